This is an optimization exercise on Yosys and OpenROAD, whose aim is small area and a short achievable clock period, not a production implementation. RTL that was checked went through simulation tests only; none was proved equivalent to the original. Runs are listed by start time; runs that overlapped did not see each other's results, and the first one shown may already differ from the original design. Some runs may be left out. An edit can pass the tests and still lose a function that they never use. For runs 11, 17 to 20, 23, 25, 31 and 32, only the layout was checked, not whether the RTL still works.

==> flow/design.v <==
module unsigned_wallace_tree_multiplier #(
    parameter in1_width = 8,
    parameter in2_width = 8
)(
    input  logic [in1_width - 1 : 0]             in1,
    input  logic [in2_width - 1 : 0]             in2,
    output logic [in1_width + in2_width - 1 : 0] out
);
    assign out = in1 * in2;
endmodule
module cla #(
    parameter width = 8
)(
    input  logic [width - 1 : 0] x,
    input  logic [width - 1 : 0] y,
    output logic [width - 1 : 0] sum
);
    assign sum = x + y;
endmodule
module mapper_lrn #(
    parameter N_WIDTH = 2,     
    parameter M_WIDTH = 10,     
    parameter E_WIDTH = 6,     
    parameter F_WIDTH = 6,     
    parameter V_WIDTH = 2,     
    parameter ADDR_BUS_WIDTH = 20,     
    parameter DATA_WIDTH     = 16,     
    parameter ROW_MAJOR      = 1      
)(
    input  logic                             core_clk,                
    input  logic                             reset,                   
    input  logic                             start_normalization,     
    input  logic [N_WIDTH- 1 : 0]            dim4,                    
    input  logic [M_WIDTH- 1 : 0]            dim3,                    
    input  logic [E_WIDTH- 1 : 0]            dim2,                    
    input  logic [F_WIDTH- 1 : 0]            dim1,                    
    input  logic [V_WIDTH- 1 : 0]            padding_num,             
    input  logic                             normalized_window,    
    input  logic                             full_flag,               
    input  logic                             div_out_valid,           
    output logic [ADDR_BUS_WIDTH - 1 : 0]    r_addr,                  
    output logic                             r_enable,                
    output logic [ADDR_BUS_WIDTH - 1 : 0]    w_addr,                  
    output logic                             w_enable,                
    output logic                             normalized_layer         
);  
    logic [(F_WIDTH + E_WIDTH + M_WIDTH) - 1 : 0]  normalized_pixels_count;
    logic [E_WIDTH- 1 : 0] padded_dim2;
    logic [F_WIDTH- 1 : 0] padded_dim1;
    logic [N_WIDTH- 1 : 0]  idx4_w;
    logic [M_WIDTH- 1 : 0]  idx3_w;
    logic [E_WIDTH- 1 : 0]  idx2_w;
    logic [F_WIDTH- 1 : 0]  idx1_w;
    logic [N_WIDTH- 1 : 0]  idx4_r;
    logic [M_WIDTH- 1 : 0]  idx3_r;
    logic [E_WIDTH- 1 : 0]  idx2_r;
    logic [F_WIDTH- 1 : 0]  idx1_r;
    always_comb begin
        padded_dim2 = dim2 + (padding_num << 1);
        padded_dim1 = dim1 + (padding_num << 1);
    end
    logic [F_WIDTH + E_WIDTH - 1 : 0] r_temp_1, r_temp_2; 
    logic [F_WIDTH + E_WIDTH + M_WIDTH - 1 : 0] r_temp_3,r_temp_4; 
    logic [F_WIDTH + E_WIDTH + M_WIDTH + N_WIDTH - 1 : 0] r_temp_5;
    logic [V_WIDTH + E_WIDTH - 1 : 0] w_temp_1; 
    logic [V_WIDTH + F_WIDTH - 1 : 0] w_temp_2; 
    logic [E_WIDTH + V_WIDTH + F_WIDTH - 1 : 0] w_temp_3; 
    logic [F_WIDTH + E_WIDTH - 1 : 0] w_temp_4; 
    logic [F_WIDTH + E_WIDTH + M_WIDTH - 1 : 0] w_temp_5,w_temp_6; 
    logic [F_WIDTH + E_WIDTH + M_WIDTH + N_WIDTH- 1 : 0] w_temp_7;
    unsigned_wallace_tree_multiplier #(.in1_width(F_WIDTH), .in2_width(E_WIDTH)) R_1(
        .in1(idx1_r),
        .in2(dim2),
        .out(r_temp_1)
    );
    unsigned_wallace_tree_multiplier #(.in1_width(F_WIDTH), .in2_width(E_WIDTH)) R_2(
        .in1(dim1),
        .in2(dim2),
        .out(r_temp_2)
    );
    unsigned_wallace_tree_multiplier #(.in1_width(F_WIDTH + E_WIDTH), .in2_width(M_WIDTH)) R_3(
        .in1(r_temp_2),
        .in2(idx3_r),
        .out(r_temp_3)
    );
    unsigned_wallace_tree_multiplier #(.in1_width(F_WIDTH + E_WIDTH), .in2_width(M_WIDTH)) R_4(
        .in1(r_temp_2),
        .in2(dim3),
        .out(r_temp_4)
    );
    unsigned_wallace_tree_multiplier #(.in1_width(F_WIDTH + E_WIDTH + M_WIDTH), .in2_width(N_WIDTH)) R_5(
        .in1(r_temp_4),
        .in2(idx4_r),
        .out(r_temp_5)
    );
    cla #(.width(V_WIDTH + E_WIDTH)) W_1(
        .x({{E_WIDTH{1'b0}}, padding_num}),
        .y({{V_WIDTH{1'b0}}, idx2_w}),
        .sum(w_temp_1)
    );
    cla #(.width(V_WIDTH + F_WIDTH)) W_2(
        .x({{F_WIDTH{1'b0}}, padding_num}),
        .y({{V_WIDTH{1'b0}}, idx1_w}),
        .sum(w_temp_2)
    );
    unsigned_wallace_tree_multiplier #(.in1_width(E_WIDTH), .in2_width(V_WIDTH + F_WIDTH)) W_3(
        .in1(padded_dim2),
        .in2(w_temp_2),
        .out(w_temp_3)
    );
    unsigned_wallace_tree_multiplier #(.in1_width(F_WIDTH), .in2_width(E_WIDTH)) W_4(
        .in1(padded_dim1),
        .in2(padded_dim2),
        .out(w_temp_4)
    );
    unsigned_wallace_tree_multiplier #(.in1_width(F_WIDTH + E_WIDTH), .in2_width(M_WIDTH)) W_5(
        .in1(w_temp_4),
        .in2(idx3_w),
        .out(w_temp_5)
    );
    unsigned_wallace_tree_multiplier #(.in1_width(F_WIDTH + E_WIDTH), .in2_width(M_WIDTH)) W_6(
        .in1(w_temp_4),
        .in2(dim3),
        .out(w_temp_6)
    );
    unsigned_wallace_tree_multiplier #(.in1_width(F_WIDTH + E_WIDTH + M_WIDTH), .in2_width(N_WIDTH)) W_7(
        .in1(w_temp_6),
        .in2(idx4_w),
        .out(w_temp_7)
    );
    assign r_addr = r_temp_5 + r_temp_3 + r_temp_1 + idx2_r;
    assign w_addr = w_temp_7 + w_temp_5 + w_temp_3 + w_temp_1;
    typedef enum logic [2:0] {IDLE, WAIT, READ, PROCESS, WRITE} state_t;
    (* fsm_encoding = "gray" *)
    state_t current_state, next_state;
    always_ff @ (posedge core_clk or posedge reset)
    begin
        if (reset)
            current_state <= IDLE;
        else 
            current_state <= next_state;
    end  
    always @(*) begin
        case(current_state) 
            IDLE  : next_state = (start_normalization) ? READ : IDLE;
            READ  : begin 
                if(full_flag) begin
                    next_state = PROCESS; 
                end else begin
                    next_state = READ; 
                end
            end 
            PROCESS: begin
                if(normalized_layer) begin
                    next_state = IDLE; 
                end
                else if(div_out_valid) begin
                    next_state = WRITE;         
                end else if (normalized_window) begin
                    next_state = WAIT;
                end else begin
                    next_state = PROCESS;       
                end
            end
            WRITE  : begin
                 if(!normalized_window) begin
                    next_state = PROCESS;           
                end
                else begin
                    next_state = WRITE;             
                end
            end 
            WAIT   : begin
                next_state = READ; 
            end
            default: next_state = IDLE;
        endcase 
    end
    always_ff @ (posedge core_clk or posedge reset) begin
        if (reset) begin
            idx4_r <= 0;
            idx3_r <= 0;
            idx2_r <= 0;
            idx1_r <= 0;
            idx4_w <= 0;
            idx3_w <= 0;
            idx2_w <= 0;
            idx1_w <= 0;
            w_enable <= 0;
            r_enable <= 0;
            normalized_pixels_count <= 0;
            normalized_layer <= 0;
        end
        else begin
            case (current_state)
                IDLE: begin
                    idx4_r <= 0;
                    idx3_r <= 0;
                    idx2_r <= 0;
                    idx1_r <= 0;
                    idx4_w <= 0;
                    idx3_w <= 0;
                    idx2_w <= 0;
                    idx1_w <= 0;
                    w_enable <= 0;
                    r_enable <= 0;
                    normalized_pixels_count <= 0;
                    normalized_layer <= 0;
                    if(next_state == READ) r_enable <= 1;
                end
                READ: begin
                        w_enable <= 0;
                        if (idx3_r == dim3-1) r_enable <= 0;
                        if(r_enable) begin
                            if (idx4_r == dim4-1) begin
                                idx4_r <= 0;
                                if (idx3_r == dim3-1) begin
                                    idx3_r <= 0;
                                    if (idx2_r == dim2-1) begin
                                        idx2_r <= 0;
                                        if (idx1_r == dim1-1) begin
                                            idx1_r <= 0;
                                        end
                                        else begin
                                            idx1_r <= idx1_r + 1;
                                        end
                                    end
                                    else idx2_r <= idx2_r + 1;
                                end
                                else idx3_r <= idx3_r + 1;
                            end
                            else idx4_r <= idx4_r + 1;
                        end
                end
                PROCESS: begin
                    r_enable <= 0;
                    normalized_layer <= 0; 
                    if(div_out_valid) begin
                        w_enable <= 1;
                        normalized_pixels_count <= normalized_pixels_count + 1;
                    end
                end
                WRITE: begin
                        r_enable <= 0;
                        w_enable <= 0;
                        if (normalized_pixels_count == dim1 * dim2 * dim3 * dim4) begin
                                normalized_pixels_count <= 0;
                                normalized_layer        <= 1;        
                        end
                        if (w_enable) begin
                        if (idx4_w == dim4-1) begin
                                idx4_w <= 0;
                                if (idx3_w == dim3-1) begin
                                    idx3_w <= 0;
                                    if (idx2_w == dim2-1) begin
                                        idx2_w <= 0;
                                        if (idx1_w == dim1-1) begin
                                            idx1_w <= 0;
                                        end
                                        else begin
                                            idx1_w <= idx1_w + 1;
                                        end
                                    end
                                    else idx2_w <= idx2_w + 1;
                                end
                                else idx3_w <= idx3_w + 1;
                            end
                            else idx4_w <= idx4_w + 1;
                        end              
                end
                WAIT: begin
                    if(next_state == IDLE) r_enable <= 0;
                    else                   r_enable <= 1;
                    normalized_layer <= 0;
                end
            endcase 
        end
    end
endmodule
==> flow/run.sh <==
#!/bin/bash
# synth_recipe.tcl (not shown) runs the flow's synth.tcl, then flattens the netlist and writes it again
# the make line also repeats each setting of config.mk as NAME=value (left out here)
make -C /OpenROAD-flow-scripts/flow DESIGN_CONFIG=/design/flow/config.mk WORK_HOME=/design/flow/orfs CLKGATE_MAP_FILE= SYNTH_SCRIPT=/design/flow/synth_recipe.tcl finish
==> flow/config.mk <==
export PLATFORM = sky130hd
export DESIGN_NAME = mapper_lrn
export DESIGN_NICKNAME = mapper_lrn
export VERILOG_FILES = /design/flow/design.v
export SDC_FILE = /design/flow/constraint.sdc
export NUM_CORES = 4
export LEC_CHECK = 0
export CAP_MARGIN = 20
export CORE_MARGIN = 2
export CORE_UTILIZATION = 40
export SLEW_MARGIN = 20
==> flow/constraint.sdc <==
create_clock -name core_clock -period 20.0 [get_ports {core_clk}]
set_input_delay 4.0000 -clock core_clock [delete_from_list [all_inputs] [get_ports {core_clk}]]
set_output_delay 4.0000 -clock core_clock [all_outputs]
set_load 0.01 [all_outputs]
==> reports/summary.txt, run 1 <==
CTS buffer count - 9
H-tree levels - 3
DR vias/cell - 5.09
Commonest non-fill, non-tap cell in the layout - inv_1
CP endpoint kind - output port
Global placer's final weighted congestion - 0.906
RSZ-0062 raised after global routing - true
Max Slew Vio Count - 0
FF-to-FF path depth - 8
Num ports - 75
Largest net degree at the start of global routing - 49
Hold-fix buffers at CTS - 0
Skew-Pair Late Insertion Delay - 0.37 ns
Die Y - 280 um
Post-synth top area cell - fa_1
Fin Clk Skew - 0.0130 ns
Routed vias - 24,100
Avg Inst Size Synth - 8.64 um2
Critical Path Sink - w_addr[19]
Required @ worst endpoint - 16.00 ns
Final ANT Viol Nets - 0
Root Driver - clkbuf_16
DRT iter0 DRCs - 1,209
IO buf count - 74
Die footprint - 0.0786 mm2
Register Area - 0.00190 mm2
Multi-input gate area - 0.0265 mm2
Syn. warnings - 1
Reg2reg start - idx3_w[8]
Commonest cells after routing, fill and taps aside - inv_1 (635), fa_1 (497), nand2_1 (398)
Fin. Hold Viols - 0
Initial core utilization - 40.3%
Worst slew pin tran - 1.04 ns
Layout cells sized above 1 - 13.3%
Mapped Area - 0.0306 mm2
Max-cap violations - 0
CP max stage delay - 0.53 ns
Worst path slowest cell - fa_1
Dpl hpwl - 65,000 um
Grt total ovfl - 0
Ys flop type - dfrtp_1
Crit path DAT - 15.76 ns
Antenna violations before repair - 5
# nets final - 4,671
Seq cells post-synth - 76
Core area - 0.0758 mm2
CP dominant cell by count - fa_1
Wirelength per Cell - 16.7 um
Tightest Hold Check Type - flop to flop
DIE WIDTH - 280 um
Vias in the first global route - 25,200
Synth unique cells - 88
Global Route Usage Sum - 20.7%
Reg2Reg Setup Slack - 16.48 ns
Share of the synthesized area in the top cell type - 33.0%
FMAX - 50.6 MHz
Drt drc - 0
Slew margin rel. - 30.7%
Clk slew on worst S/H paths - 0.07 ns
Asr flop ratio synth - 100%
Sequential area share after synthesis - 6.22%
Cell row count - 101
# fillers - 7,350
Number of enable flip-flop cells after synthesis - 0
Final period util - 98.8%
Worst Setup Path Type - primary input to output port
Drt pass-1 iters - 5
Clock Sinks - 76
Net count after synthesis - 4,459
CTS tree - done
PnR worst setup slack - 0.242 ns
Cells after Synth - 3,535
Status - complete, no violations
Area contributors post-synth - fa_1 (33%), ha_1 (16%), inv_1 (7.9%)
Max Root-Sink Buffers - 2
Place WS - -1.29 ns
Critical Path Start Type - primary input
First-pass GRT wire length - 130,000 um
Synth-to-Final Area Change - 15.5%
Final setup violation count - 0
CP max FO - 6
FF-to-FF End - idx1_w[3]
Critical Path Source - dim1[1]
Routed wire length - 79,100 um
Post-layout minimum cycle time - 19.76 ns
==> final cells by class <==
type	instances	share of cell area, %
clock buffers	9	0.638
diodes	1	0.00709
inverters	643	6.84
flip-flops and latches	76	5.39
multi-input cells	2644	75.0
well taps	978	3.47
repair buffers	373	8.40
clock inverters	7	0.284
==> metal layers <==
layer | vias to the layer above | track usage [%] | share of wire [%]
li1 | 11500 | - | -
met1 | 12000 | 27.1 | 44
met2 | 467 | 36.1 | 48
met3 | 102 | 3.52 | 5.4
met4 | 6 | 3.80 | 1.8
met5 | - | 0 | 0.037
==> cell families after synthesis <==
family | after synthesis | synth area share [%]
mux | 10 | 0.352
compound gates | 362 | 8.10
simple gates | 1158 | 19.5
xor+xnor | 222 | 6.84
buf+inv | 815 | 10.1
flops | 76 | 6.22
fa+ha+maj | 892 | 48.9
==> cells in the mapped netlist, types with 36 or more instances <==
cell	count
o21ai_0	80
a21o_1	36
nor2_1	109
nand2b_1	38
ha_1	389
nand2_1	399
clkbuf_1	160
and2_1	346
inv_1	640
a21oi_1	67
fa_1	503
nor2b_1	42
and3_1	50
dfrtp_1	76
xnor2_1	134
nand3_1	49
xor2_1	77
==> worst max-delay path: cells and delay by family <==
family	cells	cell delay, ns
and+or+nand+nor	7	1.06
AOI/OAI and AO/OA	8	1.34
xor gates and xnor gates	5	0.78
buffers and inverters	13	1.28
adders and majority gates	19	7.32
==> per-stage QoR <==
step / instances / util (%) / area, um2 / hold WS (ns) / TNS (ns)
after floorplan: 3535 / - / 30600 / 0.470 / 0
after global placement: 4700 / 44.9 / 34000 / 0.503 / -9.86
after detailed placement: 4700 / 44.9 / 34000 / 0.521 / -11.26
after CTS: 4720 / 45.7 / 34600 / 0.535 / -0.255
after global routing: 4731 / 46.6 / 35300 / 0.567 / -0.373
final: 4731 / 46.6 / 35300 / 0.536 / 0
==> flip-flops by register name, indices dropped and copies added (netlist names) <==
| signal | count |
|---|---|
| idx3_r | 10 |
| normalized_pixels_count | 22 |
| normalized_layer | 1 |
| r_enable | 1 |
| idx2_w | 6 |
| w_enable | 1 |
| current_state | 3 |
| idx1_r | 6 |
| idx2_r | 6 |
| idx4_w | 2 |
| idx1_w | 6 |
| idx3_w | 10 |
| idx4_r | 2 |
==> worst min-delay path by stage <==
stage	from	end	slack, ns	depth (start not counted)
2_1_floorplan	normalized_pixels_count[21]	normalized_pixels_count[21]	0.47	1
3_3_place_gp	normalized_pixels_count[21]	normalized_pixels_count[21]	0.50	1
3_5_place_dp	normalized_layer	current_state[2]	0.52	1
4_1_cts	normalized_layer	current_state[2]	0.53	1
5_1_grt	normalized_pixels_count[21]	normalized_pixels_count[21]	0.57	1
6_report	normalized_layer	current_state[2]	0.54	1
==> timing repair <==
action,4_1_cts,5_1_grt
pin swaps,14,98
gates cloned,0,0
endpoints found under the hold margin,0,0
gates resized for setup,87,142
buffers inserted,4,10
endpoints found under the setup margin,17,18
Power of run 1 is not shown: default switching activity piles up to over one toggle a cycle in this logic, so the estimate is an artifact.
==> inputs of run 2 (changes only) <==
--- a/flow/design.v
+++ b/flow/design.v
@@ -1,22 +1,3 @@
-module unsigned_wallace_tree_multiplier #(
-    parameter in1_width = 8,
-    parameter in2_width = 8
-)(
-    input  logic [in1_width - 1 : 0]             in1,
-    input  logic [in2_width - 1 : 0]             in2,
-    output logic [in1_width + in2_width - 1 : 0] out
-);
-    assign out = in1 * in2;
-endmodule
-module cla #(
-    parameter width = 8
-)(
-    input  logic [width - 1 : 0] x,
-    input  logic [width - 1 : 0] y,
-    output logic [width - 1 : 0] sum
-);
-    assign sum = x + y;
-endmodule
 module mapper_lrn #(
     parameter N_WIDTH = 2,     
     parameter M_WIDTH = 10,     
@@ -59,77 +40,20 @@
         padded_dim2 = dim2 + (padding_num << 1);
         padded_dim1 = dim1 + (padding_num << 1);
     end
-    logic [F_WIDTH + E_WIDTH - 1 : 0] r_temp_1, r_temp_2; 
-    logic [F_WIDTH + E_WIDTH + M_WIDTH - 1 : 0] r_temp_3,r_temp_4; 
-    logic [F_WIDTH + E_WIDTH + M_WIDTH + N_WIDTH - 1 : 0] r_temp_5;
-    logic [V_WIDTH + E_WIDTH - 1 : 0] w_temp_1; 
-    logic [V_WIDTH + F_WIDTH - 1 : 0] w_temp_2; 
-    logic [E_WIDTH + V_WIDTH + F_WIDTH - 1 : 0] w_temp_3; 
-    logic [F_WIDTH + E_WIDTH - 1 : 0] w_temp_4; 
-    logic [F_WIDTH + E_WIDTH + M_WIDTH - 1 : 0] w_temp_5,w_temp_6; 
-    logic [F_WIDTH + E_WIDTH + M_WIDTH + N_WIDTH- 1 : 0] w_temp_7;
-    unsigned_wallace_tree_multiplier #(.in1_width(F_WIDTH), .in2_width(E_WIDTH)) R_1(
-        .in1(idx1_r),
-        .in2(dim2),
-        .out(r_temp_1)
-    );
-    unsigned_wallace_tree_multiplier #(.in1_width(F_WIDTH), .in2_width(E_WIDTH)) R_2(
-        .in1(dim1),
-        .in2(dim2),
-        .out(r_temp_2)
-    );
-    unsigned_wallace_tree_multiplier #(.in1_width(F_WIDTH + E_WIDTH), .in2_width(M_WIDTH)) R_3(
-        .in1(r_temp_2),
-        .in2(idx3_r),
-        .out(r_temp_3)
-    );
-    unsigned_wallace_tree_multiplier #(.in1_width(F_WIDTH + E_WIDTH), .in2_width(M_WIDTH)) R_4(
-        .in1(r_temp_2),
-        .in2(dim3),
-        .out(r_temp_4)
-    );
-    unsigned_wallace_tree_multiplier #(.in1_width(F_WIDTH + E_WIDTH + M_WIDTH), .in2_width(N_WIDTH)) R_5(
-        .in1(r_temp_4),
-        .in2(idx4_r),
-        .out(r_temp_5)
-    );
-    cla #(.width(V_WIDTH + E_WIDTH)) W_1(
-        .x({{E_WIDTH{1'b0}}, padding_num}),
-        .y({{V_WIDTH{1'b0}}, idx2_w}),
-        .sum(w_temp_1)
-    );
-    cla #(.width(V_WIDTH + F_WIDTH)) W_2(
-        .x({{F_WIDTH{1'b0}}, padding_num}),
-        .y({{V_WIDTH{1'b0}}, idx1_w}),
-        .sum(w_temp_2)
-    );
-    unsigned_wallace_tree_multiplier #(.in1_width(E_WIDTH), .in2_width(V_WIDTH + F_WIDTH)) W_3(
-        .in1(padded_dim2),
-        .in2(w_temp_2),
-        .out(w_temp_3)
-    );
-    unsigned_wallace_tree_multiplier #(.in1_width(F_WIDTH), .in2_width(E_WIDTH)) W_4(
-        .in1(padded_dim1),
-        .in2(padded_dim2),
-        .out(w_temp_4)
-    );
-    unsigned_wallace_tree_multiplier #(.in1_width(F_WIDTH + E_WIDTH), .in2_width(M_WIDTH)) W_5(
-        .in1(w_temp_4),
-        .in2(idx3_w),
-        .out(w_temp_5)
-    );
-    unsigned_wallace_tree_multiplier #(.in1_width(F_WIDTH + E_WIDTH), .in2_width(M_WIDTH)) W_6(
-        .in1(w_temp_4),
-        .in2(dim3),
-        .out(w_temp_6)
-    );
-    unsigned_wallace_tree_multiplier #(.in1_width(F_WIDTH + E_WIDTH + M_WIDTH), .in2_width(N_WIDTH)) W_7(
-        .in1(w_temp_6),
-        .in2(idx4_w),
-        .out(w_temp_7)
-    );
-    assign r_addr = r_temp_5 + r_temp_3 + r_temp_1 + idx2_r;
-    assign w_addr = w_temp_7 + w_temp_5 + w_temp_3 + w_temp_1;
+    logic [M_WIDTH + N_WIDTH - 1 : 0]                     r_h1, w_h1;
+    logic [M_WIDTH + N_WIDTH + F_WIDTH - 1 : 0]           r_h2, w_h2;
+    assign r_h1   = idx4_r * dim3 + idx3_r;
+    assign r_h2   = r_h1 * dim1 + idx1_r;
+    assign r_addr = r_h2 * dim2 + idx2_r;
+    assign w_h1   = idx4_w * dim3 + idx3_w;
+    assign w_h2   = w_h1 * padded_dim1 + idx1_w + padding_num;
+    assign w_addr = w_h2 * padded_dim2 + idx2_w + padding_num;
+    logic [M_WIDTH + N_WIDTH - 1 : 0]                     n_h1;
+    logic [M_WIDTH + N_WIDTH + F_WIDTH - 1 : 0]           n_h2;
+    logic [F_WIDTH + E_WIDTH + M_WIDTH - 1 : 0]           layer_size;
+    assign n_h1       = dim4 * dim3;
+    assign n_h2       = n_h1 * dim1;
+    assign layer_size = n_h2 * dim2;
     typedef enum logic [2:0] {IDLE, WAIT, READ, PROCESS, WRITE} state_t;
     (* fsm_encoding = "gray" *)
     state_t current_state, next_state;
@@ -243,7 +167,7 @@
                 WRITE: begin
                         r_enable <= 0;
                         w_enable <= 0;
-                        if (normalized_pixels_count == dim1 * dim2 * dim3 * dim4) begin
+                        if (normalized_pixels_count == layer_size) begin
                                 normalized_pixels_count <= 0;
                                 normalized_layer        <= 1;        
                         end
==> reports/summary.txt, run 2 <==
Status - complete, no violations
Net count after synthesis - 3,562 (-20%)
Die Y - 250 um (-11%)
Fin Clk Skew - 0.0217 ns (+0.00869 ns)
Final ANT Viol Nets - 0 (unchanged)
Critical Path Start Type - primary input
Post-CTS sizing - 0 (-100%)
Vias in the first global route - 21,000 (-17%)
Skew-Pair Late Insertion Delay - 0.38 ns (about the same)
Routed vias - 19,700 (-18%)
DRT iter0 DRCs - 1,019 (-16%)
Num ports - 75 (unchanged)
Cells after Synth - 2,919 (-17%)
WP buf/inv - 3 (-10)
Most common cell in the netlist - inv_1
Crit path DAT - 15.40 ns (-0.36 ns)
Root Driver - clkbuf_16
Largest net degree at the start of global routing - 50 (+2.0%)
Commonest cells after routing, fill and taps aside - inv_1 (460), fa_1 (348), nand2_1 (311)
Cell row count - 90 (-11%)
DR vias/cell - 5.28 (+3.8%)
Place WS - 0.354 ns (+1.64 ns)
Number of enable flip-flop cells after synthesis - 0 (unchanged)
Share of the synthesized area in the top cell type - 28.7% (-4.2 points)
Max-cap violations - 0 (unchanged)
Multi-input gate area - 0.0203 mm2 (-23%)
Post-layout minimum cycle time - 19.40 ns (-0.361 ns)
CP max FO - 10 (+4)
Max Slew Vio Count - 0 (unchanged)
# nets final - 3,578 (-23%)
Syn. warnings - 1 (unchanged)
Slew margin rel. - 37.1% (+6.3 points)
Family with the most delay on the worst path - adder cells
H-tree levels - 3 (unchanged)
Ys flop type - dfrtp_1
Synth-to-Final Area Change - 7.76%
Die footprint - 0.0626 mm2 (-20%)
Synth unique cells - 74 (-16%)
Tightest Hold Check Type - flop to flop
Avg Inst Size Synth - 8.31 um2 (-3.9%)
Drt drc - 0 (unchanged)
Clk slew on worst S/H paths - 0.09 ns (+0.02 ns)
PnR worst setup slack - 0.603 ns (+0.361 ns)
Routed wire length - 61,700 um (-22%)
IO buf count - 74 (unchanged)
Initial core utilization - 40.3% (about the same)
Dpl hpwl - 50,800 um (-22%)
CTS tree - done
Sequential area share after synthesis - 7.84% (+1.6 points)
Required @ worst endpoint - 16.00 ns (about the same)
Final period util - 97.0% (-1.8 points)
Commonest non-fill, non-tap cell in the layout - inv_1
Register Area - 0.00190 mm2 (unchanged)
FMAX - 51.6 MHz (+1.9%)
Drt pass-1 iters - 5 (unchanged)
Setup TNS - 0 ns (unchanged)
Top reg by flops - normalized_pixels_count
CP max stage delay - 0.63 ns (+0.10 ns)
Hold-fix buffers at CTS - 0 (unchanged)
CP dominant cell by count - fa_1
Core area - 0.0601 mm2 (-21%)
Grt total ovfl - 0 (unchanged)
Biggest regs - normalized_pixels_count (22), idx3_r (10), idx3_w (10)
First-pass GRT wire length - 105,000 um (-19%)
Area contributors post-synth - fa_1 (29%), ha_1 (14%), dfrtp_1 (7.8%)
Wirelength per Cell - 16.6 um (-0.75%)
Worst path slowest cell - clkdlybuf4s50_1
# fillers - 6,028 (-18%)
Asr flop ratio synth - 100% (unchanged)
RSZ-0062 raised after global routing - true
Worst Setup Path Type - primary input to output port
Final setup violation count - 0 (unchanged)
Clock Sinks - 76 (unchanged)
Most instantiated cells after synthesis - inv_1 (461), fa_1 (348), nand2_1 (311)
DIE WIDTH - 250 um (-11%)
Mapped Area - 0.0243 mm2 (-21%)
CP endpoint kind - output port
Post-synth top area cell - fa_1
Layout cells sized above 1 - 2.82% (-10 points)
Seq cells post-synth - 76 (unchanged)
Global Route Usage Sum - 20.4% (-0.28 points)
Post-CTS Setup Bufs - 0 (-4)
CTS buffer count - 9 (unchanged)
Global placer's final weighted congestion - 0.893 (-1.4%)
Fin. Hold Viols - 0 (unchanged)
Antenna violations before repair - 2 (-3)
Final core occ - 43.5% (-3.1 points)
Max reg flops - 22 (unchanged)
Max Root-Sink Buffers - 2 (unchanged)
Worst slew pin tran - 0.937 ns (-0.0985 ns)
run 2: changes by cell type in the layout (fill, tap and decap cells not counted), sizes merged, moves of 24 or more:
cell,change
a21oi,+24
nand2,-88
ha,-126
buf,-276
fa,-155
and2,-77
inv,-175
nor2,+58
run 2: routing by layer:
layer	GRT usage [%]	routed length [um]	up-vias
met4	5.77	1550	0
met2	36.7	30700	367
li1	-	-	9391
met1	26.0	27400	9825
met3	1.95	1990	81
met5	0	0	-
run 2: path summary, 6_finish.rpt:
path,from,end,slack [ns],cells past startpoint
worst max-delay path,dim3[3],r_addr[19],0.60,40
worst min register to register,idx1_r[5],idx1_r[5],0.48,1
worst max register to register,current_state[0],normalized_pixels_count[19],16.22,11
min in group asynchronous,reset,idx3_w[4],4.02,2
max in group asynchronous,reset,idx2_r[4],14.88,3
worst min-delay path,idx1_r[5],idx1_r[5],0.48,1
run 2: kinds of logic after synthesis:
logic type | Yosys count | share of synthesized area (%)
and+or+nand+nor | 1067 | 22.3
adders and majority gates | 611 | 42.3
buffers and inverters | 558 | 8.68
AOI/OAI and AO/OA | 383 | 10.1
xor gates and xnor gates | 216 | 8.32
DFF | 76 | 7.84
muxes | 8 | 0.402
run 2: stage by stage:
step                hold slack, ns  instance area, um2  cells
floorplan                    0.445               24300   2919
CTS                          0.484               26100   3722
finish                       0.483               26100   3723
global route                 0.530               26100   3722
detailed placement           0.472               25800   3706
global placement             0.472               25800   3706
run 2: final cells by class:
type                            instances  area share (%)
Clock buffer                            9           0.862
Inverter                              461            6.63
Tap cell                              782            3.74
Antenna cell                            1         0.00958
Clock inverter                          7           0.249
Timing Repair Buffer                  102            3.60
Multi-Input combinational cell       2285            77.6
Sequential cell                        76            7.28
Power of run 2 is left out for the same reason.
--- run 3: outline of the changes from run 2 ---
flow/design.v: 203 -> 2011 lines; modules unchanged: 0
  lrn_fa: new, 4 lines
  lrn_ha: new, 4 lines
  mapper_lrn: edited, 203 -> 2003 lines, shown in part
==> module lrn_fa as of run 3 <==
module lrn_fa (input logic a, input logic b, input logic c, output logic s, output logic co);
    assign s  = a ^ b ^ c;
    assign co = (a & b) | (a & c) | (b & c);
endmodule
==> module lrn_ha as of run 3 <==
module lrn_ha (input logic a, input logic b, output logic s, output logic co);
    assign s  = a ^ b;
    assign co = a & b;
endmodule
==> module mapper_lrn as of run 3, first 35 of 2003 lines <==
module mapper_lrn #(
    parameter N_WIDTH = 2,     
    parameter M_WIDTH = 10,     
    parameter E_WIDTH = 6,     
    parameter F_WIDTH = 6,     
    parameter V_WIDTH = 2,     
    parameter ADDR_BUS_WIDTH = 20,     
    parameter DATA_WIDTH     = 16,     
    parameter ROW_MAJOR      = 1      
)(
    input  logic                             core_clk,                
    input  logic                             reset,                   
    input  logic                             start_normalization,     
    input  logic [N_WIDTH- 1 : 0]            dim4,                    
    input  logic [M_WIDTH- 1 : 0]            dim3,                    
    input  logic [E_WIDTH- 1 : 0]            dim2,                    
    input  logic [F_WIDTH- 1 : 0]            dim1,                    
    input  logic [V_WIDTH- 1 : 0]            padding_num,             
    input  logic                             normalized_window,    
    input  logic                             full_flag,               
    input  logic                             div_out_valid,           
    output logic [ADDR_BUS_WIDTH - 1 : 0]    r_addr,                  
    output logic                             r_enable,                
    output logic [ADDR_BUS_WIDTH - 1 : 0]    w_addr,                  
    output logic                             w_enable,                
    output logic                             normalized_layer         
);  
    logic [(F_WIDTH + E_WIDTH + M_WIDTH) - 1 : 0]  normalized_pixels_count;
    logic [N_WIDTH- 1 : 0]  idx4_w;
    logic [M_WIDTH- 1 : 0]  idx3_w;
    logic [E_WIDTH- 1 : 0]  idx2_w;
    logic [F_WIDTH- 1 : 0]  idx1_w;
    logic [N_WIDTH- 1 : 0]  idx4_r;
    logic [M_WIDTH- 1 : 0]  idx3_r;
    logic [E_WIDTH- 1 : 0]  idx2_r;
--- a/flow/config.mk
+++ b/flow/config.mk
@@ -9,3 +9,5 @@
 export CORE_MARGIN = 2
 export CORE_UTILIZATION = 40
 export SLEW_MARGIN = 20
+export SYNTH_HIERARCHICAL = 1
+export SYNTH_MINIMUM_KEEP_SIZE = 0
==> reports/summary.txt, run 3 <==
Net count after synthesis - 2,864 (-20%)
Core area - 0.0536 mm2 (-11%)
Family with the most delay on the worst path - adder cells
Ys flop type - dfrtp_1
Seq cells post-synth - 76 (unchanged)
Post-layout minimum cycle time - 18.38 ns (-1.01 ns)
Fin Clk Skew - 0.00756 ns (-0.0142 ns)
CP dominant cell by count - fa_1
Clock Sinks - 76 (unchanged)
Routed vias - 15,600 (-21%)
Most common cell in the netlist - nor2_1
Top reg by flops - normalized_pixels_count
Fin. Hold Viols - 0 (unchanged)
Slew margin rel. - 25.3% (-12 points)
Worst slew pin tran - 1.12 ns (+0.180 ns)
Hold_sp - normalized_pixels_count[4]
Required @ worst endpoint - 16.00 ns (about the same)
Drt drc - 0 (unchanged)
Largest net degree at the start of global routing - 77 (+54%)
Worst Setup Path Type - primary input to output port
Most instantiated cells after synthesis - nor2_1 (526), fa_1 (509), and2_1 (145)
Post-CTS Setup Bufs - 0 (unchanged)
Final setup violation count - 0 (unchanged)
Tightest Hold Check Type - flop to flop
Num ports - 75 (unchanged)
Cell row count - 85 (-5.6%)
Reg2reg start - normalized_pixels_count[2]
Met3 Use GR - 2.17% (+0.21 points)
DR vias/cell - 5.41 (+2.5%)
Die Y - 236 um (-5.5%)
Cells after Synth - 2,233 (-24%)
CP max stage delay - 0.98 ns (+0.35 ns)
Die footprint - 0.0559 mm2 (-11%)
Hold endpoint - normalized_pixels_count[4]
First-pass GRT wire length - 89,900 um (-14%)
Wirelength per Cell - 18.3 um (+10%)
H-tree levels - 3 (unchanged)
Routed wire length - 52,900 um (-14%)
CTS buffer count - 9 (unchanged)
Global Route Usage Sum - 19.8% (-0.57 points)
FMAX - 54.4 MHz (+5.5%)
Global placer's final weighted congestion - 0.848 (-5.1%)
CP max FO - 14 (+4)
Skew-Pair Late Insertion Delay - 0.36 ns (-0.02 ns)
Crit path DAT - 14.38 ns (-1.02 ns)
Synth unique cells - 77 (+4.1%)
Post-synth top area cell - fa_1
Hold path cells - 1 (unchanged)
Dpl hpwl - 42,400 um (-17%)
Avg Inst Size Synth - 9.68 um2 (+17%)
Share of the synthesized area in the top cell type - 47.1% (+18 points)
DRT iter0 DRCs - 1,032 (+1.3%)
Sequential area share after synthesis - 8.80% (+0.96 points)
# fillers - 5,272 (-13%)
Antenna diodes - 0 (-1)
Area contributors post-synth - fa_1 (47%), nor2_1 (9.1%), dfrtp_1 (8.8%)
Initial core utilization - 40.3% (about the same)
Mapped Area - 0.0216 mm2 (-11%)
GRT met1 Usage - 27.1% (+1.1 points)
Status - complete, no violations
RSZ-0062 raised after global routing - false
Clk slew on worst S/H paths - 0.06 ns (-0.03 ns)
FF-to-FF path depth - 21 (+10)
Syn. warnings - 7 (+6)
# nets final - 2,815 (-21%)
Commonest cells after routing, fill and taps aside - nor2_1 (526), fa_1 (509), and2_1 (145)
Critical Path Start Type - primary input
Layout cells sized above 1 - 3.47% (+0.65 points)
Biggest regs - normalized_pixels_count (22), idx3_r (10), idx3_w (10)
Grt total ovfl - 0 (unchanged)
FF-to-FF End - normalized_pixels_count[19]
Reg2Reg Setup Slack - 12.13 ns (-4.09 ns)
Number of enable flip-flop cells after synthesis - 0 (unchanged)
Commonest non-fill, non-tap cell in the layout - nor2_1
Placed Cells - 2,869 (-23%)
Max Slew Vio Count - 0 (unchanged)
IO buf count - 74 (unchanged)
Synth-to-Final Area Change - 6.56%
Worst path slowest cell - fa_1
WP buf/inv - 4 (+1)
Root Driver - clkbuf_16
Hold-fix buffers at CTS - 0 (unchanged)
Max reg flops - 22 (unchanged)
Non-Filler Instances - 2,885 (-23%)
CTS tree - done
Register Area - 0.00190 mm2 (unchanged)
CP endpoint kind - output port
Max-cap violations - 0 (unchanged)
DIE WIDTH - 236 um (-5.5%)
Final period util - 91.9% (-5.1 points)
Max Root-Sink Buffers - 2 (unchanged)
Final ANT Viol Nets - 0 (unchanged)
Setup TNS - 0 ns (unchanged)
GRT Max-Usage Layer - met2
Vias in the first global route - 17,200 (-18%)
Met2 Use GR - 34.4% (-2.2 points)
Drt pass-1 iters - 5 (unchanged)
Multi-input gate area - 0.0186 mm2 (-8.2%)
Antenna violations before repair - 1 (-1)
Asr flop ratio synth - 100% (unchanged)
Post-CTS sizing - 0 (unchanged)
run 3: Yosys stat by module (local to each module, per instance):
module	cells inside	copies in the design	flip-flops and latches	area (um2)
mapper_lrn	1740	1	76	11700
lrn_fa	1	493	0	20.0
run 3: routing by layer:
| layer | routed length (um) | up-vias | part of all wire (%) |
|---|---|---|---|
| met5 | 12 | - | 0.023 |
| met3 | 2380 | 62 | 4.5 |
| li1 | - | 6988 | - |
| met2 | 26900 | 359 | 51 |
| met4 | 842 | 2 | 1.6 |
| met1 | 22700 | 8202 | 43 |
run 3: metrics by stage:
stage	instance area, um2	util [%]	hold WS, ns	setup WS (ns)
after global placement	22700	42.3	0.471	1.74
final	23000	43.0	0.507	1.62
after global routing	23000	43.0	0.531	1.18
after CTS	23000	42.9	0.494	1.49
after floorplan	21600	-	0.453	3.37
after detailed placement	22700	42.4	0.490	1.54
run 3: logic make-up (layout without fill, tap and decap cells):
| family | after synthesis | count (layout) | synth area share, % |
|---|---|---|---|
| AO/OA/AOI/OAI | 199 | 199 | 6.12 |
| flip-flops | 76 | 76 | 8.80 |
| multiplexers | 11 | 11 | 0.527 |
| adder cells (fa/ha/maj) | 599 | 599 | 52.4 |
| AND/OR/NAND/NOR | 949 | 949 | 20.5 |
| XOR/XNOR | 138 | 138 | 6.27 |
| buffers and inverters | 261 | 217 | 5.38 |
run 3: cell type report:
type / count / share of cell area, %
sequential: 76 / 8.26
multi-input combinational: 1896 / 80.8
timing repair buffer: 106 / 4.28
clock buffer: 10 / 1.04
inverter: 95 / 1.55
clock inverter: 6 / 0.277
tap: 696 / 3.78
run 3: how the worst max path moves through the flow:
stage          cells after the start    start  slack, ns    endpoint
6_report                          27  dim2[2]       1.62  w_addr[19]
5_1_grt                           26  dim2[2]       1.18  w_addr[19]
4_1_cts                           25  dim2[2]       1.49  w_addr[19]
3_5_place_dp                      25  dim2[2]       1.54  w_addr[19]
3_3_place_gp                      25  dim2[2]       1.74  w_addr[19]
2_1_floorplan                     28  dim2[2]       3.37  w_addr[17]
Power of run 3 is not shown: the default activity estimate is doubtful for this run.
==> inputs of run 4 (changes only) <==
--- a/flow/config.mk
+++ b/flow/config.mk
@@ -8,6 +8,7 @@
 export CAP_MARGIN = 20
 export CORE_MARGIN = 2
 export CORE_UTILIZATION = 40
+export SETUP_SLACK_MARGIN = 2.5
 export SLEW_MARGIN = 20
 export SYNTH_HIERARCHICAL = 1
 export SYNTH_MINIMUM_KEEP_SIZE = 0
==> reports/summary.txt, run 4 <==
Critical Path Source - dim2[1]
Wirelength per Cell - 18.4 um (+0.17%)
Fin Clk Skew - 0.00665 ns (-0.000913 ns)
Net count after synthesis - 2,864 (unchanged)
Number of enable flip-flop cells after synthesis - 0 (unchanged)
Final setup violation count - 0 (unchanged)
Crit path DAT - 13.18 ns (-1.20 ns)
Routed wire length - 53,100 um (+0.52%)
Synth unique cells - 77 (unchanged)
Sequential area share after synthesis - 8.80% (unchanged)
CP endpoint kind - output port
Reg2reg start - normalized_pixels_count[2]
Post-synth top area cell - fa_1
Die footprint - 0.0559 mm2 (unchanged)
DRT iter0 DRCs - 1,027 (-0.48%)
Final period util - 85.9% (-6.0 points)
Largest net degree at the start of global routing - 77 (unchanged)
Vias in the first global route - 17,200 (+0.13%)
First-pass GRT wire length - 89,900 um (about the same)
Max-cap violations - 0 (unchanged)
DR vias/cell - 5.44 (+0.46%)
Antenna violations before repair - 1 (unchanged)
H-tree levels - 3 (unchanged)
Biggest regs - normalized_pixels_count (22), idx3_r (10), idx3_w (10)
Status - complete, no violations
Worst slew pin tran - 1.04 ns (-0.0808 ns)
Global placer's final weighted congestion - 0.848 (unchanged)
Most instantiated cells after synthesis - nor2_1 (526), fa_1 (509), and2_1 (145)
Max Root-Sink Buffers - 2 (unchanged)
Cell row count - 85 (unchanged)
DIE WIDTH - 236 um (unchanged)
# nets final - 2,825 (+0.36%)
Drt drc - 0 (unchanged)
Commonest non-fill, non-tap cell in the layout - nor2_1
FF-to-FF path depth - 21 (unchanged)
FMAX - 58.2 MHz (+7.0%)
Tightest Hold Check Type - flop to flop
Num ports - 75 (unchanged)
Slew margin rel. - 30.7% (+5.4 points)
Avg Inst Size Synth - 9.68 um2 (unchanged)
Synth-to-Final Area Change - 7.80%
Ys flop type - dfrtp_1
Grt total ovfl - 0 (unchanged)
Required @ worst endpoint - 16.00 ns (about the same)
Syn. warnings - 7 (unchanged)
Antenna diodes - 0 (unchanged)
Die Y - 236 um (unchanged)
Mapped Area - 0.0216 mm2 (unchanged)
Clk slew on worst S/H paths - 0.06 ns (about the same)
Register Area - 0.00190 mm2 (unchanged)
# fillers - 5,257 (-0.28%)
CTS buffer count - 9 (unchanged)
Commonest cells after routing, fill and taps aside - nor2_1 (526), fa_1 (504), and2_1 (145)
Worst Setup Path Type - primary input to output port
Cells after Synth - 2,233 (unchanged)
Share of the synthesized area in the top cell type - 47.1% (unchanged)
RSZ-0062 raised after global routing - true
Most common cell in the netlist - nor2_1
CTS tree - done
CP max FO - 9 (-5)
Routed vias - 15,700 (+0.81%)
Layout cells sized above 1 - 5.05% (+1.6 points)
Seq cells post-synth - 76 (unchanged)
Skew-Pair Late Insertion Delay - 0.36 ns (about the same)
Post-layout minimum cycle time - 17.18 ns (-1.20 ns)
IO buf count - 74 (unchanged)
Setup TNS - 0 ns (unchanged)
Asr flop ratio synth - 100% (unchanged)
Fin. Hold Viols - 0 (unchanged)
Initial core utilization - 40.3% (unchanged)
Final ANT Viol Nets - 0 (unchanged)
Global Route Usage Sum - 19.9% (+0.022 points)
Top reg by flops - normalized_pixels_count
Hold_sp - normalized_pixels_count[4]
Max Slew Vio Count - 0 (unchanged)
Root Driver - clkbuf_16
Hold path cells - 1 (unchanged)
Dpl hpwl - 42,400 um (unchanged)
Max reg flops - 22 (unchanged)
Area contributors post-synth - fa_1 (47%), nor2_1 (9.1%), dfrtp_1 (8.8%)
Clock Sinks - 76 (unchanged)
Multi-input gate area - 0.0188 mm2 (+0.85%)
Critical Path Start Type - primary input
Core area - 0.0536 mm2 (unchanged)
Drt pass-1 iters - 6 (+1)
-- run 4: changes by cell type in the layout (fill, tap and decap cells not counted), sizes merged --
cell,change
dlymetal6s2s,+5
buf,+10
inv,-6
clkdlybuf4s50,-11
clkdlybuf4s15,+3
clkinvlp,+6
dlygate4sd2,+3
-- run 4: critical path, stage by stage --
cell and delay [ns]:
clkdlybuf4s15_1 0.39, ha_1 0.35, inv_1 0.08, fa_2 0.48
nor2_1 0.18, fa_1 0.47, ha_1 0.34, clkinvlp_4 0.13
nor2_1 0.15, fa_1 0.44, fa_1 0.39, fa_1 0.40
fa_1 0.42, fa_1 0.39, fa_1 0.39, fa_1 0.47
fa_1 0.57, fa_1 0.44, fa_1 0.41, fa_1 0.54
and4_1 0.22, nand2_1 0.09, o21ai_2 0.18, nand2_1 0.12
o2111ai_2 0.27, a21oi_1 0.12, xnor2_1 0.16, clkdlybuf4s50_1 0.56
-- run 4: logic make-up (layout without fill, tap and decap cells) --
logic type	after synthesis	after routing	synth area share, %
muxes	11	11	0.527
xor gates and xnor gates	138	138	6.27
buffers and inverters	261	227	5.38
DFF	76	76	8.80
AOI/OAI and AO/OA	199	199	6.12
adders and majority gates	599	599	52.4
and+or+nand+nor	949	949	20.5
-- run 4: metal layers --
layer  wire [um]  vias up  track usage, %
li1            -     7001               -
met1       22800     8297            27.1
met2       27200      378            34.5
met3        2260       61            2.17
met4         866        2            3.61
met5          12        -               0
-- run 4: worst paths after layout --
kind / endpoint / slack [ns]
worst max-delay path: w_addr[19] / 2.82
worst min-delay path: normalized_pixels_count[4] / 0.50
worst max register to register: normalized_pixels_count[19] / 12.11
worst min register to register: normalized_pixels_count[4] / 0.50
max in group asynchronous: idx1_r[0] / 15.32
min in group asynchronous: normalized_layer / 4.14
-- run 4: stage by stage --
stage	cell area, um2	hold slack (ns)	instances	utilization [%]	setup WS, ns
floorplan	21600	0.453	2233	-	3.37
global placement	22700	0.471	2869	42.3	1.74
detailed placement	22700	0.490	2869	42.4	1.54
CTS	23100	0.494	2886	43.0	2.51
global route	23300	0.531	2895	43.5	2.46
finish	23300	0.503	2895	43.5	2.82
-- run 4: Yosys stat by module, one instance, submodules excluded --
module,copies in the design,flops+latches
lrn_fa,493,0
mapper_lrn,1,76
-- run 4: cell type report --
cell class / instances / area share (%)
Sequential cell: 76 / 8.16
Tap cell: 696 / 3.74
Timing Repair Buffer: 116 / 4.59
Clock buffer: 10 / 1.03
Multi-Input combinational cell: 1896 / 80.6
Inverter: 95 / 1.63
Clock inverter: 6 / 0.274
-- run 4: what timing repair did --
item | 4_1_cts | 5_1_grt
endpoints found under the setup margin | 7 | 9
pin swaps | 1 | 1
setup buffers | 1 | 9
gates resized for setup | 21 | 29
hold buffers | 0 | 0
hold endpoints to repair | 0 | 0
Power of run 4 is not shown: the default activity estimate is doubtful for this run.
==> inputs of run 5 (changes only) <==
--- a/flow/config.mk
+++ b/flow/config.mk
@@ -8,7 +8,7 @@
 export CAP_MARGIN = 20
 export CORE_MARGIN = 2
 export CORE_UTILIZATION = 40
-export SETUP_SLACK_MARGIN = 2.5
+export SETUP_SLACK_MARGIN = 5
 export SLEW_MARGIN = 20
 export SYNTH_HIERARCHICAL = 1
 export SYNTH_MINIMUM_KEEP_SIZE = 0
==> reports/summary.txt, run 5 <==
Clk slew on worst S/H paths - 0.06 ns (about the same)
Required @ worst endpoint - 16.00 ns (about the same)
Syn. warnings - 7 (unchanged)
Tightest Hold Check Type - flop to flop
Top reg by flops - normalized_pixels_count
Synth unique cells - 77 (unchanged)
Seq cells post-synth - 76 (unchanged)
CTS tree - done
Share of the synthesized area in the top cell type - 47.1% (unchanged)
Global Route Usage Sum - 20.7% (+0.81 points)
Placed inst area - 0.0229 mm2 (+0.66%)
Avg Inst Size Synth - 9.68 um2 (unchanged)
Worst Setup Path Type - primary input to output port
Final instance area - 0.0251 mm2 (+7.7%)
Sequential area share after synthesis - 8.80% (unchanged)
Slew margin rel. - 31.4% (+0.72 points)
Cells after Synth - 2,233 (unchanged)
Fin. Hold Viols - 0 (unchanged)
Num ports - 75 (unchanged)
Antenna diodes - 0 (unchanged)
Place WS - 2.18 ns (+0.643 ns)
Skew-Pair Late Insertion Delay - 0.36 ns (about the same)
Clock Sinks - 76 (unchanged)
Final setup violation count - 0 (unchanged)
CP endpoint kind - output port
Max Root-Sink Buffers - 2 (unchanged)
Commonest cells after routing, fill and taps aside - nor2_1 (502), fa_1 (438), and2_1 (133)
Most instantiated cells after synthesis - nor2_1 (526), fa_1 (509), and2_1 (145)
Final ANT Viol Nets - 0 (unchanged)
DIE WIDTH - 236 um (unchanged)
Grt total ovfl - 0 (unchanged)
FMAX - 63.6 MHz (+9.4%)
Synth-to-Final Area Change - 16.1%
CTS buffer count - 9 (unchanged)
Hold_sp - normalized_pixels_count[4]
Hold Slack - 0.489 ns (-0.0134 ns)
Ys flop type - dfrtp_1
Routed wire length - 55,800 um (+5.1%)
Dpl hpwl - 42,300 um (-0.17%)
Biggest regs - normalized_pixels_count (22), idx3_r (10), idx3_w (10)
Critical Path Source - dim3[8]
Final period util - 78.6% (-7.3 points)
Most common cell in the netlist - nor2_1
Die footprint - 0.0559 mm2 (unchanged)
Fin Clk Skew - 0.00893 ns (+0.00228 ns)
RSZ-0062 raised after global routing - true
Core area - 0.0536 mm2 (unchanged)
IO buf count - 74 (unchanged)
Reg2reg start - normalized_pixels_count[1]
Routed vias - 16,300 (+3.3%)
Cell row count - 85 (unchanged)
Initial core utilization - 40.3% (unchanged)
Layout cells sized above 1 - 17.9% (+13 points)
Setup TNS - 0 ns (unchanged)
Critical Path Start Type - primary input
Register Area - 0.00190 mm2 (unchanged)
DRT iter0 DRCs - 1,108 (+7.9%)
Area contributors post-synth - fa_1 (47%), nor2_1 (9.1%), dfrtp_1 (8.8%)
Global placer's final weighted congestion - 0.871 (+2.8%)
Net count after synthesis - 2,864 (unchanged)
Crit path DAT - 11.71 ns (-1.47 ns)
Die Y - 236 um (unchanged)
# fillers - 5,038 (-4.2%)
Antenna violations before repair - 1 (unchanged)
Multi-input gate area - 0.0197 mm2 (+4.9%)
Worst slew pin tran - 1.02 ns (-0.0146 ns)
PnR worst setup slack - 4.29 ns (+1.47 ns)
CP max FO - 3 (-6)
Status - complete, no violations
First-pass GRT wire length - 93,500 um (+3.9%)
H-tree levels - 3 (unchanged)
Max reg flops - 22 (unchanged)
Mapped Area - 0.0216 mm2 (unchanged)
# nets final - 2,919 (+3.3%)
Post-layout minimum cycle time - 15.71 ns (-1.47 ns)
Root Driver - clkbuf_16
Max Slew Vio Count - 0 (unchanged)
Vias in the first global route - 17,700 (+2.9%)
Post-synth top area cell - fa_1
Largest net degree at the start of global routing - 77 (unchanged)
DR vias/cell - 5.44 (about the same)
Asr flop ratio synth - 100% (unchanged)
Commonest non-fill, non-tap cell in the layout - nor2_1
Drt pass-1 iters - 5 (-1)
Number of enable flip-flop cells after synthesis - 0 (unchanged)
Max-cap violations - 0 (unchanged)
Wirelength per Cell - 18.7 um (+1.8%)
Drt drc - 0 (unchanged)
-- run 5: cell families after synthesis --
logic type      share of synthesized area, %
compound gates                          6.12
xor+xnor                                6.27
fa+ha+maj                               52.4
buf+inv                                 5.38
flops                                   8.80
mux                                    0.527
simple gates                            20.5
-- run 5: layout make-up --
| cell class | count | share of cell area (%) |
|---|---|---|
| multi-input cells | 1896 | 78.5 |
| inverters | 95 | 1.59 |
| flip-flops and latches | 76 | 7.58 |
| repair inverters | 1 | 0.0199 |
| repair buffers | 209 | 7.57 |
| well taps | 696 | 3.47 |
| clock inverters | 7 | 0.419 |
| clock buffers | 9 | 0.897 |
-- run 5: modules after synthesis (local to each module, per instance) --
module      cell area (um2)  cells inside
mapper_lrn            11700          1740
lrn_fa                 20.0             1
-- run 5: what timing repair did --
action                                  in CTS  in global routing
buffers inserted                            93                 10
hold buffers                                 0                  0
gates resized for setup                    347                 61
pin swaps                                  115                 55
cloned                                       2                  1
endpoints found under the setup margin      27                 22
-- run 5: worst max-delay path: stages --
cell and delay (ns):
clkdlybuf4s50_1 0.42, buf_6 0.14, and2_1 0.17, fa_1 0.55, ha_1 0.23, and2_1 0.21, a22o_1 0.27, a311oi_4 0.31
o21ba_4 0.24, nor2_1 0.06, fa_1 0.48, fa_1 0.54, fa_1 0.43, fa_1 0.51, fa_1 0.44, fa_2 0.36
fa_1 0.52, fa_1 0.42, ha_2 0.23, nor3_4 0.20, o21ai_4 0.09, a31o_2 0.25, fa_2 0.54, buf_6 0.11
-- run 5: through the flow --
step / std cells / utilization, %
global placement: 2867 / 42.6
global route: 2989 / 46.8
floorplan: 2233 / -
finish: 2989 / 46.8
CTS: 2978 / 46.2
detailed placement: 2867 / 42.6
-- run 5: path summary, 6_finish.rpt --
| path | to | slack (ns) | cells past startpoint |
|---|---|---|---|
| setup / recovery | w_addr[16] | 4.29 | 24 |
| hold reg to reg | normalized_pixels_count[4] | 0.49 | 1 |
| hold / removal | normalized_pixels_count[4] | 0.49 | 1 |
| max in group asynchronous | idx3_r[4] | 15.33 | 3 |
| min in group asynchronous | idx3_r[9] | 4.18 | 3 |
| setup reg to reg | normalized_pixels_count[8] | 12.26 | 21 |
-- run 5: per-layer routing --
layer	share of wire (%)	routed length (um)	GRT usage [%]	vias to the layer above
met5	0.020	11	0	-
met1	45	25200	29.4	8584
li1	-	-	-	7190
met3	4.2	2330	2.37	61
met2	50	27700	34.9	426
met4	1.1	588	3.13	2
Power of run 5 is not shown: the default activity estimate is doubtful for this run.
==> inputs of run 6 (changes only) <==
==> flow/flow/run.sh (new file) <==
#!/bin/bash
set -euo pipefail
bash standard.sh BUFFER_PORTS_ARGS="-buffer_cell sky130_fd_sc_hd__buf_4" finish > standard.log 2>&1
==> flow/standard.sh (new file) <==
#!/bin/bash
# synth_recipe.tcl (not shown) runs the flow's synth.tcl, then flattens the netlist and writes it again
# the make line also repeats each setting of config.mk as NAME=value (left out here)
make -C /OpenROAD-flow-scripts/flow DESIGN_CONFIG=/design/flow/config.mk WORK_HOME=/design/flow/orfs CLKGATE_MAP_FILE= SYNTH_SCRIPT=/design/flow/synth_recipe.tcl "${@:-finish}"
--- a/flow/config.mk
+++ b/flow/config.mk
@@ -8,7 +8,7 @@
 export CAP_MARGIN = 20
 export CORE_MARGIN = 2
 export CORE_UTILIZATION = 40
-export SETUP_SLACK_MARGIN = 5
+export SETUP_SLACK_MARGIN = 4
 export SLEW_MARGIN = 20
 export SYNTH_HIERARCHICAL = 1
 export SYNTH_MINIMUM_KEEP_SIZE = 0
removed: flow/run.sh
==> reports/summary.txt, run 6 <==
Biggest regs - normalized_pixels_count (22), idx3_r (10), idx3_w (10)
Dpl hpwl - 42,700 um (+0.77%)
Synth unique cells - 77 (unchanged)
Fin Clk Skew - 0.00584 ns (-0.00309 ns)
Placed inst area - 0.0225 mm2 (-1.6%)
Num ports - 75 (unchanged)
Final ANT Viol Nets - 0 (unchanged)
Die footprint - 0.0559 mm2 (unchanged)
Grt total ovfl - 0 (unchanged)
Max Root-Sink Buffers - 2 (unchanged)
Fin. Hold Viols - 0 (unchanged)
Worst path slowest cell - fa_2
Non-Filler Instances - 2,923 (-2.2%)
Reg2Reg Setup Slack - 12.17 ns (-0.09 ns)
Share of the synthesized area in the top cell type - 47.1% (unchanged)
CP max FO - 5 (+2)
Antenna violations before repair - 1 (unchanged)
Drt drc - 0 (unchanged)
DIE WIDTH - 236 um (unchanged)
CTS tree - done
Placed Cells - 2,864 (-0.10%)
Crit path DAT - 11.97 ns (+0.26 ns)
Cell row count - 85 (unchanged)
Syn. warnings - 7 (unchanged)
Final setup violation count - 0 (unchanged)
Antenna diodes - 0 (unchanged)
Final period util - 79.9% (+1.3 points)
Sequential area share after synthesis - 8.80% (unchanged)
WP buf/inv - 5 (+2)
Routed vias - 16,000 (-1.9%)
Avg Inst Size Synth - 9.68 um2 (unchanged)
RSZ-0062 raised after global routing - true
Root Driver - clkbuf_16
FMAX - 62.6 MHz (-1.6%)
H-tree levels - 3 (unchanged)
Top reg by flops - normalized_pixels_count
Required @ worst endpoint - 16.00 ns (about the same)
Max Slew Vio Count - 0 (unchanged)
CTS buffer count - 9 (unchanged)
Skew-Pair Late Insertion Delay - 0.36 ns (about the same)
Mapped Area - 0.0216 mm2 (unchanged)
Seq cells post-synth - 76 (unchanged)
Net count after synthesis - 2,864 (unchanged)
Wirelength per Cell - 18.5 um (-1.1%)
Commonest cells after routing, fill and taps aside - nor2_1 (511), fa_1 (483), and2_1 (145)
Cells after Synth - 2,233 (unchanged)
CP endpoint kind - output port
Area contributors post-synth - fa_1 (47%), nor2_1 (9.1%), dfrtp_1 (8.8%)
Slew margin rel. - 26.2% (-5.2 points)
Clk slew on worst S/H paths - 0.06 ns (about the same)
DRT iter0 DRCs - 1,138 (+2.7%)
Core area - 0.0536 mm2 (unchanged)
Most common cell in the netlist - nor2_1
Clock Sinks - 76 (unchanged)
Asr flop ratio synth - 100% (unchanged)
Worst slew pin tran - 1.10 ns (+0.0780 ns)
Family with the most delay on the worst path - adder cells
Post-layout minimum cycle time - 15.97 ns (+0.261 ns)
Largest net degree at the start of global routing - 77 (unchanged)
Hold-fix buffers at CTS - 0 (unchanged)
Layout cells sized above 1 - 12.6% (-5.3 points)
Ys flop type - dfrtp_1
Most instantiated cells after synthesis - nor2_1 (526), fa_1 (509), and2_1 (145)
# fillers - 5,165 (+2.5%)
First-pass GRT wire length - 90,000 um (-3.7%)
Global Route Usage Sum - 20.0% (-0.68 points)
Vias in the first global route - 17,300 (-2.3%)
Initial core utilization - 40.3% (unchanged)
Max-cap violations - 0 (unchanged)
Final core occ - 44.4% (-2.4 points)
Number of enable flip-flop cells after synthesis - 0 (unchanged)
Commonest non-fill, non-tap cell in the layout - nor2_1
Final instance area - 0.0238 mm2 (-5.2%)
# nets final - 2,854 (-2.2%)
Worst Setup Path Type - primary input to output port
Tightest Hold Check Type - flop to flop
Die Y - 236 um (unchanged)
Routed wire length - 54,000 um (-3.3%)
IO buf count - 74 (unchanged)
Drt pass-1 iters - 7 (+2)
DR vias/cell - 5.46 (+0.32%)
Synth-to-Final Area Change - 10.1%
CP dominant cell by count - fa_2
Max reg flops - 22 (unchanged)
CP max stage delay - 0.61 ns (+0.06 ns)
Post-synth top area cell - fa_1
Setup TNS - 0 ns (unchanged)
Status - complete, no violations
Critical Path Start Type - primary input
Global placer's final weighted congestion - 0.876 (+0.50%)
-- run 6: cell count changes in the layout (fill, tap and decap cells not counted), sizes merged --
cell           previous run  this run
clkdlybuf4s50            34         0
buf                     164       145
clkdlybuf4s15             5         0
inv                      90        86
dlygate4sd2               3         0
bufbuf                    1         0
clkbuf                   10        11
dlymetal6s2s              1         0
-- run 6: kinds of logic (layout without fill, tap and decap cells) --
group	count (synthesis)	count (layout)	synth area share, %
mux	11	11	0.527
flops	76	76	8.80
xor+xnor	138	138	6.27
buf+inv	261	255	5.38
compound gates	199	199	6.12
simple gates	949	949	20.5
fa+ha+maj	599	599	52.4
-- run 6: path summary, 6_finish.rpt --
check / startpoint / endpoint / cells after the start
min reg2reg: normalized_pixels_count[4] / normalized_pixels_count[4] / 1
max: padding_num[1] / w_addr[17] / 27
min: normalized_pixels_count[4] / normalized_pixels_count[4] / 1
max reg2reg: normalized_pixels_count[2] / normalized_pixels_count[12] / 21
max in group asynchronous: reset / idx1_w[0] / 3
min in group asynchronous: reset / normalized_layer / 3
-- run 6: worst reg2reg max path: stages (launching register included) --
cell and delay [ns]:
dfrtp_1 0.41, inv_1 0.09, fa_1 0.45, fa_1 0.50, fa_1 0.41, fa_1 0.45, fa_1 0.43, fa_1 0.44
fa_1 0.45, fa_1 0.43, fa_1 0.42, fa_1 0.39, fa_1 0.39, fa_1 0.39, xnor2_1 0.17, nor4_1 0.38
nand2_1 0.19, o22ai_1 0.16, buf_4 0.24, nand3_1 0.34, or3_1 0.46, a21oi_1 0.15
-- run 6: area by class of cell --
cell class | instances | area [um2] | share of cell area, %
Timing Repair Buffer | 145 | 1160 | 4.89
Tap cell | 696 | 871 | 3.66
Multi-Input combinational cell | 1896 | 19200 | 80.5
Clock inverter | 4 | 72.6 | 0.305
Inverter | 95 | 387 | 1.62
Clock buffer | 11 | 253 | 1.06
Sequential cell | 76 | 1900 | 7.99
-- run 6: through the flow --
step,hold WS (ns),setup slack [ns]
after floorplan,0.453,4.02
after global placement,0.478,3.03
after detailed placement,0.480,2.92
after CTS,0.490,4.00
after global routing,0.540,3.75
final,0.488,4.03
-- run 6: timing repair --
action / in CTS / in global routing
resized for setup: 61 / 70
hold endpoints to repair: 0 / 0
endpoints found under the setup margin: 12 / 9
pin swaps: 18 / 40
buffers inserted: 20 / 24
-- run 6: Yosys stat by module, one instance, submodules excluded --
module | copies in the design | flops+latches | cell area [um2] | cells
lrn_fa | 493 | 0 | 20.0 | 1
mapper_lrn | 1 | 76 | 11700 | 1740
-- run 6: routing by layer --
metal / global-route usage [%] / share of wire [%]
met1: 27.4 / 44
met2: 33.9 / 50
met3: 2.82 / 4.7
met4: 4.16 / 1.7
met5: 0 / 0.015
Power of run 6 is not shown: the default activity estimate is doubtful for this run.
==> inputs of run 7 (changes only) <==
==> flow/flow/run.sh (replaced) <==
#!/bin/bash
set -euo pipefail
bash standard.sh BUFFER_PORTS_ARGS="-buffer_cell sky130_fd_sc_hd__buf_2" SETUP_SLACK_MARGIN=5.5 finish > standard.log 2>&1
--- a/flow/config.mk
+++ b/flow/config.mk
@@ -8,7 +8,6 @@
 export CAP_MARGIN = 20
 export CORE_MARGIN = 2
 export CORE_UTILIZATION = 40
-export SETUP_SLACK_MARGIN = 4
 export SLEW_MARGIN = 20
 export SYNTH_HIERARCHICAL = 1
 export SYNTH_MINIMUM_KEEP_SIZE = 0
==> reports/summary.txt, run 7 <==
Reg2Reg Setup Slack - 12.10 ns (-0.07 ns)
Status - complete, no violations
Final ANT Viol Nets - 0 (unchanged)
First-pass GRT wire length - 91,500 um (+1.7%)
Place WS - 3.21 ns (+0.289 ns)
Hold-fix buffers at CTS - 0 (unchanged)
CP max FO - 4 (-1)
Fin Clk Skew - 0.00882 ns (+0.00298 ns)
Top reg by flops - normalized_pixels_count
Worst slew pin tran - 1.04 ns (-0.0610 ns)
Hold_sp - normalized_pixels_count[4]
Synth unique cells - 77 (unchanged)
Antenna violations before repair - 2 (+1)
Post-synth top area cell - fa_1
RSZ-0062 raised after global routing - true
Clk slew on worst S/H paths - 0.06 ns (about the same)
Root Driver - clkbuf_16
Avg Inst Size Synth - 9.68 um2 (unchanged)
Hold endpoint - normalized_pixels_count[4]
H-tree levels - 3 (unchanged)
Mapped Area - 0.0216 mm2 (unchanged)
Skew-Pair Late Insertion Delay - 0.35 ns (about the same)
Area contributors post-synth - fa_1 (47%), nor2_1 (9.1%), dfrtp_1 (8.8%)
Tightest Hold Check Type - flop to flop
Post-layout minimum cycle time - 15.77 ns (-0.202 ns)
Crit path DAT - 11.77 ns (-0.20 ns)
CTS buffer count - 9 (unchanged)
PnR worst setup slack - 4.23 ns (+0.202 ns)
Routed vias - 16,300 (+2.3%)
Required @ worst endpoint - 16.00 ns (about the same)
Fin. Hold Viols - 0 (unchanged)
Most instantiated cells after synthesis - nor2_1 (526), fa_1 (509), and2_1 (145)
Antenna diodes - 0 (unchanged)
Largest net degree at the start of global routing - 77 (unchanged)
DR vias/cell - 5.47 (+0.15%)
Max-cap violations - 0 (unchanged)
Cell row count - 85 (unchanged)
CP dominant cell by count - fa_2
Grt total ovfl - 0 (unchanged)
Reg2reg start - normalized_pixels_count[2]
Commonest non-fill, non-tap cell in the layout - nor2_1
Final period util - 78.9% (-1.0 points)
Asr flop ratio synth - 100% (unchanged)
Die Y - 236 um (unchanged)
Synth-to-Final Area Change - 14.7%
CP max stage delay - 0.54 ns (-0.07 ns)
Dpl hpwl - 42,800 um (+0.30%)
# nets final - 2,916 (+2.2%)
Initial core utilization - 40.3% (unchanged)
Drt drc - 0 (unchanged)
Max Root-Sink Buffers - 2 (unchanged)
Max Slew Vio Count - 0 (unchanged)
FF-to-FF path depth - 21 (unchanged)
CTS tree - done
Critical Path Start Type - primary input
FF-to-FF End - normalized_pixels_count[14]
Core area - 0.0536 mm2 (unchanged)
Number of enable flip-flop cells after synthesis - 0 (unchanged)
Global placer's final weighted congestion - 0.879 (+0.31%)
Most common cell in the netlist - nor2_1
Biggest regs - normalized_pixels_count (22), idx3_r (10), idx3_w (10)
Wirelength per Cell - 18.7 um (+1.1%)
Drt pass-1 iters - 5 (-2)
Cells after Synth - 2,233 (unchanged)
Slew margin rel. - 30.3% (+4.1 points)
Commonest cells after routing, fill and taps aside - nor2_1 (506), fa_1 (448), and2_1 (139)
Routed wire length - 55,800 um (+3.3%)
Net count after synthesis - 2,864 (unchanged)
Vias in the first global route - 17,500 (+1.2%)
Die footprint - 0.0559 mm2 (unchanged)
DIE WIDTH - 236 um (unchanged)
Sequential area share after synthesis - 8.80% (unchanged)
CP endpoint kind - output port
Global Route Usage Sum - 20.3% (+0.29 points)
Clock Sinks - 76 (unchanged)
Num ports - 75 (unchanged)
Worst path slowest cell - fa_1
Ys flop type - dfrtp_1
Final setup violation count - 0 (unchanged)
IO buf count - 74 (unchanged)
Share of the synthesized area in the top cell type - 47.1% (unchanged)
FMAX - 63.4 MHz (+1.3%)
Worst Setup Path Type - primary input to output port
DRT iter0 DRCs - 981 (-14%)
Hold path cells - 1 (unchanged)
Syn. warnings - 7 (unchanged)
Layout cells sized above 1 - 18.3% (+5.7 points)
Setup TNS - 0 ns (unchanged)
Seq cells post-synth - 76 (unchanged)
Max reg flops - 22 (unchanged)
## run 7: cell counts after synthesis
No cell type changed its count.
## run 7: cells by family after synthesis
| logic type | Yosys count | share of synthesized area, % |
|---|---|---|
| and+or+nand+nor | 949 | 20.5 |
| adders and majority gates | 599 | 52.4 |
| buffers and inverters | 261 | 5.38 |
| AOI/OAI and AO/OA | 199 | 6.12 |
| xor gates and xnor gates | 138 | 6.27 |
| DFF | 76 | 8.80 |
| muxes | 11 | 0.527 |
## run 7: worst max-delay path by stage
| stage | slack, ns | depth (start not counted) | start | to |
|---|---|---|---|---|
| after floorplan | 4.30 | 27 | dim2[1] | w_addr[16] |
| after global placement | 3.25 | 26 | padding_num[0] | w_addr[19] |
| after detailed placement | 3.21 | 26 | dim2[1] | w_addr[19] |
| after CTS | 4.23 | 24 | padding_num[1] | w_addr[16] |
| after global routing | 3.94 | 29 | dim2[2] | w_addr[19] |
| final | 4.23 | 27 | padding_num[0] | w_addr[16] |
## run 7: routing by layer
layer,vias up,GRT usage (%),wire length (um)
li1,7191,-,-
met1,8613,28.0,24200
met2,444,34.3,27600
met3,72,3.19,3140
met4,2,3.51,824
met5,-,0,13
## run 7: worst max-delay path, delay by kind of cell
family          cells  cell delay, ns
fa+ha+maj          15            6.18
buf+inv             5            0.58
xor+xnor            1            0.20
compound gates      2            0.36
simple gates        4            0.44
## run 7: timing repair
item	4_1_cts	5_1_grt
pin swaps	77	75
endpoints found under the setup margin	24	24
resized for setup	150	72
gates cloned	2	3
setup buffers	57	46
## run 7: modules after synthesis (local to each module, per instance)
| module | flip-flops and latches | cell area (um2) |
|---|---|---|
| lrn_fa | 0 | 20.0 |
| mapper_lrn | 76 | 11700 |
## run 7: final cells by class
cell class | instances | area (um2)
well taps | 696 | 871
clock buffers | 9 | 225
inverters | 95 | 397
clock inverters | 7 | 82.6
flip-flops and latches | 76 | 1900
fillers | 5051 | 28800
multi-input cells | 1896 | 19600
repair inverters | 1 | 5.00
repair buffers | 206 | 1700
## run 7: through the flow
stage	util, %	std cells	hold WS [ns]	area [um2]
floorplan	-	2233	0.453	21900
global placement	41.9	2862	0.471	22500
detailed placement	42.0	2862	0.484	22500
CTS	44.8	2937	0.495	24000
global route	46.3	2986	0.516	24800
finish	46.3	2986	0.497	24800
Power of run 7 is left out: the tool's default activity adds up to more than one toggle a clock period on the data nets, which glitch-free logic cannot reach.
==> inputs of run 8 (changes only) <==
==> flow/flow/run.sh (replaced) <==
#!/bin/bash
set -euo pipefail
bash standard.sh BUFFER_PORTS_ARGS="-buffer_cell sky130_fd_sc_hd__buf_2" SETUP_SLACK_MARGIN=7 finish > standard.log 2>&1
==> reports/summary.txt, run 8 <==
Worst slew pin tran - 1.04 ns (+0.00224 ns)
Fin Clk Skew - 0.00774 ns (-0.00107 ns)
Final instance area - 0.0251 mm2 (+1.1%)
FMAX - 63.2 MHz (-0.40%)
Routed wire length - 56,200 um (+0.79%)
Sequential area share after synthesis - 8.80% (unchanged)
Antenna violations before repair - 3 (+1)
Asr flop ratio synth - 100% (unchanged)
IO buf count - 74 (unchanged)
Setup TNS - 0 ns (unchanged)
Worst Setup Path Type - primary input to output port
DRT iter0 DRCs - 947 (-3.5%)
Register Area - 0.00190 mm2 (unchanged)
Die footprint - 0.0559 mm2 (unchanged)
Required @ worst endpoint - 16.00 ns (about the same)
Antenna diodes - 0 (unchanged)
Max reg flops - 22 (unchanged)
Clk slew on worst S/H paths - 0.06 ns (about the same)
Tightest Hold Check Type - flop to flop
Hold path cells - 1 (unchanged)
Share of the synthesized area in the top cell type - 47.1% (unchanged)
Number of enable flip-flop cells after synthesis - 0 (unchanged)
CP max stage delay - 0.61 ns (+0.07 ns)
Multi-input gate area - 0.0198 mm2 (+1.1%)
Final core occ - 46.7% (+0.49 points)
Reg2Reg Setup Slack - 12.29 ns (+0.19 ns)
# nets final - 2,919 (+0.10%)
Cell row count - 85 (unchanged)
Placed inst area - 0.0227 mm2 (+0.97%)
RSZ-0062 raised after global routing - true
Fin. Hold Viols - 0 (unchanged)
Area contributors post-synth - fa_1 (47%), nor2_1 (9.1%), dfrtp_1 (8.8%)
Largest net degree at the start of global routing - 77 (unchanged)
Initial core utilization - 40.3% (unchanged)
Critical Path Start Type - primary input
# fillers - 5,037 (-0.28%)
Most instantiated cells after synthesis - nor2_1 (526), fa_1 (509), and2_1 (145)
Commonest non-fill, non-tap cell in the layout - nor2_1
FF-to-FF End - normalized_pixels_count[14]
Hold_sp - normalized_pixels_count[4]
Skew-Pair Late Insertion Delay - 0.36 ns (about the same)
CP endpoint kind - output port
Max Root-Sink Buffers - 2 (unchanged)
First-pass GRT wire length - 93,900 um (+2.5%)
Status - complete, no violations
Dpl hpwl - 42,800 um (+0.12%)
CP Depth - 26 (-3.7%)
Post-synth top area cell - fa_1
Worst path slowest cell - fa_2
Commonest cells after routing, fill and taps aside - nor2_1 (499), fa_1 (419), and2_1 (139)
Wirelength per Cell - 18.8 um (+0.69%)
Drt pass-1 iters - 5 (unchanged)
Final period util - 79.2% (+0.31 points)
FF-to-FF path depth - 21 (unchanged)
Layout cells sized above 1 - 20.6% (+2.3 points)
Hold-fix buffers at CTS - 0 (unchanged)
Num ports - 75 (unchanged)
CTS tree - done
Crit path DAT - 11.83 ns (+0.06 ns)
Final ANT Viol Nets - 0 (unchanged)
Mapped Area - 0.0216 mm2 (unchanged)
DIE WIDTH - 236 um (unchanged)
CTS buffer count - 9 (unchanged)
Avg Inst Size Synth - 9.68 um2 (unchanged)
Seq cells post-synth - 76 (unchanged)
Max-cap violations - 0 (unchanged)
Global Route Usage Sum - 20.9% (+0.62 points)
Die Y - 236 um (unchanged)
Biggest regs - normalized_pixels_count (22), idx3_r (10), idx3_w (10)
H-tree levels - 3 (unchanged)
Ys flop type - dfrtp_1
Clock Sinks - 76 (unchanged)
Drt drc - 0 (unchanged)
Root Driver - clkbuf_16
Cells after Synth - 2,233 (unchanged)
Routed vias - 16,200 (-0.93%)
Reg2reg start - normalized_pixels_count[1]
Most common cell in the netlist - nor2_1
Net count after synthesis - 2,864 (unchanged)
Synth-to-Final Area Change - 15.9%
Family with the most delay on the worst path - adder cells
Grt total ovfl - 0 (unchanged)
Hold endpoint - normalized_pixels_count[4]
Post-layout minimum cycle time - 15.83 ns (+0.0628 ns)
Synth unique cells - 77 (unchanged)
Final setup violation count - 0 (unchanged)
CP max FO - 5 (+1)
WP buf/inv - 6 (+1)
Slew margin rel. - 30.1% (-0.15 points)
Core area - 0.0536 mm2 (unchanged)
Syn. warnings - 7 (unchanged)
Max Slew Vio Count - 0 (unchanged)
Vias in the first global route - 17,800 (+1.5%)
Top reg by flops - normalized_pixels_count
DR vias/cell - 5.41 (-1.0%)
Global placer's final weighted congestion - 0.875 (-0.40%)
## run 8: final cells by class
type                    instances  area share (%)
multi-input cells            1897            79.1
flip-flops and latches         76            7.59
repair buffers                208            6.80
well taps                     696            3.48
inverters                      95            1.65
clock buffers                  10           0.954
clock inverters                 6           0.374
repair inverters                1          0.0150
## run 8: metrics by stage
| step | std cells | setup WS (ns) | hold slack [ns] |
|---|---|---|---|
| floorplan | 2233 | 4.33 | 0.453 |
| global placement | 2859 | 3.24 | 0.474 |
| detailed placement | 2859 | 3.21 | 0.484 |
| CTS | 2949 | 4.21 | 0.493 |
| global route | 2989 | 3.96 | 0.507 |
| finish | 2989 | 4.17 | 0.489 |
## run 8: timing repair
item / 4_1_cts / 5_1_grt
resized for setup: 149 / 90
endpoints found under the hold margin: 0 / 0
setup endpoints to repair: 46 / 45
cloned: 3 / 0
buffers inserted: 71 / 40
pin swaps: 84 / 72
## run 8: cell families after synthesis
kind of cell / Yosys count / synth area share, %
fa+ha+maj: 599 / 52.4
simple gates: 949 / 20.5
xor+xnor: 138 / 6.27
flops: 76 / 8.80
compound gates: 199 / 6.12
mux: 11 / 0.527
buf+inv: 261 / 5.38
## run 8: worst max path at each step
stage,start,endpoint,slack (ns)
after detailed placement,dim2[1],w_addr[19],3.21
after global placement,dim2[1],w_addr[16],3.24
after CTS,padding_num[0],w_addr[16],4.21
after floorplan,dim2[1],w_addr[16],4.33
after global routing,dim3[1],w_addr[16],3.96
final,padding_num[0],w_addr[16],4.17
## run 8: worst register-to-register path: cells and delay by family, from the launching register on
kind | cells | cell delay [ns]
AO/OA/AOI/OAI | 3 | 0.71
flip-flops | 1 | 0.38
AND/OR/NAND/NOR | 3 | 0.76
adder cells (fa/ha/maj) | 12 | 5.20
buffers and inverters | 2 | 0.36
XOR/XNOR | 1 | 0.18
## run 8: layer usage
metal / wire length, um / global-route usage, % / part of all wire [%]
met1: 24300 / 28.8 / 43
met2: 27900 / 34.9 / 50
met3: 3200 / 3.61 / 5.7
met4: 729 / 4.18 / 1.3
met5: 18 / 0 / 0.032
## run 8: per-module statistics from Yosys (local to each module, per instance)
module	flops+latches	copies in the design	cells	area, um2
lrn_fa	0	493	1	20.0
mapper_lrn	76	1	1740	11700
Power of run 8 is not shown: the default activity estimate is doubtful for this run.
==> inputs of run 9 (changes only) <==
==> flow/flow/run.sh (replaced) <==
#!/bin/bash
set -euo pipefail
bash standard.sh BUFFER_PORTS_ARGS="-buffer_cell sky130_fd_sc_hd__buf_2" finish > standard.log 2>&1
--- a/flow/config.mk
+++ b/flow/config.mk
@@ -8,6 +8,7 @@
 export CAP_MARGIN = 20
 export CORE_MARGIN = 2
 export CORE_UTILIZATION = 40
+export SETUP_SLACK_MARGIN = 4
 export SLEW_MARGIN = 20
 export SYNTH_HIERARCHICAL = 1
 export SYNTH_MINIMUM_KEEP_SIZE = 0
==> reports/summary.txt, run 9 <==
Top reg by flops - normalized_pixels_count
Number of enable flip-flop cells after synthesis - 0 (unchanged)
Fin Clk Skew - 0.00678 ns (-0.000959 ns)
Clock Sinks - 76 (unchanged)
Cells after Synth - 2,233 (unchanged)
CP max stage delay - 0.58 ns (-0.03 ns)
Max Root-Sink Buffers - 2 (unchanged)
Antenna violations before repair - 0 (-3)
H-tree levels - 3 (unchanged)
Sequential area share after synthesis - 8.80% (unchanged)
Seq cells post-synth - 76 (unchanged)
CP max FO - 4 (-1)
Ys flop type - dfrtp_1
# fillers - 5,123 (+1.7%)
CTS tree - done
Largest family of logic cells by synthesized area - adder cells
Critical Path Source - padding_num[0]
Root Driver - clkbuf_16
CTS buffer count - 9 (unchanged)
Share of the synthesized area in the top cell type - 47.1% (unchanged)
Routed wire length - 54,400 um (-3.2%)
Initial core utilization - 40.3% (unchanged)
CP endpoint kind - output port
Xor/xnor share of the synthesized area - 6.27% (unchanged)
Adder-Cell Fraction of Synth Area - 52.4% (unchanged)
Global Route Usage Sum - 20.1% (-0.82 points)
Commonest non-fill, non-tap cell in the layout - nor2_1
Die Y - 236 um (unchanged)
Family with the most delay on the worst path - adder cells
IO buf count - 74 (unchanged)
Syn. warnings - 7 (unchanged)
Num ports - 75 (unchanged)
Synth-to-Final Area Change - 10.6%
Share of synthesized cell area in and, or, nand and nor gates - 20.5% (unchanged)
Post-synth top area cell - fa_1
Core area - 0.0536 mm2 (unchanged)
Final period util - 79.3% (+0.13 points)
Post-layout minimum cycle time - 15.86 ns (+0.0253 ns)
Global placer's final weighted congestion - 0.894 (+2.2%)
Worst Setup Path Type - primary input to output port
Hold_sp - normalized_pixels_count[4]
Fin. Hold Viols - 0 (unchanged)
Skew-Pair Late Insertion Delay - 0.34 ns (-0.02 ns)
First-pass GRT wire length - 91,300 um (-2.8%)
Most instantiated cells after synthesis - nor2_1 (526), fa_1 (509), and2_1 (145)
Hold-fix buffers at CTS - 0 (unchanged)
Mapped Area - 0.0216 mm2 (unchanged)
Worst slew pin tran - 1.05 ns (+0.0124 ns)
Max-cap violations - 0 (unchanged)
# nets final - 2,863 (-1.9%)
Largest net degree at the start of global routing - 77 (unchanged)
Synth unique cells - 77 (unchanged)
WP buf/inv - 5 (-1)
Tightest Hold Check Type - flop to flop
Worst path slowest cell - fa_2
Crit path DAT - 11.86 ns (+0.03 ns)
Layout cells sized above 1 - 14.8% (-5.9 points)
RSZ-0062 raised after global routing - true
DRT iter0 DRCs - 989 (+4.4%)
Vias in the first global route - 17,500 (-1.6%)
Biggest regs - normalized_pixels_count (22), idx3_r (10), idx3_w (10)
DIE WIDTH - 236 um (unchanged)
Net count after synthesis - 2,864 (unchanged)
Commonest cells after routing, fill and taps aside - nor2_1 (503), fa_1 (465), and2_1 (141)
Die footprint - 0.0559 mm2 (unchanged)
Fraction of synthesized area in multiplexers - 0.527% (unchanged)
Avg Inst Size Synth - 9.68 um2 (unchanged)
Drt pass-1 iters - 5 (unchanged)
Routed vias - 16,000 (-1.1%)
Area contributors post-synth - fa_1 (47%), nor2_1 (9.1%), dfrtp_1 (8.8%)
Required @ worst endpoint - 16.00 ns (about the same)
Slew margin rel. - 29.6% (-0.56 points)
Most common cell in the netlist - nor2_1
Dpl hpwl - 42,800 um (about the same)
Cell row count - 85 (unchanged)
Final setup violation count - 0 (unchanged)
Reg2reg start - normalized_pixels_count[2]
Wirelength per Cell - 18.5 um (-1.3%)
Status - complete, no violations
Final ANT Viol Nets - 0 (unchanged)
Asr flop ratio synth - 100% (unchanged)
Max Slew Vio Count - 0 (unchanged)
Synth Area in Compound Gates - 6.12% (unchanged)
Antenna diodes - 0 (unchanged)
Max reg flops - 22 (unchanged)
Setup TNS - 0 ns (unchanged)
Grt total ovfl - 0 (unchanged)
Clk slew on worst S/H paths - 0.06 ns (about the same)
Critical Path Start Type - primary input
FMAX - 63.1 MHz (-0.16%)
DR vias/cell - 5.45 (+0.74%)
Drt drc - 0 (unchanged)
==> run 9: cell count changes in the layout (fill, tap and decap cells not counted), sizes merged <==
cell	delta
clkinv	+3
xnor2	-1
buf	-55
bufbuf	-1
inv	-6
clkbuf	+1
clkinvlp	+3
==> run 9: kinds of logic (layout without fill, tap and decap cells) <==
| kind of cell | after synthesis | after routing |
|---|---|---|
| AND/OR/NAND/NOR | 949 | 949 |
| adder cells (fa/ha/maj) | 599 | 599 |
| buffers and inverters | 261 | 265 |
| AO/OA/AOI/OAI | 199 | 199 |
| XOR/XNOR | 138 | 138 |
| flip-flops | 76 | 76 |
| multiplexers | 11 | 11 |
==> run 9: Yosys stat by module, one instance, submodules excluded <==
module / cell area, um2 / copies in the design
mapper_lrn: 11700 / 1
lrn_fa: 20.0 / 493
==> run 9: worst paths after layout <==
path	to	slack [ns]	depth (start not counted)
max	w_addr[16]	4.14	26
min	normalized_pixels_count[4]	0.49	1
max reg2reg	normalized_pixels_count[16]	12.17	21
min reg2reg	normalized_pixels_count[4]	0.49	1
max in group asynchronous	idx2_w[5]	15.66	3
min in group asynchronous	normalized_layer	3.84	3
==> run 9: layout make-up <==
cell class	instances	area [um2]	area share (%)
Clock inverter	7	91.3	0.382
Multi-Input combinational cell	1896	19300	80.8
Timing Repair Buffer	154	1090	4.58
Inverter	95	394	1.65
Sequential cell	76	1900	7.96
Tap cell	696	871	3.64
Clock buffer	9	225	0.942
==> run 9: repair_timing <==
action                                  in CTS  in global routing
setup buffers                               27                 27
endpoints found under the setup margin      12                 10
gates resized for setup                     70                127
pin swaps                                   26                 88
==> run 9: metrics by stage <==
| stage | setup WS (ns) | instance area, um2 | hold WS [ns] | std cells | utilization [%] |
|---|---|---|---|---|---|
| floorplan | 4.02 | 21600 | 0.453 | 2233 | - |
| global placement | 2.95 | 22300 | 0.480 | 2863 | 41.6 |
| detailed placement | 2.87 | 22300 | 0.478 | 2863 | 41.6 |
| CTS | 4.01 | 23200 | 0.491 | 2906 | 43.3 |
| global route | 3.96 | 23900 | 0.545 | 2933 | 44.6 |
| finish | 4.14 | 23900 | 0.488 | 2933 | 44.6 |
==> run 9: routing by layer <==
layer	vias to the layer above	part of all wire, %	global-route usage [%]
li1	7083	-	-
met1	8460	44	28.2
met2	405	51	34.8
met3	37	4.4	2.04
met4	0	0.87	2.34
met5	-	0	0
Power of run 9 is not shown: the default activity estimate is doubtful for this run.
==> inputs of run 10 (changes only) <==
--- a/flow/config.mk
+++ b/flow/config.mk
@@ -7,7 +7,8 @@
 export LEC_CHECK = 0
 export CAP_MARGIN = 20
 export CORE_MARGIN = 2
-export CORE_UTILIZATION = 40
+export CORE_UTILIZATION = 60
+export CTS_BUF_LIST = sky130_fd_sc_hd__clkbuf_8
 export SETUP_SLACK_MARGIN = 4
 export SLEW_MARGIN = 20
 export SYNTH_HIERARCHICAL = 1
==> reports/summary.txt, run 10 <==
Status - complete, no violations
Top reg by flops - normalized_pixels_count
CP dominant cell by count - fa_2
Sequential area share after synthesis - 8.80% (unchanged)
H-tree levels - 3 (unchanged)
Die Y - 194 um (-18%)
Clock Sinks - 76 (unchanged)
Worst Setup Path Type - primary input to output port
Setup TNS - 0 ns (unchanged)
Critical Path Start Type - primary input
Worst slew pin tran - 1.00 ns (-0.0485 ns)
Layout cells sized above 1 - 14.3% (-0.49 points)
Family with the most delay on the worst path - adder cells
Routed wire length - 54,900 um (+0.97%)
Hold_sp - normalized_pixels_count[4]
Ys flop type - dfrtp_1
Num ports - 75 (unchanged)
Biggest regs - normalized_pixels_count (22), idx3_r (10), idx3_w (10)
Avg Inst Size Synth - 9.68 um2 (unchanged)
WP buf/inv - 4 (-1)
IO buf count - 74 (unchanged)
Most common cell in the netlist - nor2_1
CP max stage delay - 0.64 ns (+0.06 ns)
Dpl hpwl - 42,300 um (-1.3%)
Global placer's final weighted congestion - 0.901 (+0.74%)
Seq cells post-synth - 76 (unchanged)
Cells after Synth - 2,233 (unchanged)
Drt pass-1 iters - 6 (+1)
Required @ worst endpoint - 16.00 ns (about the same)
GRT met1 Usage - 44.5% (+16 points)
Core area - 0.0355 mm2 (-34%)
Max Slew Vio Count - 0 (unchanged)
Met3 Use GR - 3.90% (+1.9 points)
Asr flop ratio synth - 100% (unchanged)
Synth unique cells - 77 (unchanged)
CTS tree - done
Commonest cells after routing, fill and taps aside - nor2_1 (509), fa_1 (472), and2_1 (145)
Area contributors post-synth - fa_1 (47%), nor2_1 (9.1%), dfrtp_1 (8.8%)
Wirelength per Cell - 20.3 um (+9.2%)
Reg2reg start - normalized_pixels_count[2]
Drt drc - 0 (unchanged)
Fin Clk Skew - 0.0157 ns (+0.00894 ns)
Max-cap violations - 0 (unchanged)
Most instantiated cells after synthesis - nor2_1 (526), fa_1 (509), and2_1 (145)
Antenna violations before repair - 2 (+2)
GRT Max-Usage Layer - met2
Post-synth top area cell - fa_1
Max Root-Sink Buffers - 2 (unchanged)
Clk slew on worst S/H paths - 0.09 ns (+0.03 ns)
Number of enable flip-flop cells after synthesis - 0 (unchanged)
Final period util - 79.6% (+0.26 points)
Largest net degree at the start of global routing - 77 (unchanged)
Net count after synthesis - 2,864 (unchanged)
Root Driver - clkbuf_8
Critical Path Source - dim2[1]
Routed vias - 16,200 (+1.3%)
CP endpoint kind - output port
Skew-Pair Late Insertion Delay - 0.37 ns (+0.03 ns)
Met2 Use GR - 50.3% (+15 points)
DR vias/cell - 5.97 (+9.5%)
Mapped Area - 0.0216 mm2 (unchanged)
CTS buffer count - 9 (unchanged)
Fin. Hold Viols - 0 (unchanged)
Synth-to-Final Area Change - 9.00%
FMAX - 62.8 MHz (-0.33%)
RSZ-0062 raised after global routing - true
Worst path slowest cell - fa_2
DIE WIDTH - 194 um (-18%)
Slew margin rel. - 33.0% (+3.4 points)
Initial core utilization - 60.9% (+21 points)
Final ANT Viol Nets - 0 (unchanged)
Crit path DAT - 11.91 ns (+0.05 ns)
Commonest non-fill, non-tap cell in the layout - nor2_1
Tightest Hold Check Type - flop to flop
Global Route Usage Sum - 30.6% (+11 points)
Share of the synthesized area in the top cell type - 47.1% (unchanged)
Die footprint - 0.0376 mm2 (-33%)
Post-layout minimum cycle time - 15.91 ns (+0.0530 ns)
First-pass GRT wire length - 91,700 um (+0.53%)
Cell row count - 69 (-19%)
Grt total ovfl - 0 (unchanged)
Max reg flops - 22 (unchanged)
DRT iter0 DRCs - 1,043 (+5.5%)
# nets final - 2,876 (+0.45%)
Syn. warnings - 7 (unchanged)
Final setup violation count - 0 (unchanged)
Vias in the first global route - 17,500 (-0.21%)
CP max FO - 7 (+3)
## run 10: final cells by class
| type | instances | area, um2 |
|---|---|---|
| Clock inverter | 6 | 93.8 |
| Fill cell | 2945 | 11900 |
| Inverter | 95 | 390 |
| Antenna cell | 1 | 2.50 |
| Timing Repair Buffer | 167 | 1160 |
| Sequential cell | 76 | 1900 |
| Clock buffer | 10 | 138 |
| Multi-Input combinational cell | 1896 | 19300 |
| Tap cell | 461 | 577 |
## run 10: final timing paths
| kind | end | slack [ns] | cells after the start |
|---|---|---|---|
| worst max-delay path | w_addr[16] | 4.09 | 26 |
| worst min-delay path | normalized_pixels_count[4] | 0.49 | 1 |
| worst max register to register | normalized_pixels_count[14] | 11.94 | 21 |
| worst min register to register | normalized_pixels_count[4] | 0.49 | 1 |
| max in group asynchronous | idx3_r[7] | 15.67 | 3 |
| min in group asynchronous | idx3_r[4] | 3.83 | 3 |
## run 10: modules after synthesis (local to each module, per instance)
module / cell area [um2] / flip-flops and latches / times used
mapper_lrn: 11700 / 76 / 1
lrn_fa: 20.0 / 0 / 493
## run 10: logic make-up (layout without fill, tap and decap cells)
group	Yosys count	in the layout	share of synthesized area, %
compound gates	199	199	6.12
mux	11	11	0.527
simple gates	949	949	20.5
other cells	0	1	0
fa+ha+maj	599	599	52.4
buf+inv	261	278	5.38
xor+xnor	138	138	6.27
flops	76	76	8.80
## run 10: layer usage
| layer | routed length [um] | up-vias |
|---|---|---|
| met5 | 7 | - |
| met4 | 862 | 2 |
| met3 | 3070 | 59 |
| met2 | 26900 | 505 |
| met1 | 24100 | 8510 |
| li1 | - | 7112 |
## run 10: timing repair
item                       CTS  global route
setup buffers               28            33
hold buffers                 0             0
pin swaps                   32            46
gates cloned                 0             1
setup endpoints to repair   12            10
resized for setup           86            84
## run 10: through the flow
step	instance area, um2	setup WS (ns)	hold slack, ns	std cells	util (%)
2_1_floorplan	21600	4.02	0.453	2233	-
3_3_place_gp	22000	2.99	0.471	2633	62.1
3_5_place_dp	22100	2.76	0.481	2633	62.1
4_1_cts	22900	4.01	0.494	2677	64.7
5_1_grt	23600	3.83	0.509	2712	66.4
6_report	23600	4.09	0.495	2712	66.4
Power of run 10 is not shown: the default activity estimate is doubtful for this run.
--- run 11: outline of the changes from run 10 ---
flow/design.v: 2011 -> 2145 lines; modules unchanged: 2
  mapper_lrn: edited, 2003 -> 2137 lines, shown in part
==> module mapper_lrn as of run 11, first 35 of 2137 lines <==
module mapper_lrn #(
    parameter N_WIDTH = 2,     
    parameter M_WIDTH = 10,     
    parameter E_WIDTH = 6,     
    parameter F_WIDTH = 6,     
    parameter V_WIDTH = 2,     
    parameter ADDR_BUS_WIDTH = 20,     
    parameter DATA_WIDTH     = 16,     
    parameter ROW_MAJOR      = 1      
)(
    input  logic                             core_clk,                
    input  logic                             reset,                   
    input  logic                             start_normalization,     
    input  logic [N_WIDTH- 1 : 0]            dim4,                    
    input  logic [M_WIDTH- 1 : 0]            dim3,                    
    input  logic [E_WIDTH- 1 : 0]            dim2,                    
    input  logic [F_WIDTH- 1 : 0]            dim1,                    
    input  logic [V_WIDTH- 1 : 0]            padding_num,             
    input  logic                             normalized_window,    
    input  logic                             full_flag,               
    input  logic                             div_out_valid,           
    output logic [ADDR_BUS_WIDTH - 1 : 0]    r_addr,                  
    output logic                             r_enable,                
    output logic [ADDR_BUS_WIDTH - 1 : 0]    w_addr,                  
    output logic                             w_enable,                
    output logic                             normalized_layer         
);  
    logic [(F_WIDTH + E_WIDTH + M_WIDTH) - 1 : 0]  normalized_pixels_count;
    logic [N_WIDTH- 1 : 0]  idx4_w;
    logic [M_WIDTH- 1 : 0]  idx3_w;
    logic [E_WIDTH- 1 : 0]  idx2_w;
    logic [F_WIDTH- 1 : 0]  idx1_w;
    logic [N_WIDTH- 1 : 0]  idx4_r;
    logic [M_WIDTH- 1 : 0]  idx3_r;
    logic [E_WIDTH- 1 : 0]  idx2_r;
--- a/flow/config.mk
+++ b/flow/config.mk
@@ -7,8 +7,7 @@
 export LEC_CHECK = 0
 export CAP_MARGIN = 20
 export CORE_MARGIN = 2
-export CORE_UTILIZATION = 60
-export CTS_BUF_LIST = sky130_fd_sc_hd__clkbuf_8
+export CORE_UTILIZATION = 40
 export SETUP_SLACK_MARGIN = 4
 export SLEW_MARGIN = 20
 export SYNTH_HIERARCHICAL = 1
==> reports/summary.txt, run 11 <==
Biggest regs - normalized_pixels_count (22), idx3_r (10), idx3_w (10)
Hold_sp - normalized_layer
Mapped Area - 0.0216 mm2 (about the same)
Root Driver - clkbuf_16
CP endpoint kind - output port
FF-to-FF End - normalized_pixels_count[2]
Final instance area - 0.0241 mm2 (+2.2%)
Initial core utilization - 40.3% (-21 points)
Largest family of logic cells by synthesized area - adder cells
Number of enable flip-flop cells after synthesis - 0 (unchanged)
Max Root-Sink Buffers - 2 (unchanged)
Hold path cells - 1 (unchanged)
DR vias/cell - 5.46 (-8.6%)
FF-to-FF path depth - 20 (-4.8%)
Fin Clk Skew - 0.00951 ns (-0.00622 ns)
Grt total ovfl - 0 (unchanged)
Asr flop ratio synth - 100% (unchanged)
Reg2Reg Setup Slack - 11.35 ns (-0.59 ns)
Routed wire length - 55,300 um (+0.67%)
PnR worst setup slack - 4.18 ns (+0.0917 ns)
Sequential area share after synthesis - 8.80% (about the same)
Wirelength per Cell - 18.8 um (-7.4%)
Max layer used - met5
DIE WIDTH - 236 um (+22%)
Seq cells post-synth - 76 (unchanged)
First-pass GRT wire length - 92,800 um (+1.2%)
# nets final - 2,865 (-0.38%)
Critical Path Start Type - primary input
Most common cell in the netlist - nor2_1
Crit path DAT - 11.82 ns (-0.09 ns)
Cells after Synth - 2,224 (-0.40%)
Global Route Usage Sum - 20.5% (-10 points)
Commonest non-fill, non-tap cell in the layout - nor2_1
Slew margin rel. - 28.1% (-4.9 points)
CP max FO - 11 (+4)
Met2 WL - 28,300 um (+5.0%)
Max reg flops - 22 (unchanged)
Layout cells sized above 1 - 15.6% (+1.3 points)
Core area - 0.0536 mm2 (+51%)
Hold endpoint - current_state[2]
Clock Sinks - 76 (unchanged)
Register Area - 0.00190 mm2 (unchanged)
Worst Setup Path Type - primary input to output port
Synth Area in Compound Gates - 7.31% (+1.2 points)
# fillers - 5,092 (+73%)
Status - complete, no violations
Area contributors post-synth - fa_1 (46%), nor2_1 (9.3%), dfrtp_1 (8.8%)
Vias in the first global route - 17,800 (+2.0%)
Dpl hpwl - 43,000 um (+1.7%)
Share of synthesized cell area in and, or, nand and nor gates - 20.2% (-0.31 points)
Synth-to-Final Area Change - 11.4%
Top reg by flops - normalized_pixels_count
Required @ worst endpoint - 16.00 ns (about the same)
Tightest Hold Check Type - flop to flop
Drt pass-1 iters - 5 (-1)
DRT met1 WL - 24,300 um (+1.0%)
Net count after synthesis - 2,843 (-0.73%)
Adder-Cell Fraction of Synth Area - 51.3% (-1.1 points)
Cell row count - 85 (+23%)
Final period util - 79.1% (-0.46 points)
Syn. warnings - 7 (unchanged)
Setup TNS - 0 ns (unchanged)
Ys flop type - dfrtp_1
Largest net degree at the start of global routing - 67 (-13%)
CTS buffer count - 9 (unchanged)
Final core occ - 44.9% (-21 points)
Fin. Hold Viols - 0 (unchanged)
WL met3 - 2370 um (-23%)
Multi-input gate area - 0.0194 mm2 (+0.68%)
Final setup violation count - 0 (unchanged)
Share of the synthesized area in the top cell type - 46.2% (-0.94 points)
Max Slew Vio Count - 0 (unchanged)
Fraction of synthesized area in multiplexers - 0.359% (-0.17 points)
Final ANT Viol Nets - 0 (unchanged)
Post-layout minimum cycle time - 15.82 ns (-0.0917 ns)
Commonest cells after routing, fill and taps aside - nor2_1 (523), fa_1 (456), and2_1 (146)
Place WS - 2.81 ns (+0.0479 ns)
Hold-fix buffers at CTS - 0 (unchanged)
Global placer's final weighted congestion - 0.876 (-2.7%)
Worst slew pin tran - 1.08 ns (+0.0740 ns)
Most instantiated cells after synthesis - nor2_1 (537), fa_1 (499), and2_1 (148)
Num ports - 75 (unchanged)
CTS tree - done
Post-synth top area cell - fa_1
Xor/xnor share of the synthesized area - 7.00% (+0.73 points)
Placed inst area - 0.0224 mm2 (+1.6%)
Die Y - 236 um (+22%)
Routed vias - 16,100 (-0.64%)
IO buf count - 74 (unchanged)
Avg Inst Size Synth - 9.72 um2 (+0.43%)
Reg2reg start - normalized_pixels_count[3]
Drt drc - 0 (unchanged)
FMAX - 63.2 MHz (+0.58%)
H-tree levels - 3 (unchanged)
Antenna violations before repair - 3 (+1)
Synth unique cells - 82 (+6.5%)
Clk slew on worst S/H paths - 0.06 ns (-0.03 ns)
Die footprint - 0.0559 mm2 (+49%)
RSZ-0062 raised after global routing - true
DRT iter0 DRCs - 1,093 (+4.8%)
Skew-Pair Late Insertion Delay - 0.35 ns (-0.02 ns)
Max-cap violations - 0 (unchanged)
==> run 11: final cells by class <==
| class | instances | area share (%) |
|---|---|---|
| flip-flops and latches | 76 | 7.90 |
| repair buffers | 169 | 5.31 |
| clock inverters | 7 | 0.239 |
| inverters | 81 | 1.34 |
| multi-input cells | 1909 | 80.7 |
| well taps | 696 | 3.62 |
| diodes | 1 | 0.0104 |
| clock buffers | 9 | 0.935 |
==> run 11: Yosys stat by module (local to each module, per instance) <==
module	copies in the design	flops+latches
lrn_fa	493	0
mapper_lrn	1	76
==> run 11: stage by stage <==
step / cells / hold slack [ns]
final: 2948 / 0.517
after global routing: 2947 / 0.549
after floorplan: 2224 / 0.505
after global placement: 2867 / 0.495
after detailed placement: 2867 / 0.513
after CTS: 2916 / 0.511
==> run 11: critical path, stage by stage <==
cell	delay (ns)
buf_4	0.17
and2_1	0.18
fa_1	0.50
ha_1	0.26
a21o_1	0.18
a21oi_2	0.18
nor2b_1	0.07
o21a_1	0.22
o2111a_1	0.30
a311oi_4	0.32
nor2_1	0.11
fa_1	0.57
fa_1	0.43
fa_1	0.52
fa_1	0.43
fa_1	0.48
fa_2	0.38
fa_1	0.56
fa_1	0.45
ha_4	0.24
or2_4	0.25
a21oi_4	0.14
a21oi_4	0.06
a21o_1	0.19
fa_2	0.33
xor2_1	0.14
buf_2	0.15
==> run 11: cell families (layout without fill, tap and decap cells) <==
group	count (synthesis)	after routing
buf+inv	239	266
other cells	0	1
xor+xnor	165	165
simple gates	928	928
mux	7	7
fa+ha+maj	587	587
compound gates	222	222
flops	76	76
==> run 11: how the worst max path moves through the flow <==
stage	start	end	slack [ns]	depth (start not counted)
final	dim3[0]	w_addr[17]	4.18	27
after global routing	dim3[0]	w_addr[17]	3.96	27
after CTS	dim2[1]	w_addr[16]	4.03	26
after detailed placement	dim2[1]	w_addr[16]	2.81	25
after global placement	dim2[1]	w_addr[17]	2.97	25
after floorplan	dim3[2]	w_addr[17]	4.01	28
==> run 11: layer usage <==
metal / GRT usage (%) / up-vias
met4: 2.44 / 4
met5: 0 / -
met1: 28.5 / 8571
met2: 35.9 / 342
met3: 1.89 / 33
li1: - / 7134
==> run 11: timing repair <==
item / CTS / global route
setup endpoints to repair: 16 / 9
buffers inserted: 33 / 29
resized for setup: 98 / 82
pin swaps: 46 / 58
cloned: 0 / 2
Power of run 11 is not shown: the default activity estimate is doubtful for this run.
## Run 12: large edit since run 11, in outline
flow/design.v: 2145 -> 1996 lines; modules unchanged: 2
  lrn_inc: new, 8 lines
  lrn_step: new, 15 lines
  mapper_lrn: edited, 2137 -> 1965 lines, shown in part
==> module lrn_inc as of run 12 <==
module lrn_inc #(parameter W = 4) (input logic [W-1:0] a, output logic [W:0] y);
    logic [W:0] c;
    assign c[0] = 1'b1;
    for (genvar i = 0; i < W; i++) begin : g_bit
        lrn_ha u_ha (.a(a[i]), .b(c[i]), .s(y[i]), .co(c[i+1]));
    end
    assign y[W] = c[W];
endmodule
==> module lrn_step as of run 12 <==
module lrn_step #(parameter W = 4) (
    input  logic [W-1:0] a_r,
    input  logic [W-1:0] a_w,
    input  logic         sel_w,
    input  logic [W-1:0] dim,
    output logic [W-1:0] nx,
    output logic         wrap
);
    logic [W-1:0] a;
    logic [W:0]   inc;
    assign a = sel_w ? a_w : a_r;
    lrn_inc #(.W(W)) u_inc (.a(a), .y(inc));
    assign wrap = (inc == {1'b0, dim});
    assign nx = wrap ? '0 : inc[W-1:0];
endmodule
==> module mapper_lrn as of run 12, first 35 of 1965 lines <==
module mapper_lrn #(
    parameter N_WIDTH = 2,     
    parameter M_WIDTH = 10,     
    parameter E_WIDTH = 6,     
    parameter F_WIDTH = 6,     
    parameter V_WIDTH = 2,     
    parameter ADDR_BUS_WIDTH = 20,     
    parameter DATA_WIDTH     = 16,     
    parameter ROW_MAJOR      = 1      
)(
    input  logic                             core_clk,                
    input  logic                             reset,                   
    input  logic                             start_normalization,     
    input  logic [N_WIDTH- 1 : 0]            dim4,                    
    input  logic [M_WIDTH- 1 : 0]            dim3,                    
    input  logic [E_WIDTH- 1 : 0]            dim2,                    
    input  logic [F_WIDTH- 1 : 0]            dim1,                    
    input  logic [V_WIDTH- 1 : 0]            padding_num,             
    input  logic                             normalized_window,    
    input  logic                             full_flag,               
    input  logic                             div_out_valid,           
    output logic [ADDR_BUS_WIDTH - 1 : 0]    r_addr,                  
    output logic                             r_enable,                
    output logic [ADDR_BUS_WIDTH - 1 : 0]    w_addr,                  
    output logic                             w_enable,                
    output logic                             normalized_layer         
);  
    logic [(F_WIDTH + E_WIDTH + M_WIDTH) - 1 : 0]  normalized_pixels_count;
    logic [N_WIDTH- 1 : 0]  idx4_w;
    logic [M_WIDTH- 1 : 0]  idx3_w;
    logic [E_WIDTH- 1 : 0]  idx2_w;
    logic [F_WIDTH- 1 : 0]  idx1_w;
    logic [N_WIDTH- 1 : 0]  idx4_r;
    logic [M_WIDTH- 1 : 0]  idx3_r;
    logic [E_WIDTH- 1 : 0]  idx2_r;
==> flow/flow/run.sh (replaced) <==
#!/bin/bash
set -euo pipefail
bash standard.sh BUFFER_PORTS_ARGS="-buffer_cell sky130_fd_sc_hd__buf_1" finish > standard.log 2>&1
--- a/flow/config.mk
+++ b/flow/config.mk
@@ -8,6 +8,7 @@
 export CAP_MARGIN = 20
 export CORE_MARGIN = 2
 export CORE_UTILIZATION = 40
+export CTS_BUF_LIST = sky130_fd_sc_hd__clkbuf_8
 export SETUP_SLACK_MARGIN = 4
 export SLEW_MARGIN = 20
 export SYNTH_HIERARCHICAL = 1
==> reports/summary.txt, run 12 <==
Cells after Synth - 2,118 (-4.8%)
FF-to-FF End - normalized_pixels_count[11]
H-tree levels - 3 (unchanged)
Worst Setup Path Type - primary input to output port
Routed vias - 14,700 (-8.8%)
Final setup violation count - 0 (unchanged)
Antenna violations before repair - 1 (-2)
Required @ worst endpoint - 16.00 ns (about the same)
DIE WIDTH - 231 um (-2.5%)
Routed wire length - 48,600 um (-12%)
Num ports - 75 (unchanged)
Mapped Area - 0.0205 mm2 (-5.0%)
Drt pass-1 iters - 5 (unchanged)
Global Route Usage Sum - 19.2% (-1.2 points)
Max-cap violations - 0 (unchanged)
Cell row count - 83 (-2.4%)
Root Driver - clkbuf_8
DR vias/cell - 5.18 (-5.0%)
Commonest cells after routing, fill and taps aside - nor2_1 (511), fa_1 (477), nand2_1 (152)
RSZ-0062 raised after global routing - true
Fin Clk Skew - 0.00735 ns (-0.00215 ns)
Reg2Reg Setup Slack - 12.50 ns (+1.15 ns)
Commonest non-fill, non-tap cell in the layout - nor2_1
# nets final - 2,792 (-2.5%)
Skew-Pair Late Insertion Delay - 0.37 ns (+0.02 ns)
Layout cells sized above 1 - 12.9% (-2.7 points)
Largest net degree at the start of global routing - 77 (+15%)
DRT iter0 DRCs - 730 (-33%)
IO buf count - 74 (unchanged)
CP endpoint kind - output port
Share of the synthesized area in the top cell type - 49.6% (+3.4 points)
Vias in the first global route - 16,300 (-8.7%)
Clock Sinks - 76 (unchanged)
Post-synth top area cell - fa_1
Hold endpoint - idx3_r[0]
Crit path DAT - 11.99 ns (+0.17 ns)
Asr flop ratio synth - 100% (unchanged)
Global placer's final weighted congestion - 0.843 (-3.8%)
Net count after synthesis - 2,763 (-2.8%)
Hold_sp - idx3_r[0]
Number of enable flip-flop cells after synthesis - 0 (unchanged)
CP max FO - 8 (-3)
Critical Path Start Type - primary input
Final core occ - 44.7% (-0.23 points)
Status - complete, no violations
CTS tree - done
Final ANT Viol Nets - 0 (unchanged)
Wirelength per Cell - 17.2 um (-8.5%)
Worst slew pin tran - 1.07 ns (-0.00926 ns)
FF-to-FF path depth - 18 (-10%)
Max Slew Vio Count - 0 (unchanged)
Hold path cells - 2 (+1)
Fin. Hold Viols - 0 (unchanged)
Most instantiated cells after synthesis - nor2_1 (533), fa_1 (509), nand2_1 (152)
Dpl hpwl - 38,700 um (-10%)
Most common cell in the netlist - nor2_1
Area contributors post-synth - fa_1 (50%), nor2_1 (9.7%), dfrtp_1 (9.3%)
Reg2reg start - normalized_pixels_count[1]
PnR worst setup slack - 4.01 ns (-0.172 ns)
Die Y - 231 um (-2.5%)
Max reg flops - 22 (unchanged)
Place WS - 2.38 ns (-0.426 ns)
Max Root-Sink Buffers - 2 (unchanged)
Seq cells post-synth - 76 (unchanged)
Sequential area share after synthesis - 9.26% (+0.46 points)
Avg Inst Size Synth - 9.70 um2 (-0.24%)
Initial core utilization - 40.3% (-0.052 points)
Ys flop type - dfrtp_1
Setup TNS - 0 ns (unchanged)
First-pass GRT wire length - 82,300 um (-11%)
Post-layout minimum cycle time - 15.99 ns (+0.172 ns)
Drt drc - 0 (unchanged)
Grt total ovfl - 0 (unchanged)
Top reg by flops - normalized_pixels_count
Die footprint - 0.0532 mm2 (-4.9%)
FMAX - 62.5 MHz (-1.1%)
Final period util - 80.0% (+0.86 points)
Syn. warnings - 7 (unchanged)
Antenna diodes - 0 (-1)
Hold Slack - 0.529 ns (+0.0114 ns)
CTS buffer count - 9 (unchanged)
Slew margin rel. - 28.6% (+0.54 points)
Synth unique cells - 66 (-20%)
Core area - 0.0510 mm2 (-4.9%)
Tightest Hold Check Type - flop to flop
Clk slew on worst S/H paths - 0.07 ns (about the same)
Biggest regs - normalized_pixels_count (22), idx3_r (10), idx3_w (10)
Synth-to-Final Area Change - 11.0%
[run 12: changes by cell type after synthesis, sizes merged, moves of 10 or more]
| cell | before | now |
|---|---|---|
| nand2 | 50 | 153 |
| xnor2 | 102 | 60 |
| nand3 | 39 | 12 |
| nor2b | 37 | 10 |
| a21oi | 43 | 24 |
| o21ai | 53 | 71 |
| ha | 88 | 104 |
| o31ai | 18 | 3 |
| clkbuf | 108 | 94 |
| nand4 | 20 | 9 |
| fa | 499 | 509 |
[run 12: worst max-delay path by stage]
stage,from,end,slack [ns],depth (start not counted)
6_report,dim1[1],w_addr[17],4.01,28
5_1_grt,dim3[1],w_addr[17],3.82,28
4_1_cts,dim3[2],w_addr[17],4.00,28
3_5_place_dp,dim2[1],w_addr[17],2.38,25
3_3_place_gp,dim2[1],w_addr[17],2.41,25
2_1_floorplan,dim2[1],w_addr[17],4.01,27
[run 12: routing by layer]
layer	wire (um)	global-route usage, %	share of wire, %	up-vias
met1	21200	26.4	44	7765
met2	24600	33.2	51	270
li1	-	-	-	6586
met5	0	0	0	-
met4	885	3.95	1.8	0
met3	1890	2.16	3.9	53
[run 12: modules after synthesis, one instance, submodules excluded, a selection]
module | flops+latches | copies in the design
mapper_lrn | 76 | 1
lrn_fa | 0 | 493
lrn_ha | 0 | 24
[run 12: layout make-up]
cell class / count / area, um2
clock buffer: 11 / 151
multi-input combinational: 1805 / 18300
timing repair buffer: 170 / 1170
fill: 4825 / 28200
sequential: 76 / 1900
clock inverter: 4 / 120
inverter: 85 / 345
tap: 680 / 851
[run 12: through the flow]
stage,cells,instance area [um2]
floorplan,2118,20600
global placement,2749,21200
detailed placement,2749,21200
CTS,2813,22400
global route,2831,22800
finish,2831,22800
[run 12: repair_timing]
action	in CTS	in global routing
hold buffers	0	0
gates cloned	1	0
hold endpoints to repair	0	0
setup endpoints to repair	16	9
resized for setup	136	53
buffers inserted	48	18
pin swaps	62	28
[run 12: worst max-delay path, stage by stage]
cell and delay, ns:
buf_8 0.11, ha_4 0.14, inv_1 0.05, fa_2 0.57, buf_6 0.11, nor2_2 0.04, fa_2 0.38, fa_1 0.53
fa_2 0.48, ha_4 0.29, clkinvlp_4 0.17, buf_6 0.16, buf_4 0.15, nor2_4 0.10, fa_1 0.45, fa_1 0.59
fa_1 0.45, fa_1 0.54, fa_1 0.43, fa_2 0.36, fa_2 0.38, ha_4 0.22, and3_4 0.18, and3_4 0.17
a31o_4 0.26, fa_2 0.35, xor2_1 0.14, buf_2 0.16
[run 12: logic make-up after synthesis]
group           share of synthesized area (%)
compound gates                           4.54
other cells                            0.0731
simple gates                             19.9
fa+ha+maj                                55.9
mux                                    0.0487
xor+xnor                                 4.99
flops                                    9.26
buf+inv                                  5.29
Power of run 12 is not shown: default switching activity piles up to over one toggle a cycle in this logic, so the estimate is an artifact.
==> inputs of run 13 (changes only) <==
==> flow/flow/run.sh (replaced) <==
#!/bin/bash
set -euo pipefail
bash standard.sh BUFFER_PORTS_ARGS="-buffer_cell sky130_fd_sc_hd__buf_2" finish > standard.log 2>&1
--- a/flow/config.mk
+++ b/flow/config.mk
@@ -8,7 +8,6 @@
 export CAP_MARGIN = 20
 export CORE_MARGIN = 2
 export CORE_UTILIZATION = 40
-export CTS_BUF_LIST = sky130_fd_sc_hd__clkbuf_8
 export SETUP_SLACK_MARGIN = 4
 export SLEW_MARGIN = 20
 export SYNTH_HIERARCHICAL = 1
==> reports/summary.txt, run 13 <==
Tightest Hold Check Type - flop to flop
Synth unique cells - 66 (unchanged)
H-tree levels - 3 (unchanged)
Most instantiated cells after synthesis - nor2_1 (533), fa_1 (509), nand2_1 (152)
Commonest non-fill, non-tap cell in the layout - nor2_1
Antenna diodes - 0 (unchanged)
Ys flop type - dfrtp_1
Biggest regs - normalized_pixels_count (22), idx3_r (10), idx3_w (10)
Routed wire length - 49,200 um (+1.3%)
Max-cap violations - 0 (unchanged)
Share of the synthesized area in the top cell type - 49.6% (unchanged)
CP dominant cell by count - fa_1
Max Root-Sink Buffers - 2 (unchanged)
Fin. Hold Viols - 0 (unchanged)
Global Route Usage Sum - 19.7% (+0.49 points)
Asr flop ratio synth - 100% (unchanged)
Root Driver - clkbuf_16
Largest family of logic cells by synthesized area - adder cells
RSZ-0062 raised after global routing - true
Vias in the first global route - 16,500 (+1.6%)
# fillers - 4,811 (-0.29%)
Area contributors post-synth - fa_1 (50%), nor2_1 (9.7%), dfrtp_1 (9.3%)
Cell row count - 83 (unchanged)
DR vias/cell - 5.20 (+0.33%)
Mapped Area - 0.0205 mm2 (unchanged)
Largest net degree at the start of global routing - 77 (unchanged)
Grt total ovfl - 0 (unchanged)
Clock Sinks - 76 (unchanged)
Max Slew Vio Count - 0 (unchanged)
Top reg by flops - normalized_pixels_count
Cells along the critical path - buf_2 -> clkinvlp_4 -> buf_4 -> nor2_1 -> fa_1 -> fa_1 -> fa_1 -> fa_1 -> fa_1 -> fa_2 -> fa_2 -> fa_2 -> fa_1 -> fa_1 -> fa_1 -> fa_2 -> fa_2 -> ha_4 -> and3_4 -> and3_4 -> a31o_4 -> fa_2 -> xor2_1 -> buf_2
IO buf count - 74 (unchanged)
Final core occ - 44.8% (+0.086 points)
CP endpoint kind - output port
Slew margin rel. - 31.1% (+2.4 points)
Die footprint - 0.0532 mm2 (unchanged)
Drt pass-1 iters - 5 (unchanged)
Global placer's final weighted congestion - 0.850 (+0.89%)
Cells after Synth - 2,118 (unchanged)
Max reg flops - 22 (unchanged)
Reg2reg start - normalized_pixels_count[2]
Synth Area in Compound Gates - 4.54% (unchanged)
Share of synthesized cell area in and, or, nand and nor gates - 19.9% (unchanged)
Worst Setup Path Type - primary input to output port
Setup TNS - 0 ns (unchanged)
Routed vias - 14,700 (+0.19%)
Final ANT Viol Nets - 0 (unchanged)
Required @ worst endpoint - 16.00 ns (about the same)
Multi-input gate area - 0.0182 mm2 (-0.37%)
Hold_sp - idx3_r[0]
Avg Inst Size Synth - 9.70 um2 (unchanged)
Hold-fix buffers at CTS - 0 (unchanged)
Antenna violations before repair - 1 (unchanged)
Die Y - 231 um (unchanged)
Layout cells sized above 1 - 14.4% (+1.5 points)
CP max FO - 16 (+8)
Post-synth top area cell - fa_1
First-pass GRT wire length - 84,300 um (+2.5%)
Drt drc - 0 (unchanged)
# nets final - 2,787 (-0.18%)
Number of enable flip-flop cells after synthesis - 0 (unchanged)
Fin Clk Skew - 0.00443 ns (-0.00292 ns)
Worst path slowest cell - fa_1
DRT iter0 DRCs - 764 (+4.7%)
Most common cell in the netlist - nor2_1
Adder-Cell Fraction of Synth Area - 55.9% (unchanged)
DIE WIDTH - 231 um (unchanged)
Status - complete, no violations
Clk slew on worst S/H paths - 0.06 ns (about the same)
Initial core utilization - 40.3% (unchanged)
Syn. warnings - 7 (unchanged)
Skew-Pair Late Insertion Delay - 0.35 ns (-0.02 ns)
Dpl hpwl - 39,000 um (+0.80%)
Final setup violation count - 0 (unchanged)
Final period util - 79.6% (-0.38 points)
Worst slew pin tran - 1.03 ns (-0.0365 ns)
Critical Path Start Type - primary input
CTS buffer count - 9 (unchanged)
Non-Filler Instances - 2,827 (-0.14%)
Sequential area share after synthesis - 9.26% (unchanged)
Xor/xnor share of the synthesized area - 4.99% (unchanged)
Register Area - 0.00190 mm2 (unchanged)
FMAX - 62.8 MHz (+0.48%)
CTS tree - done
Net count after synthesis - 2,763 (unchanged)
Wirelength per Cell - 17.4 um (+1.4%)
Commonest cells after routing, fill and taps aside - nor2_1 (520), fa_1 (479), nand2_1 (151)
Seq cells post-synth - 76 (unchanged)
Placed Cells - 2,746 (-0.11%)
Crit path DAT - 11.92 ns (-0.07 ns)
Synth-to-Final Area Change - 11.2%
Fraction of synthesized area in multiplexers - 0.0487% (unchanged)
Core area - 0.0510 mm2 (unchanged)
CP max stage delay - 0.53 ns (-0.06 ns)
Post-layout minimum cycle time - 15.92 ns (-0.0767 ns)
Num ports - 75 (unchanged)
Critical Path Source - dim2[0]
## run 13: cell counts after synthesis
Identical to the previous run, type by type.
## run 13: metrics by stage
step | instance area, um2 | hold WS (ns) | setup slack, ns
floorplan | 20600 | 0.478 | 4.01
global placement | 21300 | 0.525 | 2.75
detailed placement | 21300 | 0.533 | 2.75
CTS | 22600 | 0.543 | 3.94
global route | 22800 | 0.561 | 3.81
finish | 22800 | 0.532 | 4.08
## run 13: per-layer routing
metal | routed length, um | GRT usage (%) | up-vias | part of all wire, %
met4 | 600 | 2.94 | 0 | 1.2
li1 | - | - | 6584 | -
met3 | 1960 | 2.24 | 43 | 4.0
met2 | 25300 | 34.9 | 280 | 51
met1 | 21300 | 26.7 | 7795 | 43
met5 | 0 | 0 | - | 0
## run 13: critical path, delay by kind of cell
| family | cells | cell delay (ns) |
|---|---|---|
| compound gates | 1 | 0.24 |
| fa+ha+maj | 15 | 6.04 |
| simple gates | 3 | 0.49 |
| xor+xnor | 1 | 0.15 |
| buf+inv | 4 | 0.97 |
## run 13: cell families (layout without fill, tap and decap cells)
group                      count (synthesis)  after routing
and+or+nand+nor                          919            919
adders and majority gates                613            613
buffers and inverters                    238            266
AOI/OAI and AO/OA                        150            150
xor gates and xnor gates                 117            118
DFF                                       76             76
other                                      4              4
muxes                                      1              1
## run 13: worst paths after layout
kind,slack [ns],endpoint,cells after the start
max in group asynchronous,15.64,idx2_r[2],3
worst max register to register,12.54,normalized_pixels_count[19],18
worst max-delay path,4.08,w_addr[17],24
worst min-delay path,0.53,idx3_r[0],2
worst min register to register,0.53,idx3_r[0],2
min in group asynchronous,3.81,normalized_pixels_count[17],3
## run 13: area by class of cell
class                           instances  share of cell area, %
Timing Repair Buffer                  165                   5.26
Inverter                               85                   1.52
Sequential cell                        76                   8.33
Clock buffer                           12                   1.12
Clock inverter                          4                  0.416
Multi-Input combinational cell       1805                   79.6
Tap cell                              680                   3.73
## run 13: modules after synthesis (local to each module, per instance), excerpt
module | cells inside | times used | flops+latches
mapper_lrn | 1593 | 1 | 76
lrn_fa | 1 | 493 | 0
lrn_ha | 1 | 24 | 0
## run 13: repair_timing
item / 4_1_cts / 5_1_grt
gates cloned: 1 / 0
resized for setup: 109 / 26
setup buffers: 51 / 13
setup endpoints to repair: 13 / 10
pin swaps: 57 / 39
Power of run 13 is left out for the same reason.
==> inputs of run 14 (changes only) <==
--- a/flow/config.mk
+++ b/flow/config.mk
@@ -8,7 +8,7 @@
 export CAP_MARGIN = 20
 export CORE_MARGIN = 2
 export CORE_UTILIZATION = 40
-export SETUP_SLACK_MARGIN = 4
+export SETUP_SLACK_MARGIN = 3
 export SLEW_MARGIN = 20
 export SYNTH_HIERARCHICAL = 1
 export SYNTH_MINIMUM_KEEP_SIZE = 0
==> reports/summary.txt, run 14 <==
Final setup violation count - 0 (unchanged)
Most instantiated cells after synthesis - nor2_1 (533), fa_1 (509), nand2_1 (152)
Clk slew on worst S/H paths - 0.05 ns (about the same)
Largest net degree at the start of global routing - 77 (unchanged)
Drt drc - 0 (unchanged)
Ys flop type - dfrtp_1
Crit path DAT - 12.62 ns (+0.70 ns)
Commonest cells after routing, fill and taps aside - nor2_1 (531), fa_1 (505), nand2_1 (152)
Global placer's final weighted congestion - 0.859 (+1.0%)
RSZ-0062 raised after global routing - false
Cell row count - 83 (unchanged)
Vias in the first global route - 16,000 (-3.2%)
# fillers - 4,989 (+3.7%)
Cells after Synth - 2,118 (unchanged)
First-pass GRT wire length - 81,800 um (-2.9%)
Final core occ - 42.9% (-1.9 points)
Max reg flops - 22 (unchanged)
Post-synth top area cell - fa_1
Antenna violations before repair - 0 (-1)
Post-layout minimum cycle time - 16.62 ns (+0.703 ns)
DIE WIDTH - 231 um (unchanged)
Share of the synthesized area in the top cell type - 49.6% (unchanged)
Global Route Usage Sum - 19.1% (-0.67 points)
Most common cell in the netlist - nor2_1
Final period util - 83.1% (+3.5 points)
Initial core utilization - 40.3% (unchanged)
Root Driver - clkbuf_16
Critical Path Start Type - primary input
Tightest Hold Check Type - flop to flop
Worst slew pin tran - 0.992 ns (-0.0413 ns)
Asr flop ratio synth - 100% (unchanged)
Routed wire length - 47,900 um (-2.5%)
Multi-input gate area - 0.0178 mm2 (-2.3%)
DRT iter0 DRCs - 639 (-16%)
Worst Setup Path Type - primary input to output port
Syn. warnings - 7 (unchanged)
Max Slew Vio Count - 0 (unchanged)
CTS buffer count - 9 (unchanged)
Core area - 0.0510 mm2 (unchanged)
IO buf count - 74 (unchanged)
Slew margin rel. - 33.0% (+2.0 points)
# nets final - 2,733 (-1.9%)
Fin. Hold Viols - 0 (unchanged)
Status - complete, no violations
FMAX - 60.2 MHz (-4.2%)
Top reg by flops - normalized_pixels_count
Commonest non-fill, non-tap cell in the layout - nor2_1
Layout cells sized above 1 - 8.84% (-5.6 points)
Seq cells post-synth - 76 (unchanged)
Register Area - 0.00190 mm2 (unchanged)
Synth unique cells - 66 (unchanged)
Net count after synthesis - 2,763 (unchanged)
CP max FO - 12 (-4)
Max Root-Sink Buffers - 2 (unchanged)
CP endpoint kind - output port
Wirelength per Cell - 17.3 um (-0.68%)
Routed vias - 14,500 (-1.1%)
Num ports - 75 (unchanged)
Clock Sinks - 76 (unchanged)
Sequential area share after synthesis - 9.26% (unchanged)
CTS tree - done
Required @ worst endpoint - 16.00 ns (about the same)
Synth-to-Final Area Change - 6.42%
Number of enable flip-flop cells after synthesis - 0 (unchanged)
Drt pass-1 iters - 6 (+1)
Skew-Pair Late Insertion Delay - 0.34 ns (about the same)
Dpl hpwl - 39,000 um (about the same)
Biggest regs - normalized_pixels_count (22), idx3_r (10), idx3_w (10)
DR vias/cell - 5.24 (+0.75%)
H-tree levels - 3 (unchanged)
Max-cap violations - 0 (unchanged)
Avg Inst Size Synth - 9.70 um2 (unchanged)
Grt total ovfl - 0 (unchanged)
Setup TNS - 0 ns (unchanged)
Mapped Area - 0.0205 mm2 (unchanged)
Die footprint - 0.0532 mm2 (unchanged)
Area contributors post-synth - fa_1 (50%), nor2_1 (9.7%), dfrtp_1 (9.3%)
Die Y - 231 um (unchanged)
Fin Clk Skew - 0.00831 ns (+0.00388 ns)
Final ANT Viol Nets - 0 (unchanged)
==> run 14: cell types whose count changed in the layout (fill, tap and decap cells not counted), sizes merged <==
cell	delta
clkinv	-1
buf	-55
diode	+1
clkbuf	+3
inv	+4
clkinvlp	-3
xnor2	-1
bufinv	-1
==> run 14: cell type report <==
type	instances	share of cell area, %
clock inverter	3	0.309
tap	680	3.89
antenna	1	0.0114
inverter	85	1.51
sequential	76	8.70
clock buffer	13	1.24
multi-input combinational	1804	81.3
timing repair buffer	112	3.07
==> run 14: path summary, 6_finish.rpt <==
check | from | end | slack (ns) | cells past startpoint
max | dim1[2] | w_addr[19] | 3.38 | 27
min | idx3_r[0] | idx3_r[0] | 0.53 | 2
max reg2reg | normalized_pixels_count[1] | normalized_pixels_count[9] | 12.49 | 18
min reg2reg | idx3_r[0] | idx3_r[0] | 0.53 | 2
max in group asynchronous | reset | idx2_r[5] | 15.62 | 3
min in group asynchronous | reset | normalized_pixels_count[17] | 3.82 | 3
==> run 14: cell families after synthesis <==
group	count (synthesis)	share of synthesized area, %
compound gates	150	4.54
xor+xnor	117	4.99
fa+ha+maj	613	55.9
buf+inv	238	5.29
flops	76	9.26
mux	1	0.0487
other cells	4	0.0731
simple gates	919	19.9
==> run 14: what timing repair did <==
action	CTS	global route
setup buffers	2	7
gates resized for setup	6	24
gates cloned	0	0
hold buffers	0	0
hold endpoints to repair	0	0
endpoints found under the setup margin	4	5
pin swaps	1	5
==> run 14: per-module statistics from Yosys, one instance, submodules excluded, a selection <==
module | copies in the design | flip-flops and latches | cells
lrn_fa | 493 | 0 | 1
mapper_lrn | 1 | 76 | 1593
lrn_ha | 24 | 0 | 1
==> run 14: routing by layer <==
layer	GRT usage, %	wire length [um]
met3	2.22	1670
met1	25.7	20800
met4	3.51	844
met5	0	0
met2	33.4	24600
==> run 14: worst max-delay path, cell delays in order <==
cell and delay (ns):
buf_2 0.16, ha_1 0.31, a21oi_1 0.18, nor2b_1 0.08
ha_1 0.19, xnor2_1 0.53, nor2_1 0.11, fa_1 0.56
fa_1 0.45, fa_1 0.41, fa_1 0.57, xnor2_4 0.47
nor2_1 0.10, fa_1 0.53, fa_1 0.45, fa_1 0.56
fa_1 0.44, fa_1 0.41, fa_1 0.37, ha_1 0.32
and3_1 0.22, and3_1 0.20, a31o_2 0.27, a31o_2 0.28
a21oi_2 0.16, xnor2_1 0.14, buf_2 0.15
==> run 14: stage by stage <==
stage	instances	area [um2]	hold WS (ns)	worst slack (ns)
2_1_floorplan	2118	20500	0.478	3.62
4_1_cts	2766	21700	0.544	3.04
6_report	2774	21900	0.530	3.38
3_3_place_gp	2748	21300	0.521	2.65
3_5_place_dp	2748	21300	0.531	2.72
5_1_grt	2773	21900	0.557	2.97
Power of run 14 is left out for the same reason.
==> inputs of run 15 (changes only) <==
--- a/flow/config.mk
+++ b/flow/config.mk
@@ -8,7 +8,7 @@
 export CAP_MARGIN = 20
 export CORE_MARGIN = 2
 export CORE_UTILIZATION = 40
-export SETUP_SLACK_MARGIN = 3
+export SETUP_SLACK_MARGIN = 5
 export SLEW_MARGIN = 20
 export SYNTH_HIERARCHICAL = 1
 export SYNTH_MINIMUM_KEEP_SIZE = 0
==> reports/summary.txt, run 15 <==
Setup TNS - 0 ns (unchanged)
Core area - 0.0510 mm2 (unchanged)
First-pass GRT wire length - 84,900 um (+3.7%)
Vias in the first global route - 16,700 (+4.2%)
Mapped Area - 0.0205 mm2 (unchanged)
Global placer's final weighted congestion - 0.848 (-1.3%)
Root Driver - clkbuf_16
RSZ-0062 raised after global routing - true
DRT iter0 DRCs - 656 (+2.7%)
Crit path DAT - 11.90 ns (-0.72 ns)
Net count after synthesis - 2,763 (unchanged)
Tightest Hold Check Type - flop to flop
Top reg by flops - normalized_pixels_count
Hold-fix buffers at CTS - 0 (unchanged)
Met3 Use GR - 2.27% (+0.049 points)
Family with the most delay on the worst path - adder cells
Slew margin rel. - 31.7% (-1.3 points)
WP buf/inv - 2 (unchanged)
Wirelength per Cell - 17.6 um (+1.9%)
Avg Inst Size Synth - 9.70 um2 (unchanged)
Clock Sinks - 76 (unchanged)
Most instantiated cells after synthesis - nor2_1 (533), fa_1 (509), nand2_1 (152)
Skew-Pair Late Insertion Delay - 0.35 ns (about the same)
Worst slew pin tran - 1.01 ns (+0.0191 ns)
FMAX - 62.9 MHz (+4.5%)
Final period util - 79.5% (-3.6 points)
Dpl hpwl - 39,100 um (+0.35%)
Final core occ - 45.5% (+2.7 points)
Worst path slowest cell - fa_1
IO buf count - 74 (unchanged)
Final setup violation count - 0 (unchanged)
Critical Path Start Type - primary input
Initial core utilization - 40.3% (unchanged)
Met2 Use GR - 35.0% (+1.6 points)
Register Area - 0.00190 mm2 (unchanged)
Largest net degree at the start of global routing - 77 (unchanged)
Clk slew on worst S/H paths - 0.06 ns (about the same)
Synth unique cells - 66 (unchanged)
Max Root-Sink Buffers - 2 (unchanged)
Ys flop type - dfrtp_1
Antenna violations before repair - 2 (+2)
Layout cells sized above 1 - 17.3% (+8.5 points)
Commonest non-fill, non-tap cell in the layout - nor2_1
CP max stage delay - 0.52 ns (-0.05 ns)
Commonest cells after routing, fill and taps aside - nor2_1 (520), fa_1 (450), nand2_1 (152)
Multi-input gate area - 0.0184 mm2 (+3.5%)
Drt pass-1 iters - 4 (-2)
Required @ worst endpoint - 16.00 ns (about the same)
Max reg flops - 22 (unchanged)
Area contributors post-synth - fa_1 (50%), nor2_1 (9.7%), dfrtp_1 (9.3%)
Fin Clk Skew - 0.00999 ns (+0.00167 ns)
CP max FO - 3 (-9)
Number of enable flip-flop cells after synthesis - 0 (unchanged)
Synth-to-Final Area Change - 13.0%
CP endpoint kind - output port
CP dominant cell by count - fa_1
Share of the synthesized area in the top cell type - 49.6% (unchanged)
Seq cells post-synth - 76 (unchanged)
Most common cell in the netlist - nor2_1
Routed vias - 14,900 (+2.6%)
Status - complete, no violations
H-tree levels - 3 (unchanged)
Post-synth top area cell - fa_1
Cell row count - 83 (unchanged)
DR vias/cell - 5.24 (about the same)
Die footprint - 0.0532 mm2 (unchanged)
Max Slew Vio Count - 0 (unchanged)
Drt drc - 0 (unchanged)
CTS tree - done
Num ports - 75 (unchanged)
DIE WIDTH - 231 um (unchanged)
Grt total ovfl - 0 (unchanged)
Post-layout minimum cycle time - 15.90 ns (-0.721 ns)
Cells after Synth - 2,118 (unchanged)
Syn. warnings - 7 (unchanged)
Asr flop ratio synth - 100% (unchanged)
CTS buffer count - 9 (unchanged)
# fillers - 4,844 (-2.9%)
Global Route Usage Sum - 19.8% (+0.76 points)
Worst Setup Path Type - primary input to output port
Max-cap violations - 0 (unchanged)
Routed wire length - 50,200 um (+4.6%)
Fin. Hold Viols - 0 (unchanged)
Biggest regs - normalized_pixels_count (22), idx3_r (10), idx3_w (10)
Die Y - 231 um (unchanged)
Final ANT Viol Nets - 0 (unchanged)
Sequential area share after synthesis - 9.26% (unchanged)
GRT Max-Usage Layer - met2
GRT met1 Usage - 26.9% (+1.2 points)
# nets final - 2,806 (+2.7%)
## run 15: cell counts after synthesis
Identical to the previous run, type by type.
## run 15: timing repair
| item | 4_1_cts | 5_1_grt |
|---|---|---|
| buffers inserted | 65 | 13 |
| gates cloned | 2 | 0 |
| endpoints found under the setup margin | 20 | 18 |
| resized for setup | 131 | 32 |
| pin swaps | 57 | 34 |
## run 15: path summary, 6_finish.rpt
| check | from | end | slack, ns | depth (start not counted) |
|---|---|---|---|---|
| hold reg to reg | idx3_w[0] | idx3_w[0] | 0.53 | 2 |
| setup reg to reg | normalized_pixels_count[2] | normalized_pixels_count[12] | 12.37 | 18 |
| hold / removal | idx3_w[0] | idx3_w[0] | 0.53 | 2 |
| min in group asynchronous | reset | current_state[0] | 3.84 | 3 |
| setup / recovery | dim3[2] | w_addr[19] | 4.10 | 29 |
| max in group asynchronous | reset | idx1_r[0] | 15.67 | 3 |
## run 15: kinds of logic after synthesis
group / synth area share, %
multiplexers: 0.0487
XOR/XNOR: 4.99
flip-flops: 9.26
buffers and inverters: 5.29
AO/OA/AOI/OAI: 4.54
AND/OR/NAND/NOR: 19.9
other: 0.0731
adder cells (fa/ha/maj): 55.9
## run 15: metrics by stage
stage | std cells | instance area, um2 | hold slack (ns) | setup slack, ns
5_1_grt | 2847 | 23200 | 0.577 | 3.79
3_3_place_gp | 2750 | 21500 | 0.524 | 3.24
2_1_floorplan | 2118 | 20900 | 0.478 | 4.28
3_5_place_dp | 2750 | 21500 | 0.527 | 3.17
6_report | 2848 | 23200 | 0.529 | 4.10
4_1_cts | 2833 | 23000 | 0.541 | 4.09
## run 15: Yosys stat by module (local to each module, per instance), a selection
module | copies in the design | cell area (um2) | flops+latches
mapper_lrn | 1 | 10300 | 76
lrn_ha | 24 | 12.5 | 0
lrn_fa | 493 | 20.0 | 0
## run 15: per-layer routing
metal / vias up / part of all wire [%]
met5: - / 0
li1: 6620 / -
met2: 333 / 52
met3: 41 / 4.3
met4: 0 / 1.1
met1: 7924 / 43
## run 15: worst register-to-register path: cells and delay by family, from the launching register on
family / cells / cell delay [ns]
fa+ha+maj: 12 / 5.40
buf+inv: 1 / 0.10
flops: 1 / 0.36
simple gates: 5 / 1.64
## run 15: area by class of cell
class | count | share of cell area [%]
well taps | 680 | 3.66
clock inverters | 5 | 0.259
clock buffers | 11 | 1.09
diodes | 2 | 0.0216
inverters | 85 | 1.49
flip-flops and latches | 76 | 8.19
multi-input cells | 1805 | 79.2
repair buffers | 184 | 6.09
Power of run 15 is left out for the same reason.
==> inputs of run 16 (changes only) <==
==> flow/flow/run.sh (replaced) <==
#!/bin/bash
set -euo pipefail
bash standard.sh BUFFER_PORTS_ARGS="-buffer_cell sky130_fd_sc_hd__buf_2" RECOVER_POWER=100 finish > standard.log 2>&1
--- a/flow/config.mk
+++ b/flow/config.mk
@@ -8,7 +8,7 @@
 export CAP_MARGIN = 20
 export CORE_MARGIN = 2
 export CORE_UTILIZATION = 40
-export SETUP_SLACK_MARGIN = 5
+export SETUP_SLACK_MARGIN = 4
 export SLEW_MARGIN = 20
 export SYNTH_HIERARCHICAL = 1
 export SYNTH_MINIMUM_KEEP_SIZE = 0
==> reports/summary.txt, run 16 <==
Status - finished with violations
Blocking Checks - capacitance limit, slew limit
CP endpoint kind - output port
Number of enable flip-flop cells after synthesis - 0 (unchanged)
Most instantiated cells after synthesis - nor2_1 (533), fa_1 (509), nand2_1 (152)
Hold_sp - idx3_r[0]
Placed inst area - 0.0213 mm2 (-0.99%)
Max Root-Sink Buffers - 2 (unchanged)
Max layer used - met4
Mapped Area - 0.0205 mm2 (unchanged)
CTS tree - done
Grt total ovfl - 0 (unchanged)
Clock Sinks - 76 (unchanged)
Multi-input gate area - 0.0181 mm2 (-1.4%)
Top reg by flops - normalized_pixels_count
Drt drc - 0 (unchanged)
Area contributors post-synth - fa_1 (50%), nor2_1 (9.7%), dfrtp_1 (9.3%)
Initial core utilization - 40.3% (unchanged)
Drt pass-1 iters - 5 (+1)
Commonest cells after routing, fill and taps aside - nor2_1 (520), fa_1 (483), nand2_1 (151)
Met2 WL - 25,300 um (-2.0%)
DRT iter0 DRCs - 756 (+15%)
Critical Path Start Type - primary input
Synth unique cells - 66 (unchanged)
Cell row count - 83 (unchanged)
Avg Inst Size Synth - 9.70 um2 (unchanged)
Largest family of logic cells by synthesized area - adder cells
Final setup violation count - 0 (unchanged)
Reg2reg start - normalized_pixels_count[2]
Net count after synthesis - 2,763 (unchanged)
Ys flop type - dfrtp_1
Fin. Hold Viols - 0 (unchanged)
Syn. warnings - 7 (unchanged)
Layout cells sized above 1 - 12.0% (-5.3 points)
Global Route Usage Sum - 19.7% (-0.095 points)
Final period util - 85.3% (+5.8 points)
Num ports - 75 (unchanged)
Max reg flops - 22 (unchanged)
Synth-to-Final Area Change - 10.6%
Setup TNS - 0 ns (unchanged)
Core area - 0.0510 mm2 (unchanged)
Xor/xnor share of the synthesized area - 4.99% (unchanged)
DIE WIDTH - 231 um (unchanged)
Register Area - 0.00190 mm2 (unchanged)
Root Driver - clkbuf_16
Largest net degree at the start of global routing - 77 (unchanged)
Share of synthesized cell area in and, or, nand and nor gates - 19.9% (unchanged)
Max Slew Vio Count - 77 (+77)
CTS buffer count - 9 (unchanged)
Antenna violations before repair - 1 (-1)
DRT met1 WL - 21,200 um (-2.0%)
Adder-Cell Fraction of Synth Area - 55.9% (unchanged)
Wirelength per Cell - 17.4 um (-1.0%)
Biggest regs - normalized_pixels_count (22), idx3_r (10), idx3_w (10)
Worst Setup Path Type - primary input to output port
Required @ worst endpoint - 16.00 ns (about the same)
Synth Area in Compound Gates - 4.54% (unchanged)
Share of the synthesized area in the top cell type - 49.6% (unchanged)
Routed vias - 14,700 (-1.2%)
Tightest Hold Check Type - flop to flop
Dpl hpwl - 39,000 um (-0.35%)
CP max FO - 24 (+21)
Die footprint - 0.0532 mm2 (unchanged)
Slew margin rel. - -176% (-210 points)
Hold Slack - 0.534 ns (+0.00495 ns)
Fin Clk Skew - 0.00510 ns (-0.00488 ns)
Seq cells post-synth - 76 (unchanged)
Global placer's final weighted congestion - 0.850 (+0.27%)
Worst slew pin tran - 4.14 ns (+3.13 ns)
Post-synth top area cell - fa_1
IO buf count - 74 (unchanged)
DR vias/cell - 5.21 (-0.49%)
Skew-Pair Late Insertion Delay - 0.35 ns (about the same)
RSZ-0062 raised after global routing - true
Cells after Synth - 2,118 (unchanged)
First-pass GRT wire length - 84,300 um (-0.74%)
Antenna diodes - 0 (-2)
Post-layout minimum cycle time - 17.06 ns (+1.16 ns)
WL met3 - 2190 um (+0.64%)
FMAX - 58.6 MHz (-6.8%)
# fillers - 4,840 (-0.083%)
H-tree levels - 3 (unchanged)
Fraction of synthesized area in multiplexers - 0.0487% (unchanged)
Most common cell in the netlist - nor2_1
Final ANT Viol Nets - 0 (unchanged)
Hold-fix buffers at CTS - 0 (unchanged)
Die Y - 231 um (unchanged)
Max-cap violations - 1 (+1)
# nets final - 2,787 (-0.68%)
Crit path DAT - 13.06 ns (+1.16 ns)
Sequential area share after synthesis - 9.26% (unchanged)
Routed wire length - 49,300 um (-1.8%)
Final core occ - 44.6% (-0.98 points)
Final instance area - 0.0227 mm2 (-2.1%)
Clk slew on worst S/H paths - 0.06 ns (about the same)
Asr flop ratio synth - 100% (unchanged)
Commonest non-fill, non-tap cell in the layout - nor2_1
Vias in the first global route - 16,500 (-0.83%)
Critical Path Source - dim2[0]
-- run 16: path summary, 6_finish.rpt --
path	to	slack [ns]	cells past startpoint
worst max-delay path	r_addr[16]	2.94	24
worst min-delay path	idx3_r[0]	0.53	2
worst max register to register	normalized_pixels_count[17]	11.94	18
worst min register to register	idx3_r[0]	0.53	2
max in group asynchronous	idx2_r[1]	12.38	3
min in group asynchronous	normalized_pixels_count[17]	5.26	3
-- run 16: Yosys stat by module (local to each module, per instance), excerpt --
module | area (um2) | flops+latches | cells inside | times used
lrn_fa | 20.0 | 0 | 1 | 493
mapper_lrn | 10300 | 76 | 1593 | 1
lrn_ha | 12.5 | 0 | 1 | 24
-- run 16: per-layer routing --
layer  GRT usage [%]  vias up
li1                -     6579
met1            26.7     7796
met2            34.9      318
met3            2.24       43
met4            2.94        0
met5               0        -
-- run 16: timing repair --
action	CTS	global route
resized for setup	109	26
cloned	1	0
pin swaps	57	39
setup buffers	51	13
endpoints found under the setup margin	13	10
endpoints found under the hold margin	0	0
-- run 16: final cells by class --
cell class / count / area share (%)
sequential: 76 / 8.37
inverter: 85 / 1.51
tap: 680 / 3.74
clock inverter: 4 / 0.419
timing repair buffer: 165 / 5.00
multi-input combinational: 1805 / 79.8
clock buffer: 12 / 1.13
-- run 16: stage by stage --
step / setup WS [ns] / std cells
2_1_floorplan: 4.01 / 2118
3_3_place_gp: 2.75 / 2746
3_5_place_dp: 2.75 / 2746
4_1_cts: 3.94 / 2814
5_1_grt: 2.51 / 2827
6_report: 2.94 / 2827
-- run 16: cell families (layout without fill, tap and decap cells) --
logic type	after synthesis	count (layout)
other	4	4
AO/OA/AOI/OAI	150	150
AND/OR/NAND/NOR	919	919
flip-flops	76	76
buffers and inverters	238	266
multiplexers	1	1
XOR/XNOR	117	118
adder cells (fa/ha/maj)	613	613
-- run 16: critical path: stages --
cell        delay [ns]
clkbuf_1          0.58
clkinvlp_2        0.61
nor2_1            0.26
fa_1              0.24
fa_1              0.23
fa_1              0.48
ha_1              0.31
inv_1             0.05
clkbuf_1          1.06
nor2_1            0.18
fa_1              0.59
fa_1              0.43
fa_1              0.42
fa_1              0.58
fa_1              0.44
fa_1              0.40
fa_1              0.42
ha_1              0.40
a21o_1            0.20
a221oi_1          0.31
o31a_1            0.24
fa_1              0.42
inv_1             0.06
buf_2             0.12
Power of run 16 is left out for the same reason.
## Run 17: large edit since run 16, in outline
flow/design.v: 1996 -> 2036 lines; modules unchanged: 4
  mapper_lrn: edited, 1965 -> 2005 lines, shown in part
==> module mapper_lrn as of run 17, first 35 of 2005 lines <==
module mapper_lrn #(
    parameter N_WIDTH = 2,     
    parameter M_WIDTH = 10,     
    parameter E_WIDTH = 6,     
    parameter F_WIDTH = 6,     
    parameter V_WIDTH = 2,     
    parameter ADDR_BUS_WIDTH = 20,     
    parameter DATA_WIDTH     = 16,     
    parameter ROW_MAJOR      = 1      
)(
    input  logic                             core_clk,                
    input  logic                             reset,                   
    input  logic                             start_normalization,     
    input  logic [N_WIDTH- 1 : 0]            dim4,                    
    input  logic [M_WIDTH- 1 : 0]            dim3,                    
    input  logic [E_WIDTH- 1 : 0]            dim2,                    
    input  logic [F_WIDTH- 1 : 0]            dim1,                    
    input  logic [V_WIDTH- 1 : 0]            padding_num,             
    input  logic                             normalized_window,    
    input  logic                             full_flag,               
    input  logic                             div_out_valid,           
    output logic [ADDR_BUS_WIDTH - 1 : 0]    r_addr,                  
    output logic                             r_enable,                
    output logic [ADDR_BUS_WIDTH - 1 : 0]    w_addr,                  
    output logic                             w_enable,                
    output logic                             normalized_layer         
);  
    logic [(F_WIDTH + E_WIDTH + M_WIDTH) - 1 : 0]  normalized_pixels_count;
    logic [N_WIDTH- 1 : 0]  idx4_w;
    logic [M_WIDTH- 1 : 0]  idx3_w;
    logic [E_WIDTH- 1 : 0]  idx2_w;
    logic [F_WIDTH- 1 : 0]  idx1_w;
    logic [N_WIDTH- 1 : 0]  idx4_r;
    logic [M_WIDTH- 1 : 0]  idx3_r;
    logic [E_WIDTH- 1 : 0]  idx2_r;
==> flow/flow/run.sh (replaced) <==
#!/bin/bash
set -euo pipefail
bash standard.sh BUFFER_PORTS_ARGS="-buffer_cell sky130_fd_sc_hd__buf_2" finish > standard.log 2>&1
==> reports/summary.txt, run 17 <==
Status - complete, no violations
FF-to-FF path depth - 18 (unchanged)
Max Root-Sink Buffers - 2 (unchanged)
CP endpoint kind - output port
Slew margin rel. - 33.1% (+210 points)
Final ANT Viol Nets - 0 (unchanged)
Drt drc - 0 (unchanged)
Synth-to-Final Area Change - 10.6% (about the same)
Max Slew Vio Count - 0 (-100%)
Tightest Hold Check Type - flop to flop
Post-synth top area cell - fa_1
Global placer's final weighted congestion - 0.840 (-1.2%)
Worst Setup Path Type - primary input to output port
Placed inst area - 0.0216 mm2 (+1.4%)
Share of the synthesized area in the top cell type - 48.0% (-1.6 points)
Asr flop ratio synth - 100% (unchanged)
FF-to-FF End - normalized_pixels_count[3]
Antenna violations before repair - 1 (unchanged)
Reg2Reg Setup Slack - 12.53 ns (+0.59 ns)
Required @ worst endpoint - 16.00 ns (about the same)
Dpl hpwl - 40,000 um (+2.6%)
Grt total ovfl - 0 (unchanged)
H-tree levels - 3 (unchanged)
Drt pass-1 iters - 5 (unchanged)
Routed wire length - 49,800 um (+0.95%)
RSZ-0062 raised after global routing - true
Critical Path Source - dim3[1]
Most common cell in the netlist - fa_1
CP Depth - 26 (+8.3%)
Vias in the first global route - 16,400 (-0.75%)
CTS tree - done
Number of enable flip-flop cells after synthesis - 0 (unchanged)
DR vias/cell - 5.25 (+0.64%)
Area contributors post-synth - fa_1 (48%), dfrtp_1 (9.1%), nor2_1 (6.9%)
Final core occ - 44.8% (+0.27 points)
Crit path DAT - 11.89 ns (-1.17 ns)
# nets final - 2,761 (-0.93%)
Critical Path Start Type - primary input
Initial core utilization - 40.6% (+0.27 points)
Final setup violation count - 0 (unchanged)
CP max FO - 6 (-75%)
Ys flop type - dfrtp_1
Cell row count - 83 (unchanged)
DRT iter0 DRCs - 693 (-8.3%)
IO buf count - 74 (unchanged)
Placed Cells - 2,738 (-0.29%)
Worst slew pin tran - 0.999 ns (-3.14 ns)
Die footprint - 0.0541 mm2 (+1.7%)
Post-layout minimum cycle time - 15.89 ns (-1.17 ns)
Mapped Area - 0.0209 mm2 (+1.7%)
FMAX - 62.9 MHz (+7.3%)
Largest net degree at the start of global routing - 77 (unchanged)
Sequential area share after synthesis - 9.11% (-0.15 points)
Synth unique cells - 62 (-6.1%)
Core area - 0.0515 mm2 (+1.0%)
Fin Clk Skew - 0.00663 ns (+0.00153 ns)
Max-cap violations - 0 (-1)
Root Driver - clkbuf_16
Setup TNS - 0 ns (unchanged)
Commonest non-fill, non-tap cell in the layout - fa_1
Worst path slowest cell - or4_4
Family with the most delay on the worst path - adder cells
CTS buffer count - 9 (unchanged)
Avg Inst Size Synth - 9.94 um2 (+2.5%)
Fin. Hold Viols - 0 (unchanged)
CP max stage delay - 0.57 ns (-0.49 ns)
CP dominant cell by count - fa_1
Net count after synthesis - 2,744 (-0.69%)
Most instantiated cells after synthesis - fa_1 (501), nor2_1 (384), and2_1 (216)
Hold-fix buffers at CTS - 0 (unchanged)
Cells after Synth - 2,101 (-0.80%)
Syn. warnings - 7 (unchanged)
Layout cells sized above 1 - 14.0% (+2.0 points)
Max reg flops - 22 (unchanged)
Final period util - 79.5% (-5.8 points)
Top reg by flops - normalized_pixels_count
Skew-Pair Late Insertion Delay - 0.35 ns (about the same)
Critical Path Sink - w_addr[16]
DIE WIDTH - 233 um (+0.83%)
Reg2reg start - normalized_pixels_count[1]
Clk slew on worst S/H paths - 0.06 ns (about the same)
Biggest regs - normalized_pixels_count (22), idx3_r (10), idx3_w (10)
Commonest cells after routing, fill and taps aside - fa_1 (466), nor2_1 (372), and2_1 (211)
WP buf/inv - 3 (-3)
Routed vias - 14,700 (-0.18%)
First-pass GRT wire length - 83,700 um (-0.74%)
Seq cells post-synth - 76 (unchanged)
Non-Filler Instances - 2,804 (-0.81%)
Final instance area - 0.0231 mm2 (+1.6%)
Global Route Usage Sum - 19.4% (-0.35 points)
Clock Sinks - 76 (unchanged)
Die Y - 233 um (+0.83%)
Wirelength per Cell - 17.7 um (+1.8%)
Num ports - 75 (unchanged)
run 17: cell count changes in the layout (fill, tap and decap cells not counted), sizes merged, moves of 8 or more:
cell    change
buf        +25
nor2      -150
a21o       +10
a21oi      +14
clkbuf     -37
and3        +8
and2       +72
fa          -8
a22o       +13
nor2b      +51
nand2      -14
o21ai      -25
run 17: how the worst min path moves through the flow:
stage	start	cells past startpoint	slack [ns]	end
after detailed placement	idx3_r[0]	2	0.51	idx3_r[0]
after floorplan	idx3_r[0]	2	0.48	idx3_r[0]
after global placement	idx3_r[0]	2	0.51	idx3_r[0]
after global routing	idx3_r[0]	2	0.57	idx3_r[0]
after CTS	idx3_r[0]	2	0.54	idx3_r[0]
final	idx3_r[0]	2	0.53	idx3_r[0]
run 17: what timing repair did:
action	4_1_cts	5_1_grt
buffers inserted	19	30
gates resized for setup	53	127
pin swaps	12	67
setup endpoints to repair	15	6
run 17: cells by family (layout without fill, tap and decap cells):
family | after synthesis | count (layout) | share of synthesized area, %
compound gates | 155 | 155 | 4.83
xor+xnor | 125 | 125 | 5.28
fa+ha+maj | 611 | 611 | 54.6
buf+inv | 226 | 248 | 5.03
flops | 76 | 76 | 9.11
mux | 7 | 7 | 0.335
other cells | 4 | 5 | 0.0719
simple gates | 897 | 897 | 20.7
run 17: worst register-to-register path: cells and delay by family, from the launching register on:
kind | cells | cell delay [ns]
adders and majority gates | 12 | 5.24
and+or+nand+nor | 5 | 1.57
DFF | 1 | 0.39
buffers and inverters | 1 | 0.12
run 17: area by class of cell:
| type | instances | area, um2 |
|---|---|---|
| antenna | 1 | 2.50 |
| clock buffer | 12 | 256 |
| clock inverter | 4 | 47.5 |
| fill | 4927 | 28400 |
| inverter | 79 | 312 |
| multi-input combinational | 1799 | 18600 |
| sequential | 76 | 1900 |
| tap | 680 | 851 |
| timing repair buffer | 153 | 1100 |
run 17: modules after synthesis, one instance, submodules excluded, excerpt:
module	times used	area [um2]	cells	flip-flops and latches
lrn_ha	24	12.5	1	0
lrn_fa	482	20.0	1	0
mapper_lrn	1	10900	1587	76
run 17: through the flow:
step	setup WS, ns	hold slack [ns]
after floorplan	4.14	0.478
after global placement	3.09	0.513
after detailed placement	2.94	0.509
after CTS	4.01	0.537
after global routing	3.89	0.569
final	4.11	0.529
run 17: metal layers:
metal | share of wire (%) | vias up | global-route usage (%)
met2 | 51 | 306 | 33.7
met1 | 43 | 7800 | 26.5
met5 | 0 | - | 0
met4 | 0.75 | 0 | 2.75
met3 | 4.5 | 29 | 2.61
li1 | - | 6574 | -
Power of run 17 is not shown: the default activity estimate is doubtful for this run.
==> inputs of run 18 (changes only) <==
--- a/flow/config.mk
+++ b/flow/config.mk
@@ -8,7 +8,7 @@
 export CAP_MARGIN = 20
 export CORE_MARGIN = 2
 export CORE_UTILIZATION = 40
-export SETUP_SLACK_MARGIN = 4
+export SETUP_SLACK_MARGIN = 3
 export SLEW_MARGIN = 20
 export SYNTH_HIERARCHICAL = 1
 export SYNTH_MINIMUM_KEEP_SIZE = 0
==> reports/summary.txt, run 18 <==
Die footprint - 0.0541 mm2 (unchanged)
Seq cells post-synth - 76 (unchanged)
Die Y - 233 um (unchanged)
Grt total ovfl - 0 (unchanged)
Mapped Area - 0.0209 mm2 (unchanged)
Drt drc - 0 (unchanged)
RSZ-0062 raised after global routing - true
# nets final - 2,717 (-1.6%)
Syn. warnings - 7 (unchanged)
Area contributors post-synth - fa_1 (48%), dfrtp_1 (9.1%), nor2_1 (6.9%)
Routed wire length - 48,600 um (-2.4%)
Cell row count - 83 (unchanged)
Vias in the first global route - 16,200 (-1.4%)
Core area - 0.0515 mm2 (unchanged)
Layout cells sized above 1 - 7.60% (-6.4 points)
WP buf/inv - 3 (unchanged)
CTS tree - done
Adder-Cell Fraction of Synth Area - 54.6% (unchanged)
Most common cell in the netlist - fa_1
Max Slew Vio Count - 0 (unchanged)
Placed Cells - 2,738 (unchanged)
Synth-to-Final Area Change - 5.66%
Net count after synthesis - 2,744 (unchanged)
Crit path DAT - 12.62 ns (+0.73 ns)
Sequential area share after synthesis - 9.11% (unchanged)
Share of the synthesized area in the top cell type - 48.0% (unchanged)
Root Driver - clkbuf_16
DRT iter0 DRCs - 694 (+0.14%)
Largest family of logic cells by synthesized area - adder cells
Dpl hpwl - 40,000 um (unchanged)
Asr flop ratio synth - 100% (unchanged)
CP dominant cell by count - fa_1
Cells after Synth - 2,101 (unchanged)
First-pass GRT wire length - 82,700 um (-1.1%)
Clock Sinks - 76 (unchanged)
Final setup violation count - 0 (unchanged)
Routed vias - 14,400 (-2.0%)
Fin Clk Skew - 0.00744 ns (+0.000809 ns)
Max-cap violations - 0 (unchanged)
FMAX - 60.2 MHz (-4.4%)
Slew margin rel. - 27.5% (-5.6 points)
Top reg by flops - normalized_pixels_count
DIE WIDTH - 233 um (unchanged)
Final core occ - 42.8% (-2.0 points)
Non-Filler Instances - 2,760 (-1.6%)
Skew-Pair Late Insertion Delay - 0.35 ns (about the same)
Worst slew pin tran - 1.08 ns (+0.0850 ns)
Global Route Usage Sum - 19.2% (-0.22 points)
CP max FO - 14 (+8)
Critical Path Start Type - primary input
Final period util - 83.1% (+3.6 points)
Num ports - 75 (unchanged)
Antenna violations before repair - 2 (+1)
CP max stage delay - 0.64 ns (+0.07 ns)
Tightest Hold Check Type - flop to flop
CP endpoint kind - output port
Post-layout minimum cycle time - 16.62 ns (+0.726 ns)
Number of enable flip-flop cells after synthesis - 0 (unchanged)
Max reg flops - 22 (unchanged)
DR vias/cell - 5.22 (-0.48%)
Xor/xnor share of the synthesized area - 5.28% (unchanged)
Commonest cells after routing, fill and taps aside - fa_1 (500), nor2_1 (384), and2_1 (216)
Setup TNS - 0 ns (unchanged)
Wirelength per Cell - 17.6 um (-0.85%)
Fin. Hold Viols - 0 (unchanged)
Biggest regs - normalized_pixels_count (22), idx3_r (10), idx3_w (10)
Worst path slowest cell - fa_1
Worst Setup Path Type - primary input to output port
Global placer's final weighted congestion - 0.840 (unchanged)
Max Root-Sink Buffers - 2 (unchanged)
Share of synthesized cell area in and, or, nand and nor gates - 20.7% (unchanged)
Avg Inst Size Synth - 9.94 um2 (unchanged)
Largest net degree at the start of global routing - 77 (unchanged)
Synth unique cells - 62 (unchanged)
IO buf count - 74 (unchanged)
Drt pass-1 iters - 5 (unchanged)
Required @ worst endpoint - 16.00 ns (about the same)
Most instantiated cells after synthesis - fa_1 (501), nor2_1 (384), and2_1 (216)
Initial core utilization - 40.6% (unchanged)
Family with the most delay on the worst path - adder cells
Final ANT Viol Nets - 0 (unchanged)
Ys flop type - dfrtp_1
CTS buffer count - 9 (unchanged)
H-tree levels - 3 (unchanged)
Clk slew on worst S/H paths - 0.06 ns (about the same)
Fraction of synthesized area in multiplexers - 0.335% (unchanged)
Synth Area in Compound Gates - 4.83% (unchanged)
Status - complete, no violations
Post-synth top area cell - fa_1
Commonest non-fill, non-tap cell in the layout - fa_1
## run 18: final cells by class
type / instances / area (um2)
fillers: 5037 / 29400
multi-input cells: 1799 / 18100
flip-flops and latches: 76 / 1900
well taps: 680 / 851
repair buffers: 109 / 637
inverters: 79 / 304
clock buffers: 12 / 256
clock inverters: 4 / 47.5
diodes: 1 / 2.50
## run 18: routing by layer
metal | global-route usage, % | vias up | part of all wire, %
li1 | - | 6491 | -
met1 | 26.3 | 7633 | 45
met2 | 33.3 | 251 | 51
met3 | 2.46 | 31 | 3.5
met4 | 2.61 | 2 | 0.94
met5 | 0 | - | 0.023
## run 18: stage by stage
stage          instance area [um2]  hold slack, ns  setup slack [ns]
2_1_floorplan                20900           0.478              4.14
3_3_place_gp                 21600           0.513              3.09
3_5_place_dp                 21600           0.509              2.94
4_1_cts                      21900           0.537              3.02
5_1_grt                      22100           0.569              2.93
6_report                     22100           0.530              3.38
## run 18: cell families after synthesis
logic type      after synthesis
simple gates                897
fa+ha+maj                   611
buf+inv                     226
compound gates              155
xor+xnor                    125
flops                        76
mux                           7
other cells                   4
## run 18: Yosys stat by module, one instance, submodules excluded, a selection
module	flops+latches	copies in the design	area (um2)	cells inside
lrn_fa	0	482	20.0	1
mapper_lrn	76	1	10900	1587
lrn_ha	0	24	12.5	1
## run 18: worst register-to-register path, cell delays in order, from the launching register on
cell and delay [ns]:
dfrtp_1 0.39, inv_1 0.12, fa_1 0.46, fa_1 0.48, fa_1 0.43, fa_1 0.43
fa_1 0.43, fa_1 0.43, fa_1 0.44, fa_1 0.43, fa_1 0.41, fa_1 0.40
fa_1 0.40, fa_1 0.50, nand4_1 0.14, or3_1 0.41, nor4_2 0.42, or2_2 0.49
nor2_1 0.11
## run 18: final timing paths
| path | startpoint | endpoint | slack (ns) | cells after the start |
|---|---|---|---|---|
| max | dim2[1] | w_addr[17] | 3.38 | 27 |
| min | idx3_r[0] | idx3_r[0] | 0.53 | 2 |
| max reg2reg | normalized_pixels_count[1] | normalized_pixels_count[3] | 12.54 | 18 |
| min reg2reg | idx3_r[0] | idx3_r[0] | 0.53 | 2 |
| max in group asynchronous | reset | idx2_w[1] | 15.64 | 3 |
| min in group asynchronous | reset | normalized_pixels_count[19] | 3.84 | 3 |
## run 18: repair_timing
action	4_1_cts	5_1_grt
buffers inserted	0	5
pin swaps	0	1
resized for setup	3	11
endpoints found under the hold margin	0	0
hold buffers	0	0
setup endpoints to repair	2	5
Power of run 18 is not shown: the default activity estimate is doubtful for this run.
==> run 19: too many edits to list; what changed since run 18 <==
flow/design.v: 2036 -> 1999 lines; modules unchanged: 4
  lrn_bsel: new, 3 lines
  mapper_lrn: edited, 2005 -> 1965 lines, shown in part
==> module lrn_bsel as of run 19 <==
module lrn_bsel (input logic one, input logic two, input logic a, input logic b, input logic neg, output logic y);
    assign y = ((one & a) | (two & b)) ^ neg;
endmodule
==> module mapper_lrn as of run 19, first 35 of 1965 lines <==
module mapper_lrn #(
    parameter N_WIDTH = 2,     
    parameter M_WIDTH = 10,     
    parameter E_WIDTH = 6,     
    parameter F_WIDTH = 6,     
    parameter V_WIDTH = 2,     
    parameter ADDR_BUS_WIDTH = 20,     
    parameter DATA_WIDTH     = 16,     
    parameter ROW_MAJOR      = 1      
)(
    input  logic                             core_clk,                
    input  logic                             reset,                   
    input  logic                             start_normalization,     
    input  logic [N_WIDTH- 1 : 0]            dim4,                    
    input  logic [M_WIDTH- 1 : 0]            dim3,                    
    input  logic [E_WIDTH- 1 : 0]            dim2,                    
    input  logic [F_WIDTH- 1 : 0]            dim1,                    
    input  logic [V_WIDTH- 1 : 0]            padding_num,             
    input  logic                             normalized_window,    
    input  logic                             full_flag,               
    input  logic                             div_out_valid,           
    output logic [ADDR_BUS_WIDTH - 1 : 0]    r_addr,                  
    output logic                             r_enable,                
    output logic [ADDR_BUS_WIDTH - 1 : 0]    w_addr,                  
    output logic                             w_enable,                
    output logic                             normalized_layer         
);  
    logic [(F_WIDTH + E_WIDTH + M_WIDTH) - 1 : 0]  normalized_pixels_count;
    logic [N_WIDTH- 1 : 0]  idx4_w;
    logic [M_WIDTH- 1 : 0]  idx3_w;
    logic [E_WIDTH- 1 : 0]  idx2_w;
    logic [F_WIDTH- 1 : 0]  idx1_w;
    logic [N_WIDTH- 1 : 0]  idx4_r;
    logic [M_WIDTH- 1 : 0]  idx3_r;
    logic [E_WIDTH- 1 : 0]  idx2_r;
--- a/flow/config.mk
+++ b/flow/config.mk
@@ -8,7 +8,7 @@
 export CAP_MARGIN = 20
 export CORE_MARGIN = 2
 export CORE_UTILIZATION = 40
-export SETUP_SLACK_MARGIN = 3
+export SETUP_SLACK_MARGIN = 4
 export SLEW_MARGIN = 20
 export SYNTH_HIERARCHICAL = 1
 export SYNTH_MINIMUM_KEEP_SIZE = 0
==> reports/summary.txt, run 19 <==
# fillers - 4,981 (-1.1%)
Core area - 0.0513 mm2 (-0.40%)
Multi-input gate area - 0.0184 mm2 (+1.6%)
FMAX - 61.3 MHz (+1.8%)
Reg2Reg Setup Slack - 12.48 ns (-0.06 ns)
Global Route Usage Sum - 20.3% (+1.2 points)
Layout cells sized above 1 - 13.0% (+5.4 points)
Vias in the first global route - 16,500 (+1.7%)
FF-to-FF End - normalized_pixels_count[8]
Hold path cells - 2 (unchanged)
Top reg by flops - normalized_pixels_count
Most common cell in the netlist - fa_1
Num ports - 75 (unchanged)
DIE WIDTH - 232 um (-0.30%)
Most instantiated cells after synthesis - fa_1 (509), nor2_1 (414), and2_1 (185)
Max-cap violations - 0 (unchanged)
H-tree levels - 3 (unchanged)
DR vias/cell - 5.28 (+1.1%)
Grt total ovfl - 0 (unchanged)
Avg Inst Size Synth - 9.90 um2 (-0.46%)
Worst slew pin tran - 0.989 ns (-0.0951 ns)
CP Depth - 27 (unchanged)
Seq cells post-synth - 76 (unchanged)
Critical Path Sink - w_addr[16]
Post-synth top area cell - fa_1
Hold-fix buffers at CTS - 0 (unchanged)
CP dominant cell by count - fa_2
Drt drc - 0 (unchanged)
Synth-to-Final Area Change - 10.2%
CP max stage delay - 0.63 ns (about the same)
Family with the most delay on the worst path - adder cells
Final period util - 81.6% (-1.5 points)
Cells after Synth - 2,098 (-0.14%)
Largest net degree at the start of global routing - 77 (unchanged)
CP endpoint kind - output port
Critical Path Source - dim2[1]
First-pass GRT wire length - 86,300 um (+4.3%)
CTS tree - done
Commonest cells after routing, fill and taps aside - fa_1 (488), nor2_1 (411), and2_1 (180)
Critical Path Start Type - primary input
Slew margin rel. - 34.0% (+6.6 points)
Crit path DAT - 12.32 ns (-0.30 ns)
Global placer's final weighted congestion - 0.863 (+2.8%)
Fin. Hold Viols - 0 (unchanged)
Initial core utilization - 40.5% (-0.082 points)
Cell row count - 83 (unchanged)
CTS buffer count - 9 (unchanged)
Fin Clk Skew - 0.0102 ns (+0.00277 ns)
Commonest non-fill, non-tap cell in the layout - fa_1
Setup TNS - 0 ns (unchanged)
Antenna violations before repair - 4 (+2)
WP buf/inv - 3 (unchanged)
Die footprint - 0.0537 mm2 (-0.60%)
Synth unique cells - 61 (-1.6%)
Biggest regs - normalized_pixels_count (22), idx3_r (10), idx3_w (10)
Final setup violation count - 0 (unchanged)
Post-layout minimum cycle time - 16.32 ns (-0.296 ns)
Share of the synthesized area in the top cell type - 49.1% (+1.1 points)
# nets final - 2,769 (+1.9%)
Routed wire length - 52,500 um (+8.2%)
Asr flop ratio synth - 100% (unchanged)
Worst Setup Path Type - primary input to output port
Mapped Area - 0.0208 mm2 (-0.61%)
CP max FO - 5 (-9)
Clock Sinks - 76 (unchanged)
Tightest Hold Check Type - flop to flop
Final ANT Viol Nets - 0 (unchanged)
Area contributors post-synth - fa_1 (49%), dfrtp_1 (9.2%), nor2_1 (7.5%)
Net count after synthesis - 2,743 (-0.036%)
Max reg flops - 22 (unchanged)
Drt pass-1 iters - 7 (+2)
IO buf count - 74 (unchanged)
Routed vias - 14,800 (+3.0%)
Worst path slowest cell - fa_2
Required @ worst endpoint - 16.00 ns (about the same)
Sequential area share after synthesis - 9.16% (+0.055 points)
Root Driver - clkbuf_16
Reg2reg start - normalized_pixels_count[3]
Wirelength per Cell - 18.7 um (+6.3%)
Dpl hpwl - 40,600 um (+1.5%)
FF-to-FF path depth - 18 (unchanged)
Register Area - 0.00190 mm2 (unchanged)
RSZ-0062 raised after global routing - true
DRT iter0 DRCs - 787 (+13%)
Clk slew on worst S/H paths - 0.06 ns (about the same)
Max Slew Vio Count - 0 (unchanged)
Final core occ - 44.6% (+1.8 points)
Number of enable flip-flop cells after synthesis - 0 (unchanged)
Skew-Pair Late Insertion Delay - 0.35 ns (about the same)
Die Y - 232 um (-0.30%)
Syn. warnings - 7 (unchanged)
Max Root-Sink Buffers - 2 (unchanged)
Ys flop type - dfrtp_1
Status - complete, no violations
run 19: cell count changes after synthesis, sizes merged, moves of 5 or more:
cell | before | now
o21ai | 46 | 67
fa | 501 | 509
a22o | 13 | 0
nor2b | 61 | 66
nand2 | 139 | 153
mux2i | 7 | 1
and2 | 216 | 185
ha | 110 | 104
nor2 | 385 | 416
a21oi | 38 | 32
clkinv | 0 | 8
a21o | 20 | 8
run 19: layout make-up:
type / instances / area share (%)
antenna: 2 / 0.0219
clock buffer: 11 / 1.02
clock inverter: 4 / 0.224
inverter: 83 / 1.45
multi-input combinational: 1797 / 80.2
sequential: 76 / 8.31
tap: 680 / 3.72
timing repair buffer: 157 / 5.03
run 19: kinds of logic (layout without fill, tap and decap cells):
logic type / count (synthesis) / in the layout / synth area share (%)
compound gates: 146 / 146 / 4.31
xor+xnor: 122 / 124 / 5.26
fa+ha+maj: 613 / 613 / 55.3
buf+inv: 227 / 255 / 5.04
flops: 76 / 76 / 9.16
mux: 1 / 1 / 0.0482
other cells: 4 / 6 / 0.0723
simple gates: 909 / 909 / 20.8
run 19: worst min path at each step:
stage                   start        end  slack [ns]
floorplan           idx3_r[0]  idx3_r[0]        0.48
global placement    idx3_w[0]  idx3_w[0]        0.51
detailed placement  idx3_w[0]  idx3_w[0]        0.51
CTS                 idx3_w[0]  idx3_w[0]        0.52
global route        idx3_w[0]  idx3_w[0]        0.56
finish              idx3_w[0]  idx3_w[0]        0.52
run 19: per-module statistics from Yosys, one instance, submodules excluded, a selection:
| module | flip-flops and latches | area, um2 |
|---|---|---|
| lrn_fa | 0 | 20.0 |
| lrn_ha | 0 | 12.5 |
| mapper_lrn | 76 | 10500 |
run 19: through the flow:
stage	hold slack (ns)	cell area (um2)	setup slack, ns	std cells
finish	0.520	22900	3.68	2810
global route	0.563	22900	3.47	2808
CTS	0.524	22500	3.66	2787
detailed placement	0.511	21700	2.67	2742
global placement	0.510	21700	2.86	2742
floorplan	0.478	20900	3.98	2098
run 19: metal layers:
metal  track usage (%)  up-vias  wire (um)  share of wire (%)
li1                  -     6560          -                  -
met4              3.67        2        679                1.3
met1              27.5     7841      22700                 43
met2              35.5      379      26500                 51
met5                 0        -         12              0.023
met3              2.41       53       2610                5.0
run 19: repair_timing:
item                                    4_1_cts  5_1_grt
resized for setup                            74       22
endpoints found under the setup margin       16       10
gates cloned                                  1        3
buffers inserted                             29       18
pin swaps                                    33       21
run 19: worst register-to-register path, cell delays in order (launching register included):
cell,delay [ns]
dfrtp_1,0.37
inv_1,0.10
fa_1,0.58
fa_1,0.44
fa_1,0.41
fa_1,0.47
fa_1,0.43
fa_1,0.42
fa_1,0.39
fa_1,0.40
fa_1,0.39
fa_1,0.41
fa_1,0.42
fa_1,0.54
nand4_1,0.15
or3_1,0.40
nor4_1,0.44
or2_2,0.52
nor2_1,0.11
Power of run 19 is left out: the tool's default activity adds up to more than one toggle a clock period on the data nets, which glitch-free logic cannot reach.
==> run 20: too many edits to list; what changed since run 19 <==
flow/design.v: 1999 -> 2159 lines; modules unchanged: 5
  mapper_lrn: edited, 1965 -> 2125 lines, shown in part
==> module mapper_lrn as of run 20, first 35 of 2125 lines <==
module mapper_lrn #(
    parameter N_WIDTH = 2,     
    parameter M_WIDTH = 10,     
    parameter E_WIDTH = 6,     
    parameter F_WIDTH = 6,     
    parameter V_WIDTH = 2,     
    parameter ADDR_BUS_WIDTH = 20,     
    parameter DATA_WIDTH     = 16,     
    parameter ROW_MAJOR      = 1      
)(
    input  logic                             core_clk,                
    input  logic                             reset,                   
    input  logic                             start_normalization,     
    input  logic [N_WIDTH- 1 : 0]            dim4,                    
    input  logic [M_WIDTH- 1 : 0]            dim3,                    
    input  logic [E_WIDTH- 1 : 0]            dim2,                    
    input  logic [F_WIDTH- 1 : 0]            dim1,                    
    input  logic [V_WIDTH- 1 : 0]            padding_num,             
    input  logic                             normalized_window,    
    input  logic                             full_flag,               
    input  logic                             div_out_valid,           
    output logic [ADDR_BUS_WIDTH - 1 : 0]    r_addr,                  
    output logic                             r_enable,                
    output logic [ADDR_BUS_WIDTH - 1 : 0]    w_addr,                  
    output logic                             w_enable,                
    output logic                             normalized_layer         
);  
    logic [(F_WIDTH + E_WIDTH + M_WIDTH) - 1 : 0]  normalized_pixels_count;
    logic [N_WIDTH- 1 : 0]  idx4_w;
    logic [M_WIDTH- 1 : 0]  idx3_w;
    logic [E_WIDTH- 1 : 0]  idx2_w;
    logic [F_WIDTH- 1 : 0]  idx1_w;
    logic [N_WIDTH- 1 : 0]  idx4_r;
    logic [M_WIDTH- 1 : 0]  idx3_r;
    logic [E_WIDTH- 1 : 0]  idx2_r;
==> reports/summary.txt, run 20 <==
Non-Filler Instances - 2,841 (+1.1%)
Commonest non-fill, non-tap cell in the layout - nor2_1
Avg Inst Size Synth - 9.87 um2 (-0.25%)
Routed wire length - 53,300 um (+1.5%)
Antenna violations before repair - 7 (+3)
Setup TNS - 0 ns (unchanged)
Fin. Hold Viols - 0 (unchanged)
Routed vias - 15,100 (+1.6%)
Slew margin rel. - 28.5% (-5.6 points)
Dpl hpwl - 41,100 um (+1.2%)
Final period util - 80.6% (-1.1 points)
Net count after synthesis - 2,821 (+2.8%)
# fillers - 4,962 (-0.38%)
Core area - 0.0524 mm2 (+2.2%)
CTS tree - done
Most instantiated cells after synthesis - nor2_1 (483), fa_1 (482), and2_1 (178)
Tightest Hold Check Type - flop to flop
Skew-Pair Late Insertion Delay - 0.36 ns (about the same)
Num ports - 75 (unchanged)
Asr flop ratio synth - 100% (unchanged)
Area contributors post-synth - fa_1 (46%), ha_1 (9.5%), dfrtp_1 (9.0%)
First-pass GRT wire length - 88,200 um (+2.2%)
Clk slew on worst S/H paths - 0.07 ns (about the same)
Initial core utilization - 40.4% (-0.078 points)
Die footprint - 0.0548 mm2 (+2.0%)
Crit path DAT - 12.11 ns (-0.21 ns)
Worst Setup Path Type - primary input to output port
Largest net degree at the start of global routing - 77 (unchanged)
CP max FO - 5 (unchanged)
Drt drc - 0 (unchanged)
Fin Clk Skew - 0.0106 ns (+0.000376 ns)
Post-synth top area cell - fa_1
CP endpoint kind - output port
Mapped Area - 0.0212 mm2 (+2.0%)
Global placer's final weighted congestion - 0.847 (-1.9%)
Status - complete, no violations
Wirelength per Cell - 18.8 um (+0.42%)
Vias in the first global route - 16,800 (+2.2%)
Share of the synthesized area in the top cell type - 45.6% (-3.5 points)
Sequential area share after synthesis - 8.98% (-0.18 points)
Global Route Usage Sum - 20.4% (+0.072 points)
DR vias/cell - 5.30 (+0.48%)
Xor/xnor share of the synthesized area - 5.13% (-0.13 points)
Max Slew Vio Count - 0 (unchanged)
Most common cell in the netlist - nor2_1
Largest family of logic cells by synthesized area - adder cells
Root Driver - clkbuf_16
DRT iter0 DRCs - 754 (-4.2%)
Max Root-Sink Buffers - 2 (unchanged)
H-tree levels - 3 (unchanged)
Max reg flops - 22 (unchanged)
Commonest cells after routing, fill and taps aside - nor2_1 (473), fa_1 (471), and2_1 (176)
WP buf/inv - 5 (+2)
Adder-Cell Fraction of Synth Area - 55.1% (-0.29 points)
Final setup violation count - 0 (unchanged)
IO buf count - 74 (unchanged)
Worst slew pin tran - 1.07 ns (+0.0834 ns)
FMAX - 62.1 MHz (+1.3%)
Placed Cells - 2,780 (+1.4%)
Seq cells post-synth - 76 (unchanged)
CP dominant cell by count - fa_1
Family with the most delay on the worst path - adder cells
# nets final - 2,818 (+1.8%)
Cells after Synth - 2,146 (+2.3%)
Die Y - 234 um (+0.99%)
Post-layout minimum cycle time - 16.11 ns (-0.211 ns)
Worst path slowest cell - fa_1
Layout cells sized above 1 - 12.8% (-0.21 points)
Clock Sinks - 76 (unchanged)
Synth unique cells - 63 (+3.3%)
Max-cap violations - 0 (unchanged)
Hold-fix buffers at CTS - 0 (unchanged)
Final ANT Viol Nets - 0 (unchanged)
Number of enable flip-flop cells after synthesis - 0 (unchanged)
Fraction of synthesized area in multiplexers - 1.85% (+1.8 points)
CTS buffer count - 9 (unchanged)
Share of synthesized cell area in and, or, nand and nor gates - 18.6% (-2.1 points)
Biggest regs - normalized_pixels_count (22), idx3_r (10), idx3_w (10)
Drt pass-1 iters - 5 (-2)
RSZ-0062 raised after global routing - true
Hold Slack - 0.533 ns (+0.0121 ns)
Required @ worst endpoint - 16.00 ns (about the same)
Grt total ovfl - 0 (unchanged)
Synth Area in Compound Gates - 4.95% (+0.64 points)
Synth-to-Final Area Change - 9.66%
DIE WIDTH - 234 um (+0.99%)
Cell row count - 84 (+1.2%)
Critical Path Start Type - primary input
Syn. warnings - 7 (unchanged)
Ys flop type - dfrtp_1
CP max stage delay - 0.57 ns (-0.06 ns)
Top reg by flops - normalized_pixels_count
## run 20: changes by cell type after synthesis, moves of 24 or more
cell | previous run | this run
nand2_1 | 153 | 74
nor2_1 | 414 | 483
ha_1 | 104 | 161
nor2b_1 | 66 | 33
mux2_2 | 0 | 30
fa_1 | 509 | 482
a21o_1 | 8 | 32
## run 20: timing repair
| item | 4_1_cts | 5_1_grt |
|---|---|---|
| cloned | 1 | 1 |
| setup endpoints to repair | 16 | 11 |
| pin swaps | 55 | 48 |
| setup buffers | 23 | 15 |
| gates resized for setup | 81 | 33 |
## run 20: stage by stage
step	setup slack, ns	util, %	instance area (um2)
2_1_floorplan	4.00	-	21200
4_1_cts	3.86	43.7	22900
3_5_place_dp	2.28	41.9	22000
3_3_place_gp	2.47	41.8	21900
5_1_grt	3.58	44.3	23200
6_report	3.89	44.3	23200
## run 20: per-module statistics from Yosys (local to each module, per instance), a selection
module / cells / flip-flops and latches / times used / cell area, um2
lrn_ha: 1 / 0 / 68 / 12.5
mapper_lrn: 1617 / 76 / 1 / 11200
lrn_fa: 1 / 0 / 453 / 20.0
## run 20: worst register-to-register path, cell delays in order (launching register included)
cell and delay, ns:
dfrtp_1 0.48, inv_1 0.15, nor3_2 0.40, buf_4 0.35
mux2_2 0.38, ha_1 0.20, ha_1 0.19, ha_1 0.19
ha_1 0.19, ha_1 0.18, ha_1 0.19, ha_1 0.19
ha_1 0.18, ha_1 0.19, ha_1 0.31, xor2_1 0.15
or4_1 0.50, nor3_1 0.61, nor2_1 0.37, or2_1 0.51
nor2_2 0.37, mux2_2 0.39
## run 20: layout make-up
class / instances / area [um2] / area share (%)
clock buffers: 9 / 225 / 0.970
clock inverters: 7 / 100 / 0.431
diodes: 5 / 12.5 / 0.0539
multi-input cells: 1824 / 18800 / 81.0
well taps: 688 / 861 / 3.71
repair buffers: 138 / 957 / 4.12
inverters: 94 / 362 / 1.56
flip-flops and latches: 76 / 1900 / 8.19
## run 20: worst paths after layout
| path | startpoint | to | slack, ns | depth (start not counted) |
|---|---|---|---|---|
| min in group asynchronous | reset | idx1_w[0] | 3.87 | 3 |
| max reg2reg | current_state[2] | idx1_w[1] | 13.24 | 21 |
| max in group asynchronous | reset | normalized_pixels_count[21] | 15.62 | 3 |
| min | idx2_r[2] | idx2_r[2] | 0.53 | 2 |
| min reg2reg | idx2_r[2] | idx2_r[2] | 0.53 | 2 |
| max | padding_num[0] | w_addr[16] | 3.89 | 31 |
## run 20: logic make-up after synthesis
family / after synthesis
simple gates: 854
fa+ha+maj: 643
buf+inv: 248
compound gates: 162
xor+xnor: 124
flops: 76
mux: 35
other cells: 4
## run 20: layer usage
| metal | share of wire, % | vias up | global-route usage [%] | wire length [um] |
|---|---|---|---|---|
| li1 | - | 6724 | - | - |
| met1 | 44 | 7922 | 27.4 | 23300 |
| met2 | 50 | 357 | 35.0 | 26500 |
| met3 | 4.6 | 64 | 2.43 | 2430 |
| met4 | 2.1 | 4 | 5.42 | 1130 |
| met5 | 0.036 | - | 0 | 19 |
Power of run 20 is not shown: the default activity estimate is doubtful for this run.
==> inputs of run 21 (changes only) <==
==> flow/design.v: back to that of run 12 <==
--- a/flow/config.mk
+++ b/flow/config.mk
@@ -7,7 +7,8 @@
 export LEC_CHECK = 0
 export CAP_MARGIN = 20
 export CORE_MARGIN = 2
-export CORE_UTILIZATION = 40
+export CORE_UTILIZATION = 55
+export PLACE_DENSITY = 0.8
 export SETUP_SLACK_MARGIN = 4
 export SLEW_MARGIN = 20
 export SYNTH_HIERARCHICAL = 1
==> reports/summary.txt, run 21 <==
Area contributors post-synth - fa_1 (50%), nor2_1 (9.7%), dfrtp_1 (9.3%)
Hold_sp - idx3_w[0]
Layout cells sized above 1 - 14.9% (+2.1 points)
Global Route Usage Sum - 26.9% (+6.5 points)
Routed vias - 15,300 (+1.2%)
CP max FO - 14 (+9)
Final period util - 80.1% (-0.51 points)
Die footprint - 0.0389 mm2 (-29%)
Core area - 0.0367 mm2 (-30%)
Synth-to-Final Area Change - 10.1%
Met2 WL - 25,200 um (-5.0%)
Drt pass-1 iters - 5 (unchanged)
Num ports - 75 (unchanged)
Share of the synthesized area in the top cell type - 49.6% (+4.1 points)
CP endpoint kind - output port
Crit path DAT - 12.01 ns (-0.10 ns)
Ys flop type - dfrtp_1
IO buf count - 74 (unchanged)
Status - complete, no violations
Placed inst area - 0.0210 mm2 (-4.5%)
Final ANT Viol Nets - 0 (unchanged)
WL met3 - 3010 um (+24%)
Commonest non-fill, non-tap cell in the layout - nor2_1
CTS tree - done
CTS buffer count - 9 (unchanged)
Family with the most delay on the worst path - adder cells
Worst slew pin tran - 1.08 ns (+0.00586 ns)
WP buf/inv - 4 (-1)
Critical Path Start Type - primary input
Drt drc - 0 (unchanged)
Hold path cells - 2 (unchanged)
CP max stage delay - 0.55 ns (-0.02 ns)
# nets final - 2,777 (-1.5%)
Largest net degree at the start of global routing - 77 (unchanged)
Placed Cells - 2,530 (-9.0%)
Fin. Hold Viols - 0 (unchanged)
Max-cap violations - 0 (unchanged)
Clock Sinks - 76 (unchanged)
CP dominant cell by count - fa_1
Root Driver - clkbuf_16
Fin Clk Skew - 0.0118 ns (+0.00123 ns)
Hold endpoint - idx3_w[0]
Wirelength per Cell - 18.9 um (+0.68%)
Required @ worst endpoint - 16.00 ns (about the same)
Dpl hpwl - 37,500 um (-8.6%)
DIE WIDTH - 197 um (-16%)
Max Root-Sink Buffers - 2 (unchanged)
Cell row count - 70 (-17%)
Final instance area - 0.0226 mm2 (-2.7%)
DR vias/cell - 5.86 (+10%)
Top reg by flops - normalized_pixels_count
Max reg flops - 22 (unchanged)
Tightest Hold Check Type - flop to flop
Die Y - 197 um (-16%)
Setup TNS - 0 ns (unchanged)
Final setup violation count - 0 (unchanged)
Reg2Reg Setup Slack - 12.46 ns (-0.78 ns)
First-pass GRT wire length - 84,000 um (-4.8%)
Seq cells post-synth - 76 (unchanged)
Max Slew Vio Count - 0 (unchanged)
# fillers - 2,827 (-43%)
Antenna diodes - 0 (-5)
Multi-input gate area - 0.0183 mm2 (-2.9%)
Vias in the first global route - 17,400 (+3.3%)
Worst path slowest cell - fa_1
Sequential area share after synthesis - 9.26% (+0.28 points)
Net count after synthesis - 2,763 (-2.1%)
Antenna violations before repair - 0 (-7)
Mapped Area - 0.0205 mm2 (-3.0%)
Post-layout minimum cycle time - 16.01 ns (-0.102 ns)
Skew-Pair Late Insertion Delay - 0.34 ns (-0.02 ns)
Most instantiated cells after synthesis - nor2_1 (533), fa_1 (509), nand2_1 (152)
Max layer used - met4
Synth unique cells - 66 (+4.8%)
Slew margin rel. - 28.1% (-0.39 points)
Grt total ovfl - 0 (unchanged)
Global placer's final weighted congestion - 0.902 (+6.5%)
Final core occ - 61.6% (+17 points)
DRT met1 WL - 19,500 um (-16%)
Register Area - 0.00190 mm2 (unchanged)
H-tree levels - 3 (unchanged)
Post-synth top area cell - fa_1
Cells after Synth - 2,118 (-1.3%)
Clk slew on worst S/H paths - 0.06 ns (about the same)
FF-to-FF End - normalized_pixels_count[2]
Initial core utilization - 56.0% (+16 points)
Non-Filler Instances - 2,605 (-8.3%)
Reg2reg start - normalized_pixels_count[1]
Commonest cells after routing, fill and taps aside - nor2_1 (519), fa_1 (467), nand2_1 (152)
FMAX - 62.5 MHz (+0.64%)
RSZ-0062 raised after global routing - true
DRT iter0 DRCs - 1,090 (+45%)
Number of enable flip-flop cells after synthesis - 0 (unchanged)
Most common cell in the netlist - nor2_1
Routed wire length - 49,200 um (-7.7%)
Syn. warnings - 7 (unchanged)
Biggest regs - normalized_pixels_count (22), idx3_r (10), idx3_w (10)
Worst Setup Path Type - primary input to output port
Avg Inst Size Synth - 9.70 um2 (-1.7%)
Asr flop ratio synth - 100% (unchanged)
FF-to-FF path depth - 18 (-14%)
==> run 21: cell types whose count changed after synthesis, sizes merged, moves of 10 or more <==
cell   previous run  this run
mux2             34         0
and3              2        13
ha              161       104
xnor2            83        60
xor2             41        57
nor2            487       535
fa              482       509
and2            178       144
a21o             32        10
nor2b            33        10
inv              94        84
o21ai            49        71
nand2            74       153
==> run 21: worst min-delay path, stage by stage (launching register included) <==
cell,delay [ns]
dfrtp_1,0.38
nand2_1,0.06
o21ai_0,0.07
==> run 21: cells by family after synthesis <==
family | count (synthesis) | share of synthesized area, %
xor gates and xnor gates | 117 | 4.99
muxes | 1 | 0.0487
buffers and inverters | 238 | 5.29
other | 4 | 0.0731
adders and majority gates | 613 | 55.9
AOI/OAI and AO/OA | 150 | 4.54
DFF | 76 | 9.26
and+or+nand+nor | 919 | 19.9
==> run 21: metrics by stage <==
| stage | hold slack [ns] | setup slack (ns) |
|---|---|---|
| 3_5_place_dp | 0.535 | 2.54 |
| 2_1_floorplan | 0.478 | 4.01 |
| 3_3_place_gp | 0.513 | 2.77 |
| 4_1_cts | 0.554 | 3.96 |
| 5_1_grt | 0.583 | 3.74 |
| 6_report | 0.542 | 3.99 |
==> run 21: layer usage <==
metal  global-route usage (%)  up-vias
li1                         -     6556
met1                     34.8     7986
met2                     46.9      580
met3                     4.32      134
met4                     8.27        0
met5                        0        -
==> run 21: worst max-delay path by stage <==
stage          slack, ns  cells past startpoint            from          to
2_1_floorplan       4.01                     27         dim2[1]  w_addr[17]
6_report            3.99                     29         dim2[2]  w_addr[19]
3_5_place_dp        2.54                     26         dim2[1]  w_addr[19]
4_1_cts             3.96                     29  padding_num[0]  w_addr[19]
3_3_place_gp        2.77                     26         dim2[1]  w_addr[19]
5_1_grt             3.74                     29         dim3[2]  w_addr[19]
==> run 21: cell type report <==
| type | instances | area share [%] |
|---|---|---|
| Clock buffer | 10 | 1.01 |
| Sequential cell | 76 | 8.41 |
| Inverter | 85 | 1.53 |
| Multi-Input combinational cell | 1804 | 80.8 |
| Timing Repair Buffer | 156 | 5.04 |
| Clock inverter | 6 | 0.603 |
| Tap cell | 468 | 2.59 |
==> run 21: repair_timing <==
action | CTS | global route
endpoints found under the setup margin | 13 | 11
hold buffers | 0 | 0
buffers inserted | 50 | 9
gates resized for setup | 119 | 52
pin swaps | 64 | 36
==> run 21: modules after synthesis (local to each module, per instance), a selection <==
module | cells inside | cell area [um2] | flops+latches | copies in the design
mapper_lrn | 1593 | 10300 | 76 | 1
lrn_ha | 1 | 12.5 | 0 | 24
lrn_fa | 1 | 20.0 | 0 | 493
Power of run 21 is not shown: default switching activity piles up to over one toggle a cycle in this logic, so the estimate is an artifact.
--- run 22: outline of the changes from run 21 ---
flow/design.v: 1996 -> 2016 lines; modules unchanged: 4
  lrn_pgi: new, 4 lines
  lrn_bsel: new, 3 lines
  mapper_lrn: edited, 1965 -> 1978 lines, shown in part
==> module lrn_pgi as of run 22 <==
module lrn_pgi (input logic a, input logic b, output logic p, output logic g);
    assign p = a ^ b;
    assign g = ~(a | b);
endmodule
==> module lrn_bsel as of run 22 <==
module lrn_bsel (input logic one, input logic two, input logic a, input logic b, input logic neg, output logic y);
    assign y = ((one & a) | (two & b)) ^ neg;
endmodule
==> module mapper_lrn as of run 22, first 35 of 1978 lines <==
module mapper_lrn #(
    parameter N_WIDTH = 2,     
    parameter M_WIDTH = 10,     
    parameter E_WIDTH = 6,     
    parameter F_WIDTH = 6,     
    parameter V_WIDTH = 2,     
    parameter ADDR_BUS_WIDTH = 20,     
    parameter DATA_WIDTH     = 16,     
    parameter ROW_MAJOR      = 1      
)(
    input  logic                             core_clk,                
    input  logic                             reset,                   
    input  logic                             start_normalization,     
    input  logic [N_WIDTH- 1 : 0]            dim4,                    
    input  logic [M_WIDTH- 1 : 0]            dim3,                    
    input  logic [E_WIDTH- 1 : 0]            dim2,                    
    input  logic [F_WIDTH- 1 : 0]            dim1,                    
    input  logic [V_WIDTH- 1 : 0]            padding_num,             
    input  logic                             normalized_window,    
    input  logic                             full_flag,               
    input  logic                             div_out_valid,           
    output logic [ADDR_BUS_WIDTH - 1 : 0]    r_addr,                  
    output logic                             r_enable,                
    output logic [ADDR_BUS_WIDTH - 1 : 0]    w_addr,                  
    output logic                             w_enable,                
    output logic                             normalized_layer         
);  
    logic [(F_WIDTH + E_WIDTH + M_WIDTH) - 1 : 0]  normalized_pixels_count;
    logic [N_WIDTH- 1 : 0]  idx4_w;
    logic [M_WIDTH- 1 : 0]  idx3_w;
    logic [E_WIDTH- 1 : 0]  idx2_w;
    logic [F_WIDTH- 1 : 0]  idx1_w;
    logic [N_WIDTH- 1 : 0]  idx4_r;
    logic [M_WIDTH- 1 : 0]  idx3_r;
    logic [E_WIDTH- 1 : 0]  idx2_r;
--- a/flow/config.mk
+++ b/flow/config.mk
@@ -7,8 +7,7 @@
 export LEC_CHECK = 0
 export CAP_MARGIN = 20
 export CORE_MARGIN = 2
-export CORE_UTILIZATION = 55
-export PLACE_DENSITY = 0.8
+export CORE_UTILIZATION = 40
 export SETUP_SLACK_MARGIN = 4
 export SLEW_MARGIN = 20
 export SYNTH_HIERARCHICAL = 1
==> reports/summary.txt, run 22 <==
Status - complete, no violations
# nets final - 2,897 (+4.3%)
Worst slew pin tran - 1.05 ns (-0.0252 ns)
Global placer's final weighted congestion - 0.854 (-5.3%)
Xor/xnor share of the synthesized area - 4.65% (-0.33 points)
CTS tree - done
Avg Inst Size Synth - 9.20 um2 (-5.2%)
Synth-to-Final Area Change - 9.97% (about the same)
Fin. Hold Viols - 0 (unchanged)
Final ANT Viol Nets - 0 (unchanged)
Max Slew Vio Count - 0 (unchanged)
Biggest regs - normalized_pixels_count (22), idx3_r (10), idx3_w (10)
Layout cells sized above 1 - 13.6% (-1.4 points)
Post-synth top area cell - fa_1
Net count after synthesis - 2,897 (+4.8%)
Final period util - 79.1% (-0.91 points)
Die footprint - 0.0536 mm2 (+38%)
Fin Clk Skew - 0.0144 ns (+0.00260 ns)
Mapped Area - 0.0207 mm2 (+0.77%)
Die Y - 231 um (+17%)
DR vias/cell - 5.18 (-12%)
DIE WIDTH - 231 um (+17%)
Num ports - 75 (unchanged)
Synth unique cells - 64 (-3.0%)
Largest net degree at the start of global routing - 77 (unchanged)
Initial core utilization - 40.4% (-16 points)
Largest family of logic cells by synthesized area - adder cells
CP endpoint kind - output port
Most instantiated cells after synthesis - nand2_1 (741), fa_1 (493), inv_1 (199)
Reg2Reg Setup Slack - 12.44 ns (-0.02 ns)
Setup TNS - 0 ns (unchanged)
Drt drc - 0 (unchanged)
First-pass GRT wire length - 83,700 um (-0.29%)
Root Driver - clkbuf_16
RSZ-0062 raised after global routing - true
Share of the synthesized area in the top cell type - 47.7% (-1.9 points)
Grt total ovfl - 0 (unchanged)
Sequential area share after synthesis - 9.19% (-0.071 points)
Core area - 0.0512 mm2 (+40%)
FF-to-FF path depth - 18 (unchanged)
Drt pass-1 iters - 5 (unchanged)
Worst Setup Path Type - primary input to output port
Asr flop ratio synth - 100% (unchanged)
Skew-Pair Late Insertion Delay - 0.36 ns (+0.02 ns)
Synth Area in Compound Gates - 4.53% (-0.011 points)
Critical Path Start Type - primary input
Commonest cells after routing, fill and taps aside - nand2_1 (736), fa_1 (469), inv_1 (188)
FMAX - 63.2 MHz (+1.1%)
PnR worst setup slack - 4.17 ns (+0.182 ns)
Max Root-Sink Buffers - 2 (unchanged)
Commonest non-fill, non-tap cell in the layout - nand2_1
Final core occ - 44.5% (-17 points)
Clock Sinks - 76 (unchanged)
Hold-fix buffers at CTS - 0 (unchanged)
Post-layout minimum cycle time - 15.83 ns (-0.182 ns)
Cells after Synth - 2,251 (+6.3%)
Crit path DAT - 11.83 ns (-0.18 ns)
Required @ worst endpoint - 16.00 ns (about the same)
DRT iter0 DRCs - 973 (-11%)
Share of synthesized cell area in and, or, nand and nor gates - 17.7% (-2.2 points)
Max reg flops - 22 (unchanged)
Worst path slowest cell - fa_1
# fillers - 4,837 (+71%)
Fraction of synthesized area in multiplexers - 0.967% (+0.92 points)
Hold path cells - 2 (unchanged)
Vias in the first global route - 16,400 (-5.8%)
Antenna diodes - 0 (unchanged)
Cell row count - 83 (+19%)
Max-cap violations - 0 (unchanged)
Seq cells post-synth - 76 (unchanged)
IO buf count - 74 (unchanged)
Routed wire length - 49,600 um (+0.81%)
Number of enable flip-flop cells after synthesis - 0 (unchanged)
H-tree levels - 3 (unchanged)
Global Route Usage Sum - 19.5% (-7.4 points)
CP max FO - 8 (-6)
Slew margin rel. - 29.5% (+1.4 points)
Routed vias - 15,200 (-0.31%)
Tightest Hold Check Type - flop to flop
CP max stage delay - 0.58 ns (+0.03 ns)
Wirelength per Cell - 16.9 um (-11%)
Ys flop type - dfrtp_1
Adder-Cell Fraction of Synth Area - 55.0% (-0.95 points)
Top reg by flops - normalized_pixels_count
Most common cell in the netlist - nand2_1
Dpl hpwl - 39,300 um (+4.8%)
CTS buffer count - 9 (unchanged)
Clk slew on worst S/H paths - 0.06 ns (about the same)
Antenna violations before repair - 0 (unchanged)
Area contributors post-synth - fa_1 (48%), nand2_1 (13%), dfrtp_1 (9.2%)
Syn. warnings - 7 (unchanged)
Place WS - 2.90 ns (+0.361 ns)
Final setup violation count - 0 (unchanged)
[run 22: cell count changes after synthesis, sizes merged, moves of 6 or more]
cell	before	now
nand2	153	741
and3	13	7
a22o	0	12
fa	509	493
a21o	10	19
mux2	0	12
inv	84	199
nor2	535	74
ha	104	121
clkbuf	94	123
o21ai	71	53
and2	144	4
a31oi	8	2
[run 22: layer usage]
| layer | wire, um | global-route usage (%) | vias to the layer above |
|---|---|---|---|
| met5 | 0 | 0 | - |
| met4 | 636 | 3.06 | 0 |
| met3 | 2380 | 2.90 | 51 |
| met2 | 24900 | 33.2 | 335 |
| met1 | 21700 | 26.8 | 8011 |
| li1 | - | - | 6811 |
[run 22: worst paths after layout]
kind                                            startpoint                     endpoint
worst min-delay path                             idx3_r[7]                    idx3_r[7]
worst max register to register  normalized_pixels_count[1]  normalized_pixels_count[13]
min in group asynchronous                            reset  normalized_pixels_count[19]
worst max-delay path                               dim1[2]                   w_addr[17]
worst min register to register                   idx3_r[7]                    idx3_r[7]
max in group asynchronous                            reset                    idx2_r[0]
[run 22: cells by family (layout without fill, tap and decap cells)]
kind of cell    Yosys count  after routing
buf+inv                 382            386
compound gates          146            146
mux                      14             14
xor+xnor                110            110
simple gates            905            905
flops                    76             76
fa+ha+maj               614            614
other cells               4              4
[run 22: per-stage QoR]
stage          std cells  hold slack, ns  cell area [um2]
6_report            2935           0.482            22800
5_1_grt             2935           0.516            22800
4_1_cts             2887           0.486            22000
3_5_place_dp        2847           0.472            21300
3_3_place_gp        2847           0.464            21300
2_1_floorplan       2251           0.450            20700
[run 22: modules after synthesis (local to each module, per instance), excerpt]
module | copies in the design | flip-flops and latches | cells inside | area, um2
mapper_lrn | 1 | 76 | 1525 | 9140
lrn_fa | 493 | 0 | 1 | 20.0
lrn_pgi | 67 | 0 | 3 | 20.0
lrn_ha | 24 | 0 | 1 | 12.5
[run 22: timing repair]
item                                    in CTS  in global routing
endpoints found under the setup margin      14                  9
buffers inserted                            24                 48
gates resized for setup                     54                111
gates cloned                                 1                  0
pin swaps                                   10                 50
[run 22: cell type report]
class                      count  area, um2  area share, %
clock buffer                  10        239           1.05
clock inverter                 5       36.3          0.159
inverter                     199        769           3.38
multi-input combinational   1793      17700           77.8
sequential                    76       1900           8.35
tap                          680        851           3.74
timing repair buffer         172       1250           5.51
[run 22: worst max-delay path: cells and delay by family]
kind	cells	cell delay [ns]
compound gates	2	0.32
simple gates	7	0.76
fa+ha+maj	16	6.11
xor+xnor	1	0.14
buf+inv	5	0.49
Power of run 22 is not shown: the default activity estimate is doubtful for this run.
==> inputs of run 23 (changes only) <==
--- a/flow/design.v
+++ b/flow/design.v
@@ -476,110 +476,110 @@
     assign n400 = ~idx2_r[5];
     lrn_fa u401 (.a(n395), .b(n359), .c(n221), .s(s401), .co(c401));
     lrn_fa u402 (.a(n396), .b(n360), .c(n365), .s(s402), .co(c402));
-    lrn_fa u403 (.a(n233), .b(s402), .c(c401), .s(s403), .co(c403));
+    lrn_fa u403 (.a(s402), .b(n233), .c(c401), .s(s403), .co(c403));
     lrn_fa u404 (.a(n397), .b(n361), .c(n366), .s(s404), .co(c404));
     lrn_fa u405 (.a(n371), .b(c402), .c(s404), .s(s405), .co(c405));
-    lrn_fa u406 (.a(n234), .b(n245), .c(s405), .s(s406), .co(c406));
+    lrn_fa u406 (.a(s405), .b(n234), .c(n245), .s(s406), .co(c406));
     lrn_fa u407 (.a(n223), .b(c403), .c(s406), .s(s407), .co(c407));
     lrn_fa u408 (.a(n398), .b(n362), .c(n367), .s(s408), .co(c408));
     lrn_fa u409 (.a(n372), .b(n377), .c(c404), .s(s409), .co(c409));
-    lrn_fa u410 (.a(s408), .b(n246), .c(c405), .s(s410), .co(c410));
-    lrn_fa u411 (.a(s409), .b(n235), .c(n257), .s(s411), .co(c411));
-    lrn_fa u412 (.a(n224), .b(c406), .c(s410), .s(s412), .co(c412));
+    lrn_fa u410 (.a(s408), .b(c405), .c(s409), .s(s410), .co(c410));
+    lrn_fa u411 (.a(n246), .b(n235), .c(s410), .s(s411), .co(c411));
+    lrn_fa u412 (.a(n224), .b(c406), .c(n257), .s(s412), .co(c412));
     lrn_fa u413 (.a(s411), .b(c407), .c(s412), .s(s413), .co(c413));
     lrn_fa u414 (.a(n399), .b(n363), .c(n368), .s(s414), .co(c414));
     lrn_fa u415 (.a(n373), .b(n378), .c(n383), .s(s415), .co(c415));
     lrn_fa u416 (.a(c408), .b(s414), .c(s415), .s(s416), .co(c416));
     lrn_fa u417 (.a(c409), .b(s416), .c(n247), .s(s417), .co(c417));
-    lrn_fa u418 (.a(c410), .b(n258), .c(n236), .s(s418), .co(c418));
-    lrn_fa u419 (.a(s417), .b(n225), .c(n269), .s(s419), .co(c419));
-    lrn_fa u420 (.a(c411), .b(c412), .c(s418), .s(s420), .co(c420));
+    lrn_fa u418 (.a(c410), .b(n236), .c(n258), .s(s418), .co(c418));
+    lrn_fa u419 (.a(s417), .b(n225), .c(c411), .s(s419), .co(c419));
+    lrn_fa u420 (.a(n269), .b(c412), .c(s418), .s(s420), .co(c420));
     lrn_fa u421 (.a(s419), .b(c413), .c(s420), .s(s421), .co(c421));
     lrn_fa u422 (.a(n400), .b(n364), .c(n369), .s(s422), .co(c422));
     lrn_fa u423 (.a(n374), .b(n379), .c(n384), .s(s423), .co(c423));
     lrn_fa u424 (.a(n389), .b(c414), .c(c415), .s(s424), .co(c424));
     lrn_fa u425 (.a(s422), .b(s423), .c(c416), .s(s425), .co(c425));
-    lrn_fa u426 (.a(s424), .b(n259), .c(n248), .s(s426), .co(c426));
-    lrn_fa u427 (.a(s425), .b(c417), .c(n237), .s(s427), .co(c427));
-    lrn_fa u428 (.a(n270), .b(c418), .c(s426), .s(s428), .co(c428));
-    lrn_fa u429 (.a(n226), .b(s427), .c(n281), .s(s429), .co(c429));
-    lrn_fa u430 (.a(c419), .b(c420), .c(s428), .s(s430), .co(c430));
+    lrn_fa u426 (.a(s424), .b(s425), .c(n248), .s(s426), .co(c426));
+    lrn_fa u427 (.a(n259), .b(c417), .c(n237), .s(s427), .co(c427));
+    lrn_fa u428 (.a(s426), .b(n226), .c(n270), .s(s428), .co(c428));
+    lrn_fa u429 (.a(c418), .b(c419), .c(s427), .s(s429), .co(c429));
+    lrn_fa u430 (.a(n281), .b(c420), .c(s428), .s(s430), .co(c430));
     lrn_fa u431 (.a(s429), .b(c421), .c(s430), .s(s431), .co(c431));
     lrn_fa u432 (.a(n370), .b(n375), .c(n380), .s(s432), .co(c432));
     lrn_fa u433 (.a(n385), .b(n390), .c(c422), .s(s433), .co(c433));
     lrn_fa u434 (.a(c423), .b(s432), .c(c424), .s(s434), .co(c434));
     lrn_fa u435 (.a(s433), .b(c425), .c(s434), .s(s435), .co(c435));
-    lrn_fa u436 (.a(n260), .b(n249), .c(n271), .s(s436), .co(c436));
-    lrn_fa u437 (.a(c426), .b(s435), .c(n227), .s(s437), .co(c437));
-    lrn_fa u438 (.a(n238), .b(c427), .c(n282), .s(s438), .co(c438));
-    lrn_fa u439 (.a(s436), .b(c428), .c(s437), .s(s439), .co(c439));
-    lrn_fa u440 (.a(n293), .b(c429), .c(s438), .s(s440), .co(c440));
+    lrn_fa u436 (.a(n260), .b(n249), .c(s435), .s(s436), .co(c436));
+    lrn_fa u437 (.a(c426), .b(n227), .c(n238), .s(s437), .co(c437));
+    lrn_fa u438 (.a(n271), .b(c427), .c(s436), .s(s438), .co(c438));
+    lrn_fa u439 (.a(n282), .b(c428), .c(s437), .s(s439), .co(c439));
+    lrn_fa u440 (.a(c429), .b(s438), .c(n293), .s(s440), .co(c440));
     lrn_fa u441 (.a(c430), .b(s439), .c(s440), .s(s441), .co(c441));
     lrn_fa u442 (.a(n376), .b(n381), .c(n386), .s(s442), .co(c442));
     lrn_fa u443 (.a(n391), .b(c432), .c(s442), .s(s443), .co(c443));
     lrn_fa u444 (.a(c433), .b(s443), .c(c434), .s(s444), .co(c444));
-    lrn_fa u445 (.a(n261), .b(c435), .c(s444), .s(s445), .co(c445));
-    lrn_fa u446 (.a(n272), .b(n228), .c(n239), .s(s446), .co(c446));
-    lrn_fa u447 (.a(n250), .b(n283), .c(c436), .s(s447), .co(c447));
-    lrn_fa u448 (.a(s445), .b(c437), .c(s446), .s(s448), .co(c448));
-    lrn_fa u449 (.a(n294), .b(c438), .c(s447), .s(s449), .co(c449));
+    lrn_fa u445 (.a(c435), .b(s444), .c(n261), .s(s445), .co(c445));
+    lrn_fa u446 (.a(n228), .b(n239), .c(n250), .s(s446), .co(c446));
+    lrn_fa u447 (.a(n272), .b(c436), .c(s445), .s(s447), .co(c447));
+    lrn_fa u448 (.a(c437), .b(n283), .c(s446), .s(s448), .co(c448));
+    lrn_fa u449 (.a(c438), .b(s447), .c(n294), .s(s449), .co(c449));
     lrn_fa u450 (.a(c439), .b(s448), .c(n305), .s(s450), .co(c450));
     lrn_fa u451 (.a(c440), .b(s449), .c(s450), .s(s451), .co(c451));
     lrn_fa u452 (.a(n382), .b(n387), .c(n392), .s(s452), .co(c452));
     lrn_fa u453 (.a(c442), .b(s452), .c(c443), .s(s453), .co(c453));
-    lrn_fa u454 (.a(s453), .b(c444), .c(n273), .s(s454), .co(c454));
-    lrn_fa u455 (.a(n229), .b(n240), .c(n251), .s(s455), .co(c455));
-    lrn_fa u456 (.a(n262), .b(c445), .c(n284), .s(s456), .co(c456));
-    lrn_fa u457 (.a(s454), .b(c446), .c(s455), .s(s457), .co(c457));
-    lrn_fa u458 (.a(n295), .b(c447), .c(s456), .s(s458), .co(c458));
-    lrn_fa u459 (.a(c448), .b(s457), .c(n306), .s(s459), .co(c459));
+    lrn_fa u454 (.a(s453), .b(c444), .c(n229), .s(s454), .co(c454));
+    lrn_fa u455 (.a(n240), .b(n251), .c(n262), .s(s455), .co(c455));
+    lrn_fa u456 (.a(n273), .b(c445), .c(c446), .s(s456), .co(c456));
+    lrn_fa u457 (.a(n284), .b(s454), .c(s455), .s(s457), .co(c457));
+    lrn_fa u458 (.a(c447), .b(n295), .c(c448), .s(s458), .co(c458));
+    lrn_fa u459 (.a(s456), .b(s457), .c(n306), .s(s459), .co(c459));
     lrn_fa u460 (.a(c449), .b(s458), .c(c450), .s(s460), .co(c460));
     lrn_fa u461 (.a(n317), .b(s459), .c(c451), .s(s461), .co(c461));
     lrn_fa u462 (.a(n388), .b(n393), .c(c452), .s(s462), .co(c462));
     lrn_fa u463 (.a(s462), .b(c453), .c(n241), .s(s463), .co(c463));
     lrn_fa u464 (.a(n252), .b(n263), .c(n274), .s(s464), .co(c464));
-    lrn_fa u465 (.a(n230), .b(n285), .c(c454), .s(s465), .co(c465));
-    lrn_fa u466 (.a(c455), .b(s463), .c(s464), .s(s466), .co(c466));
-    lrn_fa u467 (.a(n296), .b(c456), .c(s465), .s(s467), .co(c467));
-    lrn_fa u468 (.a(c457), .b(s466), .c(n307), .s(s468), .co(c468));
+    lrn_fa u465 (.a(n230), .b(c454), .c(c455), .s(s465), .co(c465));
+    lrn_fa u466 (.a(n285), .b(s463), .c(s464), .s(s466), .co(c466));
+    lrn_fa u467 (.a(c456), .b(n296), .c(c457), .s(s467), .co(c467));
+    lrn_fa u468 (.a(s465), .b(s466), .c(n307), .s(s468), .co(c468));
     lrn_fa u469 (.a(c458), .b(s467), .c(c459), .s(s469), .co(c469));
     lrn_fa u470 (.a(n318), .b(s468), .c(n329), .s(s470), .co(c470));
     lrn_fa u471 (.a(c460), .b(s469), .c(s470), .s(s471), .co(c471));
     lrn_fa u472 (.a(n394), .b(c462), .c(n253), .s(s472), .co(c472));
     lrn_fa u473 (.a(n264), .b(n275), .c(n231), .s(s473), .co(c473));
-    lrn_fa u474 (.a(n242), .b(n286), .c(c463), .s(s474), .co(c474));
-    lrn_fa u475 (.a(c464), .b(s472), .c(n297), .s(s475), .co(c475));
-    lrn_fa u476 (.a(c465), .b(s473), .c(c466), .s(s476), .co(c476));
-    lrn_fa u477 (.a(s474), .b(n308), .c(c467), .s(s477), .co(c477));
-    lrn_fa u478 (.a(s475), .b(s476), .c(c468), .s(s478), .co(c478));
+    lrn_fa u474 (.a(n242), .b(c463), .c(n286), .s(s474), .co(c474));
+    lrn_fa u475 (.a(c464), .b(s472), .c(s473), .s(s475), .co(c475));
+    lrn_fa u476 (.a(c465), .b(n297), .c(c466), .s(s476), .co(c476));
+    lrn_fa u477 (.a(s474), .b(n308), .c(s475), .s(s477), .co(c477));
+    lrn_fa u478 (.a(c467), .b(s476), .c(c468), .s(s478), .co(c478));
     lrn_fa u479 (.a(n319), .b(s477), .c(n330), .s(s479), .co(c479));
     lrn_fa u480 (.a(n340), .b(c469), .c(s478), .s(s480), .co(c480));
     lrn_fa u481 (.a(c470), .b(s479), .c(s480), .s(s481), .co(c481));
     lrn_fa u482 (.a(n265), .b(n276), .c(n232), .s(s482), .co(c482));
-    lrn_fa u483 (.a(n243), .b(n254), .c(n287), .s(s483), .co(c483));
-    lrn_fa u484 (.a(c472), .b(s482), .c(c473), .s(s484), .co(c484));
-    lrn_fa u485 (.a(n298), .b(s483), .c(c474), .s(s485), .co(c485));
+    lrn_fa u483 (.a(n243), .b(n254), .c(c472), .s(s483), .co(c483));
+    lrn_fa u484 (.a(n287), .b(s482), .c(c473), .s(s484), .co(c484));
+    lrn_fa u485 (.a(n298), .b(c474), .c(s483), .s(s485), .co(c485));
     lrn_fa u486 (.a(n309), .b(c475), .c(s484), .s(s486), .co(c486));
     lrn_fa u487 (.a(c476), .b(s485), .c(n320), .s(s487), .co(c487));
-    lrn_fa u488 (.a(n350), .b(c477), .c(s486), .s(s488), .co(c488));
+    lrn_fa u488 (.a(c477), .b(s486), .c(n350), .s(s488), .co(c488));
     lrn_fa u489 (.a(n331), .b(n341), .c(c478), .s(s489), .co(c489));
     lrn_fa u490 (.a(s487), .b(s488), .c(c479), .s(s490), .co(c490));
     lrn_fa u491 (.a(c480), .b(s489), .c(s490), .s(s491), .co(c491));
     lrn_fa u492 (.a(n277), .b(n244), .c(n255), .s(s492), .co(c492));
     lrn_fa u493 (.a(n266), .b(n288), .c(c482), .s(s493), .co(c493));
-    lrn_fa u494 (.a(n299), .b(c483), .c(s492), .s(s494), .co(c494));
-    lrn_fa u495 (.a(s493), .b(n310), .c(c484), .s(s495), .co(c495));
-    lrn_fa u496 (.a(c485), .b(s494), .c(n321), .s(s496), .co(c496));
-    lrn_fa u497 (.a(n351), .b(c486), .c(s495), .s(s497), .co(c497));
+    lrn_fa u494 (.a(s492), .b(c483), .c(n299), .s(s494), .co(c494));
+    lrn_fa u495 (.a(s493), .b(c484), .c(n310), .s(s495), .co(c495));
+    lrn_fa u496 (.a(c485), .b(s494), .c(c486), .s(s496), .co(c496));
+    lrn_fa u497 (.a(n321), .b(s495), .c(n351), .s(s497), .co(c497));
     lrn_fa u498 (.a(n332), .b(n342), .c(c487), .s(s498), .co(c498));
     lrn_fa u499 (.a(s496), .b(c488), .c(s497), .s(s499), .co(c499));
     lrn_fa u500 (.a(c489), .b(s498), .c(s499), .s(s500), .co(c500));
     lrn_fa u501 (.a(c490), .b(s500), .c(c491), .s(s501), .co(c501));
     lrn_fa u502 (.a(n256), .b(n267), .c(n278), .s(s502), .co(c502));
-    lrn_fa u503 (.a(n289), .b(c492), .c(n300), .s(s503), .co(c503));
-    lrn_fa u504 (.a(s502), .b(c493), .c(n311), .s(s504), .co(c504));
-    lrn_fa u505 (.a(c494), .b(s503), .c(n322), .s(s505), .co(c505));
-    lrn_fa u506 (.a(s504), .b(c495), .c(n352), .s(s506), .co(c506));
+    lrn_fa u503 (.a(n289), .b(c492), .c(s502), .s(s503), .co(c503));
+    lrn_fa u504 (.a(n300), .b(c493), .c(n311), .s(s504), .co(c504));
+    lrn_fa u505 (.a(s503), .b(c494), .c(c495), .s(s505), .co(c505));
+    lrn_fa u506 (.a(n322), .b(s504), .c(n352), .s(s506), .co(c506));
     lrn_fa u507 (.a(n333), .b(n343), .c(c496), .s(s507), .co(c507));
     lrn_fa u508 (.a(s505), .b(c497), .c(s506), .s(s508), .co(c508));
     lrn_fa u509 (.a(c498), .b(s507), .c(c499), .s(s509), .co(c509));
@@ -603,8 +603,8 @@
     lrn_fa u527 (.a(c519), .b(n325), .c(s526), .s(s527), .co(c527));
     lrn_fa u528 (.a(n355), .b(c520), .c(n336), .s(s528), .co(c528));
     lrn_fa u529 (.a(n346), .b(s527), .c(c521), .s(s529), .co(c529));
-    lrn_fa u530 (.a(c522), .b(s528), .c(s529), .s(s530), .co(c530));
-    lrn_fa u531 (.a(c523), .b(c524), .c(s530), .s(s531), .co(c531));
+    lrn_fa u530 (.a(c522), .b(s528), .c(c523), .s(s530), .co(c530));
+    lrn_fa u531 (.a(s529), .b(c524), .c(s530), .s(s531), .co(c531));
     lrn_fa u532 (.a(n304), .b(n315), .c(c526), .s(s532), .co(c532));
     lrn_fa u533 (.a(n326), .b(n356), .c(n337), .s(s533), .co(c533));
     lrn_fa u534 (.a(n347), .b(c527), .c(s532), .s(s534), .co(c534));
@@ -1236,130 +1236,130 @@
     assign n1160 = ~idx2_w[5];
     assign n1161 = ~padding_num[0];
     assign n1162 = ~padding_num[1];
-    lrn_fa u1163 (.a(n1155), .b(n1161), .c(n1107), .s(s1163), .co(c1163));
-    lrn_fa u1164 (.a(n1143), .b(n969), .c(s1163), .s(s1164), .co(c1164));
-    lrn_fa u1165 (.a(n1156), .b(n1162), .c(n1113), .s(s1165), .co(c1165));
-    lrn_fa u1166 (.a(n1149), .b(n1108), .c(n1144), .s(s1166), .co(c1166));
-    lrn_fa u1167 (.a(c1163), .b(s1165), .c(n981), .s(s1167), .co(c1167));
-    lrn_fa u1168 (.a(s1166), .b(n970), .c(c1164), .s(s1168), .co(c1168));
-    lrn_fa u1169 (.a(n1157), .b(n1119), .c(n1114), .s(s1169), .co(c1169));
-    lrn_fa u1170 (.a(n1150), .b(n1109), .c(n1145), .s(s1170), .co(c1170));
-    lrn_fa u1171 (.a(c1165), .b(c1166), .c(s1169), .s(s1171), .co(c1171));
-    lrn_fa u1172 (.a(n982), .b(s1170), .c(n971), .s(s1172), .co(c1172));
-    lrn_fa u1173 (.a(c1167), .b(s1171), .c(n993), .s(s1173), .co(c1173));
-    lrn_fa u1174 (.a(c1168), .b(s1172), .c(s1173), .s(s1174), .co(c1174));
+    lrn_fa u1163 (.a(n1155), .b(n1161), .c(n1143), .s(s1163), .co(c1163));
+    lrn_fa u1164 (.a(n1107), .b(s1163), .c(n969), .s(s1164), .co(c1164));
+    lrn_fa u1165 (.a(n1156), .b(n1162), .c(n1149), .s(s1165), .co(c1165));
+    lrn_fa u1166 (.a(n1113), .b(n1144), .c(n1108), .s(s1166), .co(c1166));
+    lrn_fa u1167 (.a(c1163), .b(s1165), .c(s1166), .s(s1167), .co(c1167));
+    lrn_fa u1168 (.a(n981), .b(c1164), .c(n970), .s(s1168), .co(c1168));
+    lrn_fa u1169 (.a(n1157), .b(n1119), .c(n1150), .s(s1169), .co(c1169));
+    lrn_fa u1170 (.a(n1114), .b(n1145), .c(c1165), .s(s1170), .co(c1170));
+    lrn_fa u1171 (.a(n1109), .b(s1169), .c(c1166), .s(s1171), .co(c1171));
+    lrn_fa u1172 (.a(s1170), .b(n982), .c(c1167), .s(s1172), .co(c1172));
+    lrn_fa u1173 (.a(s1171), .b(n971), .c(c1168), .s(s1173), .co(c1173));
+    lrn_fa u1174 (.a(s1172), .b(n993), .c(s1173), .s(s1174), .co(c1174));
     lrn_fa u1175 (.a(n1158), .b(n1125), .c(n1120), .s(s1175), .co(c1175));
-    lrn_fa u1176 (.a(n1115), .b(n1151), .c(c1169), .s(s1176), .co(c1176));
-    lrn_fa u1177 (.a(s1175), .b(n1110), .c(n1146), .s(s1177), .co(c1177));
-    lrn_fa u1178 (.a(c1170), .b(n983), .c(c1171), .s(s1178), .co(c1178));
-    lrn_fa u1179 (.a(s1176), .b(s1177), .c(n972), .s(s1179), .co(c1179));
-    lrn_fa u1180 (.a(n994), .b(c1172), .c(s1178), .s(s1180), .co(c1180));
+    lrn_fa u1176 (.a(n1151), .b(n1115), .c(c1169), .s(s1176), .co(c1176));
+    lrn_fa u1177 (.a(n1146), .b(s1175), .c(n1110), .s(s1177), .co(c1177));
+    lrn_fa u1178 (.a(c1170), .b(s1176), .c(c1171), .s(s1178), .co(c1178));
+    lrn_fa u1179 (.a(n983), .b(s1177), .c(c1172), .s(s1179), .co(c1179));
+    lrn_fa u1180 (.a(s1178), .b(n972), .c(n994), .s(s1180), .co(c1180));
     lrn_fa u1181 (.a(c1173), .b(s1179), .c(s1180), .s(s1181), .co(c1181));
-    lrn_fa u1182 (.a(n1005), .b(c1174), .c(s1181), .s(s1182), .co(c1182));
+    lrn_fa u1182 (.a(c1174), .b(n1005), .c(s1181), .s(s1182), .co(c1182));
     lrn_fa u1183 (.a(n1159), .b(n1131), .c(n1126), .s(s1183), .co(c1183));
-    lrn_fa u1184 (.a(n1121), .b(c1175), .c(s1183), .s(s1184), .co(c1184));
-    lrn_fa u1185 (.a(n1116), .b(n1152), .c(n1111), .s(s1185), .co(c1185));
-    lrn_fa u1186 (.a(n1147), .b(c1176), .c(s1184), .s(s1186), .co(c1186));
-    lrn_fa u1187 (.a(c1177), .b(n984), .c(n995), .s(s1187), .co(c1187));
-    lrn_fa u1188 (.a(s1185), .b(n973), .c(c1178), .s(s1188), .co(c1188));
-    lrn_fa u1189 (.a(s1186), .b(c1179), .c(s1187), .s(s1189), .co(c1189));
-    lrn_fa u1190 (.a(c1180), .b(s1188), .c(n1006), .s(s1190), .co(c1190));
-    lrn_fa u1191 (.a(s1189), .b(c1181), .c(n1017), .s(s1191), .co(c1191));
+    lrn_fa u1184 (.a(n1121), .b(n1152), .c(c1175), .s(s1184), .co(c1184));
+    lrn_fa u1185 (.a(s1183), .b(n1116), .c(n1147), .s(s1185), .co(c1185));
+    lrn_fa u1186 (.a(n1111), .b(c1176), .c(s1184), .s(s1186), .co(c1186));
+    lrn_fa u1187 (.a(c1177), .b(s1185), .c(c1178), .s(s1187), .co(c1187));
+    lrn_fa u1188 (.a(n984), .b(s1186), .c(n995), .s(s1188), .co(c1188));
+    lrn_fa u1189 (.a(n973), .b(c1179), .c(s1187), .s(s1189), .co(c1189));
+    lrn_fa u1190 (.a(c1180), .b(s1188), .c(s1189), .s(s1190), .co(c1190));
+    lrn_fa u1191 (.a(n1006), .b(c1181), .c(n1017), .s(s1191), .co(c1191));
     lrn_fa u1192 (.a(s1190), .b(c1182), .c(s1191), .s(s1192), .co(c1192));
     lrn_fa u1193 (.a(n1160), .b(n1137), .c(n1132), .s(s1193), .co(c1193));
     lrn_fa u1194 (.a(n1127), .b(c1183), .c(s1193), .s(s1194), .co(c1194));
-    lrn_fa u1195 (.a(n1122), .b(n1117), .c(n1153), .s(s1195), .co(c1195));
-    lrn_fa u1196 (.a(n1112), .b(n1148), .c(c1184), .s(s1196), .co(c1196));
-    lrn_fa u1197 (.a(s1194), .b(n996), .c(c1185), .s(s1197), .co(c1197));
-    lrn_fa u1198 (.a(s1195), .b(n985), .c(c1186), .s(s1198), .co(c1198));
-    lrn_fa u1199 (.a(s1196), .b(c1187), .c(n974), .s(s1199), .co(c1199));
-    lrn_fa u1200 (.a(s1197), .b(c1188), .c(s1198), .s(s1200), .co(c1200));
-    lrn_fa u1201 (.a(n1007), .b(c1189), .c(s1199), .s(s1201), .co(c1201));
-    lrn_fa u1202 (.a(n1018), .b(c1190), .c(s1200), .s(s1202), .co(c1202));
+    lrn_fa u1195 (.a(n1122), .b(n1153), .c(n1117), .s(s1195), .co(c1195));
+    lrn_fa u1196 (.a(n1148), .b(c1184), .c(n1112), .s(s1196), .co(c1196));
+    lrn_fa u1197 (.a(s1194), .b(c1185), .c(s1195), .s(s1197), .co(c1197));
+    lrn_fa u1198 (.a(c1186), .b(s1196), .c(n996), .s(s1198), .co(c1198));
+    lrn_fa u1199 (.a(n985), .b(s1197), .c(c1187), .s(s1199), .co(c1199));
+    lrn_fa u1200 (.a(n974), .b(c1188), .c(s1198), .s(s1200), .co(c1200));
+    lrn_fa u1201 (.a(c1189), .b(s1199), .c(n1007), .s(s1201), .co(c1201));
+    lrn_fa u1202 (.a(s1200), .b(c1190), .c(n1018), .s(s1202), .co(c1202));
     lrn_fa u1203 (.a(s1201), .b(n1029), .c(c1191), .s(s1203), .co(c1203));
     lrn_fa u1204 (.a(s1202), .b(c1192), .c(s1203), .s(s1204), .co(c1204));
     lrn_fa u1205 (.a(n1138), .b(n1133), .c(c1193), .s(s1205), .co(c1205));
-    lrn_fa u1206 (.a(n1128), .b(n1123), .c(n1118), .s(s1206), .co(c1206));
-    lrn_fa u1207 (.a(n1154), .b(c1194), .c(s1205), .s(s1207), .co(c1207));
-    lrn_fa u1208 (.a(c1195), .b(n997), .c(c1196), .s(s1208), .co(c1208));
-    lrn_fa u1209 (.a(s1206), .b(s1207), .c(c1197), .s(s1209), .co(c1209));
-    lrn_fa u1210 (.a(n975), .b(n986), .c(c1198), .s(s1210), .co(c1210));
-    lrn_fa u1211 (.a(s1208), .b(n1008), .c(c1199), .s(s1211), .co(c1211));
-    lrn_fa u1212 (.a(s1209), .b(c1200), .c(s1210), .s(s1212), .co(c1212));
-    lrn_fa u1213 (.a(n1019), .b(c1201), .c(s1211), .s(s1213), .co(c1213));
-    lrn_fa u1214 (.a(n1030), .b(c1202), .c(s1212), .s(s1214), .co(c1214));
+    lrn_fa u1206 (.a(n1128), .b(n1123), .c(n1154), .s(s1206), .co(c1206));
+    lrn_fa u1207 (.a(n1118), .b(c1194), .c(s1205), .s(s1207), .co(c1207));
+    lrn_fa u1208 (.a(c1195), .b(s1206), .c(c1196), .s(s1208), .co(c1208));
+    lrn_fa u1209 (.a(s1207), .b(n997), .c(c1197), .s(s1209), .co(c1209));
+    lrn_fa u1210 (.a(s1208), .b(n975), .c(n986), .s(s1210), .co(c1210));
+    lrn_fa u1211 (.a(c1198), .b(s1209), .c(c1199), .s(s1211), .co(c1211));
+    lrn_fa u1212 (.a(n1008), .b(s1210), .c(c1200), .s(s1212), .co(c1212));
+    lrn_fa u1213 (.a(s1211), .b(n1019), .c(c1201), .s(s1213), .co(c1213));
+    lrn_fa u1214 (.a(s1212), .b(n1030), .c(c1202), .s(s1214), .co(c1214));
     lrn_fa u1215 (.a(s1213), .b(n1041), .c(c1203), .s(s1215), .co(c1215));
-    lrn_fa u1216 (.a(s1214), .b(c1204), .c(s1215), .s(s1216), .co(c1216));
+    lrn_fa u1216 (.a(s1214), .b(s1215), .c(c1204), .s(s1216), .co(c1216));
     lrn_fa u1217 (.a(n1139), .b(n1134), .c(n1129), .s(s1217), .co(c1217));
-    lrn_fa u1218 (.a(c1205), .b(n1124), .c(s1217), .s(s1218), .co(c1218));
-    lrn_fa u1219 (.a(c1206), .b(c1207), .c(n976), .s(s1219), .co(c1219));
-    lrn_fa u1220 (.a(n987), .b(n998), .c(s1218), .s(s1220), .co(c1220));
-    lrn_fa u1221 (.a(c1208), .b(n1009), .c(c1209), .s(s1221), .co(c1221));
-    lrn_fa u1222 (.a(s1219), .b(s1220), .c(c1210), .s(s1222), .co(c1222));
-    lrn_fa u1223 (.a(n1020), .b(c1211), .c(s1221), .s(s1223), .co(c1223));
-    lrn_fa u1224 (.a(c1212), .b(s1222), .c(n1031), .s(s1224), .co(c1224));
+    lrn_fa u1218 (.a(c1205), .b(n1124), .c(c1206), .s(s1218), .co(c1218));
+    lrn_fa u1219 (.a(s1217), .b(c1207), .c(s1218), .s(s1219), .co(c1219));
+    lrn_fa u1220 (.a(c1208), .b(n976), .c(n987), .s(s1220), .co(c1220));
+    lrn_fa u1221 (.a(n998), .b(c1209), .c(s1219), .s(s1221), .co(c1221));
+    lrn_fa u1222 (.a(c1210), .b(n1009), .c(s1220), .s(s1222), .co(c1222));
+    lrn_fa u1223 (.a(c1211), .b(s1221), .c(n1020), .s(s1223), .co(c1223));
+    lrn_fa u1224 (.a(s1222), .b(c1212), .c(n1031), .s(s1224), .co(c1224));
     lrn_fa u1225 (.a(c1213), .b(s1223), .c(n1042), .s(s1225), .co(c1225));
     lrn_fa u1226 (.a(c1214), .b(s1224), .c(n1053), .s(s1226), .co(c1226));
     lrn_fa u1227 (.a(c1215), .b(s1225), .c(s1226), .s(s1227), .co(c1227));
     lrn_fa u1228 (.a(n1140), .b(n1135), .c(n1130), .s(s1228), .co(c1228));
-    lrn_fa u1229 (.a(c1217), .b(s1228), .c(n977), .s(s1229), .co(c1229));
-    lrn_fa u1230 (.a(n988), .b(n999), .c(c1218), .s(s1230), .co(c1230));
-    lrn_fa u1231 (.a(n1010), .b(c1219), .c(s1229), .s(s1231), .co(c1231));
-    lrn_fa u1232 (.a(c1220), .b(s1230), .c(n1021), .s(s1232), .co(c1232));
-    lrn_fa u1233 (.a(c1221), .b(s1231), .c(c1222), .s(s1233), .co(c1233));
-    lrn_fa u1234 (.a(n1032), .b(s1232), .c(c1223), .s(s1234), .co(c1234));
+    lrn_fa u1229 (.a(c1217), .b(s1228), .c(c1218), .s(s1229), .co(c1229));
+    lrn_fa u1230 (.a(n977), .b(n988), .c(n999), .s(s1230), .co(c1230));
+    lrn_fa u1231 (.a(c1219), .b(s1229), .c(c1220), .s(s1231), .co(c1231));
+    lrn_fa u1232 (.a(n1010), .b(s1230), .c(c1221), .s(s1232), .co(c1232));
+    lrn_fa u1233 (.a(n1021), .b(c1222), .c(s1231), .s(s1233), .co(c1233));
+    lrn_fa u1234 (.a(s1232), .b(n1032), .c(c1223), .s(s1234), .co(c1234));
     lrn_fa u1235 (.a(s1233), .b(n1043), .c(c1224), .s(s1235), .co(c1235));
     lrn_fa u1236 (.a(s1234), .b(n1054), .c(c1225), .s(s1236), .co(c1236));
     lrn_fa u1237 (.a(s1235), .b(c1226), .c(n1065), .s(s1237), .co(c1237));
     lrn_fa u1238 (.a(s1236), .b(c1227), .c(s1237), .s(s1238), .co(c1238));
     lrn_fa u1239 (.a(n1141), .b(n1136), .c(c1228), .s(s1239), .co(c1239));
-    lrn_fa u1240 (.a(n989), .b(n1000), .c(s1239), .s(s1240), .co(c1240));
-    lrn_fa u1241 (.a(n978), .b(n1011), .c(c1229), .s(s1241), .co(c1241));
-    lrn_fa u1242 (.a(c1230), .b(s1240), .c(n1022), .s(s1242), .co(c1242));
-    lrn_fa u1243 (.a(c1231), .b(s1241), .c(n1033), .s(s1243), .co(c1243));
-    lrn_fa u1244 (.a(c1232), .b(s1242), .c(c1233), .s(s1244), .co(c1244));
-    lrn_fa u1245 (.a(n1044), .b(s1243), .c(c1234), .s(s1245), .co(c1245));
-    lrn_fa u1246 (.a(n1055), .b(s1244), .c(c1235), .s(s1246), .co(c1246));
+    lrn_fa u1240 (.a(s1239), .b(n989), .c(n1000), .s(s1240), .co(c1240));
+    lrn_fa u1241 (.a(c1229), .b(n978), .c(c1230), .s(s1241), .co(c1241));
+    lrn_fa u1242 (.a(n1011), .b(s1240), .c(c1231), .s(s1242), .co(c1242));
+    lrn_fa u1243 (.a(n1022), .b(s1241), .c(c1232), .s(s1243), .co(c1243));
+    lrn_fa u1244 (.a(n1033), .b(c1233), .c(s1242), .s(s1244), .co(c1244));
+    lrn_fa u1245 (.a(s1243), .b(n1044), .c(c1234), .s(s1245), .co(c1245));
+    lrn_fa u1246 (.a(s1244), .b(n1055), .c(c1235), .s(s1246), .co(c1246));
     lrn_fa u1247 (.a(s1245), .b(n1066), .c(c1236), .s(s1247), .co(c1247));
     lrn_fa u1248 (.a(s1246), .b(n1077), .c(c1237), .s(s1248), .co(c1248));
     lrn_fa u1249 (.a(s1247), .b(c1238), .c(s1248), .s(s1249), .co(c1249));
-    lrn_fa u1250 (.a(n1142), .b(n1001), .c(c1239), .s(s1250), .co(c1250));
-    lrn_fa u1251 (.a(n979), .b(n990), .c(n1012), .s(s1251), .co(c1251));
-    lrn_fa u1252 (.a(c1240), .b(s1250), .c(n1023), .s(s1252), .co(c1252));
-    lrn_fa u1253 (.a(s1251), .b(c1241), .c(n1034), .s(s1253), .co(c1253));
-    lrn_fa u1254 (.a(c1242), .b(s1252), .c(n1045), .s(s1254), .co(c1254));
-    lrn_fa u1255 (.a(c1243), .b(s1253), .c(n1056), .s(s1255), .co(c1255));
-    lrn_fa u1256 (.a(c1244), .b(s1254), .c(c1245), .s(s1256), .co(c1256));
-    lrn_fa u1257 (.a(n1067), .b(s1255), .c(c1246), .s(s1257), .co(c1257));
+    lrn_fa u1250 (.a(n1142), .b(c1239), .c(n1001), .s(s1250), .co(c1250));
+    lrn_fa u1251 (.a(n979), .b(n990), .c(c1240), .s(s1251), .co(c1251));
+    lrn_fa u1252 (.a(n1012), .b(s1250), .c(c1241), .s(s1252), .co(c1252));
+    lrn_fa u1253 (.a(n1023), .b(s1251), .c(c1242), .s(s1253), .co(c1253));
+    lrn_fa u1254 (.a(n1034), .b(s1252), .c(c1243), .s(s1254), .co(c1254));
+    lrn_fa u1255 (.a(n1045), .b(c1244), .c(s1253), .s(s1255), .co(c1255));
+    lrn_fa u1256 (.a(n1056), .b(s1254), .c(c1245), .s(s1256), .co(c1256));
+    lrn_fa u1257 (.a(s1255), .b(n1067), .c(c1246), .s(s1257), .co(c1257));
     lrn_fa u1258 (.a(s1256), .b(n1078), .c(n1088), .s(s1258), .co(c1258));
     lrn_fa u1259 (.a(c1247), .b(s1257), .c(s1258), .s(s1259), .co(c1259));
     lrn_fa u1260 (.a(c1248), .b(s1259), .c(c1249), .s(s1260), .co(c1260));
     lrn_fa u1261 (.a(n980), .b(n991), .c(n1002), .s(s1261), .co(c1261));
-    lrn_fa u1262 (.a(n1013), .b(c1250), .c(n1024), .s(s1262), .co(c1262));
-    lrn_fa u1263 (.a(c1251), .b(s1261), .c(n1035), .s(s1263), .co(c1263));
-    lrn_fa u1264 (.a(c1252), .b(s1262), .c(n1046), .s(s1264), .co(c1264));
-    lrn_fa u1265 (.a(c1253), .b(s1263), .c(n1057), .s(s1265), .co(c1265));
-    lrn_fa u1266 (.a(c1254), .b(s1264), .c(c1255), .s(s1266), .co(c1266));
-    lrn_fa u1267 (.a(n1068), .b(s1265), .c(n1098), .s(s1267), .co(c1267));
-    lrn_fa u1268 (.a(c1256), .b(n1079), .c(n1089), .s(s1268), .co(c1268));
-    lrn_fa u1269 (.a(s1266), .b(c1257), .c(s1267), .s(s1269), .co(c1269));
+    lrn_fa u1262 (.a(c1250), .b(n1013), .c(s1261), .s(s1262), .co(c1262));
+    lrn_fa u1263 (.a(c1251), .b(n1024), .c(c1252), .s(s1263), .co(c1263));
+    lrn_fa u1264 (.a(s1262), .b(n1035), .c(c1253), .s(s1264), .co(c1264));
+    lrn_fa u1265 (.a(n1046), .b(s1263), .c(c1254), .s(s1265), .co(c1265));
+    lrn_fa u1266 (.a(n1057), .b(c1255), .c(s1264), .s(s1266), .co(c1266));
+    lrn_fa u1267 (.a(s1265), .b(n1068), .c(n1098), .s(s1267), .co(c1267));
+    lrn_fa u1268 (.a(c1256), .b(s1266), .c(n1079), .s(s1268), .co(c1268));
+    lrn_fa u1269 (.a(n1089), .b(c1257), .c(s1267), .s(s1269), .co(c1269));
     lrn_fa u1270 (.a(c1258), .b(s1268), .c(s1269), .s(s1270), .co(c1270));
     lrn_fa u1271 (.a(c1259), .b(s1270), .c(c1260), .s(s1271), .co(c1271));
     lrn_fa u1272 (.a(n992), .b(n1003), .c(n1014), .s(s1272), .co(c1272));
     lrn_fa u1273 (.a(c1261), .b(n1025), .c(s1272), .s(s1273), .co(c1273));
-    lrn_fa u1274 (.a(n1036), .b(c1262), .c(s1273), .s(s1274), .co(c1274));
-    lrn_fa u1275 (.a(n1047), .b(c1263), .c(s1274), .s(s1275), .co(c1275));
+    lrn_fa u1274 (.a(c1262), .b(n1036), .c(s1273), .s(s1274), .co(c1274));
+    lrn_fa u1275 (.a(c1263), .b(n1047), .c(s1274), .s(s1275), .co(c1275));
     lrn_fa u1276 (.a(n1058), .b(c1264), .c(s1275), .s(s1276), .co(c1276));
     lrn_fa u1277 (.a(c1265), .b(n1069), .c(n1099), .s(s1277), .co(c1277));
-    lrn_fa u1278 (.a(n1080), .b(n1090), .c(s1276), .s(s1278), .co(c1278));
-    lrn_fa u1279 (.a(c1266), .b(c1267), .c(s1277), .s(s1279), .co(c1279));
+    lrn_fa u1278 (.a(c1266), .b(n1080), .c(n1090), .s(s1278), .co(c1278));
+    lrn_fa u1279 (.a(s1276), .b(c1267), .c(s1277), .s(s1279), .co(c1279));
     lrn_fa u1280 (.a(c1268), .b(s1278), .c(c1269), .s(s1280), .co(c1280));
     lrn_fa u1281 (.a(s1279), .b(c1270), .c(s1280), .s(s1281), .co(c1281));
     lrn_fa u1282 (.a(n1004), .b(n1015), .c(n1026), .s(s1282), .co(c1282));
     lrn_fa u1283 (.a(c1272), .b(n1037), .c(c1273), .s(s1283), .co(c1283));
     lrn_fa u1284 (.a(s1282), .b(n1048), .c(c1274), .s(s1284), .co(c1284));
-    lrn_fa u1285 (.a(s1283), .b(n1059), .c(c1275), .s(s1285), .co(c1285));
-    lrn_fa u1286 (.a(s1284), .b(n1070), .c(n1100), .s(s1286), .co(c1286));
+    lrn_fa u1285 (.a(s1283), .b(n1059), .c(s1284), .s(s1285), .co(c1285));
+    lrn_fa u1286 (.a(c1275), .b(n1070), .c(n1100), .s(s1286), .co(c1286));
     lrn_fa u1287 (.a(s1285), .b(c1276), .c(n1081), .s(s1287), .co(c1287));
     lrn_fa u1288 (.a(n1091), .b(c1277), .c(s1286), .s(s1288), .co(c1288));
     lrn_fa u1289 (.a(c1278), .b(s1287), .c(c1279), .s(s1289), .co(c1289));
@@ -1373,8 +1373,8 @@
     lrn_fa u1297 (.a(c1287), .b(s1295), .c(c1288), .s(s1297), .co(c1297));
     lrn_fa u1298 (.a(s1296), .b(c1289), .c(s1297), .s(s1298), .co(c1298));
     lrn_fa u1299 (.a(n1028), .b(n1039), .c(n1050), .s(s1299), .co(c1299));
-    lrn_fa u1300 (.a(c1291), .b(n1061), .c(c1292), .s(s1300), .co(c1300));
-    lrn_fa u1301 (.a(s1299), .b(n1072), .c(n1102), .s(s1301), .co(c1301));
+    lrn_fa u1300 (.a(c1291), .b(n1061), .c(s1299), .s(s1300), .co(c1300));
+    lrn_fa u1301 (.a(c1292), .b(n1072), .c(n1102), .s(s1301), .co(c1301));
     lrn_fa u1302 (.a(s1300), .b(c1293), .c(n1083), .s(s1302), .co(c1302));
     lrn_fa u1303 (.a(n1093), .b(c1294), .c(s1301), .s(s1303), .co(c1303));
     lrn_fa u1304 (.a(c1295), .b(s1302), .c(c1296), .s(s1304), .co(c1304));
@@ -1387,13 +1387,13 @@
     lrn_fa u1311 (.a(s1309), .b(c1304), .c(s1310), .s(s1311), .co(c1311));
     lrn_fa u1312 (.a(n1052), .b(n1063), .c(c1306), .s(s1312), .co(c1312));
     lrn_fa u1313 (.a(n1074), .b(n1104), .c(n1085), .s(s1313), .co(c1313));
-    lrn_fa u1314 (.a(n1095), .b(s1312), .c(c1307), .s(s1314), .co(c1314));
+    lrn_fa u1314 (.a(n1095), .b(c1307), .c(s1312), .s(s1314), .co(c1314));
     lrn_fa u1315 (.a(c1308), .b(s1313), .c(s1314), .s(s1315), .co(c1315));
     lrn_fa u1316 (.a(c1309), .b(s1315), .c(c1310), .s(s1316), .co(c1316));
     lrn_fa u1317 (.a(n1064), .b(n1075), .c(n1105), .s(s1317), .co(c1317));
     lrn_fa u1318 (.a(n1086), .b(n1096), .c(c1312), .s(s1318), .co(c1318));
-    lrn_fa u1319 (.a(s1317), .b(c1313), .c(s1318), .s(s1319), .co(c1319));
-    lrn_fa u1320 (.a(c1314), .b(s1319), .c(c1315), .s(s1320), .co(c1320));
+    lrn_fa u1319 (.a(s1317), .b(c1313), .c(c1314), .s(s1319), .co(c1319));
+    lrn_fa u1320 (.a(s1318), .b(c1315), .c(s1319), .s(s1320), .co(c1320));
     lrn_fa u1321 (.a(n1076), .b(n1106), .c(n1087), .s(s1321), .co(c1321));
     lrn_fa u1322 (.a(n1097), .b(c1317), .c(s1321), .s(s1322), .co(c1322));
     lrn_fa u1323 (.a(c1318), .b(s1322), .c(c1319), .s(s1323), .co(c1323));
@@ -1749,9 +1749,9 @@
     assign n1673 = ~(n100 & n1530);
     assign n1674 = ~(n100 & n1531);
     assign n1675 = ~(n100 & n1532);
-    lrn_fa u1676 (.a(normalized_pixels_count[1]), .b(n1534), .c(n1545), .s(s1676), .co(c1676));
+    lrn_fa u1676 (.a(normalized_pixels_count[1]), .b(n1545), .c(n1534), .s(s1676), .co(c1676));
     lrn_fa u1677 (.a(normalized_pixels_count[2]), .b(n1546), .c(n1535), .s(s1677), .co(c1677));
-    lrn_fa u1678 (.a(c1676), .b(n1557), .c(s1677), .s(s1678), .co(c1678));
+    lrn_fa u1678 (.a(n1557), .b(c1676), .c(s1677), .s(s1678), .co(c1678));
     lrn_fa u1679 (.a(normalized_pixels_count[3]), .b(n1547), .c(n1558), .s(s1679), .co(c1679));
     lrn_fa u1680 (.a(n1536), .b(c1677), .c(n1569), .s(s1680), .co(c1680));
     lrn_fa u1681 (.a(s1679), .b(c1678), .c(s1680), .s(s1681), .co(c1681));
@@ -1760,20 +1760,20 @@
     lrn_fa u1684 (.a(s1682), .b(n1581), .c(c1680), .s(s1684), .co(c1684));
     lrn_fa u1685 (.a(s1683), .b(c1681), .c(s1684), .s(s1685), .co(c1685));
     lrn_fa u1686 (.a(normalized_pixels_count[5]), .b(n1560), .c(n1549), .s(s1686), .co(c1686));
-    lrn_fa u1687 (.a(c1682), .b(n1571), .c(n1538), .s(s1687), .co(c1687));
+    lrn_fa u1687 (.a(n1571), .b(c1682), .c(n1538), .s(s1687), .co(c1687));
     lrn_fa u1688 (.a(s1686), .b(n1582), .c(c1683), .s(s1688), .co(c1688));
     lrn_fa u1689 (.a(s1687), .b(n1593), .c(c1684), .s(s1689), .co(c1689));
     lrn_fa u1690 (.a(s1688), .b(c1685), .c(s1689), .s(s1690), .co(c1690));
     lrn_fa u1691 (.a(normalized_pixels_count[6]), .b(n1561), .c(n1572), .s(s1691), .co(c1691));
     lrn_fa u1692 (.a(n1539), .b(n1550), .c(c1686), .s(s1692), .co(c1692));
-    lrn_fa u1693 (.a(n1583), .b(c1687), .c(s1691), .s(s1693), .co(c1693));
+    lrn_fa u1693 (.a(n1583), .b(s1691), .c(c1687), .s(s1693), .co(c1693));
     lrn_fa u1694 (.a(s1692), .b(n1594), .c(c1688), .s(s1694), .co(c1694));
     lrn_fa u1695 (.a(s1693), .b(n1605), .c(c1689), .s(s1695), .co(c1695));
     lrn_fa u1696 (.a(s1694), .b(c1690), .c(s1695), .s(s1696), .co(c1696));
     lrn_fa u1697 (.a(normalized_pixels_count[7]), .b(n1573), .c(n1540), .s(s1697), .co(c1697));
     lrn_fa u1698 (.a(n1551), .b(n1562), .c(n1584), .s(s1698), .co(c1698));
     lrn_fa u1699 (.a(c1691), .b(s1697), .c(c1692), .s(s1699), .co(c1699));
-    lrn_fa u1700 (.a(n1595), .b(c1693), .c(s1698), .s(s1700), .co(c1700));
+    lrn_fa u1700 (.a(n1595), .b(s1698), .c(c1693), .s(s1700), .co(c1700));
     lrn_fa u1701 (.a(s1699), .b(n1606), .c(c1694), .s(s1701), .co(c1701));
     lrn_fa u1702 (.a(s1700), .b(n1617), .c(c1695), .s(s1702), .co(c1702));
     lrn_fa u1703 (.a(s1701), .b(c1696), .c(s1702), .s(s1703), .co(c1703));
@@ -1781,43 +1781,43 @@
     lrn_fa u1705 (.a(n1563), .b(n1574), .c(n1585), .s(s1705), .co(c1705));
     lrn_fa u1706 (.a(c1697), .b(s1704), .c(n1596), .s(s1706), .co(c1706));
     lrn_fa u1707 (.a(c1698), .b(s1705), .c(c1699), .s(s1707), .co(c1707));
-    lrn_fa u1708 (.a(n1607), .b(c1700), .c(s1706), .s(s1708), .co(c1708));
+    lrn_fa u1708 (.a(n1607), .b(s1706), .c(c1700), .s(s1708), .co(c1708));
     lrn_fa u1709 (.a(s1707), .b(n1618), .c(c1701), .s(s1709), .co(c1709));
     lrn_fa u1710 (.a(s1708), .b(n1629), .c(c1702), .s(s1710), .co(c1710));
     lrn_fa u1711 (.a(s1709), .b(c1703), .c(s1710), .s(s1711), .co(c1711));
     lrn_fa u1712 (.a(normalized_pixels_count[9]), .b(n1553), .c(n1564), .s(s1712), .co(c1712));
-    lrn_fa u1713 (.a(n1575), .b(n1542), .c(n1586), .s(s1713), .co(c1713));
+    lrn_fa u1713 (.a(n1575), .b(n1586), .c(n1542), .s(s1713), .co(c1713));
     lrn_fa u1714 (.a(c1704), .b(s1712), .c(n1597), .s(s1714), .co(c1714));
     lrn_fa u1715 (.a(c1705), .b(s1713), .c(n1608), .s(s1715), .co(c1715));
     lrn_fa u1716 (.a(c1706), .b(s1714), .c(c1707), .s(s1716), .co(c1716));
-    lrn_fa u1717 (.a(n1619), .b(c1708), .c(s1715), .s(s1717), .co(c1717));
+    lrn_fa u1717 (.a(n1619), .b(s1715), .c(c1708), .s(s1717), .co(c1717));
     lrn_fa u1718 (.a(s1716), .b(n1630), .c(c1709), .s(s1718), .co(c1718));
     lrn_fa u1719 (.a(s1717), .b(n1641), .c(c1710), .s(s1719), .co(c1719));
-    lrn_fa u1720 (.a(s1718), .b(s1719), .c(c1711), .s(s1720), .co(c1720));
+    lrn_fa u1720 (.a(s1718), .b(c1711), .c(s1719), .s(s1720), .co(c1720));
     lrn_fa u1721 (.a(normalized_pixels_count[10]), .b(n1565), .c(n1576), .s(s1721), .co(c1721));
-    lrn_fa u1722 (.a(n1543), .b(n1554), .c(n1587), .s(s1722), .co(c1722));
+    lrn_fa u1722 (.a(n1587), .b(n1543), .c(n1554), .s(s1722), .co(c1722));
     lrn_fa u1723 (.a(c1712), .b(s1721), .c(n1598), .s(s1723), .co(c1723));
     lrn_fa u1724 (.a(c1713), .b(s1722), .c(n1609), .s(s1724), .co(c1724));
     lrn_fa u1725 (.a(c1714), .b(s1723), .c(n1620), .s(s1725), .co(c1725));
     lrn_fa u1726 (.a(c1715), .b(s1724), .c(c1716), .s(s1726), .co(c1726));
     lrn_fa u1727 (.a(n1631), .b(s1725), .c(c1717), .s(s1727), .co(c1727));
-    lrn_fa u1728 (.a(s1726), .b(n1642), .c(n1653), .s(s1728), .co(c1728));
+    lrn_fa u1728 (.a(n1642), .b(n1653), .c(s1726), .s(s1728), .co(c1728));
     lrn_fa u1729 (.a(c1718), .b(s1727), .c(s1728), .s(s1729), .co(c1729));
     lrn_fa u1730 (.a(c1719), .b(s1729), .c(c1720), .s(s1730), .co(c1730));
     lrn_fa u1731 (.a(normalized_pixels_count[11]), .b(n1577), .c(n1544), .s(s1731), .co(c1731));
-    lrn_fa u1732 (.a(n1555), .b(n1566), .c(n1588), .s(s1732), .co(c1732));
+    lrn_fa u1732 (.a(n1588), .b(n1555), .c(n1566), .s(s1732), .co(c1732));
     lrn_fa u1733 (.a(c1721), .b(s1731), .c(n1599), .s(s1733), .co(c1733));
     lrn_fa u1734 (.a(c1722), .b(s1732), .c(n1610), .s(s1734), .co(c1734));
     lrn_fa u1735 (.a(c1723), .b(s1733), .c(n1621), .s(s1735), .co(c1735));
     lrn_fa u1736 (.a(c1724), .b(s1734), .c(c1725), .s(s1736), .co(c1736));
     lrn_fa u1737 (.a(n1632), .b(s1735), .c(n1665), .s(s1737), .co(c1737));
-    lrn_fa u1738 (.a(c1726), .b(n1643), .c(n1654), .s(s1738), .co(c1738));
-    lrn_fa u1739 (.a(s1736), .b(c1727), .c(s1737), .s(s1739), .co(c1739));
+    lrn_fa u1738 (.a(n1643), .b(n1654), .c(c1726), .s(s1738), .co(c1738));
+    lrn_fa u1739 (.a(s1736), .b(s1737), .c(c1727), .s(s1739), .co(c1739));
     lrn_fa u1740 (.a(c1728), .b(s1738), .c(s1739), .s(s1740), .co(c1740));
     lrn_fa u1741 (.a(c1729), .b(s1740), .c(c1730), .s(s1741), .co(c1741));
-    lrn_fa u1742 (.a(normalized_pixels_count[12]), .b(n1556), .c(n1567), .s(s1742), .co(c1742));
-    lrn_fa u1743 (.a(n1578), .b(n1589), .c(c1731), .s(s1743), .co(c1743));
-    lrn_fa u1744 (.a(s1742), .b(n1600), .c(c1732), .s(s1744), .co(c1744));
+    lrn_fa u1742 (.a(normalized_pixels_count[12]), .b(n1556), .c(n1589), .s(s1742), .co(c1742));
+    lrn_fa u1743 (.a(n1567), .b(n1578), .c(c1731), .s(s1743), .co(c1743));
+    lrn_fa u1744 (.a(n1600), .b(c1732), .c(s1742), .s(s1744), .co(c1744));
     lrn_fa u1745 (.a(s1743), .b(n1611), .c(c1733), .s(s1745), .co(c1745));
     lrn_fa u1746 (.a(s1744), .b(n1622), .c(c1734), .s(s1746), .co(c1746));
     lrn_fa u1747 (.a(s1745), .b(c1735), .c(n1633), .s(s1747), .co(c1747));
@@ -1827,29 +1827,29 @@
     lrn_fa u1751 (.a(s1749), .b(c1739), .c(s1750), .s(s1751), .co(c1751));
     lrn_fa u1752 (.a(c1740), .b(s1751), .c(c1741), .s(s1752), .co(c1752));
     lrn_fa u1753 (.a(normalized_pixels_count[13]), .b(n1568), .c(n1579), .s(s1753), .co(c1753));
-    lrn_fa u1754 (.a(n1590), .b(c1742), .c(s1753), .s(s1754), .co(c1754));
-    lrn_fa u1755 (.a(n1601), .b(c1743), .c(n1612), .s(s1755), .co(c1755));
+    lrn_fa u1754 (.a(n1590), .b(n1601), .c(c1742), .s(s1754), .co(c1754));
+    lrn_fa u1755 (.a(s1753), .b(c1743), .c(n1612), .s(s1755), .co(c1755));
     lrn_fa u1756 (.a(c1744), .b(s1754), .c(n1623), .s(s1756), .co(c1756));
     lrn_fa u1757 (.a(c1745), .b(s1755), .c(n1634), .s(s1757), .co(c1757));
-    lrn_fa u1758 (.a(s1756), .b(c1746), .c(n1667), .s(s1758), .co(c1758));
+    lrn_fa u1758 (.a(s1756), .b(n1667), .c(c1746), .s(s1758), .co(c1758));
     lrn_fa u1759 (.a(n1645), .b(n1656), .c(c1747), .s(s1759), .co(c1759));
     lrn_fa u1760 (.a(s1757), .b(s1758), .c(c1748), .s(s1760), .co(c1760));
     lrn_fa u1761 (.a(c1749), .b(s1759), .c(c1750), .s(s1761), .co(c1761));
     lrn_fa u1762 (.a(s1760), .b(c1751), .c(s1761), .s(s1762), .co(c1762));
     lrn_fa u1763 (.a(normalized_pixels_count[14]), .b(n1580), .c(n1591), .s(s1763), .co(c1763));
-    lrn_fa u1764 (.a(c1753), .b(n1602), .c(s1763), .s(s1764), .co(c1764));
-    lrn_fa u1765 (.a(c1754), .b(n1613), .c(s1764), .s(s1765), .co(c1765));
+    lrn_fa u1764 (.a(n1602), .b(c1753), .c(s1763), .s(s1764), .co(c1764));
+    lrn_fa u1765 (.a(n1613), .b(c1754), .c(s1764), .s(s1765), .co(c1765));
     lrn_fa u1766 (.a(n1624), .b(c1755), .c(s1765), .s(s1766), .co(c1766));
     lrn_fa u1767 (.a(c1756), .b(n1635), .c(n1668), .s(s1767), .co(c1767));
-    lrn_fa u1768 (.a(s1766), .b(n1646), .c(n1657), .s(s1768), .co(c1768));
+    lrn_fa u1768 (.a(n1646), .b(n1657), .c(s1766), .s(s1768), .co(c1768));
     lrn_fa u1769 (.a(c1757), .b(c1758), .c(s1767), .s(s1769), .co(c1769));
     lrn_fa u1770 (.a(s1768), .b(c1759), .c(s1769), .s(s1770), .co(c1770));
     lrn_fa u1771 (.a(c1760), .b(s1770), .c(c1761), .s(s1771), .co(c1771));
     lrn_fa u1772 (.a(normalized_pixels_count[15]), .b(n1592), .c(n1603), .s(s1772), .co(c1772));
-    lrn_fa u1773 (.a(c1763), .b(n1614), .c(c1764), .s(s1773), .co(c1773));
-    lrn_fa u1774 (.a(s1772), .b(n1625), .c(c1765), .s(s1774), .co(c1774));
-    lrn_fa u1775 (.a(s1773), .b(n1636), .c(n1669), .s(s1775), .co(c1775));
-    lrn_fa u1776 (.a(c1766), .b(s1774), .c(n1647), .s(s1776), .co(c1776));
+    lrn_fa u1773 (.a(c1763), .b(n1614), .c(s1772), .s(s1773), .co(c1773));
+    lrn_fa u1774 (.a(c1764), .b(n1625), .c(s1773), .s(s1774), .co(c1774));
+    lrn_fa u1775 (.a(c1765), .b(n1636), .c(n1669), .s(s1775), .co(c1775));
+    lrn_fa u1776 (.a(s1774), .b(c1766), .c(n1647), .s(s1776), .co(c1776));
     lrn_fa u1777 (.a(n1658), .b(c1767), .c(s1775), .s(s1777), .co(c1777));
     lrn_fa u1778 (.a(c1768), .b(s1776), .c(c1769), .s(s1778), .co(c1778));
     lrn_fa u1779 (.a(s1777), .b(c1770), .c(s1778), .s(s1779), .co(c1779));
@@ -1864,8 +1864,8 @@
     lrn_fa u1788 (.a(c1780), .b(n1638), .c(s1787), .s(s1788), .co(c1788));
     lrn_fa u1789 (.a(n1671), .b(c1781), .c(n1649), .s(s1789), .co(c1789));
     lrn_fa u1790 (.a(n1660), .b(s1788), .c(c1782), .s(s1790), .co(c1790));
-    lrn_fa u1791 (.a(c1783), .b(s1789), .c(s1790), .s(s1791), .co(c1791));
-    lrn_fa u1792 (.a(c1784), .b(c1785), .c(s1791), .s(s1792), .co(c1792));
+    lrn_fa u1791 (.a(c1783), .b(s1789), .c(c1784), .s(s1791), .co(c1791));
+    lrn_fa u1792 (.a(s1790), .b(c1785), .c(s1791), .s(s1792), .co(c1792));
     lrn_fa u1793 (.a(normalized_pixels_count[18]), .b(n1628), .c(c1787), .s(s1793), .co(c1793));
     lrn_fa u1794 (.a(n1639), .b(n1672), .c(n1650), .s(s1794), .co(c1794));
     lrn_fa u1795 (.a(n1661), .b(c1788), .c(s1793), .s(s1795), .co(c1795));
==> reports/summary.txt, run 23 <==
Status - complete, no violations
Top reg by flops - normalized_pixels_count
Slew margin rel. - 25.3% (-4.3 points)
Fin Clk Skew - 0.00881 ns (-0.00560 ns)
Fin. Hold Viols - 0 (unchanged)
Wirelength per Cell - 17.8 um (+5.2%)
CP dominant cell by count - fa_2
Share of the synthesized area in the top cell type - 47.7% (unchanged)
Clock Sinks - 76 (unchanged)
Largest net degree at the start of global routing - 77 (unchanged)
Most common cell in the netlist - nand2_1
Core area - 0.0512 mm2 (unchanged)
IO buf count - 74 (unchanged)
WP buf/inv - 5 (unchanged)
Vias in the first global route - 16,400 (+0.32%)
Crit path DAT - 11.84 ns (about the same)
CP max stage delay - 0.55 ns (-0.03 ns)
Most instantiated cells after synthesis - nand2_1 (741), fa_1 (493), inv_1 (199)
Mapped Area - 0.0207 mm2 (unchanged)
Avg Inst Size Synth - 9.20 um2 (unchanged)
Routed vias - 15,100 (-0.66%)
Max reg flops - 22 (unchanged)
H-tree levels - 3 (unchanged)
Ys flop type - dfrtp_1
Die footprint - 0.0536 mm2 (unchanged)
DIE WIDTH - 231 um (unchanged)
Final ANT Viol Nets - 0 (unchanged)
Worst slew pin tran - 1.12 ns (+0.0637 ns)
Die Y - 231 um (unchanged)
Grt total ovfl - 0 (unchanged)
Antenna violations before repair - 5 (+5)
Tightest Hold Check Type - flop to flop
Family with the most delay on the worst path - adder cells
Synth-to-Final Area Change - 9.03%
Xor/xnor share of the synthesized area - 4.65% (unchanged)
Sequential area share after synthesis - 9.19% (unchanged)
Num ports - 75 (unchanged)
FMAX - 63.1 MHz (about the same)
Max Root-Sink Buffers - 2 (unchanged)
Synth Area in Compound Gates - 4.53% (unchanged)
Reg2Reg Setup Slack - 12.59 ns (+0.15 ns)
Max-cap violations - 0 (unchanged)
Critical Path Start Type - primary input
Required @ worst endpoint - 16.00 ns (about the same)
Skew-Pair Late Insertion Delay - 0.37 ns (about the same)
CTS tree - done
Net count after synthesis - 2,897 (unchanged)
Syn. warnings - 7 (unchanged)
Reg2reg start - normalized_pixels_count[2]
Routed wire length - 51,500 um (+3.8%)
Adder-Cell Fraction of Synth Area - 55.0% (unchanged)
Number of enable flip-flop cells after synthesis - 0 (unchanged)
RSZ-0062 raised after global routing - true
Asr flop ratio synth - 100% (unchanged)
Setup TNS - 0 ns (unchanged)
# nets final - 2,858 (-1.3%)
Dpl hpwl - 41,200 um (+4.7%)
Critical Path Source - padding_num[1]
Worst path slowest cell - fa_1
Drt drc - 0 (unchanged)
Post-layout minimum cycle time - 15.84 ns (+0.0108 ns)
Global Route Usage Sum - 20.1% (+0.61 points)
Cell row count - 83 (unchanged)
Max Slew Vio Count - 0 (unchanged)
Hold_sp - idx3_r[6]
Hold-fix buffers at CTS - 0 (unchanged)
Worst Setup Path Type - primary input to output port
CP endpoint kind - output port
Seq cells post-synth - 76 (unchanged)
Largest family of logic cells by synthesized area - adder cells
CP max FO - 7 (-1)
Fraction of synthesized area in multiplexers - 0.967% (unchanged)
DRT iter0 DRCs - 852 (-12%)
Biggest regs - normalized_pixels_count (22), idx3_r (10), idx3_w (10)
Commonest non-fill, non-tap cell in the layout - nand2_1
CTS buffer count - 9 (unchanged)
DR vias/cell - 5.21 (+0.64%)
Drt pass-1 iters - 5 (unchanged)
Layout cells sized above 1 - 12.4% (-1.1 points)
Commonest cells after routing, fill and taps aside - nand2_1 (739), fa_1 (453), inv_1 (196)
Initial core utilization - 40.4% (unchanged)
Share of synthesized cell area in and, or, nand and nor gates - 17.7% (unchanged)
Synth unique cells - 64 (unchanged)
Post-synth top area cell - fa_1
Root Driver - clkbuf_16
Cells after Synth - 2,251 (unchanged)
Final setup violation count - 0 (unchanged)
Global placer's final weighted congestion - 0.848 (-0.67%)
Area contributors post-synth - fa_1 (48%), nand2_1 (13%), dfrtp_1 (9.2%)
Antenna diodes - 0 (unchanged)
First-pass GRT wire length - 85,300 um (+1.8%)
Clk slew on worst S/H paths - 0.06 ns (about the same)
Final period util - 79.2% (about the same)
## run 23: per-module statistics from Yosys, one instance, submodules excluded, excerpt
module / cells / flops+latches
lrn_fa: 1 / 0
mapper_lrn: 1525 / 76
lrn_pgi: 3 / 0
lrn_ha: 1 / 0
## run 23: layer usage
layer  routed length [um]  track usage, %  up-vias
li1                     -               -     6762
met3                 2510            3.09       83
met2                26300            35.1      361
met1                21300            25.7     7891
met5                   67               0        -
met4                 1330            6.11       10
## run 23: what timing repair did
action                                  CTS  global route
pin swaps                                12            27
buffers inserted                         17            13
gates cloned                              1             1
gates resized for setup                  80            73
endpoints found under the setup margin   12             7
## run 23: area by class of cell
class / count / area (um2)
Fill cell: 4906 / 28600
Tap cell: 680 / 851
Timing Repair Buffer: 133 / 952
Inverter: 199 / 752
Clock buffer: 12 / 256
Sequential cell: 76 / 1900
Multi-Input combinational cell: 1793 / 17800
Clock inverter: 4 / 55.1
## run 23: kinds of logic after synthesis
| family | Yosys count |
|---|---|
| and+or+nand+nor | 905 |
| AOI/OAI and AO/OA | 146 |
| other | 4 |
| adders and majority gates | 614 |
| DFF | 76 |
| buffers and inverters | 382 |
| muxes | 14 |
| xor gates and xnor gates | 110 |
## run 23: final timing paths
check / end / depth (start not counted)
min in group asynchronous: current_state[2] / 3
worst max-delay path: w_addr[17] / 31
worst max register to register: normalized_pixels_count[17] / 18
worst min register to register: idx3_r[6] / 2
max in group asynchronous: idx3_w[7] / 3
worst min-delay path: idx3_r[6] / 2
## run 23: worst min-delay path: stages (launching register included)
cell     delay, ns
dfrtp_1       0.34
nand2_1       0.04
o21ai_0       0.06
## run 23: stage by stage
| step | instance area (um2) | hold slack, ns | cells | util [%] | setup slack, ns |
|---|---|---|---|---|---|
| 2_1_floorplan | 20700 | 0.450 | 2251 | - | 4.01 |
| 3_3_place_gp | 21300 | 0.464 | 2848 | 41.5 | 2.95 |
| 3_5_place_dp | 21300 | 0.472 | 2849 | 41.6 | 2.61 |
| 4_1_cts | 22100 | 0.485 | 2883 | 43.2 | 3.99 |
| 5_1_grt | 22600 | 0.522 | 2897 | 44.1 | 3.86 |
| 6_report | 22600 | 0.479 | 2897 | 44.1 | 4.16 |
Power of run 23 is not shown: the default activity estimate is doubtful for this run.
==> inputs of run 24 (changes only) <==
--- a/flow/design.v
+++ b/flow/design.v
@@ -10,6 +10,12 @@
     assign p = a ^ b;
     assign g = ~(a | b);
 endmodule
+module lrn_xor2 (input logic a, input logic b, output logic y);
+    assign y = a ^ b;
+endmodule
+module lrn_nor2 (input logic a, input logic b, output logic y);
+    assign y = ~(a | b);
+endmodule
 module lrn_bsel (input logic one, input logic two, input logic a, input logic b, input logic neg, output logic y);
     assign y = ((one & a) | (two & b)) ^ neg;
 endmodule
@@ -131,16 +137,21 @@
     lrn_fa u55 (.a(c51), .b(s54), .c(c52), .s(s55), .co(c55));
     lrn_fa u56 (.a(n30), .b(n35), .c(c54), .s(s56), .co(c56));
     assign n57 = ~n1;
-    lrn_pgi u58 (.a(n2), .b(n7), .p(p58), .g(g58));
+    lrn_xor2 u58x (.a(n2), .b(n7), .y(p58));
+    lrn_nor2 u58n (.a(n2), .b(n7), .y(g58));
     assign n59 = ~s37;
     assign n60 = ~s39;
     assign n61 = ~s42;
     assign n62 = ~s46;
     assign n63 = ~s50;
-    lrn_pgi u64 (.a(c50), .b(s53), .p(p64), .g(g64));
-    lrn_pgi u65 (.a(c53), .b(s55), .p(p65), .g(g65));
-    lrn_pgi u66 (.a(c55), .b(s56), .p(p66), .g(g66));
-    lrn_pgi u67 (.a(n36), .b(c56), .p(p67), .g(g67));
+    lrn_xor2 u64x (.a(c50), .b(s53), .y(p64));
+    lrn_nor2 u64n (.a(c50), .b(s53), .y(g64));
+    lrn_xor2 u65x (.a(c53), .b(s55), .y(p65));
+    lrn_nor2 u65n (.a(c53), .b(s55), .y(g65));
+    lrn_xor2 u66x (.a(c55), .b(s56), .y(p66));
+    lrn_nor2 u66n (.a(c55), .b(s56), .y(g66));
+    lrn_xor2 u67x (.a(n36), .b(c56), .y(p67));
+    lrn_nor2 u67n (.a(n36), .b(c56), .y(g67));
     assign n68 = p58 & n57;
     assign n69 = n60 & n59;
     assign n70 = n62 & n61;
@@ -223,17 +234,27 @@
     lrn_fa u147 (.a(n138), .b(n118), .c(n127), .s(s147), .co(c147));
     lrn_fa u148 (.a(n139), .b(n119), .c(n128), .s(s148), .co(c148));
     lrn_fa u149 (.a(n140), .b(n120), .c(n129), .s(s149), .co(c149));
-    lrn_pgi u150 (.a(n111), .b(n131), .p(p150), .g(g150));
+    lrn_xor2 u150x (.a(n111), .b(n131), .y(p150));
+    lrn_nor2 u150n (.a(n111), .b(n131), .y(g150));
     assign n151 = ~s141;
-    lrn_pgi u152 (.a(c141), .b(s142), .p(p152), .g(g152));
-    lrn_pgi u153 (.a(c142), .b(s143), .p(p153), .g(g153));
-    lrn_pgi u154 (.a(c143), .b(s144), .p(p154), .g(g154));
-    lrn_pgi u155 (.a(c144), .b(s145), .p(p155), .g(g155));
-    lrn_pgi u156 (.a(c145), .b(s146), .p(p156), .g(g156));
-    lrn_pgi u157 (.a(c146), .b(s147), .p(p157), .g(g157));
-    lrn_pgi u158 (.a(c147), .b(s148), .p(p158), .g(g158));
-    lrn_pgi u159 (.a(c148), .b(s149), .p(p159), .g(g159));
-    lrn_pgi u160 (.a(n130), .b(c149), .p(p160), .g(g160));
+    lrn_xor2 u152x (.a(c141), .b(s142), .y(p152));
+    lrn_nor2 u152n (.a(c141), .b(s142), .y(g152));
+    lrn_xor2 u153x (.a(c142), .b(s143), .y(p153));
+    lrn_nor2 u153n (.a(c142), .b(s143), .y(g153));
+    lrn_xor2 u154x (.a(c143), .b(s144), .y(p154));
+    lrn_nor2 u154n (.a(c143), .b(s144), .y(g154));
+    lrn_xor2 u155x (.a(c144), .b(s145), .y(p155));
+    lrn_nor2 u155n (.a(c144), .b(s145), .y(g155));
+    lrn_xor2 u156x (.a(c145), .b(s146), .y(p156));
+    lrn_nor2 u156n (.a(c145), .b(s146), .y(g156));
+    lrn_xor2 u157x (.a(c146), .b(s147), .y(p157));
+    lrn_nor2 u157n (.a(c146), .b(s147), .y(g157));
+    lrn_xor2 u158x (.a(c147), .b(s148), .y(p158));
+    lrn_nor2 u158n (.a(c147), .b(s148), .y(g158));
+    lrn_xor2 u159x (.a(c148), .b(s149), .y(p159));
+    lrn_nor2 u159n (.a(c148), .b(s149), .y(g159));
+    lrn_xor2 u160x (.a(n130), .b(c149), .y(p160));
+    lrn_nor2 u160n (.a(n130), .b(c149), .y(g160));
     assign n161 = n151 & g150;
     assign n162 = n151 & p150;
     assign n163 = p153 & g152;
@@ -618,25 +639,39 @@
     lrn_fa u542 (.a(n349), .b(c537), .c(s541), .s(s542), .co(c542));
     lrn_fa u543 (.a(c538), .b(s542), .c(c539), .s(s543), .co(c543));
     assign n544 = ~s401;
-    lrn_pgi u545 (.a(n222), .b(s403), .p(p545), .g(g545));
+    lrn_xor2 u545x (.a(n222), .b(s403), .y(p545));
+    lrn_nor2 u545n (.a(n222), .b(s403), .y(g545));
     assign n546 = ~s407;
     assign n547 = ~s413;
     assign n548 = ~s421;
     assign n549 = ~s431;
-    lrn_pgi u550 (.a(c431), .b(s441), .p(p550), .g(g550));
-    lrn_pgi u551 (.a(c441), .b(s451), .p(p551), .g(g551));
-    lrn_pgi u552 (.a(s460), .b(s461), .p(p552), .g(g552));
-    lrn_pgi u553 (.a(c461), .b(s471), .p(p553), .g(g553));
-    lrn_pgi u554 (.a(c471), .b(s481), .p(p554), .g(g554));
-    lrn_pgi u555 (.a(c481), .b(s491), .p(p555), .g(g555));
+    lrn_xor2 u550x (.a(c431), .b(s441), .y(p550));
+    lrn_nor2 u550n (.a(c431), .b(s441), .y(g550));
+    lrn_xor2 u551x (.a(c441), .b(s451), .y(p551));
+    lrn_nor2 u551n (.a(c441), .b(s451), .y(g551));
+    lrn_xor2 u552x (.a(s460), .b(s461), .y(p552));
+    lrn_nor2 u552n (.a(s460), .b(s461), .y(g552));
+    lrn_xor2 u553x (.a(c461), .b(s471), .y(p553));
+    lrn_nor2 u553n (.a(c461), .b(s471), .y(g553));
+    lrn_xor2 u554x (.a(c471), .b(s481), .y(p554));
+    lrn_nor2 u554n (.a(c471), .b(s481), .y(g554));
+    lrn_xor2 u555x (.a(c481), .b(s491), .y(p555));
+    lrn_nor2 u555n (.a(c481), .b(s491), .y(g555));
     assign n556 = ~s501;
-    lrn_pgi u557 (.a(c501), .b(s510), .p(p557), .g(g557));
-    lrn_pgi u558 (.a(c510), .b(s518), .p(p558), .g(g558));
-    lrn_pgi u559 (.a(c518), .b(s525), .p(p559), .g(g559));
-    lrn_pgi u560 (.a(c525), .b(s531), .p(p560), .g(g560));
-    lrn_pgi u561 (.a(c531), .b(s536), .p(p561), .g(g561));
-    lrn_pgi u562 (.a(c536), .b(s540), .p(p562), .g(g562));
-    lrn_pgi u563 (.a(c540), .b(s543), .p(p563), .g(g563));
+    lrn_xor2 u557x (.a(c501), .b(s510), .y(p557));
+    lrn_nor2 u557n (.a(c501), .b(s510), .y(g557));
+    lrn_xor2 u558x (.a(c510), .b(s518), .y(p558));
+    lrn_nor2 u558n (.a(c510), .b(s518), .y(g558));
+    lrn_xor2 u559x (.a(c518), .b(s525), .y(p559));
+    lrn_nor2 u559n (.a(c518), .b(s525), .y(g559));
+    lrn_xor2 u560x (.a(c525), .b(s531), .y(p560));
+    lrn_nor2 u560n (.a(c525), .b(s531), .y(g560));
+    lrn_xor2 u561x (.a(c531), .b(s536), .y(p561));
+    lrn_nor2 u561n (.a(c531), .b(s536), .y(g561));
+    lrn_xor2 u562x (.a(c536), .b(s540), .y(p562));
+    lrn_nor2 u562n (.a(c536), .b(s540), .y(g562));
+    lrn_xor2 u563x (.a(c540), .b(s543), .y(p563));
+    lrn_nor2 u563n (.a(c540), .b(s543), .y(g563));
     assign n564 = p545 & n544;
     assign n565 = n547 & n546;
     assign n566 = n549 & n548;
@@ -767,8 +802,10 @@
     assign n691 = ~padding_num[0];
     assign n692 = ~padding_num[1];
     assign n693 = ~n685;
-    lrn_pgi u694 (.a(n686), .b(n691), .p(p694), .g(g694));
-    lrn_pgi u695 (.a(n687), .b(n692), .p(p695), .g(g695));
+    lrn_xor2 u694x (.a(n686), .b(n691), .y(p694));
+    lrn_nor2 u694n (.a(n686), .b(n691), .y(g694));
+    lrn_xor2 u695x (.a(n687), .b(n692), .y(p695));
+    lrn_nor2 u695n (.a(n687), .b(n692), .y(g695));
     assign n696 = ~n688;
     assign n697 = ~n689;
     assign n698 = ~n690;
@@ -799,8 +836,10 @@
     assign n723 = ~padding_num[0];
     assign n724 = ~padding_num[1];
     assign n725 = ~n717;
-    lrn_pgi u726 (.a(n718), .b(n723), .p(p726), .g(g726));
-    lrn_pgi u727 (.a(n719), .b(n724), .p(p727), .g(g727));
+    lrn_xor2 u726x (.a(n718), .b(n723), .y(p726));
+    lrn_nor2 u726n (.a(n718), .b(n723), .y(g726));
+    lrn_xor2 u727x (.a(n719), .b(n724), .y(p727));
+    lrn_nor2 u727n (.a(n719), .b(n724), .y(g727));
     assign n728 = ~n720;
     assign n729 = ~n721;
     assign n730 = ~n722;
@@ -861,17 +900,27 @@
     lrn_fa u785 (.a(n776), .b(n756), .c(n765), .s(s785), .co(c785));
     lrn_fa u786 (.a(n777), .b(n757), .c(n766), .s(s786), .co(c786));
     lrn_fa u787 (.a(n778), .b(n758), .c(n767), .s(s787), .co(c787));
-    lrn_pgi u788 (.a(n749), .b(n769), .p(p788), .g(g788));
+    lrn_xor2 u788x (.a(n749), .b(n769), .y(p788));
+    lrn_nor2 u788n (.a(n749), .b(n769), .y(g788));
     assign n789 = ~s779;
-    lrn_pgi u790 (.a(c779), .b(s780), .p(p790), .g(g790));
-    lrn_pgi u791 (.a(c780), .b(s781), .p(p791), .g(g791));
-    lrn_pgi u792 (.a(c781), .b(s782), .p(p792), .g(g792));
-    lrn_pgi u793 (.a(c782), .b(s783), .p(p793), .g(g793));
-    lrn_pgi u794 (.a(c783), .b(s784), .p(p794), .g(g794));
-    lrn_pgi u795 (.a(c784), .b(s785), .p(p795), .g(g795));
-    lrn_pgi u796 (.a(c785), .b(s786), .p(p796), .g(g796));
-    lrn_pgi u797 (.a(c786), .b(s787), .p(p797), .g(g797));
-    lrn_pgi u798 (.a(n768), .b(c787), .p(p798), .g(g798));
+    lrn_xor2 u790x (.a(c779), .b(s780), .y(p790));
+    lrn_nor2 u790n (.a(c779), .b(s780), .y(g790));
+    lrn_xor2 u791x (.a(c780), .b(s781), .y(p791));
+    lrn_nor2 u791n (.a(c780), .b(s781), .y(g791));
+    lrn_xor2 u792x (.a(c781), .b(s782), .y(p792));
+    lrn_nor2 u792n (.a(c781), .b(s782), .y(g792));
+    lrn_xor2 u793x (.a(c782), .b(s783), .y(p793));
+    lrn_nor2 u793n (.a(c782), .b(s783), .y(g793));
+    lrn_xor2 u794x (.a(c783), .b(s784), .y(p794));
+    lrn_nor2 u794n (.a(c783), .b(s784), .y(g794));
+    lrn_xor2 u795x (.a(c784), .b(s785), .y(p795));
+    lrn_nor2 u795n (.a(c784), .b(s785), .y(g795));
+    lrn_xor2 u796x (.a(c785), .b(s786), .y(p796));
+    lrn_nor2 u796n (.a(c785), .b(s786), .y(g796));
+    lrn_xor2 u797x (.a(c786), .b(s787), .y(p797));
+    lrn_nor2 u797n (.a(c786), .b(s787), .y(g797));
+    lrn_xor2 u798x (.a(n768), .b(c787), .y(p798));
+    lrn_nor2 u798n (.a(n768), .b(c787), .y(g798));
     assign n799 = n789 & g788;
     assign n800 = n789 & p788;
     assign n801 = p791 & g790;
@@ -989,16 +1038,21 @@
     lrn_fa u913 (.a(c909), .b(s912), .c(c910), .s(s913), .co(c913));
     lrn_fa u914 (.a(n888), .b(n893), .c(c912), .s(s914), .co(c914));
     assign n915 = ~n859;
-    lrn_pgi u916 (.a(n860), .b(n865), .p(p916), .g(g916));
+    lrn_xor2 u916x (.a(n860), .b(n865), .y(p916));
+    lrn_nor2 u916n (.a(n860), .b(n865), .y(g916));
     assign n917 = ~s895;
     assign n918 = ~s897;
     assign n919 = ~s900;
     assign n920 = ~s904;
     assign n921 = ~s908;
-    lrn_pgi u922 (.a(c908), .b(s911), .p(p922), .g(g922));
-    lrn_pgi u923 (.a(c911), .b(s913), .p(p923), .g(g923));
-    lrn_pgi u924 (.a(c913), .b(s914), .p(p924), .g(g924));
-    lrn_pgi u925 (.a(n894), .b(c914), .p(p925), .g(g925));
+    lrn_xor2 u922x (.a(c908), .b(s911), .y(p922));
+    lrn_nor2 u922n (.a(c908), .b(s911), .y(g922));
+    lrn_xor2 u923x (.a(c911), .b(s913), .y(p923));
+    lrn_nor2 u923n (.a(c911), .b(s913), .y(g923));
+    lrn_xor2 u924x (.a(c913), .b(s914), .y(p924));
+    lrn_nor2 u924n (.a(c913), .b(s914), .y(g924));
+    lrn_xor2 u925x (.a(n894), .b(c914), .y(p925));
+    lrn_nor2 u925n (.a(n894), .b(c914), .y(g925));
     assign n926 = p916 & n915;
     assign n927 = n918 & n917;
     assign n928 = n920 & n919;
@@ -1398,25 +1452,35 @@
     lrn_fa u1322 (.a(n1097), .b(c1317), .c(s1321), .s(s1322), .co(c1322));
     lrn_fa u1323 (.a(c1318), .b(s1322), .c(c1319), .s(s1323), .co(c1323));
     assign n1324 = ~s1164;
-    lrn_pgi u1325 (.a(s1167), .b(s1168), .p(p1325), .g(g1325));
+    lrn_xor2 u1325x (.a(s1167), .b(s1168), .y(p1325));
+    lrn_nor2 u1325n (.a(s1167), .b(s1168), .y(g1325));
     assign n1326 = ~s1174;
     assign n1327 = ~s1182;
     assign n1328 = ~s1192;
     assign n1329 = ~s1204;
     assign n1330 = ~s1216;
-    lrn_pgi u1331 (.a(c1216), .b(s1227), .p(p1331), .g(g1331));
+    lrn_xor2 u1331x (.a(c1216), .b(s1227), .y(p1331));
+    lrn_nor2 u1331n (.a(c1216), .b(s1227), .y(g1331));
     assign n1332 = ~s1238;
     assign n1333 = ~s1249;
     assign n1334 = ~s1260;
     assign n1335 = ~s1271;
-    lrn_pgi u1336 (.a(c1271), .b(s1281), .p(p1336), .g(g1336));
-    lrn_pgi u1337 (.a(c1281), .b(s1290), .p(p1337), .g(g1337));
-    lrn_pgi u1338 (.a(c1290), .b(s1298), .p(p1338), .g(g1338));
-    lrn_pgi u1339 (.a(c1298), .b(s1305), .p(p1339), .g(g1339));
-    lrn_pgi u1340 (.a(c1305), .b(s1311), .p(p1340), .g(g1340));
-    lrn_pgi u1341 (.a(c1311), .b(s1316), .p(p1341), .g(g1341));
-    lrn_pgi u1342 (.a(c1316), .b(s1320), .p(p1342), .g(g1342));
-    lrn_pgi u1343 (.a(c1320), .b(s1323), .p(p1343), .g(g1343));
+    lrn_xor2 u1336x (.a(c1271), .b(s1281), .y(p1336));
+    lrn_nor2 u1336n (.a(c1271), .b(s1281), .y(g1336));
+    lrn_xor2 u1337x (.a(c1281), .b(s1290), .y(p1337));
+    lrn_nor2 u1337n (.a(c1281), .b(s1290), .y(g1337));
+    lrn_xor2 u1338x (.a(c1290), .b(s1298), .y(p1338));
+    lrn_nor2 u1338n (.a(c1290), .b(s1298), .y(g1338));
+    lrn_xor2 u1339x (.a(c1298), .b(s1305), .y(p1339));
+    lrn_nor2 u1339n (.a(c1298), .b(s1305), .y(g1339));
+    lrn_xor2 u1340x (.a(c1305), .b(s1311), .y(p1340));
+    lrn_nor2 u1340n (.a(c1305), .b(s1311), .y(g1340));
+    lrn_xor2 u1341x (.a(c1311), .b(s1316), .y(p1341));
+    lrn_nor2 u1341n (.a(c1311), .b(s1316), .y(g1341));
+    lrn_xor2 u1342x (.a(c1316), .b(s1320), .y(p1342));
+    lrn_nor2 u1342n (.a(c1316), .b(s1320), .y(g1342));
+    lrn_xor2 u1343x (.a(c1320), .b(s1323), .y(p1343));
+    lrn_nor2 u1343n (.a(c1320), .b(s1323), .y(g1343));
     assign n1344 = p1325 & n1324;
     assign n1345 = n1327 & n1326;
     assign n1346 = n1329 & n1328;
@@ -1539,15 +1603,24 @@
     assign n1463 = ~(dim4[1] & dim3[8]);
     assign n1464 = ~(dim4[1] & dim3[9]);
     assign n1465 = ~n1445;
-    lrn_pgi u1466 (.a(n1446), .b(n1455), .p(p1466), .g(g1466));
-    lrn_pgi u1467 (.a(n1447), .b(n1456), .p(p1467), .g(g1467));
-    lrn_pgi u1468 (.a(n1448), .b(n1457), .p(p1468), .g(g1468));
-    lrn_pgi u1469 (.a(n1449), .b(n1458), .p(p1469), .g(g1469));
-    lrn_pgi u1470 (.a(n1450), .b(n1459), .p(p1470), .g(g1470));
-    lrn_pgi u1471 (.a(n1451), .b(n1460), .p(p1471), .g(g1471));
-    lrn_pgi u1472 (.a(n1452), .b(n1461), .p(p1472), .g(g1472));
-    lrn_pgi u1473 (.a(n1453), .b(n1462), .p(p1473), .g(g1473));
-    lrn_pgi u1474 (.a(n1454), .b(n1463), .p(p1474), .g(g1474));
+    lrn_xor2 u1466x (.a(n1446), .b(n1455), .y(p1466));
+    lrn_nor2 u1466n (.a(n1446), .b(n1455), .y(g1466));
+    lrn_xor2 u1467x (.a(n1447), .b(n1456), .y(p1467));
+    lrn_nor2 u1467n (.a(n1447), .b(n1456), .y(g1467));
+    lrn_xor2 u1468x (.a(n1448), .b(n1457), .y(p1468));
+    lrn_nor2 u1468n (.a(n1448), .b(n1457), .y(g1468));
+    lrn_xor2 u1469x (.a(n1449), .b(n1458), .y(p1469));
+    lrn_nor2 u1469n (.a(n1449), .b(n1458), .y(g1469));
+    lrn_xor2 u1470x (.a(n1450), .b(n1459), .y(p1470));
+    lrn_nor2 u1470n (.a(n1450), .b(n1459), .y(g1470));
+    lrn_xor2 u1471x (.a(n1451), .b(n1460), .y(p1471));
+    lrn_nor2 u1471n (.a(n1451), .b(n1460), .y(g1471));
+    lrn_xor2 u1472x (.a(n1452), .b(n1461), .y(p1472));
+    lrn_nor2 u1472n (.a(n1452), .b(n1461), .y(g1472));
+    lrn_xor2 u1473x (.a(n1453), .b(n1462), .y(p1473));
+    lrn_nor2 u1473n (.a(n1453), .b(n1462), .y(g1473));
+    lrn_xor2 u1474x (.a(n1454), .b(n1463), .y(p1474));
+    lrn_nor2 u1474n (.a(n1454), .b(n1463), .y(g1474));
     assign n1475 = ~n1464;
     assign n1476 = p1466 & n1465;
     assign n1477 = p1468 & g1467;
==> reports/summary.txt, run 24 <==
Status - complete, no violations
Crit path DAT - 11.96 ns (+0.12 ns)
DRT iter0 DRCs - 832 (-2.3%)
Seq cells post-synth - 76 (unchanged)
Cell row count - 82 (-1.2%)
Global placer's final weighted congestion - 0.847 (-0.13%)
# nets final - 2,746 (-3.9%)
First-pass GRT wire length - 83,500 um (-2.1%)
Final setup violation count - 0 (unchanged)
Worst path slowest cell - fa_2
Die footprint - 0.0523 mm2 (-2.4%)
# fillers - 4,837 (-1.4%)
Hold Slack - 0.480 ns (+0.00129 ns)
Root Driver - clkbuf_16
Placed Cells - 2,780 (-2.4%)
H-tree levels - 3 (unchanged)
Max reg flops - 22 (unchanged)
Top reg by flops - normalized_pixels_count
Family with the most delay on the worst path - adder cells
Max Root-Sink Buffers - 2 (unchanged)
Commonest cells after routing, fill and taps aside - nand2_1 (735), fa_1 (456), nor2_1 (130)
Num ports - 75 (unchanged)
Avg Inst Size Synth - 9.25 um2 (+0.62%)
Synth-to-Final Area Change - 9.85%
Most instantiated cells after synthesis - nand2_1 (741), fa_1 (493), nor2_1 (138)
Routed wire length - 50,300 um (-2.4%)
Synth unique cells - 64 (unchanged)
Vias in the first global route - 16,100 (-1.9%)
DIE WIDTH - 229 um (-1.2%)
Global Route Usage Sum - 19.9% (-0.18 points)
CP endpoint kind - output port
Worst Setup Path Type - primary input to output port
Drt drc - 0 (unchanged)
Asr flop ratio synth - 100% (unchanged)
Syn. warnings - 7 (unchanged)
Cells after Synth - 2,182 (-3.1%)
DR vias/cell - 5.22 (about the same)
IO buf count - 74 (unchanged)
Routed vias - 14,800 (-1.8%)
Final ANT Viol Nets - 0 (unchanged)
Share of the synthesized area in the top cell type - 48.9% (+1.2 points)
Non-Filler Instances - 2,845 (-1.8%)
Skew-Pair Late Insertion Delay - 0.36 ns (about the same)
Wirelength per Cell - 17.7 um (-0.59%)
WP buf/inv - 5 (unchanged)
Critical Path Start Type - primary input
Fin. Hold Viols - 0 (unchanged)
Die Y - 229 um (-1.2%)
Dpl hpwl - 40,100 um (-2.5%)
Layout cells sized above 1 - 13.7% (+1.2 points)
Biggest regs - normalized_pixels_count (22), idx3_r (10), idx3_w (10)
Clk slew on worst S/H paths - 0.05 ns (about the same)
CP max stage delay - 0.54 ns (about the same)
Largest net degree at the start of global routing - 77 (unchanged)
CTS buffer count - 9 (unchanged)
Most common cell in the netlist - nand2_1
RSZ-0062 raised after global routing - true
Initial core utilization - 40.4% (about the same)
Tightest Hold Check Type - flop to flop
Post-layout minimum cycle time - 15.96 ns (+0.118 ns)
Ys flop type - dfrtp_1
CTS tree - done
Net count after synthesis - 2,761 (-4.7%)
Worst slew pin tran - 1.05 ns (-0.0652 ns)
Post-synth top area cell - fa_1
CP max FO - 5 (-2)
Commonest non-fill, non-tap cell in the layout - nand2_1
Number of enable flip-flop cells after synthesis - 0 (unchanged)
Core area - 0.0500 mm2 (-2.4%)
Slew margin rel. - 29.9% (+4.6 points)
Grt total ovfl - 0 (unchanged)
Max-cap violations - 0 (unchanged)
Antenna violations before repair - 3 (-2)
Final period util - 79.8% (+0.59 points)
Area contributors post-synth - fa_1 (49%), nand2_1 (14%), dfrtp_1 (9.4%)
Max Slew Vio Count - 0 (unchanged)
CP dominant cell by count - fa_2
Sequential area share after synthesis - 9.42% (+0.23 points)
Clock Sinks - 76 (unchanged)
Mapped Area - 0.0202 mm2 (-2.5%)
Drt pass-1 iters - 5 (unchanged)
Required @ worst endpoint - 16.00 ns (about the same)
FMAX - 62.7 MHz (-0.74%)
Setup TNS - 0 ns (unchanged)
Fin Clk Skew - 0.00891 ns (+0.0000980 ns)
Hold-fix buffers at CTS - 0 (unchanged)
-- run 24: worst paths after layout --
| check | startpoint | endpoint | slack (ns) | depth (start not counted) |
|---|---|---|---|---|
| min | idx3_r[8] | idx3_r[8] | 0.48 | 2 |
| max | padding_num[0] | w_addr[17] | 4.04 | 30 |
| min reg2reg | idx3_r[8] | idx3_r[8] | 0.48 | 2 |
| max reg2reg | normalized_pixels_count[2] | normalized_pixels_count[11] | 12.63 | 18 |
| max in group asynchronous | reset | idx2_w[3] | 15.65 | 3 |
| min in group asynchronous | reset | idx3_w[5] | 3.84 | 3 |
-- run 24: modules after synthesis (local to each module, per instance), excerpt --
module / copies in the design / cells / flops+latches / area [um2]
mapper_lrn: 1 / 1525 / 76 / 9140
lrn_ha: 24 / 1 / 0 / 12.5
lrn_xor2: 67 / 1 / 0 / 8.76
lrn_nor2: 65 / 1 / 0 / 3.75
lrn_fa: 493 / 1 / 0 / 20.0
-- run 24: cells by family after synthesis --
group,synth area share (%)
multiplexers,0.992
adder cells (fa/ha/maj),52.2
AO/OA/AOI/OAI,4.64
AND/OR/NAND/NOR,19.3
XOR/XNOR,7.68
buffers and inverters,5.63
other,0.0743
flip-flops,9.42
-- run 24: repair_timing --
action	CTS	global route
pin swaps	4	55
cloned	0	2
endpoints found under the setup margin	10	9
hold endpoints to repair	0	0
buffers inserted	13	33
resized for setup	40	118
-- run 24: worst reg2reg max path, stage by stage (launching register included) --
cell and delay [ns]:
dfrtp_1 0.43, fa_1 0.46, fa_1 0.48, fa_1 0.41
fa_1 0.43, fa_1 0.43, fa_1 0.43, fa_1 0.43
fa_1 0.43, fa_1 0.42, fa_1 0.38, fa_1 0.38
fa_1 0.46, nor4_1 0.17, nand2_1 0.10, nor4_1 0.28
nand4_1 0.30, nand2_1 0.68, nor2_1 0.12
-- run 24: cell type report --
| cell class | instances | area (um2) | share of cell area [%] |
|---|---|---|---|
| Inverter | 65 | 268 | 1.21 |
| Timing Repair Buffer | 157 | 1180 | 5.32 |
| Multi-Input combinational cell | 1858 | 17700 | 79.7 |
| Sequential cell | 76 | 1900 | 8.58 |
| Antenna cell | 1 | 2.50 | 0.0113 |
| Clock buffer | 10 | 239 | 1.08 |
| Clock inverter | 6 | 62.6 | 0.282 |
| Tap cell | 672 | 841 | 3.79 |
-- run 24: routing by layer --
layer / vias to the layer above / share of wire, % / global-route usage [%]
li1: 6643 / - / -
met1: 7842 / 43 / 26.4
met2: 304 / 51 / 35.2
met3: 50 / 3.8 / 2.54
met4: 2 / 1.5 / 3.66
met5: - / 0.022 / 0
-- run 24: per-stage QoR --
stage	area (um2)	worst slack (ns)	util [%]
floorplan	20200	4.03	-
global placement	20800	3.19	41.7
detailed placement	20800	3.06	41.7
CTS	21400	3.94	42.8
global route	22200	3.71	44.4
finish	22200	4.04	44.4
Power of run 24 is not shown: the default activity estimate is doubtful for this run.
==> inputs of run 25 (changes only) <==
--- a/flow/design.v
+++ b/flow/design.v
@@ -118,40 +118,40 @@
     assign n36 = ~(dim1[5] & dim2[5]);
     lrn_fa u37 (.a(n3), .b(n8), .c(n13), .s(s37), .co(c37));
     lrn_fa u38 (.a(n4), .b(n9), .c(n14), .s(s38), .co(c38));
-    lrn_fa u39 (.a(n19), .b(c37), .c(s38), .s(s39), .co(c39));
-    lrn_fa u40 (.a(n5), .b(n10), .c(n15), .s(s40), .co(c40));
-    lrn_fa u41 (.a(n20), .b(n25), .c(c38), .s(s41), .co(c41));
-    lrn_fa u42 (.a(s40), .b(c39), .c(s41), .s(s42), .co(c42));
-    lrn_fa u43 (.a(n6), .b(n11), .c(n16), .s(s43), .co(c43));
-    lrn_fa u44 (.a(n21), .b(n26), .c(n31), .s(s44), .co(c44));
-    lrn_fa u45 (.a(c40), .b(s43), .c(s44), .s(s45), .co(c45));
-    lrn_fa u46 (.a(c41), .b(s45), .c(c42), .s(s46), .co(c46));
-    lrn_fa u47 (.a(n12), .b(n17), .c(n22), .s(s47), .co(c47));
-    lrn_fa u48 (.a(n27), .b(n32), .c(c43), .s(s48), .co(c48));
-    lrn_fa u49 (.a(c44), .b(s47), .c(c45), .s(s49), .co(c49));
-    lrn_fa u50 (.a(s48), .b(s49), .c(c46), .s(s50), .co(c50));
-    lrn_fa u51 (.a(n18), .b(n23), .c(n28), .s(s51), .co(c51));
-    lrn_fa u52 (.a(n33), .b(c47), .c(s51), .s(s52), .co(c52));
-    lrn_fa u53 (.a(c48), .b(s52), .c(c49), .s(s53), .co(c53));
-    lrn_fa u54 (.a(n24), .b(n29), .c(n34), .s(s54), .co(c54));
-    lrn_fa u55 (.a(c51), .b(s54), .c(c52), .s(s55), .co(c55));
-    lrn_fa u56 (.a(n30), .b(n35), .c(c54), .s(s56), .co(c56));
+    lrn_fa u39 (.a(n5), .b(n10), .c(n15), .s(s39), .co(c39));
+    lrn_fa u40 (.a(n6), .b(n11), .c(n16), .s(s40), .co(c40));
+    lrn_fa u41 (.a(n21), .b(n26), .c(n31), .s(s41), .co(c41));
+    lrn_fa u42 (.a(n12), .b(n17), .c(n22), .s(s42), .co(c42));
+    lrn_fa u43 (.a(n18), .b(n23), .c(n28), .s(s43), .co(c43));
+    lrn_fa u44 (.a(n24), .b(n29), .c(n34), .s(s44), .co(c44));
+    lrn_fa u45 (.a(n19), .b(c37), .c(s38), .s(s45), .co(c45));
+    lrn_fa u46 (.a(n20), .b(n25), .c(c38), .s(s46), .co(c46));
+    lrn_fa u47 (.a(c39), .b(s40), .c(s41), .s(s47), .co(c47));
+    lrn_fa u48 (.a(n27), .b(n32), .c(c40), .s(s48), .co(c48));
+    lrn_fa u49 (.a(n33), .b(c42), .c(s43), .s(s49), .co(c49));
+    lrn_fa u50 (.a(n30), .b(n35), .c(c44), .s(s50), .co(c50));
+    lrn_fa u51 (.a(s39), .b(c45), .c(s46), .s(s51), .co(c51));
+    lrn_fa u52 (.a(c41), .b(s42), .c(c47), .s(s52), .co(c52));
+    lrn_fa u53 (.a(c43), .b(s44), .c(c49), .s(s53), .co(c53));
+    lrn_fa u54 (.a(c46), .b(s47), .c(c51), .s(s54), .co(c54));
+    lrn_fa u55 (.a(c48), .b(s49), .c(c52), .s(s55), .co(c55));
+    lrn_fa u56 (.a(s48), .b(s52), .c(c54), .s(s56), .co(c56));
     assign n57 = ~n1;
     lrn_xor2 u58x (.a(n2), .b(n7), .y(p58));
     lrn_nor2 u58n (.a(n2), .b(n7), .y(g58));
     assign n59 = ~s37;
-    assign n60 = ~s39;
-    assign n61 = ~s42;
-    assign n62 = ~s46;
-    assign n63 = ~s50;
-    lrn_xor2 u64x (.a(c50), .b(s53), .y(p64));
-    lrn_nor2 u64n (.a(c50), .b(s53), .y(g64));
-    lrn_xor2 u65x (.a(c53), .b(s55), .y(p65));
-    lrn_nor2 u65n (.a(c53), .b(s55), .y(g65));
-    lrn_xor2 u66x (.a(c55), .b(s56), .y(p66));
-    lrn_nor2 u66n (.a(c55), .b(s56), .y(g66));
-    lrn_xor2 u67x (.a(n36), .b(c56), .y(p67));
-    lrn_nor2 u67n (.a(n36), .b(c56), .y(g67));
+    assign n60 = ~s45;
+    assign n61 = ~s51;
+    assign n62 = ~s54;
+    assign n63 = ~s56;
+    lrn_xor2 u64x (.a(c56), .b(s55), .y(p64));
+    lrn_nor2 u64n (.a(c56), .b(s55), .y(g64));
+    lrn_xor2 u65x (.a(s53), .b(c55), .y(p65));
+    lrn_nor2 u65n (.a(s53), .b(c55), .y(g65));
+    lrn_xor2 u66x (.a(s50), .b(c53), .y(p66));
+    lrn_nor2 u66n (.a(s50), .b(c53), .y(g66));
+    lrn_xor2 u67x (.a(n36), .b(c50), .y(p67));
+    lrn_nor2 u67n (.a(n36), .b(c50), .y(g67));
     assign n68 = p58 & n57;
     assign n69 = n60 & n59;
     assign n70 = n62 & n61;
@@ -234,8 +234,8 @@
     lrn_fa u147 (.a(n138), .b(n118), .c(n127), .s(s147), .co(c147));
     lrn_fa u148 (.a(n139), .b(n119), .c(n128), .s(s148), .co(c148));
     lrn_fa u149 (.a(n140), .b(n120), .c(n129), .s(s149), .co(c149));
-    lrn_xor2 u150x (.a(n111), .b(n131), .y(p150));
-    lrn_nor2 u150n (.a(n111), .b(n131), .y(g150));
+    lrn_xor2 u150x (.a(n131), .b(n111), .y(p150));
+    lrn_nor2 u150n (.a(n131), .b(n111), .y(g150));
     assign n151 = ~s141;
     lrn_xor2 u152x (.a(c141), .b(s142), .y(p152));
     lrn_nor2 u152n (.a(c141), .b(s142), .y(g152));
@@ -497,76 +497,76 @@
     assign n400 = ~idx2_r[5];
     lrn_fa u401 (.a(n395), .b(n359), .c(n221), .s(s401), .co(c401));
     lrn_fa u402 (.a(n396), .b(n360), .c(n365), .s(s402), .co(c402));
-    lrn_fa u403 (.a(s402), .b(n233), .c(c401), .s(s403), .co(c403));
-    lrn_fa u404 (.a(n397), .b(n361), .c(n366), .s(s404), .co(c404));
-    lrn_fa u405 (.a(n371), .b(c402), .c(s404), .s(s405), .co(c405));
-    lrn_fa u406 (.a(s405), .b(n234), .c(n245), .s(s406), .co(c406));
-    lrn_fa u407 (.a(n223), .b(c403), .c(s406), .s(s407), .co(c407));
-    lrn_fa u408 (.a(n398), .b(n362), .c(n367), .s(s408), .co(c408));
-    lrn_fa u409 (.a(n372), .b(n377), .c(c404), .s(s409), .co(c409));
-    lrn_fa u410 (.a(s408), .b(c405), .c(s409), .s(s410), .co(c410));
-    lrn_fa u411 (.a(n246), .b(n235), .c(s410), .s(s411), .co(c411));
-    lrn_fa u412 (.a(n224), .b(c406), .c(n257), .s(s412), .co(c412));
-    lrn_fa u413 (.a(s411), .b(c407), .c(s412), .s(s413), .co(c413));
-    lrn_fa u414 (.a(n399), .b(n363), .c(n368), .s(s414), .co(c414));
-    lrn_fa u415 (.a(n373), .b(n378), .c(n383), .s(s415), .co(c415));
-    lrn_fa u416 (.a(c408), .b(s414), .c(s415), .s(s416), .co(c416));
-    lrn_fa u417 (.a(c409), .b(s416), .c(n247), .s(s417), .co(c417));
-    lrn_fa u418 (.a(c410), .b(n236), .c(n258), .s(s418), .co(c418));
-    lrn_fa u419 (.a(s417), .b(n225), .c(c411), .s(s419), .co(c419));
-    lrn_fa u420 (.a(n269), .b(c412), .c(s418), .s(s420), .co(c420));
-    lrn_fa u421 (.a(s419), .b(c413), .c(s420), .s(s421), .co(c421));
-    lrn_fa u422 (.a(n400), .b(n364), .c(n369), .s(s422), .co(c422));
-    lrn_fa u423 (.a(n374), .b(n379), .c(n384), .s(s423), .co(c423));
-    lrn_fa u424 (.a(n389), .b(c414), .c(c415), .s(s424), .co(c424));
-    lrn_fa u425 (.a(s422), .b(s423), .c(c416), .s(s425), .co(c425));
-    lrn_fa u426 (.a(s424), .b(s425), .c(n248), .s(s426), .co(c426));
-    lrn_fa u427 (.a(n259), .b(c417), .c(n237), .s(s427), .co(c427));
-    lrn_fa u428 (.a(s426), .b(n226), .c(n270), .s(s428), .co(c428));
-    lrn_fa u429 (.a(c418), .b(c419), .c(s427), .s(s429), .co(c429));
-    lrn_fa u430 (.a(n281), .b(c420), .c(s428), .s(s430), .co(c430));
-    lrn_fa u431 (.a(s429), .b(c421), .c(s430), .s(s431), .co(c431));
-    lrn_fa u432 (.a(n370), .b(n375), .c(n380), .s(s432), .co(c432));
-    lrn_fa u433 (.a(n385), .b(n390), .c(c422), .s(s433), .co(c433));
-    lrn_fa u434 (.a(c423), .b(s432), .c(c424), .s(s434), .co(c434));
-    lrn_fa u435 (.a(s433), .b(c425), .c(s434), .s(s435), .co(c435));
-    lrn_fa u436 (.a(n260), .b(n249), .c(s435), .s(s436), .co(c436));
-    lrn_fa u437 (.a(c426), .b(n227), .c(n238), .s(s437), .co(c437));
-    lrn_fa u438 (.a(n271), .b(c427), .c(s436), .s(s438), .co(c438));
-    lrn_fa u439 (.a(n282), .b(c428), .c(s437), .s(s439), .co(c439));
-    lrn_fa u440 (.a(c429), .b(s438), .c(n293), .s(s440), .co(c440));
-    lrn_fa u441 (.a(c430), .b(s439), .c(s440), .s(s441), .co(c441));
-    lrn_fa u442 (.a(n376), .b(n381), .c(n386), .s(s442), .co(c442));
-    lrn_fa u443 (.a(n391), .b(c432), .c(s442), .s(s443), .co(c443));
-    lrn_fa u444 (.a(c433), .b(s443), .c(c434), .s(s444), .co(c444));
-    lrn_fa u445 (.a(c435), .b(s444), .c(n261), .s(s445), .co(c445));
-    lrn_fa u446 (.a(n228), .b(n239), .c(n250), .s(s446), .co(c446));
-    lrn_fa u447 (.a(n272), .b(c436), .c(s445), .s(s447), .co(c447));
-    lrn_fa u448 (.a(c437), .b(n283), .c(s446), .s(s448), .co(c448));
-    lrn_fa u449 (.a(c438), .b(s447), .c(n294), .s(s449), .co(c449));
-    lrn_fa u450 (.a(c439), .b(s448), .c(n305), .s(s450), .co(c450));
-    lrn_fa u451 (.a(c440), .b(s449), .c(s450), .s(s451), .co(c451));
-    lrn_fa u452 (.a(n382), .b(n387), .c(n392), .s(s452), .co(c452));
-    lrn_fa u453 (.a(c442), .b(s452), .c(c443), .s(s453), .co(c453));
-    lrn_fa u454 (.a(s453), .b(c444), .c(n229), .s(s454), .co(c454));
-    lrn_fa u455 (.a(n240), .b(n251), .c(n262), .s(s455), .co(c455));
-    lrn_fa u456 (.a(n273), .b(c445), .c(c446), .s(s456), .co(c456));
-    lrn_fa u457 (.a(n284), .b(s454), .c(s455), .s(s457), .co(c457));
-    lrn_fa u458 (.a(c447), .b(n295), .c(c448), .s(s458), .co(c458));
-    lrn_fa u459 (.a(s456), .b(s457), .c(n306), .s(s459), .co(c459));
-    lrn_fa u460 (.a(c449), .b(s458), .c(c450), .s(s460), .co(c460));
-    lrn_fa u461 (.a(n317), .b(s459), .c(c451), .s(s461), .co(c461));
-    lrn_fa u462 (.a(n388), .b(n393), .c(c452), .s(s462), .co(c462));
-    lrn_fa u463 (.a(s462), .b(c453), .c(n241), .s(s463), .co(c463));
+    lrn_fa u403 (.a(n397), .b(n361), .c(n366), .s(s403), .co(c403));
+    lrn_fa u404 (.a(n398), .b(n362), .c(n367), .s(s404), .co(c404));
+    lrn_fa u405 (.a(n399), .b(n363), .c(n368), .s(s405), .co(c405));
+    lrn_fa u406 (.a(n373), .b(n378), .c(n383), .s(s406), .co(c406));
+    lrn_fa u407 (.a(n400), .b(n364), .c(n369), .s(s407), .co(c407));
+    lrn_fa u408 (.a(n374), .b(n379), .c(n384), .s(s408), .co(c408));
+    lrn_fa u409 (.a(n370), .b(n375), .c(n380), .s(s409), .co(c409));
+    lrn_fa u410 (.a(n376), .b(n381), .c(n386), .s(s410), .co(c410));
+    lrn_fa u411 (.a(n382), .b(n387), .c(n392), .s(s411), .co(c411));
+    lrn_fa u412 (.a(s402), .b(n233), .c(c401), .s(s412), .co(c412));
+    lrn_fa u413 (.a(n371), .b(c402), .c(s403), .s(s413), .co(c413));
+    lrn_fa u414 (.a(n372), .b(n377), .c(c403), .s(s414), .co(c414));
+    lrn_fa u415 (.a(c404), .b(s405), .c(s406), .s(s415), .co(c415));
+    lrn_fa u416 (.a(n389), .b(c405), .c(c406), .s(s416), .co(c416));
+    lrn_fa u417 (.a(n385), .b(n390), .c(c407), .s(s417), .co(c417));
+    lrn_fa u418 (.a(n391), .b(c409), .c(s410), .s(s418), .co(c418));
+    lrn_fa u419 (.a(n388), .b(n393), .c(c411), .s(s419), .co(c419));
+    lrn_fa u420 (.a(s404), .b(c413), .c(s414), .s(s420), .co(c420));
+    lrn_fa u421 (.a(s407), .b(s408), .c(c415), .s(s421), .co(c421));
+    lrn_fa u422 (.a(c408), .b(s409), .c(c416), .s(s422), .co(c422));
+    lrn_fa u423 (.a(c410), .b(s411), .c(c418), .s(s423), .co(c423));
+    lrn_fa u424 (.a(c414), .b(s415), .c(c420), .s(s424), .co(c424));
+    lrn_fa u425 (.a(s417), .b(c421), .c(s422), .s(s425), .co(c425));
+    lrn_fa u426 (.a(c417), .b(s418), .c(c422), .s(s426), .co(c426));
+    lrn_fa u427 (.a(s416), .b(s421), .c(c424), .s(s427), .co(c427));
+    lrn_fa u428 (.a(s413), .b(n234), .c(n245), .s(s428), .co(c428));
+    lrn_fa u429 (.a(n223), .b(c412), .c(s428), .s(s429), .co(c429));
+    lrn_fa u430 (.a(n246), .b(n235), .c(s420), .s(s430), .co(c430));
+    lrn_fa u431 (.a(n224), .b(c428), .c(n257), .s(s431), .co(c431));
+    lrn_fa u432 (.a(s430), .b(c429), .c(s431), .s(s432), .co(c432));
+    lrn_fa u433 (.a(n247), .b(n236), .c(n258), .s(s433), .co(c433));
+    lrn_fa u434 (.a(n225), .b(s424), .c(c430), .s(s434), .co(c434));
+    lrn_fa u435 (.a(n269), .b(c431), .c(s433), .s(s435), .co(c435));
+    lrn_fa u436 (.a(s434), .b(c432), .c(s435), .s(s436), .co(c436));
+    lrn_fa u437 (.a(n248), .b(n259), .c(n237), .s(s437), .co(c437));
+    lrn_fa u438 (.a(n226), .b(n270), .c(c433), .s(s438), .co(c438));
+    lrn_fa u439 (.a(s427), .b(c434), .c(s437), .s(s439), .co(c439));
+    lrn_fa u440 (.a(n281), .b(c435), .c(s438), .s(s440), .co(c440));
+    lrn_fa u441 (.a(s439), .b(c436), .c(s440), .s(s441), .co(c441));
+    lrn_fa u442 (.a(n260), .b(n249), .c(s425), .s(s442), .co(c442));
+    lrn_fa u443 (.a(n227), .b(n238), .c(n271), .s(s443), .co(c443));
+    lrn_fa u444 (.a(c427), .b(c437), .c(s442), .s(s444), .co(c444));
+    lrn_fa u445 (.a(n282), .b(c438), .c(s443), .s(s445), .co(c445));
+    lrn_fa u446 (.a(c439), .b(s444), .c(n293), .s(s446), .co(c446));
+    lrn_fa u447 (.a(c440), .b(s445), .c(s446), .s(s447), .co(c447));
+    lrn_fa u448 (.a(c425), .b(s426), .c(n261), .s(s448), .co(c448));
+    lrn_fa u449 (.a(n228), .b(n239), .c(n250), .s(s449), .co(c449));
+    lrn_fa u450 (.a(n272), .b(c442), .c(s448), .s(s450), .co(c450));
+    lrn_fa u451 (.a(n283), .b(c443), .c(s449), .s(s451), .co(c451));
+    lrn_fa u452 (.a(c444), .b(s450), .c(n294), .s(s452), .co(c452));
+    lrn_fa u453 (.a(c445), .b(s451), .c(n305), .s(s453), .co(c453));
+    lrn_fa u454 (.a(c446), .b(s452), .c(s453), .s(s454), .co(c454));
+    lrn_fa u455 (.a(s423), .b(c426), .c(n229), .s(s455), .co(c455));
+    lrn_fa u456 (.a(n240), .b(n251), .c(n262), .s(s456), .co(c456));
+    lrn_fa u457 (.a(n273), .b(c448), .c(c449), .s(s457), .co(c457));
+    lrn_fa u458 (.a(n284), .b(s455), .c(s456), .s(s458), .co(c458));
+    lrn_fa u459 (.a(c450), .b(n295), .c(c451), .s(s459), .co(c459));
+    lrn_fa u460 (.a(s457), .b(s458), .c(n306), .s(s460), .co(c460));
+    lrn_fa u461 (.a(c452), .b(s459), .c(c453), .s(s461), .co(c461));
+    lrn_fa u462 (.a(n317), .b(s460), .c(c454), .s(s462), .co(c462));
+    lrn_fa u463 (.a(s419), .b(c423), .c(n241), .s(s463), .co(c463));
     lrn_fa u464 (.a(n252), .b(n263), .c(n274), .s(s464), .co(c464));
-    lrn_fa u465 (.a(n230), .b(c454), .c(c455), .s(s465), .co(c465));
+    lrn_fa u465 (.a(n230), .b(c455), .c(c456), .s(s465), .co(c465));
     lrn_fa u466 (.a(n285), .b(s463), .c(s464), .s(s466), .co(c466));
-    lrn_fa u467 (.a(c456), .b(n296), .c(c457), .s(s467), .co(c467));
+    lrn_fa u467 (.a(c457), .b(n296), .c(c458), .s(s467), .co(c467));
     lrn_fa u468 (.a(s465), .b(s466), .c(n307), .s(s468), .co(c468));
-    lrn_fa u469 (.a(c458), .b(s467), .c(c459), .s(s469), .co(c469));
+    lrn_fa u469 (.a(c459), .b(s467), .c(c460), .s(s469), .co(c469));
     lrn_fa u470 (.a(n318), .b(s468), .c(n329), .s(s470), .co(c470));
-    lrn_fa u471 (.a(c460), .b(s469), .c(s470), .s(s471), .co(c471));
-    lrn_fa u472 (.a(n394), .b(c462), .c(n253), .s(s472), .co(c472));
+    lrn_fa u471 (.a(c461), .b(s469), .c(s470), .s(s471), .co(c471));
+    lrn_fa u472 (.a(n394), .b(c419), .c(n253), .s(s472), .co(c472));
     lrn_fa u473 (.a(n264), .b(n275), .c(n231), .s(s473), .co(c473));
     lrn_fa u474 (.a(n242), .b(c463), .c(n286), .s(s474), .co(c474));
     lrn_fa u475 (.a(c464), .b(s472), .c(s473), .s(s475), .co(c475));
@@ -639,20 +639,20 @@
     lrn_fa u542 (.a(n349), .b(c537), .c(s541), .s(s542), .co(c542));
     lrn_fa u543 (.a(c538), .b(s542), .c(c539), .s(s543), .co(c543));
     assign n544 = ~s401;
-    lrn_xor2 u545x (.a(n222), .b(s403), .y(p545));
-    lrn_nor2 u545n (.a(n222), .b(s403), .y(g545));
-    assign n546 = ~s407;
-    assign n547 = ~s413;
-    assign n548 = ~s421;
-    assign n549 = ~s431;
-    lrn_xor2 u550x (.a(c431), .b(s441), .y(p550));
-    lrn_nor2 u550n (.a(c431), .b(s441), .y(g550));
-    lrn_xor2 u551x (.a(c441), .b(s451), .y(p551));
-    lrn_nor2 u551n (.a(c441), .b(s451), .y(g551));
-    lrn_xor2 u552x (.a(s460), .b(s461), .y(p552));
-    lrn_nor2 u552n (.a(s460), .b(s461), .y(g552));
-    lrn_xor2 u553x (.a(c461), .b(s471), .y(p553));
-    lrn_nor2 u553n (.a(c461), .b(s471), .y(g553));
+    lrn_xor2 u545x (.a(s412), .b(n222), .y(p545));
+    lrn_nor2 u545n (.a(s412), .b(n222), .y(g545));
+    assign n546 = ~s429;
+    assign n547 = ~s432;
+    assign n548 = ~s436;
+    assign n549 = ~s441;
+    lrn_xor2 u550x (.a(c441), .b(s447), .y(p550));
+    lrn_nor2 u550n (.a(c441), .b(s447), .y(g550));
+    lrn_xor2 u551x (.a(c447), .b(s454), .y(p551));
+    lrn_nor2 u551n (.a(c447), .b(s454), .y(g551));
+    lrn_xor2 u552x (.a(s461), .b(s462), .y(p552));
+    lrn_nor2 u552n (.a(s461), .b(s462), .y(g552));
+    lrn_xor2 u553x (.a(c462), .b(s471), .y(p553));
+    lrn_nor2 u553n (.a(c462), .b(s471), .y(g553));
     lrn_xor2 u554x (.a(c471), .b(s481), .y(p554));
     lrn_nor2 u554n (.a(c471), .b(s481), .y(g554));
     lrn_xor2 u555x (.a(c481), .b(s491), .y(p555));
@@ -900,8 +900,8 @@
     lrn_fa u785 (.a(n776), .b(n756), .c(n765), .s(s785), .co(c785));
     lrn_fa u786 (.a(n777), .b(n757), .c(n766), .s(s786), .co(c786));
     lrn_fa u787 (.a(n778), .b(n758), .c(n767), .s(s787), .co(c787));
-    lrn_xor2 u788x (.a(n749), .b(n769), .y(p788));
-    lrn_nor2 u788n (.a(n749), .b(n769), .y(g788));
+    lrn_xor2 u788x (.a(n769), .b(n749), .y(p788));
+    lrn_nor2 u788n (.a(n769), .b(n749), .y(g788));
     assign n789 = ~s779;
     lrn_xor2 u790x (.a(c779), .b(s780), .y(p790));
     lrn_nor2 u790n (.a(c779), .b(s780), .y(g790));
@@ -1018,11 +1018,11 @@
     assign n893 = ~(n716 & n747);
     assign n894 = ~(n716 & n748);
     lrn_fa u895 (.a(n866), .b(n861), .c(n871), .s(s895), .co(c895));
-    lrn_fa u896 (.a(n867), .b(n872), .c(n862), .s(s896), .co(c896));
-    lrn_fa u897 (.a(n877), .b(c895), .c(s896), .s(s897), .co(c897));
+    lrn_fa u896 (.a(n867), .b(n872), .c(c895), .s(s896), .co(c896));
+    lrn_fa u897 (.a(n862), .b(n877), .c(s896), .s(s897), .co(c897));
     lrn_fa u898 (.a(n873), .b(n868), .c(n878), .s(s898), .co(c898));
-    lrn_fa u899 (.a(n863), .b(n883), .c(c896), .s(s899), .co(c899));
-    lrn_fa u900 (.a(s898), .b(c897), .c(s899), .s(s900), .co(c900));
+    lrn_fa u899 (.a(n863), .b(n883), .c(s898), .s(s899), .co(c899));
+    lrn_fa u900 (.a(c896), .b(s899), .c(c897), .s(s900), .co(c900));
     lrn_fa u901 (.a(n874), .b(n879), .c(n869), .s(s901), .co(c901));
     lrn_fa u902 (.a(n884), .b(n864), .c(n889), .s(s902), .co(c902));
     lrn_fa u903 (.a(c898), .b(s901), .c(s902), .s(s903), .co(c903));
@@ -1291,112 +1291,112 @@
     assign n1161 = ~padding_num[0];
     assign n1162 = ~padding_num[1];
     lrn_fa u1163 (.a(n1155), .b(n1161), .c(n1143), .s(s1163), .co(c1163));
-    lrn_fa u1164 (.a(n1107), .b(s1163), .c(n969), .s(s1164), .co(c1164));
-    lrn_fa u1165 (.a(n1156), .b(n1162), .c(n1149), .s(s1165), .co(c1165));
-    lrn_fa u1166 (.a(n1113), .b(n1144), .c(n1108), .s(s1166), .co(c1166));
-    lrn_fa u1167 (.a(c1163), .b(s1165), .c(s1166), .s(s1167), .co(c1167));
-    lrn_fa u1168 (.a(n981), .b(c1164), .c(n970), .s(s1168), .co(c1168));
-    lrn_fa u1169 (.a(n1157), .b(n1119), .c(n1150), .s(s1169), .co(c1169));
-    lrn_fa u1170 (.a(n1114), .b(n1145), .c(c1165), .s(s1170), .co(c1170));
-    lrn_fa u1171 (.a(n1109), .b(s1169), .c(c1166), .s(s1171), .co(c1171));
-    lrn_fa u1172 (.a(s1170), .b(n982), .c(c1167), .s(s1172), .co(c1172));
-    lrn_fa u1173 (.a(s1171), .b(n971), .c(c1168), .s(s1173), .co(c1173));
-    lrn_fa u1174 (.a(s1172), .b(n993), .c(s1173), .s(s1174), .co(c1174));
-    lrn_fa u1175 (.a(n1158), .b(n1125), .c(n1120), .s(s1175), .co(c1175));
-    lrn_fa u1176 (.a(n1151), .b(n1115), .c(c1169), .s(s1176), .co(c1176));
-    lrn_fa u1177 (.a(n1146), .b(s1175), .c(n1110), .s(s1177), .co(c1177));
-    lrn_fa u1178 (.a(c1170), .b(s1176), .c(c1171), .s(s1178), .co(c1178));
-    lrn_fa u1179 (.a(n983), .b(s1177), .c(c1172), .s(s1179), .co(c1179));
-    lrn_fa u1180 (.a(s1178), .b(n972), .c(n994), .s(s1180), .co(c1180));
-    lrn_fa u1181 (.a(c1173), .b(s1179), .c(s1180), .s(s1181), .co(c1181));
-    lrn_fa u1182 (.a(c1174), .b(n1005), .c(s1181), .s(s1182), .co(c1182));
-    lrn_fa u1183 (.a(n1159), .b(n1131), .c(n1126), .s(s1183), .co(c1183));
-    lrn_fa u1184 (.a(n1121), .b(n1152), .c(c1175), .s(s1184), .co(c1184));
-    lrn_fa u1185 (.a(s1183), .b(n1116), .c(n1147), .s(s1185), .co(c1185));
-    lrn_fa u1186 (.a(n1111), .b(c1176), .c(s1184), .s(s1186), .co(c1186));
-    lrn_fa u1187 (.a(c1177), .b(s1185), .c(c1178), .s(s1187), .co(c1187));
-    lrn_fa u1188 (.a(n984), .b(s1186), .c(n995), .s(s1188), .co(c1188));
-    lrn_fa u1189 (.a(n973), .b(c1179), .c(s1187), .s(s1189), .co(c1189));
-    lrn_fa u1190 (.a(c1180), .b(s1188), .c(s1189), .s(s1190), .co(c1190));
-    lrn_fa u1191 (.a(n1006), .b(c1181), .c(n1017), .s(s1191), .co(c1191));
-    lrn_fa u1192 (.a(s1190), .b(c1182), .c(s1191), .s(s1192), .co(c1192));
-    lrn_fa u1193 (.a(n1160), .b(n1137), .c(n1132), .s(s1193), .co(c1193));
-    lrn_fa u1194 (.a(n1127), .b(c1183), .c(s1193), .s(s1194), .co(c1194));
-    lrn_fa u1195 (.a(n1122), .b(n1153), .c(n1117), .s(s1195), .co(c1195));
-    lrn_fa u1196 (.a(n1148), .b(c1184), .c(n1112), .s(s1196), .co(c1196));
-    lrn_fa u1197 (.a(s1194), .b(c1185), .c(s1195), .s(s1197), .co(c1197));
-    lrn_fa u1198 (.a(c1186), .b(s1196), .c(n996), .s(s1198), .co(c1198));
-    lrn_fa u1199 (.a(n985), .b(s1197), .c(c1187), .s(s1199), .co(c1199));
-    lrn_fa u1200 (.a(n974), .b(c1188), .c(s1198), .s(s1200), .co(c1200));
-    lrn_fa u1201 (.a(c1189), .b(s1199), .c(n1007), .s(s1201), .co(c1201));
-    lrn_fa u1202 (.a(s1200), .b(c1190), .c(n1018), .s(s1202), .co(c1202));
-    lrn_fa u1203 (.a(s1201), .b(n1029), .c(c1191), .s(s1203), .co(c1203));
-    lrn_fa u1204 (.a(s1202), .b(c1192), .c(s1203), .s(s1204), .co(c1204));
-    lrn_fa u1205 (.a(n1138), .b(n1133), .c(c1193), .s(s1205), .co(c1205));
-    lrn_fa u1206 (.a(n1128), .b(n1123), .c(n1154), .s(s1206), .co(c1206));
-    lrn_fa u1207 (.a(n1118), .b(c1194), .c(s1205), .s(s1207), .co(c1207));
-    lrn_fa u1208 (.a(c1195), .b(s1206), .c(c1196), .s(s1208), .co(c1208));
-    lrn_fa u1209 (.a(s1207), .b(n997), .c(c1197), .s(s1209), .co(c1209));
-    lrn_fa u1210 (.a(s1208), .b(n975), .c(n986), .s(s1210), .co(c1210));
-    lrn_fa u1211 (.a(c1198), .b(s1209), .c(c1199), .s(s1211), .co(c1211));
-    lrn_fa u1212 (.a(n1008), .b(s1210), .c(c1200), .s(s1212), .co(c1212));
-    lrn_fa u1213 (.a(s1211), .b(n1019), .c(c1201), .s(s1213), .co(c1213));
-    lrn_fa u1214 (.a(s1212), .b(n1030), .c(c1202), .s(s1214), .co(c1214));
-    lrn_fa u1215 (.a(s1213), .b(n1041), .c(c1203), .s(s1215), .co(c1215));
-    lrn_fa u1216 (.a(s1214), .b(s1215), .c(c1204), .s(s1216), .co(c1216));
-    lrn_fa u1217 (.a(n1139), .b(n1134), .c(n1129), .s(s1217), .co(c1217));
-    lrn_fa u1218 (.a(c1205), .b(n1124), .c(c1206), .s(s1218), .co(c1218));
-    lrn_fa u1219 (.a(s1217), .b(c1207), .c(s1218), .s(s1219), .co(c1219));
-    lrn_fa u1220 (.a(c1208), .b(n976), .c(n987), .s(s1220), .co(c1220));
-    lrn_fa u1221 (.a(n998), .b(c1209), .c(s1219), .s(s1221), .co(c1221));
-    lrn_fa u1222 (.a(c1210), .b(n1009), .c(s1220), .s(s1222), .co(c1222));
-    lrn_fa u1223 (.a(c1211), .b(s1221), .c(n1020), .s(s1223), .co(c1223));
-    lrn_fa u1224 (.a(s1222), .b(c1212), .c(n1031), .s(s1224), .co(c1224));
-    lrn_fa u1225 (.a(c1213), .b(s1223), .c(n1042), .s(s1225), .co(c1225));
-    lrn_fa u1226 (.a(c1214), .b(s1224), .c(n1053), .s(s1226), .co(c1226));
-    lrn_fa u1227 (.a(c1215), .b(s1225), .c(s1226), .s(s1227), .co(c1227));
-    lrn_fa u1228 (.a(n1140), .b(n1135), .c(n1130), .s(s1228), .co(c1228));
-    lrn_fa u1229 (.a(c1217), .b(s1228), .c(c1218), .s(s1229), .co(c1229));
-    lrn_fa u1230 (.a(n977), .b(n988), .c(n999), .s(s1230), .co(c1230));
-    lrn_fa u1231 (.a(c1219), .b(s1229), .c(c1220), .s(s1231), .co(c1231));
-    lrn_fa u1232 (.a(n1010), .b(s1230), .c(c1221), .s(s1232), .co(c1232));
-    lrn_fa u1233 (.a(n1021), .b(c1222), .c(s1231), .s(s1233), .co(c1233));
-    lrn_fa u1234 (.a(s1232), .b(n1032), .c(c1223), .s(s1234), .co(c1234));
-    lrn_fa u1235 (.a(s1233), .b(n1043), .c(c1224), .s(s1235), .co(c1235));
-    lrn_fa u1236 (.a(s1234), .b(n1054), .c(c1225), .s(s1236), .co(c1236));
-    lrn_fa u1237 (.a(s1235), .b(c1226), .c(n1065), .s(s1237), .co(c1237));
-    lrn_fa u1238 (.a(s1236), .b(c1227), .c(s1237), .s(s1238), .co(c1238));
-    lrn_fa u1239 (.a(n1141), .b(n1136), .c(c1228), .s(s1239), .co(c1239));
-    lrn_fa u1240 (.a(s1239), .b(n989), .c(n1000), .s(s1240), .co(c1240));
-    lrn_fa u1241 (.a(c1229), .b(n978), .c(c1230), .s(s1241), .co(c1241));
-    lrn_fa u1242 (.a(n1011), .b(s1240), .c(c1231), .s(s1242), .co(c1242));
-    lrn_fa u1243 (.a(n1022), .b(s1241), .c(c1232), .s(s1243), .co(c1243));
-    lrn_fa u1244 (.a(n1033), .b(c1233), .c(s1242), .s(s1244), .co(c1244));
-    lrn_fa u1245 (.a(s1243), .b(n1044), .c(c1234), .s(s1245), .co(c1245));
-    lrn_fa u1246 (.a(s1244), .b(n1055), .c(c1235), .s(s1246), .co(c1246));
-    lrn_fa u1247 (.a(s1245), .b(n1066), .c(c1236), .s(s1247), .co(c1247));
-    lrn_fa u1248 (.a(s1246), .b(n1077), .c(c1237), .s(s1248), .co(c1248));
-    lrn_fa u1249 (.a(s1247), .b(c1238), .c(s1248), .s(s1249), .co(c1249));
-    lrn_fa u1250 (.a(n1142), .b(c1239), .c(n1001), .s(s1250), .co(c1250));
-    lrn_fa u1251 (.a(n979), .b(n990), .c(c1240), .s(s1251), .co(c1251));
-    lrn_fa u1252 (.a(n1012), .b(s1250), .c(c1241), .s(s1252), .co(c1252));
-    lrn_fa u1253 (.a(n1023), .b(s1251), .c(c1242), .s(s1253), .co(c1253));
-    lrn_fa u1254 (.a(n1034), .b(s1252), .c(c1243), .s(s1254), .co(c1254));
-    lrn_fa u1255 (.a(n1045), .b(c1244), .c(s1253), .s(s1255), .co(c1255));
-    lrn_fa u1256 (.a(n1056), .b(s1254), .c(c1245), .s(s1256), .co(c1256));
-    lrn_fa u1257 (.a(s1255), .b(n1067), .c(c1246), .s(s1257), .co(c1257));
+    lrn_fa u1164 (.a(n1156), .b(n1162), .c(n1149), .s(s1164), .co(c1164));
+    lrn_fa u1165 (.a(n1113), .b(n1144), .c(n1108), .s(s1165), .co(c1165));
+    lrn_fa u1166 (.a(n1157), .b(n1119), .c(n1150), .s(s1166), .co(c1166));
+    lrn_fa u1167 (.a(n1114), .b(n1145), .c(n1109), .s(s1167), .co(c1167));
+    lrn_fa u1168 (.a(n1158), .b(n1125), .c(n1120), .s(s1168), .co(c1168));
+    lrn_fa u1169 (.a(n1151), .b(n1115), .c(n1146), .s(s1169), .co(c1169));
+    lrn_fa u1170 (.a(n1159), .b(n1131), .c(n1126), .s(s1170), .co(c1170));
+    lrn_fa u1171 (.a(n1121), .b(n1152), .c(n1116), .s(s1171), .co(c1171));
+    lrn_fa u1172 (.a(n1160), .b(n1137), .c(n1132), .s(s1172), .co(c1172));
+    lrn_fa u1173 (.a(n1127), .b(n1122), .c(n1153), .s(s1173), .co(c1173));
+    lrn_fa u1174 (.a(n1117), .b(n1148), .c(n1112), .s(s1174), .co(c1174));
+    lrn_fa u1175 (.a(n1138), .b(n1133), .c(n1128), .s(s1175), .co(c1175));
+    lrn_fa u1176 (.a(n1123), .b(n1154), .c(n1118), .s(s1176), .co(c1176));
+    lrn_fa u1177 (.a(n1139), .b(n1134), .c(n1129), .s(s1177), .co(c1177));
+    lrn_fa u1178 (.a(n1140), .b(n1135), .c(n1130), .s(s1178), .co(c1178));
+    lrn_fa u1179 (.a(n1107), .b(s1163), .c(n969), .s(s1179), .co(c1179));
+    lrn_fa u1180 (.a(c1163), .b(s1164), .c(s1165), .s(s1180), .co(c1180));
+    lrn_fa u1181 (.a(c1164), .b(s1166), .c(c1165), .s(s1181), .co(c1181));
+    lrn_fa u1182 (.a(s1167), .b(n982), .c(n971), .s(s1182), .co(c1182));
+    lrn_fa u1183 (.a(c1166), .b(s1168), .c(n1110), .s(s1183), .co(c1183));
+    lrn_fa u1184 (.a(c1167), .b(s1169), .c(n983), .s(s1184), .co(c1184));
+    lrn_fa u1185 (.a(c1168), .b(s1170), .c(n1147), .s(s1185), .co(c1185));
+    lrn_fa u1186 (.a(n1111), .b(c1169), .c(s1171), .s(s1186), .co(c1186));
+    lrn_fa u1187 (.a(c1170), .b(s1172), .c(c1171), .s(s1187), .co(c1187));
+    lrn_fa u1188 (.a(c1172), .b(c1173), .c(s1175), .s(s1188), .co(c1188));
+    lrn_fa u1189 (.a(n1124), .b(c1175), .c(s1177), .s(s1189), .co(c1189));
+    lrn_fa u1190 (.a(n1141), .b(n1136), .c(c1178), .s(s1190), .co(c1190));
+    lrn_fa u1191 (.a(n981), .b(c1179), .c(n970), .s(s1191), .co(c1191));
+    lrn_fa u1192 (.a(c1180), .b(s1181), .c(s1182), .s(s1192), .co(c1192));
+    lrn_fa u1193 (.a(c1181), .b(s1183), .c(c1182), .s(s1193), .co(c1193));
+    lrn_fa u1194 (.a(c1183), .b(s1185), .c(c1184), .s(s1194), .co(c1194));
+    lrn_fa u1195 (.a(c1185), .b(s1173), .c(s1174), .s(s1195), .co(c1195));
+    lrn_fa u1196 (.a(c1174), .b(s1176), .c(c1187), .s(s1196), .co(c1196));
+    lrn_fa u1197 (.a(c1176), .b(c1188), .c(s1189), .s(s1197), .co(c1197));
+    lrn_fa u1198 (.a(c1177), .b(s1178), .c(c1189), .s(s1198), .co(c1198));
+    lrn_fa u1199 (.a(s1184), .b(c1192), .c(s1193), .s(s1199), .co(c1199));
+    lrn_fa u1200 (.a(s1186), .b(c1193), .c(s1194), .s(s1200), .co(c1200));
+    lrn_fa u1201 (.a(c1186), .b(s1187), .c(s1195), .s(s1201), .co(c1201));
+    lrn_fa u1202 (.a(s1188), .b(c1195), .c(s1196), .s(s1202), .co(c1202));
+    lrn_fa u1203 (.a(c1194), .b(s1201), .c(c1200), .s(s1203), .co(c1203));
+    lrn_fa u1204 (.a(c1196), .b(s1197), .c(c1202), .s(s1204), .co(c1204));
+    lrn_fa u1205 (.a(c1201), .b(s1202), .c(c1203), .s(s1205), .co(c1205));
+    lrn_fa u1206 (.a(c1197), .b(s1198), .c(c1204), .s(s1206), .co(c1206));
+    lrn_fa u1207 (.a(s1190), .b(c1198), .c(c1206), .s(s1207), .co(c1207));
+    lrn_fa u1208 (.a(n1142), .b(c1190), .c(c1207), .s(s1208), .co(c1208));
+    lrn_fa u1209 (.a(c1191), .b(n993), .c(s1192), .s(s1209), .co(c1209));
+    lrn_fa u1210 (.a(n972), .b(n994), .c(n1005), .s(s1210), .co(c1210));
+    lrn_fa u1211 (.a(s1199), .b(c1209), .c(s1210), .s(s1211), .co(c1211));
+    lrn_fa u1212 (.a(n984), .b(n995), .c(n973), .s(s1212), .co(c1212));
+    lrn_fa u1213 (.a(s1212), .b(c1199), .c(n1006), .s(s1213), .co(c1213));
+    lrn_fa u1214 (.a(s1200), .b(n1017), .c(c1210), .s(s1214), .co(c1214));
+    lrn_fa u1215 (.a(s1213), .b(c1211), .c(s1214), .s(s1215), .co(c1215));
+    lrn_fa u1216 (.a(n996), .b(n985), .c(n974), .s(s1216), .co(c1216));
+    lrn_fa u1217 (.a(c1212), .b(s1216), .c(n1007), .s(s1217), .co(c1217));
+    lrn_fa u1218 (.a(n1018), .b(c1213), .c(s1203), .s(s1218), .co(c1218));
+    lrn_fa u1219 (.a(s1217), .b(n1029), .c(c1214), .s(s1219), .co(c1219));
+    lrn_fa u1220 (.a(s1218), .b(c1215), .c(s1219), .s(s1220), .co(c1220));
+    lrn_fa u1221 (.a(n997), .b(n975), .c(n986), .s(s1221), .co(c1221));
+    lrn_fa u1222 (.a(c1216), .b(s1221), .c(n1008), .s(s1222), .co(c1222));
+    lrn_fa u1223 (.a(n1019), .b(c1217), .c(s1222), .s(s1223), .co(c1223));
+    lrn_fa u1224 (.a(n1030), .b(s1205), .c(c1218), .s(s1224), .co(c1224));
+    lrn_fa u1225 (.a(s1223), .b(n1041), .c(c1219), .s(s1225), .co(c1225));
+    lrn_fa u1226 (.a(s1224), .b(s1225), .c(c1220), .s(s1226), .co(c1226));
+    lrn_fa u1227 (.a(n976), .b(n987), .c(n998), .s(s1227), .co(c1227));
+    lrn_fa u1228 (.a(c1221), .b(s1227), .c(n1009), .s(s1228), .co(c1228));
+    lrn_fa u1229 (.a(s1204), .b(n1020), .c(c1222), .s(s1229), .co(c1229));
+    lrn_fa u1230 (.a(s1228), .b(c1205), .c(n1031), .s(s1230), .co(c1230));
+    lrn_fa u1231 (.a(c1223), .b(s1229), .c(n1042), .s(s1231), .co(c1231));
+    lrn_fa u1232 (.a(c1224), .b(s1230), .c(n1053), .s(s1232), .co(c1232));
+    lrn_fa u1233 (.a(c1225), .b(s1231), .c(s1232), .s(s1233), .co(c1233));
+    lrn_fa u1234 (.a(n977), .b(n988), .c(n999), .s(s1234), .co(c1234));
+    lrn_fa u1235 (.a(c1227), .b(s1234), .c(n1010), .s(s1235), .co(c1235));
+    lrn_fa u1236 (.a(n1021), .b(c1228), .c(s1235), .s(s1236), .co(c1236));
+    lrn_fa u1237 (.a(s1206), .b(n1032), .c(c1229), .s(s1237), .co(c1237));
+    lrn_fa u1238 (.a(s1236), .b(n1043), .c(c1230), .s(s1238), .co(c1238));
+    lrn_fa u1239 (.a(s1237), .b(n1054), .c(c1231), .s(s1239), .co(c1239));
+    lrn_fa u1240 (.a(s1238), .b(c1232), .c(n1065), .s(s1240), .co(c1240));
+    lrn_fa u1241 (.a(s1239), .b(c1233), .c(s1240), .s(s1241), .co(c1241));
+    lrn_fa u1242 (.a(n989), .b(n1000), .c(n978), .s(s1242), .co(c1242));
+    lrn_fa u1243 (.a(c1234), .b(n1011), .c(s1242), .s(s1243), .co(c1243));
+    lrn_fa u1244 (.a(n1022), .b(c1235), .c(s1243), .s(s1244), .co(c1244));
+    lrn_fa u1245 (.a(n1033), .b(c1236), .c(s1244), .s(s1245), .co(c1245));
+    lrn_fa u1246 (.a(s1207), .b(n1044), .c(c1237), .s(s1246), .co(c1246));
+    lrn_fa u1247 (.a(n1055), .b(s1245), .c(c1238), .s(s1247), .co(c1247));
+    lrn_fa u1248 (.a(s1246), .b(n1066), .c(c1239), .s(s1248), .co(c1248));
+    lrn_fa u1249 (.a(s1247), .b(n1077), .c(c1240), .s(s1249), .co(c1249));
+    lrn_fa u1250 (.a(s1248), .b(c1241), .c(s1249), .s(s1250), .co(c1250));
+    lrn_fa u1251 (.a(n1001), .b(n979), .c(n990), .s(s1251), .co(c1251));
+    lrn_fa u1252 (.a(n1012), .b(c1242), .c(s1251), .s(s1252), .co(c1252));
+    lrn_fa u1253 (.a(n1023), .b(c1243), .c(s1252), .s(s1253), .co(c1253));
+    lrn_fa u1254 (.a(n1034), .b(c1244), .c(s1253), .s(s1254), .co(c1254));
+    lrn_fa u1255 (.a(n1045), .b(n1056), .c(c1245), .s(s1255), .co(c1255));
+    lrn_fa u1256 (.a(s1254), .b(s1208), .c(c1246), .s(s1256), .co(c1256));
+    lrn_fa u1257 (.a(n1067), .b(s1255), .c(c1247), .s(s1257), .co(c1257));
     lrn_fa u1258 (.a(s1256), .b(n1078), .c(n1088), .s(s1258), .co(c1258));
-    lrn_fa u1259 (.a(c1247), .b(s1257), .c(s1258), .s(s1259), .co(c1259));
-    lrn_fa u1260 (.a(c1248), .b(s1259), .c(c1249), .s(s1260), .co(c1260));
+    lrn_fa u1259 (.a(c1248), .b(s1257), .c(s1258), .s(s1259), .co(c1259));
+    lrn_fa u1260 (.a(c1249), .b(s1259), .c(c1250), .s(s1260), .co(c1260));
     lrn_fa u1261 (.a(n980), .b(n991), .c(n1002), .s(s1261), .co(c1261));
-    lrn_fa u1262 (.a(c1250), .b(n1013), .c(s1261), .s(s1262), .co(c1262));
-    lrn_fa u1263 (.a(c1251), .b(n1024), .c(c1252), .s(s1263), .co(c1263));
-    lrn_fa u1264 (.a(s1262), .b(n1035), .c(c1253), .s(s1264), .co(c1264));
-    lrn_fa u1265 (.a(n1046), .b(s1263), .c(c1254), .s(s1265), .co(c1265));
-    lrn_fa u1266 (.a(n1057), .b(c1255), .c(s1264), .s(s1266), .co(c1266));
-    lrn_fa u1267 (.a(s1265), .b(n1068), .c(n1098), .s(s1267), .co(c1267));
-    lrn_fa u1268 (.a(c1256), .b(s1266), .c(n1079), .s(s1268), .co(c1268));
-    lrn_fa u1269 (.a(n1089), .b(c1257), .c(s1267), .s(s1269), .co(c1269));
+    lrn_fa u1262 (.a(n1013), .b(c1251), .c(s1261), .s(s1262), .co(c1262));
+    lrn_fa u1263 (.a(n1024), .b(c1252), .c(s1262), .s(s1263), .co(c1263));
+    lrn_fa u1264 (.a(n1035), .b(c1253), .c(s1263), .s(s1264), .co(c1264));
+    lrn_fa u1265 (.a(n1046), .b(n1057), .c(c1254), .s(s1265), .co(c1265));
+    lrn_fa u1266 (.a(c1208), .b(s1264), .c(c1255), .s(s1266), .co(c1266));
+    lrn_fa u1267 (.a(n1068), .b(s1265), .c(n1098), .s(s1267), .co(c1267));
+    lrn_fa u1268 (.a(c1256), .b(n1079), .c(n1089), .s(s1268), .co(c1268));
+    lrn_fa u1269 (.a(s1266), .b(c1257), .c(s1267), .s(s1269), .co(c1269));
     lrn_fa u1270 (.a(c1258), .b(s1268), .c(s1269), .s(s1270), .co(c1270));
     lrn_fa u1271 (.a(c1259), .b(s1270), .c(c1260), .s(s1271), .co(c1271));
     lrn_fa u1272 (.a(n992), .b(n1003), .c(n1014), .s(s1272), .co(c1272));
@@ -1405,16 +1405,16 @@
     lrn_fa u1275 (.a(c1263), .b(n1047), .c(s1274), .s(s1275), .co(c1275));
     lrn_fa u1276 (.a(n1058), .b(c1264), .c(s1275), .s(s1276), .co(c1276));
     lrn_fa u1277 (.a(c1265), .b(n1069), .c(n1099), .s(s1277), .co(c1277));
-    lrn_fa u1278 (.a(c1266), .b(n1080), .c(n1090), .s(s1278), .co(c1278));
-    lrn_fa u1279 (.a(s1276), .b(c1267), .c(s1277), .s(s1279), .co(c1279));
+    lrn_fa u1278 (.a(n1080), .b(n1090), .c(s1276), .s(s1278), .co(c1278));
+    lrn_fa u1279 (.a(c1266), .b(c1267), .c(s1277), .s(s1279), .co(c1279));
     lrn_fa u1280 (.a(c1268), .b(s1278), .c(c1269), .s(s1280), .co(c1280));
     lrn_fa u1281 (.a(s1279), .b(c1270), .c(s1280), .s(s1281), .co(c1281));
     lrn_fa u1282 (.a(n1004), .b(n1015), .c(n1026), .s(s1282), .co(c1282));
     lrn_fa u1283 (.a(c1272), .b(n1037), .c(c1273), .s(s1283), .co(c1283));
     lrn_fa u1284 (.a(s1282), .b(n1048), .c(c1274), .s(s1284), .co(c1284));
-    lrn_fa u1285 (.a(s1283), .b(n1059), .c(s1284), .s(s1285), .co(c1285));
-    lrn_fa u1286 (.a(c1275), .b(n1070), .c(n1100), .s(s1286), .co(c1286));
-    lrn_fa u1287 (.a(s1285), .b(c1276), .c(n1081), .s(s1287), .co(c1287));
+    lrn_fa u1285 (.a(s1283), .b(n1059), .c(c1275), .s(s1285), .co(c1285));
+    lrn_fa u1286 (.a(s1284), .b(n1070), .c(n1100), .s(s1286), .co(c1286));
+    lrn_fa u1287 (.a(c1276), .b(s1285), .c(n1081), .s(s1287), .co(c1287));
     lrn_fa u1288 (.a(n1091), .b(c1277), .c(s1286), .s(s1288), .co(c1288));
     lrn_fa u1289 (.a(c1278), .b(s1287), .c(c1279), .s(s1289), .co(c1289));
     lrn_fa u1290 (.a(s1288), .b(c1280), .c(s1289), .s(s1290), .co(c1290));
@@ -1451,18 +1451,18 @@
     lrn_fa u1321 (.a(n1076), .b(n1106), .c(n1087), .s(s1321), .co(c1321));
     lrn_fa u1322 (.a(n1097), .b(c1317), .c(s1321), .s(s1322), .co(c1322));
     lrn_fa u1323 (.a(c1318), .b(s1322), .c(c1319), .s(s1323), .co(c1323));
-    assign n1324 = ~s1164;
-    lrn_xor2 u1325x (.a(s1167), .b(s1168), .y(p1325));
-    lrn_nor2 u1325n (.a(s1167), .b(s1168), .y(g1325));
-    assign n1326 = ~s1174;
-    assign n1327 = ~s1182;
-    assign n1328 = ~s1192;
-    assign n1329 = ~s1204;
-    assign n1330 = ~s1216;
-    lrn_xor2 u1331x (.a(c1216), .b(s1227), .y(p1331));
-    lrn_nor2 u1331n (.a(c1216), .b(s1227), .y(g1331));
-    assign n1332 = ~s1238;
-    assign n1333 = ~s1249;
+    assign n1324 = ~s1179;
+    lrn_xor2 u1325x (.a(s1180), .b(s1191), .y(p1325));
+    lrn_nor2 u1325n (.a(s1180), .b(s1191), .y(g1325));
+    assign n1326 = ~s1209;
+    assign n1327 = ~s1211;
+    assign n1328 = ~s1215;
+    assign n1329 = ~s1220;
+    assign n1330 = ~s1226;
+    lrn_xor2 u1331x (.a(c1226), .b(s1233), .y(p1331));
+    lrn_nor2 u1331n (.a(c1226), .b(s1233), .y(g1331));
+    assign n1332 = ~s1241;
+    assign n1333 = ~s1250;
     assign n1334 = ~s1260;
     assign n1335 = ~s1271;
     lrn_xor2 u1336x (.a(c1271), .b(s1281), .y(p1336));
==> reports/summary.txt, run 25 <==
Status - complete, no violations
DRT iter0 DRCs - 858 (+3.1%)
Reg2reg start - normalized_pixels_count[2]
Synth-to-Final Area Change - 10.0%
Antenna diodes - 0 (-1)
Clk slew on worst S/H paths - 0.06 ns (about the same)
Final ANT Viol Nets - 0 (unchanged)
Area contributors post-synth - fa_1 (49%), nand2_1 (14%), dfrtp_1 (9.4%)
Biggest regs - normalized_pixels_count (22), idx3_r (10), idx3_w (10)
Layout cells sized above 1 - 13.5% (-0.18 points)
Critical Path Sink - w_addr[19]
Max Slew Vio Count - 0 (unchanged)
FMAX - 62.6 MHz (-0.17%)
Final setup violation count - 0 (unchanged)
Reg2Reg Setup Slack - 12.45 ns (-0.18 ns)
Commonest non-fill, non-tap cell in the layout - nand2_1
Setup TNS - 0 ns (unchanged)
Global Route Usage Sum - 20.8% (+0.92 points)
Share of synthesized cell area in and, or, nand and nor gates - 19.3% (unchanged)
CP max FO - 7 (+2)
Seq cells post-synth - 76 (unchanged)
Critical Path Start Type - primary input
Num ports - 75 (unchanged)
Sequential area share after synthesis - 9.42% (unchanged)
Worst Setup Path Type - primary input to output port
Mapped Area - 0.0202 mm2 (unchanged)
Fin. Hold Viols - 0 (unchanged)
Max-cap violations - 0 (unchanged)
Crit path DAT - 11.98 ns (+0.02 ns)
Wirelength per Cell - 18.6 um (+4.9%)
DR vias/cell - 5.30 (+1.6%)
Fraction of synthesized area in multiplexers - 0.992% (unchanged)
Core area - 0.0500 mm2 (unchanged)
Net count after synthesis - 2,761 (unchanged)
CTS buffer count - 9 (unchanged)
PnR worst setup slack - 4.02 ns (-0.0273 ns)
Cells after Synth - 2,182 (unchanged)
Slew margin rel. - 27.8% (-2.1 points)
H-tree levels - 3 (unchanged)
FF-to-FF End - normalized_pixels_count[7]
Synth unique cells - 64 (unchanged)
Ys flop type - dfrtp_1
Synth Area in Compound Gates - 4.64% (unchanged)
Post-layout minimum cycle time - 15.98 ns (+0.0273 ns)
Non-Filler Instances - 2,844 (-0.035%)
Clock Sinks - 76 (unchanged)
Global placer's final weighted congestion - 0.885 (+4.4%)
Worst path slowest cell - fa_1
Vias in the first global route - 16,600 (+2.8%)
Critical Path Source - padding_num[0]
Routed wire length - 52,800 um (+4.9%)
Skew-Pair Late Insertion Delay - 0.36 ns (about the same)
CP max stage delay - 0.59 ns (+0.05 ns)
# fillers - 4,844 (+0.14%)
CP dominant cell by count - fa_2
Hold Slack - 0.482 ns (+0.00168 ns)
Xor/xnor share of the synthesized area - 7.68% (unchanged)
Cell row count - 82 (unchanged)
RSZ-0062 raised after global routing - true
Largest net degree at the start of global routing - 77 (unchanged)
Place WS - 2.73 ns (-0.327 ns)
Avg Inst Size Synth - 9.25 um2 (unchanged)
Grt total ovfl - 0 (unchanged)
Worst slew pin tran - 1.08 ns (+0.0278 ns)
IO buf count - 74 (unchanged)
Antenna violations before repair - 1 (-2)
Routed vias - 15,100 (+1.6%)
Max Root-Sink Buffers - 2 (unchanged)
First-pass GRT wire length - 87,200 um (+4.5%)
Largest family of logic cells by synthesized area - adder cells
Most common cell in the netlist - nand2_1
Number of enable flip-flop cells after synthesis - 0 (unchanged)
Adder-Cell Fraction of Synth Area - 52.2% (unchanged)
Fin Clk Skew - 0.00737 ns (-0.00154 ns)
FF-to-FF path depth - 18 (unchanged)
Dpl hpwl - 41,900 um (+4.4%)
Syn. warnings - 7 (unchanged)
Post-synth top area cell - fa_1
Drt pass-1 iters - 5 (unchanged)
Die Y - 229 um (unchanged)
# nets final - 2,746 (unchanged)
Tightest Hold Check Type - flop to flop
Most instantiated cells after synthesis - nand2_1 (741), fa_1 (493), nor2_1 (138)
Top reg by flops - normalized_pixels_count
CP endpoint kind - output port
DIE WIDTH - 229 um (unchanged)
Commonest cells after routing, fill and taps aside - nand2_1 (737), fa_1 (465), nor2_1 (129)
Share of the synthesized area in the top cell type - 48.9% (unchanged)
Max reg flops - 22 (unchanged)
Initial core utilization - 40.4% (unchanged)
Placed Cells - 2,776 (-0.14%)
Asr flop ratio synth - 100% (unchanged)
Required @ worst endpoint - 16.00 ns (about the same)
Final period util - 79.9% (+0.14 points)
Die footprint - 0.0523 mm2 (unchanged)
CTS tree - done
Drt drc - 0 (unchanged)
Root Driver - clkbuf_16
==> run 25: cells by family after synthesis <==
kind of cell               count (synthesis)
and+or+nand+nor                          970
adders and majority gates                547
buffers and inverters                    248
xor gates and xnor gates                 177
AOI/OAI and AO/OA                        146
DFF                                       76
muxes                                     14
other                                      4
==> run 25: what timing repair did <==
action,CTS,global route
resized for setup,82,80
endpoints found under the setup margin,15,9
pin swaps,37,27
hold buffers,0,0
buffers inserted,36,13
gates cloned,0,2
==> run 25: worst min path at each step <==
| stage | startpoint | end | slack, ns | depth (start not counted) |
|---|---|---|---|---|
| global placement | idx3_r[1] | idx3_r[1] | 0.46 | 2 |
| detailed placement | idx3_r[5] | idx3_r[5] | 0.47 | 2 |
| finish | idx3_r[7] | idx3_r[7] | 0.48 | 2 |
| global route | idx3_r[7] | idx3_r[7] | 0.51 | 2 |
| CTS | idx3_r[5] | idx3_r[5] | 0.49 | 2 |
| floorplan | idx3_r[0] | idx3_r[0] | 0.45 | 2 |
==> run 25: layer usage <==
layer	vias to the layer above	global-route usage [%]	routed length, um
met1	7973	27.3	22100
met5	-	0	13
met4	2	5.35	1080
met2	380	37.3	27600
met3	75	1.70	2010
li1	6649	-	-
==> run 25: through the flow <==
step	instance area [um2]	utilization (%)
after floorplan	20200	-
after global placement	20800	41.6
after detailed placement	20800	41.6
after CTS	21700	43.5
after global routing	22200	44.4
final	22200	44.4
==> run 25: layout make-up <==
type / instances / area, um2 / area share, %
multi-input combinational: 1858 / 17700 / 79.8
sequential: 76 / 1900 / 8.56
timing repair buffer: 157 / 1180 / 5.34
tap: 672 / 841 / 3.79
inverter: 65 / 258 / 1.16
clock buffer: 9 / 225 / 1.01
clock inverter: 7 / 76.3 / 0.344
==> run 25: per-module statistics from Yosys (local to each module, per instance), a selection <==
module | copies in the design | area [um2] | flops+latches
mapper_lrn | 1 | 9140 | 76
lrn_nor2 | 65 | 3.75 | 0
lrn_ha | 24 | 12.5 | 0
lrn_xor2 | 67 | 8.76 | 0
lrn_fa | 493 | 20.0 | 0
==> run 25: worst max-delay path: cells and delay by family <==
kind	cells	cell delay, ns
xor+xnor	1	0.21
simple gates	6	0.45
fa+ha+maj	14	5.77
mux	1	0.22
buf+inv	6	0.83
compound gates	2	0.45
Power of run 25 is not shown: default switching activity piles up to over one toggle a cycle in this logic, so the estimate is an artifact.
==> inputs of run 26 (changes only) <==
==> flow/design.v: back to that of run 24 <==
--- a/flow/config.mk
+++ b/flow/config.mk
@@ -8,7 +8,7 @@
 export CAP_MARGIN = 20
 export CORE_MARGIN = 2
 export CORE_UTILIZATION = 40
-export SETUP_SLACK_MARGIN = 4
+export SETUP_SLACK_MARGIN = 3.5
 export SLEW_MARGIN = 20
 export SYNTH_HIERARCHICAL = 1
 export SYNTH_MINIMUM_KEEP_SIZE = 0
==> reports/summary.txt, run 26 <==
First-pass GRT wire length - 84,400 um (-3.2%)
Sequential area share after synthesis - 9.42% (unchanged)
# fillers - 4,885 (+0.85%)
Syn. warnings - 7 (unchanged)
CP dominant cell by count - fa_1
Worst slew pin tran - 1.08 ns (-0.00402 ns)
Status - complete, no violations
Post-synth top area cell - fa_1
Wirelength per Cell - 17.6 um (-5.4%)
IO buf count - 74 (unchanged)
Max reg flops - 22 (unchanged)
Clock Sinks - 76 (unchanged)
Global placer's final weighted congestion - 0.847 (-4.3%)
Critical Path Start Type - primary input
CP max FO - 7 (unchanged)
CTS tree - done
Worst Setup Path Type - primary input to output port
Most instantiated cells after synthesis - nand2_1 (741), fa_1 (493), nor2_1 (138)
H-tree levels - 3 (unchanged)
DRT iter0 DRCs - 817 (-4.8%)
Root Driver - clkbuf_16
Num ports - 75 (unchanged)
DIE WIDTH - 229 um (unchanged)
Synth unique cells - 64 (unchanged)
CP max stage delay - 0.58 ns (about the same)
Max-cap violations - 0 (unchanged)
Cells after Synth - 2,182 (unchanged)
Synth-to-Final Area Change - 6.19%
Grt total ovfl - 0 (unchanged)
Post-layout minimum cycle time - 16.17 ns (+0.187 ns)
Net count after synthesis - 2,761 (unchanged)
Asr flop ratio synth - 100% (unchanged)
Final setup violation count - 0 (unchanged)
Ys flop type - dfrtp_1
Commonest non-fill, non-tap cell in the layout - nand2_1
Commonest cells after routing, fill and taps aside - nand2_1 (741), fa_1 (492), nor2_1 (136)
Top reg by flops - normalized_pixels_count
Slew margin rel. - 28.0% (+0.27 points)
Reg2Reg Setup Slack - 12.50 ns (+0.05 ns)
FF-to-FF End - normalized_pixels_count[21]
Initial core utilization - 40.4% (unchanged)
Hold_sp - idx3_r[9]
Global Route Usage Sum - 20.0% (-0.83 points)
Die footprint - 0.0523 mm2 (unchanged)
Hold-fix buffers at CTS - 0 (unchanged)
Area contributors post-synth - fa_1 (49%), nand2_1 (14%), dfrtp_1 (9.4%)
Final ANT Viol Nets - 0 (unchanged)
Seq cells post-synth - 76 (unchanged)
Fin Clk Skew - 0.0176 ns (+0.0102 ns)
Critical Path Source - padding_num[0]
Antenna violations before repair - 3 (+2)
Die Y - 229 um (unchanged)
FF-to-FF path depth - 18 (unchanged)
Reg2reg start - normalized_pixels_count[2]
Layout cells sized above 1 - 9.40% (-4.1 points)
Fin. Hold Viols - 0 (unchanged)
Core area - 0.0500 mm2 (unchanged)
Skew-Pair Late Insertion Delay - 0.36 ns (about the same)
# nets final - 2,712 (-1.2%)
Clk slew on worst S/H paths - 0.06 ns (about the same)
Drt drc - 0 (unchanged)
Family with the most delay on the worst path - adder cells
Hold path cells - 2 (unchanged)
FMAX - 61.8 MHz (-1.2%)
Drt pass-1 iters - 5 (unchanged)
Tightest Hold Check Type - flop to flop
Cell row count - 82 (unchanged)
Most common cell in the netlist - nand2_1
DR vias/cell - 5.22 (-1.5%)
RSZ-0062 raised after global routing - true
Biggest regs - normalized_pixels_count (22), idx3_r (10), idx3_w (10)
Max Root-Sink Buffers - 2 (unchanged)
Final period util - 80.9% (+0.94 points)
Max Slew Vio Count - 0 (unchanged)
Routed wire length - 49,400 um (-6.5%)
Routed vias - 14,700 (-2.7%)
WP buf/inv - 4 (-2)
Avg Inst Size Synth - 9.25 um2 (unchanged)
Hold endpoint - idx3_r[9]
Crit path DAT - 12.17 ns (+0.19 ns)
Vias in the first global route - 16,400 (-1.0%)
Antenna diodes - 0 (unchanged)
Largest net degree at the start of global routing - 77 (unchanged)
Worst path slowest cell - fa_2
Number of enable flip-flop cells after synthesis - 0 (unchanged)
Dpl hpwl - 40,000 um (-4.4%)
Share of the synthesized area in the top cell type - 48.9% (unchanged)
CP endpoint kind - output port
CTS buffer count - 9 (unchanged)
Mapped Area - 0.0202 mm2 (unchanged)
Setup TNS - 0 ns (unchanged)
Required @ worst endpoint - 16.00 ns (about the same)
[run 26: what timing repair did]
item,CTS,global route
buffers inserted,2,15
resized for setup,12,33
pin swaps,0,3
endpoints found under the setup margin,8,9
[run 26: modules after synthesis (local to each module, per instance), a selection]
module      flip-flops and latches  cells  times used  area (um2)
mapper_lrn                      76   1525           1        9140
lrn_fa                           0      1         493        20.0
lrn_ha                           0      1          24        12.5
lrn_xor2                         0      1          67        8.76
lrn_nor2                         0      1          65        3.75
[run 26: cell type report]
cell class                 count  area, um2  share of cell area (%)
sequential                    76       1900                    8.87
timing repair buffer         123        759                    3.54
inverter                      65        256                    1.20
tap                          672        841                    3.92
clock inverter                 7       62.6                   0.292
clock buffer                   9        225                    1.05
multi-input combinational   1858      17400                    81.1
[run 26: how the worst max path moves through the flow]
stage                            end  slack, ns  cells after the start
after floorplan           w_addr[17]       3.81                     29
after global placement    w_addr[17]       3.11                     28
after detailed placement  w_addr[17]       2.84                     28
after CTS                 w_addr[17]       3.45                     31
after global routing      w_addr[17]       3.32                     30
final                     w_addr[17]       3.83                     28
[run 26: logic make-up after synthesis]
group | count (synthesis) | synth area share (%)
simple gates | 970 | 19.3
fa+ha+maj | 547 | 52.2
buf+inv | 248 | 5.63
xor+xnor | 177 | 7.68
compound gates | 146 | 4.64
flops | 76 | 9.42
mux | 14 | 0.992
other cells | 4 | 0.0743
[run 26: per-stage QoR]
| step | instance area (um2) | cells | utilization [%] | hold slack (ns) | setup WS [ns] |
|---|---|---|---|---|---|
| floorplan | 20200 | 2182 | - | 0.450 | 3.81 |
| finish | 21400 | 2810 | 42.9 | 0.482 | 3.83 |
| CTS | 21200 | 2795 | 42.4 | 0.485 | 3.45 |
| global route | 21400 | 2810 | 42.9 | 0.513 | 3.32 |
| global placement | 20800 | 2777 | 41.6 | 0.463 | 3.11 |
| detailed placement | 20800 | 2777 | 41.6 | 0.471 | 2.84 |
[run 26: worst min-delay path, delay by kind of cell (launching register included)]
kind               cells  cell delay (ns)
AOI/OAI and AO/OA      1             0.06
DFF                    1             0.34
and+or+nand+nor        1             0.04
[run 26: routing by layer]
metal	global-route usage [%]	routed length [um]	vias to the layer above
met5	0	13	-
met4	3.02	535	2
met3	2.07	1740	30
met2	36.1	26000	292
met1	26.5	21100	7769
li1	-	-	6580
Power of run 26 is not shown: the default activity estimate is doubtful for this run.
==> inputs of run 27 (changes only) <==
==> flow/flow/run.sh (replaced) <==
#!/bin/bash
set -euo pipefail
bash standard.sh BUFFER_PORTS_ARGS="-buffer_cell sky130_fd_sc_hd__buf_1" finish > standard.log 2>&1
--- a/flow/config.mk
+++ b/flow/config.mk
@@ -8,7 +8,8 @@
 export CAP_MARGIN = 20
 export CORE_MARGIN = 2
 export CORE_UTILIZATION = 40
-export SETUP_SLACK_MARGIN = 3.5
+export CTS_BUF_LIST = sky130_fd_sc_hd__clkbuf_8
+export SETUP_SLACK_MARGIN = 4
 export SLEW_MARGIN = 20
 export SYNTH_HIERARCHICAL = 1
 export SYNTH_MINIMUM_KEEP_SIZE = 0
==> reports/summary.txt, run 27 <==
Routed wire length - 50,000 um (+1.3%)
Commonest cells after routing, fill and taps aside - nand2_1 (738), fa_1 (471), nor2_1 (129)
Num ports - 75 (unchanged)
Seq cells post-synth - 76 (unchanged)
Drt drc - 0 (unchanged)
Net count after synthesis - 2,761 (unchanged)
# fillers - 4,875 (-0.20%)
Final setup violation count - 0 (unchanged)
Core area - 0.0500 mm2 (unchanged)
CP max stage delay - 0.57 ns (about the same)
Synth-to-Final Area Change - 8.51%
Number of enable flip-flop cells after synthesis - 0 (unchanged)
Antenna violations before repair - 2 (-1)
Post-synth top area cell - fa_1
Fin. Hold Viols - 0 (unchanged)
Multi-input gate area - 0.0177 mm2 (+1.5%)
Asr flop ratio synth - 100% (unchanged)
Vias in the first global route - 16,300 (-0.87%)
Worst slew pin tran - 1.07 ns (-0.00379 ns)
Routed vias - 14,900 (+1.4%)
Die footprint - 0.0523 mm2 (unchanged)
Commonest non-fill, non-tap cell in the layout - nand2_1
Final instance area - 0.0219 mm2 (+2.2%)
Top reg by flops - normalized_pixels_count
Drt pass-1 iters - 7 (+2)
DR vias/cell - 5.24 (+0.39%)
Fin Clk Skew - 0.0184 ns (+0.000814 ns)
CTS tree - done
RSZ-0062 raised after global routing - true
Grt total ovfl - 0 (unchanged)
Status - complete, no violations
Max reg flops - 22 (unchanged)
Max Slew Vio Count - 0 (unchanged)
Worst Setup Path Type - primary input to output port
DRT iter0 DRCs - 939 (+15%)
Mapped Area - 0.0202 mm2 (unchanged)
Required @ worst endpoint - 16.00 ns (about the same)
CP endpoint kind - output port
First-pass GRT wire length - 83,800 um (-0.78%)
Sequential area share after synthesis - 9.42% (unchanged)
Most common cell in the netlist - nand2_1
Final ANT Viol Nets - 0 (unchanged)
Biggest regs - normalized_pixels_count (22), idx3_r (10), idx3_w (10)
Most instantiated cells after synthesis - nand2_1 (741), fa_1 (493), nor2_1 (138)
Register Area - 0.00190 mm2 (unchanged)
Skew-Pair Late Insertion Delay - 0.39 ns (+0.03 ns)
Final period util - 79.6% (-1.2 points)
Share of the synthesized area in the top cell type - 48.9% (unchanged)
Initial core utilization - 40.4% (unchanged)
Largest net degree at the start of global routing - 77 (unchanged)
Max Root-Sink Buffers - 2 (unchanged)
H-tree levels - 3 (unchanged)
Cell row count - 82 (unchanged)
Ys flop type - dfrtp_1
Global Route Usage Sum - 19.8% (-0.19 points)
Syn. warnings - 7 (unchanged)
FMAX - 62.8 MHz (+1.6%)
Critical Path Start Type - primary input
Hold Slack - 0.486 ns (+0.00339 ns)
Layout cells sized above 1 - 10.4% (+0.99 points)
CTS buffer count - 9 (unchanged)
# nets final - 2,740 (+1.0%)
Area contributors post-synth - fa_1 (49%), nand2_1 (14%), dfrtp_1 (9.4%)
Wirelength per Cell - 17.6 um (+0.23%)
Post-layout minimum cycle time - 15.92 ns (-0.249 ns)
Cells after Synth - 2,182 (unchanged)
DIE WIDTH - 229 um (unchanged)
Dpl hpwl - 39,700 um (-0.96%)
Root Driver - clkbuf_8
Clk slew on worst S/H paths - 0.08 ns (+0.02 ns)
Avg Inst Size Synth - 9.25 um2 (unchanged)
Placed inst area - 0.0207 mm2 (-0.26%)
CP max FO - 7 (unchanged)
Crit path DAT - 11.92 ns (-0.25 ns)
Clock Sinks - 76 (unchanged)
CP dominant cell by count - fa_2
Global placer's final weighted congestion - 0.841 (-0.66%)
IO buf count - 74 (unchanged)
Worst path slowest cell - fa_1
Die Y - 229 um (unchanged)
Slew margin rel. - 28.5% (+0.50 points)
Synth unique cells - 64 (unchanged)
Setup TNS - 0 ns (unchanged)
Max-cap violations - 0 (unchanged)
Tightest Hold Check Type - flop to flop
run 27: critical path, delay by kind of cell:
kind                       cells  cell delay [ns]
AOI/OAI and AO/OA              3             0.40
xor gates and xnor gates       3             0.50
adders and majority gates     14             5.67
buffers and inverters          4             0.56
and+or+nand+nor                7             0.79
run 27: final cells by class:
cell class              count  area share (%)
multi-input cells        1858            80.6
flip-flops and latches     76            8.68
repair buffers            151            4.89
well taps                 672            3.84
inverters                  65            1.21
clock buffers               9           0.565
clock inverters             7           0.234
diodes                      1          0.0114
run 27: final timing paths:
check	startpoint	endpoint	slack, ns	cells after the start
max	padding_num[1]	w_addr[17]	4.08	31
min	idx3_r[0]	idx3_r[0]	0.49	2
max reg2reg	normalized_pixels_count[2]	normalized_pixels_count[19]	12.61	18
min reg2reg	idx3_r[0]	idx3_r[0]	0.49	2
max in group asynchronous	reset	idx2_r[1]	15.70	3
min in group asynchronous	reset	normalized_pixels_count[19]	3.78	3
run 27: cells by family after synthesis:
logic type	synth area share (%)
AO/OA/AOI/OAI	4.64
XOR/XNOR	7.68
adder cells (fa/ha/maj)	52.2
buffers and inverters	5.63
flip-flops	9.42
multiplexers	0.992
other	0.0743
AND/OR/NAND/NOR	19.3
run 27: modules after synthesis, one instance, submodules excluded, excerpt:
module / cells inside / flops+latches
lrn_fa: 1 / 0
lrn_ha: 1 / 0
lrn_nor2: 1 / 0
lrn_xor2: 1 / 0
mapper_lrn: 1525 / 76
run 27: what timing repair did:
item                       4_1_cts  5_1_grt
pin swaps                        2       38
hold buffers                     0        0
resized for setup               61      106
setup buffers                    7       30
gates cloned                     0        4
setup endpoints to repair       14       11
run 27: layer usage:
layer / global-route usage, % / vias to the layer above / wire length (um)
li1: - / 6641 / -
met1: 26.6 / 7843 / 21700
met2: 34.6 / 346 / 25300
met3: 2.18 / 50 / 2130
met4: 4.27 / 2 / 816
met5: 0 / - / 13
run 27: through the flow:
step	setup slack [ns]	cells	utilization, %
2_1_floorplan	4.03	2182	-
3_3_place_gp	2.87	2781	41.5
3_5_place_dp	2.60	2781	41.5
4_1_cts	3.85	2804	42.4
5_1_grt	3.75	2839	43.8
6_report	4.08	2839	43.8
Power of run 27 is not shown: the default activity estimate is doubtful for this run.
==> inputs of run 28 (changes only) <==
--- a/flow/config.mk
+++ b/flow/config.mk
@@ -9,7 +9,7 @@
 export CORE_MARGIN = 2
 export CORE_UTILIZATION = 40
 export CTS_BUF_LIST = sky130_fd_sc_hd__clkbuf_8
-export SETUP_SLACK_MARGIN = 4
+export SETUP_SLACK_MARGIN = 3
 export SLEW_MARGIN = 20
 export SYNTH_HIERARCHICAL = 1
 export SYNTH_MINIMUM_KEEP_SIZE = 0
==> reports/summary.txt, run 28 <==
Status - complete, no violations
DR vias/cell - 5.26 (+0.29%)
Share of the synthesized area in the top cell type - 48.9% (unchanged)
Avg Inst Size Synth - 9.25 um2 (unchanged)
Clk slew on worst S/H paths - 0.08 ns (about the same)
Worst Setup Path Type - primary input to output port
Placed inst area - 0.0207 mm2 (about the same)
DRT iter0 DRCs - 960 (+2.2%)
Max reg flops - 22 (unchanged)
Biggest regs - normalized_pixels_count (22), idx3_r (10), idx3_w (10)
Final instance area - 0.0210 mm2 (-4.1%)
Asr flop ratio synth - 100% (unchanged)
Grt total ovfl - 0 (unchanged)
Layout cells sized above 1 - 4.75% (-5.6 points)
# nets final - 2,702 (-1.4%)
Final ANT Viol Nets - 0 (unchanged)
Drt pass-1 iters - 5 (-2)
Core area - 0.0500 mm2 (unchanged)
Die Y - 229 um (unchanged)
Most instantiated cells after synthesis - nand2_1 (741), fa_1 (493), nor2_1 (138)
Commonest cells after routing, fill and taps aside - nand2_1 (741), fa_1 (493), nor2_1 (137)
CP max FO - 14 (+7)
Critical Path Start Type - primary input
Vias in the first global route - 16,000 (-1.9%)
Hold Slack - 0.486 ns (+0.0000840 ns)
Synth-to-Final Area Change - 4.10%
Number of enable flip-flop cells after synthesis - 0 (unchanged)
Antenna violations before repair - 1 (-1)
Commonest non-fill, non-tap cell in the layout - nand2_1
CTS tree - done
Most common cell in the netlist - nand2_1
First-pass GRT wire length - 82,900 um (-1.1%)
Wirelength per Cell - 17.4 um (-1.1%)
CP dominant cell by count - fa_1
Net count after synthesis - 2,761 (unchanged)
Cell row count - 82 (unchanged)
Tightest Hold Check Type - flop to flop
CTS buffer count - 9 (unchanged)
Global placer's final weighted congestion - 0.870 (+3.5%)
Worst path slowest cell - o41ai_1
Worst slew pin tran - 1.06 ns (-0.00784 ns)
DIE WIDTH - 229 um (unchanged)
RSZ-0062 raised after global routing - false
Global Route Usage Sum - 19.7% (-0.073 points)
Fin Clk Skew - 0.0112 ns (-0.00715 ns)
Post-synth top area cell - fa_1
Max-cap violations - 0 (unchanged)
Cells after Synth - 2,182 (unchanged)
Top reg by flops - normalized_pixels_count
Routed vias - 14,700 (-1.1%)
Dpl hpwl - 39,800 um (+0.41%)
WP buf/inv - 5 (+1)
CP endpoint kind - output port
IO buf count - 74 (unchanged)
Synth unique cells - 64 (unchanged)
Largest net degree at the start of global routing - 77 (unchanged)
Max Slew Vio Count - 0 (unchanged)
Initial core utilization - 40.4% (unchanged)
Sequential area share after synthesis - 9.42% (unchanged)
Family with the most delay on the worst path - adder cells
Mapped Area - 0.0202 mm2 (unchanged)
Setup TNS - 0 ns (unchanged)
Skew-Pair Late Insertion Delay - 0.39 ns (about the same)
Ys flop type - dfrtp_1
Final period util - 82.8% (+3.1 points)
Fin. Hold Viols - 0 (unchanged)
Clock Sinks - 76 (unchanged)
Syn. warnings - 7 (unchanged)
Area contributors post-synth - fa_1 (49%), nand2_1 (14%), dfrtp_1 (9.4%)
Required @ worst endpoint - 16.00 ns (about the same)
Root Driver - clkbuf_8
Final setup violation count - 0 (unchanged)
CP max stage delay - 0.65 ns (+0.08 ns)
Num ports - 75 (unchanged)
Slew margin rel. - 28.8% (+0.28 points)
Die footprint - 0.0523 mm2 (unchanged)
Antenna diodes - 0 (-1)
Post-layout minimum cycle time - 16.55 ns (+0.629 ns)
Crit path DAT - 12.55 ns (+0.63 ns)
FMAX - 60.4 MHz (-3.8%)
H-tree levels - 3 (unchanged)
Routed wire length - 48,700 um (-2.5%)
Drt drc - 0 (unchanged)
Seq cells post-synth - 76 (unchanged)
Max Root-Sink Buffers - 2 (unchanged)
run 28: cell counts after synthesis:
Identical to the previous run, type by type.
run 28: repair_timing:
item	CTS	global route
setup endpoints to repair	6	7
pin swaps	0	2
resized for setup	4	12
setup buffers	0	3
gates cloned	0	0
hold buffers	0	0
run 28: Yosys stat by module, one instance, submodules excluded, a selection:
module | cell area (um2) | copies in the design | cells | flops+latches
lrn_fa | 20.0 | 493 | 1 | 0
mapper_lrn | 9140 | 1 | 1525 | 76
lrn_nor2 | 3.75 | 65 | 1 | 0
lrn_ha | 12.5 | 24 | 1 | 0
lrn_xor2 | 8.76 | 67 | 1 | 0
run 28: worst paths after layout:
path	startpoint	to	slack, ns	depth (start not counted)
max	padding_num[1]	w_addr[19]	3.45	29
min	idx3_r[1]	idx3_r[1]	0.49	2
max reg2reg	normalized_pixels_count[2]	normalized_pixels_count[21]	12.56	18
min reg2reg	idx3_r[1]	idx3_r[1]	0.49	2
max in group asynchronous	reset	idx4_r[1]	15.70	3
min in group asynchronous	reset	idx3_r[4]	3.79	3
run 28: worst min-delay path, cell delays in order (launching register included):
cell     delay, ns
dfrtp_1       0.35
nand2_1       0.04
o21ai_0       0.06
run 28: kinds of logic (layout without fill, tap and decap cells):
group / count (synthesis) / after routing / synth area share (%)
AO/OA/AOI/OAI: 146 / 146 / 4.64
adder cells (fa/ha/maj): 547 / 547 / 52.2
other: 4 / 4 / 0.0743
multiplexers: 14 / 14 / 0.992
buffers and inverters: 248 / 194 / 5.63
AND/OR/NAND/NOR: 970 / 970 / 19.3
XOR/XNOR: 177 / 177 / 7.68
flip-flops: 76 / 76 / 9.42
run 28: area by class of cell:
| type | instances | area, um2 |
|---|---|---|
| Clock buffer | 9 | 124 |
| Clock inverter | 7 | 57.6 |
| Fill cell | 4939 | 28900 |
| Inverter | 65 | 245 |
| Multi-Input combinational cell | 1858 | 17200 |
| Sequential cell | 76 | 1900 |
| Tap cell | 672 | 841 |
| Timing Repair Buffer | 113 | 604 |
run 28: per-layer routing:
layer  vias to the layer above  global-route usage (%)  wire length, um
met5                         -                       0               12
met4                         2                    3.47              765
met3                        48                    2.62             1970
met2                       278                    34.7            25200
met1                      7832                    26.4            20800
li1                       6560                       -                -
run 28: metrics by stage:
step	cells	setup WS (ns)	utilization, %
after floorplan	2182	3.81	-
after global placement	2781	2.75	41.5
after detailed placement	2781	2.53	41.5
after CTS	2797	3.09	41.9
after global routing	2800	3.03	42.1
final	2800	3.45	42.1
Power of run 28 is not shown: the default activity estimate is doubtful for this run.
==> inputs of run 29 (changes only) <==
--- a/flow/config.mk
+++ b/flow/config.mk
@@ -9,7 +9,7 @@
 export CORE_MARGIN = 2
 export CORE_UTILIZATION = 40
 export CTS_BUF_LIST = sky130_fd_sc_hd__clkbuf_8
-export SETUP_SLACK_MARGIN = 3
+export SETUP_SLACK_MARGIN = 3.5
 export SLEW_MARGIN = 20
 export SYNTH_HIERARCHICAL = 1
 export SYNTH_MINIMUM_KEEP_SIZE = 0
==> reports/summary.txt, run 29 <==
Status - complete, no violations
Critical Path Start Type - primary input
First-pass GRT wire length - 83,000 um (+0.21%)
Ys flop type - dfrtp_1
Global placer's final weighted congestion - 0.870 (unchanged)
Mapped Area - 0.0202 mm2 (unchanged)
Clk slew on worst S/H paths - 0.08 ns (about the same)
Biggest regs - normalized_pixels_count (22), idx3_r (10), idx3_w (10)
Post-synth top area cell - fa_1
DR vias/cell - 5.25 (-0.20%)
Area contributors post-synth - fa_1 (49%), nand2_1 (14%), dfrtp_1 (9.4%)
Share of the synthesized area in the top cell type - 48.9% (unchanged)
Worst slew pin tran - 1.10 ns (+0.0386 ns)
Final setup violation count - 0 (unchanged)
IO buf count - 74 (unchanged)
Slew margin rel. - 26.2% (-2.6 points)
Die Y - 229 um (unchanged)
Top reg by flops - normalized_pixels_count
Reg2Reg Setup Slack - 12.57 ns (about the same)
Commonest non-fill, non-tap cell in the layout - nand2_1
Fin Clk Skew - 0.0125 ns (+0.00128 ns)
Post-layout minimum cycle time - 16.13 ns (-0.418 ns)
Die footprint - 0.0523 mm2 (unchanged)
Antenna diodes - 0 (unchanged)
Routed wire length - 48,800 um (+0.25%)
Worst Setup Path Type - primary input to output port
Max-cap violations - 0 (unchanged)
Max Slew Vio Count - 0 (unchanged)
Skew-Pair Late Insertion Delay - 0.39 ns (about the same)
FF-to-FF End - normalized_pixels_count[21]
Num ports - 75 (unchanged)
Avg Inst Size Synth - 9.25 um2 (unchanged)
DIE WIDTH - 229 um (unchanged)
Wirelength per Cell - 17.4 um (+0.14%)
Reg2reg start - normalized_pixels_count[2]
Hold endpoint - idx3_r[1]
Core area - 0.0500 mm2 (unchanged)
Layout cells sized above 1 - 6.29% (+1.5 points)
Commonest cells after routing, fill and taps aside - nand2_1 (741), fa_1 (493), nor2_1 (136)
Most common cell in the netlist - nand2_1
Fin. Hold Viols - 0 (unchanged)
FMAX - 62.0 MHz (+2.6%)
Required @ worst endpoint - 16.00 ns (about the same)
Antenna violations before repair - 1 (unchanged)
# nets final - 2,705 (+0.11%)
FF-to-FF path depth - 18 (unchanged)
Max Root-Sink Buffers - 2 (unchanged)
Hold-fix buffers at CTS - 0 (unchanged)
Sequential area share after synthesis - 9.42% (unchanged)
Cells after Synth - 2,182 (unchanged)
Tightest Hold Check Type - flop to flop
Syn. warnings - 7 (unchanged)
Vias in the first global route - 16,000 (+0.28%)
Global Route Usage Sum - 19.8% (+0.035 points)
Max reg flops - 22 (unchanged)
Asr flop ratio synth - 100% (unchanged)
Initial core utilization - 40.4% (unchanged)
Hold path cells - 2 (unchanged)
CTS buffer count - 9 (unchanged)
Cell row count - 82 (unchanged)
CP endpoint kind - output port
Synth-to-Final Area Change - 5.03%
RSZ-0062 raised after global routing - true
Setup TNS - 0 ns (unchanged)
Final period util - 80.7% (-2.1 points)
Dpl hpwl - 39,800 um (unchanged)
Drt pass-1 iters - 5 (unchanged)
Synth unique cells - 64 (unchanged)
Number of enable flip-flop cells after synthesis - 0 (unchanged)
Drt drc - 0 (unchanged)
Hold_sp - idx3_r[1]
H-tree levels - 3 (unchanged)
Most instantiated cells after synthesis - nand2_1 (741), fa_1 (493), nor2_1 (138)
Net count after synthesis - 2,761 (unchanged)
Largest net degree at the start of global routing - 77 (unchanged)
DRT iter0 DRCs - 885 (-7.8%)
CTS tree - done
Clock Sinks - 76 (unchanged)
Grt total ovfl - 0 (unchanged)
Seq cells post-synth - 76 (unchanged)
Root Driver - clkbuf_8
Final ANT Viol Nets - 0 (unchanged)
Routed vias - 14,700 (-0.088%)
CP max FO - 14 (unchanged)
Crit path DAT - 12.13 ns (-0.42 ns)
-- run 29: cell counts after synthesis --
No cell type changed its count.
-- run 29: routing by layer --
layer / part of all wire [%] / track usage [%]
met1: 42 / 26.4
met2: 52 / 34.8
met3: 4.1 / 2.62
met4: 1.6 / 3.47
met5: 0.025 / 0
-- run 29: cell type report --
class | instances | area (um2)
sequential | 76 | 1900
fill | 4917 | 28800
timing repair buffer | 116 | 668
clock inverter | 7 | 57.6
multi-input combinational | 1858 | 17400
inverter | 65 | 254
tap | 672 | 841
clock buffer | 9 | 124
-- run 29: worst max path at each step --
stage	end	slack, ns	startpoint
finish	w_addr[17]	3.87	dim2[1]
global route	w_addr[17]	3.47	dim1[2]
CTS	w_addr[17]	3.46	dim2[1]
detailed placement	w_addr[17]	2.53	dim2[1]
global placement	w_addr[17]	2.75	dim2[1]
floorplan	w_addr[17]	3.81	dim2[1]
-- run 29: worst max-delay path, stage by stage --
cell        delay [ns]
buf_6             0.16
clkinvlp_4        0.17
xor2_4            0.26
nand2_1           0.10
fa_1              0.46
fa_1              0.42
fa_1              0.40
fa_1              0.51
fa_1              0.43
fa_1              0.42
fa_1              0.42
fa_1              0.40
fa_1              0.46
fa_1              0.48
fa_1              0.40
fa_1              0.41
fa_1              0.39
fa_1              0.50
nor4_2            0.17
nand2_1           0.12
o21bai_4          0.18
nand3_1           0.10
nand2_1           0.12
a21o_1            0.12
ha_1              0.14
nor2_1            0.05
xnor2_1           0.15
buf_1             0.16
-- run 29: repair_timing --
item / CTS / global route
buffers inserted: 2 / 4
gates resized for setup: 15 / 52
setup endpoints to repair: 9 / 8
pin swaps: 2 / 2
-- run 29: cell families (layout without fill, tap and decap cells) --
family                     after synthesis  count (layout)  share of synthesized area [%]
and+or+nand+nor                        970             970                           19.3
adders and majority gates              547             547                           52.2
buffers and inverters                  248             197                           5.63
xor gates and xnor gates               177             177                           7.68
AOI/OAI and AO/OA                      146             146                           4.64
DFF                                     76              76                           9.42
muxes                                   14              14                          0.992
other                                    4               4                         0.0743
-- run 29: modules after synthesis, one instance, submodules excluded, a selection --
| module | cells inside | times used | flops+latches | cell area [um2] |
|---|---|---|---|---|
| lrn_xor2 | 1 | 67 | 0 | 8.76 |
| mapper_lrn | 1525 | 1 | 76 | 9140 |
| lrn_nor2 | 1 | 65 | 0 | 3.75 |
| lrn_ha | 1 | 24 | 0 | 12.5 |
| lrn_fa | 1 | 493 | 0 | 20.0 |
-- run 29: per-stage QoR --
step	setup slack [ns]	cells	cell area [um2]	utilization (%)	hold WS [ns]
finish	3.87	2803	21200	42.4	0.486
global route	3.47	2803	21200	42.4	0.520
CTS	3.46	2799	21000	42.0	0.492
detailed placement	2.53	2781	20700	41.5	0.470
global placement	2.75	2781	20700	41.5	0.464
floorplan	3.81	2182	20200	-	0.450
Power of run 29 is not shown: the default activity estimate is doubtful for this run.
==> inputs of run 30 (changes only) <==
--- a/flow/config.mk
+++ b/flow/config.mk
@@ -7,7 +7,7 @@
 export LEC_CHECK = 0
 export CAP_MARGIN = 20
 export CORE_MARGIN = 2
-export CORE_UTILIZATION = 40
+export CORE_UTILIZATION = 50
 export CTS_BUF_LIST = sky130_fd_sc_hd__clkbuf_8
 export SETUP_SLACK_MARGIN = 3.5
 export SLEW_MARGIN = 20
==> reports/summary.txt, run 30 <==
Synth-to-Final Area Change - 4.38%
Initial core utilization - 50.7% (+10 points)
First-pass GRT wire length - 81,300 um (-2.1%)
Net count after synthesis - 2,761 (unchanged)
Worst Setup Path Type - primary input to output port
Syn. warnings - 7 (unchanged)
Grt total ovfl - 0 (unchanged)
Sequential area share after synthesis - 9.42% (unchanged)
Non-Filler Instances - 2,662 (-5.0%)
Ys flop type - dfrtp_1
Mapped Area - 0.0202 mm2 (unchanged)
Global placer's final weighted congestion - 0.860 (-1.2%)
Final period util - 81.0% (+0.33 points)
Worst slew pin tran - 1.04 ns (-0.0602 ns)
Fin Clk Skew - 0.0198 ns (+0.00734 ns)
Fin. Hold Viols - 0 (unchanged)
Hold-fix buffers at CTS - 0 (unchanged)
Layout cells sized above 1 - 6.47% (+0.18 points)
Die footprint - 0.0420 mm2 (-20%)
Antenna violations before repair - 3 (+2)
Post-synth top area cell - fa_1
Wirelength per Cell - 18.2 um (+4.3%)
Cell row count - 73 (-11%)
Number of enable flip-flop cells after synthesis - 0 (unchanged)
Dpl hpwl - 39,700 um (-0.34%)
Worst path slowest cell - fa_1
Status - complete, no violations
Drt drc - 0 (unchanged)
Crit path DAT - 12.20 ns (+0.07 ns)
CTS tree - done
Commonest non-fill, non-tap cell in the layout - nand2_1
CP dominant cell by count - fa_1
Asr flop ratio synth - 100% (unchanged)
Core area - 0.0398 mm2 (-20%)
Clk slew on worst S/H paths - 0.08 ns (about the same)
DRT iter0 DRCs - 750 (-15%)
Root Driver - clkbuf_8
Skew-Pair Late Insertion Delay - 0.38 ns (about the same)
Clock Sinks - 76 (unchanged)
Top reg by flops - normalized_pixels_count
Routed vias - 14,600 (-0.99%)
Hold Slack - 0.482 ns (-0.00350 ns)
H-tree levels - 3 (unchanged)
Biggest regs - normalized_pixels_count (22), idx3_r (10), idx3_w (10)
Tightest Hold Check Type - flop to flop
Required @ worst endpoint - 16.00 ns (about the same)
Avg Inst Size Synth - 9.25 um2 (unchanged)
Setup TNS - 0 ns (unchanged)
Num ports - 75 (unchanged)
Vias in the first global route - 15,900 (-0.73%)
Die Y - 205 um (-10%)
FMAX - 61.7 MHz (-0.40%)
Post-layout minimum cycle time - 16.20 ns (+0.0656 ns)
Final ANT Viol Nets - 0 (unchanged)
Placed inst area - 0.0205 mm2 (-0.92%)
# nets final - 2,708 (+0.11%)
Max Slew Vio Count - 0 (unchanged)
Routed wire length - 48,400 um (-0.96%)
Final setup violation count - 0 (unchanged)
Most instantiated cells after synthesis - nand2_1 (741), fa_1 (493), nor2_1 (138)
Slew margin rel. - 30.3% (+4.0 points)
Placed Cells - 2,633 (-5.3%)
Synth unique cells - 64 (unchanged)
Drt pass-1 iters - 5 (unchanged)
Final instance area - 0.0211 mm2 (-0.62%)
Share of the synthesized area in the top cell type - 48.9% (unchanged)
Seq cells post-synth - 76 (unchanged)
Max reg flops - 22 (unchanged)
Commonest cells after routing, fill and taps aside - nand2_1 (741), fa_1 (493), nor2_1 (136)
IO buf count - 74 (unchanged)
CTS buffer count - 9 (unchanged)
Cells after Synth - 2,182 (unchanged)
Critical Path Start Type - primary input
Largest net degree at the start of global routing - 56 (-27%)
Area contributors post-synth - fa_1 (49%), nand2_1 (14%), dfrtp_1 (9.4%)
CP max stage delay - 0.57 ns (+0.06 ns)
CP endpoint kind - output port
CP max FO - 14 (unchanged)
DIE WIDTH - 205 um (-10%)
DR vias/cell - 5.47 (+4.3%)
RSZ-0062 raised after global routing - true
Most common cell in the netlist - nand2_1
Max Root-Sink Buffers - 2 (unchanged)
Max-cap violations - 0 (unchanged)
Global Route Usage Sum - 24.7% (+4.9 points)
## run 30: what timing repair did
action / in CTS / in global routing
pin swaps: 2 / 1
setup endpoints to repair: 9 / 8
gates cloned: 0 / 0
setup buffers: 6 / 4
gates resized for setup: 17 / 45
## run 30: Yosys stat by module (local to each module, per instance), excerpt
module,flip-flops and latches,times used,cells inside
lrn_xor2,0,67,1
lrn_nor2,0,65,1
lrn_ha,0,24,1
mapper_lrn,76,1,1525
lrn_fa,0,493,1
## run 30: final cells by class
type                       instances  area (um2)
fill                            3756       18800
multi-input combinational       1858       17400
sequential                        76        1900
timing repair buffer             119         658
tap                              525         657
inverter                          65         249
clock buffer                       9         124
clock inverter                     7        85.1
antenna                            3        7.51
## run 30: through the flow
stage | setup WS, ns | util [%]
finish | 3.80 | 52.9
CTS | 3.53 | 52.4
global placement | 2.75 | 51.6
global route | 3.39 | 52.9
detailed placement | 2.47 | 51.6
floorplan | 3.81 | -
## run 30: worst paths after layout
kind                       cells past startpoint                    endpoint                       start  slack (ns)
min reg2reg                                    2                   idx3_r[5]                   idx3_r[5]        0.48
min                                            2                   idx3_r[5]                   idx3_r[5]        0.48
max                                           31                  w_addr[17]                     dim2[2]        3.80
min in group asynchronous                      2  normalized_pixels_count[8]                       reset        3.58
max reg2reg                                   18  normalized_pixels_count[6]  normalized_pixels_count[1]       12.57
max in group asynchronous                      3                   idx1_r[4]                       reset       15.32
## run 30: kinds of logic after synthesis
group,Yosys count,synth area share (%)
adder cells (fa/ha/maj),547,52.2
multiplexers,14,0.992
buffers and inverters,248,5.63
AO/OA/AOI/OAI,146,4.64
AND/OR/NAND/NOR,970,19.3
flip-flops,76,9.42
other,4,0.0743
XOR/XNOR,177,7.68
## run 30: worst max-delay path: cells and delay by family
kind                     cells  cell delay (ns)
adder cells (fa/ha/maj)     14             5.78
AO/OA/AOI/OAI                3             0.40
AND/OR/NAND/NOR              7             0.78
buffers and inverters        4             0.71
XOR/XNOR                     3             0.50
## run 30: per-layer routing
layer / track usage, % / part of all wire [%]
met3: 3.02 / 3.8
met2: 43.3 / 51
met4: 4.14 / 1.3
met5: 0 / 0
met1: 33.4 / 44
Power of run 30 is not shown: the default activity estimate is doubtful for this run.
--- run 31: outline of the changes from run 30 ---
flow/design.v: 2089 -> 2059 lines; modules unchanged: 8
  mapper_lrn: edited, 2045 -> 2015 lines, shown in part
==> module mapper_lrn as of run 31, first 35 of 2015 lines <==
module mapper_lrn #(
    parameter N_WIDTH = 2,     
    parameter M_WIDTH = 10,     
    parameter E_WIDTH = 6,     
    parameter F_WIDTH = 6,     
    parameter V_WIDTH = 2,     
    parameter ADDR_BUS_WIDTH = 20,     
    parameter DATA_WIDTH     = 16,     
    parameter ROW_MAJOR      = 1      
)(
    input  logic                             core_clk,                
    input  logic                             reset,                   
    input  logic                             start_normalization,     
    input  logic [N_WIDTH- 1 : 0]            dim4,                    
    input  logic [M_WIDTH- 1 : 0]            dim3,                    
    input  logic [E_WIDTH- 1 : 0]            dim2,                    
    input  logic [F_WIDTH- 1 : 0]            dim1,                    
    input  logic [V_WIDTH- 1 : 0]            padding_num,             
    input  logic                             normalized_window,    
    input  logic                             full_flag,               
    input  logic                             div_out_valid,           
    output logic [ADDR_BUS_WIDTH - 1 : 0]    r_addr,                  
    output logic                             r_enable,                
    output logic [ADDR_BUS_WIDTH - 1 : 0]    w_addr,                  
    output logic                             w_enable,                
    output logic                             normalized_layer         
);  
    logic [(F_WIDTH + E_WIDTH + M_WIDTH) - 1 : 0]  normalized_pixels_count;
    logic [N_WIDTH- 1 : 0]  idx4_w;
    logic [M_WIDTH- 1 : 0]  idx3_w;
    logic [E_WIDTH- 1 : 0]  idx2_w;
    logic [F_WIDTH- 1 : 0]  idx1_w;
    logic [N_WIDTH- 1 : 0]  idx4_r;
    logic [M_WIDTH- 1 : 0]  idx3_r;
    logic [E_WIDTH- 1 : 0]  idx2_r;
--- a/flow/config.mk
+++ b/flow/config.mk
@@ -7,7 +7,7 @@
 export LEC_CHECK = 0
 export CAP_MARGIN = 20
 export CORE_MARGIN = 2
-export CORE_UTILIZATION = 50
+export CORE_UTILIZATION = 40
 export CTS_BUF_LIST = sky130_fd_sc_hd__clkbuf_8
 export SETUP_SLACK_MARGIN = 3.5
 export SLEW_MARGIN = 20
==> reports/summary.txt, run 31 <==
Status - complete, no violations
CTS buffer count - 9 (unchanged)
Most instantiated cells after synthesis - nand2_1 (661), fa_1 (493), nor2_1 (146)
Core area - 0.0503 mm2 (+26%)
Fin Clk Skew - 0.0107 ns (-0.00913 ns)
Root Driver - clkbuf_8
Avg Inst Size Synth - 9.38 um2 (+1.4%)
Antenna violations before repair - 2 (-1)
Fin. Hold Viols - 0 (unchanged)
Final period util - 80.6% (-0.35 points)
Worst path slowest cell - fa_1
Cell row count - 82 (+12%)
Largest net degree at the start of global routing - 72 (+29%)
# nets final - 2,721 (+0.48%)
Sequential area share after synthesis - 9.33% (-0.088 points)
Top reg by flops - normalized_pixels_count
Final ANT Viol Nets - 0 (unchanged)
Number of enable flip-flop cells after synthesis - 0 (unchanged)
Tightest Hold Check Type - flop to flop
Ys flop type - dfrtp_1
Slew margin rel. - 23.1% (-7.2 points)
Share of synthesized cell area in and, or, nand and nor gates - 19.7% (+0.32 points)
Initial core utilization - 40.5% (-10 points)
Final setup violation count - 0 (unchanged)
Global Route Usage Sum - 19.8% (-4.9 points)
Routed vias - 15,100 (+3.4%)
RSZ-0062 raised after global routing - true
Routed wire length - 49,900 um (+3.2%)
Drt pass-1 iters - 5 (unchanged)
Die footprint - 0.0528 mm2 (+26%)
Mapped Area - 0.0204 mm2 (+0.94%)
Clk slew on worst S/H paths - 0.08 ns (about the same)
Post-layout minimum cycle time - 16.13 ns (-0.0704 ns)
CP max stage delay - 0.57 ns (about the same)
Post-synth top area cell - fa_1
Share of the synthesized area in the top cell type - 48.4% (-0.46 points)
Largest family of logic cells by synthesized area - adder cells
IO buf count - 74 (unchanged)
Setup TNS - 0 ns (unchanged)
Synth unique cells - 60 (-6.3%)
Max-cap violations - 0 (unchanged)
Die Y - 230 um (+12%)
Max reg flops - 22 (unchanged)
H-tree levels - 3 (unchanged)
CP endpoint kind - output port
First-pass GRT wire length - 84,100 um (+3.5%)
Crit path DAT - 12.13 ns (-0.07 ns)
Num ports - 75 (unchanged)
Worst slew pin tran - 1.15 ns (+0.103 ns)
Xor/xnor share of the synthesized area - 7.42% (-0.26 points)
Grt total ovfl - 0 (unchanged)
Critical Path Start Type - primary input
Asr flop ratio synth - 100% (unchanged)
Area contributors post-synth - fa_1 (48%), nand2_1 (12%), dfrtp_1 (9.3%)
Layout cells sized above 1 - 6.64% (+0.18 points)
Commonest non-fill, non-tap cell in the layout - nand2_1
Synth Area in Compound Gates - 5.38% (+0.74 points)
DR vias/cell - 5.35 (-2.1%)
Biggest regs - normalized_pixels_count (22), idx3_r (10), idx3_w (10)
Net count after synthesis - 2,762 (+0.036%)
Fraction of synthesized area in multiplexers - 0.344% (-0.65 points)
Dpl hpwl - 40,400 um (+1.8%)
DRT iter0 DRCs - 730 (-2.7%)
Cells after Synth - 2,173 (-0.41%)
CP dominant cell by count - fa_1
Worst Setup Path Type - primary input to output port
Vias in the first global route - 16,400 (+3.4%)
Most common cell in the netlist - nand2_1
Clock Sinks - 76 (unchanged)
FMAX - 62.0 MHz (+0.44%)
CTS tree - done
Seq cells post-synth - 76 (unchanged)
Family with the most delay on the worst path - adder cells
Commonest cells after routing, fill and taps aside - nand2_1 (661), fa_1 (489), nor2_1 (142)
Hold-fix buffers at CTS - 0 (unchanged)
Required @ worst endpoint - 16.00 ns (about the same)
Synth-to-Final Area Change - 6.29%
Drt drc - 0 (unchanged)
DIE WIDTH - 230 um (+12%)
Max Root-Sink Buffers - 2 (unchanged)
CP max FO - 14 (unchanged)
Max Slew Vio Count - 0 (unchanged)
WP buf/inv - 4 (unchanged)
Wirelength per Cell - 17.8 um (-2.3%)
Syn. warnings - 7 (unchanged)
Skew-Pair Late Insertion Delay - 0.38 ns (about the same)
Global placer's final weighted congestion - 0.854 (-0.70%)
Adder-Cell Fraction of Synth Area - 52.4% (+0.13 points)
==> run 31: cell families (layout without fill, tap and decap cells) <==
logic type,count (synthesis),count (layout)
buffers and inverters,243,207
DFF,76,76
adders and majority gates,557,557
AOI/OAI and AO/OA,164,164
other,4,6
muxes,7,7
xor gates and xnor gates,171,171
and+or+nand+nor,951,951
==> run 31: final timing paths <==
check / from / endpoint / slack, ns / cells past startpoint
max: dim2[1] / w_addr[19] / 3.87 / 30
min: idx3_r[8] / idx3_r[8] / 0.51 / 1
max reg2reg: normalized_pixels_count[2] / normalized_pixels_count[2] / 11.70 / 17
min reg2reg: idx3_r[8] / idx3_r[8] / 0.51 / 1
max in group asynchronous: reset / idx1_r[2] / 15.37 / 3
min in group asynchronous: reset / normalized_pixels_count[13] / 3.47 / 2
==> run 31: final cells by class <==
class | count | area [um2]
diodes | 2 | 5.00
clock buffers | 9 | 124
clock inverters | 7 | 92.6
fillers | 4980 | 28600
inverters | 66 | 256
multi-input cells | 1854 | 17700
flip-flops and latches | 76 | 1900
well taps | 672 | 841
repair buffers | 125 | 716
==> run 31: stage by stage <==
stage               area [um2]  utilization, %  setup slack, ns  std cells  hold slack, ns
CTS                      21300            42.3             3.52       2791           0.514
global placement         20900            41.7             2.91       2775           0.488
floorplan                20400               -             4.05       2173           0.469
global route             21700            43.1             3.42       2810           0.530
finish                   21700            43.1             3.87       2811           0.514
detailed placement       20900            41.7             2.75       2775           0.492
==> run 31: what timing repair did <==
action / in CTS / in global routing
pin swaps: 0 / 8
gates resized for setup: 17 / 50
hold endpoints to repair: 0 / 0
setup buffers: 0 / 18
cloned: 0 / 0
setup endpoints to repair: 8 / 8
==> run 31: metal layers <==
layer	vias up	global-route usage [%]	part of all wire (%)
li1	6674	-	-
met1	7957	25.8	42
met2	370	34.8	52
met3	50	3.15	5.3
met4	0	3.97	1.6
met5	-	0	0
==> run 31: Yosys stat by module (local to each module, per instance), a selection <==
module,cell area [um2],times used,cells,flops+latches
lrn_fa,20.0,493,1,0
lrn_ha,12.5,24,1,0
lrn_nor2,3.75,65,1,0
lrn_xor2,8.76,67,1,0
mapper_lrn,9330,1,1516,76
Power of run 31 is not shown: the default activity estimate is doubtful for this run.
--- run 32: outline of the changes from run 31 ---
flow/design.v: 2059 -> 2083 lines; modules unchanged: 8
  mapper_lrn: edited, 2015 -> 2039 lines, shown in part
==> module mapper_lrn as of run 32, first 35 of 2039 lines <==
module mapper_lrn #(
    parameter N_WIDTH = 2,     
    parameter M_WIDTH = 10,     
    parameter E_WIDTH = 6,     
    parameter F_WIDTH = 6,     
    parameter V_WIDTH = 2,     
    parameter ADDR_BUS_WIDTH = 20,     
    parameter DATA_WIDTH     = 16,     
    parameter ROW_MAJOR      = 1      
)(
    input  logic                             core_clk,                
    input  logic                             reset,                   
    input  logic                             start_normalization,     
    input  logic [N_WIDTH- 1 : 0]            dim4,                    
    input  logic [M_WIDTH- 1 : 0]            dim3,                    
    input  logic [E_WIDTH- 1 : 0]            dim2,                    
    input  logic [F_WIDTH- 1 : 0]            dim1,                    
    input  logic [V_WIDTH- 1 : 0]            padding_num,             
    input  logic                             normalized_window,    
    input  logic                             full_flag,               
    input  logic                             div_out_valid,           
    output logic [ADDR_BUS_WIDTH - 1 : 0]    r_addr,                  
    output logic                             r_enable,                
    output logic [ADDR_BUS_WIDTH - 1 : 0]    w_addr,                  
    output logic                             w_enable,                
    output logic                             normalized_layer         
);  
    logic [(F_WIDTH + E_WIDTH + M_WIDTH) - 1 : 0]  normalized_pixels_count;
    logic [N_WIDTH- 1 : 0]  idx4_w;
    logic [M_WIDTH- 1 : 0]  idx3_w;
    logic [E_WIDTH- 1 : 0]  idx2_w;
    logic [F_WIDTH- 1 : 0]  idx1_w;
    logic [N_WIDTH- 1 : 0]  idx4_r;
    logic [M_WIDTH- 1 : 0]  idx3_r;
    logic [E_WIDTH- 1 : 0]  idx2_r;
==> reports/summary.txt, run 32 <==
Synth-to-Final Area Change - 6.86%
Net count after synthesis - 2,750 (-0.43%)
Max Root-Sink Buffers - 2 (unchanged)
Post-synth top area cell - fa_1
Cells after Synth - 2,169 (-0.18%)
Commonest cells after routing, fill and taps aside - nand2_1 (745), fa_1 (477), nor2_1 (126)
Layout cells sized above 1 - 7.74% (+1.1 points)
CP Depth - 27 (-10%)
Synth unique cells - 65 (+8.3%)
Hold Slack - 0.486 ns (-0.0278 ns)
Slew margin rel. - 37.3% (+14 points)
Share of the synthesized area in the top cell type - 49.1% (+0.69 points)
Antenna violations before repair - 2 (unchanged)
# nets final - 2,720 (-0.037%)
First-pass GRT wire length - 81,300 um (-3.4%)
Hold-fix buffers at CTS - 0 (unchanged)
Top reg by flops - normalized_pixels_count
Crit path DAT - 12.12 ns (about the same)
Clock Sinks - 76 (unchanged)
FF-to-FF path depth - 18 (+1)
Die footprint - 0.0520 mm2 (-1.4%)
Required @ worst endpoint - 16.00 ns (about the same)
Fin Clk Skew - 0.0176 ns (+0.00686 ns)
CP endpoint kind - output port
FMAX - 62.0 MHz (about the same)
Hold endpoint - idx3_r[5]
Critical Path Start Type - primary input
CP max stage delay - 0.58 ns (about the same)
Most instantiated cells after synthesis - nand2_1 (745), fa_1 (493), nor2_1 (129)
Drt pass-1 iters - 5 (unchanged)
Syn. warnings - 7 (unchanged)
DRT iter0 DRCs - 779 (+6.7%)
Area contributors post-synth - fa_1 (49%), nand2_1 (14%), dfrtp_1 (9.5%)
Drt drc - 0 (unchanged)
Place WS - 2.32 ns (-0.426 ns)
WP buf/inv - 5 (+1)
Routed wire length - 48,300 um (-3.2%)
CTS tree - done
Final setup violation count - 0 (unchanged)
Max Slew Vio Count - 0 (unchanged)
# fillers - 5,035 (+1.1%)
Seq cells post-synth - 76 (unchanged)
Tightest Hold Check Type - flop to flop
Mapped Area - 0.0201 mm2 (-1.4%)
Sequential area share after synthesis - 9.46% (+0.13 points)
Final period util - 80.6% (about the same)
Largest net degree at the start of global routing - 69 (-4.2%)
Grt total ovfl - 0 (unchanged)
Vias in the first global route - 16,200 (-1.2%)
Worst path slowest cell - fa_1
RSZ-0062 raised after global routing - false
CP max FO - 6 (-8)
Setup TNS - 0 ns (unchanged)
Dpl hpwl - 39,300 um (-2.7%)
Initial core utilization - 40.3% (-0.24 points)
Die Y - 228 um (-0.69%)
Core area - 0.0499 mm2 (-0.82%)
Avg Inst Size Synth - 9.26 um2 (-1.2%)
Num ports - 75 (unchanged)
Worst Setup Path Type - primary input to output port
Biggest regs - normalized_pixels_count (22), idx3_r (10), idx3_w (10)
Hold path cells - 2 (+1)
Reg2reg start - normalized_pixels_count[2]
Skew-Pair Late Insertion Delay - 0.39 ns (about the same)
Commonest non-fill, non-tap cell in the layout - nand2_1
Final ANT Viol Nets - 0 (unchanged)
Max-cap violations - 0 (unchanged)
Number of enable flip-flop cells after synthesis - 0 (unchanged)
Worst slew pin tran - 0.938 ns (-0.208 ns)
Ys flop type - dfrtp_1
Cell row count - 82 (unchanged)
Routed vias - 14,700 (-2.6%)
Hold_sp - idx3_r[5]
PnR worst setup slack - 3.88 ns (+0.00488 ns)
Reg2Reg Setup Slack - 12.25 ns (+0.55 ns)
Most common cell in the netlist - nand2_1
CTS buffer count - 9 (unchanged)
Clk slew on worst S/H paths - 0.09 ns (about the same)
DIE WIDTH - 228 um (-0.69%)
Root Driver - clkbuf_8
Status - complete, no violations
CP dominant cell by count - fa_1
IO buf count - 74 (unchanged)
Family with the most delay on the worst path - adder cells
Global placer's final weighted congestion - 0.825 (-3.4%)
H-tree levels - 3 (unchanged)
DR vias/cell - 5.20 (-2.8%)
Wirelength per Cell - 17.2 um (-3.4%)
Max reg flops - 22 (unchanged)
Asr flop ratio synth - 100% (unchanged)
FF-to-FF End - normalized_pixels_count[15]
Global Route Usage Sum - 19.3% (-0.51 points)
Fin. Hold Viols - 0 (unchanged)
Post-layout minimum cycle time - 16.12 ns (-0.00488 ns)
-- run 32: worst min-delay path, cell delays in order (launching register included) --
cell,delay (ns)
dfrtp_1,0.35
nand2_1,0.05
o21ai_0,0.06
-- run 32: through the flow --
stage / utilization (%) / instance area (um2) / cells
2_1_floorplan: - / 20100 / 2169
3_3_place_gp: 41.4 / 20600 / 2774
3_5_place_dp: 41.4 / 20700 / 2774
4_1_cts: 42.3 / 21100 / 2796
5_1_grt: 43.1 / 21500 / 2818
6_report: 43.1 / 21500 / 2818
-- run 32: final cells by class --
class	instances	area, um2	share of cell area [%]
Antenna cell	2	5.00	0.0233
Multi-Input combinational cell	1851	17500	81.4
Clock buffer	10	138	0.641
Clock inverter	6	86.3	0.402
Tap cell	672	841	3.92
Sequential cell	76	1900	8.86
Timing Repair Buffer	136	776	3.61
Inverter	65	253	1.18
-- run 32: kinds of logic (layout without fill, tap and decap cells) --
kind of cell / Yosys count / after routing / synth area share, %
adders and majority gates: 549 / 549 / 52.6
xor gates and xnor gates: 176 / 176 / 7.67
buffers and inverters: 242 / 217 / 5.58
AOI/OAI and AO/OA: 159 / 159 / 5.17
muxes: 2 / 2 / 0.0996
and+or+nand+nor: 961 / 961 / 19.3
other: 4 / 6 / 0.0747
DFF: 76 / 76 / 9.46
-- run 32: how the worst max path moves through the flow --
stage | to | startpoint
floorplan | w_addr[19] | dim2[1]
global route | w_addr[19] | dim2[1]
detailed placement | w_addr[19] | dim2[2]
CTS | w_addr[19] | dim3[0]
finish | w_addr[19] | dim2[1]
global placement | w_addr[19] | dim2[2]
-- run 32: per-module statistics from Yosys, one instance, submodules excluded, excerpt --
| module | area [um2] | times used |
|---|---|---|
| lrn_nor2 | 3.75 | 65 |
| lrn_xor2 | 8.76 | 67 |
| mapper_lrn | 9050 | 1 |
| lrn_fa | 20.0 | 493 |
| lrn_ha | 12.5 | 24 |
-- run 32: repair_timing --
| item | in CTS | in global routing |
|---|---|---|
| hold endpoints to repair | 0 | 0 |
| setup endpoints to repair | 10 | 11 |
| resized for setup | 37 | 46 |
| buffers inserted | 6 | 20 |
| pin swaps | 3 | 23 |
-- run 32: per-layer routing --
layer  GRT usage (%)  wire length (um)  up-vias
met2            34.9             25500      262
met3            2.76              1800       69
met4            4.88               985        0
met1            24.1             20000     7752
li1                -                 -     6578
met5               0                 0        -
Power of run 32 is not shown: default switching activity piles up to over one toggle a cycle in this logic, so the estimate is an artifact.
==> inputs of run 33 (changes only) <==
==> flow/design.v: back to that of run 24 <==
--- a/flow/config.mk
+++ b/flow/config.mk
@@ -9,6 +9,7 @@
 export CORE_MARGIN = 2
 export CORE_UTILIZATION = 40
 export CTS_BUF_LIST = sky130_fd_sc_hd__clkbuf_8
+export PLACE_DENSITY = 0.7
 export SETUP_SLACK_MARGIN = 3.5
 export SLEW_MARGIN = 20
 export SYNTH_HIERARCHICAL = 1
==> reports/summary.txt, run 33 <==
Status - complete, no violations
RSZ-0062 raised after global routing - true
Largest family of logic cells by synthesized area - adder cells
Layout cells sized above 1 - 6.42% (-1.3 points)
Max Slew Vio Count - 0 (unchanged)
Synth-to-Final Area Change - 5.68%
Dpl hpwl - 38,700 um (-1.5%)
Post-synth top area cell - fa_1
Root Driver - clkbuf_8
Commonest cells after routing, fill and taps aside - nand2_1 (741), fa_1 (493), nor2_1 (135)
Syn. warnings - 7 (unchanged)
Hold-fix buffers at CTS - 0 (unchanged)
Number of enable flip-flop cells after synthesis - 0 (unchanged)
Critical Path Start Type - primary input
Global Route Usage Sum - 18.9% (-0.38 points)
Share of synthesized cell area in and, or, nand and nor gates - 19.3% (about the same)
CP max stage delay - 0.54 ns (-0.04 ns)
Post-layout minimum cycle time - 16.31 ns (+0.184 ns)
CTS buffer count - 9 (unchanged)
Antenna violations before repair - 0 (-2)
Die Y - 229 um (+0.23%)
Family with the most delay on the worst path - adder cells
Worst path slowest cell - fa_1
Max reg flops - 22 (unchanged)
Antenna diodes - 0 (-2)
Commonest non-fill, non-tap cell in the layout - nand2_1
Vias in the first global route - 16,200 (-0.14%)
CP max FO - 7 (+1)
Core area - 0.0500 mm2 (+0.21%)
Top reg by flops - normalized_pixels_count
Skew-Pair Late Insertion Delay - 0.38 ns (about the same)
Clk slew on worst S/H paths - 0.08 ns (about the same)
Setup TNS - 0 ns (unchanged)
Seq cells post-synth - 76 (unchanged)
Mapped Area - 0.0202 mm2 (+0.47%)
Fin. Hold Viols - 0 (unchanged)
Adder-Cell Fraction of Synth Area - 52.2% (-0.37 points)
Num ports - 75 (unchanged)
DIE WIDTH - 229 um (+0.23%)
Routed vias - 14,900 (+1.6%)
Die footprint - 0.0523 mm2 (+0.46%)
DRT iter0 DRCs - 871 (+12%)
First-pass GRT wire length - 80,400 um (-1.2%)
Most common cell in the netlist - nand2_1
Required @ worst endpoint - 16.00 ns (about the same)
Biggest regs - normalized_pixels_count (22), idx3_r (10), idx3_w (10)
Asr flop ratio synth - 100% (unchanged)
Wirelength per Cell - 17.0 um (-1.1%)
Sequential area share after synthesis - 9.42% (-0.045 points)
Initial core utilization - 40.4% (+0.11 points)
Net count after synthesis - 2,761 (+0.40%)
Cells after Synth - 2,182 (+0.60%)
Slew margin rel. - 26.1% (-11 points)
Tightest Hold Check Type - flop to flop
Worst slew pin tran - 1.10 ns (+0.164 ns)
# fillers - 4,814 (-4.4%)
WP buf/inv - 4 (-1)
Fraction of synthesized area in multiplexers - 0.992% (+0.89 points)
Final core occ - 42.7% (-0.36 points)
Share of the synthesized area in the top cell type - 48.9% (-0.23 points)
Final ANT Viol Nets - 0 (unchanged)
Area contributors post-synth - fa_1 (49%), nand2_1 (14%), dfrtp_1 (9.4%)
Crit path DAT - 12.31 ns (+0.19 ns)
Synth unique cells - 64 (-1.5%)
Synth Area in Compound Gates - 4.64% (-0.53 points)
CP dominant cell by count - fa_1
Max-cap violations - 0 (unchanged)
Final period util - 81.5% (+0.92 points)
FMAX - 61.3 MHz (-1.1%)
Avg Inst Size Synth - 9.25 um2 (-0.13%)
Grt total ovfl - 0 (unchanged)
H-tree levels - 3 (unchanged)
Largest net degree at the start of global routing - 77 (+12%)
Drt pass-1 iters - 6 (+1)
# nets final - 2,709 (-0.40%)
Clock Sinks - 76 (unchanged)
CTS tree - done
Global placer's final weighted congestion - 0.870 (+5.5%)
Most instantiated cells after synthesis - nand2_1 (741), fa_1 (493), nor2_1 (138)
Routed wire length - 47,600 um (-1.5%)
Ys flop type - dfrtp_1
Cell row count - 82 (unchanged)
Drt drc - 0 (unchanged)
CP endpoint kind - output port
IO buf count - 74 (unchanged)
DR vias/cell - 5.31 (+2.0%)
Max Root-Sink Buffers - 2 (unchanged)
Xor/xnor share of the synthesized area - 7.68% (about the same)
Final setup violation count - 0 (unchanged)
Worst Setup Path Type - primary input to output port
Fin Clk Skew - 0.0155 ns (-0.00206 ns)
-- run 33: changes by cell type in the layout (fill, tap and decap cells not counted), moves of 6 or more --
cell	previous run	this run
fa_1	477	493
buf_2	7	0
xnor2_1	41	48
fa_2	16	0
nor2_1	126	135
buf_4	58	42
nand4_1	8	14
a21oi_1	14	26
clkbuf_2	4	10
xor2_2	9	3
mux2_4	0	12
a21o_1	27	18
o21ai_1	10	1
-- run 33: tightest hold or removal path, delay by kind of cell, from the launching register on --
| family | cells | cell delay, ns |
|---|---|---|
| AOI/OAI and AO/OA | 1 | 0.06 |
| DFF | 1 | 0.35 |
| and+or+nand+nor | 1 | 0.05 |
-- run 33: per-layer routing --
layer | routed length [um] | GRT usage (%) | vias up
met4 | 1210 | 4.80 | 0
met1 | 19900 | 24.2 | 7846
met2 | 24300 | 33.4 | 394
met3 | 2170 | 2.82 | 79
met5 | 0 | 0 | -
li1 | - | - | 6576
-- run 33: layout make-up --
class	instances	area [um2]	share of cell area (%)
well taps	672	841	3.94
clock inverters	6	128	0.598
clock buffers	10	138	0.645
repair buffers	120	654	3.07
inverters	65	249	1.17
multi-input cells	1858	17400	81.7
flip-flops and latches	76	1900	8.91
-- run 33: kinds of logic after synthesis --
logic type | Yosys count
compound gates | 146
other cells | 4
mux | 14
flops | 76
simple gates | 970
buf+inv | 248
xor+xnor | 177
fa+ha+maj | 547
-- run 33: through the flow --
stage	worst slack, ns	std cells	hold WS (ns)	area (um2)
final	3.69	2807	0.489	21300
after global routing	3.32	2807	0.515	21300
after CTS	3.42	2798	0.490	21100
after detailed placement	2.20	2778	0.471	20700
after global placement	2.47	2777	0.465	20700
after floorplan	3.81	2182	0.450	20200
-- run 33: final timing paths --
path,startpoint,to,slack (ns),cells after the start
max,padding_num[1],w_addr[17],3.69,30
min,idx3_r[5],idx3_r[5],0.49,2
max reg2reg,normalized_pixels_count[2],normalized_pixels_count[14],12.46,18
min reg2reg,idx3_r[5],idx3_r[5],0.49,2
max in group asynchronous,reset,idx1_r[0],15.68,3
min in group asynchronous,reset,normalized_pixels_count[21],3.78,3
-- run 33: timing repair --
action                     in CTS  in global routing
resized for setup              19                 38
setup endpoints to repair      11                 10
setup buffers                   4                  9
pin swaps                       2                  3
-- run 33: per-module statistics from Yosys (local to each module, per instance), excerpt --
module      area (um2)  cells  times used  flops+latches
mapper_lrn        9140   1525           1             76
lrn_fa            20.0      1         493              0
lrn_ha            12.5      1          24              0
lrn_xor2          8.76      1          67              0
lrn_nor2          3.75      1          65              0
Power of run 33 is not shown: the default activity estimate is doubtful for this run.
==> inputs of run 34 (changes only) <==
--- a/flow/config.mk
+++ b/flow/config.mk
@@ -9,8 +9,7 @@
 export CORE_MARGIN = 2
 export CORE_UTILIZATION = 40
 export CTS_BUF_LIST = sky130_fd_sc_hd__clkbuf_8
-export PLACE_DENSITY = 0.7
-export SETUP_SLACK_MARGIN = 3.5
+export SETUP_SLACK_MARGIN = 3.75
 export SLEW_MARGIN = 20
 export SYNTH_HIERARCHICAL = 1
 export SYNTH_MINIMUM_KEEP_SIZE = 0
==> reports/summary.txt, run 34 <==
Status - complete, no violations
Syn. warnings - 7 (unchanged)
RSZ-0062 raised after global routing - true
CTS tree - done
# fillers - 4,864 (+1.0%)
Setup TNS - 0 ns (unchanged)
FF-to-FF path depth - 18 (unchanged)
Required @ worst endpoint - 16.00 ns (about the same)
Worst Setup Path Type - primary input to output port
Final ANT Viol Nets - 0 (unchanged)
DRT iter0 DRCs - 874 (+0.34%)
Max Slew Vio Count - 0 (unchanged)
Core area - 0.0500 mm2 (unchanged)
Clock Sinks - 76 (unchanged)
Number of enable flip-flop cells after synthesis - 0 (unchanged)
DIE WIDTH - 229 um (unchanged)
CP endpoint kind - output port
Top reg by flops - normalized_pixels_count
Routed wire length - 49,400 um (+3.8%)
# nets final - 2,732 (+0.85%)
Global placer's final weighted congestion - 0.870 (about the same)
Ys flop type - dfrtp_1
Vias in the first global route - 16,000 (-0.96%)
Die footprint - 0.0523 mm2 (unchanged)
Antenna diodes - 0 (unchanged)
Largest net degree at the start of global routing - 77 (unchanged)
DR vias/cell - 5.27 (-0.60%)
Post-layout minimum cycle time - 15.90 ns (-0.403 ns)
Commonest cells after routing, fill and taps aside - nand2_1 (738), fa_1 (466), nor2_1 (136)
Skew-Pair Late Insertion Delay - 0.39 ns (about the same)
Reg2Reg Setup Slack - 12.57 ns (+0.11 ns)
Most common cell in the netlist - nand2_1
Hold endpoint - idx3_r[1]
Synth-to-Final Area Change - 7.16%
Avg Inst Size Synth - 9.25 um2 (unchanged)
Worst path slowest cell - fa_1
Critical Path Start Type - primary input
CP max FO - 7 (unchanged)
Reg2reg start - normalized_pixels_count[2]
Tightest Hold Check Type - flop to flop
Commonest non-fill, non-tap cell in the layout - nand2_1
CTS buffer count - 9 (unchanged)
Grt total ovfl - 0 (unchanged)
Drt pass-1 iters - 5 (-1)
Final setup violation count - 0 (unchanged)
Antenna violations before repair - 1 (+1)
Crit path DAT - 11.90 ns (-0.41 ns)
Num ports - 75 (unchanged)
Place WS - 2.53 ns (+0.328 ns)
Asr flop ratio synth - 100% (unchanged)
CP max stage delay - 0.55 ns (about the same)
IO buf count - 74 (unchanged)
Fin. Hold Viols - 0 (unchanged)
Most instantiated cells after synthesis - nand2_1 (741), fa_1 (493), nor2_1 (138)
Multi-input gate area - 0.0176 mm2 (+0.77%)
Final period util - 79.5% (-2.0 points)
Max reg flops - 22 (unchanged)
Drt drc - 0 (unchanged)
Initial core utilization - 40.4% (unchanged)
Fin Clk Skew - 0.0128 ns (-0.00269 ns)
Slew margin rel. - 26.5% (+0.45 points)
Die Y - 229 um (unchanged)
Seq cells post-synth - 76 (unchanged)
FF-to-FF End - normalized_pixels_count[21]
Register Area - 0.00190 mm2 (unchanged)
Hold path cells - 2 (unchanged)
Dpl hpwl - 39,800 um (+2.8%)
First-pass GRT wire length - 83,200 um (+3.6%)
Layout cells sized above 1 - 9.41% (+3.0 points)
Post-synth top area cell - fa_1
Net count after synthesis - 2,761 (unchanged)
Routed vias - 14,900 (+0.21%)
Cell row count - 82 (unchanged)
FMAX - 62.9 MHz (+2.5%)
Worst slew pin tran - 1.10 ns (-0.00254 ns)
Mapped Area - 0.0202 mm2 (unchanged)
PnR worst setup slack - 4.10 ns (+0.403 ns)
H-tree levels - 3 (unchanged)
Global Route Usage Sum - 19.8% (+0.97 points)
Hold_sp - idx3_r[1]
Biggest regs - normalized_pixels_count (22), idx3_r (10), idx3_w (10)
Area contributors post-synth - fa_1 (49%), nand2_1 (14%), dfrtp_1 (9.4%)
Wirelength per Cell - 17.5 um (+3.0%)
Max-cap violations - 0 (unchanged)
Max Root-Sink Buffers - 2 (unchanged)
Share of the synthesized area in the top cell type - 48.9% (unchanged)
Root Driver - clkbuf_8
Clk slew on worst S/H paths - 0.09 ns (about the same)
Synth unique cells - 64 (unchanged)
Cells after Synth - 2,182 (unchanged)
Sequential area share after synthesis - 9.42% (unchanged)
run 34: cell count changes in the layout (fill, tap and decap cells not counted), moves of 6 or more:
cell / previous run / this run
ha_2: 9 / 3
clkbuf_2: 10 / 0
fa_1: 493 / 466
buf_2: 0 / 12
buf_4: 42 / 62
fa_2: 0 / 27
buf_1: 63 / 56
ha_4: 2 / 8
run 34: final cells by class:
type	instances	share of cell area [%]
clock buffers	9	0.573
clock inverters	7	0.266
inverters	65	1.21
multi-input cells	1858	81.2
flip-flops and latches	76	8.79
well taps	672	3.89
repair buffers	143	4.11
run 34: what timing repair did:
| action | CTS | global route |
|---|---|---|
| hold buffers | 0 | 0 |
| gates resized for setup | 47 | 86 |
| buffers inserted | 8 | 24 |
| cloned | 0 | 1 |
| pin swaps | 2 | 36 |
| setup endpoints to repair | 12 | 7 |
run 34: cell families after synthesis:
family                     count (synthesis)  share of synthesized area [%]
other                                      4                         0.0743
buffers and inverters                    248                           5.63
DFF                                       76                           9.42
muxes                                     14                          0.992
AOI/OAI and AO/OA                        146                           4.64
xor gates and xnor gates                 177                           7.68
and+or+nand+nor                          970                           19.3
adders and majority gates                547                           52.2
run 34: routing by layer:
layer  track usage, %  share of wire, %  vias up
li1                 -                 -     6619
met4             3.51               1.7        2
met3             2.67               4.6       58
met2             34.9                52      328
met5                0             0.024        -
met1             26.4                42     7920
run 34: how the worst max path moves through the flow:
stage | to | slack (ns) | cells after the start | start
floorplan | w_addr[17] | 3.81 | 29 | dim2[1]
global placement | w_addr[17] | 2.75 | 28 | dim2[1]
detailed placement | w_addr[17] | 2.53 | 28 | dim2[1]
CTS | w_addr[17] | 3.76 | 30 | dim2[2]
global route | r_addr[17] | 3.72 | 28 | dim2[0]
finish | w_addr[17] | 4.10 | 31 | padding_num[1]
run 34: per-module statistics from Yosys, one instance, submodules excluded, a selection:
module,cells inside,times used
lrn_fa,1,493
lrn_ha,1,24
lrn_nor2,1,65
lrn_xor2,1,67
mapper_lrn,1525,1
run 34: worst max-delay path: cells and delay by family:
| kind | cells | cell delay [ns] |
|---|---|---|
| AND/OR/NAND/NOR | 7 | 0.78 |
| XOR/XNOR | 3 | 0.51 |
| adder cells (fa/ha/maj) | 14 | 5.69 |
| buffers and inverters | 4 | 0.53 |
| AO/OA/AOI/OAI | 3 | 0.39 |
run 34: stage by stage:
stage	util (%)	instances	hold WS [ns]	cell area, um2
floorplan	-	2182	0.450	20200
global placement	41.5	2781	0.464	20700
detailed placement	41.5	2781	0.470	20700
CTS	42.3	2805	0.492	21100
global route	43.3	2830	0.520	21600
finish	43.3	2830	0.486	21600
Power of run 34 is not shown: the default activity estimate is doubtful for this run.

-- what the ideal ports hide --
The results above use ideal ports. As a check the final layouts listed here were re-extracted and re-timed, cells and wires unchanged.
Step 1: set_driving_cell puts a clkbuf_16 on core_clk and a buf_2 on each other input, an assumption about the parent block.
Step 2, shift: input delay + t, output delay - t, t = (earliest + latest rising clock arrival at the registers) / 2. This alone moves slack from input paths to output paths.
Slacks: no drivers / after step 1 / after step 2; pairs: no drivers / after step 1.
| run | t, ns | setup WS [ns] | worst setup path after step 2 |
|---|---|---|---|
| run 1 | 0.419 | 0.242 / 0.176 / 0.176 | input to output |
| run 2 | 0.434 | 0.603 / 0.547 / 0.547 | input to output |
| run 3 | 0.400 | 1.616 / 1.583 / 1.583 | input to output |
| run 4 | 0.400 | 2.818 / 2.795 / 2.795 | input to output |
| run 5 | 0.401 | 4.288 / 4.216 / 4.216 | input to output |
| run 6 | 0.395 | 4.026 / 3.980 / 3.980 | input to output |
| run 7 | 0.393 | 4.228 / 4.160 / 4.160 | input to output |
| run 8 | 0.400 | 4.166 / 4.086 / 4.086 | input to output |
| run 9 | 0.387 | 4.140 / 4.070 / 4.070 | input to output |
| run 10 | 0.405 | 4.087 / 4.020 / 4.020 | input to output |
| run 11 | 0.389 | 4.179 / 4.108 / 4.108 | input to output |
| run 12 | 0.404 | 4.007 / 3.944 / 3.944 | input to output |
| run 13 | 0.392 | 4.084 / 4.033 / 4.033 | input to output |
| run 14 | 0.382 | 3.381 / 3.350 / 3.350 | input to output |
| run 15 | 0.393 | 4.102 / 4.044 / 4.044 | input to output |
| run 16 | 0.392 | 2.938 / 2.911 / 2.911 | input to output |
| run 17 | 0.397 | 4.106 / 4.041 / 4.041 | input to output |
| run 18 | 0.396 | 3.380 / 3.341 / 3.341 | input to output |
| run 19 | 0.393 | 3.676 / 3.610 / 3.610 | input to output |
| run 20 | 0.403 | 3.887 / 3.836 / 3.836 | input to output |
| run 21 | 0.374 | 3.989 / 3.944 / 3.944 | input to output |
| run 22 | 0.397 | 4.171 / 4.141 / 4.141 | input to output |
| run 23 | 0.415 | 4.160 / 4.092 / 4.092 | input to output |
| run 24 | 0.402 | 4.043 / 3.974 / 3.974 | input to output |
| run 25 | 0.397 | 4.015 / 3.948 / 3.948 | input to output |
| run 26 | 0.404 | 3.828 / 3.803 / 3.803 | input to output |
| run 27 | 0.432 | 4.077 / 4.012 / 4.012 | input to output |
| run 28 | 0.427 | 3.448 / 3.421 / 3.421 | input to output |
| run 29 | 0.427 | 3.867 / 3.826 / 3.826 | input to output |
| run 30 | 0.421 | 3.801 / 3.777 / 3.777 | input to output |
| run 31 | 0.411 | 3.871 / 3.809 / 3.809 | input to output |
| run 32 | 0.432 | 3.876 / 3.804 / 3.804 | input to output |
| run 33 | 0.413 | 3.692 / 3.651 / 3.651 | input to output |
| run 34 | 0.429 | 4.095 / 4.029 / 4.029 | input to output |
The setup slack of run 8, which loses most, moves by -0.080 ns with the drivers and by -0.080 ns with both steps.
